Source: an optimization exercise on an open RTL-to-GDS flow (aim: small area and a short achievable clock period). Production flows keep margins and buffers that such runs may drop. RTL that was checked went through simulation tests only; none was proved equivalent to the original. The runs stand in the order in which they began. Some may have run side by side, so a run need not build on the results above it, and the first need not be the original design. The series may have gaps, and a smaller design here may also do less where the tests do not look. For runs 2 to 7, 9, 20 to 23, 25 to 28, 32, 37 and 38, only the layout was checked, not whether the RTL still works. Power is estimated from default activity; no workload was simulated.

**flow/config.mk**
```make
export PLATFORM = sky130hd
export DESIGN_NAME = pipelined_divider
export DESIGN_NICKNAME = pipelined_divider
export VERILOG_FILES = /design/flow/design.v
export SDC_FILE = /design/flow/constraint.sdc
export NUM_CORES = 4
export LEC_CHECK = 0
export CAP_MARGIN = 20
export CORE_MARGIN = 2
export CORE_UTILIZATION = 40
export SLEW_MARGIN = 20
```
**flow/constraint.sdc**
```tcl
create_clock -name core_clock -period 7.0 [get_ports {clock}]
set_input_delay 1.4000 -clock core_clock [delete_from_list [all_inputs] [get_ports {clock}]]
set_output_delay 1.4000 -clock core_clock [all_outputs]
set_load 0.01 [all_outputs]
```
**flow/design.v**
```verilog
`timescale 1ns/100ps
module pipelined_divider (input                             clock,
                          input                             reset,
                          input                             input_valid,
                          input                       [5:0] input_tag,
                          input       [divisor_width - 1:0] divisor,
                          input      [dividend_width - 1:0] dividend,
                          output reg                        output_valid,
                          output reg                  [5:0] output_tag,
                          output reg [dividend_width - 1:0] quotient,
                          output reg [dividend_width - 1:0] remainder);
    parameter dividend_width = 32, divisor_width = 24, stages = dividend_width + 1;
    reg [dividend_width + divisor_width - 1:0] divisors   [0:stages];
    reg [dividend_width + divisor_width - 1:0] remainders [0:stages];
    reg [dividend_width - 1:0]                 quotients  [0:stages];
    reg neg_flags [0:stages];  
    reg stage_valid [0:stages];
    reg [5:0] stage_tag [0:stages];
    always @(posedge clock) begin
        if (dividend[dividend_width - 1] == 1'b1) begin
            neg_flags[0] <= 1'b1;
            remainders[0] <= {{divisor_width{1'b0}}, -dividend};
        end else begin
            neg_flags[0] <= 1'b0;
            remainders[0] <= {{divisor_width{1'b0}}, dividend};
        end
        divisors[0]   <= {divisor, {dividend_width{1'b0}}};
        quotients[0]  <= {dividend_width{1'b0}};
        stage_valid[0] <= reset ? 1'b0 : input_valid;
        stage_tag[0] <= input_tag;
    end
    genvar i;
    generate
        for (i = 0; i < stages; i = i + 1) begin
            always @(posedge clock) begin
                if (remainders[i] - divisors[i] <= remainders[i]) begin  
                    remainders[i + 1] <= remainders[i] - divisors[i];
                    quotients[i + 1] <= (quotients[i] << 1) | 1;
                end else begin  
                    remainders[i + 1] <= remainders[i];
                    quotients[i + 1] <= quotients[i] << 1;
                end
                divisors[i + 1] <= divisors[i] >> 1;
                neg_flags[i + 1] <= neg_flags[i];
                stage_valid[i + 1] <= reset ? 1'b0 : stage_valid[i];
                stage_tag[i + 1] <= stage_tag[i];
            end
        end
    endgenerate
    always @(posedge clock) begin
        if (neg_flags[stages]) begin
            quotient <= -quotients[stages];
            remainder <= -remainders[stages];  
        end else begin
            quotient <= quotients[stages];
            remainder <= remainders[stages];
        end
        output_valid <= reset ? 1'b0 : stage_valid[stages];
        output_tag <= stage_tag[stages];
    end
endmodule
```
**flow/run.sh**
```bash
#!/bin/bash
# synth_recipe.tcl (not shown) runs the flow's synth.tcl, then flattens the netlist and writes it again
# the make line also repeats each setting of config.mk as NAME=value (left out here)
make -C /OpenROAD-flow-scripts/flow DESIGN_CONFIG=/design/flow/config.mk WORK_HOME=/design/flow/orfs CLKGATE_MAP_FILE= SYNTH_SCRIPT=/design/flow/synth_recipe.tcl finish
```
==> impl.org, run 1 <==
** Power and ir drop
- Power density over cell area :: 551 mW/mm²
- Overall Power :: 103 mW
- Largest voltage drop on the vdd net :: 0.293 mV
- Leakage power figure :: roughly 86 nW

** Layout
- Area growth syn-to-layout :: 13.4%
- For this run, the post-layout net count is 19700.
- End-of-flow core utilization :: 45.5%
- The post-route netlist has 7.85% of its cells at a drive strength greater than 1.

** Placement
- At the end of routability-driven placement, the weighted congestion stood at approximately 0.89.
- Dpl hpwl :: between 300000 and 400000 µm
- At the placement stage, the worst setup path has a slack of around 300 ps.
- Number of buffers inserted by port buffering :: ~140

** Clocking
- Gates resized during post-CTS repair numbered 0.
- Number of buffers added by the clock tree synthesis step :: 373
- The tree built by TritonCTS fans out to 3519 sinks.
- Clock latency on the worst-skew pair :: 950 ps
- Number of setup buffers added after CTS :: 0
- CTS tree :: done
- Clock transition at the registers of the reported paths :: 70 ps
- After clock tree synthesis, the flow added hold-fix buffers numbering 0.
- Max clock buf depth :: 4
- CTS root buf :: clkbuf_16
- H-tree levels :: 5

** Floorplanning
- From bottom edge to top edge, the die measures 645 µm.
- The floorplan step defined a die boundary enclosing 0.416 mm².
- After floorplanning, the core was divided into 235 placement rows.
- The total area inside the core boundary comes to 0.409 mm².
- Measured along the x axis, the die boundary spans around 640 µm.
- The initial utilization of the core area, before any placement, comes to 40.1%.
- Pin placement for this block handled 136 I/O pins.

** Logic synthesis
- Sorting the synthesized cells by how often they occur yields 3519 x dfxtp_1, 2111 x inv_1, 1786 x ha_1.
- Share of synthesized flip-flops with an asynchronous set or reset :: 0%
- Area share of the largest cell type after synthesis :: 42.9%
- Synthesis handed over a netlist of 17400 instances.
- Of all cell types, the one taking the most synthesized area is dfxtp_1.
- Counting distinct cell types in the post-synthesis netlist gives 117.
- Number of enable-type register cells in the synthesized netlist :: 0
- In the post-synthesis netlist, the cell with the most instances is dfxtp_1.
- Mean post-synth cell area :: 9.44 µm²
- Cell area after technology mapping :: 0.164 mm²
- Total of flip-flops plus latches after synthesis :: between 3000 and 4000
- Most frequently used flop master after synthesis :: dfxtp_1
- By area the synthesized netlist is led by dfxtp_1 43%, ha_1 14%, inv_1 4.8%, xnor2_1 4.0%, a21oi_1 3.1%.
- The Yosys step of the flow raised 7 warnings.
- Sequential element share of the synthesized area :: 42.9%

** Setup path
- Critical-path cell with the highest stage delay :: fa_1
- STA classifies the critical path startpoint as a flip-flop.
- Critical path arrival :: 7310 ps
- Along the worst path, the maximum fanout reaches 62.
- CP Data Required Time :: 7800 ps
- Worst setup path class :: flip-flop to flip-flop
- STA classifies the critical path endpoint as a flip-flop.
- Largest stage delay, worst path :: around 400 ps

** Timing
- Count of endpoints failing setup in the final report :: 0
- Peak Freq :: about 0.15 GHz
- Slew of the pin with the lowest slew margin :: around 1000 ps
- Clock period minus final worst setup slack :: 6510 ps
- Setup total negative slack on the finished layout was measured at 0 ps.
- The worst pin sits at a relative slew slack of 31.6%.
- After layout, the worst setup slack is 486 ps.
- Max-slew violations :: 0
- Setup repair after global routing left no endpoint under its margin.
- Post-route clock period utilization :: 93.1%
- The number of hold violations in the final report is 0.
- Worst slack on hold paths :: 285 ps
- Between clock sinks in the finished design, the worst skew comes to 53.6 ps.

** Global route
- Global routing used 18.7% of the available tracks.
- The number of antenna violations at the first check in global routing was 29.
- Vias in the first global route :: 116000
- After global routing the overflow that remains totals 0.
- First-pass GRT wire length :: 630000 µm
- Entering global routing, the biggest net connects 80 pins.

** Drt
- Post-DR wirelength/cell :: about 17 µm
- For this run, design rule violations remaining after detail routing come to 0.
- Iteration-0 DRC Markers :: 6885
- After detailed routing, the number of vias per cell comes to 5.05.
- Summed over all layers, the routed wires come to 399000 µm.
- The detail route stage leaves a number of antenna-violating nets equal to 0.
- The routed layout has roughly 120k vias.
- For this run, the detailed router's first-pass iteration total came to 6.

** Status
- Status :: finished clean

** Job
- Max-cap violations :: 0

** Worst hold path
- In this run the worst hold path is classified as flip-flop to flip-flop.
## worst paths after layout
kind                    startpoint                end  slack [ps]  cells after the start
setup reg to reg   divisors[26][6]  remainders[27][8]         490                     28
setup / recovery   divisors[26][6]  remainders[27][8]         490                     28
hold / removal    quotients[32][2]   quotients[33][3]         290                      0
hold reg to reg   quotients[32][2]   quotients[33][3]         290                      0
## critical path: cells and delay by family, from the launching register on
kind                       cells  cell delay [ps]
DFF                            1              390
adders and majority gates      3              870
xor gates and xnor gates       1              200
muxes                          1              370
and+or+nand+nor                9             1760
buffers and inverters          3              500
AOI/OAI and AO/OA             11             2270
## through the flow
| stage | cell area (µm²) | instances |
|---|---|---|
| CTS | 186000 | 23600 |
| detailed placement | 173000 | 22900 |
| global placement | 173000 | 22900 |
| floorplan | 164000 | 17400 |
| finish | 186000 | 23600 |
| global route | 186000 | 23600 |
## final cells by class
cell class	instances	area (µm²)
inverters	2113	7930
flip-flops and latches	3519	70500
fillers	39200	223000
well taps	5451	6820
clock inverters	189	2750
multi-input cells	11500	85100
diodes	60	150
clock buffers	500	10500
repair buffers	266	2570
## cells in the final DEF, fill, tap and decap left out, types with 160 or more instances in the layout
cell type and count:
a21o_1 508, a21oi_1 1021, clkbuf_16 375, dfxtp_1 3517, ha_1 1786, inv_1 2111, mux2_2 415, mux2i_1 210
nand2_1 994, nand2b_1 203, nand3_1 264, nand4_1 228, nor2_1 1009, nor2b_1 263, nor3_1 382, o21a_1 176
o21ai_0 883, or3_1 160, xnor2_1 759, xor2_1 439
## kinds of logic (layout without fill, tap and decap cells)
| kind of cell | Yosys count | count (layout) | share of synthesized area [%] |
|---|---|---|---|
| mux | 635 | 635 | 4.19 |
| buf+inv | 2386 | 3068 | 5.58 |
| flops | 3519 | 3519 | 42.9 |
| fa+ha+maj | 1818 | 1818 | 14.0 |
| xor+xnor | 1198 | 1198 | 6.39 |
| simple gates | 4232 | 4233 | 12.9 |
| other cells | 1 | 82 | 0.00228 |
| compound gates | 3620 | 3621 | 14.0 |
## sequential cells by signal, indices dropped and copies added, names as in the netlist
register	flops
output_valid	1
neg_flags	34
remainder	32
divisors	792
stage_valid	34
remainders	1856
output_tag	6
quotients	528
quotient	32
stage_tag	204
## power breakdown
group	switching [mW]	internal (mW)	leakage, nW
clock network	8.38	12.4	6.43
logic	27.8	22.8	49.9
registers	5.40	25.9	29.6
## layer usage
layer / GRT usage, % / vias to the layer above / part of all wire [%] / wire length [µm]
met5: 0 / - / 0.0033 / 13
met4: 6.13 / 2 / 3.3 / 13000
met3: 2.12 / 631 / 3.9 / 15700
met2: 32.1 / 2265 / 47 / 186000
met1: 24.3 / 55400 / 46 / 184000
li1: - / 60900 / - / -
==> inputs of run 2 (changes only) <==
==> flow/design.v (replaced) <==
`timescale 1ns/100ps
module pipelined_divider (input             clock,
                          input             reset,
                          input             input_valid,
                          input       [5:0] input_tag,
                          input      [23:0] divisor,
                          input      [31:0] dividend,
                          output reg        output_valid,
                          output reg  [5:0] output_tag,
                          output reg [31:0] quotient,
                          output reg [31:0] remainder);
    reg        v0;
    reg  [5:0] t0;
    reg [31:0] a0;
    reg [23:0] d0;
    reg        z0;
    wire       in_z = (divisor == 24'd0);
    always @(posedge clock) begin
        v0 <= reset ? 1'b0 : input_valid;
        t0 <= input_tag;
        a0 <= dividend;
        d0 <= {divisor[23:1], divisor[0] | in_z};
        z0 <= in_z;
    end
    wire        n0 = a0[31];
    wire [31:0] x0 = n0 ? -a0 : a0;
    wire [0:0] p1 = x0[31];
    wire [1:0] s1 = {1'b0, p1} - {1'b0, d0[0:0]};
    wire g1 = (d0[23:1] == 23'd0) & ~s1[1];
    wire [0:0] r1_c = g1 ? s1[0:0] : p1;
    wire [1:0] p2 = {r1_c, x0[30]};
    wire [2:0] s2 = {1'b0, p2} - {1'b0, d0[1:0]};
    wire g2 = (d0[23:2] == 22'd0) & ~s2[2];
    wire [1:0] r2_c = g2 ? s2[1:0] : p2;
    wire [2:0] p3 = {r2_c, x0[29]};
    wire [3:0] s3 = {1'b0, p3} - {1'b0, d0[2:0]};
    wire g3 = (d0[23:3] == 21'd0) & ~s3[3];
    wire [2:0] r3_c = g3 ? s3[2:0] : p3;
    wire [3:0] p4 = {r3_c, x0[28]};
    wire [4:0] s4 = {1'b0, p4} - {1'b0, d0[3:0]};
    wire g4 = (d0[23:4] == 20'd0) & ~s4[4];
    wire [3:0] r4_c = g4 ? s4[3:0] : p4;
    reg        v1, n1, z1;
    reg  [5:0] t1;
    reg [23:0] d1;
    reg [27:0] a1;
    reg [31:28] q1;
    reg [3:0] r1;
    always @(posedge clock) begin
        v1 <= reset ? 1'b0 : v0;
        t1 <= t0;
        n1 <= n0;
        z1 <= z0;
        d1 <= d0;
        a1 <= x0[27:0];
        q1 <= {g1, g2, g3, g4};
        r1 <= r4_c;
    end
    wire [4:0] p5 = {r1, a1[27]};
    wire [5:0] s5 = {1'b0, p5} - {1'b0, d1[4:0]};
    wire g5 = (d1[23:5] == 19'd0) & ~s5[5];
    wire [4:0] r5_c = g5 ? s5[4:0] : p5;
    wire [5:0] p6 = {r5_c, a1[26]};
    wire [6:0] s6 = {1'b0, p6} - {1'b0, d1[5:0]};
    wire g6 = (d1[23:6] == 18'd0) & ~s6[6];
    wire [5:0] r6_c = g6 ? s6[5:0] : p6;
    wire [6:0] p7 = {r6_c, a1[25]};
    wire [7:0] s7 = {1'b0, p7} - {1'b0, d1[6:0]};
    wire g7 = (d1[23:7] == 17'd0) & ~s7[7];
    wire [6:0] r7_c = g7 ? s7[6:0] : p7;
    reg        v2, n2, z2;
    reg  [5:0] t2;
    reg [23:0] d2;
    reg [24:0] a2;
    reg [31:25] q2;
    reg [6:0] r2;
    always @(posedge clock) begin
        v2 <= reset ? 1'b0 : v1;
        t2 <= t1;
        n2 <= n1;
        z2 <= z1;
        d2 <= d1;
        a2 <= a1[24:0];
        q2 <= {q1, g5, g6, g7};
        r2 <= r7_c;
    end
    wire [7:0] p8 = {r2, a2[24]};
    wire [8:0] s8 = {1'b0, p8} - {1'b0, d2[7:0]};
    wire g8 = (d2[23:8] == 16'd0) & ~s8[8];
    wire [7:0] r8_c = g8 ? s8[7:0] : p8;
    wire [8:0] p9 = {r8_c, a2[23]};
    wire [9:0] s9 = {1'b0, p9} - {1'b0, d2[8:0]};
    wire g9 = (d2[23:9] == 15'd0) & ~s9[9];
    wire [8:0] r9_c = g9 ? s9[8:0] : p9;
    wire [9:0] p10 = {r9_c, a2[22]};
    wire [10:0] s10 = {1'b0, p10} - {1'b0, d2[9:0]};
    wire g10 = (d2[23:10] == 14'd0) & ~s10[10];
    wire [9:0] r10_c = g10 ? s10[9:0] : p10;
    reg        v3, n3, z3;
    reg  [5:0] t3;
    reg [23:0] d3;
    reg [21:0] a3;
    reg [31:22] q3;
    reg [9:0] r3;
    always @(posedge clock) begin
        v3 <= reset ? 1'b0 : v2;
        t3 <= t2;
        n3 <= n2;
        z3 <= z2;
        d3 <= d2;
        a3 <= a2[21:0];
        q3 <= {q2, g8, g9, g10};
        r3 <= r10_c;
    end
    wire [10:0] p11 = {r3, a3[21]};
    wire [11:0] s11 = {1'b0, p11} - {1'b0, d3[10:0]};
    wire g11 = (d3[23:11] == 13'd0) & ~s11[11];
    wire [10:0] r11_c = g11 ? s11[10:0] : p11;
    wire [11:0] p12 = {r11_c, a3[20]};
    wire [12:0] s12 = {1'b0, p12} - {1'b0, d3[11:0]};
    wire g12 = (d3[23:12] == 12'd0) & ~s12[12];
    wire [11:0] r12_c = g12 ? s12[11:0] : p12;
    reg        v4, n4, z4;
    reg  [5:0] t4;
    reg [23:0] d4;
    reg [19:0] a4;
    reg [31:20] q4;
    reg [11:0] r4;
    always @(posedge clock) begin
        v4 <= reset ? 1'b0 : v3;
        t4 <= t3;
        n4 <= n3;
        z4 <= z3;
        d4 <= d3;
        a4 <= a3[19:0];
        q4 <= {q3, g11, g12};
        r4 <= r12_c;
    end
    wire [12:0] p13 = {r4, a4[19]};
    wire [13:0] s13 = {1'b0, p13} - {1'b0, d4[12:0]};
    wire g13 = (d4[23:13] == 11'd0) & ~s13[13];
    wire [12:0] r13_c = g13 ? s13[12:0] : p13;
    wire [13:0] p14 = {r13_c, a4[18]};
    wire [14:0] s14 = {1'b0, p14} - {1'b0, d4[13:0]};
    wire g14 = (d4[23:14] == 10'd0) & ~s14[14];
    wire [13:0] r14_c = g14 ? s14[13:0] : p14;
    reg        v5, n5, z5;
    reg  [5:0] t5;
    reg [23:0] d5;
    reg [17:0] a5;
    reg [31:18] q5;
    reg [13:0] r5;
    always @(posedge clock) begin
        v5 <= reset ? 1'b0 : v4;
        t5 <= t4;
        n5 <= n4;
        z5 <= z4;
        d5 <= d4;
        a5 <= a4[17:0];
        q5 <= {q4, g13, g14};
        r5 <= r14_c;
    end
    wire [14:0] p15 = {r5, a5[17]};
    wire [15:0] s15 = {1'b0, p15} - {1'b0, d5[14:0]};
    wire g15 = (d5[23:15] == 9'd0) & ~s15[15];
    wire [14:0] r15_c = g15 ? s15[14:0] : p15;
    wire [15:0] p16 = {r15_c, a5[16]};
    wire [16:0] s16 = {1'b0, p16} - {1'b0, d5[15:0]};
    wire g16 = (d5[23:16] == 8'd0) & ~s16[16];
    wire [15:0] r16_c = g16 ? s16[15:0] : p16;
    reg        v6, n6, z6;
    reg  [5:0] t6;
    reg [23:0] d6;
    reg [15:0] a6;
    reg [31:16] q6;
    reg [15:0] r6;
    always @(posedge clock) begin
        v6 <= reset ? 1'b0 : v5;
        t6 <= t5;
        n6 <= n5;
        z6 <= z5;
        d6 <= d5;
        a6 <= a5[15:0];
        q6 <= {q5, g15, g16};
        r6 <= r16_c;
    end
    wire [16:0] p17 = {r6, a6[15]};
    wire [17:0] s17 = {1'b0, p17} - {1'b0, d6[16:0]};
    wire g17 = (d6[23:17] == 7'd0) & ~s17[17];
    wire [16:0] r17_c = g17 ? s17[16:0] : p17;
    wire [17:0] p18 = {r17_c, a6[14]};
    wire [18:0] s18 = {1'b0, p18} - {1'b0, d6[17:0]};
    wire g18 = (d6[23:18] == 6'd0) & ~s18[18];
    wire [17:0] r18_c = g18 ? s18[17:0] : p18;
    reg        v7, n7, z7;
    reg  [5:0] t7;
    reg [23:0] d7;
    reg [13:0] a7;
    reg [31:14] q7;
    reg [17:0] r7;
    always @(posedge clock) begin
        v7 <= reset ? 1'b0 : v6;
        t7 <= t6;
        n7 <= n6;
        z7 <= z6;
        d7 <= d6;
        a7 <= a6[13:0];
        q7 <= {q6, g17, g18};
        r7 <= r18_c;
    end
    wire [18:0] p19 = {r7, a7[13]};
    wire [19:0] s19 = {1'b0, p19} - {1'b0, d7[18:0]};
    wire g19 = (d7[23:19] == 5'd0) & ~s19[19];
    wire [18:0] r19_c = g19 ? s19[18:0] : p19;
    wire [19:0] p20 = {r19_c, a7[12]};
    wire [20:0] s20 = {1'b0, p20} - {1'b0, d7[19:0]};
    wire g20 = (d7[23:20] == 4'd0) & ~s20[20];
    wire [19:0] r20_c = g20 ? s20[19:0] : p20;
    reg        v8, n8, z8;
    reg  [5:0] t8;
    reg [23:0] d8;
    reg [11:0] a8;
    reg [31:12] q8;
    reg [19:0] r8;
    always @(posedge clock) begin
        v8 <= reset ? 1'b0 : v7;
        t8 <= t7;
        n8 <= n7;
        z8 <= z7;
        d8 <= d7;
        a8 <= a7[11:0];
        q8 <= {q7, g19, g20};
        r8 <= r20_c;
    end
    wire [20:0] p21 = {r8, a8[11]};
    wire [21:0] s21 = {1'b0, p21} - {1'b0, d8[20:0]};
    wire g21 = (d8[23:21] == 3'd0) & ~s21[21];
    wire [20:0] r21_c = g21 ? s21[20:0] : p21;
    wire [21:0] p22 = {r21_c, a8[10]};
    wire [22:0] s22 = {1'b0, p22} - {1'b0, d8[21:0]};
    wire g22 = (d8[23:22] == 2'd0) & ~s22[22];
    wire [21:0] r22_c = g22 ? s22[21:0] : p22;
    reg        v9, n9, z9;
    reg  [5:0] t9;
    reg [23:0] d9;
    reg [9:0] a9;
    reg [31:10] q9;
    reg [21:0] r9;
    always @(posedge clock) begin
        v9 <= reset ? 1'b0 : v8;
        t9 <= t8;
        n9 <= n8;
        z9 <= z8;
        d9 <= d8;
        a9 <= a8[9:0];
        q9 <= {q8, g21, g22};
        r9 <= r22_c;
    end
    wire [22:0] p23 = {r9, a9[9]};
    wire [23:0] s23 = {1'b0, p23} - {1'b0, d9[22:0]};
    wire g23 = (d9[23:23] == 1'd0) & ~s23[23];
    wire [22:0] r23_c = g23 ? s23[22:0] : p23;
    wire [23:0] p24 = {r23_c, a9[8]};
    wire [24:0] s24 = {1'b0, p24} - {1'b0, d9[23:0]};
    wire g24 = 1'b1 & ~s24[24];
    wire [23:0] r24_c = g24 ? s24[23:0] : p24;
    reg        v10, n10, z10;
    reg  [5:0] t10;
    reg [23:0] d10;
    reg [7:0] a10;
    reg [31:8] q10;
    reg [23:0] r10;
    always @(posedge clock) begin
        v10 <= reset ? 1'b0 : v9;
        t10 <= t9;
        n10 <= n9;
        z10 <= z9;
        d10 <= d9;
        a10 <= a9[7:0];
        q10 <= {q9, g23, g24};
        r10 <= r24_c;
    end
    wire [24:0] p25 = {r10, a10[7]};
    wire [25:0] s25 = {1'b0, p25} - {2'b0, d10};
    wire g25 = ~s25[25];
    wire [23:0] r25_c = g25 ? s25[23:0] : p25[23:0];
    wire [24:0] p26 = {r25_c, a10[6]};
    wire [25:0] s26 = {1'b0, p26} - {2'b0, d10};
    wire g26 = ~s26[25];
    wire [23:0] r26_c = g26 ? s26[23:0] : p26[23:0];
    reg        v11, n11, z11;
    reg  [5:0] t11;
    reg [23:0] d11;
    reg [5:0] a11;
    reg [31:6] q11;
    reg [23:0] r11;
    always @(posedge clock) begin
        v11 <= reset ? 1'b0 : v10;
        t11 <= t10;
        n11 <= n10;
        z11 <= z10;
        d11 <= d10;
        a11 <= a10[5:0];
        q11 <= {q10, g25, g26};
        r11 <= r26_c;
    end
    wire [24:0] p27 = {r11, a11[5]};
    wire [25:0] s27 = {1'b0, p27} - {2'b0, d11};
    wire g27 = ~s27[25];
    wire [23:0] r27_c = g27 ? s27[23:0] : p27[23:0];
    wire [24:0] p28 = {r27_c, a11[4]};
    wire [25:0] s28 = {1'b0, p28} - {2'b0, d11};
    wire g28 = ~s28[25];
    wire [23:0] r28_c = g28 ? s28[23:0] : p28[23:0];
    reg        v12, n12, z12;
    reg  [5:0] t12;
    reg [23:0] d12;
    reg [3:0] a12;
    reg [31:4] q12;
    reg [23:0] r12;
    always @(posedge clock) begin
        v12 <= reset ? 1'b0 : v11;
        t12 <= t11;
        n12 <= n11;
        z12 <= z11;
        d12 <= d11;
        a12 <= a11[3:0];
        q12 <= {q11, g27, g28};
        r12 <= r28_c;
    end
    wire [24:0] p29 = {r12, a12[3]};
    wire [25:0] s29 = {1'b0, p29} - {2'b0, d12};
    wire g29 = ~s29[25];
    wire [23:0] r29_c = g29 ? s29[23:0] : p29[23:0];
    wire [24:0] p30 = {r29_c, a12[2]};
    wire [25:0] s30 = {1'b0, p30} - {2'b0, d12};
    wire g30 = ~s30[25];
    wire [23:0] r30_c = g30 ? s30[23:0] : p30[23:0];
    reg        v13, n13, z13;
    reg  [5:0] t13;
    reg [23:0] d13;
    reg [1:0] a13;
    reg [31:2] q13;
    reg [23:0] r13;
    always @(posedge clock) begin
        v13 <= reset ? 1'b0 : v12;
        t13 <= t12;
        n13 <= n12;
        z13 <= z12;
        d13 <= d12;
        a13 <= a12[1:0];
        q13 <= {q12, g29, g30};
        r13 <= r30_c;
    end
    wire [24:0] p31 = {r13, a13[1]};
    wire [25:0] s31 = {1'b0, p31} - {2'b0, d13};
    wire g31 = ~s31[25];
    wire [23:0] r31_c = g31 ? s31[23:0] : p31[23:0];
    wire [24:0] p32 = {r31_c, a13[0]};
    wire [25:0] s32 = {1'b0, p32} - {2'b0, d13};
    wire g32 = ~s32[25];
    wire [23:0] r32_c = g32 ? s32[23:0] : p32[23:0];
    wire [31:0] qf = {q13, g31, g32};
    wire [23:0] rf = r32_c;
    reg        v14, n14, z14;
    reg  [5:0] t14;
    reg [31:0] q14;
    reg [23:0] r14;
    always @(posedge clock) begin
        v14 <= reset ? 1'b0 : v13;
        t14 <= t13;
        n14 <= n13;
        z14 <= z13;
        q14 <= qf;
        r14 <= rf;
    end
    wire [31:0] qs = n14 ? -q14 : q14;
    wire [31:0] rs = n14 ? -{8'd0, r14} : {8'd0, r14};
    always @(posedge clock) begin
        output_valid <= reset ? 1'b0 : v14;
        output_tag <= t14;
        quotient <= z14 ? {{31{~n14}}, 1'b1} : qs;
        remainder <= z14 ? qs : rs;
    end
endmodule
--- a/flow/config.mk
+++ b/flow/config.mk
@@ -6,6 +6,8 @@
 export NUM_CORES = 4
 export LEC_CHECK = 0
+export ABC_CLOCK_PERIOD_IN_PS = 3500
 export CAP_MARGIN = 20
 export CORE_MARGIN = 2
 export CORE_UTILIZATION = 40
+export SETUP_SLACK_MARGIN = 3.5
 export SLEW_MARGIN = 20
==> impl.org, run 2 <==
** Status
- The run finished with no timing, DRC or antenna violations.

** Global route
- Vias in the first global route :: 40900
- Initial antenna violation count :: 5
- Entering global routing, the biggest net connects 77 pins.
- Global routing used 18.9% of the available tracks.
- Leftover overflow at the end of global routing :: 0
- The first global-routing pass estimated 215000 µm of wire.

** Drt
- Summing over every cut layer, the via total after detailed routing is 41300.
- After detailed routing, the average wire length per cell comes to 17.0 µm.
- Iteration-0 DRC Markers :: 1897
- After detailed routing, the total wire length is 138000 µm.
- DRC violation count after routing :: 0
- Number of routed nets with antenna violations :: 0
- Via-per-instance ratio :: 5.08
- First-pass detailed-route iteration total :: 6

** Layout
- Area growth syn-to-layout :: 35.0%
- Leading cell types in the layout, fill and taps excluded :: 1184 x dfxtp_1, 365 x buf_4, 358 x inv_1
- Most common library cell in the layout ignoring fill and taps :: dfxtp_1
- Fraction of final layout cells with drive strength greater than 1 :: between 20 and 30%
- After the flow finishes, the layout carries non-filler instances totaling slightly above 8000.
- The number of antenna diodes in the final layout is 0.
- Net count reported at finish :: 6815
- End-of-flow core utilization :: 54.2%

** Logic synthesis
- Total of flip-flops plus latches after synthesis :: about 1300
- dfxtp_1 is the most common cell in the netlist.
- Counting flops with a built-in enable in the synthesized netlist gives 0.
- Cell area after technology mapping :: 0.0550 mm²
- Share of synthesized flip-flops with an asynchronous set or reset :: 0%
- Cell accounting for the most synthesized area :: dfxtp_1
- Counting distinct cell types in the post-synthesis netlist gives between 80 and 90.
- Area share of the largest cell type after synthesis :: ~46%
- Yosys warns :: 1
- Sequential element share of the synthesized area :: 46.0%
- After synthesis, the mean cell area works out to 10.0 µm².
- The most used flip-flop cell after synthesis is dfxtp_1.
- Most numerous cell types in the synthesized netlist :: 1264 x dfxtp_1, 494 x ha_1, 409 x inv_1
- The cell count after synthesis came out at between 5000 and 6000.
- Area contributors post-synth :: dfxtp_1 46%, ha_1 11%, mux2_2 5.7%, xnor2_1 4.6%, a21oi_1 3.5%

** Clocking
- Buffers inserted to repair hold after CTS numbered 0.
- For the worst-skew pair, the clock arrives at the later sink with an insertion delay of 780 ps.
- After clock tree synthesis, the clock-pin slew on the worst setup and hold paths is 60 ps.
- CTS tree :: done
- H-tree levels :: 4
- CTS root buf :: clkbuf_16
- The longest clock path from root to sink contains 3 buffers.
- The tree built by TritonCTS fans out to ~1300 sinks.
- Number of buffers added by the clock tree synthesis step :: 135

** Placement
- Once detailed placement completed, the half-perimeter wirelength came to 92700 µm.
- Worst slack after detailed placement :: between 200 and 250 ps
- Placed instance count :: 7359
- Routability-driven placement congestion ratio :: 0.842
- Number of buffers inserted by port buffering :: 135

** Worst hold path
- The min-delay analysis places its worst path in the category flip-flop to flip-flop.
- Number of cells traversed by the worst hold path :: 0
- The worst hold path terminates at q14[3].
- The worst hold path begins at q13[3].

** Setup path
- Cell occurring most often along the worst timing path :: buf_4
- Beginning of the worst register-to-register path :: a2[24]
- Highest net fanout along the worst path :: 6
- STA classifies the critical path endpoint as a flip-flop.
- STA puts the critical path data required time at 7660 ps.
- The worst setup path is of the flip-flop to flip-flop kind.
- Measured in cells, the most critical reg-to-reg path has a length of 36.
- Critical Path Source Type :: flip-flop
- The worst register-to-register path has a setup slack of around 880 ps.
- Largest stage delay, worst path :: 370 ps
- The worst register-to-register path ends at r3[1].
- Critical path arrival :: 6780 ps
- Critical-path cell with the highest stage delay :: mux2_2

** Timing
- Count of endpoints failing setup in the final report :: 0
- Clock period minus final worst setup slack :: 6120 ps
- Number of hold-slack violations in the final timing report :: 0
- Post-route clock period utilization :: 87.4%
- Peak Freq :: 0.164 GHz
- Final Worst Setup Slack :: 884 ps
- Setup repair after global routing missed its margin :: yes
- Max-slew violations :: 0
- Adding up every negative setup slack in the final design gives 0 ps.
- Clock skew on the completed layout was measured at about 54 ps.
- The worst pin sits at a relative slew slack of 41.3%.
- At the pin with the least slew margin, the transition time is 877 ps.

** Power and ir drop
- Power comes to 36.2 mW.
- VDD sags by at most 0.346 mV.
- Power density over cell area :: around 490 mW/mm²
- Leakage power figure :: 32.0 nW

** Job
- Max-cap violations :: 0

** Floorplanning
- Area of the core :: approximately 0.14 mm²
- Row generation in the floorplan step produced 136 rows.
- In this run the horizontal extent of the chip is roughly 370 µm.
- The floorplan step defined a die boundary enclosing 0.140 mm².
- Initial standard-cell utilization of the core :: 40.1%
- Die Span Y :: 375 µm
- Number of primary I/O pins :: 136
==> run 2: changes by cell type in the layout (fill, tap and decap cells not counted), sizes merged, moves of 639 or more <==
| cell | previous run | this run |
|---|---|---|
| inv | 2131 | 414 |
| dfxtp | 3519 | 1264 |
| a21oi | 1043 | 383 |
| ha | 1786 | 494 |
| nor2 | 1013 | 374 |
| nand2 | 996 | 317 |
==> run 2: worst max-delay path by stage <==
stage	from	endpoint	slack [ps]	cells after the start
5_1_grt	a2[24]	r3[1]	610	35
4_1_cts	a0[13]	r1[1]	850	23
2_1_floorplan	a2[24]	r3[4]	880	36
6_report	a2[24]	r3[1]	880	36
3_5_place_dp	d2[0]	r3[9]	220	33
3_3_place_gp	a2[24]	r3[1]	280	34
==> run 2: power breakdown <==
group | switching, mW | internal, mW | leakage, nW
Clock | 3.06 | 4.36 | 2.31
Sequential | 0.692 | 8.26 | 10.6
Combinational | 9.18 | 10.7 | 19.1
==> run 2: logic make-up (layout without fill, tap and decap cells) <==
kind of cell | Yosys count | after routing | share of synthesized area (%)
DFF | 1264 | 1264 | 46.0
AOI/OAI and AO/OA | 1261 | 1265 | 14.5
and+or+nand+nor | 1196 | 1204 | 10.4
adders and majority gates | 525 | 525 | 12.4
buffers and inverters | 504 | 1325 | 3.49
xor gates and xnor gates | 436 | 436 | 6.95
muxes | 310 | 310 | 6.30
==> run 2: worst max-delay path: cells and delay by family, from the launching register on <==
| kind | cells | cell delay (ps) |
|---|---|---|
| AOI/OAI and AO/OA | 13 | 1910 |
| buffers and inverters | 11 | 1240 |
| adders and majority gates | 4 | 1020 |
| muxes | 3 | 900 |
| and+or+nand+nor | 4 | 450 |
| DFF | 1 | 330 |
| xor gates and xnor gates | 1 | 140 |
==> run 2: timing repair <==
action                                 in CTS  in global routing
buffers inserted                          352                126
cloned                                     41                  4
gates resized for setup                   665                383
endpoints found under the hold margin       0                  0
pin swaps                                 284                217
setup endpoints to repair                 266                269
==> run 2: routing by layer <==
layer  vias up  share of wire, %  GRT usage (%)  wire length (µm)
met4         0               2.5           5.30              3390
met2       684                50           33.8             68900
met3       233               3.3           2.60              4630
met1     19700                44           23.7             61400
met5         -                 0              0                 0
li1      20700                 -              -                 -
==> run 2: per-stage QoR <==
stage	instance area (µm²)	hold slack, ps
after detailed placement	60000	312
after global routing	74200	314
after global placement	60000	310
final	74200	295
after CTS	71500	298
after floorplan	57000	310
==> run 2: final cells by class <==
cell class | instances | area [µm²]
clock buffers | 176 | 3790
clock inverters | 65 | 1020
fillers | 11600 | 62800
inverters | 410 | 1610
multi-input cells | 3740 | 33200
flip-flops and latches | 1264 | 25500
well taps | 1794 | 2240
repair buffers | 673 | 6900
repair inverters | 1 | 7.51
==> inputs of run 3 (changes only) <==
==> flow/design.v (replaced) <==
`timescale 1ns/100ps
module pipelined_divider (input             clock,
                          input             reset,
                          input             input_valid,
                          input       [5:0] input_tag,
                          input      [23:0] divisor,
                          input      [31:0] dividend,
                          output reg        output_valid,
                          output reg  [5:0] output_tag,
                          output reg [31:0] quotient,
                          output reg [31:0] remainder);
    reg        v0;
    reg  [5:0] t0;
    reg [31:0] a0;
    reg [23:0] d0;
    reg        z0;
    wire       in_z = (divisor == 24'd0);
    always @(posedge clock) begin
        v0 <= reset ? 1'b0 : input_valid;
        t0 <= input_tag;
        a0 <= dividend;
        d0 <= {divisor[23:1], divisor[0] | in_z};
        z0 <= in_z;
    end
    wire        n0 = a0[31];
    wire [31:0] x0 = n0 ? -a0 : a0;
    wire [0:0] p1 = x0[31];
    wire [1:0] s1 = {1'b0, p1} - {1'b0, d0[0:0]};
    wire g1 = (d0[23:1] == 23'd0) & ~s1[1];
    wire [0:0] r1_c = g1 ? s1[0:0] : p1;
    reg        v1, n1, z1;
    reg  [5:0] t1;
    reg [23:0] d1;
    reg [30:0] a1;
    reg [31:31] q1;
    reg [0:0] r1;
    always @(posedge clock) begin
        v1 <= reset ? 1'b0 : v0;
        t1 <= t0;
        n1 <= n0;
        z1 <= z0;
        d1 <= d0;
        a1 <= x0[30:0];
        q1 <= {g1};
        r1 <= r1_c;
    end
    wire [1:0] p2 = {r1, a1[30]};
    wire [2:0] s2 = {1'b0, p2} - {1'b0, d1[1:0]};
    wire g2 = (d1[23:2] == 22'd0) & ~s2[2];
    wire [1:0] r2_c = g2 ? s2[1:0] : p2;
    reg        v2, n2, z2;
    reg  [5:0] t2;
    reg [23:0] d2;
    reg [29:0] a2;
    reg [31:30] q2;
    reg [1:0] r2;
    always @(posedge clock) begin
        v2 <= reset ? 1'b0 : v1;
        t2 <= t1;
        n2 <= n1;
        z2 <= z1;
        d2 <= d1;
        a2 <= a1[29:0];
        q2 <= {q1, g2};
        r2 <= r2_c;
    end
    wire [2:0] p3 = {r2, a2[29]};
    wire [3:0] s3 = {1'b0, p3} - {1'b0, d2[2:0]};
    wire g3 = (d2[23:3] == 21'd0) & ~s3[3];
    wire [2:0] r3_c = g3 ? s3[2:0] : p3;
    reg        v3, n3, z3;
    reg  [5:0] t3;
    reg [23:0] d3;
    reg [28:0] a3;
    reg [31:29] q3;
    reg [2:0] r3;
    always @(posedge clock) begin
        v3 <= reset ? 1'b0 : v2;
        t3 <= t2;
        n3 <= n2;
        z3 <= z2;
        d3 <= d2;
        a3 <= a2[28:0];
        q3 <= {q2, g3};
        r3 <= r3_c;
    end
    wire [3:0] p4 = {r3, a3[28]};
    wire [4:0] s4 = {1'b0, p4} - {1'b0, d3[3:0]};
    wire g4 = (d3[23:4] == 20'd0) & ~s4[4];
    wire [3:0] r4_c = g4 ? s4[3:0] : p4;
    reg        v4, n4, z4;
    reg  [5:0] t4;
    reg [23:0] d4;
    reg [27:0] a4;
    reg [31:28] q4;
    reg [3:0] r4;
    always @(posedge clock) begin
        v4 <= reset ? 1'b0 : v3;
        t4 <= t3;
        n4 <= n3;
        z4 <= z3;
        d4 <= d3;
        a4 <= a3[27:0];
        q4 <= {q3, g4};
        r4 <= r4_c;
    end
    wire [4:0] p5 = {r4, a4[27]};
    wire [5:0] s5 = {1'b0, p5} - {1'b0, d4[4:0]};
    wire g5 = (d4[23:5] == 19'd0) & ~s5[5];
    wire [4:0] r5_c = g5 ? s5[4:0] : p5;
    reg        v5, n5, z5;
    reg  [5:0] t5;
    reg [23:0] d5;
    reg [26:0] a5;
    reg [31:27] q5;
    reg [4:0] r5;
    always @(posedge clock) begin
        v5 <= reset ? 1'b0 : v4;
        t5 <= t4;
        n5 <= n4;
        z5 <= z4;
        d5 <= d4;
        a5 <= a4[26:0];
        q5 <= {q4, g5};
        r5 <= r5_c;
    end
    wire [5:0] p6 = {r5, a5[26]};
    wire [6:0] s6 = {1'b0, p6} - {1'b0, d5[5:0]};
    wire g6 = (d5[23:6] == 18'd0) & ~s6[6];
    wire [5:0] r6_c = g6 ? s6[5:0] : p6;
    reg        v6, n6, z6;
    reg  [5:0] t6;
    reg [23:0] d6;
    reg [25:0] a6;
    reg [31:26] q6;
    reg [5:0] r6;
    always @(posedge clock) begin
        v6 <= reset ? 1'b0 : v5;
        t6 <= t5;
        n6 <= n5;
        z6 <= z5;
        d6 <= d5;
        a6 <= a5[25:0];
        q6 <= {q5, g6};
        r6 <= r6_c;
    end
    wire [6:0] p7 = {r6, a6[25]};
    wire [7:0] s7 = {1'b0, p7} - {1'b0, d6[6:0]};
    wire g7 = (d6[23:7] == 17'd0) & ~s7[7];
    wire [6:0] r7_c = g7 ? s7[6:0] : p7;
    reg        v7, n7, z7;
    reg  [5:0] t7;
    reg [23:0] d7;
    reg [24:0] a7;
    reg [31:25] q7;
    reg [6:0] r7;
    always @(posedge clock) begin
        v7 <= reset ? 1'b0 : v6;
        t7 <= t6;
        n7 <= n6;
        z7 <= z6;
        d7 <= d6;
        a7 <= a6[24:0];
        q7 <= {q6, g7};
        r7 <= r7_c;
    end
    wire [7:0] p8 = {r7, a7[24]};
    wire [8:0] s8 = {1'b0, p8} - {1'b0, d7[7:0]};
    wire g8 = (d7[23:8] == 16'd0) & ~s8[8];
    wire [7:0] r8_c = g8 ? s8[7:0] : p8;
    reg        v8, n8, z8;
    reg  [5:0] t8;
    reg [23:0] d8;
    reg [23:0] a8;
    reg [31:24] q8;
    reg [7:0] r8;
    always @(posedge clock) begin
        v8 <= reset ? 1'b0 : v7;
        t8 <= t7;
        n8 <= n7;
        z8 <= z7;
        d8 <= d7;
        a8 <= a7[23:0];
        q8 <= {q7, g8};
        r8 <= r8_c;
    end
    wire [8:0] p9 = {r8, a8[23]};
    wire [9:0] s9 = {1'b0, p9} - {1'b0, d8[8:0]};
    wire g9 = (d8[23:9] == 15'd0) & ~s9[9];
    wire [8:0] r9_c = g9 ? s9[8:0] : p9;
    reg        v9, n9, z9;
    reg  [5:0] t9;
    reg [23:0] d9;
    reg [22:0] a9;
    reg [31:23] q9;
    reg [8:0] r9;
    always @(posedge clock) begin
        v9 <= reset ? 1'b0 : v8;
        t9 <= t8;
        n9 <= n8;
        z9 <= z8;
        d9 <= d8;
        a9 <= a8[22:0];
        q9 <= {q8, g9};
        r9 <= r9_c;
    end
    wire [9:0] p10 = {r9, a9[22]};
    wire [10:0] s10 = {1'b0, p10} - {1'b0, d9[9:0]};
    wire g10 = (d9[23:10] == 14'd0) & ~s10[10];
    wire [9:0] r10_c = g10 ? s10[9:0] : p10;
    reg        v10, n10, z10;
    reg  [5:0] t10;
    reg [23:0] d10;
    reg [21:0] a10;
    reg [31:22] q10;
    reg [9:0] r10;
    always @(posedge clock) begin
        v10 <= reset ? 1'b0 : v9;
        t10 <= t9;
        n10 <= n9;
        z10 <= z9;
        d10 <= d9;
        a10 <= a9[21:0];
        q10 <= {q9, g10};
        r10 <= r10_c;
    end
    wire [10:0] p11 = {r10, a10[21]};
    wire [11:0] s11 = {1'b0, p11} - {1'b0, d10[10:0]};
    wire g11 = (d10[23:11] == 13'd0) & ~s11[11];
    wire [10:0] r11_c = g11 ? s11[10:0] : p11;
    reg        v11, n11, z11;
    reg  [5:0] t11;
    reg [23:0] d11;
    reg [20:0] a11;
    reg [31:21] q11;
    reg [10:0] r11;
    always @(posedge clock) begin
        v11 <= reset ? 1'b0 : v10;
        t11 <= t10;
        n11 <= n10;
        z11 <= z10;
        d11 <= d10;
        a11 <= a10[20:0];
        q11 <= {q10, g11};
        r11 <= r11_c;
    end
    wire [11:0] p12 = {r11, a11[20]};
    wire [12:0] s12 = {1'b0, p12} - {1'b0, d11[11:0]};
    wire g12 = (d11[23:12] == 12'd0) & ~s12[12];
    wire [11:0] r12_c = g12 ? s12[11:0] : p12;
    reg        v12, n12, z12;
    reg  [5:0] t12;
    reg [23:0] d12;
    reg [19:0] a12;
    reg [31:20] q12;
    reg [11:0] r12;
    always @(posedge clock) begin
        v12 <= reset ? 1'b0 : v11;
        t12 <= t11;
        n12 <= n11;
        z12 <= z11;
        d12 <= d11;
        a12 <= a11[19:0];
        q12 <= {q11, g12};
        r12 <= r12_c;
    end
    wire [12:0] p13 = {r12, a12[19]};
    wire [13:0] s13 = {1'b0, p13} - {1'b0, d12[12:0]};
    wire g13 = (d12[23:13] == 11'd0) & ~s13[13];
    wire [12:0] r13_c = g13 ? s13[12:0] : p13;
    reg        v13, n13, z13;
    reg  [5:0] t13;
    reg [23:0] d13;
    reg [18:0] a13;
    reg [31:19] q13;
    reg [12:0] r13;
    always @(posedge clock) begin
        v13 <= reset ? 1'b0 : v12;
        t13 <= t12;
        n13 <= n12;
        z13 <= z12;
        d13 <= d12;
        a13 <= a12[18:0];
        q13 <= {q12, g13};
        r13 <= r13_c;
    end
    wire [13:0] p14 = {r13, a13[18]};
    wire [14:0] s14 = {1'b0, p14} - {1'b0, d13[13:0]};
    wire g14 = (d13[23:14] == 10'd0) & ~s14[14];
    wire [13:0] r14_c = g14 ? s14[13:0] : p14;
    reg        v14, n14, z14;
    reg  [5:0] t14;
    reg [23:0] d14;
    reg [17:0] a14;
    reg [31:18] q14;
    reg [13:0] r14;
    always @(posedge clock) begin
        v14 <= reset ? 1'b0 : v13;
        t14 <= t13;
        n14 <= n13;
        z14 <= z13;
        d14 <= d13;
        a14 <= a13[17:0];
        q14 <= {q13, g14};
        r14 <= r14_c;
    end
    wire [14:0] p15 = {r14, a14[17]};
    wire [15:0] s15 = {1'b0, p15} - {1'b0, d14[14:0]};
    wire g15 = (d14[23:15] == 9'd0) & ~s15[15];
    wire [14:0] r15_c = g15 ? s15[14:0] : p15;
    reg        v15, n15, z15;
    reg  [5:0] t15;
    reg [23:0] d15;
    reg [16:0] a15;
    reg [31:17] q15;
    reg [14:0] r15;
    always @(posedge clock) begin
        v15 <= reset ? 1'b0 : v14;
        t15 <= t14;
        n15 <= n14;
        z15 <= z14;
        d15 <= d14;
        a15 <= a14[16:0];
        q15 <= {q14, g15};
        r15 <= r15_c;
    end
    wire [15:0] p16 = {r15, a15[16]};
    wire [16:0] s16 = {1'b0, p16} - {1'b0, d15[15:0]};
    wire g16 = (d15[23:16] == 8'd0) & ~s16[16];
    wire [15:0] r16_c = g16 ? s16[15:0] : p16;
    reg        v16, n16, z16;
    reg  [5:0] t16;
    reg [23:0] d16;
    reg [15:0] a16;
    reg [31:16] q16;
    reg [15:0] r16;
    always @(posedge clock) begin
        v16 <= reset ? 1'b0 : v15;
        t16 <= t15;
        n16 <= n15;
        z16 <= z15;
        d16 <= d15;
        a16 <= a15[15:0];
        q16 <= {q15, g16};
        r16 <= r16_c;
    end
    wire [16:0] p17 = {r16, a16[15]};
    wire [17:0] s17 = {1'b0, p17} - {1'b0, d16[16:0]};
    wire g17 = (d16[23:17] == 7'd0) & ~s17[17];
    wire [16:0] r17_c = g17 ? s17[16:0] : p17;
    reg        v17, n17, z17;
    reg  [5:0] t17;
    reg [23:0] d17;
    reg [14:0] a17;
    reg [31:15] q17;
    reg [16:0] r17;
    always @(posedge clock) begin
        v17 <= reset ? 1'b0 : v16;
        t17 <= t16;
        n17 <= n16;
        z17 <= z16;
        d17 <= d16;
        a17 <= a16[14:0];
        q17 <= {q16, g17};
        r17 <= r17_c;
    end
    wire [17:0] p18 = {r17, a17[14]};
    wire [18:0] s18 = {1'b0, p18} - {1'b0, d17[17:0]};
    wire g18 = (d17[23:18] == 6'd0) & ~s18[18];
    wire [17:0] r18_c = g18 ? s18[17:0] : p18;
    reg        v18, n18, z18;
    reg  [5:0] t18;
    reg [23:0] d18;
    reg [13:0] a18;
    reg [31:14] q18;
    reg [17:0] r18;
    always @(posedge clock) begin
        v18 <= reset ? 1'b0 : v17;
        t18 <= t17;
        n18 <= n17;
        z18 <= z17;
        d18 <= d17;
        a18 <= a17[13:0];
        q18 <= {q17, g18};
        r18 <= r18_c;
    end
    wire [18:0] p19 = {r18, a18[13]};
    wire [19:0] s19 = {1'b0, p19} - {1'b0, d18[18:0]};
    wire g19 = (d18[23:19] == 5'd0) & ~s19[19];
    wire [18:0] r19_c = g19 ? s19[18:0] : p19;
    reg        v19, n19, z19;
    reg  [5:0] t19;
    reg [23:0] d19;
    reg [12:0] a19;
    reg [31:13] q19;
    reg [18:0] r19;
    always @(posedge clock) begin
        v19 <= reset ? 1'b0 : v18;
        t19 <= t18;
        n19 <= n18;
        z19 <= z18;
        d19 <= d18;
        a19 <= a18[12:0];
        q19 <= {q18, g19};
        r19 <= r19_c;
    end
    wire [19:0] p20 = {r19, a19[12]};
    wire [20:0] s20 = {1'b0, p20} - {1'b0, d19[19:0]};
    wire g20 = (d19[23:20] == 4'd0) & ~s20[20];
    wire [19:0] r20_c = g20 ? s20[19:0] : p20;
    reg        v20, n20, z20;
    reg  [5:0] t20;
    reg [23:0] d20;
    reg [11:0] a20;
    reg [31:12] q20;
    reg [19:0] r20;
    always @(posedge clock) begin
        v20 <= reset ? 1'b0 : v19;
        t20 <= t19;
        n20 <= n19;
        z20 <= z19;
        d20 <= d19;
        a20 <= a19[11:0];
        q20 <= {q19, g20};
        r20 <= r20_c;
    end
    wire [20:0] p21 = {r20, a20[11]};
    wire [21:0] s21 = {1'b0, p21} - {1'b0, d20[20:0]};
    wire g21 = (d20[23:21] == 3'd0) & ~s21[21];
    wire [20:0] r21_c = g21 ? s21[20:0] : p21;
    reg        v21, n21, z21;
    reg  [5:0] t21;
    reg [23:0] d21;
    reg [10:0] a21;
    reg [31:11] q21;
    reg [20:0] r21;
    always @(posedge clock) begin
        v21 <= reset ? 1'b0 : v20;
        t21 <= t20;
        n21 <= n20;
        z21 <= z20;
        d21 <= d20;
        a21 <= a20[10:0];
        q21 <= {q20, g21};
        r21 <= r21_c;
    end
    wire [21:0] p22 = {r21, a21[10]};
    wire [22:0] s22 = {1'b0, p22} - {1'b0, d21[21:0]};
    wire g22 = (d21[23:22] == 2'd0) & ~s22[22];
    wire [21:0] r22_c = g22 ? s22[21:0] : p22;
    reg        v22, n22, z22;
    reg  [5:0] t22;
    reg [23:0] d22;
    reg [9:0] a22;
    reg [31:10] q22;
    reg [21:0] r22;
    always @(posedge clock) begin
        v22 <= reset ? 1'b0 : v21;
        t22 <= t21;
        n22 <= n21;
        z22 <= z21;
        d22 <= d21;
        a22 <= a21[9:0];
        q22 <= {q21, g22};
        r22 <= r22_c;
    end
    wire [22:0] p23 = {r22, a22[9]};
    wire [23:0] s23 = {1'b0, p23} - {1'b0, d22[22:0]};
    wire g23 = (d22[23:23] == 1'd0) & ~s23[23];
    wire [22:0] r23_c = g23 ? s23[22:0] : p23;
    reg        v23, n23, z23;
    reg  [5:0] t23;
    reg [23:0] d23;
    reg [8:0] a23;
    reg [31:9] q23;
    reg [22:0] r23;
    always @(posedge clock) begin
        v23 <= reset ? 1'b0 : v22;
        t23 <= t22;
        n23 <= n22;
        z23 <= z22;
        d23 <= d22;
        a23 <= a22[8:0];
        q23 <= {q22, g23};
        r23 <= r23_c;
    end
    wire [23:0] p24 = {r23, a23[8]};
    wire [24:0] s24 = {1'b0, p24} - {1'b0, d23[23:0]};
    wire g24 = 1'b1 & ~s24[24];
    wire [23:0] r24_c = g24 ? s24[23:0] : p24;
    reg        v24, n24, z24;
    reg  [5:0] t24;
    reg [23:0] d24;
    reg [7:0] a24;
    reg [31:8] q24;
    reg [23:0] r24;
    always @(posedge clock) begin
        v24 <= reset ? 1'b0 : v23;
        t24 <= t23;
        n24 <= n23;
        z24 <= z23;
        d24 <= d23;
        a24 <= a23[7:0];
        q24 <= {q23, g24};
        r24 <= r24_c;
    end
    wire [24:0] p25 = {r24, a24[7]};
    wire [25:0] s25 = {1'b0, p25} - {2'b0, d24};
    wire g25 = ~s25[25];
    wire [23:0] r25_c = g25 ? s25[23:0] : p25[23:0];
    reg        v25, n25, z25;
    reg  [5:0] t25;
    reg [23:0] d25;
    reg [6:0] a25;
    reg [31:7] q25;
    reg [23:0] r25;
    always @(posedge clock) begin
        v25 <= reset ? 1'b0 : v24;
        t25 <= t24;
        n25 <= n24;
        z25 <= z24;
        d25 <= d24;
        a25 <= a24[6:0];
        q25 <= {q24, g25};
        r25 <= r25_c;
    end
    wire [24:0] p26 = {r25, a25[6]};
    wire [25:0] s26 = {1'b0, p26} - {2'b0, d25};
    wire g26 = ~s26[25];
    wire [23:0] r26_c = g26 ? s26[23:0] : p26[23:0];
    reg        v26, n26, z26;
    reg  [5:0] t26;
    reg [23:0] d26;
    reg [5:0] a26;
    reg [31:6] q26;
    reg [23:0] r26;
    always @(posedge clock) begin
        v26 <= reset ? 1'b0 : v25;
        t26 <= t25;
        n26 <= n25;
        z26 <= z25;
        d26 <= d25;
        a26 <= a25[5:0];
        q26 <= {q25, g26};
        r26 <= r26_c;
    end
    wire [24:0] p27 = {r26, a26[5]};
    wire [25:0] s27 = {1'b0, p27} - {2'b0, d26};
    wire g27 = ~s27[25];
    wire [23:0] r27_c = g27 ? s27[23:0] : p27[23:0];
    reg        v27, n27, z27;
    reg  [5:0] t27;
    reg [23:0] d27;
    reg [4:0] a27;
    reg [31:5] q27;
    reg [23:0] r27;
    always @(posedge clock) begin
        v27 <= reset ? 1'b0 : v26;
        t27 <= t26;
        n27 <= n26;
        z27 <= z26;
        d27 <= d26;
        a27 <= a26[4:0];
        q27 <= {q26, g27};
        r27 <= r27_c;
    end
    wire [24:0] p28 = {r27, a27[4]};
    wire [25:0] s28 = {1'b0, p28} - {2'b0, d27};
    wire g28 = ~s28[25];
    wire [23:0] r28_c = g28 ? s28[23:0] : p28[23:0];
    reg        v28, n28, z28;
    reg  [5:0] t28;
    reg [23:0] d28;
    reg [3:0] a28;
    reg [31:4] q28;
    reg [23:0] r28;
    always @(posedge clock) begin
        v28 <= reset ? 1'b0 : v27;
        t28 <= t27;
        n28 <= n27;
        z28 <= z27;
        d28 <= d27;
        a28 <= a27[3:0];
        q28 <= {q27, g28};
        r28 <= r28_c;
    end
    wire [24:0] p29 = {r28, a28[3]};
    wire [25:0] s29 = {1'b0, p29} - {2'b0, d28};
    wire g29 = ~s29[25];
    wire [23:0] r29_c = g29 ? s29[23:0] : p29[23:0];
    reg        v29, n29, z29;
    reg  [5:0] t29;
    reg [23:0] d29;
    reg [2:0] a29;
    reg [31:3] q29;
    reg [23:0] r29;
    always @(posedge clock) begin
        v29 <= reset ? 1'b0 : v28;
        t29 <= t28;
        n29 <= n28;
        z29 <= z28;
        d29 <= d28;
        a29 <= a28[2:0];
        q29 <= {q28, g29};
        r29 <= r29_c;
    end
    wire [24:0] p30 = {r29, a29[2]};
    wire [25:0] s30 = {1'b0, p30} - {2'b0, d29};
    wire g30 = ~s30[25];
    wire [23:0] r30_c = g30 ? s30[23:0] : p30[23:0];
    reg        v30, n30, z30;
    reg  [5:0] t30;
    reg [23:0] d30;
    reg [1:0] a30;
    reg [31:2] q30;
    reg [23:0] r30;
    always @(posedge clock) begin
        v30 <= reset ? 1'b0 : v29;
        t30 <= t29;
        n30 <= n29;
        z30 <= z29;
        d30 <= d29;
        a30 <= a29[1:0];
        q30 <= {q29, g30};
        r30 <= r30_c;
    end
    wire [24:0] p31 = {r30, a30[1]};
    wire [25:0] s31 = {1'b0, p31} - {2'b0, d30};
    wire g31 = ~s31[25];
    wire [23:0] r31_c = g31 ? s31[23:0] : p31[23:0];
    reg        v31, n31, z31;
    reg  [5:0] t31;
    reg [23:0] d31;
    reg [0:0] a31;
    reg [31:1] q31;
    reg [23:0] r31;
    always @(posedge clock) begin
        v31 <= reset ? 1'b0 : v30;
        t31 <= t30;
        n31 <= n30;
        z31 <= z30;
        d31 <= d30;
        a31 <= a30[0:0];
        q31 <= {q30, g31};
        r31 <= r31_c;
    end
    wire [24:0] p32 = {r31, a31[0]};
    wire [25:0] s32 = {1'b0, p32} - {2'b0, d31};
    wire g32 = ~s32[25];
    wire [23:0] r32_c = g32 ? s32[23:0] : p32[23:0];
    wire [31:0] qf = {q31, g32};
    wire [23:0] rf = r32_c;
    reg        v32, n32, z32;
    reg  [5:0] t32;
    reg [31:0] q32;
    reg [23:0] r32;
    always @(posedge clock) begin
        v32 <= reset ? 1'b0 : v31;
        t32 <= t31;
        n32 <= n31;
        z32 <= z31;
        q32 <= qf;
        r32 <= rf;
    end
    wire [31:0] qs = n32 ? -q32 : q32;
    wire [31:0] rs = n32 ? -{8'd0, r32} : {8'd0, r32};
    always @(posedge clock) begin
        output_valid <= reset ? 1'b0 : v32;
        output_tag <= t32;
        quotient <= z32 ? {{31{~n32}}, 1'b1} : qs;
        remainder <= z32 ? qs : rs;
    end
endmodule
--- a/flow/config.mk
+++ b/flow/config.mk
@@ -6,8 +6,8 @@
 export NUM_CORES = 4
 export LEC_CHECK = 0
-export ABC_CLOCK_PERIOD_IN_PS = 3500
+export ABC_CLOCK_PERIOD_IN_PS = 2500
 export CAP_MARGIN = 20
 export CORE_MARGIN = 2
 export CORE_UTILIZATION = 40
-export SETUP_SLACK_MARGIN = 3.5
+export SETUP_SLACK_MARGIN = 4.5
 export SLEW_MARGIN = 20
==> impl.org, run 3 <==
** Clocking
- Total number of clock tree sinks :: 2683
- In this run, CTS created clock tree buffers numbering 285.
- In this run, post-CTS hold repair placed 0 buffers.
- CTS tree :: done
- For the worst-skew pair, the clock arrives at the later sink with an insertion delay of 940 ps.
- After clock tree synthesis, the clock-pin slew on the worst setup and hold paths is approximately 60 ps.
- The clock passes through at most 4 buffers.
- CTS placed an instance of clkbuf_16 at the clock tree root.
- H-tree levels :: 5

** Placement
- Number of buffers inserted by port buffering :: roughly 140
- Dpl hpwl :: ~110000 µm
- Routability-driven placement congestion ratio :: 0.852

** Logic synthesis
- Most numerous cell types in the synthesized netlist :: 2683 x dfxtp_1, 648 x inv_1, 494 x ha_1
- Synthesized instance count :: 7385
- After synthesis the netlist holds a flip-flop and latch count of approximately 2700.
- Cell accounting for the most synthesized area :: dfxtp_1
- After synthesis, flip-flops and latches occupy 63.2% of the total area.
- Number of enable-type register cells in the synthesized netlist :: 0
- Yosys instantiated no cell more often than dfxtp_1.
- The most used flip-flop cell after synthesis is dfxtp_1.
- For this run, the number of Yosys warnings is 1.
- Each instance of the synthesized netlist takes up on average 11.5 µm².
- The synthesized netlist occupies a cell area of about 0.085 mm².
- Area contributors post-synth :: dfxtp_1 63%, ha_1 7.3%, inv_1 2.9%, mux2_2 2.8%, xnor2_1 2.7%
- Share of synthesized flip-flops with an asynchronous set or reset :: 0%
- The synthesized design devotes to its leading area cell type around 63% of total area.
- The netlist uses 80 different library cells.

** Global route
- Vias in the first global route :: 55300
- Entering global routing, the biggest net connects 95 pins.
- Initial antenna violation count :: 5
- Global routing finished with a remaining overflow of 0.
- Gr busiest metal :: met2
- Met2 routing resource usage after global routing :: 29.4%
- Gr usage total :: 15.6%
- The first global-routing pass estimated roughly 270000 µm of wire.
- Global routing used between 15 and 20% of the available met1 tracks.
- Global routing used 3.04% of the available met3 tracks.

** Floorplanning
- For this configuration, the core starts out at a cell density of 40.2%.
- Die Span Y :: 465 µm
- ~140 I/O pins were placed.
- From left edge to right edge, the die measures 465 µm.
- The region available for standard cell placement spans 0.212 mm².
- The floorplan has approximately 170 rows.
- Die Outline Area :: about 0.22 mm²

** Layout
- The library cell used most frequently in the layout, excluding fill and tap cells, is dfxtp_1.
- Fraction of final layout cells with drive strength greater than 1 :: approximately 29%
- End-of-flow core utilization :: ~53%
- In the final design database the tool counted 8856 nets.
- The filler cells instantiated in the layout total approximately 17000.
- Area growth syn-to-layout :: 32.3%
- Leading cell types in the layout, fill and taps excluded :: 2525 x dfxtp_1, 584 x inv_1, 388 x ha_1

** Timing
- Slew of the pin with the lowest slew margin :: 1090 ps
- Clock period minus final worst setup slack :: between 3000 and 4000 ps
- Number of hold-slack violations in the final timing report :: 0
- Max-slew violations :: 0
- The clock arrives with roughly 97 ps of skew.
- Setup violations remaining at the end of the flow were counted as 0.
- Worst slew margin :: 27.3%
- Dividing the final minimum period by the clock period gives 51.0%.
- Setup repair after global routing missed its margin :: yes
- After routing, the total negative slack on setup checks comes to 0 ps.
- Static timing analysis puts the maximum clock frequency at 0.280 GHz.

** Setup path
- In this design, the stage delay of the slowest critical-path cell is 330 ps.
- The worst setup path is captured at a flip-flop.
- The worst setup path is launched from a flip-flop.
- Worst setup path class :: flip-flop to flip-flop
- Critical-path cell with the highest stage delay :: dfxtp_2
- Data on the critical path is required at its endpoint by 7840 ps.
- Critical path arrival :: roughly 4400 ps
- Of all nets on the critical path, the largest fanout is 2.
- Cell occurring most often along the worst timing path :: buf_6

** Power and ir drop
- For this design the static power due to leakage is 48.9 nW.
- Dividing total power by cell area gives a power density of 428 mW/mm².
- IR analysis of the VDD net gives a maximum drop of 0.305 mV.

** Drt
- Number of routed nets with antenna violations :: 0
- First-pass detailed-route iteration total :: 5
- Summed over all layers, the routed wires come to 175000 µm.
- The routed layout has 53400 vias.
- After detailed routing, the average wire length per cell comes to between 15 and 20 µm.
- In the routed design, unresolved DRC markers number 0.
- After detailed routing, the number of vias per cell comes to ~4.7.
- Iteration-0 DRC Markers :: 2333

** Worst hold path
- Type of the worst min-delay path :: flip-flop to flip-flop

** Status
- Status :: finished clean

** Job
- Max-cap violations :: 0
-- run 3: changes by cell type in the layout (fill, tap and decap cells not counted), sizes merged, moves of 40 or more --
cell           delta
dfxtp          +1419
inv             +241
clkbuf          +219
buf              +91
nand2            +82
o21ai            +74
clkdlybuf4s50    -72
mux2             -66
nor4             +40
-- run 3: worst max-delay path, delay by kind of cell, from the launching register on --
kind	cells	cell delay [ps]
buffers and inverters	30	3020
DFF	1	330
muxes	1	110
-- run 3: repair_timing --
item,CTS,global route
buffers inserted,340,119
endpoints found under the hold margin,0,0
endpoints found under the setup margin,603,602
pin swaps,435,352
cloned,83,2
resized for setup,1440,568
-- run 3: worst paths after layout --
check | startpoint | endpoint | slack (ps) | depth (start not counted)
max | a21[10] | r22[0] | 3430 | 31
min | a2[0] | a3[0] | 280 | 0
max reg2reg | a21[10] | r22[0] | 3430 | 31
min reg2reg | a2[0] | a3[0] | 280 | 0
-- run 3: through the flow --
step                      cells  area (µm²)  setup slack [ps]  hold WS, ps  total power, mW
after floorplan            7385       86800              3720          310             25.8
after global placement    10300       91100              3390          310             27.6
after detailed placement  10300       91100              3400          312             27.8
after CTS                 11200      109000              3570          280             47.0
after global routing      11300      113000              3380          289             50.6
final                     11300      113000              3430          283             48.2
-- run 3: logic make-up after synthesis --
family,Yosys count,share of synthesized area [%]
AOI/OAI and AO/OA,1338,9.85
adders and majority gates,525,8.00
and+or+nand+nor,1403,7.94
DFF,2683,63.2
xor gates and xnor gates,435,4.48
muxes,246,3.22
buffers and inverters,755,3.34
-- run 3: power breakdown --
part	switching (mW)	internal, mW	total, mW
clock	5.78	9.13	14.9
sequential	1.20	17.1	18.3
combinational	7.15	7.76	14.9
total	14.1	34.0	48.2
-- run 3: per-layer routing --
| metal | up-vias | part of all wire, % |
|---|---|---|
| met1 | 25300 | 40 |
| met2 | 930 | 53 |
| li1 | 26800 | - |
| met5 | - | 0 |
| met4 | 0 | 3.4 |
| met3 | 413 | 4.1 |
-- run 3: final cells by class --
type	count	area, µm²	area share, %
repair buffers	688	7910	7.03
multi-input cells	3960	35200	31.3
diodes	3	7.51	0.00667
clock inverters	89	1140	1.01
well taps	2821	3530	3.14
inverters	648	2460	2.19
clock buffers	397	8280	7.36
flip-flops and latches	2683	53900	47.9
==> inputs of run 4 (changes only) <==
==> flow/design.v (replaced) <==
`timescale 1ns/100ps
module pipelined_divider (input             clock,
                          input             reset,
                          input             input_valid,
                          input       [5:0] input_tag,
                          input      [23:0] divisor,
                          input      [31:0] dividend,
                          output reg        output_valid,
                          output reg  [5:0] output_tag,
                          output reg [31:0] quotient,
                          output reg [31:0] remainder);
    reg        v0;
    reg  [5:0] t0;
    reg [31:0] a0;
    reg [23:0] d0;
    reg        z0;
    reg        n0;
    wire       in_z = (divisor == 24'd0);
    always @(posedge clock) begin
        v0 <= reset ? 1'b0 : input_valid;
        t0 <= input_tag;
        a0 <= dividend ^ {32{dividend[31]}};   
        d0 <= {divisor[23:1], divisor[0] | in_z};
        z0 <= in_z;
        n0 <= dividend[31];
    end
    wire [31:0] x0 = a0;
    wire [25:0] d3_0 = {2'd0, d0} + {1'd0, d0, 1'b0};
    wire [0:0] p1 = x0[31];
    wire [1:0] s1 = {1'b0, p1} - {1'b0, d0[0:0]};
    wire g1 = (d0[23:1] == 23'd0) & ~s1[1];
    wire [0:0] r1_c = g1 ? s1[0:0] : p1;
    wire [1:0] p2 = {r1_c, x0[30]};
    wire [2:0] s2 = {1'b0, p2} - {1'b0, d0[1:0]};
    wire g2 = (d0[23:2] == 22'd0) & ~s2[2];
    wire [1:0] r2_c = g2 ? s2[1:0] : p2;
    reg        v1, n1, z1;
    reg  [5:0] t1;
    reg [23:0] d1;
    reg [25:0] d3_1;
    reg [29:0] a1;
    reg [31:30] q1;
    reg [1:0] r1;
    always @(posedge clock) begin
        v1 <= reset ? 1'b0 : v0;
        t1 <= t0;
        n1 <= n0;
        z1 <= z0;
        d1 <= d0;
        d3_1 <= d3_0;
        a1 <= x0[29:0];
        q1 <= {g1, g2};
        r1 <= r2_c;
    end
    wire [3:0] x4 = {r1, a1[29], a1[28]};
    wire [26:0] s4_1 = {23'd0, x4} - {3'd0, d1};
    wire [26:0] s4_2 = {23'd0, x4} - {2'd0, d1, 1'b0};
    wire [26:0] s4_3 = {23'd0, x4} - {1'd0, d3_1};
    wire c4_1 = ~s4_1[26], c4_2 = ~s4_2[26], c4_3 = ~s4_3[26];
    wire [3:0] r4_c = c4_2 ? (c4_3 ? s4_3[3:0] : s4_2[3:0]) : (c4_1 ? s4_1[3:0] : x4[3:0]);
    reg        v2, n2, z2;
    reg  [5:0] t2;
    reg [23:0] d2;
    reg [25:0] d3_2;
    reg [27:0] a2;
    reg [31:28] q2;
    reg [3:0] r2;
    always @(posedge clock) begin
        v2 <= reset ? 1'b0 : v1;
        t2 <= t1;
        n2 <= n1;
        z2 <= z1;
        d2 <= d1;
        d3_2 <= d3_1;
        a2 <= a1[27:0];
        q2 <= {q1, c4_2, (c4_2 ? c4_3 : c4_1)};
        r2 <= r4_c;
    end
    wire [5:0] x6 = {r2, a2[27], a2[26]};
    wire [26:0] s6_1 = {21'd0, x6} - {3'd0, d2};
    wire [26:0] s6_2 = {21'd0, x6} - {2'd0, d2, 1'b0};
    wire [26:0] s6_3 = {21'd0, x6} - {1'd0, d3_2};
    wire c6_1 = ~s6_1[26], c6_2 = ~s6_2[26], c6_3 = ~s6_3[26];
    wire [5:0] r6_c = c6_2 ? (c6_3 ? s6_3[5:0] : s6_2[5:0]) : (c6_1 ? s6_1[5:0] : x6[5:0]);
    reg        v3, n3, z3;
    reg  [5:0] t3;
    reg [23:0] d3;
    reg [25:0] d3_3;
    reg [25:0] a3;
    reg [31:26] q3;
    reg [5:0] r3;
    always @(posedge clock) begin
        v3 <= reset ? 1'b0 : v2;
        t3 <= t2;
        n3 <= n2;
        z3 <= z2;
        d3 <= d2;
        d3_3 <= d3_2;
        a3 <= a2[25:0];
        q3 <= {q2, c6_2, (c6_2 ? c6_3 : c6_1)};
        r3 <= r6_c;
    end
    wire [7:0] x8 = {r3, a3[25], a3[24]};
    wire [26:0] s8_1 = {19'd0, x8} - {3'd0, d3};
    wire [26:0] s8_2 = {19'd0, x8} - {2'd0, d3, 1'b0};
    wire [26:0] s8_3 = {19'd0, x8} - {1'd0, d3_3};
    wire c8_1 = ~s8_1[26], c8_2 = ~s8_2[26], c8_3 = ~s8_3[26];
    wire [7:0] r8_c = c8_2 ? (c8_3 ? s8_3[7:0] : s8_2[7:0]) : (c8_1 ? s8_1[7:0] : x8[7:0]);
    reg        v4, n4, z4;
    reg  [5:0] t4;
    reg [23:0] d4;
    reg [25:0] d3_4;
    reg [23:0] a4;
    reg [31:24] q4;
    reg [7:0] r4;
    always @(posedge clock) begin
        v4 <= reset ? 1'b0 : v3;
        t4 <= t3;
        n4 <= n3;
        z4 <= z3;
        d4 <= d3;
        d3_4 <= d3_3;
        a4 <= a3[23:0];
        q4 <= {q3, c8_2, (c8_2 ? c8_3 : c8_1)};
        r4 <= r8_c;
    end
    wire [9:0] x10 = {r4, a4[23], a4[22]};
    wire [26:0] s10_1 = {17'd0, x10} - {3'd0, d4};
    wire [26:0] s10_2 = {17'd0, x10} - {2'd0, d4, 1'b0};
    wire [26:0] s10_3 = {17'd0, x10} - {1'd0, d3_4};
    wire c10_1 = ~s10_1[26], c10_2 = ~s10_2[26], c10_3 = ~s10_3[26];
    wire [9:0] r10_c = c10_2 ? (c10_3 ? s10_3[9:0] : s10_2[9:0]) : (c10_1 ? s10_1[9:0] : x10[9:0]);
    reg        v5, n5, z5;
    reg  [5:0] t5;
    reg [23:0] d5;
    reg [25:0] d3_5;
    reg [21:0] a5;
    reg [31:22] q5;
    reg [9:0] r5;
    always @(posedge clock) begin
        v5 <= reset ? 1'b0 : v4;
        t5 <= t4;
        n5 <= n4;
        z5 <= z4;
        d5 <= d4;
        d3_5 <= d3_4;
        a5 <= a4[21:0];
        q5 <= {q4, c10_2, (c10_2 ? c10_3 : c10_1)};
        r5 <= r10_c;
    end
    wire [11:0] x12 = {r5, a5[21], a5[20]};
    wire [26:0] s12_1 = {15'd0, x12} - {3'd0, d5};
    wire [26:0] s12_2 = {15'd0, x12} - {2'd0, d5, 1'b0};
    wire [26:0] s12_3 = {15'd0, x12} - {1'd0, d3_5};
    wire c12_1 = ~s12_1[26], c12_2 = ~s12_2[26], c12_3 = ~s12_3[26];
    wire [11:0] r12_c = c12_2 ? (c12_3 ? s12_3[11:0] : s12_2[11:0]) : (c12_1 ? s12_1[11:0] : x12[11:0]);
    reg        v6, n6, z6;
    reg  [5:0] t6;
    reg [23:0] d6;
    reg [25:0] d3_6;
    reg [19:0] a6;
    reg [31:20] q6;
    reg [11:0] r6;
    always @(posedge clock) begin
        v6 <= reset ? 1'b0 : v5;
        t6 <= t5;
        n6 <= n5;
        z6 <= z5;
        d6 <= d5;
        d3_6 <= d3_5;
        a6 <= a5[19:0];
        q6 <= {q5, c12_2, (c12_2 ? c12_3 : c12_1)};
        r6 <= r12_c;
    end
    wire [13:0] x14 = {r6, a6[19], a6[18]};
    wire [26:0] s14_1 = {13'd0, x14} - {3'd0, d6};
    wire [26:0] s14_2 = {13'd0, x14} - {2'd0, d6, 1'b0};
    wire [26:0] s14_3 = {13'd0, x14} - {1'd0, d3_6};
    wire c14_1 = ~s14_1[26], c14_2 = ~s14_2[26], c14_3 = ~s14_3[26];
    wire [13:0] r14_c = c14_2 ? (c14_3 ? s14_3[13:0] : s14_2[13:0]) : (c14_1 ? s14_1[13:0] : x14[13:0]);
    reg        v7, n7, z7;
    reg  [5:0] t7;
    reg [23:0] d7;
    reg [25:0] d3_7;
    reg [17:0] a7;
    reg [31:18] q7;
    reg [13:0] r7;
    always @(posedge clock) begin
        v7 <= reset ? 1'b0 : v6;
        t7 <= t6;
        n7 <= n6;
        z7 <= z6;
        d7 <= d6;
        d3_7 <= d3_6;
        a7 <= a6[17:0];
        q7 <= {q6, c14_2, (c14_2 ? c14_3 : c14_1)};
        r7 <= r14_c;
    end
    wire [15:0] x16 = {r7, a7[17], a7[16]};
    wire [26:0] s16_1 = {11'd0, x16} - {3'd0, d7};
    wire [26:0] s16_2 = {11'd0, x16} - {2'd0, d7, 1'b0};
    wire [26:0] s16_3 = {11'd0, x16} - {1'd0, d3_7};
    wire c16_1 = ~s16_1[26], c16_2 = ~s16_2[26], c16_3 = ~s16_3[26];
    wire [15:0] r16_c = c16_2 ? (c16_3 ? s16_3[15:0] : s16_2[15:0]) : (c16_1 ? s16_1[15:0] : x16[15:0]);
    reg        v8, n8, z8;
    reg  [5:0] t8;
    reg [23:0] d8;
    reg [25:0] d3_8;
    reg [15:0] a8;
    reg [31:16] q8;
    reg [15:0] r8;
    always @(posedge clock) begin
        v8 <= reset ? 1'b0 : v7;
        t8 <= t7;
        n8 <= n7;
        z8 <= z7;
        d8 <= d7;
        d3_8 <= d3_7;
        a8 <= a7[15:0];
        q8 <= {q7, c16_2, (c16_2 ? c16_3 : c16_1)};
        r8 <= r16_c;
    end
    wire [17:0] x18 = {r8, a8[15], a8[14]};
    wire [26:0] s18_1 = {9'd0, x18} - {3'd0, d8};
    wire [26:0] s18_2 = {9'd0, x18} - {2'd0, d8, 1'b0};
    wire [26:0] s18_3 = {9'd0, x18} - {1'd0, d3_8};
    wire c18_1 = ~s18_1[26], c18_2 = ~s18_2[26], c18_3 = ~s18_3[26];
    wire [17:0] r18_c = c18_2 ? (c18_3 ? s18_3[17:0] : s18_2[17:0]) : (c18_1 ? s18_1[17:0] : x18[17:0]);
    reg        v9, n9, z9;
    reg  [5:0] t9;
    reg [23:0] d9;
    reg [25:0] d3_9;
    reg [13:0] a9;
    reg [31:14] q9;
    reg [17:0] r9;
    always @(posedge clock) begin
        v9 <= reset ? 1'b0 : v8;
        t9 <= t8;
        n9 <= n8;
        z9 <= z8;
        d9 <= d8;
        d3_9 <= d3_8;
        a9 <= a8[13:0];
        q9 <= {q8, c18_2, (c18_2 ? c18_3 : c18_1)};
        r9 <= r18_c;
    end
    wire [19:0] x20 = {r9, a9[13], a9[12]};
    wire [26:0] s20_1 = {7'd0, x20} - {3'd0, d9};
    wire [26:0] s20_2 = {7'd0, x20} - {2'd0, d9, 1'b0};
    wire [26:0] s20_3 = {7'd0, x20} - {1'd0, d3_9};
    wire c20_1 = ~s20_1[26], c20_2 = ~s20_2[26], c20_3 = ~s20_3[26];
    wire [19:0] r20_c = c20_2 ? (c20_3 ? s20_3[19:0] : s20_2[19:0]) : (c20_1 ? s20_1[19:0] : x20[19:0]);
    reg        v10, n10, z10;
    reg  [5:0] t10;
    reg [23:0] d10;
    reg [25:0] d3_10;
    reg [11:0] a10;
    reg [31:12] q10;
    reg [19:0] r10;
    always @(posedge clock) begin
        v10 <= reset ? 1'b0 : v9;
        t10 <= t9;
        n10 <= n9;
        z10 <= z9;
        d10 <= d9;
        d3_10 <= d3_9;
        a10 <= a9[11:0];
        q10 <= {q9, c20_2, (c20_2 ? c20_3 : c20_1)};
        r10 <= r20_c;
    end
    wire [21:0] x22 = {r10, a10[11], a10[10]};
    wire [26:0] s22_1 = {5'd0, x22} - {3'd0, d10};
    wire [26:0] s22_2 = {5'd0, x22} - {2'd0, d10, 1'b0};
    wire [26:0] s22_3 = {5'd0, x22} - {1'd0, d3_10};
    wire c22_1 = ~s22_1[26], c22_2 = ~s22_2[26], c22_3 = ~s22_3[26];
    wire [21:0] r22_c = c22_2 ? (c22_3 ? s22_3[21:0] : s22_2[21:0]) : (c22_1 ? s22_1[21:0] : x22[21:0]);
    reg        v11, n11, z11;
    reg  [5:0] t11;
    reg [23:0] d11;
    reg [25:0] d3_11;
    reg [9:0] a11;
    reg [31:10] q11;
    reg [21:0] r11;
    always @(posedge clock) begin
        v11 <= reset ? 1'b0 : v10;
        t11 <= t10;
        n11 <= n10;
        z11 <= z10;
        d11 <= d10;
        d3_11 <= d3_10;
        a11 <= a10[9:0];
        q11 <= {q10, c22_2, (c22_2 ? c22_3 : c22_1)};
        r11 <= r22_c;
    end
    wire [23:0] x24 = {r11, a11[9], a11[8]};
    wire [26:0] s24_1 = {3'd0, x24} - {3'd0, d11};
    wire [26:0] s24_2 = {3'd0, x24} - {2'd0, d11, 1'b0};
    wire [26:0] s24_3 = {3'd0, x24} - {1'd0, d3_11};
    wire c24_1 = ~s24_1[26], c24_2 = ~s24_2[26], c24_3 = ~s24_3[26];
    wire [23:0] r24_c = c24_2 ? (c24_3 ? s24_3[23:0] : s24_2[23:0]) : (c24_1 ? s24_1[23:0] : x24[23:0]);
    reg        v12, n12, z12;
    reg  [5:0] t12;
    reg [23:0] d12;
    reg [25:0] d3_12;
    reg [7:0] a12;
    reg [31:8] q12;
    reg [23:0] r12;
    always @(posedge clock) begin
        v12 <= reset ? 1'b0 : v11;
        t12 <= t11;
        n12 <= n11;
        z12 <= z11;
        d12 <= d11;
        d3_12 <= d3_11;
        a12 <= a11[7:0];
        q12 <= {q11, c24_2, (c24_2 ? c24_3 : c24_1)};
        r12 <= r24_c;
    end
    wire [25:0] x26 = {r12, a12[7], a12[6]};
    wire [26:0] s26_1 = {1'd0, x26} - {3'd0, d12};
    wire [26:0] s26_2 = {1'd0, x26} - {2'd0, d12, 1'b0};
    wire [26:0] s26_3 = {1'd0, x26} - {1'd0, d3_12};
    wire c26_1 = ~s26_1[26], c26_2 = ~s26_2[26], c26_3 = ~s26_3[26];
    wire [23:0] r26_c = c26_2 ? (c26_3 ? s26_3[23:0] : s26_2[23:0]) : (c26_1 ? s26_1[23:0] : x26[23:0]);
    reg        v13, n13, z13;
    reg  [5:0] t13;
    reg [23:0] d13;
    reg [25:0] d3_13;
    reg [5:0] a13;
    reg [31:6] q13;
    reg [23:0] r13;
    always @(posedge clock) begin
        v13 <= reset ? 1'b0 : v12;
        t13 <= t12;
        n13 <= n12;
        z13 <= z12;
        d13 <= d12;
        d3_13 <= d3_12;
        a13 <= a12[5:0];
        q13 <= {q12, c26_2, (c26_2 ? c26_3 : c26_1)};
        r13 <= r26_c;
    end
    wire [25:0] x28 = {r13, a13[5], a13[4]};
    wire [26:0] s28_1 = {1'd0, x28} - {3'd0, d13};
    wire [26:0] s28_2 = {1'd0, x28} - {2'd0, d13, 1'b0};
    wire [26:0] s28_3 = {1'd0, x28} - {1'd0, d3_13};
    wire c28_1 = ~s28_1[26], c28_2 = ~s28_2[26], c28_3 = ~s28_3[26];
    wire [23:0] r28_c = c28_2 ? (c28_3 ? s28_3[23:0] : s28_2[23:0]) : (c28_1 ? s28_1[23:0] : x28[23:0]);
    reg        v14, n14, z14;
    reg  [5:0] t14;
    reg [23:0] d14;
    reg [25:0] d3_14;
    reg [3:0] a14;
    reg [31:4] q14;
    reg [23:0] r14;
    always @(posedge clock) begin
        v14 <= reset ? 1'b0 : v13;
        t14 <= t13;
        n14 <= n13;
        z14 <= z13;
        d14 <= d13;
        d3_14 <= d3_13;
        a14 <= a13[3:0];
        q14 <= {q13, c28_2, (c28_2 ? c28_3 : c28_1)};
        r14 <= r28_c;
    end
    wire [25:0] x30 = {r14, a14[3], a14[2]};
    wire [26:0] s30_1 = {1'd0, x30} - {3'd0, d14};
    wire [26:0] s30_2 = {1'd0, x30} - {2'd0, d14, 1'b0};
    wire [26:0] s30_3 = {1'd0, x30} - {1'd0, d3_14};
    wire c30_1 = ~s30_1[26], c30_2 = ~s30_2[26], c30_3 = ~s30_3[26];
    wire [23:0] r30_c = c30_2 ? (c30_3 ? s30_3[23:0] : s30_2[23:0]) : (c30_1 ? s30_1[23:0] : x30[23:0]);
    reg        v15, n15, z15;
    reg  [5:0] t15;
    reg [23:0] d15;
    reg [25:0] d3_15;
    reg [1:0] a15;
    reg [31:2] q15;
    reg [23:0] r15;
    always @(posedge clock) begin
        v15 <= reset ? 1'b0 : v14;
        t15 <= t14;
        n15 <= n14;
        z15 <= z14;
        d15 <= d14;
        d3_15 <= d3_14;
        a15 <= a14[1:0];
        q15 <= {q14, c30_2, (c30_2 ? c30_3 : c30_1)};
        r15 <= r30_c;
    end
    wire [25:0] x32 = {r15, a15[1], a15[0]};
    wire [26:0] s32_1 = {1'd0, x32} - {3'd0, d15};
    wire [26:0] s32_2 = {1'd0, x32} - {2'd0, d15, 1'b0};
    wire [26:0] s32_3 = {1'd0, x32} - {1'd0, d3_15};
    wire c32_1 = ~s32_1[26], c32_2 = ~s32_2[26], c32_3 = ~s32_3[26];
    wire [23:0] r32_c = c32_2 ? (c32_3 ? s32_3[23:0] : s32_2[23:0]) : (c32_1 ? s32_1[23:0] : x32[23:0]);
    wire [31:0] qf = {q15, c32_2, (c32_2 ? c32_3 : c32_1)};
    wire [23:0] rf = r32_c;
    reg        v16, n16, z16;
    reg  [5:0] t16;
    reg [31:0] q16;
    reg [23:0] r16;
    reg [23:0] d16;
    always @(posedge clock) begin
        d16 <= d15;
        v16 <= reset ? 1'b0 : v15;
        t16 <= t15;
        n16 <= n15;
        z16 <= z15;
        q16 <= qf;
        r16 <= rf;
    end
    wire        ex = ({1'b0, r16} + 25'd1) == {1'b0, d16};
    wire [31:0] qs = n16 ? ~q16 + {31'd0, ~ex} : q16;
    wire [31:0] rs = n16 ? (ex ? 32'd0 : ~{8'd0, r16}) : {8'd0, r16};
    always @(posedge clock) begin
        output_valid <= reset ? 1'b0 : v16;
        output_tag <= t16;
        quotient <= z16 ? {{31{~n16}}, 1'b1} : qs;
        remainder <= z16 ? qs : rs;
    end
endmodule
--- a/flow/config.mk
+++ b/flow/config.mk
@@ -6,8 +6,8 @@
 export NUM_CORES = 4
 export LEC_CHECK = 0
-export ABC_CLOCK_PERIOD_IN_PS = 2500
+export ABC_CLOCK_PERIOD_IN_PS = 3000
 export CAP_MARGIN = 20
 export CORE_MARGIN = 2
 export CORE_UTILIZATION = 40
-export SETUP_SLACK_MARGIN = 4.5
+export SETUP_SLACK_MARGIN = 3.0
 export SLEW_MARGIN = 20
==> impl.org, run 4 <==
** Status
- The flow ran to the end and the layout has no timing, DRC or antenna violations.

** Worst hold path
- The worst hold path begins at a6[13].
- Type of the worst min-delay path :: flip-flop to flip-flop
- The worst hold path passes through 0 cells.
- Hold Path End :: a7[13]

** Setup path
- Counting cells, the worst reg-to-reg path comes to 21.
- Of all nets on the critical path, the largest fanout is 6.
- Cell occurring most often along the worst timing path :: or3_4
- The critical path runs through a total of 21 cells.
- Critical Path Source Type :: flip-flop
- Grouping stages by cell kind, the critical path spends the most delay in simple AND/OR/NAND/NOR gates.
- Critical path arrival :: 4850 ps
- Traced cell by cell, the critical path runs through and4_4 -> nand4_1 -> buf_4 -> buf_4 -> nor2_1 -> xnor2_1 -> nor4_2 -> and3_1 -> nand3_1 -> or4_4 -> ha_4 -> ha_4 -> nand2_4 -> or3_4 -> nor3_4 -> nand2_2 -> or3_4 -> or3_4 -> nand2_2 -> xnor2_1 -> a21o_1.
- R2R Path End :: remainder[28]
- Among all stages on the critical path, the largest delay is contributed by dfxtp_4.
- Worst setup path class :: flip-flop to flip-flop
- At the worst endpoint, the required time is 7710 ps.
- In this run the critical register-to-register path is launched from r16[4].
- Sort of element at the end of the critical path :: flip-flop
- Largest stage delay, worst path :: slightly below 400 ps
- The critical path contains buffers and inverters numbering 2 combined.
- For flop-to-flop paths, the worst setup slack is 2860 ps.

** Logic synthesis
- Synthesis produced a netlist whose cell count is 8607.
- Counting instances in the post-synthesis netlist gives the leading cell types as 1802 x dfxtp_1, 783 x ha_1, 698 x inv_1.
- Distinct cells, synth :: 105
- Counting flops with an async set or reset pin after synthesis yields a share of 0%.
- Cell accounting for the most synthesized area :: dfxtp_1
- Yosys warns :: 1
- Of the post-synthesis cell area, the dominant cell type holds 43.8%.
- Mean post-synth cell area :: about 9.6 µm²
- Sequential element share of the synthesized area :: between 40 and 50%
- Most frequently used flop master after synthesis :: dfxtp_1
- Yosys instantiated no cell more often than dfxtp_1.
- Number of enable-type register cells in the synthesized netlist :: 0
- Ranked by total cell area, the synthesized netlist is headed by dfxtp_1 44%, ha_1 12%, a21oi_1 3.8%, xnor2_1 3.6%, inv_1 3.2%.
- Total of flip-flops plus latches after synthesis :: between 1500 and 2000
- After synthesis the cells add up to between 0.08 and 0.09 mm².

** Clocking
- The tree is rooted in a clkbuf_16.
- Clock latency on the worst-skew pair, taken at its later pin, is 830 ps.
- TritonCTS built the clock tree.
- In this run the deepest clock path goes through 3 buffers.
- Clock tree synthesis inserted a total of 184 buffers.
- The clock tree synthesis step divided the H-tree into 4 levels.
- Clock transition at the registers of the reported paths :: 60 ps
- The clock net in this run drives a total of roughly 1800 sinks.

** Floorplanning
- Initial standard-cell utilization of the core :: 40.3%
- Die Span Y :: roughly 460 µm
- Number of placement rows :: 166
- Pin placement for this block handled 136 I/O pins.
- Die X-Extent :: 458 µm
- Die Outline Area :: roughly 0.21 mm²
- The region available for standard cell placement spans 0.205 mm².

** Timing
- Subtracting the final worst setup slack from the clock period gives 4140 ps.
- Of the available clock period, the critical path in the final layout requires 59.1%.
- Number of hold-slack violations in the final timing report :: 0
- Max-slew violations :: 0
- Setup repair after global routing could not meet its margin everywhere.
- Worst slew margin :: 18.8%
- Worst slack on hold paths :: around 300 ps
- At the pin with the least slew margin, the transition time is about 1200 ps.
- Final-layout setup total negative slack :: 0 ps
- Layout Skew :: about 50 ps
- Setup violations remaining at the end of the flow were counted as 0.
- Final Worst Setup Slack :: 2860 ps
- Peak Freq :: 0.242 GHz

** Power and ir drop
- Largest voltage drop on the vdd net :: 0.351 mV
- Summed over all cells, the static leakage comes to 41.8 nW.
- Power spread over the standard cell area amounts to 417 mW/mm².

** Placement
- Number of buffers inserted by port buffering :: 135
- Dpl hpwl :: 167000 µm
- Timing analysis after detailed placement gives a worst setup slack of 2320 ps.
- The congestion estimate from routability-driven global placement came to 0.903.

** Global route
- Initial antenna violation count :: 1
- Gr usage total :: 19.5%
- Largest net degree at the start of global routing :: 75
- The first global-routing pass estimated 329000 µm of wire.
- Leftover overflow at the end of global routing :: 0
- The number of global-route vias before repair came to 60000.

** Layout
- Area growth syn-to-layout :: 14.4%
- Net count reported at finish :: 9741
- Number of diodes added for antenna fixing :: 0
- Cells fill 46.1% of the core in the end.
- The library cell used most frequently in the layout, excluding fill and tap cells, is dfxtp_1.
- Fraction of final layout cells with drive strength greater than 1 :: 6.92%
- Top Registers :: q16 (32), quotient (32), remainder (32)
- Leading cell types in the layout, fill and taps excluded :: 1789 x dfxtp_1, 780 x ha_1, 697 x inv_1

** Drt
- DR vias :: 61600
- First-pass detailed-route iteration total :: 6
- The detailed router finished its first iteration with 3648 violations.
- DRC violation count after routing :: 0
- In the final routed layout, each cell accounts on average for 18.2 µm.
- Routed wire length :: about 210000 µm
- Number of routed nets with antenna violations :: 0
- Via-per-instance ratio :: approximately 5.3

** Job
- The tool flagged a number of max-cap violations equal to 0.
==> run 4: changes by cell type after synthesis, moves of 62 or more <==
cell / change
a211oi_1: +152
a31oi_1: +62
nor2_1: +221
xnor2_1: +80
nor3_1: +88
a21oi_1: +263
dfxtp_1: -881
ha_1: +289
mux2_2: -174
o21a_1: +84
mux2i_1: +206
o21ai_0: +65
==> run 4: layer usage <==
metal	share of wire, %	global-route usage (%)
met1	43	23.8
met2	49	34.9
met3	4.0	2.62
met4	3.6	7.26
met5	0	0
==> run 4: logic make-up (layout without fill, tap and decap cells) <==
| kind of cell | count (synthesis) | in the layout | share of synthesized area [%] |
|---|---|---|---|
| other | 1 | 1 | 0.00455 |
| AND/OR/NAND/NOR | 2043 | 2043 | 12.2 |
| multiplexers | 278 | 278 | 3.44 |
| flip-flops | 1802 | 1802 | 43.8 |
| XOR/XNOR | 560 | 560 | 5.95 |
| buffers and inverters | 868 | 1257 | 4.06 |
| adder cells (fa/ha/maj) | 830 | 830 | 13.0 |
| AO/OA/AOI/OAI | 2225 | 2227 | 17.5 |
==> run 4: stage by stage <==
stage                     instances  cell area [µm²]  power, mW
after CTS                     11700            93800       39.3
after global routing          11700            94200       41.9
after detailed placement      11300            86900       28.6
final                         11700            94200       39.3
after floorplan                8607            82400       24.6
after global placement        11300            86900       28.4
==> run 4: repair_timing <==
item / 4_1_cts / 5_1_grt
gates cloned: 0 / 3
hold buffers: 0 / 0
endpoints found under the setup margin: 89 / 204
buffers inserted: 24 / 15
pin swaps: 15 / 9
resized for setup: 45 / 48
endpoints found under the hold margin: 0 / 0
==> run 4: worst register-to-register path, cell delays in order (launching register included) <==
cell	delay, ps
dfxtp_4	390
and4_4	270
nand4_1	250
buf_4	230
buf_4	130
nor2_1	110
xnor2_1	170
nor4_2	70
and3_1	150
nand3_1	60
or4_4	160
ha_4	150
ha_4	140
nand2_4	40
or3_4	380
nor3_4	170
nand2_2	110
or3_4	350
or3_4	350
nand2_2	80
xnor2_1	80
a21o_1	180
==> run 4: power by group <==
part / switching, mW / internal (mW)
Sequential: 1.51 / 11.8
Combinational: 8.76 / 6.85
Clock: 4.20 / 6.19
==> run 4: cell type report <==
class | instances | area (µm²)
inverter | 702 | 2650
timing repair buffer | 217 | 2060
tap | 2688 | 3360
clock buffer | 243 | 5220
clock inverter | 95 | 1380
multi-input combinational | 5939 | 43400
sequential | 1802 | 36100
fill | 19300 | 110000
==> run 4: worst max-delay path by stage <==
stage	from	endpoint	slack [ps]
floorplan	r16[2]	remainder[28]	2900
global placement	r16[9]	remainder[28]	2320
detailed placement	r16[9]	remainder[28]	2320
CTS	r16[0]	remainder[28]	2880
global route	r16[0]	remainder[28]	2670
finish	r16[4]	remainder[28]	2860
==> inputs of run 5 (changes only) <==
--- a/flow/config.mk
+++ b/flow/config.mk
@@ -10,4 +10,4 @@
 export CORE_MARGIN = 2
 export CORE_UTILIZATION = 40
-export SETUP_SLACK_MARGIN = 3.0
+export SETUP_SLACK_MARGIN = 3.6
 export SLEW_MARGIN = 20
==> impl.org, run 5 <==
** Status
- Status :: finished clean

** Layout
- The library cells used most frequently in the layout, excluding fill and tap cells, are 1744 x dfxtp_1, 749 x ha_1, 682 x inv_1.
- For this run, the post-layout net count is between 9000 and 10000.
- For this run, the share of the core covered by cells in the final layout is 48.7%.
- Leaving out fill and tap cells, the most frequent cell in the layout is dfxtp_1.
- Fraction of final layout cells with drive strength greater than 1 :: 13.4%
- Top Registers :: q16 (32), quotient (32), remainder (32)
- Layout filler cell count :: roughly 19000
- Area growth syn-to-layout :: 20.9%
- With fillers left out, the area of the finished cells amounts to between 0.09 and 0.1 mm².

** Setup path
- The worst register-to-register path has a setup slack of between 2000 and 3000 ps.
- Beginning of the worst register-to-register path :: r16[0]
- R2R Path End :: remainder[28]
- Sum of buffers and inverters on the critical path :: 1
- The worst setup path is captured at a flip-flop.
- On the critical path, the stage with the largest delay is an instance of dfxtp_4.
- The cell family contributing the most delay on the critical path is simple AND/OR/NAND/NOR gates.
- Cell breakdown of the critical path :: ha_4 -> and2_4 -> buf_6 -> nor2_1 -> o211a_1 -> o31ai_1 -> o31a_1 -> nor4_2 -> and3_1 -> nand3_1 -> or4_4 -> ha_4 -> ha_4 -> nand2_4 -> or3_4 -> nor3_4 -> nand2_2 -> or3_4 -> or3_4 -> nand2_2 -> xnor2_1 -> a21o_1
- Cell count of the worst reg-to-reg path :: 22
- Critical Path Source Type :: flip-flop
- Highest net fanout along the worst path :: 4
- For the worst setup path, the data required time is 7720 ps.
- Critical path arrival :: 4880 ps
- Worst setup path class :: flip-flop to flip-flop
- In this design, the stage delay of the slowest critical-path cell is between 300 and 400 ps.

** Global route
- The number of global-route vias before repair came to 61500.
- The first global-routing pass estimated 346000 µm of wire.
- The number of antenna violations at the first check in global routing is 7.
- Global routing used 20.7% of the available tracks across all layers.
- Largest net degree at the start of global routing :: between 80 and 90
- Summed over all layers, the global routing overflow is 0.

** Logic synthesis
- Most common cell in the netlist :: dfxtp_1
- Synthesis produced 8607 cells.
- Area contributors post-synth :: dfxtp_1 44%, ha_1 12%, a21oi_1 3.8%, xnor2_1 3.6%, inv_1 3.2%
- Dividing the synthesized area by the synthesized cell count gives around 9.6 µm².
- Sequential elements use around 44% of the synthesized area.
- Share of synthesized flip-flops with an asynchronous set or reset :: 0%
- Most numerous cell types in the synthesized netlist :: 1802 x dfxtp_1, 783 x ha_1, 698 x inv_1
- After Yosys synthesis, full adders, half adders and majority gates account for between 10% and 20% of the synthesized area.
- Counting flops and latches in the post-synthesis netlist gives roughly 1800.
- Multiplexer cells account for 3.44% of the synthesized area.
- After synthesis, the largest family of logic cells by area is compound AO/OA/AOI/OAI gates.
- Yosys mapped a number of flops with a built-in enable equal to 0.
- Distinct cells, synth :: between 100 and 150
- Summing the areas of all and, or, nand and nor instances in the mapped netlist gives 12.2% of the synthesized area.
- Cell area after technology mapping :: 0.0824 mm²
- The synthesized design devotes to its leading area cell type 43.8% of total area.
- The synthesized design spends more area on one cell type than any other, namely dfxtp_1.
- Synthesized-area fraction occupied by ao, oa, aoi and oai cells :: 17.5%
- For this run, the number of Yosys warnings is 1.
- For this run, the leading register cell type out of synthesis is dfxtp_1.
- Post-synthesis share of cell area spent on xor and xnor gates :: 5.95%

** Placement
- Number of buffers inserted by port buffering :: roughly 140
- Dpl hpwl :: around 170000 µm
- Standard cell area after detailed placement :: 0.0869 mm²
- Routability-driven placement congestion ratio :: about 0.9

** Power and ir drop
- The clock network burns 25.1% of the power.
- The internal power of the cells totals between 20 and 30 mW.
- The analysis attributes to net switching a power of between 15 and 20 mW.
- IR analysis of the VDD net gives a maximum drop of 0.315 mV.
- Switching Share :: 37.7%
- Proportion of power drawn by flip-flops and latches :: 31.4%
- Power share of the combinational group :: 43.6%
- Leakage power figure :: 43.7 nW
- Dividing total power by cell area gives a power density of 426 mW/mm².

** Timing
- Slew of the pin with the lowest slew margin :: 990 ps
- Layout Skew :: between 50 and 60 ps
- Max-slew violations :: 0
- Final-layout setup total negative slack :: 0 ps
- Count of endpoints failing setup in the final report :: 0
- Setup repair after global routing missed its margin :: yes
- Number of hold-slack violations in the final timing report :: 0
- Timing would allow up to 0.240 GHz.
- Headroom to the max-slew limit came out at 34.0%.
- Post-route clock period utilization :: 59.5%
- Clock period minus final worst setup slack :: 4160 ps

** Drt
- For this block, wires on met1 add up to 99200 µm.
- The routed design uses 9800 µm of met3 wire.
- Iteration-0 DRC Markers :: 4216
- Summing over every cut layer, the via total after detailed routing is 64000.
- DRC violation count after routing :: 0
- Max layer used :: met5
- After detailed routing, the met2 layer carries 115000 µm of wire.
- First-pass detailed-route iteration total :: 6
- Routed wire length :: ~230000 µm
- Post-DR wirelength/cell :: 19.5 µm
- Via-per-instance ratio :: approximately 5.4
- Once detail routing completed, the nets flagged for antenna violations numbered 0.

** Clocking
- TritonCTS built the clock tree.
- CTS root buf :: clkbuf_16
- Clock transition at the registers of the reported paths :: around 60 ps
- The later pin in the worst-skew pair is clocked with a latency of about 840 ps.
- Max clock buf depth :: 3
- Total number of clock tree sinks :: 1802
- Number of buffers added by the clock tree synthesis step :: 188
- H-tree levels :: 4

** Floorplanning
- During I/O placement, the number of pins put on the boundary was 136.
- After floorplanning, the core was sized to cover 0.205 mm².
- The floorplan step defined a die boundary enclosing 0.210 mm².
- Measured along the x axis, the die boundary spans 458 µm.
- Number of placement rows :: 166
- Die Span Y :: 458 µm
- Initial standard-cell utilization of the core :: slightly above 40%

** Worst hold path
- The worst hold path begins at a6[13].
- Hold Path End :: a7[13]
- Number of cells traversed by the worst hold path :: 0
- Type of the worst min-delay path :: flip-flop to flip-flop

** Job
- Max-cap violations :: 0
run 5: final cells by class:
cell class	count	area, µm²	area share (%)
Clock buffer	247	5260	5.28
Clock inverter	97	1540	1.54
Inverter	702	2670	2.68
Multi-Input combinational cell	5947	45800	46.0
Antenna cell	10	25.0	0.0251
Tap cell	2688	3360	3.38
Timing Repair Buffer	458	4700	4.72
Sequential cell	1802	36200	36.4
run 5: metal layers:
layer	GRT usage, %	vias to the layer above
met5	0	-
met4	7.69	4
li1	-	31400
met1	25.3	30600
met2	37.0	1464
met3	2.72	463
run 5: power by group through the flow:
stage,Combinational [mW],Sequential [mW],Clock [mW]
2_1_floorplan,11.9,12.6,0
3_3_place_gp,15.2,13.5,0
3_5_place_dp,15.4,13.5,0
4_1_cts,16.7,13.3,10.9
5_1_grt,20.1,13.4,11.3
6_report,18.5,13.3,10.6
run 5: cells by family after synthesis:
| family | count (synthesis) |
|---|---|
| compound gates | 2225 |
| xor+xnor | 560 |
| fa+ha+maj | 830 |
| buf+inv | 868 |
| flops | 1802 |
| mux | 278 |
| other cells | 1 |
| simple gates | 2043 |
run 5: stage by stage:
step | hold slack (ps) | setup WS (ps) | power [mW] | std cells
floorplan | 310 | 2900 | 24.6 | 8607
global placement | 309 | 2290 | 28.7 | 11300
detailed placement | 312 | 2270 | 28.9 | 11300
CTS | 291 | 2860 | 40.9 | 11800
global route | 296 | 2700 | 44.9 | 11900
finish | 286 | 2840 | 42.4 | 12000
run 5: timing repair:
item                       4_1_cts  5_1_grt
gates cloned                    19       22
setup endpoints to repair      300      300
hold buffers                     0        0
gates resized for setup        358      362
setup buffers                  105      149
pin swaps                      111      150
run 5: how the worst max path moves through the flow:
stage / from / end / slack [ps] / cells past startpoint
after global placement: r16[9] / remainder[28] / 2290 / 19
after CTS: r16[5] / remainder[28] / 2860 / 19
after detailed placement: r16[9] / remainder[28] / 2270 / 19
after floorplan: r16[2] / remainder[28] / 2900 / 21
after global routing: r16[0] / quotient[24] / 2700 / 25
final: r16[0] / remainder[28] / 2840 / 22
==> inputs of run 6 (changes only) <==
--- a/flow/design.v
+++ b/flow/design.v
@@ -26,5 +26,4 @@
     end
     wire [31:0] x0 = a0;
-    wire [25:0] d3_0 = {2'd0, d0} + {1'd0, d0, 1'b0};
     wire [0:0] p1 = x0[31];
     wire [1:0] s1 = {1'b0, p1} - {1'b0, d0[0:0]};
@@ -48,5 +47,5 @@
         z1 <= z0;
         d1 <= d0;
-        d3_1 <= d3_0;
+        d3_1 <= {2'd0, d0} + {1'd0, d0, 1'b0};
         a1 <= x0[29:0];
         q1 <= {g1, g2};
@@ -54,8 +53,11 @@
     end
     wire [3:0] x4 = {r1, a1[29], a1[28]};
-    wire [26:0] s4_1 = {23'd0, x4} - {3'd0, d1};
-    wire [26:0] s4_2 = {23'd0, x4} - {2'd0, d1, 1'b0};
-    wire [26:0] s4_3 = {23'd0, x4} - {1'd0, d3_1};
-    wire c4_1 = ~s4_1[26], c4_2 = ~s4_2[26], c4_3 = ~s4_3[26];
+    wire [3:0] dl4 = d1[3:0];
+    wire hz4 = (d1[23:4] == 20'd0);
+    wire [5:0] dl4_3 = {2'd0, dl4} + {1'd0, dl4, 1'b0};
+    wire [6:0] s4_1 = {3'd0, x4} - {3'd0, dl4};
+    wire [6:0] s4_2 = {3'd0, x4} - {2'd0, dl4, 1'b0};
+    wire [6:0] s4_3 = {3'd0, x4} - {1'd0, dl4_3};
+    wire c4_1 = hz4 & ~s4_1[6], c4_2 = hz4 & ~s4_2[6], c4_3 = hz4 & ~s4_3[6];
     wire [3:0] r4_c = c4_2 ? (c4_3 ? s4_3[3:0] : s4_2[3:0]) : (c4_1 ? s4_1[3:0] : x4[3:0]);
     reg        v2, n2, z2;
@@ -78,8 +80,11 @@
     end
     wire [5:0] x6 = {r2, a2[27], a2[26]};
-    wire [26:0] s6_1 = {21'd0, x6} - {3'd0, d2};
-    wire [26:0] s6_2 = {21'd0, x6} - {2'd0, d2, 1'b0};
-    wire [26:0] s6_3 = {21'd0, x6} - {1'd0, d3_2};
-    wire c6_1 = ~s6_1[26], c6_2 = ~s6_2[26], c6_3 = ~s6_3[26];
+    wire [5:0] dl6 = d2[5:0];
+    wire hz6 = (d2[23:6] == 18'd0);
+    wire [7:0] dl6_3 = {2'd0, dl6} + {1'd0, dl6, 1'b0};
+    wire [8:0] s6_1 = {3'd0, x6} - {3'd0, dl6};
+    wire [8:0] s6_2 = {3'd0, x6} - {2'd0, dl6, 1'b0};
+    wire [8:0] s6_3 = {3'd0, x6} - {1'd0, dl6_3};
+    wire c6_1 = hz6 & ~s6_1[8], c6_2 = hz6 & ~s6_2[8], c6_3 = hz6 & ~s6_3[8];
     wire [5:0] r6_c = c6_2 ? (c6_3 ? s6_3[5:0] : s6_2[5:0]) : (c6_1 ? s6_1[5:0] : x6[5:0]);
     reg        v3, n3, z3;
@@ -102,8 +107,11 @@
     end
     wire [7:0] x8 = {r3, a3[25], a3[24]};
-    wire [26:0] s8_1 = {19'd0, x8} - {3'd0, d3};
-    wire [26:0] s8_2 = {19'd0, x8} - {2'd0, d3, 1'b0};
-    wire [26:0] s8_3 = {19'd0, x8} - {1'd0, d3_3};
-    wire c8_1 = ~s8_1[26], c8_2 = ~s8_2[26], c8_3 = ~s8_3[26];
+    wire [7:0] dl8 = d3[7:0];
+    wire hz8 = (d3[23:8] == 16'd0);
+    wire [9:0] dl8_3 = {2'd0, dl8} + {1'd0, dl8, 1'b0};
+    wire [10:0] s8_1 = {3'd0, x8} - {3'd0, dl8};
+    wire [10:0] s8_2 = {3'd0, x8} - {2'd0, dl8, 1'b0};
+    wire [10:0] s8_3 = {3'd0, x8} - {1'd0, dl8_3};
+    wire c8_1 = hz8 & ~s8_1[10], c8_2 = hz8 & ~s8_2[10], c8_3 = hz8 & ~s8_3[10];
     wire [7:0] r8_c = c8_2 ? (c8_3 ? s8_3[7:0] : s8_2[7:0]) : (c8_1 ? s8_1[7:0] : x8[7:0]);
     reg        v4, n4, z4;
@@ -126,8 +134,11 @@
     end
     wire [9:0] x10 = {r4, a4[23], a4[22]};
-    wire [26:0] s10_1 = {17'd0, x10} - {3'd0, d4};
-    wire [26:0] s10_2 = {17'd0, x10} - {2'd0, d4, 1'b0};
-    wire [26:0] s10_3 = {17'd0, x10} - {1'd0, d3_4};
-    wire c10_1 = ~s10_1[26], c10_2 = ~s10_2[26], c10_3 = ~s10_3[26];
+    wire [9:0] dl10 = d4[9:0];
+    wire hz10 = (d4[23:10] == 14'd0);
+    wire [11:0] dl10_3 = {2'd0, dl10} + {1'd0, dl10, 1'b0};
+    wire [12:0] s10_1 = {3'd0, x10} - {3'd0, dl10};
+    wire [12:0] s10_2 = {3'd0, x10} - {2'd0, dl10, 1'b0};
+    wire [12:0] s10_3 = {3'd0, x10} - {1'd0, dl10_3};
+    wire c10_1 = hz10 & ~s10_1[12], c10_2 = hz10 & ~s10_2[12], c10_3 = hz10 & ~s10_3[12];
     wire [9:0] r10_c = c10_2 ? (c10_3 ? s10_3[9:0] : s10_2[9:0]) : (c10_1 ? s10_1[9:0] : x10[9:0]);
     reg        v5, n5, z5;
@@ -150,8 +161,11 @@
     end
     wire [11:0] x12 = {r5, a5[21], a5[20]};
-    wire [26:0] s12_1 = {15'd0, x12} - {3'd0, d5};
-    wire [26:0] s12_2 = {15'd0, x12} - {2'd0, d5, 1'b0};
-    wire [26:0] s12_3 = {15'd0, x12} - {1'd0, d3_5};
-    wire c12_1 = ~s12_1[26], c12_2 = ~s12_2[26], c12_3 = ~s12_3[26];
+    wire [11:0] dl12 = d5[11:0];
+    wire hz12 = (d5[23:12] == 12'd0);
+    wire [13:0] dl12_3 = {2'd0, dl12} + {1'd0, dl12, 1'b0};
+    wire [14:0] s12_1 = {3'd0, x12} - {3'd0, dl12};
+    wire [14:0] s12_2 = {3'd0, x12} - {2'd0, dl12, 1'b0};
+    wire [14:0] s12_3 = {3'd0, x12} - {1'd0, dl12_3};
+    wire c12_1 = hz12 & ~s12_1[14], c12_2 = hz12 & ~s12_2[14], c12_3 = hz12 & ~s12_3[14];
     wire [11:0] r12_c = c12_2 ? (c12_3 ? s12_3[11:0] : s12_2[11:0]) : (c12_1 ? s12_1[11:0] : x12[11:0]);
     reg        v6, n6, z6;
@@ -412,11 +426,13 @@
     end
     wire        ex = ({1'b0, r16} + 25'd1) == {1'b0, d16};
-    wire [31:0] qs = n16 ? ~q16 + {31'd0, ~ex} : q16;
+    wire [31:0] qn = -q16;
+    wire [31:0] qs = n16 ? (ex ? ~q16 : qn) : q16;
     wire [31:0] rs = n16 ? (ex ? 32'd0 : ~{8'd0, r16}) : {8'd0, r16};
+    wire [31:0] qa = q16 ^ {32{n16}};   
     always @(posedge clock) begin
         output_valid <= reset ? 1'b0 : v16;
         output_tag <= t16;
         quotient <= z16 ? {{31{~n16}}, 1'b1} : qs;
-        remainder <= z16 ? qs : rs;
+        remainder <= z16 ? qa : rs;
     end
 endmodule
==> impl.org, run 6 <==
** Setup path
- For the worst setup path, the data required time is 7730 ps.
- Sort of element at the end of the critical path :: flip-flop
- Along the worst path, the maximum fanout reaches 5.
- Cell count of the worst reg-to-reg path :: 15
- Critical-path cell with the highest stage delay :: or3_4
- Data arrives at the worst endpoint at between 4000 and 5000 ps.
- Critical Path Source Type :: flip-flop
- Cell breakdown of the critical path :: inv_2 -> ha_4 -> inv_2 -> fa_2 -> a211oi_4 -> o21a_1 -> nor4b_2 -> or3_4 -> o21ai_4 -> a21oi_2 -> a22o_4 -> buf_6 -> o31a_4 -> or3_1 -> a31oi_1
- Cell occurring most often along the worst timing path :: inv_2
- Worst setup path class :: flip-flop to flip-flop
- Largest stage delay, worst path :: about 410 ps

** Floorplanning
- Number of primary I/O pins :: 136
- For this configuration, the core starts out at a cell density of about two fifths.
- The die is 458 µm tall.
- Die X-Extent :: roughly 460 µm
- The initialized floorplan defines 166 standard-cell rows.
- Area of the core :: between 0.2 and 0.25 mm²
- Die Outline Area :: roughly 0.21 mm²

** Layout
- Layout filler cell count :: 18700
- Top Registers :: q16 (32), quotient (32), remainder (32)
- The library cells used most frequently in the layout, excluding fill and tap cells, are 1734 x dfxtp_1, 763 x ha_1, 714 x inv_1.
- Final cell count without fillers :: about 12000
- Fraction of final layout cells with drive strength greater than 1 :: 13.4%
- Area growth syn-to-layout :: 20.3%
- The sequential cells in the finished layout cover a total of 0.0362 mm².
- Area of the multi-input gates :: 0.0459 mm²
- For this run, the post-layout net count is 9914.
- Most common library cell in the layout ignoring fill and taps :: dfxtp_1

** Timing
- Max-slew violations :: 8
- The clock period could shrink to roughly 3500 ps.
- Layout Skew :: between 50 and 60 ps
- The number of hold violations in the final report was 0.
- In this run the tightest slew margin relative to its limit is -7.79%.
- Slew of the pin with the lowest slew margin :: 1600 ps
- Count of endpoints failing setup in the final report :: 0
- Post-route clock period utilization :: between 40 and 50%
- Hold is met by 305 ps.
- After layout, the worst setup slack is 3510 ps.
- Final-layout setup total negative slack :: 0 ps
- Peak Freq :: 0.286 GHz
- Setup repair after global routing missed its margin :: yes

** Drt
- First-pass detailed-route iteration total :: 6
- Routed wire length :: 224000 µm
- Via-per-instance ratio :: 5.33
- After detailed routing, the wire length on met1 is 95600 µm.
- Once detail routing completed, the nets flagged for antenna violations numbered 0.
- Wire length on met3 :: 9270 µm
- For this run, design rule violations remaining after detail routing come to 0.
- Iteration-0 DRC Markers :: a little under 4000
- For this block, the via count after detailed routing is 63000.
- Max layer used :: met4
- Dividing the detail-routed wire length by the instance count gives 19.0 µm.
- Wire length on met2 :: 110000 µm

** Logic synthesis
- Mean post-synth cell area :: 9.69 µm²
- By count the netlist is led by 1802 x dfxtp_1, 794 x ha_1, 741 x inv_1.
- Number of enable-type register cells in the synthesized netlist :: 0
- Cell accounting for the most synthesized area :: dfxtp_1
- Area share of the largest cell type after synthesis :: between 40% and 50%
- For this run, the number of Yosys warnings is 1.
- In the post-synthesis netlist, the cell with the most instances is dfxtp_1.
- Sequential element share of the synthesized area :: approximately 44%
- Distinct cells, synth :: 95
- Total of flip-flops plus latches after synthesis :: 1802
- Ranked by total cell area, the synthesized netlist is headed by dfxtp_1 44%, ha_1 12%, xnor2_1 3.9%, a21oi_1 3.8%, mux2i_1 3.5%.
- Most frequently used flop master after synthesis :: dfxtp_1
- Share of synthesized flip-flops with an asynchronous set or reset :: 0%
- Cell area after technology mapping :: 0.0826 mm²
- Synthesized instance count :: between 8000 and 9000

** Placement
- Placed instance count :: 11200
- During placement, the flow inserted port buffers numbering around 140.
- The congestion estimate from routability-driven global placement came to 0.897.
- Dpl hpwl :: 161000 µm
- Before CTS, the worst setup slack after placement is 2620 ps.

** Clocking
- Clock transition at the registers of the reported paths :: 70 ps
- TritonCTS built the clock tree.
- CTS root buf :: clkbuf_16
- Max clock buf depth :: 3
- Total number of clock tree sinks :: 1802
- In this run, post-CTS hold repair placed 0 buffers.
- Number of buffers added by the clock tree synthesis step :: about 180
- Clock latency on the worst-skew pair :: about 840 ps
- The clock tree synthesis step divided the H-tree into 4 levels.

** Worst hold path
- The worst hold path was traced through 0 stages.
- Type of the worst min-delay path :: flip-flop to flip-flop

** Global route
- The number of antenna violations at the first check in global routing was 1.
- The first global-routing pass estimated 341000 µm of wire.
- Gr usage total :: 20.3%
- Leftover overflow at the end of global routing :: 0
- Largest net degree at the start of global routing :: 79
- Vias in the first global route :: roughly 62000

** Status
- The run finished, with violations left.
- SO Viols :: max-capacitance violations, max-slew violations

** Power and ir drop
- IR analysis of the VDD net gives a maximum drop of 0.297 mV.
- Leakage power figure :: 43.4 nW
- Overall Power :: 42.2 mW
- Power density over cell area :: 424 mW/mm²

** Job
- Across the run, the number of max-cap violations was 1.
## run 6: cell count changes after synthesis, moves of 21 or more
cell	change
a31oi_1	-23
xnor2_1	+24
o221a_2	+21
nand2_1	-22
or3_1	-23
o21ai_0	-29
nor2_1	-32
fa_1	+30
o211ai_1	+30
a211oi_1	-21
inv_1	+43
mux2i_1	+49
nor2b_1	-27
nand2b_1	-27
## run 6: power breakdown
group | leakage [nW] | internal, mW | total (mW) | switching (mW)
combinational | 25.1 | 8.35 | 18.5 | 10.1
sequential | 15.1 | 11.8 | 13.3 | 1.52
clock | 3.19 | 6.18 | 10.4 | 4.25
total | 43.4 | 26.3 | 42.2 | 15.9
## run 6: cells by family (layout without fill, tap and decap cells)
logic type,after synthesis,in the layout,synth area share [%]
AO/OA/AOI/OAI,2174,2193,17.1
AND/OR/NAND/NOR,1864,1866,10.9
flip-flops,1802,1802,43.7
buffers and inverters,912,1497,4.20
adder cells (fa/ha/maj),871,871,13.9
XOR/XNOR,576,576,6.11
multiplexers,326,326,4.01
other,1,2,0.00454
## run 6: layout make-up
cell class                 count  area share, %
timing repair buffer         411           4.35
multi-input combinational   5833           46.2
sequential                  1802           36.4
tap                         2688           3.39
antenna                        1        0.00252
clock inverter               102           1.62
inverter                     744           2.85
clock buffer                 236           5.07
timing repair inverter         4         0.0365
## run 6: worst max-delay path, delay by kind of cell (launching register included)
family | cells | cell delay [ps]
AND/OR/NAND/NOR | 3 | 850
buffers and inverters | 3 | 230
AO/OA/AOI/OAI | 7 | 1460
flip-flops | 1 | 310
adder cells (fa/ha/maj) | 2 | 550
## run 6: per-stage QoR
step           util [%]  instance area (µm²)
6_report           48.5                99300
5_1_grt            48.5                99300
4_1_cts            47.3                97000
3_5_place_dp       42.5                87000
3_3_place_gp       42.4                87000
2_1_floorplan         -                82600
## run 6: layer usage
metal / GRT usage [%] / up-vias
met5: 0 / -
met4: 8.34 / 0
met3: 2.79 / 457
met2: 35.8 / 1422
met1: 24.6 / 30100
li1: - / 31100
## run 6: repair_timing
action,in CTS,in global routing
setup buffers,137,77
resized for setup,392,368
endpoints found under the setup margin,323,316
pin swaps,131,164
cloned,30,19
## run 6: final timing paths
path	slack [ps]	start	to
setup / recovery	3510	a11[8]	r12[13]
hold / removal	310	d3_5[14]	d3_6[14]
setup reg to reg	3510	a11[8]	r12[13]
hold reg to reg	310	d3_5[14]	d3_6[14]
==> inputs of run 7 (changes only) <==
--- a/flow/config.mk
+++ b/flow/config.mk
@@ -6,4 +6,5 @@
 export NUM_CORES = 4
 export LEC_CHECK = 0
+export ABC_AREA = 1
 export ABC_CLOCK_PERIOD_IN_PS = 3000
 export CAP_MARGIN = 20
==> impl.org, run 7 <==
** Logic synthesis
- For this run, the leading register cell type out of synthesis is dfxtp_1.
- Area share of the largest cell type after synthesis :: 40.6%
- Total of flip-flops plus latches after synthesis :: between 1500 and 2000
- Share of synthesized flip-flops with an asynchronous set or reset :: 0%
- Yosys attributes the largest share of cell area to dfxtp_1 41%, ha_1 11%, nand2_1 9.3%, inv_1 6.0%, a21oi_1 4.7%.
- Most common cell in the netlist :: nand2_1
- Dividing the synthesized area by the synthesized cell count gives 7.94 µm².
- Yosys mapped a number of flops with a built-in enable equal to 0.
- Cell area after technology mapping :: between 0.08 and 0.09 mm²
- The synthesized design spends more area on one cell type than any other, namely dfxtp_1.
- Synthesis produced roughly 11000 cells.
- The commonest cells after synthesis are 2200 x nand2_1, 1802 x dfxtp_1, 1411 x inv_1.
- Yosys mapped the design onto 68 distinct sky130hd cell types.
- Sequential element share of the synthesized area :: 40.6%
- Yosys warns :: 1

** Floorplanning
- For this configuration, the core starts out at a cell density of 40.4%.
- Die Outline Area :: 0.226 mm²
- The die is 475 µm tall.
- 136 I/O pins were placed.
- The core region is 0.220 mm².
- Number of placement rows :: 172
- The die is 475 µm wide.

** Drt
- For this run, the detailed router's first-pass iteration total came to 6.
- Post-DR wirelength/cell :: 21.7 µm
- DRC violation count after routing :: 0
- Summed over all layers, the routed wires come to 317000 µm.
- After detailed routing, the number of vias per cell comes to 5.27.
- Detailed routing inserted a total of 76900 vias.
- After the first detailed-routing iteration, the DRC count stood at 6447.
- The count of nets left with antenna violations once routing finished came out at 0.

** Layout
- Leading cell types in the layout, fill and taps excluded :: 2191 x nand2_1, 1762 x dfxtp_1, 1393 x inv_1
- Leaving out fill and tap cells, the most frequent cell in the layout is nand2_1.
- Area growth syn-to-layout :: 13.6%
- End-of-flow core utilization :: 45.9%
- Top Registers :: q16 (32), quotient (32), remainder (32)
- Fraction of final layout cells with drive strength greater than 1 :: 5.54%
- The net count of the finished layout is 12400.
- The count of cells in the finished layout, fillers not included, comes to about 15000.
- Layout filler cell count :: 21900

** Global route
- Global routing met3 resource utilization :: 3.79%
- Global routing met1 resource utilization :: 36.8%
- Leftover overflow at the end of global routing :: 0
- The number of antenna violations at the first check in global routing was 26.
- Met2 routing resource usage after global routing :: between 40% and 50%
- The number of global-route vias before repair was 73800.
- Largest net degree at the start of global routing :: 63
- Gr usage total :: 27.4%
- The first global-routing pass estimated 466000 µm of wire.
- In this run the most used layer during global routing was met2.

** Setup path
- Sum of buffers and inverters on the critical path :: 1
- By startpoint and endpoint, the worst setup path is classified as flip-flop to output pin.
- Sort of element at the end of the critical path :: output pin
- Critical-path cell with the highest stage delay :: clkdlybuf4s50_1
- Critical Path Source Type :: flip-flop
- Data on the critical path arrives at its endpoint at 1950 ps.
- In this run the worst path has a maximum fanout of 1.
- In this design, the stage delay of the slowest critical-path cell is 600 ps.
- The critical path goes through clkdlybuf4s50_1.
- Number of cells on the critical path :: 1
- STA puts the critical path data required time at 5600 ps.
- For the worst flop-to-flop path, the logic depth is 13.
- Among cell families on the critical path, the largest total delay comes from buffers and inverters.

** Job
- Max-cap violations :: 0

** Clocking
- Clock transition at the registers of the reported paths :: 60 ps
- Number of buffers added by the clock tree synthesis step :: 193
- Clock tree synthesis selected as its root buffer the cell clkbuf_16.
- Max clock buf depth :: 3
- TritonCTS built the clock tree.
- Total number of clock tree sinks :: 1802
- Number of buffers added to fix hold violations after cts :: 0
- H-tree levels :: 4
- Clock latency on the worst-skew pair :: approximately 890 ps

** Timing
- For the pin with the worst max-slew slack, the measured transition is 997 ps.
- Number of hold-slack violations in the final timing report :: 0
- Layout Skew :: ~68 ps
- Worst slew margin :: 32.9%
- The worst path uses 47.8% of the clock period.
- In the post-route analysis, the smallest setup slack over all paths is ~3700 ps.
- Peak Freq :: 0.299 GHz
- Max-slew violations :: 0
- Setup repair after global routing could not meet its margin everywhere.
- Final-layout setup total negative slack :: 0 ps
- Count of endpoints failing setup in the final report :: 0
- Subtracting the final worst setup slack from the clock period gives 3350 ps.

** Status
- The run finished with no timing, DRC or antenna violations.

** Power and ir drop
- Summed over all cells, the static leakage comes to between 40 and 50 nW.
- Largest voltage drop on the vdd net :: 0.275 mV
- Summing internal, switching and leakage power gives 43.6 mW.
- Power density over cell area :: 432 mW/mm²

** Placement
- Number of buffers inserted by port buffering :: 135
- Once placement completed, the tool counted placed cells totaling 14200.
- Routability-driven placement congestion ratio :: 1.01
- Worst slack after detailed placement :: 2920 ps
- Dpl hpwl :: 260000 µm

** Worst hold path
- Number of cells traversed by the worst hold path :: 0
- The min-delay analysis places its worst path in the category flip-flop to flip-flop.
[run 7: cell count changes in the layout (fill, tap and decap cells not counted), sizes merged, moves of 103 or more]
cell    delta
nand3    +437
nand4    +124
buf      -205
o21ai    +481
a211oi   -124
nor2b    -140
xnor2    -148
xor2     +135
mux2i    -274
a21oi    +217
inv      +679
a21o     -103
nor2     +251
nand2   +1802
[run 7: path summary, 6_finish.rpt]
path	start	endpoint	slack, ps
setup reg to reg	d14[6]	r15[19]	3680
hold / removal	a1[11]	a2[11]	300
setup / recovery	quotient[8]	quotient[8]	3650
hold reg to reg	a1[11]	a2[11]	300
[run 7: metal layers]
metal	vias to the layer above	wire length, µm
met2	2543	140000
met3	581	18900
met4	4	15200
met5	-	28
li1	37700	-
met1	36000	143000
[run 7: repair_timing]
action | CTS | global route
gates cloned | 6 | 7
buffers inserted | 0 | 26
gates resized for setup | 76 | 83
pin swaps | 0 | 1
endpoints found under the setup margin | 166 | 201
[run 7: cell families (layout without fill, tap and decap cells)]
group	count (synthesis)	after routing	synth area share [%]
and+or+nand+nor	4071	4071	19.5
AOI/OAI and AO/OA	2294	2294	14.5
DFF	1802	1802	40.6
buffers and inverters	1576	1992	6.76
adders and majority gates	871	871	12.9
xor gates and xnor gates	563	563	5.55
muxes	14	14	0.158
other	1	16	0.00422
[run 7: through the flow]
step           cell area, µm²  hold WS [ps]
4_1_cts                100000           305
3_3_place_gp            93500           310
6_report               101000           300
3_5_place_dp            93500           312
5_1_grt                101000           296
2_1_floorplan           88800           310
[run 7: power breakdown]
group          total, mW  internal [mW]  leakage [nW]  switching (mW)
logic               19.0           6.54          28.6            12.4
clock network       10.7           6.11          3.27            4.59
registers           14.0           11.8          15.1            2.17
[run 7: layout make-up]
class                      instances  area [µm²]  share of cell area (%)
sequential                      1802       36100                    35.8
timing repair buffer             193        1850                    1.83
multi-input combinational       7814       46900                    46.5
inverter                        1426        5430                    5.38
clock buffer                     238        5270                    5.22
antenna                           15        37.5                  0.0372
tap                             2958        3700                    3.67
clock inverter                   122        1530                    1.52
timing repair inverter            13        95.1                  0.0942
==> inputs of run 8 (changes only) <==
==> flow/design.v (replaced) <==
`timescale 1ns/100ps
module pipelined_divider (input             clock,
                          input             reset,
                          input             input_valid,
                          input       [5:0] input_tag,
                          input      [23:0] divisor,
                          input      [31:0] dividend,
                          output reg        output_valid,
                          output reg  [5:0] output_tag,
                          output reg [31:0] quotient,
                          output reg [31:0] remainder);
    reg        v0;
    reg  [5:0] t0;
    reg [31:0] a0;
    reg [23:0] d0;
    reg        z0;
    reg        n0;
    wire       in_z = (divisor == 24'd0);
    always @(posedge clock) begin
        v0 <= reset ? 1'b0 : input_valid;
        t0 <= input_tag;
        a0 <= dividend ^ {32{dividend[31]}};   
        d0 <= {divisor[23:1], divisor[0] | in_z};
        z0 <= in_z;
        n0 <= dividend[31];
    end
    wire [31:0] x0 = a0;
    wire [1:0] x2 = {x0[31], x0[30]};
    wire [1:0] dl2 = d0[1:0];
    wire hz2 = (d0[23:2] == 22'd0);
    wire [3:0] dl2_3 = {2'd0, dl2} + {1'd0, dl2, 1'b0};
    wire [4:0] s2_1 = {3'd0, x2} - {3'd0, dl2};
    wire [4:0] s2_2 = {3'd0, x2} - {2'd0, dl2, 1'b0};
    wire [4:0] s2_3 = {3'd0, x2} - {1'd0, dl2_3};
    wire c2_1 = hz2 & ~s2_1[4], c2_2 = hz2 & ~s2_2[4], c2_3 = hz2 & ~s2_3[4];
    wire [1:0] r2_c = c2_2 ? (c2_3 ? s2_3[1:0] : s2_2[1:0]) : (c2_1 ? s2_1[1:0] : x2[1:0]);
    wire [3:0] x4 = {r2_c, x0[29], x0[28]};
    wire [3:0] dl4 = d0[3:0];
    wire hz4 = (d0[23:4] == 20'd0);
    wire [5:0] dl4_3 = {2'd0, dl4} + {1'd0, dl4, 1'b0};
    wire [6:0] s4_1 = {3'd0, x4} - {3'd0, dl4};
    wire [6:0] s4_2 = {3'd0, x4} - {2'd0, dl4, 1'b0};
    wire [6:0] s4_3 = {3'd0, x4} - {1'd0, dl4_3};
    wire c4_1 = hz4 & ~s4_1[6], c4_2 = hz4 & ~s4_2[6], c4_3 = hz4 & ~s4_3[6];
    wire [3:0] r4_c = c4_2 ? (c4_3 ? s4_3[3:0] : s4_2[3:0]) : (c4_1 ? s4_1[3:0] : x4[3:0]);
    reg        v1, n1, z1;
    reg  [5:0] t1;
    reg [23:0] d1;
    reg [25:0] d3_1;
    reg [27:0] a1;
    reg [31:28] q1;
    reg [3:0] r1;
    always @(posedge clock) begin
        v1 <= reset ? 1'b0 : v0;
        t1 <= t0;
        n1 <= n0;
        z1 <= z0;
        d1 <= d0;
        d3_1 <= {2'd0, d0} + {1'd0, d0, 1'b0};
        a1 <= x0[27:0];
        q1 <= {c2_2, (c2_2 ? c2_3 : c2_1), c4_2, (c4_2 ? c4_3 : c4_1)};
        r1 <= r4_c;
    end
    wire [5:0] x6 = {r1, a1[27], a1[26]};
    wire [5:0] dl6 = d1[5:0];
    wire hz6 = (d1[23:6] == 18'd0);
    wire [7:0] dl6_3 = {2'd0, dl6} + {1'd0, dl6, 1'b0};
    wire [8:0] s6_1 = {3'd0, x6} - {3'd0, dl6};
    wire [8:0] s6_2 = {3'd0, x6} - {2'd0, dl6, 1'b0};
    wire [8:0] s6_3 = {3'd0, x6} - {1'd0, dl6_3};
    wire c6_1 = hz6 & ~s6_1[8], c6_2 = hz6 & ~s6_2[8], c6_3 = hz6 & ~s6_3[8];
    wire [5:0] r6_c = c6_2 ? (c6_3 ? s6_3[5:0] : s6_2[5:0]) : (c6_1 ? s6_1[5:0] : x6[5:0]);
    reg        v2, n2, z2;
    reg  [5:0] t2;
    reg [23:0] d2;
    reg [25:0] d3_2;
    reg [25:0] a2;
    reg [31:26] q2;
    reg [5:0] r2;
    always @(posedge clock) begin
        v2 <= reset ? 1'b0 : v1;
        t2 <= t1;
        n2 <= n1;
        z2 <= z1;
        d2 <= d1;
        d3_2 <= d3_1;
        a2 <= a1[25:0];
        q2 <= {q1, c6_2, (c6_2 ? c6_3 : c6_1)};
        r2 <= r6_c;
    end
    wire [7:0] x8 = {r2, a2[25], a2[24]};
    wire [7:0] dl8 = d2[7:0];
    wire hz8 = (d2[23:8] == 16'd0);
    wire [9:0] dl8_3 = {2'd0, dl8} + {1'd0, dl8, 1'b0};
    wire [10:0] s8_1 = {3'd0, x8} - {3'd0, dl8};
    wire [10:0] s8_2 = {3'd0, x8} - {2'd0, dl8, 1'b0};
    wire [10:0] s8_3 = {3'd0, x8} - {1'd0, dl8_3};
    wire c8_1 = hz8 & ~s8_1[10], c8_2 = hz8 & ~s8_2[10], c8_3 = hz8 & ~s8_3[10];
    wire [7:0] r8_c = c8_2 ? (c8_3 ? s8_3[7:0] : s8_2[7:0]) : (c8_1 ? s8_1[7:0] : x8[7:0]);
    reg        v3, n3, z3;
    reg  [5:0] t3;
    reg [23:0] d3;
    reg [25:0] d3_3;
    reg [23:0] a3;
    reg [31:24] q3;
    reg [7:0] r3;
    always @(posedge clock) begin
        v3 <= reset ? 1'b0 : v2;
        t3 <= t2;
        n3 <= n2;
        z3 <= z2;
        d3 <= d2;
        d3_3 <= d3_2;
        a3 <= a2[23:0];
        q3 <= {q2, c8_2, (c8_2 ? c8_3 : c8_1)};
        r3 <= r8_c;
    end
    wire [9:0] x10 = {r3, a3[23], a3[22]};
    wire [9:0] dl10 = d3[9:0];
    wire hz10 = (d3[23:10] == 14'd0);
    wire [11:0] dl10_3 = {2'd0, dl10} + {1'd0, dl10, 1'b0};
    wire [12:0] s10_1 = {3'd0, x10} - {3'd0, dl10};
    wire [12:0] s10_2 = {3'd0, x10} - {2'd0, dl10, 1'b0};
    wire [12:0] s10_3 = {3'd0, x10} - {1'd0, dl10_3};
    wire c10_1 = hz10 & ~s10_1[12], c10_2 = hz10 & ~s10_2[12], c10_3 = hz10 & ~s10_3[12];
    wire [9:0] r10_c = c10_2 ? (c10_3 ? s10_3[9:0] : s10_2[9:0]) : (c10_1 ? s10_1[9:0] : x10[9:0]);
    reg        v4, n4, z4;
    reg  [5:0] t4;
    reg [23:0] d4;
    reg [25:0] d3_4;
    reg [21:0] a4;
    reg [31:22] q4;
    reg [9:0] r4;
    always @(posedge clock) begin
        v4 <= reset ? 1'b0 : v3;
        t4 <= t3;
        n4 <= n3;
        z4 <= z3;
        d4 <= d3;
        d3_4 <= d3_3;
        a4 <= a3[21:0];
        q4 <= {q3, c10_2, (c10_2 ? c10_3 : c10_1)};
        r4 <= r10_c;
    end
    wire [11:0] x12 = {r4, a4[21], a4[20]};
    wire [11:0] dl12 = d4[11:0];
    wire hz12 = (d4[23:12] == 12'd0);
    wire [13:0] dl12_3 = {2'd0, dl12} + {1'd0, dl12, 1'b0};
    wire [14:0] s12_1 = {3'd0, x12} - {3'd0, dl12};
    wire [14:0] s12_2 = {3'd0, x12} - {2'd0, dl12, 1'b0};
    wire [14:0] s12_3 = {3'd0, x12} - {1'd0, dl12_3};
    wire c12_1 = hz12 & ~s12_1[14], c12_2 = hz12 & ~s12_2[14], c12_3 = hz12 & ~s12_3[14];
    wire [11:0] r12_c = c12_2 ? (c12_3 ? s12_3[11:0] : s12_2[11:0]) : (c12_1 ? s12_1[11:0] : x12[11:0]);
    reg        v5, n5, z5;
    reg  [5:0] t5;
    reg [23:0] d5;
    reg [25:0] d3_5;
    reg [19:0] a5;
    reg [31:20] q5;
    reg [11:0] r5;
    always @(posedge clock) begin
        v5 <= reset ? 1'b0 : v4;
        t5 <= t4;
        n5 <= n4;
        z5 <= z4;
        d5 <= d4;
        d3_5 <= d3_4;
        a5 <= a4[19:0];
        q5 <= {q4, c12_2, (c12_2 ? c12_3 : c12_1)};
        r5 <= r12_c;
    end
    wire [13:0] x14 = {r5, a5[19], a5[18]};
    wire [13:0] dl14 = d5[13:0];
    wire hz14 = (d5[23:14] == 10'd0);
    wire [15:0] dl14_3 = {2'd0, dl14} + {1'd0, dl14, 1'b0};
    wire [16:0] s14_1 = {3'd0, x14} - {3'd0, dl14};
    wire [16:0] s14_2 = {3'd0, x14} - {2'd0, dl14, 1'b0};
    wire [16:0] s14_3 = {3'd0, x14} - {1'd0, dl14_3};
    wire c14_1 = hz14 & ~s14_1[16], c14_2 = hz14 & ~s14_2[16], c14_3 = hz14 & ~s14_3[16];
    wire [13:0] r14_c = c14_2 ? (c14_3 ? s14_3[13:0] : s14_2[13:0]) : (c14_1 ? s14_1[13:0] : x14[13:0]);
    reg        v6, n6, z6;
    reg  [5:0] t6;
    reg [23:0] d6;
    reg [25:0] d3_6;
    reg [17:0] a6;
    reg [31:18] q6;
    reg [13:0] r6;
    always @(posedge clock) begin
        v6 <= reset ? 1'b0 : v5;
        t6 <= t5;
        n6 <= n5;
        z6 <= z5;
        d6 <= d5;
        d3_6 <= d3_5;
        a6 <= a5[17:0];
        q6 <= {q5, c14_2, (c14_2 ? c14_3 : c14_1)};
        r6 <= r14_c;
    end
    wire [15:0] x16 = {r6, a6[17], a6[16]};
    wire [26:0] s16_1 = {11'd0, x16} - {3'd0, d6};
    wire [26:0] s16_2 = {11'd0, x16} - {2'd0, d6, 1'b0};
    wire [26:0] s16_3 = {11'd0, x16} - {1'd0, d3_6};
    wire c16_1 = ~s16_1[26], c16_2 = ~s16_2[26], c16_3 = ~s16_3[26];
    wire [15:0] r16_c = c16_2 ? (c16_3 ? s16_3[15:0] : s16_2[15:0]) : (c16_1 ? s16_1[15:0] : x16[15:0]);
    reg        v7, n7, z7;
    reg  [5:0] t7;
    reg [23:0] d7;
    reg [25:0] d3_7;
    reg [15:0] a7;
    reg [31:16] q7;
    reg [15:0] r7;
    always @(posedge clock) begin
        v7 <= reset ? 1'b0 : v6;
        t7 <= t6;
        n7 <= n6;
        z7 <= z6;
        d7 <= d6;
        d3_7 <= d3_6;
        a7 <= a6[15:0];
        q7 <= {q6, c16_2, (c16_2 ? c16_3 : c16_1)};
        r7 <= r16_c;
    end
    wire [17:0] x18 = {r7, a7[15], a7[14]};
    wire [26:0] s18_1 = {9'd0, x18} - {3'd0, d7};
    wire [26:0] s18_2 = {9'd0, x18} - {2'd0, d7, 1'b0};
    wire [26:0] s18_3 = {9'd0, x18} - {1'd0, d3_7};
    wire c18_1 = ~s18_1[26], c18_2 = ~s18_2[26], c18_3 = ~s18_3[26];
    wire [17:0] r18_c = c18_2 ? (c18_3 ? s18_3[17:0] : s18_2[17:0]) : (c18_1 ? s18_1[17:0] : x18[17:0]);
    reg        v8, n8, z8;
    reg  [5:0] t8;
    reg [23:0] d8;
    reg [25:0] d3_8;
    reg [13:0] a8;
    reg [31:14] q8;
    reg [17:0] r8;
    always @(posedge clock) begin
        v8 <= reset ? 1'b0 : v7;
        t8 <= t7;
        n8 <= n7;
        z8 <= z7;
        d8 <= d7;
        d3_8 <= d3_7;
        a8 <= a7[13:0];
        q8 <= {q7, c18_2, (c18_2 ? c18_3 : c18_1)};
        r8 <= r18_c;
    end
    wire [19:0] x20 = {r8, a8[13], a8[12]};
    wire [26:0] s20_1 = {7'd0, x20} - {3'd0, d8};
    wire [26:0] s20_2 = {7'd0, x20} - {2'd0, d8, 1'b0};
    wire [26:0] s20_3 = {7'd0, x20} - {1'd0, d3_8};
    wire c20_1 = ~s20_1[26], c20_2 = ~s20_2[26], c20_3 = ~s20_3[26];
    wire [19:0] r20_c = c20_2 ? (c20_3 ? s20_3[19:0] : s20_2[19:0]) : (c20_1 ? s20_1[19:0] : x20[19:0]);
    reg        v9, n9, z9;
    reg  [5:0] t9;
    reg [23:0] d9;
    reg [25:0] d3_9;
    reg [11:0] a9;
    reg [31:12] q9;
    reg [19:0] r9;
    always @(posedge clock) begin
        v9 <= reset ? 1'b0 : v8;
        t9 <= t8;
        n9 <= n8;
        z9 <= z8;
        d9 <= d8;
        d3_9 <= d3_8;
        a9 <= a8[11:0];
        q9 <= {q8, c20_2, (c20_2 ? c20_3 : c20_1)};
        r9 <= r20_c;
    end
    wire [21:0] x22 = {r9, a9[11], a9[10]};
    wire [26:0] s22_1 = {5'd0, x22} - {3'd0, d9};
    wire [26:0] s22_2 = {5'd0, x22} - {2'd0, d9, 1'b0};
    wire [26:0] s22_3 = {5'd0, x22} - {1'd0, d3_9};
    wire c22_1 = ~s22_1[26], c22_2 = ~s22_2[26], c22_3 = ~s22_3[26];
    wire [21:0] r22_c = c22_2 ? (c22_3 ? s22_3[21:0] : s22_2[21:0]) : (c22_1 ? s22_1[21:0] : x22[21:0]);
    reg        v10, n10, z10;
    reg  [5:0] t10;
    reg [23:0] d10;
    reg [25:0] d3_10;
    reg [9:0] a10;
    reg [31:10] q10;
    reg [21:0] r10;
    always @(posedge clock) begin
        v10 <= reset ? 1'b0 : v9;
        t10 <= t9;
        n10 <= n9;
        z10 <= z9;
        d10 <= d9;
        d3_10 <= d3_9;
        a10 <= a9[9:0];
        q10 <= {q9, c22_2, (c22_2 ? c22_3 : c22_1)};
        r10 <= r22_c;
    end
    wire [23:0] x24 = {r10, a10[9], a10[8]};
    wire [26:0] s24_1 = {3'd0, x24} - {3'd0, d10};
    wire [26:0] s24_2 = {3'd0, x24} - {2'd0, d10, 1'b0};
    wire [26:0] s24_3 = {3'd0, x24} - {1'd0, d3_10};
    wire c24_1 = ~s24_1[26], c24_2 = ~s24_2[26], c24_3 = ~s24_3[26];
    wire [23:0] r24_c = c24_2 ? (c24_3 ? s24_3[23:0] : s24_2[23:0]) : (c24_1 ? s24_1[23:0] : x24[23:0]);
    reg        v11, n11, z11;
    reg  [5:0] t11;
    reg [23:0] d11;
    reg [25:0] d3_11;
    reg [7:0] a11;
    reg [31:8] q11;
    reg [23:0] r11;
    always @(posedge clock) begin
        v11 <= reset ? 1'b0 : v10;
        t11 <= t10;
        n11 <= n10;
        z11 <= z10;
        d11 <= d10;
        d3_11 <= d3_10;
        a11 <= a10[7:0];
        q11 <= {q10, c24_2, (c24_2 ? c24_3 : c24_1)};
        r11 <= r24_c;
    end
    wire [25:0] x26 = {r11, a11[7], a11[6]};
    wire [26:0] s26_1 = {1'd0, x26} - {3'd0, d11};
    wire [26:0] s26_2 = {1'd0, x26} - {2'd0, d11, 1'b0};
    wire [26:0] s26_3 = {1'd0, x26} - {1'd0, d3_11};
    wire c26_1 = ~s26_1[26], c26_2 = ~s26_2[26], c26_3 = ~s26_3[26];
    wire [23:0] r26_c = c26_2 ? (c26_3 ? s26_3[23:0] : s26_2[23:0]) : (c26_1 ? s26_1[23:0] : x26[23:0]);
    reg        v12, n12, z12;
    reg  [5:0] t12;
    reg [23:0] d12;
    reg [25:0] d3_12;
    reg [5:0] a12;
    reg [31:6] q12;
    reg [23:0] r12;
    always @(posedge clock) begin
        v12 <= reset ? 1'b0 : v11;
        t12 <= t11;
        n12 <= n11;
        z12 <= z11;
        d12 <= d11;
        d3_12 <= d3_11;
        a12 <= a11[5:0];
        q12 <= {q11, c26_2, (c26_2 ? c26_3 : c26_1)};
        r12 <= r26_c;
    end
    wire [25:0] x28 = {r12, a12[5], a12[4]};
    wire [26:0] s28_1 = {1'd0, x28} - {3'd0, d12};
    wire [26:0] s28_2 = {1'd0, x28} - {2'd0, d12, 1'b0};
    wire [26:0] s28_3 = {1'd0, x28} - {1'd0, d3_12};
    wire c28_1 = ~s28_1[26], c28_2 = ~s28_2[26], c28_3 = ~s28_3[26];
    wire [23:0] r28_c = c28_2 ? (c28_3 ? s28_3[23:0] : s28_2[23:0]) : (c28_1 ? s28_1[23:0] : x28[23:0]);
    reg        v13, n13, z13;
    reg  [5:0] t13;
    reg [23:0] d13;
    reg [25:0] d3_13;
    reg [3:0] a13;
    reg [31:4] q13;
    reg [23:0] r13;
    always @(posedge clock) begin
        v13 <= reset ? 1'b0 : v12;
        t13 <= t12;
        n13 <= n12;
        z13 <= z12;
        d13 <= d12;
        d3_13 <= d3_12;
        a13 <= a12[3:0];
        q13 <= {q12, c28_2, (c28_2 ? c28_3 : c28_1)};
        r13 <= r28_c;
    end
    wire [25:0] x30 = {r13, a13[3], a13[2]};
    wire [26:0] s30_1 = {1'd0, x30} - {3'd0, d13};
    wire [26:0] s30_2 = {1'd0, x30} - {2'd0, d13, 1'b0};
    wire [26:0] s30_3 = {1'd0, x30} - {1'd0, d3_13};
    wire c30_1 = ~s30_1[26], c30_2 = ~s30_2[26], c30_3 = ~s30_3[26];
    wire [23:0] r30_c = c30_2 ? (c30_3 ? s30_3[23:0] : s30_2[23:0]) : (c30_1 ? s30_1[23:0] : x30[23:0]);
    reg        v14, n14, z14;
    reg  [5:0] t14;
    reg [23:0] d14;
    reg [25:0] d3_14;
    reg [1:0] a14;
    reg [31:2] q14;
    reg [23:0] r14;
    always @(posedge clock) begin
        v14 <= reset ? 1'b0 : v13;
        t14 <= t13;
        n14 <= n13;
        z14 <= z13;
        d14 <= d13;
        d3_14 <= d3_13;
        a14 <= a13[1:0];
        q14 <= {q13, c30_2, (c30_2 ? c30_3 : c30_1)};
        r14 <= r30_c;
    end
    wire [25:0] x32 = {r14, a14[1], a14[0]};
    wire [26:0] s32_1 = {1'd0, x32} - {3'd0, d14};
    wire [26:0] s32_2 = {1'd0, x32} - {2'd0, d14, 1'b0};
    wire [26:0] s32_3 = {1'd0, x32} - {1'd0, d3_14};
    wire c32_1 = ~s32_1[26], c32_2 = ~s32_2[26], c32_3 = ~s32_3[26];
    wire [23:0] r32_c = c32_2 ? (c32_3 ? s32_3[23:0] : s32_2[23:0]) : (c32_1 ? s32_1[23:0] : x32[23:0]);
    wire [31:0] qf = {q14, c32_2, (c32_2 ? c32_3 : c32_1)};
    wire [23:0] rf = r32_c;
    reg        v15, n15, z15;
    reg  [5:0] t15;
    reg [31:0] q15;
    reg [23:0] r15;
    reg [23:0] d15;
    always @(posedge clock) begin
        d15 <= d14;
        v15 <= reset ? 1'b0 : v14;
        t15 <= t14;
        n15 <= n14;
        z15 <= z14;
        q15 <= qf;
        r15 <= rf;
    end
    wire        ex = ({1'b0, r15} + 25'd1) == {1'b0, d15};
    wire [31:0] qn = -q15;
    wire [31:0] qs = n15 ? (ex ? ~q15 : qn) : q15;
    wire [31:0] rs = n15 ? (ex ? 32'd0 : ~{8'd0, r15}) : {8'd0, r15};
    wire [31:0] qa = q15 ^ {32{n15}};   
    always @(posedge clock) begin
        output_valid <= reset ? 1'b0 : v15;
        output_tag <= t15;
        quotient <= z15 ? {{31{~n15}}, 1'b1} : qs;
        remainder <= z15 ? qa : rs;
    end
endmodule
--- a/flow/config.mk
+++ b/flow/config.mk
@@ -6,9 +6,8 @@
 export NUM_CORES = 4
 export LEC_CHECK = 0
-export ABC_AREA = 1
 export ABC_CLOCK_PERIOD_IN_PS = 3000
 export CAP_MARGIN = 20
 export CORE_MARGIN = 2
 export CORE_UTILIZATION = 40
-export SETUP_SLACK_MARGIN = 3.6
+export SETUP_SLACK_MARGIN = 3.9
 export SLEW_MARGIN = 20
==> impl.org, run 8 <==
** Status
- The flow ran to the end and the layout has no timing, DRC or antenna violations.

** Logic synthesis
- Cell accounting for the most synthesized area :: dfxtp_1
- Dividing the synthesized area by the synthesized cell count gives about 9.6 µm².
- Counting every instance in the synthesized netlist gives 8421.
- Yosys attributes the largest share of cell area to dfxtp_1 42%, ha_1 12%, xnor2_1 4.0%, a21oi_1 3.8%, mux2i_1 3.4%.
- Counting flops with an async set or reset pin after synthesis yields a share of 0%.
- For this run, the number of Yosys warnings is 1.
- Most frequently used flop master after synthesis :: dfxtp_1
- Of the post-synthesis cell area, the dominant cell type holds 42.4%.
- Sequential element share of the synthesized area :: between 40% and 50%
- Cell area after technology mapping :: 0.0806 mm²
- The synthesized netlist contains between 90 and 100 unique library cells.
- dfxtp_1 is the most common cell in the netlist.
- Number of enable-type register cells in the synthesized netlist :: 0
- After synthesis the netlist holds a flip-flop and latch count of 1710.
- Most numerous cell types in the synthesized netlist :: 1710 x dfxtp_1, 788 x ha_1, 705 x inv_1

** Drt
- Via-per-instance ratio :: around 5.4
- Routed wire length :: 233000 µm
- The first routing iteration left 4276 violations.
- For this run, the detailed router's first-pass iteration total came to 5.
- DR vias :: 64100
- In the routed design, unresolved DRC markers number 0.
- Number of routed nets with antenna violations :: 0
- Post-DR wirelength/cell :: ~20 µm

** Global route
- Global routing finished with a remaining overflow of 0.
- Across every metal layer, demand over resource in global routing totals about a fifth.
- Gr busiest metal :: met2
- The number of global-route vias before repair came to 62500.
- In the global route stage, met2 resource usage came out at 37.1%.
- For this run, global-route usage on met1 was measured as 26.0%.
- First-pass GRT wire length :: around 340000 µm
- Largest net degree at the start of global routing :: 105
- For this run, global-route usage on met3 was measured as 2.73%.
- The number of antenna violations at the first check in global routing is 9.

** Timing
- Number of hold-slack violations in the final timing report :: 0
- Peak Freq :: 0.299 GHz
- Final-layout setup total negative slack :: 0 ps
- Setup repair after global routing missed its margin :: yes
- Count of endpoints failing setup in the final report :: 0
- After layout, the worst path uses 47.8% of the clock period.
- Worst slew margin :: between 30 and 40%
- Slew of the pin with the lowest slew margin :: approximately 1000 ps
- Max-slew violations :: 0
- Clock period minus final worst setup slack :: around 3300 ps
- On the final layout, the worst clock skew is 44.5 ps.

** Layout
- Final cell count without fillers :: 11900
- Cell area after layout :: roughly 0.10 mm²
- In the final layout, the share of cells above drive strength 1 is 21.2%.
- In the final design database the tool counted 10100 nets.
- Most common library cell in the layout ignoring fill and taps :: dfxtp_1
- Cells fill 51.5% of the core in the end.
- The largest registers in the layout are q15 (32), quotient (32), remainder (32).
- Leading cell types in the layout, fill and taps excluded :: 1550 x dfxtp_1, 719 x ha_1, 650 x inv_1
- Compared with the post-synthesis result, the final layout area differs by 27.7%.

** Placement
- Dpl hpwl :: 161000 µm
- Placed instance count :: 11100
- In this run the cell area measured after placement is between 0.08 and 0.09 mm².
- The congestion estimate from routability-driven global placement came to between 0.8 and 0.9.
- Number of buffers inserted by port buffering :: 135

** Clocking
- CTS tree :: done
- After clock tree synthesis, the clock-pin slew on the worst setup and hold paths is 70 ps.
- Number of buffers added to fix hold violations after cts :: 0
- The tree built by TritonCTS fans out to about 1700 sinks.
- CTS root buf :: clkbuf_16
- In this run the number of H-tree levels came out at 4.
- Clock latency on the worst-skew pair :: 830 ps
- TritonCTS created 177 clock buffers.
- Max clock buf depth :: 3

** Setup path
- Critical Path Source :: a14[0]
- Data on the critical path is required at its endpoint by 7700 ps.
- In this run the critical register-to-register path is launched from a14[0].
- Internal reg-to-reg setup slack :: 3650 ps
- Sort of element at the end of the critical path :: flip-flop
- Following the worst setup path forward leads to its endpoint at r15[23].
- Worst setup path class :: flip-flop to flip-flop
- Critical Path Source Type :: flip-flop
- At the worst endpoint, the arrival time is 4040 ps.
- Of all nets on the critical path, the largest fanout is 7.
- R2R Path End :: r15[23]
- Cell count of the worst reg-to-reg path :: 16

** Floorplanning
- Pin placement for this block handled roughly 140 I/O pins.
- Area of the core :: 0.200 mm²
- Die Span Y :: between 400 and 500 µm
- The floorplan has ~160 rows.
- The floorplan step defined a die boundary enclosing 0.205 mm².
- Initial standard-cell utilization of the core :: 40.3%
- The floorplan step set the die width to between 400 and 500 µm.

** Worst hold path
- The startpoint identified for the worst hold timing path is a8[1].
- Type of the worst min-delay path :: flip-flop to flip-flop

** Power and ir drop
- Leakage power figure :: 44.5 nW
- Power density over cell area :: 418 mW/mm²
- VDD sags by at most ~0.29 mV.

** Job
- Max-cap violations in this run came to 0.
## run 8: changes by cell type in the layout (fill, tap and decap cells not counted), sizes merged, moves of 127 or more
cell   previous run  this run
xor2            347       220
xnor2           216       370
buf              59       525
nor2            818       567
mux2i            14       272
o21ai           896       436
a21oi           840       607
nand2          2211       407
nand3           566       123
nor2b             0       173
inv            1434       714
## run 8: cell families (layout without fill, tap and decap cells)
group           Yosys count  after routing  share of synthesized area, %
xor+xnor                591            591                          6.44
fa+ha+maj               876            876                          14.4
flops                  1710           1710                          42.4
other cells               0              5                             0
compound gates         2138           2150                          17.0
mux                     308            308                          3.88
buf+inv                 880           1721                          4.13
simple gates           1918           1919                          11.7
## run 8: per-stage QoR
stage | total power, mW | hold WS [ps] | worst slack [ps]
2_1_floorplan | 23.8 | 310 | 3900
3_3_place_gp | 27.6 | 310 | 2640
3_5_place_dp | 27.8 | 312 | 2690
4_1_cts | 40.3 | 305 | 3670
5_1_grt | 45.4 | 316 | 3530
6_report | 43.0 | 309 | 3650
## run 8: layout make-up
type	count	area [µm²]
fill	17800	97100
multi-input combinational	5844	48700
sequential	1710	34600
timing repair buffer	684	7470
clock buffer	216	4740
tap	2656	3320
inverter	710	2750
clock inverter	109	1440
antenna	5	12.5
timing repair inverter	2	11.3
## run 8: power breakdown
| group | total [mW] | internal, mW | switching (mW) |
|---|---|---|---|
| Sequential | 12.7 | 11.2 | 1.53 |
| Clock | 9.75 | 5.59 | 4.16 |
| Combinational | 20.5 | 9.50 | 11.0 |
## run 8: routing by layer
metal	share of wire [%]	wire, µm
met5	0	0
met4	4.2	9670
met1	43	99600
met3	4.4	10200
met2	49	113000
## run 8: how the worst min path moves through the flow
stage	end	cells past startpoint
after floorplan	a10[0]	0
after global placement	a4[2]	0
after detailed placement	a10[7]	0
after CTS	a7[2]	0
after global routing	a7[2]	0
final	a9[1]	0
## run 8: worst max-delay path: stages (launching register included)
cell and delay (ps):
dfxtp_2 320, inv_2 70, ha_4 160, buf_6 100, buf_6 80, fa_2 210
nor2b_4 60, o31a_1 300, o221ai_4 270, nand3_4 140, a41oi_4 230, o21ai_2 110
a2111oi_4 320, buf_6 260, buf_12 180, o21ai_0 100, a221o_1 300
## run 8: timing repair
action,CTS,global route
setup buffers,250,203
gates resized for setup,904,797
pin swaps,265,420
cloned,44,33
endpoints found under the setup margin,421,331
==> inputs of run 9 (changes only) <==
--- a/flow/design.v
+++ b/flow/design.v
@@ -10,45 +10,27 @@
                           output reg [31:0] quotient,
                           output reg [31:0] remainder);
-    reg        v0;
-    reg  [5:0] t0;
-    reg [31:0] a0;
-    reg [23:0] d0;
-    reg        z0;
-    reg        n0;
     wire       in_z = (divisor == 24'd0);
-    always @(posedge clock) begin
-        v0 <= reset ? 1'b0 : input_valid;
-        t0 <= input_tag;
-        a0 <= dividend ^ {32{dividend[31]}};   
-        d0 <= {divisor[23:1], divisor[0] | in_z};
-        z0 <= in_z;
-        n0 <= dividend[31];
-    end
+    wire       v0 = input_valid;
+    wire [5:0] t0 = input_tag;
+    wire [31:0] a0 = dividend ^ {32{dividend[31]}};   
+    wire [23:0] d0 = {divisor[23:1], divisor[0] | in_z};
+    wire       z0 = in_z;
+    wire       n0 = dividend[31];
     wire [31:0] x0 = a0;
-    wire [1:0] x2 = {x0[31], x0[30]};
-    wire [1:0] dl2 = d0[1:0];
-    wire hz2 = (d0[23:2] == 22'd0);
-    wire [3:0] dl2_3 = {2'd0, dl2} + {1'd0, dl2, 1'b0};
-    wire [4:0] s2_1 = {3'd0, x2} - {3'd0, dl2};
-    wire [4:0] s2_2 = {3'd0, x2} - {2'd0, dl2, 1'b0};
-    wire [4:0] s2_3 = {3'd0, x2} - {1'd0, dl2_3};
-    wire c2_1 = hz2 & ~s2_1[4], c2_2 = hz2 & ~s2_2[4], c2_3 = hz2 & ~s2_3[4];
-    wire [1:0] r2_c = c2_2 ? (c2_3 ? s2_3[1:0] : s2_2[1:0]) : (c2_1 ? s2_1[1:0] : x2[1:0]);
-    wire [3:0] x4 = {r2_c, x0[29], x0[28]};
-    wire [3:0] dl4 = d0[3:0];
-    wire hz4 = (d0[23:4] == 20'd0);
-    wire [5:0] dl4_3 = {2'd0, dl4} + {1'd0, dl4, 1'b0};
-    wire [6:0] s4_1 = {3'd0, x4} - {3'd0, dl4};
-    wire [6:0] s4_2 = {3'd0, x4} - {2'd0, dl4, 1'b0};
-    wire [6:0] s4_3 = {3'd0, x4} - {1'd0, dl4_3};
-    wire c4_1 = hz4 & ~s4_1[6], c4_2 = hz4 & ~s4_2[6], c4_3 = hz4 & ~s4_3[6];
-    wire [3:0] r4_c = c4_2 ? (c4_3 ? s4_3[3:0] : s4_2[3:0]) : (c4_1 ? s4_1[3:0] : x4[3:0]);
+    wire [0:0] p1 = x0[31];
+    wire [1:0] s1 = {1'b0, p1} - {1'b0, d0[0:0]};
+    wire g1 = (d0[23:1] == 23'd0) & ~s1[1];
+    wire [0:0] r1_c = g1 ? s1[0:0] : p1;
+    wire [1:0] p2 = {r1_c, x0[30]};
+    wire [2:0] s2 = {1'b0, p2} - {1'b0, d0[1:0]};
+    wire g2 = (d0[23:2] == 22'd0) & ~s2[2];
+    wire [1:0] r2_c = g2 ? s2[1:0] : p2;
     reg        v1, n1, z1;
     reg  [5:0] t1;
     reg [23:0] d1;
     reg [25:0] d3_1;
-    reg [27:0] a1;
-    reg [31:28] q1;
-    reg [3:0] r1;
+    reg [29:0] a1;
+    reg [31:30] q1;
+    reg [1:0] r1;
     always @(posedge clock) begin
         v1 <= reset ? 1'b0 : v0;
@@ -58,9 +40,18 @@
         d1 <= d0;
         d3_1 <= {2'd0, d0} + {1'd0, d0, 1'b0};
-        a1 <= x0[27:0];
-        q1 <= {c2_2, (c2_2 ? c2_3 : c2_1), c4_2, (c4_2 ? c4_3 : c4_1)};
-        r1 <= r4_c;
+        a1 <= x0[29:0];
+        q1 <= {g1, g2};
+        r1 <= r2_c;
     end
-    wire [5:0] x6 = {r1, a1[27], a1[26]};
+    wire [3:0] x4 = {r1, a1[29], a1[28]};
+    wire [3:0] dl4 = d1[3:0];
+    wire hz4 = (d1[23:4] == 20'd0);
+    wire [5:0] dl4_3 = {2'd0, dl4} + {1'd0, dl4, 1'b0};
+    wire [6:0] s4_1 = {3'd0, x4} - {3'd0, dl4};
+    wire [6:0] s4_2 = {3'd0, x4} - {2'd0, dl4, 1'b0};
+    wire [6:0] s4_3 = {3'd0, x4} - {1'd0, dl4_3};
+    wire c4_1 = hz4 & ~s4_1[6], c4_2 = hz4 & ~s4_2[6], c4_3 = hz4 & ~s4_3[6];
+    wire [3:0] r4_c = c4_2 ? (c4_3 ? s4_3[3:0] : s4_2[3:0]) : (c4_1 ? s4_1[3:0] : x4[3:0]);
+    wire [5:0] x6 = {r4_c, a1[27], a1[26]};
     wire [5:0] dl6 = d1[5:0];
     wire hz6 = (d1[23:6] == 18'd0);
@@ -86,5 +77,5 @@
         d3_2 <= d3_1;
         a2 <= a1[25:0];
-        q2 <= {q1, c6_2, (c6_2 ? c6_3 : c6_1)};
+        q2 <= {q1, c4_2, (c4_2 ? c4_3 : c4_1), c6_2, (c6_2 ? c6_3 : c6_1)};
         r2 <= r6_c;
     end
--- a/flow/config.mk
+++ b/flow/config.mk
@@ -10,4 +10,4 @@
 export CORE_MARGIN = 2
 export CORE_UTILIZATION = 40
-export SETUP_SLACK_MARGIN = 3.9
+export SETUP_SLACK_MARGIN = 3.6
 export SLEW_MARGIN = 20
==> impl.org, run 9 <==
** Power and ir drop
- Largest voltage drop on the vdd net :: 0.283 mV
- Clock share of power :: between 20 and 25%
- In this run the static leakage power is 41.9 nW.
- Overall Power :: about 39 mW
- Int Pwr :: 24.2 mW
- Power spread over the standard cell area amounts to 411 mW/mm².
- Of the total power, registers draw between 30% and 40%.
- Net switching power of the design :: between 15 and 20 mW
- In this run switching power makes up 38.8% of total power.
- Power share of the combinational group :: a little under half

** Global route
- Gr usage total :: between 20% and 30%
- Leftover overflow at the end of global routing :: 0
- The first global-routing pass estimated 336000 µm of wire.
- Entering global routing, the biggest net connects 73 pins.
- The number of global-route vias before repair was approximately 60000.
- Initial antenna violation count :: 6

** Timing
- Count of endpoints failing setup in the final report :: 0
- Setup repair after global routing could not meet its margin everywhere.
- Number of hold-slack violations in the final timing report :: 0
- Once routing completed, OpenROAD measured the worst setup slack at 2470 ps.
- The final count of pins violating max slew was 0.
- For the pin with the worst max-slew slack, the measured transition is around 960 ps.
- Worst slew margin :: 35.7%
- For the final database, setup skew stands at 33.3 ps.
- Adding up every negative setup slack in the final design gives 0 ps.
- Post-route clock period utilization :: 64.7%
- Peak Freq :: approximately 0.22 GHz
- For the finished layout, the period the worst path requires is 4530 ps.

** Logic synthesis
- Multiplexer cells account for 3.40% of the synthesized area.
- Yosys warns :: 1
- The mapped netlist covers 0.0798 mm².
- Post-synthesis share of cell area spent on xor and xnor gates :: 6.23%
- Post-Synth Simple-Gate Area :: 12.1%
- By count the netlist is led by 1644 x dfxtp_1, 798 x ha_1, 688 x inv_1.
- Mean post-synth cell area :: 9.46 µm²
- Cell accounting for the most synthesized area :: dfxtp_1
- By instance count, the leading cell after synthesis is dfxtp_1.
- Summing the areas of all compound-gate instances in the mapped netlist gives 18.2% of the synthesized area.
- In this run, distinct cell masters in the synthesized netlist total 90.
- Area share of the largest cell type after synthesis :: 41.2%
- Sequential element share of the synthesized area :: between 40% and 50%
- The most used flip-flop cell after synthesis is dfxtp_1.
- In the synthesized netlist the async set-or-reset flop fraction comes to 0%.
- After synthesis the netlist holds a flip-flop and latch count of 1644.
- In this run, synthesis inferred 0 flip-flops with an integrated enable.
- After Yosys synthesis, full adders, half adders and majority gates account for 14.7% of the synthesized area.
- Largest family of logic cells by synthesized area :: compound AO/OA/AOI/OAI gates
- The cell count after synthesis came out at 8439.
- Yosys attributes the largest share of cell area to dfxtp_1 41%, ha_1 13%, a21oi_1 3.8%, xnor2_1 3.7%, inv_1 3.2%.

** Layout
- Fraction of final layout cells with drive strength greater than 1 :: 13.7%
- In the layout the commonest cells are 1584 x dfxtp_1, 757 x ha_1, 641 x inv_1.
- The largest registers in the layout are q15 (32), quotient (32), remainder (32).
- The area growth from synthesis to layout is 20.2%.
- Final cell count without fillers :: 11700
- Net count reported at finish :: 9852
- Most common library cell in the layout ignoring fill and taps :: dfxtp_1
- Layout filler cell count :: 18300
- Cells fill around half of the core in the end.

** Placement
- Buffers placed on the I/O ports in this run total 135.
- Dpl hpwl :: approximately 160000 µm
- The number of placed instances, taps included, is 11100.
- Prior to clock tree synthesis, the placed netlist has a worst setup slack of approximately 1600 ps.
- The congestion estimate from routability-driven global placement came to 0.913.

** Setup path
- The critical path is of the flip-flop to flip-flop type.
- Critical-path cell with the highest stage delay :: fa_1
- The worst setup path is captured at a flip-flop.
- In this design, the largest share of critical-path delay is due to adder cells.
- In this run the worst path has a maximum fanout of 6.
- Sum of buffers and inverters on the critical path :: 4
- Walking the worst path, the cells encountered are inv_8 -> fa_1 -> ha_4 -> a21o_1 -> a21oi_2 -> nor3b_2 -> and2_4 -> a21oi_4 -> a221o_1 -> inv_2 -> fa_1 -> inv_2 -> ha_4 -> nor2b_4 -> o21ai_2 -> nand2b_1 -> a21oi_2 -> nor2b_1 -> o211ai_1 -> buf_4 -> mux2_4 -> o21ai_2.
- Critical Path Source Type :: flip-flop
- STA puts the critical path data required time at 7720 ps.
- The largest single stage delay on the critical path is around 490 ps.
- Critical path arrival :: about 5300 ps
- In this run the register-to-register setup slack is 2470 ps.

** Floorplanning
- Number of primary I/O pins :: 136
- Die Outline Area :: 0.203 mm²
- Die X-Extent :: approximately 450 µm
- The floorplan has 163 rows.
- Die Span Y :: 451 µm
- Initial standard-cell utilization of the core :: 40.3%
- The total area inside the core boundary comes to 0.198 mm².

** Drt
- The first detailed-routing pass took 6 iterations.
- DRC violation count after routing :: 0
- DR vias :: 62300
- For this block, the routed nets add up to 222000 µm of wire.
- Number of routed nets with antenna violations :: 0
- Post-DR wirelength/cell :: 19.0 µm
- For this block, the initial DRC count from the detailed router was 4564.
- After detailed routing, the number of vias per cell comes to 5.34.

** Clocking
- Clock transition at the registers of the reported paths :: 60 ps
- CTS tree :: done
- Clock latency on the worst-skew pair :: around 800 ps
- Number of buffers added by the clock tree synthesis step :: 165
- The longest clock path from root to sink contains 3 buffers.
- The clock tree synthesis step divided the H-tree into 4 levels.
- The tree is rooted in a clkbuf_16.
- For this design, the sink count on the clock tree is 1644.

** Worst hold path
- Type of the worst min-delay path :: flip-flop to flip-flop

** Status
- The run finished with no timing, DRC or antenna violations.

** Job
- Max-cap violations :: 0
==> run 9: power groups by stage <==
stage / clock network, mW / logic, mW / registers (mW)
finish: 9.01 / 18.2 / 12.2
global route: 9.63 / 20.0 / 12.3
CTS: 9.24 / 16.8 / 12.2
detailed placement: 0 / 15.1 / 12.4
global placement: 0 / 14.9 / 12.4
floorplan: 0 / 11.9 / 11.6
==> run 9: worst paths after layout <==
path	startpoint	to	cells past startpoint
max	d1[2]	r2[1]	22
max reg2reg	d1[2]	r2[1]	22
min	q11[21]	q12[21]	0
min reg2reg	q11[21]	q12[21]	0
==> run 9: cell type report <==
type                            instances  area [µm²]  area share (%)
Clock buffer                          208        4540            4.74
Multi-Input combinational cell       5948       46500            48.5
Tap cell                             2640        3300            3.44
Clock inverter                         92        1120            1.17
Timing Repair Buffer                  451        4640            4.83
Inverter                              691        2730            2.85
Sequential cell                      1644       33000            34.4
Antenna cell                            5        12.5          0.0130
==> run 9: per-layer routing <==
metal	routed length (µm)	GRT usage, %	vias to the layer above
met4	7920	7.15	0
met2	106000	35.2	1521
met1	98000	26.4	29600
met5	0	0	-
met3	10300	2.85	420
li1	-	-	30800
==> run 9: per-stage QoR <==
| step | cell area (µm²) | hold slack (ps) |
|---|---|---|
| after global routing | 95900 | 318 |
| after floorplan | 80100 | 310 |
| after CTS | 93000 | 314 |
| after detailed placement | 84500 | 312 |
| after global placement | 84500 | 310 |
| final | 95900 | 300 |
==> run 9: logic make-up after synthesis <==
kind of cell             after synthesis
flip-flops                          1644
adder cells (fa/ha/maj)              886
AND/OR/NAND/NOR                     1989
XOR/XNOR                             568
buffers and inverters                857
AO/OA/AOI/OAI                       2227
multiplexers                         267
other                                  1
==> run 9: worst register-to-register path: stages (launching register included) <==
cell,delay [ps]
dfxtp_4,380
inv_8,50
fa_1,490
ha_4,290
a21o_1,130
a21oi_2,70
nor3b_2,230
and2_4,200
a21oi_4,30
a221o_1,370
inv_2,70
fa_1,420
inv_2,80
ha_4,200
nor2b_4,130
o21ai_2,100
nand2b_1,100
a21oi_2,130
nor2b_1,50
o211ai_1,290
buf_4,210
mux2_4,310
o21ai_2,130
==> run 9: what timing repair did <==
item,4_1_cts,5_1_grt
gates resized for setup,460,400
endpoints found under the setup margin,342,295
hold buffers,0,0
pin swaps,114,188
buffers inserted,129,122
gates cloned,18,19
==> inputs of run 10 (changes only) <==
==> flow/design.v: back to that of run 8 <==
==> impl.org, run 10 <==
** Job
- Max-cap violations :: 0

** Status
- Status :: finished clean

** Placement
- Dpl hpwl :: 161000 µm
- Number of buffers inserted by port buffering :: 135
- Worst slack after detailed placement :: between 2000 and 3000 ps
- Routability-driven placement congestion ratio :: ~0.9

** Timing
- In this run the tightest slew margin relative to its limit is about 31%.
- Number of hold-slack violations in the final timing report :: 0
- Slew of the pin with the lowest slew margin :: about 1000 ps
- Layout Skew :: 47.5 ps
- Count of endpoints failing setup in the final report :: 0
- Post-route clock period utilization :: 48.9%
- On the final layout, the worst hold slack is 311 ps.
- Setup repair after global routing missed its margin :: yes
- The final count of pins violating max slew was 0.
- Peak Freq :: 0.292 GHz
- For the finished layout, the period the worst path requires is 3420 ps.
- The worst path meets setup with 3580 ps of slack.
- Adding up every negative setup slack in the final design gives 0 ps.

** Logic synthesis
- Total of flip-flops plus latches after synthesis :: 1710
- The biggest area contributor in the post-synthesis netlist is dfxtp_1.
- In this run the mean area of a mapped cell was 9.58 µm².
- Number of enable-type register cells in the synthesized netlist :: 0
- Distinct cells, synth :: 94
- Sequential cells were found to cover 42.4% of the synthesized design area.
- In the synthesized netlist the dominant register cell turns out to be dfxtp_1.
- Share of synthesized flip-flops with an asynchronous set or reset :: 0%
- Most common cell in the netlist :: dfxtp_1
- Yosys warns :: 1
- By count the netlist is led by 1710 x dfxtp_1, 788 x ha_1, 705 x inv_1.
- After technology mapping, the gate count stands at between 8000 and 9000.
- Area contributors post-synth :: dfxtp_1 42%, ha_1 12%, xnor2_1 4.0%, a21oi_1 3.8%, mux2i_1 3.4%
- Area share of the largest cell type after synthesis :: 42.4%
- Cell area after technology mapping :: 0.0806 mm²

** Power and ir drop
- Power share of the combinational group :: 43.3%
- Int Pwr :: 24.6 mW
- Summed over all nets, the switching power comes to 15.0 mW.
- In this run switching power makes up between 30% and 40% of total power.
- The worst-case IR drop observed on VDD is 0.253 mV.
- Clock share of power :: 24.7%
- Power density over cell area :: 411 mW/mm²
- Overall Power :: around 40 mW
- Leakage power figure :: around 42 nW
- Per report_power, the sequential group accounts for 32.0% of the total.

** Clocking
- Clock latency on the worst-skew pair :: a little over 800 ps
- No sink is reached through more buffers than the 3 on the longest clock path.
- CTS placed an instance of clkbuf_16 at the clock tree root.
- CTS tree :: done
- Clock transition at the registers of the reported paths :: 60 ps
- CTS built an H-tree with a depth of 4.
- Counting the buffers created by CTS gives 174.
- The tree built by TritonCTS fans out to roughly 1700 sinks.

** Layout
- Net count reported at finish :: approximately 9800
- The largest registers in the layout are q15 (32), quotient (32), remainder (32).
- In the final layout, the multi-input gates occupy 0.0456 mm².
- End-of-flow core utilization :: 48.1%
- The library cell used most frequently in the layout, excluding fill and tap cells, is dfxtp_1.
- Relative to the synthesized area, the layout overhead comes to 19.4%.
- Leading cell types in the layout, fill and taps excluded :: 1629 x dfxtp_1, 758 x ha_1, 673 x inv_1
- The filler cells instantiated in the layout total 18500.
- Register Area :: 0.0344 mm²
- Of the cells placed in the final design, the portion with a size suffix greater than 1 is 12.2%.

** Drt
- Iteration-0 DRC Markers :: around 3500
- In the routed layout, each cell is associated on average with a via count of 5.30.
- Number of routed nets with antenna violations :: 0
- In the routed design, unresolved DRC markers number 0.
- DR vias :: 61600
- First-pass detailed-route iteration total :: 6
- The final layout contains routed wiring with a total length of ~220000 µm.
- Post-DR wirelength/cell :: 18.6 µm

** Setup path
- Highest net fanout along the worst path :: 6
- For the worst flop-to-flop path, the logic depth is 10.
- Beginning of the worst register-to-register path :: q15[9]
- Across all register-to-register paths, the minimum setup slack is 3580 ps.
- Critical Path Source :: q15[9]
- Worst setup path class :: flip-flop to flip-flop
- Data on the critical path arrives at its endpoint at 4150 ps.
- STA classifies the critical path endpoint as a flip-flop.
- R2R Path End :: quotient[31]
- CP Data Required Time :: between 7000 and 8000 ps
- Critical Path Source Type :: flip-flop
- In this run the worst setup path terminates at quotient[31].

** Floorplanning
- Measured along the y axis, the die boundary spans 453 µm.
- Die Outline Area :: 0.205 mm²
- Number of primary I/O pins :: 136
- Die X-Extent :: 453 µm
- Number of placement rows :: 164
- Initial standard-cell utilization of the core :: between 40% and 50%
- The floorplan step defined a core boundary enclosing 0.200 mm².

** Global route
- After global routing, the most crowded layer is met2.
- Entering global routing, the biggest net connects 105 pins.
- First-pass GRT wire length :: 329000 µm
- Met2 routing resource usage after global routing :: 34.4%
- Initial antenna violation count :: 6
- Global routing used 20.0% of the available tracks.
- Global routing consumed, on the met1 layer, between 20% and 30% of the routing resources.
- For met3 alone, demand over resource in global routing was 2.74%.
- The number of global-route vias before repair came to 60500.
- Global routing finished with a remaining overflow of 0.

** Worst hold path
- Type of the worst min-delay path :: flip-flop to flip-flop
- Worst Hold Launch :: a11[2]
==> run 10: cell types whose count changed in the layout (fill, tap and decap cells not counted), sizes merged, moves of 23 or more <==
| cell | before | now |
|---|---|---|
| xnor2 | 337 | 370 |
| nor2 | 633 | 567 |
| clkdlybuf4s50 | 110 | 134 |
| a31oi | 114 | 72 |
| clkbuf | 226 | 250 |
| mux2i | 237 | 272 |
| dfxtp | 1644 | 1710 |
| o221a | 25 | 2 |
| buf | 315 | 245 |
| nand2b | 145 | 111 |
| nor3 | 138 | 172 |
| nand2 | 438 | 407 |
==> run 10: repair_timing <==
| item | in CTS | in global routing |
|---|---|---|
| setup endpoints to repair | 337 | 320 |
| pin swaps | 85 | 147 |
| gates cloned | 8 | 21 |
| buffers inserted | 100 | 103 |
| resized for setup | 319 | 386 |
| endpoints found under the hold margin | 0 | 0 |
| hold buffers | 0 | 0 |
==> run 10: cells by family after synthesis <==
logic type      synth area share (%)
compound gates                  17.0
flops                           42.4
buf+inv                         4.13
xor+xnor                        6.44
simple gates                    11.7
mux                             3.88
fa+ha+maj                       14.4
==> run 10: how the worst min path moves through the flow <==
stage	cells past startpoint	slack, ps	to
finish	0	310	a12[2]
detailed placement	0	310	z15
floorplan	0	310	a10[0]
global placement	0	310	a12[2]
CTS	0	310	q15[2]
global route	0	320	d3_14[5]
==> run 10: through the flow <==
stage                     std cells  cell area, µm²
after detailed placement      11100           85100
final                         11600           96300
after global routing          11600           96300
after floorplan                8421           80700
after global placement        11100           85100
after CTS                     11500           93600
==> run 10: area by class of cell <==
type                       instances  share of cell area (%)
multi-input combinational       5840                    47.4
sequential                      1710                    35.7
clock buffer                     239                    5.17
timing repair buffer             394                    4.13
tap                             2656                    3.45
inverter                         710                    2.83
clock inverter                    77                    1.29
antenna                            3                 0.00780
==> run 10: metal layers <==
layer | wire [µm] | vias to the layer above | share of wire [%]
met5 | 0 | - | 0
met3 | 8600 | 428 | 4.0
met4 | 8730 | 0 | 4.0
li1 | - | 30500 | -
met2 | 104000 | 1367 | 48
met1 | 95200 | 29300 | 44
==> run 10: power by group through the flow <==
stage | Combinational (mW) | Clock, mW | Sequential [mW]
after detailed placement | 15.0 | 0 | 12.8
after CTS | 15.9 | 10.0 | 12.6
after floorplan | 11.8 | 0 | 12.0
after global placement | 14.7 | 0 | 12.8
final | 17.2 | 9.79 | 12.7
after global routing | 18.9 | 10.4 | 12.8
==> run 10: worst max-delay path: stages, from the launching register on <==
cell and delay, ps:
dfxtp_4 400, nor3_4 250, nand4b_4 130, or4_4 550, nor3_4 220, or3b_4 410
or3_4 420, or4_4 480, nor2_4 130, o221ai_2 100, a211oi_2 230
==> inputs of run 11 (changes only) <==
--- a/flow/config.mk
+++ b/flow/config.mk
@@ -10,4 +10,4 @@
 export CORE_MARGIN = 2
 export CORE_UTILIZATION = 40
-export SETUP_SLACK_MARGIN = 3.6
+export SETUP_SLACK_MARGIN = 3.3
 export SLEW_MARGIN = 20
==> impl.org, run 11 <==
** Setup path
- The setup check on the worst reg-to-reg path leaves a slack of 3430 ps.
- At the worst endpoint, the required time is between 7000 and 8000 ps.
- Critical-path cell with the highest stage delay :: fa_1
- Beginning of the worst register-to-register path :: d3_11[0]
- Cell breakdown of the critical path :: ha_1 -> fa_1 -> nor2b_2 -> o2111ai_1 -> and3_1 -> or2_2 -> o311ai_4 -> nand3_1 -> a31oi_2 -> nor2_2 -> buf_6 -> mux2i_1 -> mux2_2
- For this run, the slowest stage of the critical path takes 460 ps.
- The worst setup path is of the flip-flop to flip-flop kind.
- The worst register-to-register path ends at r12[1].
- Critical Path Source Type :: flip-flop
- Data arrives at the worst endpoint at between 4000 and 5000 ps.
- Cell count of the worst reg-to-reg path :: 13
- Highest net fanout along the worst path :: 26
- STA classifies the critical path endpoint as a flip-flop.

** Placement
- Port buffering added around 140 buffers.
- Routability-driven placement congestion ratio :: 0.897
- Dpl hpwl :: 160000 µm
- The number of placed instances, taps included, is 11100.

** Layout
- Net count reported at finish :: 9619
- Of the cells placed in the final design, the portion with a size suffix greater than 1 is ~7.9%.
- Leading cell types in the layout, fill and taps excluded :: 1699 x dfxtp_1, 784 x ha_1, 697 x inv_1
- Once layout is complete, the cells apart from fillers number between 10000 and 15000.
- Top Registers :: q15 (32), quotient (32), remainder (32)
- The library cell used most frequently in the layout, excluding fill and tap cells, is dfxtp_1.
- Area growth syn-to-layout :: 15.8%
- After filler insertion, the fill cell instance count of the layout stands at around 19000.
- Once layout is complete, the utilization of the core stands at 46.7%.

** Logic synthesis
- Most common cell in the netlist :: dfxtp_1
- In this run, synthesis inferred 0 flip-flops with an integrated enable.
- Area contributors post-synth :: dfxtp_1 42%, ha_1 12%, xnor2_1 4.0%, a21oi_1 3.8%, mux2i_1 3.4%
- Most frequently used flop master after synthesis :: dfxtp_1
- dfxtp_1 takes more of the synthesized area than any other cell.
- The cell count after synthesis came out at 8421.
- The mapped netlist covers 0.0806 mm².
- Most numerous cell types in the synthesized netlist :: 1710 x dfxtp_1, 788 x ha_1, 705 x inv_1
- For this run, the number of Yosys warnings is 1.
- Distinct cells, synth :: 94
- After synthesis, flip-flops and latches occupy between 40 and 50% of the total area.
- Mean post-synth cell area :: 9.58 µm²
- After synthesis, the largest area contributor takes up 42.4% of total cell area.
- In this run, synthesis produced a sequential element count of 1710.
- Of all flip-flops after synthesis, the portion carrying an async set or reset was 0%.

** Global route
- Leftover overflow at the end of global routing :: 0
- Entering global routing, the biggest net connects 105 pins.
- The number of antenna violations at the first check in global routing was 7.
- Global routing used 19.6% of the available tracks across all layers.
- The number of global-route vias before repair is 59300.
- First-pass GRT wire length :: 322000 µm

** Clocking
- Clock transition at the registers of the reported paths :: 60 ps
- The number of clock buffers added by TritonCTS is 178.
- The tree is rooted in a clkbuf_16.
- CTS built an H-tree with a depth of 4.
- Max clock buf depth :: 3
- Total number of clock tree sinks :: 1710
- The later pin in the worst-skew pair is clocked with a latency of 840 ps.
- CTS tree :: done

** Timing
- The final count of pins violating max slew is 0.
- Across all hold checks on the routed design, the worst slack comes to 286 ps.
- Setup repair after global routing could not meet its margin everywhere.
- Final-layout setup total negative slack :: 0 ps
- Layout Skew :: 54.5 ps
- For the pin with the worst max-slew slack, the measured transition is 1020 ps.
- Post-route clock period utilization :: about half
- Number of hold-slack violations in the final timing report :: 0
- Clock period minus final worst setup slack :: ~3600 ps
- Worst slew margin :: 30.3%
- Setup violations remaining at the end of the flow were counted as 0.
- Derived from the worst setup path, the maximum achievable clock frequency is 0.280 GHz.

** Worst hold path
- Worst Hold Launch :: q2[30]
- Type of the worst min-delay path :: flip-flop to flip-flop
- Hold Path End :: q3[30]
- Number of cells traversed by the worst hold path :: 0

** Floorplanning
- Die Span Y :: 453 µm
- Measured along the x axis, the die boundary spans 453 µm.
- Area of the core :: about 0.2 mm²
- Number of placement rows :: 164
- 136 I/O pins were placed.
- The initial utilization of the core area, before any placement, comes to 40.3%.
- The floorplan step defined a die boundary enclosing 0.205 mm².

** Power and ir drop
- For this design the static power due to leakage is 41.1 nW.
- Dividing total power by cell area gives a power density of 412 mW/mm².
- IR analysis of the VDD net gives a maximum drop of 0.288 mV.

** Status
- Status :: finished clean

** Job
- Across the run, the number of max-cap violations was 0.

** Drt
- For this block, the routed nets add up to 207000 µm of wire.
- Using the TritonRoute via totals, the vias-per-cell ratio works out to 5.24.
- For this block, the via count after detailed routing is between 60000 and 70000.
- In the final routed layout, each cell accounts on average for around 18 µm.
- Iteration-0 DRC Markers :: between 3000 and 4000
- After detailed routing, the number of remaining DRC violations is 0.
- Number of routed nets with antenna violations :: 0
- Before antenna repair, the detailed router went through 5 iterations.
## run 11: cell counts after synthesis
Identical to the previous run, type by type.
## run 11: cell families after synthesis
family	synth area share [%]
adder cells (fa/ha/maj)	14.4
AO/OA/AOI/OAI	17.0
XOR/XNOR	6.44
flip-flops	42.4
AND/OR/NAND/NOR	11.7
multiplexers	3.88
buffers and inverters	4.13
## run 11: power breakdown
part	total, mW	internal (mW)	leakage [nW]	switching [mW]
Clock	10.0	5.93	3.13	4.09
Sequential	12.6	11.2	14.3	1.42
Combinational	15.9	6.95	23.6	8.94
Total	38.5	24.0	41.1	14.4
## run 11: repair_timing
action / CTS / global route
endpoints found under the setup margin: 300 / 289
pin swaps: 17 / 46
gates resized for setup: 113 / 140
hold buffers: 0 / 0
gates cloned: 4 / 4
buffers inserted: 27 / 42
## run 11: area by class of cell
class / count / area [µm²] / share of cell area (%)
Sequential cell: 1710 / 34200 / 36.7
Tap cell: 2656 / 3320 / 3.56
Multi-Input combinational cell: 5837 / 44200 / 47.4
Clock inverter: 91 / 1350 / 1.44
Inverter: 710 / 2700 / 2.90
Antenna cell: 4 / 10.0 / 0.0107
Timing Repair Buffer: 241 / 2380 / 2.55
Clock buffer: 241 / 5130 / 5.49
## run 11: per-stage QoR
step | total power, mW | setup slack (ps) | instance area, µm²
after CTS | 38.3 | 3300 | 92400
after floorplan | 23.8 | 3380 | 80600
after global placement | 27.6 | 2670 | 85100
after detailed placement | 27.8 | 2610 | 85100
final | 38.5 | 3430 | 93400
after global routing | 41.1 | 3280 | 93400
## run 11: how the worst max path moves through the flow
stage	end	start	cells after the start	slack, ps
6_report	r12[1]	d3_11[0]	13	3430
5_1_grt	r15[0]	r14[12]	12	3280
4_1_cts	r9[10]	a8[13]	15	3300
3_5_place_dp	r9[17]	d3_8[0]	12	2610
3_3_place_gp	r9[2]	d3_8[0]	12	2670
2_1_floorplan	r6[13]	d5[1]	14	3380
## run 11: critical path, delay by kind of cell, from the launching register on
family,cells,cell delay (ps)
multiplexers,2,430
adder cells (fa/ha/maj),2,730
AND/OR/NAND/NOR,5,980
AO/OA/AOI/OAI,3,760
buffers and inverters,1,200
flip-flops,1,330
## run 11: layer usage
metal  vias up  GRT usage [%]  wire length [µm]
li1      30200              -                 -
met3       364           2.55              7730
met4         0           7.24              7390
met1     28400           24.7             91700
met5         -              0                 0
met2      1268           33.8             99700
==> inputs of run 12 (changes only) <==
--- a/flow/config.mk
+++ b/flow/config.mk
@@ -10,4 +10,5 @@
 export CORE_MARGIN = 2
 export CORE_UTILIZATION = 40
-export SETUP_SLACK_MARGIN = 3.3
+export CTS_BUF_LIST = sky130_fd_sc_hd__clkbuf_8
+export SETUP_SLACK_MARGIN = 3.6
 export SLEW_MARGIN = 20
==> impl.org, run 12 <==
** Setup path
- In this design, the stage delay of the slowest critical-path cell is 390 ps.
- Critical path arrival :: approximately 4200 ps
- STA classifies the critical path endpoint as a flip-flop.
- Worst setup path class :: flip-flop to flip-flop
- The critical path goes through inv_2 -> ha_4 -> fa_2 -> nor2b_2 -> o31a_1 -> o41ai_4 -> a21oi_2 -> o211ai_1 -> nand3_1 -> a31o_2 -> a31oi_4 -> buf_12 -> buf_8 -> a21boi_2 -> a22oi_2.
- Among all stages on the critical path, the largest delay is contributed by o41ai_4.
- Highest net fanout along the worst path :: 6
- The worst setup path is launched from a flip-flop.
- STA puts the critical path data required time at 7840 ps.

** Drt
- DR vias :: 62500
- Via-per-instance ratio :: around 5.3
- First-pass detailed-route iteration total :: 6
- In the final routed layout, each cell accounts on average for 18.6 µm.
- The detailed router finished its first iteration with between 3000 and 4000 violations.
- Number of routed nets with antenna violations :: 0
- DRC violation count after routing :: 0
- Summed over all layers, the routed wires come to approximately 220000 µm.

** Logic synthesis
- Most frequently used flop master after synthesis :: dfxtp_1
- Synthesis produced approximately 8400 cells.
- Sorting the synthesized cells by area gives the leading types as dfxtp_1 42%, ha_1 12%, xnor2_1 4.0%, a21oi_1 3.8%, mux2i_1 3.4%.
- Mean post-synth cell area :: 9.58 µm²
- Of all cell types, the one taking the most synthesized area is dfxtp_1.
- The most common cell in the synthesized netlist is dfxtp_1.
- For this run, the register share of the synthesized area comes to 42.4%.
- Share of synthesized flip-flops with an asynchronous set or reset :: 0%
- The mapped netlist covers 0.0806 mm².
- Total of flip-flops plus latches after synthesis :: 1710
- The synthesized netlist contains 94 unique library cells.
- By count the netlist is led by 1710 x dfxtp_1, 788 x ha_1, 705 x inv_1.
- Number of enable-type register cells in the synthesized netlist :: 0
- Area share of the largest cell type after synthesis :: 42.4%
- For this run, the number of Yosys warnings is 1.

** Timing
- Final Worst Setup Slack :: approximately 3600 ps
- The final count of pins violating max slew was 0.
- Derived from the worst setup path, the maximum achievable clock frequency is 0.295 GHz.
- Final-layout setup total negative slack :: 0 ps
- Post-route clock period utilization :: 48.4%
- Setup repair after global routing missed its margin :: yes
- Worst slew margin :: 33.1%
- Count of endpoints failing setup in the final report :: 0
- Between clock sinks in the finished design, the worst skew comes to 59.3 ps.
- The number of hold violations in the final report was 0.
- For the pin with the worst max-slew slack, the measured transition is 1000 ps.
- Clock period minus final worst setup slack :: 3390 ps

** Power and ir drop
- Of the total power, the share spent switching nets is 38.4%.
- Net switching power of the design :: between 15 and 20 mW
- Clock share of power :: around 23%
- The worst-case IR drop observed on VDD is 0.193 mV.
- Power share of the combinational group :: 44.5%
- Summed over all cells, the static leakage comes to 42.5 nW.
- Power density over cell area :: 407 mW/mm²
- The internal power of the cells totals 24.2 mW.
- Sequential cells burn 32.3% of the power.

** Floorplanning
- Initial standard-cell utilization of the core :: about 40%
- Die Span Y :: approximately 450 µm
- From left edge to right edge, the die measures 453 µm.
- Die Outline Area :: 0.205 mm²
- The core region is between 0.2 and 0.25 mm².
- The floorplan has 164 rows.
- around 140 I/O pins were placed.

** Global route
- Largest net degree at the start of global routing :: 105
- Gr usage total :: 20.2%
- First-pass GRT wire length :: 333000 µm
- The number of antenna violations at the first check in global routing was 11.
- Leftover overflow at the end of global routing :: 0
- Vias in the first global route :: 61300

** Clocking
- For this design, the CTS-stage hold fixing added 0 buffers.
- TritonCTS built the clock tree.
- Number of buffers added by the clock tree synthesis step :: 295
- CTS placed an instance of clkbuf_8 at the clock tree root.
- For this design, the sink count on the clock tree is 1710.
- Clock transition at the registers of the reported paths :: roughly 60 ps
- No sink is reached through more buffers than the 4 on the longest clock path.
- H-tree levels :: 5
- The clock reaches the later pin of the worst-skew pair after 990 ps.

** Layout
- Most common library cell in the layout ignoring fill and taps :: dfxtp_1
- Net count reported at finish :: 9909
- Leading cell types in the layout, fill and taps excluded :: 1628 x dfxtp_1, 756 x ha_1, 734 x inv_1
- In the final layout, the registers with the most flip-flops are q15 (32), quotient (32), remainder (32).
- Of the cells placed in the final design, the portion with a size suffix greater than 1 is between 10% and 20%.
- The area growth from synthesis to layout is 19.6%.

** Placement
- Routability-driven placement finished with a final weighted congestion of 0.900.
- Dpl hpwl :: between 150000 and 200000 µm
- At the placement stage, the worst setup path has a slack of between 2000 and 3000 ps.
- Number of buffers inserted by port buffering :: 135

** Status
- The run finished with no timing, DRC or antenna violations.

** Job
- The tool flagged a number of max-cap violations equal to 0.

** Worst hold path
- Type of the worst min-delay path :: flip-flop to flip-flop
## run 12: cell count changes in the layout (fill, tap and decap cells not counted), sizes merged, moves of 2 or more
cell,delta
buf,+158
clkbuf,+128
inv,+53
clkinv,-9
clkdlybuf4s50,-5
dlygate4sd2,+5
bufinv,-4
a31o,+3
bufbuf,+2
clkinvlp,+2
diode,+2
o21a,-2
## run 12: power groups by stage
stage / clock network, mW / logic [mW] / registers [mW]
6_report: 9.11 / 17.5 / 12.7
4_1_cts: 9.41 / 15.9 / 12.6
5_1_grt: 9.85 / 19.2 / 12.8
3_5_place_dp: 0 / 15.0 / 12.8
3_3_place_gp: 0 / 14.7 / 12.8
2_1_floorplan: 0 / 11.8 / 12.0
## run 12: per-stage QoR
stage / hold slack [ps] / cell area, µm² / power, mW / util (%) / std cells
3_3_place_gp: 310 / 85100 / 27.5 / 42.5 / 11100
6_report: 275 / 96400 / 39.3 / 48.2 / 11800
2_1_floorplan: 310 / 80700 / 23.8 / - / 8421
3_5_place_dp: 312 / 85100 / 27.8 / 42.5 / 11100
4_1_cts: 275 / 93500 / 37.9 / 46.7 / 11700
5_1_grt: 293 / 96400 / 41.9 / 48.2 / 11800
## run 12: area by class of cell
cell class              instances  area [µm²]
inverters                     710        2720
fillers                     18700      104000
well taps                    2656        3320
repair buffers                412        4280
clock buffers                 358        4930
flip-flops and latches       1710       34400
diodes                          6        15.0
clock inverters               133        1010
multi-input cells            5839       45800
## run 12: cells by family (layout without fill, tap and decap cells)
kind of cell / count (synthesis) / in the layout / share of synthesized area (%)
xor gates and xnor gates: 591 / 591 / 6.44
AOI/OAI and AO/OA: 2138 / 2146 / 17.0
buffers and inverters: 880 / 1613 / 4.13
DFF: 1710 / 1710 / 42.4
muxes: 308 / 308 / 3.88
adders and majority gates: 876 / 876 / 14.4
other: 0 / 6 / 0
and+or+nand+nor: 1918 / 1918 / 11.7
## run 12: path summary, 6_finish.rpt
path,from,to,slack (ps),depth (start not counted)
worst min register to register,q9[12],q10[12],280,0
worst max register to register,a8[13],r9[19],3610,15
worst min-delay path,q9[12],q10[12],280,0
worst max-delay path,a8[13],r9[19],3610,15
## run 12: layer usage
| metal | vias to the layer above | track usage (%) | routed length [µm] |
|---|---|---|---|
| li1 | 30900 | - | - |
| met1 | 29600 | 25.1 | 95500 |
| met2 | 1511 | 34.5 | 105000 |
| met3 | 523 | 3.00 | 9700 |
| met4 | 0 | 9.11 | 9820 |
| met5 | - | 0 | 0 |
## run 12: timing repair
| action | 4_1_cts | 5_1_grt |
|---|---|---|
| setup endpoints to repair | 342 | 307 |
| cloned | 10 | 24 |
| pin swaps | 89 | 175 |
| gates resized for setup | 328 | 451 |
| buffers inserted | 106 | 109 |
| endpoints found under the hold margin | 0 | 0 |
## run 12: critical path: cells and delay by family, from the launching register on
family / cells / cell delay (ps)
buf+inv: 3 / 410
compound gates: 8 / 1990
simple gates: 2 / 190
flops: 1 / 320
fa+ha+maj: 2 / 370
==> inputs of run 13 (changes only) <==
--- a/flow/config.mk
+++ b/flow/config.mk
@@ -9,6 +9,6 @@
 export CAP_MARGIN = 20
 export CORE_MARGIN = 2
-export CORE_UTILIZATION = 40
-export CTS_BUF_LIST = sky130_fd_sc_hd__clkbuf_8
+export CORE_UTILIZATION = 60
+export PLACE_DENSITY = 0.7
 export SETUP_SLACK_MARGIN = 3.6
 export SLEW_MARGIN = 20
==> impl.org, run 13 <==
** Status
- The run finished with no timing, DRC or antenna violations.

** Setup path
- Data on the critical path is required at its endpoint by 7690 ps.
- STA classifies the critical path startpoint as a flip-flop.
- Highest net fanout along the worst path :: 12
- Tracing the worst setup path back leads to its startpoint at a13[2].
- The largest single stage delay on the critical path is about 400 ps.
- Beginning of the worst register-to-register path :: a13[2]
- CP delay by family, top :: compound AO/OA/AOI/OAI gates
- Worst setup path class :: flip-flop to flip-flop
- Sum of buffers and inverters on the critical path :: 3
- Critical path arrival :: 4120 ps
- Sort of element at the end of the critical path :: flip-flop
- On the critical path, the stage with the largest delay is an instance of o31ai_2.
- Cell breakdown of the critical path :: inv_1 -> ha_1 -> fa_2 -> nor2b_4 -> o31a_1 -> o221ai_2 -> a21boi_2 -> a311oi_2 -> o31ai_2 -> a31oi_4 -> buf_12 -> inv_2 -> mux2_2 -> mux2i_1

** Drt
- In the routed design, unresolved DRC markers number 0.
- Number of routed nets with antenna violations :: 0
- For this block, the routed nets add up to between 200000 and 250000 µm of wire.
- The first routing iteration left 4478 violations.
- The pre-antenna-repair detailed-routing pass consisted of 6 iterations.
- In the routed layout, each cell is associated on average with a via count of 5.80.
- Post-DR wirelength/cell :: ~20 µm
- Detailed routing inserted a total of 62200 vias.

** Global route
- Largest net degree at the start of global routing :: roughly 110
- Vias in the first global route :: around 60000
- The number of antenna violations at the first check in global routing came to 8.
- For met1 alone, demand over resource in global routing was a little under two fifths.
- Leftover overflow at the end of global routing :: 0
- Global routing consumed, over all layers together, 29.4% of the routing resources.
- Global routing met3 resource utilization :: 4.02%
- First-pass GRT wire length :: 321000 µm
- Met2 routing resource usage after global routing :: 51.2%
- Gr busiest metal :: met2

** Power and ir drop
- The analysis attributes to cell leakage a power of approximately 42 nW.
- Largest voltage drop on the vdd net :: 0.275 mV
- Power density over cell area :: 414 mW/mm²
- Clock share of power :: a little under a quarter
- Internal power comes to 24.2 mW.
- In this run switching power makes up about two fifths of total power.
- Power share of the combinational group :: 44.1%
- Proportion of power drawn by flip-flops and latches :: 32.0%
- The completed layout was analyzed and its total power is 39.3 mW.
- Net switching power of the design :: 15.0 mW

** Logic synthesis
- Number of enable-type register cells in the synthesized netlist :: 0
- Sequential element share of the synthesized area :: 42.4%
- Synthesis produced 8421 cells.
- Most common cell in the netlist :: dfxtp_1
- Counting flops with an async set or reset pin after synthesis yields a share of 0%.
- Dividing the synthesized area by the synthesized cell count gives around 9.6 µm².
- The mapped netlist covers 0.0806 mm².
- Most frequently used flop master after synthesis :: dfxtp_1
- Cell accounting for the most synthesized area :: dfxtp_1
- For this run, the number of Yosys warnings is 1.
- By count the netlist is led by 1710 x dfxtp_1, 788 x ha_1, 705 x inv_1.
- Counting flops and latches in the post-synthesis netlist gives 1710.
- The netlist uses 94 different library cells.
- Area share of the largest cell type after synthesis :: 42.4%
- Area contributors post-synth :: dfxtp_1 42%, ha_1 12%, xnor2_1 4.0%, a21oi_1 3.8%, mux2i_1 3.4%

** Layout
- Area of the multi-input gates :: 0.0456 mm²
- After routing the design area is 0.0949 mm².
- Most common library cell in the layout ignoring fill and taps :: dfxtp_1
- In the final layout, the share of cells above drive strength 1 is approximately an eighth.
- Register Area :: 0.0344 mm²
- Relative to the synthesized area, the layout overhead comes to 17.6%.
- The largest registers in the layout are q15 (32), quotient (32), remainder (32).
- Layout filler cell count :: around 10000
- Leading cell types in the layout, fill and taps excluded :: 1639 x dfxtp_1, 763 x ha_1, 678 x inv_1
- The final layout contains a little under 10000 nets.

** Timing
- Layout Skew :: 74.2 ps
- The final count of pins violating max slew is 0.
- Setup violations remaining at the end of the flow were counted as 0.
- Clock period minus final worst setup slack :: approximately 3400 ps
- Number of hold-slack violations in the final timing report :: 0
- At the pin with the least slew margin, the transition time is between 1000 and 1500 ps.
- Peak Freq :: 0.292 GHz
- Post-route clock period utilization :: 48.9%
- In this run the tightest slew margin relative to its limit is between 30% and 40%.
- Setup repair after global routing missed its margin :: yes
- After routing, the total negative slack on setup checks comes to 0 ps.

** Floorplanning
- The floorplan has 134 rows.
- Once the floorplan was initialized, standard cells occupied 60.4% of the core.
- Die Span Y :: 371 µm
- Die Outline Area :: 0.137 mm²
- Die X-Extent :: 371 µm
- Number of primary I/O pins :: around 140
- The region available for standard cell placement spans 0.133 mm².

** Clocking
- CTS root buf :: clkbuf_16
- The H-tree was split into 4 levels.
- Number of buffers added by the clock tree synthesis step :: between 150 and 200
- The clock reaches the later pin of the worst-skew pair after between 800 and 900 ps.
- TritonCTS built the clock tree.
- Clock transition at the registers of the reported paths :: 70 ps
- Max clock buf depth :: 3
- Total number of clock tree sinks :: 1710

** Placement
- Once detailed placement completed, the half-perimeter wirelength came to 157000 µm.
- In this run the cell area measured after placement is 0.0840 mm².
- Number of buffers inserted by port buffering :: 135
- Routability-driven placement congestion ratio :: between 0.9 and 1

** Worst hold path
- Type of the worst min-delay path :: flip-flop to flip-flop
- Worst Hold Launch :: a4[14]

** Job
- Max-cap violations :: 0
run 13: timing repair:
action,in CTS,in global routing
resized for setup,288,388
pin swaps,62,173
cloned,9,27
buffers inserted,64,129
hold buffers,0,0
endpoints found under the setup margin,328,310
run 13: routing by layer:
metal  up-vias  part of all wire (%)  routed length [µm]
li1      30500                     -                   -
met1     29500                    43               91800
met2      1704                    48              104000
met3       444                   5.4               11500
met4         2                   3.8                8240
met5         -                0.0060                  13
run 13: power groups by stage:
stage / logic (mW) / registers (mW) / clock network (mW)
final: 17.3 / 12.6 / 9.35
after global routing: 19.0 / 12.7 / 9.94
after global placement: 14.6 / 12.7 / 0
after detailed placement: 14.9 / 12.7 / 0
after CTS: 15.7 / 12.5 / 9.53
after floorplan: 11.8 / 12.0 / 0
run 13: path summary, 6_finish.rpt:
kind | to | slack (ps) | depth (start not counted)
max | r14[0] | 3580 | 14
min | a5[14] | 300 | 0
max reg2reg | r14[0] | 3580 | 14
min reg2reg | a5[14] | 300 | 0
run 13: cell families (layout without fill, tap and decap cells):
kind of cell,Yosys count,after routing,share of synthesized area [%]
compound gates,2138,2147,17.0
mux,308,308,3.88
simple gates,1918,1918,11.7
buf+inv,880,1409,4.13
xor+xnor,591,591,6.44
other cells,0,2,0
flops,1710,1710,42.4
fa+ha+maj,876,876,14.4
run 13: through the flow:
step	hold slack, ps	setup slack, ps	std cells	utilization [%]
finish	299	3580	10700	71.1
global route	305	3470	10700	71.1
CTS	294	3520	10600	68.8
detailed placement	312	2680	10200	62.9
floorplan	310	3620	8421	-
global placement	309	2650	10200	62.9
run 13: layout make-up:
class / instances / share of cell area, %
repair inverters: 2 / 0.0106
clock buffers: 224 / 5.06
clock inverters: 85 / 1.20
diodes: 2 / 0.00528
repair buffers: 388 / 4.27
flip-flops and latches: 1710 / 36.2
well taps: 1768 / 2.33
multi-input cells: 5840 / 48.0
inverters: 710 / 2.85
run 13: worst reg2reg max path, stage by stage (launching register included):
cell and delay, ps:
dfxtp_1 320, inv_1 60, ha_1 240, fa_2 390
nor2b_4 140, o31a_1 220, o221ai_2 180, a21boi_2 270
a311oi_2 160, o31ai_2 400, a31oi_4 190, buf_12 200
inv_2 140, mux2_2 200, mux2i_1 210
==> inputs of run 14 (changes only) <==
--- a/flow/config.mk
+++ b/flow/config.mk
@@ -6,9 +6,9 @@
 export NUM_CORES = 4
 export LEC_CHECK = 0
+export ABC_AREA = 1
 export ABC_CLOCK_PERIOD_IN_PS = 3000
 export CAP_MARGIN = 20
 export CORE_MARGIN = 2
-export CORE_UTILIZATION = 60
-export PLACE_DENSITY = 0.7
-export SETUP_SLACK_MARGIN = 3.6
+export CORE_UTILIZATION = 40
+export SETUP_SLACK_MARGIN = 3.9
 export SLEW_MARGIN = 20
==> impl.org, run 14 <==
** Timing
- Post-route clock period utilization :: 44.0%
- At the pin with the least slew margin, the transition time is 913 ps.
- Worst slew margin :: 38.5%
- Max-slew violations :: 0
- Count of endpoints failing setup in the final report :: 0
- The number of hold violations in the final report was 0.
- Across the routed clock network, the largest skew measured is between 80 and 90 ps.
- Adding up every negative setup slack in the final design gives 0 ps.
- Setup repair after global routing could not meet its margin everywhere.
- Clock period minus final worst setup slack :: 3080 ps
- Peak Freq :: 0.324 GHz

** Drt
- In the routed design, unresolved DRC markers number 0.
- The routed design has 313000 µm of wire.
- Number of routed nets with antenna violations :: 0
- The first detailed-routing pass took 8 iterations.
- After the first detailed-routing iteration, the DRC count stood at 6587.
- DR vias :: 76700
- After detailed routing, the average wire length per cell comes to 21.6 µm.
- Dividing the detail-routed via count by the number of cells gives 5.28.

** Worst hold path
- Number of cells traversed by the worst hold path :: 0
- The worst hold path terminates at a5[16].
- Worst Hold Launch :: a4[16]
- The worst hold path belongs to the class flip-flop to flip-flop.

** Setup path
- R2R Path End :: r13[20]
- For flop-to-flop paths, the worst setup slack is 3920 ps.
- In this run the worst path has a maximum fanout of 4.
- Sort of element at the end of the critical path :: flip-flop
- Cell count of the worst reg-to-reg path :: 10
- STA classifies the critical path startpoint as a flip-flop.
- STA puts the critical path data required time at roughly 8000 ps.
- At the worst endpoint, the arrival time is roughly 3900 ps.
- The setup path with the least slack is of type flip-flop to flip-flop.
- The worst register-to-register path begins at r12[11].

** Logic synthesis
- Most common cell in the netlist :: nand2_1
- Largest family of logic cells by synthesized area :: simple AND/OR/NAND/NOR gates
- The synthesized netlist devotes ~14% of its cell area to compound gates.
- Synthesis produced about 11000 cells.
- Cell accounting for the most synthesized area :: dfxtp_1
- In this run the biggest area consumer among cell types represents 39.3% of the synthesized area.
- In the synthesized netlist the dominant register cell turns out to be dfxtp_1.
- Summing the areas of all fa, ha and maj instances in the mapped netlist gives 13.3% of the synthesized area.
- Mean post-synth cell area :: 7.80 µm²
- Of the post-synthesis cell area, the part taken by muxes is 0.172%.
- Sorting the synthesized cells by area gives the leading types as dfxtp_1 39%, ha_1 11%, nand2_1 10%, inv_1 6.1%, a21oi_1 4.8%.
- The cell area that synthesis handed to floorplanning was between 0.08 and 0.09 mm².
- Post-synthesis share of cell area spent on xor and xnor gates :: 5.72%
- Sequential cells were found to cover 39.3% of the synthesized design area.
- Distinct cells, synth :: 58
- Number of enable-type register cells in the synthesized netlist :: 0
- Total of flip-flops plus latches after synthesis :: 1710
- Post-Synth Simple-Gate Area :: 20.2%
- Most numerous cell types in the synthesized netlist :: 2361 x nand2_1, 1710 x dfxtp_1, 1406 x inv_1
- For this run, the number of Yosys warnings is 1.
- After synthesis, the share of flip-flops with an asynchronous set or reset is 0%.

** Clocking
- At the later pin of the worst-skew pair, clock insertion delay measures 890 ps.
- Buffers inserted during clock tree synthesis total 182.
- In this run the clock root is driven by a clkbuf_16.
- Total number of clock tree sinks :: roughly 1700
- In this run the deepest clock path goes through 3 buffers.
- After clock tree synthesis, the clock-pin slew on the worst setup and hold paths is 60 ps.
- The clock tree synthesis step divided the H-tree into 4 levels.
- Number of buffers added to fix hold violations after cts :: 0
- TritonCTS built the clock tree.

** Global route
- First-pass GRT wire length :: 459000 µm
- Initial antenna violation count :: 25
- Global routing finished with a remaining overflow of 0.
- Vias in the first global route :: roughly 73000
- Gr usage total :: 27.1%
- Largest net degree at the start of global routing :: 73

** Floorplanning
- Initial standard-cell utilization of the core :: 40.2%
- Number of placement rows :: 171
- For this design the top-level I/O count stands at 136.
- In this run the vertical extent of the chip is around 470 µm.
- Area of the core :: between 0.2 and 0.25 mm²
- The die covers 0.222 mm².
- Die X-Extent :: 471 µm

** Placement
- Number of buffers inserted by port buffering :: 135
- Routability-driven placement finished with a final weighted congestion of slightly above 1.
- Dpl hpwl :: about 260000 µm

** Layout
- Leaving out fill and tap cells, the most frequent cells in the layout are 2330 x nand2_1, 1628 x dfxtp_1, 1365 x inv_1.
- In the final layout, the registers with the most flip-flops are q15 (32), quotient (32), remainder (32).
- Net count reported at finish :: 12400
- The library cell used most frequently in the layout, excluding fill and tap cells, is nand2_1.
- Area growth syn-to-layout :: 15.5%
- Cells with a size suffix above 1 make up 7.80% of the layout.

** Power and ir drop
- Largest voltage drop on the vdd net :: 0.304 mV
- Overall Power :: roughly 43 mW
- Summed over all cells, the static leakage comes to approximately 47 nW.
- Power density over cell area :: 430 mW/mm²

** Job
- Across the run, the number of max-cap violations was 0.

** Status
- The flow ran to the end and the layout has no timing, DRC or antenna violations.
==> run 14: cell types whose count changed after synthesis, sizes merged, moves of 111 or more <==
cell    delta
nor2     +247
nand2b   -111
xnor2    -127
inv      +712
nand2   +1961
a211oi   -122
a21oi    +229
o21ai    +453
mux2i    -257
o21a     -115
nand3    +428
nor2b    -173
==> run 14: how the worst max path moves through the flow <==
stage	startpoint	endpoint	slack (ps)
after global routing	d0[6]	r1[0]	3840
final	r12[11]	r13[20]	3920
after detailed placement	a6[17]	r7[12]	2870
after global placement	a6[17]	r7[12]	2960
after CTS	d11[4]	r12[0]	3900
after floorplan	d0[16]	r1[0]	3930
==> run 14: kinds of logic after synthesis <==
family	count (synthesis)
DFF	1710
xor gates and xnor gates	569
and+or+nand+nor	4182
AOI/OAI and AO/OA	2238
buffers and inverters	1585
adders and majority gates	876
muxes	15
==> run 14: power breakdown <==
part           switching (mW)  internal (mW)  total (mW)
clock network            4.28           5.87        10.2
registers                2.06           11.2        13.3
logic                    13.0           6.84        19.8
total                    19.3           23.9        43.2
==> run 14: layer usage <==
layer / global-route usage (%) / wire, µm / part of all wire (%)
met1: 37.0 / 142000 / 45
met2: 44.1 / 142000 / 45
met3: 3.47 / 17700 / 5.7
met4: 9.47 / 11000 / 3.5
met5: 0 / 41 / 0.013
==> run 14: metrics by stage <==
stage               utilization, %  hold WS [ps]  area [µm²]  setup slack, ps  instances
CTS                           45.8           265       99300             3900      14400
finish                        46.4           273      101000             3920      14500
global placement              42.2           310       91700             2960      14000
detailed placement            42.2           312       91700             2870      14000
global route                  46.4           278      101000             3840      14500
floorplan                        -           310       87200             3930      11200
==> run 14: critical path: stages, from the launching register on <==
cell,delay [ps]
dfxtp_1,500
ha_1,360
a21oi_1,290
o21ai_0,340
a211oi_2,520
nand3_1,340
xor2_1,250
nand2_1,70
o21ai_0,100
nand2_1,120
nand2_1,70
==> run 14: cell type report <==
type / count / area (µm²)
Fill cell: 21700 / 116000
Timing Repair inverter: 5 / 37.5
Sequential cell: 1710 / 34400
Inverter: 1428 / 5460
Tap cell: 2854 / 3570
Clock inverter: 97 / 1410
Multi-Input combinational cell: 7893 / 48100
Clock buffer: 242 / 5110
Antenna cell: 38 / 95.1
Timing Repair Buffer: 258 / 2430
==> run 14: what timing repair did <==
item	CTS	global route
gates cloned	9	12
gates resized for setup	336	248
pin swaps	15	35
buffers inserted	47	44
setup endpoints to repair	347	296
==> inputs of run 15 (changes only) <==
==> flow/flow/run.sh (new file) <==
#!/bin/bash
set -euo pipefail
here=$(cd "$(dirname "$0")" && pwd)
source "$here/vars.sh"
bash standard.sh > flow.log 2>&1
==> flow/flow/vars.sh (new file) <==
# ORFS variables for this flow (see run.sh)
# No full-adder cell mapping in synthesis: ABC maps the adders itself.
export ADDER_MAP_FILE=
# Port buffers: a plain buffer rather than the default pick (a delay cell).
export BUFFER_PORTS_ARGS="-buffer_cell sky130_fd_sc_hd__buf_2"
==> flow/standard.sh (new file) <==
#!/bin/bash
# synth_recipe.tcl (not shown) runs the flow's synth.tcl, then flattens the netlist and writes it again
# the make line also repeats each setting of config.mk as NAME=value (left out here)
make -C /OpenROAD-flow-scripts/flow DESIGN_CONFIG=/design/flow/config.mk WORK_HOME=/design/flow/orfs CLKGATE_MAP_FILE= SYNTH_SCRIPT=/design/flow/synth_recipe.tcl "${@:-finish}"
removed: flow/run.sh
==> impl.org, run 15 <==
** Layout
- Cells with a size suffix above 1 make up 5.74% of the layout.
- Area growth syn-to-layout :: 12.8%
- Top Registers :: q15 (32), quotient (32), remainder (32)
- Most common library cell in the layout ignoring fill and taps :: nand2_1
- Layout filler cell count :: 23000
- For this run, the number of standard cells in the final layout without fillers is 16900.
- End-of-flow core utilization :: 45.3%
- After the last flow step, the layout net total stands at 14000.
- In the layout the commonest cells are 3697 x nand2_1, 2159 x nor2_1, 1865 x inv_1.
- Cell area after layout :: 0.0994 mm²

** Drt
- The routed design has 312000 µm of wire.
- First-pass detailed-route iteration total :: 7
- Using the TritonRoute via totals, the vias-per-cell ratio works out to 5.11.
- DRC violation count after routing :: 0
- In the final routed layout, each cell accounts on average for 18.4 µm.
- The first routing iteration left 8410 violations.
- DR vias :: 86500
- In this run the remaining antenna-violating nets after routing total 0.

** Clocking
- The clock tree synthesis step divided the H-tree into 4 levels.
- Clock transition at the registers of the reported paths :: 60 ps
- Clock tree synthesis found a total of about 1700 sinks.
- The tree is rooted in a clkbuf_16.
- Clock latency on the worst-skew pair :: 860 ps
- TritonCTS built the clock tree.
- The number of clock buffers added by TritonCTS is 181.
- The clock passes through at most 3 buffers.

** Global route
- Gr usage total :: 26.8%
- For this run the aggregate overflow at the end of global routing stands at 0.
- Vias in the first global route :: 79000
- Largest net degree at the start of global routing :: 95
- First-pass GRT wire length :: 466000 µm
- Initial antenna violation count :: 15

** Setup path
- At the worst endpoint, the required time is 5600 ps.
- Internal reg-to-reg setup slack :: 4020 ps
- Counting cells, the worst reg-to-reg path comes to 12.
- The worst register-to-register path begins at d3_13[0].
- Sum of buffers and inverters on the critical path :: 1
- The slowest stage of the critical path belongs to the cell dfxtp_1.
- Of all nets on the critical path, the largest fanout is 1.
- CP delay by family, top :: flip-flops
- Sort of element at the end of the critical path :: output pin
- The endpoint identified for the worst register-to-register timing path is r14[7].
- Critical Path Source Type :: flip-flop
- Critical path arrival :: 1590 ps
- Worst setup path class :: flip-flop to output pin
- Largest stage delay, worst path :: about 470 ps
- Cell breakdown of the critical path :: buf_2

** Power and ir drop
- Power density over cell area :: 411 mW/mm²
- VDD sags by at most 0.283 mV.
- Overall Power :: 40.9 mW
- Leakage power figure :: 49.4 nW

** Timing
- Number of hold-slack violations in the final timing report :: 0
- Based on the critical path, the design can be clocked at up to approximately 0.33 GHz.
- Worst slack on hold paths :: roughly 280 ps
- Count of endpoints failing setup in the final report :: 0
- Layout Skew :: 75.1 ps
- Setup repair after global routing could not meet its margin everywhere.
- Post-route clock period utilization :: 42.7%
- Adding up every negative setup slack in the final design gives 0 ps.
- Measured against its own limit, the worst slew margin works out to 25.5%.
- For the pin with the worst max-slew slack, the measured transition is 1110 ps.
- Max-slew violations :: 0
- Clock period minus final worst setup slack :: around 3000 ps
- Across all setup checks in the final design, the least slack found is 4010 ps.

** Floorplanning
- Area of the core :: 0.219 mm²
- Die Span Y :: between 400 and 500 µm
- Initial standard-cell utilization of the core :: 40.2%
- Number of primary I/O pins :: 136
- In this run the horizontal extent of the chip is 473 µm.
- Number of placement rows :: 172
- Die Outline Area :: 0.224 mm²

** Logic synthesis
- Area share of the largest cell type after synthesis :: between 30% and 40%
- Counting every instance in the synthesized netlist gives around 14000.
- Most numerous cell types in the synthesized netlist :: 3716 x nand2_1, 2176 x nor2_1, 1877 x inv_1
- Distinct cells, synth :: 69
- The share of the Yosys chip area taken by registers is just under 40%.
- Most frequently used flop master after synthesis :: dfxtp_1
- Yosys warns :: 1
- Most common cell in the netlist :: nand2_1
- The synthesized design contains 0 enable-type register cells.
- Counting flops and latches in the post-synthesis netlist gives 1710.
- Share of synthesized flip-flops with an asynchronous set or reset :: 0%
- Yosys attributes the largest share of cell area to dfxtp_1 39%, nand2_1 16%, nor2_1 9.3%, inv_1 8.0%, nand3_1 5.3%.
- Mean post-synth cell area :: 6.45 µm²
- The mapped netlist covers ~0.088 mm².
- Cell accounting for the most synthesized area :: dfxtp_1

** Placement
- Routability-driven placement congestion ratio :: 1.00
- Number of buffers inserted by port buffering :: 135
- Standard cell area after detailed placement :: 0.0919 mm²
- After legalization and detailed placement, the total HPWL measured 252000 µm.
- OpenSTA, run right after detailed placement, puts the worst setup slack at 3260 ps.
- Placed instance count :: ~17000

** Worst hold path
- The worst hold path was traced through 0 stages.
- The worst hold path begins at d3_4[1].
- Type of the worst min-delay path :: flip-flop to flip-flop
- The worst hold path terminates at d3_5[1].

** Job
- Max-cap violations :: 0

** Status
- The flow ran to the end and the layout has no timing, DRC or antenna violations.
[run 15: cell types whose count changed after synthesis, sizes merged, moves of 62 or more]
cell,delta
nor2,+1379
ha,-788
fa,-88
a21o,-79
nand2,+1368
xnor2,-69
a21oi,-129
o211ai,+62
nand3,+385
inv,+479
o21ai,-89
[run 15: power breakdown]
group	internal, mW	total (mW)	switching (mW)
sequential	11.1	12.8	1.68
clock	6.03	10.4	4.33
combinational	5.38	17.7	12.4
[run 15: layer usage]
layer / share of wire [%] / track usage [%] / vias up
met5: 0.0042 / 0 / -
met4: 3.9 / 9.80 / 2
met3: 7.4 / 3.83 / 548
met2: 43 / 42.1 / 3056
met1: 46 / 37.3 / 39000
li1: - / - / 43900
[run 15: area by class of cell]
cell class | count | area (µm²) | area share (%)
antenna | 3 | 7.51 | 0.00755
tap | 2871 | 3590 | 3.61
inverter | 1899 | 7190 | 7.23
timing repair buffer | 207 | 1330 | 1.34
clock buffer | 229 | 5010 | 5.04
timing repair inverter | 5 | 35.0 | 0.0352
clock inverter | 107 | 1620 | 1.63
multi-input combinational | 9891 | 46400 | 46.6
sequential | 1710 | 34300 | 34.5
[run 15: worst max-delay path by stage]
stage,depth (start not counted),slack [ps],endpoint,startpoint
floorplan,3,4770,a0[0],dividend[31]
finish,1,4010,remainder[19],remainder[19]
detailed placement,12,3260,r13[11],d3_12[0]
global placement,12,3250,r13[11],d3_12[0]
CTS,12,3870,r13[11],d3_12[0]
global route,12,3880,r13[11],r12[3]
[run 15: cell families (layout without fill, tap and decap cells)]
| family | count (synthesis) | count (layout) | synth area share (%) |
|---|---|---|---|
| other | 1 | 4 | 0.00425 |
| AOI/OAI and AO/OA | 1978 | 1980 | 12.6 |
| buffers and inverters | 2067 | 2447 | 9.00 |
| and+or+nand+nor | 7372 | 7373 | 34.2 |
| xor gates and xnor gates | 534 | 534 | 5.30 |
| adders and majority gates | 3 | 3 | 0.0341 |
| DFF | 1710 | 1710 | 38.8 |
[run 15: what timing repair did]
| item | CTS | global route |
|---|---|---|
| hold buffers | 0 | 0 |
| endpoints found under the setup margin | 156 | 268 |
| gates resized for setup | 45 | 117 |
| gates cloned | 5 | 3 |
| buffers inserted | 16 | 21 |
| pin swaps | 2 | 5 |
==> inputs of run 16 (changes only) <==
==> flow/flow/vars.sh (replaced) <==
# ORFS variables for this flow (see run.sh)
# No full-adder cell mapping in synthesis: ABC maps the adders itself.
export ADDER_MAP_FILE=
==> impl.org, run 16 <==
** Placement
- Number of buffers inserted by port buffering :: 135
- The HPWL after detailed placement is 245000 µm.
- Routability-driven placement congestion ratio :: 1.02
- Prior to clock tree synthesis, the placed netlist has a worst setup slack of 3380 ps.
- Placed instance count :: 16500
- Standard cell area after detailed placement :: 0.0926 mm²

** Floorplanning
- Initial standard-cell utilization of the core :: 40.2%
- Pin placement for this block handled 136 I/O pins.
- The initialized floorplan defines 172 standard-cell rows.
- From left edge to right edge, the die measures 473 µm.
- From bottom edge to top edge, the die measures 473 µm.
- Die Outline Area :: ~0.22 mm²
- The core region is roughly 0.22 mm².

** Drt
- DR vias :: 86800
- Dividing the detail-routed via count by the number of cells gives ~5.1.
- First-pass detailed-route iteration total :: 6
- For this run, design rule violations remaining after detail routing come to 0.
- The count of nets left with antenna violations once routing finished came out at 0.
- After detailed routing, the total wire length is 304000 µm.
- The detailed router finished its first iteration with 8495 violations.
- Post-DR wirelength/cell :: 18.0 µm

** Setup path
- CP delay by family, top :: flip-flops
- Together, buffers and inverters on the worst path number 1.
- The setup path with the least slack is of type flip-flop to output pin.
- Cell breakdown of the critical path :: clkdlybuf4s15_2
- The slowest stage of the critical path belongs to the cell dfxtp_1.
- Largest stage delay, worst path :: 450 ps
- STA classifies the critical path startpoint as a flip-flop.
- Of all nets on the critical path, the largest fanout is 1.
- STA puts the critical path data required time at between 5000 and 6000 ps.
- The worst setup path is captured at an output pin.
- At the worst endpoint, the arrival time is 1630 ps.

** Clocking
- Clock transition at the registers of the reported paths :: 60 ps
- H-tree levels :: 4
- TritonCTS built the clock tree.
- Number of buffers added by the clock tree synthesis step :: 183
- CTS saw between 1500 and 2000 sinks.
- Max clock buf depth :: 3
- Number of buffers added to fix hold violations after cts :: 0
- In this run the clock root is driven by a clkbuf_16.
- Clock latency on the worst-skew pair, taken at its later pin, is approximately 860 ps.

** Power and ir drop
- Dividing total power by cell area gives a power density of 409 mW/mm².
- The analysis attributes to cell leakage a power of 49.5 nW.
- The worst-case IR drop observed on VDD is 0.285 mV.
- Overall Power :: approximately 41 mW

** Logic synthesis
- For this run, the number of Yosys warnings is 1.
- The synthesized design spends more area on one cell type than any other, namely dfxtp_1.
- The most used flip-flop cell after synthesis is dfxtp_1.
- Most common cell in the netlist :: nand2_1
- Cell area after technology mapping :: 0.0882 mm²
- Area share of the largest cell type after synthesis :: 38.8%
- Synthesized instance count :: between 10000 and 15000
- Sequential element share of the synthesized area :: 38.8%
- The netlist uses 69 different library cells.
- Share of synthesized flip-flops with an asynchronous set or reset :: 0%
- After synthesis, the mean cell area works out to 6.45 µm².
- Most numerous cell types in the synthesized netlist :: 3716 x nand2_1, 2176 x nor2_1, 1877 x inv_1
- Area contributors post-synth :: dfxtp_1 39%, nand2_1 16%, nor2_1 9.3%, inv_1 8.0%, nand3_1 5.3%
- Counting flops with a built-in enable in the synthesized netlist gives 0.
- The synthesized design contains 1710 register bits.

** Layout
- For this run, the post-layout net count is about 14000.
- Most common library cell in the layout ignoring fill and taps :: nand2_1
- The finished cells cover 0.100 mm².
- The post-route netlist has 4.75% of its cells at a drive strength greater than 1.
- End-of-flow core utilization :: 45.6%
- Area growth syn-to-layout :: 13.5%
- The largest registers in the layout are q15 (32), quotient (32), remainder (32).
- The finished layout holds approximately 17000 standard cells, fillers aside.
- The filler cells instantiated in the layout total 23100.
- Leading cell types in the layout, fill and taps excluded :: 3696 x nand2_1, 2155 x nor2_1, 1864 x inv_1

** Timing
- Setup violations remaining at the end of the flow were counted as 0.
- The number of hold violations in the final report came to 0.
- Clock period minus final worst setup slack :: 3030 ps
- Worst slack on hold paths :: 284 ps
- The worst pin sits at a relative slew slack of 27.6%.
- Derived from the worst setup path, the maximum achievable clock frequency is between 0.3 and 0.4 GHz.
- The final count of pins violating max slew is 0.
- In the finished design, the share of the clock period the worst path needs comes to roughly 43%.
- Across the routed clock network, the largest skew measured is 73.9 ps.
- Summed over all failing endpoints, the final setup total negative slack is 0 ps.
- At the pin with the least slew margin, the transition time is around 1100 ps.
- The worst path meets setup with 3970 ps of slack.
- Setup repair after global routing missed its margin :: yes

** Job
- Max-cap violations :: 0

** Global route
- Largest net degree at the start of global routing :: 95
- The first global-routing pass estimated 459000 µm of wire.
- Gr usage total :: about a quarter
- Initial antenna violation count :: 9
- The number of global-route vias before repair came to approximately 79000.
- After global routing the overflow that remains totals 0.

** Worst hold path
- In this run the worst hold path is classified as flip-flop to flip-flop.

** Status
- The run finished with no timing, DRC or antenna violations.
[run 16: logic make-up after synthesis]
family | after synthesis | share of synthesized area [%]
flip-flops | 1710 | 38.8
AO/OA/AOI/OAI | 1978 | 12.6
buffers and inverters | 2067 | 9.00
other | 1 | 0.00425
AND/OR/NAND/NOR | 7372 | 34.2
adder cells (fa/ha/maj) | 3 | 0.0341
XOR/XNOR | 534 | 5.30
[run 16: per-layer routing]
layer / global-route usage (%) / vias up / routed length (µm)
li1: - / 43900 / -
met1: 36.6 / 39200 / 139000
met2: 40.9 / 3138 / 131000
met3: 3.82 / 548 / 22000
met4: 9.77 / 0 / 12100
met5: 0 / - / 0
[run 16: timing repair]
| item | CTS | global route |
|---|---|---|
| setup buffers | 12 | 21 |
| endpoints found under the setup margin | 247 | 267 |
| gates cloned | 6 | 4 |
| pin swaps | 3 | 5 |
| gates resized for setup | 133 | 118 |
[run 16: path summary, 6_finish.rpt]
check / end / depth (start not counted) / slack, ps / startpoint
setup / recovery: remainder[19] / 1 / 3970 / remainder[19]
hold / removal: d3_4[13] / 0 / 280 / d3_3[13]
setup reg to reg: r12[19] / 14 / 4010 / d11[11]
hold reg to reg: d3_4[13] / 0 / 280 / d3_3[13]
[run 16: final cells by class]
type	instances	area, µm²	share of cell area, %
multi-input cells	9892	46400	46.4
flip-flops and latches	1710	34300	34.2
inverters	1899	7200	7.19
clock buffers	233	5040	5.03
well taps	2871	3590	3.59
repair buffers	199	1840	1.84
clock inverters	111	1700	1.70
repair inverters	6	45.0	0.0450
diodes	5	12.5	0.0125
[run 16: worst reg2reg max path: cells and delay by family (launching register included)]
kind	cells	cell delay (ps)
buffers and inverters	3	300
AND/OR/NAND/NOR	9	1460
AO/OA/AOI/OAI	2	600
flip-flops	1	590
[run 16: power by group]
part / internal [mW] / switching, mW
Combinational: 5.38 / 12.3
Sequential: 11.1 / 1.63
Clock: 6.14 / 4.34
Total: 22.6 / 18.3
==> inputs of run 17 (changes only) <==
==> flow/flow/vars.sh (replaced) <==
# ORFS variables for this flow (see run.sh)
# No full-adder cell mapping in synthesis: ABC maps the adders itself.
export ADDER_MAP_FILE=
# Port buffers: a plain buffer rather than the default pick (a delay cell).
export BUFFER_PORTS_ARGS="-buffer_cell sky130_fd_sc_hd__buf_2"
--- a/flow/config.mk
+++ b/flow/config.mk
@@ -11,4 +11,6 @@
 export CORE_MARGIN = 2
 export CORE_UTILIZATION = 40
-export SETUP_SLACK_MARGIN = 3.9
+export CTS_CLUSTER_DIAMETER = 80
+export CTS_CLUSTER_SIZE = 30
+export SETUP_SLACK_MARGIN = 4.2
 export SLEW_MARGIN = 20
==> impl.org, run 17 <==
** Clocking
- Number of buffers added by the clock tree synthesis step :: 106
- Clock latency on the worst-skew pair :: approximately 800 ps
- CTS built an H-tree with a depth of 3.
- CTS root buf :: clkbuf_16
- The number of hold buffers added after CTS was 0.
- The clock passes through at most 3 buffers.
- TritonCTS built the clock tree.
- Clock-pin slew was measured on the worst setup and hold paths at approximately 100 ps.
- Total number of clock tree sinks :: 1710

** Placement
- Input and output buffers added on the ports amount to 135.
- In this run, placement finished with an instance count of around 17000.
- The wire-length estimate of the detail-placed layout is between 200000 and 300000 µm.
- Routability-driven placement congestion ratio :: 1.00

** Layout
- The area growth from synthesis to layout is 11.5%.
- Top Registers :: q15 (32), quotient (32), remainder (32)
- For this run, the share of the core covered by cells in the final layout is 44.8%.
- After the last flow step, the layout net total stands at 13900.
- The library cell used most frequently in the layout, excluding fill and tap cells, is nand2_1.
- Final cell count without fillers :: around 17000
- Fraction of final layout cells with drive strength greater than 1 :: 7.15%
- Counting the fill cells in the layout gives ~23000.
- The library cells used most frequently in the layout, excluding fill and tap cells, are 3658 x nand2_1, 2081 x nor2_1, 1851 x inv_1.

** Global route
- Global routing finished with a remaining overflow of 0.
- The number of antenna violations at the first check in global routing came to 9.
- Gr usage total :: about a quarter
- The first global-routing pass estimated ~460000 µm of wire.
- Entering global routing, the biggest net connects 95 pins.
- The number of global-route vias before repair is just under 80000.

** Timing
- Worst slew margin :: between 20 and 30%
- Count of endpoints failing setup in the final report :: 0
- Slew of the pin with the lowest slew margin :: 1080 ps
- Number of hold-slack violations in the final timing report :: 0
- After layout, the minimum clock period comes to around 2800 ps.
- Setup repair after global routing could not meet its margin everywhere.
- Max-slew violations :: 0
- Layout Skew :: 52.0 ps
- Peak Freq :: 0.362 GHz
- Final-layout setup total negative slack :: 0 ps
- Dividing the final minimum period by the clock period gives about two fifths.

** Setup path
- Critical Path Source :: remainder[6]
- Sum of buffers and inverters on the critical path :: 1
- The worst setup path is launched from a flip-flop.
- Among cell families on the critical path, the largest total delay comes from flip-flops.
- Highest net fanout along the worst path :: 1
- Sort of element at the end of the critical path :: output pin
- Critical-path cell with the highest stage delay :: dfxtp_1
- By startpoint and endpoint, the worst setup path is classified as flip-flop to output pin.
- The worst register-to-register path begins at d13[11].
- In this design, the stage delay of the slowest critical-path cell is 380 ps.
- In this run the critical register-to-register path is captured at r14[22].
- Critical path arrival :: roughly 1400 ps
- The worst register-to-register path has a depth of 13.
- Internal reg-to-reg setup slack :: 4250 ps
- Cell breakdown of the critical path :: buf_4
- CP Data Required Time :: 5600 ps

** Drt
- After detailed routing, the average wire length per cell comes to 18.6 µm.
- The count of nets left with antenna violations once routing finished came out at 0.
- In the routed layout, each cell is associated on average with a via count of a little over 5.
- The routed layout has 86200 vias.
- The detailed router finished its first iteration with 8379 violations.
- First-pass detailed-route iteration total :: 7
- The routed design has 312000 µm of wire.
- After detailed routing, the number of remaining DRC violations is 0.

** Floorplanning
- Initial standard-cell utilization of the core :: about 40%
- Die Span Y :: 473 µm
- In this run the core area contains 172 standard-cell rows.
- Die X-Extent :: 473 µm
- In this run the count of I/O pins placed on the die edge is around 140.
- Die Outline Area :: 0.224 mm²
- The floorplan step defined a core boundary enclosing 0.219 mm².

** Worst hold path
- Number of cells traversed by the worst hold path :: 0
- Type of the worst min-delay path :: flip-flop to flip-flop
- The path with the worst hold slack has its endpoint at t5[4].
- The worst hold path begins at t4[4].

** Logic synthesis
- Area contributors post-synth :: dfxtp_1 39%, nand2_1 16%, nor2_1 9.3%, inv_1 8.0%, nand3_1 5.3%
- Number of enable-type register cells in the synthesized netlist :: 0
- Yosys warns :: 1
- Most frequently used flop master after synthesis :: dfxtp_1
- Sequential element share of the synthesized area :: ~39%
- Distinct cells, synth :: a little under 70
- The average instance in the mapped netlist occupies 6.45 µm².
- Most numerous cell types in the synthesized netlist :: 3716 x nand2_1, 2176 x nor2_1, 1877 x inv_1
- The synthesized design contains 1710 register bits.
- Synthesized instance count :: 13700
- By instance count, the leading cell after synthesis is nand2_1.
- Cell area after technology mapping :: 0.0882 mm²
- The top cell type by area accounts for ~39% of the synthesized area.
- The biggest area contributor in the post-synthesis netlist is dfxtp_1.
- Counting flops with an async set or reset pin after synthesis yields a share of 0%.

** Power and ir drop
- The worst-case IR drop observed on VDD is 0.217 mV.
- Leakage power figure :: about 49 nW
- Power density over cell area :: between 300 and 400 mW/mm²

** Status
- The flow ran to the end and the layout has no timing, DRC or antenna violations.

** Job
- The tool flagged a number of max-cap violations equal to 0.
## run 17: cell counts after synthesis
Identical to the previous run, type by type.
## run 17: repair_timing
| item | CTS | global route |
|---|---|---|
| setup buffers | 40 | 36 |
| cloned | 8 | 8 |
| resized for setup | 182 | 422 |
| pin swaps | 8 | 33 |
| setup endpoints to repair | 292 | 309 |
## run 17: worst max-delay path by stage
stage                     depth (start not counted)           end  slack (ps)
final                                             1  remainder[6]        4240
after global routing                             15       r10[13]        4120
after CTS                                        12       r13[11]        4120
after detailed placement                         12       r13[11]        3260
after global placement                           12       r13[11]        3250
after floorplan                                   3         a0[0]        4770
## run 17: through the flow
step                total power [mW]  hold WS, ps  setup slack [ps]  instance area [µm²]
detailed placement              29.8          312              3260                91900
floorplan                       24.3          310              4770                88200
global placement                29.9          310              3250                91900
finish                          38.3          314              4240                98300
global route                    40.8          317              4120                98300
CTS                             37.4          315              4120                96800
## run 17: cells by family after synthesis
family | after synthesis | synth area share (%)
AND/OR/NAND/NOR | 7372 | 34.2
buffers and inverters | 2067 | 9.00
AO/OA/AOI/OAI | 1978 | 12.6
flip-flops | 1710 | 38.8
XOR/XNOR | 534 | 5.30
adder cells (fa/ha/maj) | 3 | 0.0341
other | 1 | 0.00425
## run 17: layer usage
layer	vias to the layer above	track usage (%)	routed length [µm]
met4	2	9.42	12300
met5	-	0	13
met3	498	3.52	22000
met2	2833	41.9	134000
li1	43800	-	-
met1	39100	37.4	144000
## run 17: power by group
group          leakage [nW]  internal [mW]  switching [mW]
logic                  32.4           5.65            12.6
registers              14.3           11.1            1.69
clock network          1.86           3.15            4.01
total                  48.6           19.9            18.3
## run 17: area by class of cell
type / instances / area (µm²) / share of cell area [%]
clock buffers: 111 / 2720 / 2.77
repair buffers: 250 / 1890 / 1.92
multi-input cells: 9895 / 47200 / 48.0
flip-flops and latches: 1710 / 34500 / 35.0
inverters: 1899 / 7230 / 7.35
clock inverters: 71 / 1170 / 1.19
repair inverters: 5 / 37.5 / 0.0382
diodes: 4 / 10.0 / 0.0102
well taps: 2871 / 3590 / 3.65
==> inputs of run 18 (changes only) <==
--- a/flow/config.mk
+++ b/flow/config.mk
@@ -13,4 +13,4 @@
 export CTS_CLUSTER_DIAMETER = 80
 export CTS_CLUSTER_SIZE = 30
-export SETUP_SLACK_MARGIN = 4.2
+export SETUP_SLACK_MARGIN = 4.4
 export SLEW_MARGIN = 20
==> impl.org, run 18 <==
** Setup path
- Worst setup path class :: flip-flop to output pin
- STA classifies the critical path startpoint as a flip-flop.
- In this design, the stage delay of the slowest critical-path cell is approximately 440 ps.
- CP delay by family, top :: flip-flops
- STA classifies the critical path endpoint as an output pin.
- Of all nets on the critical path, the largest fanout is 1.
- Data on the critical path arrives at its endpoint at 1350 ps.
- For the worst setup path, the data required time is 5600 ps.
- Critical Path Source :: remainder[14]
- Traced cell by cell, the critical path runs through buf_6.
- The startpoint identified for the worst register-to-register timing path is r15[7].
- Sum of buffers and inverters on the critical path :: 1
- Critical-path cell with the highest stage delay :: dfxtp_4

** Global route
- Leftover overflow at the end of global routing :: 0
- Global routing used 26.9% of the available tracks across all layers.
- The number of global-route vias before repair came to just under 80000.
- Entering global routing, the biggest net connects 95 pins.
- Initial antenna violation count :: 8
- The first global-routing pass estimated 468000 µm of wire.

** Floorplanning
- Number of primary I/O pins :: 136
- Once the floorplan was initialized, standard cells occupied 40.2% of the core.
- Area of the core :: roughly 0.22 mm²
- Die Outline Area :: ~0.22 mm²
- Number of placement rows :: 172
- Die Span Y :: 473 µm
- Die X-Extent :: 473 µm

** Drt
- In the routed layout, each cell is associated on average with a via count of 5.18.
- After detailed routing, the total wire length is 321000 µm.
- For this run, the detailed router's first-pass iteration total came to 6.
- Post-DR wirelength/cell :: 18.9 µm
- For this run, design rule violations remaining after detail routing come to 0.
- DR vias :: 87900
- After the first detailed-routing iteration, the DRC count stood at a little under 9000.
- Number of routed nets with antenna violations :: 0

** Timing
- After routing, the total negative slack on setup checks comes to 0 ps.
- Setup violations remaining at the end of the flow were counted as 0.
- Max-slew violations :: 0
- Layout Skew :: 55.0 ps
- Worst slew margin :: around 27%
- Worst slack on hold paths :: about 310 ps
- Final Worst Setup Slack :: 4250 ps
- Post-route clock period utilization :: 39.3%
- Clock period minus final worst setup slack :: 2750 ps
- Number of hold-slack violations in the final timing report :: 0
- Peak Freq :: 0.363 GHz
- At the pin with the least slew margin, the transition time is roughly 1100 ps.
- Setup repair after global routing could not meet its margin everywhere.

** Layout
- Most common library cell in the layout ignoring fill and taps :: nand2_1
- End-of-flow core utilization :: 47.0%
- At the end of the flow, the number of nets in the layout was around 14000.
- After filler insertion, the fill cell instance count of the layout stands at 22900.
- In the final layout, the registers with the most flip-flops are q15 (32), quotient (32), remainder (32).
- Leading cell types in the layout, fill and taps excluded :: 3550 x nand2_1, 1911 x nor2_1, 1823 x inv_1
- Area growth syn-to-layout :: 16.8%
- Cell area after layout :: 0.103 mm²
- Fraction of final layout cells with drive strength greater than 1 :: 13.2%
- Final cell count without fillers :: 17000

** Worst hold path
- In this run the most critical hold path is launched from t4[4].
- The path class of the tightest hold or removal check is flip-flop to flip-flop.

** Logic synthesis
- Most common cell in the netlist :: nand2_1
- Yosys warns :: 1
- Total of flip-flops plus latches after synthesis :: roughly 1700
- The cell area that synthesis handed to floorplanning was 0.0882 mm².
- By area the synthesized netlist is led by dfxtp_1 39%, nand2_1 16%, nor2_1 9.3%, inv_1 8.0%, nand3_1 5.3%.
- After synthesis, the share of flip-flops with an asynchronous set or reset is 0%.
- Counting flops with a built-in enable in the synthesized netlist gives 0.
- Synthesized instance count :: between 10000 and 15000
- Of the synthesized area, sequential elements account for 38.8%.
- Dividing the synthesized area by the synthesized cell count gives 6.45 µm².
- Distinct cells, synth :: 69
- In the synthesized netlist the dominant register cell turns out to be dfxtp_1.
- The synthesized design devotes to its leading area cell type approximately two fifths of total area.
- The largest total area in the synthesized netlist belongs to dfxtp_1.
- Most numerous cell types in the synthesized netlist :: 3716 x nand2_1, 2176 x nor2_1, 1877 x inv_1

** Clocking
- In this run the clock root is driven by a clkbuf_16.
- The longest clock path from root to sink contains 3 buffers.
- Clock latency on the worst-skew pair :: 790 ps
- Number of buffers added by the clock tree synthesis step :: 106
- The number of hold buffers added after CTS was 0.
- H-tree levels :: 3
- TritonCTS built the clock tree.
- Clock transition at the registers of the reported paths :: 100 ps
- The tree built by TritonCTS fans out to 1710 sinks.

** Power and ir drop
- In this run the power density over the cells is 388 mW/mm².
- VDD sags by at most 0.217 mV.
- Total power for the finished layout comes to 40.0 mW.
- In this run the static leakage power is 50.1 nW.

** Placement
- Once placement finished, the instance area stood at 0.0919 mm².
- Placed instance count :: approximately 17000
- Dpl hpwl :: between 200000 and 300000 µm
- Port buffering added 135 buffers.
- Before CTS, the worst setup slack after placement is 3260 ps.
- Routability-driven placement finished with a final weighted congestion of 1.00.

** Job
- Max-cap violations in this run came to 0.

** Status
- The run finished with no timing, DRC or antenna violations.
## run 18: kinds of logic after synthesis
logic type / after synthesis / share of synthesized area, %
other: 1 / 0.00425
XOR/XNOR: 534 / 5.30
flip-flops: 1710 / 38.8
AO/OA/AOI/OAI: 1978 / 12.6
buffers and inverters: 2067 / 9.00
AND/OR/NAND/NOR: 7372 / 34.2
adder cells (fa/ha/maj): 3 / 0.0341
## run 18: path summary, 6_finish.rpt
check / endpoint / slack, ps / depth (start not counted)
min: t5[4] / 310 / 0
max reg2reg: remainder[19] / 4330 / 18
max: remainder[14] / 4250 / 1
min reg2reg: t5[4] / 310 / 0
## run 18: power breakdown
part           switching, mW  internal, mW  total, mW
sequential              1.74          11.2       13.0
combinational           13.4          6.47       19.8
clock                   4.02          3.15       7.18
## run 18: what timing repair did
item / 4_1_cts / 5_1_grt
gates cloned: 14 / 23
hold endpoints to repair: 0 / 0
buffers inserted: 74 / 144
setup endpoints to repair: 394 / 403
gates resized for setup: 577 / 1050
pin swaps: 31 / 137
## run 18: final cells by class
| type | instances | area (µm²) | share of cell area, % |
|---|---|---|---|
| Clock inverter | 71 | 1170 | 1.14 |
| Inverter | 1899 | 7270 | 7.06 |
| Multi-Input combinational cell | 9902 | 49500 | 48.1 |
| Clock buffer | 111 | 2720 | 2.64 |
| Antenna cell | 2 | 5.00 | 0.00486 |
| Tap cell | 2871 | 3590 | 3.49 |
| Sequential cell | 1710 | 34800 | 33.8 |
| Timing Repair Buffer | 404 | 3840 | 3.73 |
| Timing Repair inverter | 7 | 50.0 | 0.0486 |
## run 18: layer usage
layer  track usage, %  part of all wire, %  up-vias
li1                 -                    -    44100
met1             37.7                   45    40100
met5                0                    0        -
met3             3.60                  7.4      549
met4             9.99                  4.2        0
met2             42.1                   43     3173
==> inputs of run 19 (changes only) <==
--- a/flow/config.mk
+++ b/flow/config.mk
@@ -11,6 +11,4 @@
 export CORE_MARGIN = 2
 export CORE_UTILIZATION = 40
-export CTS_CLUSTER_DIAMETER = 80
-export CTS_CLUSTER_SIZE = 30
-export SETUP_SLACK_MARGIN = 4.4
+export SETUP_SLACK_MARGIN = 4.2
 export SLEW_MARGIN = 20
==> impl.org, run 19 <==
** Clocking
- Clock transition at the registers of the reported paths :: 60 ps
- In this run, CTS created clock tree buffers numbering 181.
- Hold repair after CTS inserted 0 buffers.
- Max clock buf depth :: 3
- For this design, the sink count on the clock tree is 1710.
- H-tree levels :: 4
- CTS root buf :: clkbuf_16
- Clock latency on the worst-skew pair :: between 800 and 900 ps
- TritonCTS built the clock tree.

** Layout
- Net count reported at finish :: around 14000
- The library cells used most frequently in the layout, excluding fill and tap cells, are 3666 x nand2_1, 2078 x nor2_1, 1853 x inv_1.
- End-of-flow core utilization :: 46.1%
- The library cell used most frequently in the layout, excluding fill and tap cells, is nand2_1.
- Register Area :: 0.0344 mm²
- Area growth syn-to-layout :: 14.7%
- Top Registers :: q15 (32), quotient (32), remainder (32)
- Counting the fill cells in the layout gives 22900.
- Cells with a size suffix above 1 make up 7.99% of the layout.
- Area of the multi-input gates :: 0.0473 mm²
- After routing the design area is 0.101 mm².

** Drt
- Max layer used :: met4
- The first routing iteration left 8570 violations.
- DR vias :: 87000
- Routed metal-1 wirelength :: 144000 µm
- Number of routed nets with antenna violations :: 0
- Wire length on met2 :: 135000 µm
- Post-DR wirelength/cell :: 18.5 µm
- Using the TritonRoute via totals, the vias-per-cell ratio works out to approximately 5.1.
- Routed wire length :: 314000 µm
- DRC violation count after routing :: 0
- Detailed routing placed a total of 22800 µm of wire on met3.
- First-pass detailed-route iteration total :: 6

** Logic synthesis
- Cell area after technology mapping :: 0.0882 mm²
- By instance count, the leading cell after synthesis is nand2_1.
- Averaged over all synthesized cells, the footprint is 6.45 µm².
- Cell accounting for the most synthesized area :: dfxtp_1
- Sequential element share of the synthesized area :: between 30% and 40%
- Summed over its instances, the top area cell type makes up 38.8% of the synthesized netlist area.
- Area contributors post-synth :: dfxtp_1 39%, nand2_1 16%, nor2_1 9.3%, inv_1 8.0%, nand3_1 5.3%
- Total of flip-flops plus latches after synthesis :: approximately 1700
- Distinct cells, synth :: slightly below 70
- Number of enable-type register cells in the synthesized netlist :: 0
- Yosys warns :: 1
- Share of synthesized flip-flops with an asynchronous set or reset :: 0%
- The most used flip-flop cell after synthesis is dfxtp_1.
- The commonest cells after synthesis are 3716 x nand2_1, 2176 x nor2_1, 1877 x inv_1.
- Synthesized instance count :: 13700

** Timing
- Subtracting the final worst setup slack from the clock period gives approximately 2800 ps.
- The worst pin sits at a relative slew slack of 25.3%.
- Final-layout setup total negative slack :: 0 ps
- Setup repair after global routing missed its margin :: yes
- Count of endpoints failing setup in the final report :: 0
- Post-route clock period utilization :: about 40%
- The final count of pins violating max slew was 0.
- Slew of the pin with the lowest slew margin :: between 1000 and 1500 ps
- Peak Freq :: 0.359 GHz
- Layout Skew :: approximately 75 ps
- The number of hold violations in the final report came to 0.

** Global route
- Global routing finished with a remaining overflow of 0.
- Entering global routing, the biggest net connects 95 pins.
- Vias in the first global route :: 79300
- Gr usage total :: 27.0%
- The first global-routing pass estimated 468000 µm of wire.
- The number of antenna violations at the first check in global routing came to 10.

** Power and ir drop
- Net switching power of the design :: roughly 19 mW
- Power density over cell area :: 410 mW/mm²
- Leakage power figure :: 49.9 nW
- Largest voltage drop on the vdd net :: 0.283 mV
- Clock share of power :: 25.0%
- The design draws approximately 41 mW.
- Net switching is roughly 45% of the power.
- The share of total power dissipated in combinational logic is ~44%.
- The internal power of the cells totals about 23 mW.
- Proportion of power drawn by flip-flops and latches :: 31.0%

** Setup path
- Critical Path Source :: remainder[14]
- Largest stage delay, worst path :: 420 ps
- At the worst endpoint, the arrival time is 1390 ps.
- In this run the worst setup path terminates at remainder[14].
- Together, buffers and inverters on the worst path number 1.
- In this run the number of cells on the critical path is 1.
- The critical path is of the flip-flop to output pin type.
- The worst setup path is launched from a flip-flop.
- The number of cells on the worst reg-to-reg path is 13.
- Among cell families on the critical path, the largest total delay comes from flip-flops.
- Internal reg-to-reg setup slack :: ~4300 ps
- The critical path goes through buf_6.
- CP Data Required Time :: 5600 ps
- Along the worst path, the maximum fanout reaches 1.
- The slowest stage of the critical path belongs to the cell dfxtp_4.
- The worst register-to-register path ends at r12[16].
- The worst setup path is captured at an output pin.
- In this run the critical register-to-register path is launched from r11[4].

** Floorplanning
- The floorplan step defined a die boundary enclosing 0.224 mm².
- The core region is approximately 0.22 mm².
- The initial utilization of the core area, before any placement, comes to 40.2%.
- Pin placement for this block handled 136 I/O pins.
- Die X-Extent :: 473 µm
- Die Span Y :: 473 µm
- Number of placement rows :: 172

** Status
- Status :: finished clean

** Job
- Across the run, the number of max-cap violations was 0.

** Placement
- The count of buffers added on input and output ports is 135.
- The placed instances occupy a cell area of 0.0919 mm².
- Routability-driven placement congestion ratio :: 1.00
- Once detailed placement completed, the half-perimeter wirelength came to 252000 µm.

** Worst hold path
- The min-delay analysis places its worst path in the category flip-flop to flip-flop.
run 19: cell families (layout without fill, tap and decap cells):
| group | after synthesis | in the layout | synth area share, % |
|---|---|---|---|
| buffers and inverters | 2067 | 2492 | 9.00 |
| adders and majority gates | 3 | 3 | 0.0341 |
| xor gates and xnor gates | 534 | 534 | 5.30 |
| DFF | 1710 | 1710 | 38.8 |
| other | 1 | 6 | 0.00425 |
| and+or+nand+nor | 7372 | 7376 | 34.2 |
| AOI/OAI and AO/OA | 1978 | 1980 | 12.6 |
run 19: power groups by stage:
stage / clock network [mW] / logic (mW) / registers, mW
2_1_floorplan: 0 / 12.2 / 12.1
3_3_place_gp: 0 / 16.9 / 13.0
3_5_place_dp: 0 / 16.8 / 13.0
4_1_cts: 10.6 / 17.3 / 12.8
5_1_grt: 11.0 / 20.1 / 12.9
6_report: 10.4 / 18.3 / 12.9
run 19: final cells by class:
| class | count | area share (%) |
|---|---|---|
| clock inverter | 107 | 1.60 |
| tap | 2871 | 3.55 |
| clock buffer | 229 | 4.96 |
| multi-input combinational | 9894 | 46.8 |
| inverter | 1899 | 7.15 |
| timing repair inverter | 6 | 0.0421 |
| antenna | 5 | 0.0124 |
| timing repair buffer | 251 | 1.87 |
| sequential | 1710 | 34.1 |
run 19: worst min-delay path by stage:
stage / start / to / slack [ps] / depth (start not counted)
floorplan: a9[0] / a10[0] / 310 / 0
CTS: d3_1[13] / d3_2[13] / 270 / 0
global placement: q10[24] / q11[24] / 310 / 0
detailed placement: a0[12] / a1[12] / 310 / 0
finish: d3_4[1] / d3_5[1] / 280 / 0
global route: d3_3[13] / d3_4[13] / 290 / 0
run 19: per-layer routing:
| metal | global-route usage [%] | vias up |
|---|---|---|
| met4 | 9.87 | 0 |
| met3 | 3.79 | 564 |
| met1 | 37.5 | 39400 |
| met2 | 42.3 | 3068 |
| li1 | - | 44000 |
| met5 | 0 | - |
run 19: repair_timing:
action,in CTS,in global routing
buffers inserted,45,34
cloned,8,6
pin swaps,8,27
gates resized for setup,186,424
endpoints found under the setup margin,296,324
run 19: stage by stage:
step	worst slack [ps]	instances	hold slack [ps]
global route	4140	17000	289
CTS	4040	16900	272
global placement	3250	16500	310
detailed placement	3260	16500	312
finish	4210	17000	282
floorplan	4770	13700	310
==> inputs of run 20 (changes only) <==
--- a/flow/design.v
+++ b/flow/design.v
@@ -47,5 +47,4 @@
     reg  [5:0] t1;
     reg [23:0] d1;
-    reg [25:0] d3_1;
     reg [27:0] a1;
     reg [31:28] q1;
@@ -57,5 +56,4 @@
         z1 <= z0;
         d1 <= d0;
-        d3_1 <= {2'd0, d0} + {1'd0, d0, 1'b0};
         a1 <= x0[27:0];
         q1 <= {c2_2, (c2_2 ? c2_3 : c2_1), c4_2, (c4_2 ? c4_3 : c4_1)};
@@ -74,5 +72,4 @@
     reg  [5:0] t2;
     reg [23:0] d2;
-    reg [25:0] d3_2;
     reg [25:0] a2;
     reg [31:26] q2;
@@ -84,5 +81,4 @@
         z2 <= z1;
         d2 <= d1;
-        d3_2 <= d3_1;
         a2 <= a1[25:0];
         q2 <= {q1, c6_2, (c6_2 ? c6_3 : c6_1)};
@@ -101,5 +97,4 @@
     reg  [5:0] t3;
     reg [23:0] d3;
-    reg [25:0] d3_3;
     reg [23:0] a3;
     reg [31:24] q3;
@@ -111,5 +106,4 @@
         z3 <= z2;
         d3 <= d2;
-        d3_3 <= d3_2;
         a3 <= a2[23:0];
         q3 <= {q2, c8_2, (c8_2 ? c8_3 : c8_1)};
@@ -128,5 +122,4 @@
     reg  [5:0] t4;
     reg [23:0] d4;
-    reg [25:0] d3_4;
     reg [21:0] a4;
     reg [31:22] q4;
@@ -138,5 +131,4 @@
         z4 <= z3;
         d4 <= d3;
-        d3_4 <= d3_3;
         a4 <= a3[21:0];
         q4 <= {q3, c10_2, (c10_2 ? c10_3 : c10_1)};
@@ -155,5 +147,4 @@
     reg  [5:0] t5;
     reg [23:0] d5;
-    reg [25:0] d3_5;
     reg [19:0] a5;
     reg [31:20] q5;
@@ -165,5 +156,4 @@
         z5 <= z4;
         d5 <= d4;
-        d3_5 <= d3_4;
         a5 <= a4[19:0];
         q5 <= {q4, c12_2, (c12_2 ? c12_3 : c12_1)};
@@ -192,5 +182,5 @@
         z6 <= z5;
         d6 <= d5;
-        d3_6 <= d3_5;
+        d3_6 <= {2'd0, d5} + {1'd0, d5, 1'b0};
         a6 <= a5[17:0];
         q6 <= {q5, c14_2, (c14_2 ? c14_3 : c14_1)};
==> impl.org, run 20 <==
** Logic synthesis
- The synthesized netlist devotes between 30% and 40% of its cell area to simple gates.
- Sequential element share of the synthesized area :: 36.9%
- Summing the areas of all xor and xnor instances in the mapped netlist gives roughly 5% of the synthesized area.
- In the post-synthesis netlist, the biggest area contributors are dfxtp_1 37%, nand2_1 16%, nor2_1 9.7%, inv_1 8.1%, nand3_1 5.6%.
- Share of synthesized flip-flops with an asynchronous set or reset :: 0%
- Synthesized-area fraction occupied by ao, oa, aoi and oai cells :: 12.8%
- Most common cell in the netlist :: nand2_1
- Total of flip-flops plus latches after synthesis :: 1585
- Counting distinct cell types in the post-synthesis netlist gives 61.
- Yosys warns :: 1
- Synthesized instance count :: 13600
- Most numerous cell types in the synthesized netlist :: 3757 x nand2_1, 2231 x nor2_1, 1848 x inv_1
- By area, the combinational part of the netlist is dominated by simple AND/OR/NAND/NOR gates.
- Cell area after technology mapping :: 0.0861 mm²
- Counting flops with a built-in enable in the synthesized netlist gives 0.
- Mean post-synth cell area :: 6.31 µm²
- The most used flip-flop cell after synthesis is dfxtp_1.
- Area share of the largest cell type after synthesis :: 36.9%
- Measured against the total synthesized area, the mux share comes to 0%.
- Adder-cell area share of the yosys netlist :: 0%
- The biggest area contributor in the post-synthesis netlist is dfxtp_1.

** Setup path
- Along the worst path, the maximum fanout reaches 5.
- Walking the worst path, the cells encountered are inv_1 -> or2_2 -> nand2_2 -> o21ai_0 -> nand3_2 -> o211ai_1 -> a21oi_1 -> nand4_1 -> nand3_1 -> nand2_1 -> nand2_1 -> nand2_1.
- In this run the critical register-to-register path is launched from r12[18].
- For the worst setup path, the data required time is 7740 ps.
- Largest stage delay, worst path :: 390 ps
- STA classifies the critical path startpoint as a flip-flop.
- Cell occurring most often along the worst timing path :: nand2_1
- Tracing the worst setup path back leads to its startpoint at r12[18].
- For the worst flop-to-flop path, the logic depth is 12.
- The worst setup path is captured at a flip-flop.
- The critical path is of the flip-flop to flip-flop type.
- On the critical path, the stage with the largest delay is an instance of dfxtp_2.
- Critical path arrival :: 3560 ps

** Clocking
- CTS tree :: done
- CTS placed an instance of clkbuf_16 at the clock tree root.
- Clock transition at the registers of the reported paths :: 60 ps
- H-tree levels :: 4
- The clock net in this run drives a total of 1585 sinks.
- Max clock buf depth :: 3
- Number of buffers added to fix hold violations after cts :: 0
- Number of buffers added by the clock tree synthesis step :: 174
- Clock latency on the worst-skew pair :: 890 ps

** Floorplanning
- Number of placement rows :: 170
- In this run the standard cell core region covers 0.214 mm².
- The die is 468 µm tall.
- Initial standard-cell utilization of the core :: approximately 40%
- The die covers 0.219 mm².
- Number of primary I/O pins :: ~140
- Die X-Extent :: between 400 and 500 µm

** Timing
- The clock arrives with between 70 and 80 ps of skew.
- The number of hold violations in the final report came to 0.
- Count of endpoints failing setup in the final report :: 0
- Final-layout setup total negative slack :: 0 ps
- Setup repair after global routing missed its margin :: yes
- Worst slew margin :: 32.9%
- At the pin with the least slew margin, the transition time is 1010 ps.
- Dividing the final minimum period by the clock period gives around two fifths.
- Once routing completed, OpenROAD measured the worst setup slack at ~4200 ps.
- Peak Freq :: 0.354 GHz
- Worst slack on hold paths :: between 200 and 300 ps
- Clock period minus final worst setup slack :: 2830 ps
- Max-slew violations :: 0

** Job
- Max-cap violations :: 0

** Worst hold path
- Worst Hold Launch :: a4[11]
- Type of the worst min-delay path :: flip-flop to flip-flop
- Counting instances, the worst hold path has a depth of 0.

** Layout
- The library cell used most frequently in the layout, excluding fill and tap cells, is nand2_1.
- Top Registers :: q15 (32), quotient (32), remainder (32)
- Cell area after layout :: slightly below 0.1 mm²
- Area growth syn-to-layout :: 14.8%
- Final cell count without fillers :: 16900
- Counting the fill cells in the layout gives 22500.
- The top cell types in the final layout, fill and taps aside, are 3717 x nand2_1, 2117 x nor2_1, 1833 x inv_1.
- Net count reported at finish :: 14000
- Fraction of final layout cells with drive strength greater than 1 :: 8.31%

** Drt
- The pre-antenna-repair detailed-routing pass consisted of 8 iterations.
- DR vias :: 88000
- DRC violation count after routing :: 0
- In the final routed layout, each cell accounts on average for 19.0 µm.
- Number of routed nets with antenna violations :: 0
- For this block, the initial DRC count from the detailed router was just over 9000.
- Dividing the detail-routed via count by the number of cells gives 5.21.
- Routed wire length :: 321000 µm

** Placement
- In this run the tool buffered the top-level ports with about 140 buffer cells.
- Routability-driven placement congestion ratio :: ~1.1
- After detailed placement, the total cell area comes to roughly 0.090 mm².
- Before CTS, the worst setup slack after placement is between 3000 and 4000 ps.
- Placed instance count :: 16500
- Once detailed placement completed, the half-perimeter wirelength came to 259000 µm.

** Global route
- Initial antenna violation count :: 19
- Entering global routing, the biggest net connects 96 pins.
- Leftover overflow at the end of global routing :: 0
- The number of global-route vias before repair came to 79600.
- Global routing used 28.2% of the available tracks.
- The first global-routing pass estimated 475000 µm of wire.

** Power and ir drop
- Largest voltage drop on the vdd net :: 0.313 mV
- Power density over cell area :: 410 mW/mm²
- Leakage power figure :: 48.9 nW

** Status
- The flow ran to the end and the layout has no timing, DRC or antenna violations.
run 20: cell types whose count changed in the layout (fill, tap and decap cells not counted), moves of 22 or more:
cell      previous run  this run
o211ai_1           183       210
dfxtp_2            106       128
dfxtp_1           1584      1434
nor2_1            2078      2117
nand2_1           3666      3717
nand3_1            920       947
o21bai_1            63        87
nand4_1            140       168
o21ai_0            678       613
run 20: final cells by class:
class	instances	area, µm²	area share, %
timing repair buffer	244	1980	2.00
inverter	1899	7250	7.34
timing repair inverter	3	22.5	0.0228
multi-input combinational	10000	47700	48.3
clock inverter	112	1600	1.62
antenna	8	20.0	0.0203
tap	2838	3550	3.59
clock buffer	211	4710	4.77
sequential	1585	32000	32.4
run 20: cell families (layout without fill, tap and decap cells):
logic type             count (synthesis)  in the layout
flip-flops                          1585           1585
XOR/XNOR                             494            494
AND/OR/NAND/NOR                     7543           7556
other                                  1              9
buffers and inverters               2069           2469
AO/OA/AOI/OAI                       1949           1949
run 20: per-layer routing:
layer	vias up	wire length, µm	global-route usage, %
met5	-	40	0
met4	6	14400	11.7
met3	618	27000	5.09
met2	3421	137000	43.0
met1	40000	143000	38.8
li1	43900	-	-
run 20: path summary, 6_finish.rpt:
check / to / slack, ps
setup / recovery: r13[23] / 4170
hold / removal: a5[11] / 290
setup reg to reg: r13[23] / 4170
hold reg to reg: a5[11] / 290
run 20: critical path, delay by kind of cell (launching register included):
| kind | cells | cell delay (ps) |
|---|---|---|
| simple gates | 8 | 1440 |
| buf+inv | 1 | 120 |
| compound gates | 3 | 740 |
| flops | 1 | 390 |
run 20: through the flow:
| stage | utilization [%] | power [mW] |
|---|---|---|
| 2_1_floorplan | - | 23.4 |
| 3_3_place_gp | 41.9 | 29.0 |
| 3_5_place_dp | 41.9 | 28.8 |
| 4_1_cts | 45.3 | 39.4 |
| 5_1_grt | 46.1 | 43.0 |
| 6_report | 46.1 | 40.5 |
run 20: power by group:
group	switching [mW]	total, mW	internal (mW)
Sequential	1.68	12.0	10.3
Clock	4.14	9.97	5.83
Combinational	12.7	18.5	5.75
run 20: timing repair:
| item | CTS | global route |
|---|---|---|
| buffers inserted | 31 | 50 |
| setup endpoints to repair | 329 | 330 |
| pin swaps | 18 | 30 |
| gates resized for setup | 231 | 407 |
| gates cloned | 10 | 7 |
==> inputs of run 21 (changes only) <==
--- a/flow/design.v
+++ b/flow/design.v
@@ -10,19 +10,11 @@
                           output reg [31:0] quotient,
                           output reg [31:0] remainder);
-    reg        v0;
-    reg  [5:0] t0;
-    reg [31:0] a0;
-    reg [23:0] d0;
-    reg        z0;
-    reg        n0;
     wire       in_z = (divisor == 24'd0);
-    always @(posedge clock) begin
-        v0 <= reset ? 1'b0 : input_valid;
-        t0 <= input_tag;
-        a0 <= dividend ^ {32{dividend[31]}};   
-        d0 <= {divisor[23:1], divisor[0] | in_z};
-        z0 <= in_z;
-        n0 <= dividend[31];
-    end
+    wire       v0 = input_valid;
+    wire [5:0] t0 = input_tag;
+    wire [31:0] a0 = dividend ^ {32{dividend[31]}};   
+    wire [23:0] d0 = {divisor[23:1], divisor[0] | in_z};
+    wire       z0 = in_z;
+    wire       n0 = dividend[31];
     wire [31:0] x0 = a0;
     wire [1:0] x2 = {x0[31], x0[30]};
@@ -35,19 +27,10 @@
     wire c2_1 = hz2 & ~s2_1[4], c2_2 = hz2 & ~s2_2[4], c2_3 = hz2 & ~s2_3[4];
     wire [1:0] r2_c = c2_2 ? (c2_3 ? s2_3[1:0] : s2_2[1:0]) : (c2_1 ? s2_1[1:0] : x2[1:0]);
-    wire [3:0] x4 = {r2_c, x0[29], x0[28]};
-    wire [3:0] dl4 = d0[3:0];
-    wire hz4 = (d0[23:4] == 20'd0);
-    wire [5:0] dl4_3 = {2'd0, dl4} + {1'd0, dl4, 1'b0};
-    wire [6:0] s4_1 = {3'd0, x4} - {3'd0, dl4};
-    wire [6:0] s4_2 = {3'd0, x4} - {2'd0, dl4, 1'b0};
-    wire [6:0] s4_3 = {3'd0, x4} - {1'd0, dl4_3};
-    wire c4_1 = hz4 & ~s4_1[6], c4_2 = hz4 & ~s4_2[6], c4_3 = hz4 & ~s4_3[6];
-    wire [3:0] r4_c = c4_2 ? (c4_3 ? s4_3[3:0] : s4_2[3:0]) : (c4_1 ? s4_1[3:0] : x4[3:0]);
     reg        v1, n1, z1;
     reg  [5:0] t1;
     reg [23:0] d1;
-    reg [27:0] a1;
-    reg [31:28] q1;
-    reg [3:0] r1;
+    reg [29:0] a1;
+    reg [31:30] q1;
+    reg [1:0] r1;
     always @(posedge clock) begin
         v1 <= reset ? 1'b0 : v0;
@@ -56,9 +39,18 @@
         z1 <= z0;
         d1 <= d0;
-        a1 <= x0[27:0];
-        q1 <= {c2_2, (c2_2 ? c2_3 : c2_1), c4_2, (c4_2 ? c4_3 : c4_1)};
-        r1 <= r4_c;
+        a1 <= x0[29:0];
+        q1 <= {c2_2, (c2_2 ? c2_3 : c2_1)};
+        r1 <= r2_c;
     end
-    wire [5:0] x6 = {r1, a1[27], a1[26]};
+    wire [3:0] x4 = {r1, a1[29], a1[28]};
+    wire [3:0] dl4 = d1[3:0];
+    wire hz4 = (d1[23:4] == 20'd0);
+    wire [5:0] dl4_3 = {2'd0, dl4} + {1'd0, dl4, 1'b0};
+    wire [6:0] s4_1 = {3'd0, x4} - {3'd0, dl4};
+    wire [6:0] s4_2 = {3'd0, x4} - {2'd0, dl4, 1'b0};
+    wire [6:0] s4_3 = {3'd0, x4} - {1'd0, dl4_3};
+    wire c4_1 = hz4 & ~s4_1[6], c4_2 = hz4 & ~s4_2[6], c4_3 = hz4 & ~s4_3[6];
+    wire [3:0] r4_c = c4_2 ? (c4_3 ? s4_3[3:0] : s4_2[3:0]) : (c4_1 ? s4_1[3:0] : x4[3:0]);
+    wire [5:0] x6 = {r4_c, a1[27], a1[26]};
     wire [5:0] dl6 = d1[5:0];
     wire hz6 = (d1[23:6] == 18'd0);
@@ -82,5 +74,5 @@
         d2 <= d1;
         a2 <= a1[25:0];
-        q2 <= {q1, c6_2, (c6_2 ? c6_3 : c6_1)};
+        q2 <= {q1, c4_2, (c4_2 ? c4_3 : c4_1), c6_2, (c6_2 ? c6_3 : c6_1)};
         r2 <= r6_c;
     end
==> impl.org, run 21 <==
** Timing
- The final count of pins violating max slew is 0.
- Setup violations remaining at the end of the flow were counted as 0.
- After layout, the minimum clock period comes to 2890 ps.
- For this run, the top clock speed supported by timing is 0.346 GHz.
- The number of hold violations in the final report was 0.
- Post-route clock period utilization :: 41.3%
- The worst pin sits at a relative slew slack of between 30% and 40%.
- Final-layout setup total negative slack :: 0 ps
- Slew of the pin with the lowest slew margin :: 1020 ps
- Layout Skew :: 54.9 ps
- Setup repair after global routing missed its margin :: yes

** Drt
- The first detailed-routing pass took 5 iterations.
- Number of routed nets with antenna violations :: 0
- In the routed layout, each cell is associated on average with a via count of 5.18.
- Wires add up to roughly 270000 µm.
- After detailed routing, the number of remaining DRC violations is 0.
- Iteration-0 DRC Markers :: between 5000 and 6000
- Post-DR wirelength/cell :: ~18 µm
- For this block, the via count after detailed routing is between 70000 and 80000.

** Clocking
- H-tree levels :: 4
- Number of buffers added by the clock tree synthesis step :: 166
- Max clock buf depth :: 3
- CTS root buf :: clkbuf_16
- Clock transition at the registers of the reported paths :: 60 ps
- For this design, the sink count on the clock tree is 1519.
- CTS tree :: done
- Clock latency on the worst-skew pair :: just over 800 ps

** Setup path
- Highest net fanout along the worst path :: 5
- For the worst flop-to-flop path, the logic depth is 19.
- The endpoint identified for the worst register-to-register timing path is quotient[9].
- STA classifies the critical path startpoint as a flip-flop.
- The worst setup path is captured at a flip-flop.
- The setup check on the worst reg-to-reg path leaves a slack of 4110 ps.
- The startpoint identified for the worst register-to-register timing path is r15[2].
- The most critical setup path has its startpoint at r15[2].
- Data arrives at the worst endpoint at 3560 ps.
- Worst setup path class :: flip-flop to flip-flop
- Data on the critical path is required at its endpoint by 7670 ps.

** Global route
- Initial antenna violation count :: 7
- First-pass GRT wire length :: around 400000 µm
- The number of global-route vias before repair came to 71600.
- The total overflow left after global routing is 0.
- Gr usage total :: 25.9%
- Entering global routing, the biggest net connects 104 pins.

** Layout
- Of the cells placed in the final design, the portion with a size suffix greater than 1 is 18.9%.
- The final layout contains 12200 nets.
- Top Registers :: q15 (32), quotient (32), remainder (32)
- Layout filler cell count :: roughly 19000
- From synthesis to final layout, the design area changed by 23.9%.
- Leaving out fill and tap cells, the most frequent cell in the layout is nor2_1.
- The top cell types in the final layout, fill and taps aside, are 2019 x nor2_1, 1950 x nand2_1, 1612 x inv_1.
- End-of-flow core utilization :: around 50%
- After routing the design area is 0.0960 mm².

** Logic synthesis
- Share of synthesized flip-flops with an asynchronous set or reset :: 0%
- Area share of the largest cell type after synthesis :: 39.3%
- The cell area that synthesis handed to floorplanning was 0.0775 mm².
- Counting distinct cell types in the post-synthesis netlist gives slightly below 80.
- In the post-synthesis netlist, the cell with the most instances is nor2_1.
- In the synthesized netlist the dominant register cell turns out to be dfxtp_1.
- Yosys warns :: 1
- The synthesized design contains between 1500 and 2000 register bits.
- Number of enable-type register cells in the synthesized netlist :: 0
- After technology mapping, the gate count stands at 11600.
- The largest total area in the synthesized netlist belongs to dfxtp_1.
- Sorting the synthesized cells by area gives the leading types as dfxtp_1 39%, nor2_1 11%, nand2_1 11%, inv_1 8.5%, xor2_1 5.3%.
- Mean post-synth cell area :: 6.66 µm²
- Most numerous cell types in the synthesized netlist :: 2292 x nor2_1, 2170 x nand2_1, 1748 x inv_1
- Sequential element share of the synthesized area :: 39.3%

** Floorplanning
- Number of primary I/O pins :: 136
- After floorplanning, the core was sized to cover around 0.19 mm².
- Initial standard-cell utilization of the core :: 40.3%
- Number of placement rows :: 161
- Die Span Y :: about 440 µm
- The die is 444 µm wide.
- The die covers 0.197 mm².

** Placement
- The congestion estimate from routability-driven global placement came to 1.00.
- Standard cell area after detailed placement :: approximately 0.081 mm²
- During placement, the flow inserted port buffers numbering 135.
- Once detailed placement completed, the half-perimeter wirelength came to 206000 µm.

** Worst hold path
- Along the worst hold path, the cell count comes to 0.
- The startpoint identified for the worst hold timing path is a4[1].
- The tightest min-delay check is of the flip-flop to flip-flop type.
- For hold timing, the worst endpoint is a5[1].

** Power and ir drop
- Largest voltage drop on the vdd net :: 0.254 mV
- The analysis attributes to cell leakage a power of 45.3 nW.
- In this run the power density over the cells is 404 mW/mm².

** Job
- Across the run, the number of max-cap violations was 0.

** Status
- Status :: finished clean
run 21: worst max path at each step:
stage,endpoint,cells after the start
floorplan,r6[12],16
global placement,r14[2],15
detailed placement,r14[2],15
CTS,remainder[7],15
global route,r2[2],19
finish,quotient[9],19
run 21: kinds of logic after synthesis:
family | synth area share [%]
and+or+nand+nor | 29.0
AOI/OAI and AO/OA | 15.3
buffers and inverters | 9.76
DFF | 39.3
xor gates and xnor gates | 6.62
muxes | 0.0388
other | 0.00484
run 21: layout make-up:
type                    count  area (µm²)  area share [%]
repair inverters            7        56.3          0.0587
multi-input cells        8165       44400            46.3
inverters                1779        6950            7.24
clock inverters            89        1250            1.30
repair buffers            521        4560            4.75
flip-flops and latches   1519       30900            32.2
clock buffers             217        4630            4.82
well taps                2526        3160            3.29
diodes                      8        20.0          0.0209
run 21: stage by stage:
stage	hold slack [ps]	instances	worst slack (ps)	total power, mW
2_1_floorplan	310	11600	4590	21.4
3_3_place_gp	310	14200	2390	26.1
3_5_place_dp	312	14200	2380	26.1
4_1_cts	309	14600	4080	36.8
5_1_grt	315	14800	3920	41.2
6_report	309	14800	4110	38.8
run 21: layer usage:
| metal | track usage, % | routed length, µm | up-vias |
|---|---|---|---|
| met4 | 12.7 | 15200 | 0 |
| li1 | - | - | 38200 |
| met3 | 3.12 | 14400 | 584 |
| met5 | 0 | 0 | - |
| met2 | 44.0 | 127000 | 2323 |
| met1 | 32.5 | 115000 | 35700 |
run 21: power breakdown:
group          switching, mW  internal, mW  leakage [nW]
Combinational           11.6          6.36          29.7
Sequential              1.62          9.98          12.8
Clock                   3.80          5.40          2.85
run 21: repair_timing:
action                                  in CTS  in global routing
cloned                                      22                 18
gates resized for setup                    660               1289
setup buffers                              137                187
endpoints found under the setup margin     336                327
pin swaps                                   93                261
hold buffers                                 0                  0
run 21: worst max-delay path, cell delays in order (launching register included):
cell,delay [ps]
dfxtp_4,380
nand4_4,150
nor2_4,180
nand3_2,110
nor2_4,150
nand3_2,90
or3_1,340
xor2_1,170
nor2_2,100
nand2_2,70
nor2_4,130
buf_12,140
nand3_4,150
buf_6,200
nand2_1,50
o21ai_1,60
nand2_1,60
o21ai_1,80
nand2_1,100
nand2_1,60
==> inputs of run 22 (changes only) <==
==> flow/design.v: back to that of run 20 <==
--- a/flow/config.mk
+++ b/flow/config.mk
@@ -11,4 +11,6 @@
 export CORE_MARGIN = 2
 export CORE_UTILIZATION = 40
-export SETUP_SLACK_MARGIN = 4.2
+export CTS_CLUSTER_DIAMETER = 80
+export CTS_CLUSTER_SIZE = 30
+export SETUP_SLACK_MARGIN = 4.25
 export SLEW_MARGIN = 20
==> impl.org, run 22 <==
** Layout
- Area growth syn-to-layout :: 13.3%
- Once layout is done, the placed cells without fillers occupy 0.0976 mm².
- Net count reported at finish :: 13900
- The library cell used most frequently in the layout, excluding fill and tap cells, is nand2_1.
- Of the cells placed in the final design, the portion with a size suffix greater than 1 is 8.56%.
- Top Registers :: q15 (32), quotient (32), remainder (32)
- In the layout the commonest cells are 3703 x nand2_1, 2085 x nor2_1, 1830 x inv_1.

** Drt
- Dividing the detail-routed wire length by the instance count gives approximately 19 µm.
- First-pass detailed-route iteration total :: 6
- After detailed routing, the number of vias per cell comes to about 5.2.
- DRC violation count after routing :: 0
- The routed layout has approximately 87000 vias.
- The first routing iteration left approximately 9000 violations.
- Number of routed nets with antenna violations :: 0
- Routed wire length :: 319000 µm

** Global route
- Entering global routing, the biggest net connects 96 pins.
- For this run, the total global-route usage over all layers was measured as 28.0%.
- The number of global-route vias before repair was roughly 80000.
- Leftover overflow at the end of global routing :: 0
- Initial antenna violation count :: 16
- First-pass GRT wire length :: 473000 µm

** Status
- Status :: finished clean

** Worst hold path
- Number of cells traversed by the worst hold path :: 0
- Type of the worst min-delay path :: flip-flop to flip-flop
- The startpoint identified for the worst hold timing path is a1[15].
- For hold timing, the worst endpoint is a2[15].

** Floorplanning
- Number of primary I/O pins :: 136
- Once the floorplan was initialized, standard cells occupied 40.2% of the core.
- Die Outline Area :: about 0.22 mm²
- Number of placement rows :: 170
- Die Span Y :: around 470 µm
- Area of the core :: ~0.21 mm²
- Die X-Extent :: 468 µm

** Timing
- Setup violations remaining at the end of the flow were counted as 0.
- The worst pin sits at a relative slew slack of between 30% and 40%.
- Layout Skew :: 77.2 ps
- Final Worst Setup Slack :: 4170 ps
- Post-route clock period utilization :: 40.4%
- Setup repair after global routing missed its margin :: yes
- For the final routed database, the setup TNS stands at 0 ps.
- After layout, the minimum clock period comes to 2830 ps.
- Peak Freq :: 0.354 GHz
- Max-slew violations :: 0
- Across all hold checks on the routed design, the worst slack comes to about 280 ps.
- For the pin with the worst max-slew slack, the measured transition is 1010 ps.
- Number of hold-slack violations in the final timing report :: 0

** Setup path
- STA classifies the critical path startpoint as a flip-flop.
- STA classifies the critical path endpoint as a flip-flop.
- The critical path is of the flip-flop to flip-flop type.
- Cell count of the worst reg-to-reg path :: 11
- Of all nets on the critical path, the largest fanout is 6.
- For this run, the slowest stage of the critical path takes 670 ps.
- The setup check on the worst reg-to-reg path leaves a slack of around 4200 ps.
- Cell occurring most often along the worst timing path :: nand3_1
- The signal on the critical path passes through inv_1 -> nand2_1 -> nand2_1 -> nor2_1 -> nand2_1 -> nor4_1 -> nand3_1 -> nand3_1 -> nand3_1 -> nand3_1 -> xor2_1.
- Critical path arrival :: 3570 ps
- R2R Path End :: d3_6[23]
- STA puts the critical path data required time at 7740 ps.
- Beginning of the worst register-to-register path :: d5[10]
- On the critical path, the stage with the largest delay is an instance of nor4_1.

** Placement
- During placement, the flow inserted port buffers numbering 135.
- Dpl hpwl :: 259000 µm
- Routability-driven placement congestion ratio :: 1.05
- Standard cell area after detailed placement :: about 0.090 mm²
- OpenSTA, run right after detailed placement, puts the worst setup slack at between 3000 and 4000 ps.

** Logic synthesis
- After synthesis the cells add up to 0.0861 mm².
- The netlist uses approximately 60 different library cells.
- Sequential element share of the synthesized area :: 36.9%
- Most frequently used flop master after synthesis :: dfxtp_1
- The top cell type by area accounts for 36.9% of the synthesized area.
- Synthesized instance count :: between 10000 and 15000
- In the synthesized netlist the async set-or-reset flop fraction comes to 0%.
- In this run the mean area of a mapped cell was 6.31 µm².
- The largest total area in the synthesized netlist belongs to dfxtp_1.
- By count the netlist is led by 3757 x nand2_1, 2231 x nor2_1, 1848 x inv_1.
- By area the synthesized netlist is led by dfxtp_1 37%, nand2_1 16%, nor2_1 9.7%, inv_1 8.1%, nand3_1 5.6%.
- Most common cell in the netlist :: nand2_1
- Counting flops and latches in the post-synthesis netlist gives between 1500 and 2000.
- Yosys warns :: 1
- In this run, synthesis inferred 0 flip-flops with an integrated enable.

** Clocking
- The tree is rooted in a clkbuf_16.
- The clock tree synthesis step divided the H-tree into 3 levels.
- Clock latency on the worst-skew pair, taken at its later pin, is 840 ps.
- Total number of clock tree sinks :: 1585
- CTS tree :: done
- Max clock buf depth :: 3
- Clock transition at the registers of the reported paths :: 100 ps
- Number of buffers added by the clock tree synthesis step :: ~110

** Power and ir drop
- VDD sags by at most between 0.2 and 0.3 mV.
- The analysis attributes to cell leakage a power of 48.1 nW.
- For this design the ratio of total power to cell area is 393 mW/mm².
- After layout, the design draws a total of between 30 and 40 mW.

** Job
- Max-cap violations in this run came to 0.
-- run 22: cell types whose count changed after synthesis, moves of 48 or more --
| cell | change |
|---|---|
| clkbuf_1 | -48 |
| nand2_1 | +1587 |
| nor2_1 | -61 |
| inv_1 | +100 |
| a21oi_1 | -81 |
| nand3_1 | +419 |
| xor2_1 | -120 |
| o211ai_1 | +79 |
| buf_2 | +50 |
| nand4_1 | +85 |
| dfxtp_1 | +66 |
-- run 22: cell families (layout without fill, tap and decap cells) --
kind of cell,after synthesis,count (layout),share of synthesized area [%]
AOI/OAI and AO/OA,1949,1949,12.8
xor gates and xnor gates,494,494,5.03
buffers and inverters,2069,2357,9.26
DFF,1585,1585,36.9
other,1,10,0.00436
and+or+nand+nor,7543,7558,36.0
-- run 22: layout make-up --
type	count	area, µm²
Timing Repair inverter	3	22.5
Inverter	1899	7260
Tap cell	2838	3550
Clock inverter	81	1640
Sequential cell	1585	32100
Antenna cell	9	22.5
Clock buffer	114	2790
Multi-Input combinational cell	10000	48000
Timing Repair Buffer	260	2250
Fill cell	22700	117000
-- run 22: critical path, delay by kind of cell (launching register included) --
family	cells	cell delay (ps)
xor+xnor	1	160
flops	1	430
simple gates	9	2060
buf+inv	1	100
-- run 22: power by group --
part	switching [mW]	leakage, nW	internal (mW)
logic	12.8	32.8	5.87
clock network	4.17	2.08	3.47
registers	1.69	13.3	10.3
total	18.6	48.1	19.7
-- run 22: worst max-delay path by stage --
| stage | start | endpoint | slack (ps) | depth (start not counted) |
|---|---|---|---|---|
| floorplan | dividend[31] | a0[0] | 4770 | 3 |
| global placement | d3_10[0] | r11[2] | 3380 | 13 |
| detailed placement | d3_10[0] | r11[2] | 3380 | 14 |
| CTS | r10[17] | r11[2] | 4150 | 13 |
| global route | d5[10] | d3_6[23] | 4150 | 11 |
| finish | d5[10] | d3_6[23] | 4170 | 11 |
-- run 22: metrics by stage --
| step | std cells | utilization, % |
|---|---|---|
| final | 16800 | 45.5 |
| after global routing | 16800 | 45.5 |
| after CTS | 16700 | 44.6 |
| after floorplan | 13600 | - |
| after detailed placement | 16500 | 41.9 |
| after global placement | 16500 | 41.9 |
-- run 22: repair_timing --
item	in CTS	in global routing
pin swaps	21	47
hold buffers	0	0
buffers inserted	42	55
setup endpoints to repair	344	348
gates cloned	14	5
resized for setup	311	503
-- run 22: per-layer routing --
metal  wire length, µm  vias up  track usage [%]
met5                13        -                0
met4             13600        2             11.0
met1            143000    39700             38.7
li1                  -    43800                -
met3             26400      552             4.89
met2            136000     3271             43.0
==> inputs of run 23 (changes only) <==
==> flow/design.v: back to that of run 21 <==
==> impl.org, run 23 <==
** Clocking
- Number of buffers added by the clock tree synthesis step :: 99
- Number of buffers added to fix hold violations after cts :: 0
- In this run the number of H-tree levels came out at 3.
- Clock-pin slew was measured on the worst setup and hold paths at 100 ps.
- The cell sitting at the root of the clock tree is a clkbuf_16.
- CTS tree :: done
- Total number of clock tree sinks :: approximately 1500
- Clock latency on the worst-skew pair :: roughly 800 ps
- Counting along the longest clock path gives a buffer depth of 3.

** Logic synthesis
- Yosys warns :: 1
- Cell accounting for the most synthesized area :: dfxtp_1
- Area share of the largest cell type after synthesis :: between 30 and 40%
- Most frequently used flop master after synthesis :: dfxtp_1
- Most common cell in the netlist :: nor2_1
- Sequential element share of the synthesized area :: 39.3%
- After synthesis, the share of flip-flops with an asynchronous set or reset is 0%.
- The mapped netlist covers approximately 0.077 mm².
- Counting every instance in the synthesized netlist gives about 12000.
- In this run, synthesis produced a sequential element count of roughly 1500.
- Most numerous cell types in the synthesized netlist :: 2292 x nor2_1, 2170 x nand2_1, 1748 x inv_1
- The synthesized design contains 0 enable-type register cells.
- The average instance in the mapped netlist occupies 6.66 µm².
- The synthesized netlist contains a little under 80 unique library cells.
- Area contributors post-synth :: dfxtp_1 39%, nor2_1 11%, nand2_1 11%, inv_1 8.5%, xor2_1 5.3%

** Layout
- After the flow finishes, the layout carries non-filler instances totaling about 15000.
- The area growth from synthesis to layout is 24.7%.
- The library cell used most frequently in the layout, excluding fill and tap cells, is nor2_1.
- Leading cell types in the layout, fill and taps excluded :: 1940 x nor2_1, 1890 x nand2_1, 1558 x inv_1
- Register Area :: 0.0311 mm²
- In the final layout, the multi-input gates occupy 0.0455 mm².
- Cells with a size suffix above 1 make up 22.2% of the layout.
- The largest registers in the layout are q15 (32), quotient (32), remainder (32).
- Net count reported at finish :: 12300
- Layout filler cell count :: 19000

** Timing
- Clock period minus final worst setup slack :: between 2000 and 3000 ps
- Setup violations remaining at the end of the flow were counted as 0.
- Setup slack on the critical path of the routed design comes to 4030 ps.
- Number of hold-slack violations in the final timing report :: 0
- Setup repair after global routing could not meet its margin everywhere.
- Worst slew margin :: 33.4%
- Between clock sinks in the finished design, the worst skew comes to approximately 30 ps.
- Slew of the pin with the lowest slew margin :: 998 ps
- Post-route clock period utilization :: 42.4%
- The final count of pins violating max slew was 0.
- Timing would allow up to 0.337 GHz.
- Final-layout setup total negative slack :: 0 ps

** Floorplanning
- Initial standard-cell utilization of the core :: 40.3%
- The floorplan step set the die height to 444 µm.
- The die is 444 µm wide.
- Die Outline Area :: about 0.20 mm²
- Number of primary I/O pins :: 136
- The initialized floorplan defines ~160 standard-cell rows.
- Area of the core :: 0.192 mm²

** Setup path
- The worst setup path is launched from a flip-flop.
- Critical path arrival :: ~3600 ps
- Of all nets on the critical path, the largest fanout is 6.
- CP Data Required Time :: 7640 ps
- The critical path is of the flip-flop to flip-flop type.
- STA classifies the critical path endpoint as a flip-flop.

** Placement
- Worst slack after detailed placement :: approximately 2400 ps
- Placed instance count :: roughly 14000
- Number of buffers inserted by port buffering :: 135
- Dpl hpwl :: 206000 µm
- At the end of routability-driven placement, the weighted congestion stood at around 1.0.

** Power and ir drop
- Across the VDD grid, the largest voltage drop is 0.219 mV.
- Dividing total power by cell area gives a power density of about 380 mW/mm².
- Leakage power figure :: between 40 and 50 nW
- Overall Power :: ~37 mW

** Drt
- DRC violation count after routing :: 0
- The final layout contains routed wiring with a total length of 274000 µm.
- Via-per-instance ratio :: 5.20
- DR vias :: 77400
- Number of routed nets with antenna violations :: 0
- Post-DR wirelength/cell :: approximately 18 µm
- The first routing iteration left 6302 violations.
- First-pass detailed-route iteration total :: 8

** Global route
- Summed over all layers, the global routing overflow is 0.
- The number of global-route vias before repair is 71400.
- Gr usage total :: 25.9%
- Largest net degree at the start of global routing :: 104
- The first global-routing pass estimated 404000 µm of wire.
- Initial antenna violation count :: 11

** Status
- Status :: finished clean

** Worst hold path
- Type of the worst min-delay path :: flip-flop to flip-flop

** Job
- Max-cap violations :: 0
run 23: cell types whose count changed in the layout (fill, tap and decap cells not counted), moves of 131 or more:
cell	previous run	this run
buf_4	93	456
inv_1	1830	1558
nand2_2	59	240
inv_2	36	167
nand3_1	945	460
dfxtp_1	1381	1217
nor2_1	2085	1940
nand2_1	3703	1890
run 23: final cells by class:
type                            count  share of cell area, %
Tap cell                         2526                   3.27
Timing Repair inverter             12                  0.104
Clock inverter                     66                   1.08
Timing Repair Buffer              706                   6.35
Inverter                         1779                   7.23
Sequential cell                  1519                   32.2
Clock buffer                      106                   2.64
Antenna cell                        5                 0.0130
Multi-Input combinational cell   8165                   47.1
run 23: worst paths after layout:
kind	from	to	slack (ps)	cells past startpoint
hold / removal	a7[3]	a8[3]	330	0
hold reg to reg	a7[3]	a8[3]	330	0
setup / recovery	r15[14]	quotient[12]	4030	17
setup reg to reg	r15[14]	quotient[12]	4030	17
run 23: power by group:
group,switching [mW],internal (mW)
logic,12.1,6.88
clock network,3.57,2.96
registers,1.62,9.99
run 23: per-stage QoR:
stage          hold WS (ps)  instance area, µm²  utilization, %
2_1_floorplan           310               77500               -
4_1_cts                 326               89100            46.3
5_1_grt                 324               96600            50.2
3_5_place_dp            312               80700            42.0
6_report                326               96600            50.2
3_3_place_gp            310               80700            42.0
run 23: repair_timing:
item                       4_1_cts  5_1_grt
cloned                          28       21
gates resized for setup        876     1581
buffers inserted               193      313
pin swaps                      142      417
setup endpoints to repair      343      331
run 23: cells by family (layout without fill, tap and decap cells):
| kind of cell | after synthesis | after routing | synth area share (%) |
|---|---|---|---|
| compound gates | 2081 | 2081 | 15.3 |
| xor+xnor | 585 | 585 | 6.62 |
| buf+inv | 1957 | 2669 | 9.76 |
| flops | 1519 | 1519 | 39.3 |
| mux | 3 | 3 | 0.0388 |
| other cells | 1 | 7 | 0.00484 |
| simple gates | 5483 | 5494 | 29.0 |
run 23: critical path: stages, from the launching register on:
cell and delay [ps]:
dfxtp_1 580, nand2_1 230, nor2_1 180, nand3_2 100
or3_4 380, xor2_4 170, nor2_2 100, nand2_2 70
nor2_4 130, buf_12 150, nand3_4 140, buf_6 190
nand2_1 60, o21ai_2 50, nand2_1 60, nand2_1 100
nand2_1 80, nand2_1 70
run 23: per-layer routing:
| metal | up-vias | part of all wire, % | global-route usage [%] |
|---|---|---|---|
| li1 | 38400 | - | - |
| met1 | 35900 | 42 | 32.6 |
| met2 | 2460 | 47 | 44.2 |
| met3 | 581 | 5.1 | 2.85 |
| met4 | 4 | 5.7 | 12.3 |
| met5 | - | 0.0099 | 0 |
==> inputs of run 24 (changes only) <==
--- a/flow/design.v
+++ b/flow/design.v
@@ -383,7 +383,7 @@
     reg [31:0] q15;
     reg [23:0] r15;
-    reg [23:0] d15;
+    reg [23:0] dm15;   
     always @(posedge clock) begin
-        d15 <= d14;
+        dm15 <= d14 - 24'd1;
         v15 <= reset ? 1'b0 : v14;
         t15 <= t14;
@@ -393,5 +393,5 @@
         r15 <= rf;
     end
-    wire        ex = ({1'b0, r15} + 25'd1) == {1'b0, d15};
+    wire        ex = (r15 == dm15);
     wire [31:0] qn = -q15;
     wire [31:0] qs = n15 ? (ex ? ~q15 : qn) : q15;
==> impl.org, run 24 <==
** Status
- The flow ran to the end and the layout has no timing, DRC or antenna violations.

** Timing
- Final-layout setup total negative slack :: 0 ps
- Setup repair after global routing missed its margin :: yes
- For the pin with the worst max-slew slack, the measured transition is 1240 ps.
- In the finished design, the share of the clock period the worst path needs comes to 41.0%.
- Setup violations remaining at the end of the flow were counted as 0.
- The number of hold violations in the final report is 0.
- Across the routed clock network, the largest skew measured is ~46 ps.
- The final count of pins violating max slew was 0.
- Setup slack on the critical path of the routed design comes to 4130 ps.
- Worst slack on hold paths :: 305 ps
- Based on the critical path, the design can be clocked at up to 0.349 GHz.
- Worst slew margin :: 17.1%
- After layout, the minimum clock period comes to 2870 ps.

** Logic synthesis
- Most common cell in the netlist :: nor2_1
- By area the synthesized netlist is led by dfxtp_1 39%, nor2_1 11%, nand2_1 10%, inv_1 8.4%, xor2_1 5.7%.
- For this run, the number of Yosys warnings is 1.
- Area share of the largest cell type after synthesis :: about two fifths
- Number of enable-type register cells in the synthesized netlist :: 0
- Share of synthesized flip-flops with an asynchronous set or reset :: 0%
- In this run, distinct cell masters in the synthesized netlist total 81.
- Cell accounting for the most synthesized area :: dfxtp_1
- In the synthesized netlist, the number of instances is between 10000 and 15000.
- Sequential element share of the synthesized area :: between 30% and 40%
- Averaged over all synthesized cells, the footprint is just under 7 µm².
- Most frequently used flop master after synthesis :: dfxtp_1
- After synthesis the netlist holds a flip-flop and latch count of 1519.
- The commonest cells after synthesis are 2234 x nor2_1, 2109 x nand2_1, 1717 x inv_1.
- Cell area after technology mapping :: 0.0771 mm²

** Floorplanning
- Die Span Y :: 443 µm
- The floorplan step set the die width to 443 µm.
- The initialized floorplan defines 161 standard-cell rows.
- Initial standard-cell utilization of the core :: 40.2%
- Number of primary I/O pins :: around 140
- Die Outline Area :: 0.196 mm²
- Area of the core :: 0.192 mm²

** Drt
- For this block, the via count after detailed routing is 75700.
- For this run, design rule violations remaining after detail routing come to 0.
- First-pass detailed-route iteration total :: 8
- Routed wire length :: approximately 270000 µm
- After detailed routing, the number of vias per cell comes to 5.19.
- Iteration-0 DRC Markers :: 6585
- Dividing the detail-routed wire length by the instance count gives about 18 µm.
- Number of routed nets with antenna violations :: 0

** Setup path
- STA classifies the critical path startpoint as a flip-flop.
- Across all register-to-register paths, the minimum setup slack is 4130 ps.
- Cell count of the worst reg-to-reg path :: 24
- In this run the critical register-to-register path is captured at r2[3].
- Sort of element at the end of the critical path :: flip-flop
- Beginning of the worst register-to-register path :: d1[10]
- CP Data Required Time :: 7650 ps
- Critical path arrival :: 3520 ps
- Along the worst path, the maximum fanout reaches 7.
- The worst setup path is of the flip-flop to flip-flop kind.

** Power and ir drop
- Switching Share :: 46.0%
- For this design the static power due to leakage is ~44 nW.
- Overall Power :: 35.7 mW
- For this design the total switching power over the nets is about 16 mW.
- Largest voltage drop on the vdd net :: 0.229 mV
- For this design the ratio of total power to cell area is 379 mW/mm².
- Power share of the combinational group :: 49.1%
- In this run, the clock network consumes 18.8% of the power.
- Proportion of power drawn by flip-flops and latches :: 32.1%
- Internal power comes to 19.3 mW.

** Layout
- Fraction of final layout cells with drive strength greater than 1 :: roughly a fifth
- The area growth from synthesis to layout is 22.2%.
- The largest registers in the layout are q15 (32), quotient (32), remainder (32).
- Leaving out fill and tap cells, the most frequent cells in the layout are 1970 x nor2_1, 1902 x nand2_1, 1576 x inv_1.
- At the end of the flow, the number of nets in the layout was roughly 12000.
- Cell area after layout :: 0.0942 mm²
- The library cell used most frequently in the layout, excluding fill and tap cells, is nor2_1.
- Measured on the finished design, the core utilization comes to 49.1%.
- Excluding fillers, the count of instances in the completed layout stands at 14600.

** Worst hold path
- Type of the worst min-delay path :: flip-flop to flip-flop
- Number of cells traversed by the worst hold path :: 0
- The worst hold path terminates at q5[23].
- Worst Hold Launch :: q4[23]

** Clocking
- CTS root buf :: clkbuf_16
- The clock reaches the later pin of the worst-skew pair after around 790 ps.
- The longest clock path from root to sink contains 3 buffers.
- In this run, CTS created clock tree buffers numbering 95.
- Clock-pin slew was measured on the worst setup and hold paths at 100 ps.
- Total number of clock tree sinks :: 1519
- CTS tree :: done
- In this run the number of H-tree levels came out at 3.

** Placement
- Standard cell area after detailed placement :: ~0.080 mm²
- Number of buffers inserted by port buffering :: 135
- The HPWL after detailed placement is 198000 µm.
- Routability-driven placement congestion ratio :: 0.961
- OpenSTA, run right after detailed placement, puts the worst setup slack at between 2000 and 3000 ps.
- Once placement completed, the tool counted placed cells totaling 14000.

** Global route
- Initial antenna violation count :: 12
- Vias in the first global route :: around 68000
- Gr usage total :: 24.9%
- Entering global routing, the biggest net connects 87 pins.
- The first global-routing pass estimated 388000 µm of wire.
- Leftover overflow at the end of global routing :: 0

** Job
- Max-cap violations in this run came to 0.
## run 24: cell count changes after synthesis, moves of 20 or more
cell      before   now
inv_2         22    46
o21bai_1      52    32
nor2_1      2292  2234
o21ai_0      664   692
clkbuf_1      92    69
o211ai_1     131   157
o21ai_1      100    73
nand2_2       16    39
nand2_1     2170  2109
or2_2        105    81
a31oi_1       81    55
nand3_1      538   442
inv_1       1748  1717
xor2_1       465   502
## run 24: layer usage
layer  vias up  global-route usage [%]  share of wire (%)
li1      37500                       -                  -
met1     35200                    32.8                 44
met2      2444                    42.3                 47
met3       466                    2.87                6.3
met4         0                    7.93                3.3
met5         -                       0                  0
## run 24: cell families after synthesis
kind of cell    synth area share, %
other cells                 0.00486
compound gates                 15.3
buf+inv                        9.70
flops                          39.4
xor+xnor                       7.19
simple gates                   28.3
mux                          0.0260
## run 24: repair_timing
action | in CTS | in global routing
setup buffers | 126 | 275
resized for setup | 706 | 1312
gates cloned | 25 | 26
pin swaps | 96 | 293
hold buffers | 0 | 0
setup endpoints to repair | 308 | 298
## run 24: worst max-delay path: stages (launching register included)
cell	delay, ps
dfxtp_4	390
nor2_2	110
nand2_1	80
nor2_4	130
nand3_4	170
nor2_4	160
nand2_2	70
nor2_4	200
nand2_4	100
nand2_4	80
nand3_4	140
nand2_4	120
nand2_4	70
nand2_4	80
nand2_2	60
nand2_2	70
inv_2	40
nand3_2	90
nand2_2	80
nand2_4	100
nand2_8	70
nand2_8	120
nand2_4	50
nand3_2	60
nand2_2	80
## run 24: power by group through the flow
stage                     sequential (mW)  combinational (mW)  clock [mW]
after global placement               11.5                13.7           0
after CTS                            11.3                15.1        6.88
after floorplan                      10.7                10.4           0
after detailed placement             11.5                13.8           0
final                                11.4                17.5        6.69
after global routing                 11.5                19.2        7.21
## run 24: how the worst max path moves through the flow
stage | startpoint | to | slack [ps] | depth (start not counted)
finish | d1[10] | r2[3] | 4130 | 24
global route | d1[22] | r2[3] | 3970 | 23
CTS | d1[10] | r2[3] | 4140 | 21
detailed placement | d3_10[0] | r11[0] | 2800 | 17
global placement | d3_10[0] | r11[0] | 2770 | 17
floorplan | d5[0] | r6[5] | 4680 | 20
## run 24: final cells by class
class / count / area, µm²
diodes: 6 / 15.0
clock buffers: 101 / 2430
clock inverters: 66 / 1320
flip-flops and latches: 1519 / 31100
repair inverters: 16 / 139
repair buffers: 581 / 5100
inverters: 1768 / 6950
multi-input cells: 8010 / 44000
well taps: 2526 / 3160
fillers: 19100 / 97800
==> inputs of run 25 (changes only) <==
--- a/flow/design.v
+++ b/flow/design.v
@@ -356,5 +356,4 @@
     reg  [5:0] t14;
     reg [23:0] d14;
-    reg [25:0] d3_14;
     reg [1:0] a14;
     reg [31:2] q14;
@@ -366,36 +365,40 @@
         z14 <= z13;
         d14 <= d13;
-        d3_14 <= d3_13;
         a14 <= a13[1:0];
         q14 <= {q13, c30_2, (c30_2 ? c30_3 : c30_1)};
         r14 <= r30_c;
     end
-    wire [25:0] x32 = {r14, a14[1], a14[0]};
-    wire [26:0] s32_1 = {1'd0, x32} - {3'd0, d14};
-    wire [26:0] s32_2 = {1'd0, x32} - {2'd0, d14, 1'b0};
-    wire [26:0] s32_3 = {1'd0, x32} - {1'd0, d3_14};
-    wire c32_1 = ~s32_1[26], c32_2 = ~s32_2[26], c32_3 = ~s32_3[26];
-    wire [23:0] r32_c = c32_2 ? (c32_3 ? s32_3[23:0] : s32_2[23:0]) : (c32_1 ? s32_1[23:0] : x32[23:0]);
-    wire [31:0] qf = {q14, c32_2, (c32_2 ? c32_3 : c32_1)};
-    wire [23:0] rf = r32_c;
+    wire [24:0] p31 = {r14, a14[1]};
+    wire [25:0] s31 = {1'b0, p31} - {2'b0, d14};
+    wire g31 = ~s31[25];
+    wire [23:0] r31_c = g31 ? s31[23:0] : p31[23:0];
     reg        v15, n15, z15;
     reg  [5:0] t15;
-    reg [31:0] q15;
+    reg [23:0] d15;
+    reg [0:0] a15;
+    reg [31:1] q15;
     reg [23:0] r15;
-    reg [23:0] dm15;   
     always @(posedge clock) begin
-        dm15 <= d14 - 24'd1;
         v15 <= reset ? 1'b0 : v14;
         t15 <= t14;
         n15 <= n14;
         z15 <= z14;
-        q15 <= qf;
-        r15 <= rf;
+        d15 <= d14;
+        a15 <= a14[0:0];
+        q15 <= {q14, g31};
+        r15 <= r31_c;
     end
-    wire        ex = (r15 == dm15);
-    wire [31:0] qn = -q15;
-    wire [31:0] qs = n15 ? (ex ? ~q15 : qn) : q15;
-    wire [31:0] rs = n15 ? (ex ? 32'd0 : ~{8'd0, r15}) : {8'd0, r15};
-    wire [31:0] qa = q15 ^ {32{n15}};   
+    wire [24:0] xf = {r15, a15[0]};
+    wire [25:0] sf = {1'b0, xf} - {2'd0, d15};
+    wire        gf = ~sf[25];
+    wire [23:0] rf = gf ? sf[23:0] : xf[23:0];
+    wire [31:0] qf = {q15, gf};
+    wire [25:0] xi = {1'b0, xf} + 26'd1;
+    wire        ex = gf ? (xi == {1'b0, d15, 1'b0}) : (xi == {2'd0, d15});
+    wire [30:0] qhn = -q15;
+    wire [31:0] qn = gf ? {~q15, 1'b1} : {qhn, 1'b0};   
+    wire [31:0] qs = n15 ? (ex ? ~qf : qn) : qf;
+    wire [31:0] rs = n15 ? (ex ? 32'd0 : ~{8'd0, rf}) : {8'd0, rf};
+    wire [31:0] qa = qf ^ {32{n15}};   
     always @(posedge clock) begin
         output_valid <= reset ? 1'b0 : v15;
==> impl.org, run 25 <==
** Power and ir drop
- Dividing total power by cell area gives a power density of slightly below 400 mW/mm².
- Leakage power figure :: 45.9 nW
- Across the VDD grid, the largest voltage drop is approximately 0.26 mV.

** Floorplanning
- 136 I/O pins were placed.
- The die covers 0.194 mm².
- Die Span Y :: between 400 and 500 µm
- Number of placement rows :: 160
- The total area inside the core boundary comes to 0.190 mm².
- Die X-Extent :: 440 µm
- The initial utilization of the core area, before any placement, comes to 40.1%.

** Worst hold path
- The tightest min-delay check is of the flip-flop to flip-flop type.
- Number of cells traversed by the worst hold path :: 0

** Setup path
- Critical Path Source Type :: flip-flop
- Of all nets on the critical path, the largest fanout is 8.
- Worst setup path class :: flip-flop to flip-flop
- Cell count of the worst reg-to-reg path :: 25
- CP Data Required Time :: 7660 ps
- Critical path arrival :: 3840 ps
- Sort of element at the end of the critical path :: flip-flop

** Logic synthesis
- Summing the sequential cell areas from Yosys gives approximately two fifths of the chip area.
- After synthesis the netlist holds a flip-flop and latch count of 1494.
- Share of synthesized flip-flops with an asynchronous set or reset :: 0%
- Area share of the largest cell type after synthesis :: 39.3%
- Yosys warns :: 1
- In the post-synthesis netlist, the cell with the most instances is nand2_1.
- Most numerous cell types in the synthesized netlist :: 2294 x nand2_1, 2286 x nor2_1, 1786 x inv_1
- Synthesis handed over a netlist of 11600 instances.
- Cell accounting for the most synthesized area :: dfxtp_1
- Distinct cells, synth :: 70
- Most frequently used flop master after synthesis :: dfxtp_1
- Cell area after technology mapping :: 0.0761 mm²
- Area contributors post-synth :: dfxtp_1 39%, nand2_1 11%, nor2_1 11%, inv_1 8.8%, xor2_1 4.9%
- Counting flops with a built-in enable in the synthesized netlist gives 0.
- Mean post-synth cell area :: 6.57 µm²

** Timing
- Post-route clock period utilization :: 45.4%
- Summed over all failing endpoints, the final setup total negative slack is 0 ps.
- Static timing analysis puts the maximum clock frequency at 0.315 GHz.
- The number of hold violations in the final report came to 0.
- Clock skew on the completed layout was measured at between 40 and 50 ps.
- Setup repair after global routing could not meet its margin everywhere.
- Max-slew violations :: 0
- Slew of the pin with the lowest slew margin :: 976 ps
- Counting I/O delays and the setup requirement, the final critical path takes 3180 ps.
- Worst slew margin :: about a third
- Count of endpoints failing setup in the final report :: 0
- Across all hold checks on the routed design, the worst slack comes to 312 ps.

** Drt
- Routed wire length :: 277000 µm
- DRC violation count after routing :: 0
- Number of routed nets with antenna violations :: 0
- The routed design uses 132000 µm of met2 wire.
- First-pass detailed-route iteration total :: 6
- After detailed routing, no signal wire sits above met5.
- Dividing the detail-routed via count by the number of cells gives between 5 and 6.
- Iteration-0 DRC Markers :: 5783
- After detailed routing, the average wire length per cell comes to 18.6 µm.
- The final route contains between 70000 and 80000 vias.
- Detailed routing placed a total of 13200 µm of wire on met3.
- Routed metal-1 wirelength :: 120000 µm

** Placement
- Number of buffers inserted by port buffering :: 135
- Dpl hpwl :: between 200000 and 250000 µm
- Routability-driven placement congestion ratio :: just under 1

** Layout
- The filler cells instantiated in the layout total 18600.
- The library cell used most frequently in the layout, excluding fill and tap cells, is nand2_1.
- In the final layout, flip-flops and latches occupy 0.0307 mm².
- Area growth syn-to-layout :: 28.3%
- Number of diodes added for antenna fixing :: 0
- In the layout the commonest cells are 1925 x nand2_1, 1910 x nor2_1, 1595 x inv_1.
- The largest registers in the layout are quotient (32), remainder (32), q15 (31).
- Area of the multi-input gates :: 0.0457 mm²
- Fraction of final layout cells with drive strength greater than 1 :: 24.3%
- The final layout contains 12400 nets.

** Clocking
- Buffers inserted during clock tree synthesis total 97.
- For this design, the sink count on the clock tree is 1494.
- In this run the clock root is driven by a clkbuf_16.
- At the later pin of the worst-skew pair, clock insertion delay measures slightly below 800 ps.
- CTS built an H-tree with a depth of 3.
- Counting along the longest clock path gives a buffer depth of 3.
- The number of hold buffers added after CTS was 0.
- TritonCTS built the clock tree.
- Clock-pin slew was measured on the worst setup and hold paths at 100 ps.

** Status
- The flow ran to the end and the layout has no timing, DRC or antenna violations.

** Global route
- Largest net degree at the start of global routing :: 118
- Global routing used about a quarter of the available tracks across all layers.
- Vias in the first global route :: between 70000 and 80000
- The number of antenna violations at the first check in global routing came to 6.
- The first global-routing pass estimated between 400000 and 500000 µm of wire.
- After global routing the overflow that remains totals 0.

** Job
- Across the run, the number of max-cap violations was 0.
run 25: cell count changes after synthesis, moves of 48 or more:
cell	previous run	this run
nand3_1	442	611
nand2_1	2109	2294
xor2_1	502	422
inv_1	1717	1786
nor2_1	2234	2286
clkbuf_1	69	117
run 25: routing by layer:
layer / vias up / GRT usage, %
met1: 35800 / 34.1
met5: - / 0
li1: 38300 / -
met2: 2133 / 45.8
met3: 533 / 2.73
met4: 2 / 10.5
run 25: layout make-up:
cell class                 count  area share, %
tap                         2511           3.22
multi-input combinational   8117           46.8
clock buffer                 105           2.55
inverter                    1828           7.31
clock inverter                66           1.18
sequential                  1494           31.4
timing repair buffer         785           7.34
timing repair inverter        14          0.127
run 25: worst max-delay path, stage by stage (launching register included):
cell	delay [ps]
dfxtp_2	380
inv_2	70
buf_4	130
buf_4	120
buf_4	120
buf_4	120
buf_4	120
buf_4	120
buf_4	120
buf_4	120
buf_4	120
buf_4	120
nand3_1	110
nand3_1	90
nand2_1	110
nand2_1	80
nor2_2	140
nand2_2	110
nor2_4	130
buf_12	120
nand2_8	90
buf_6	180
nand3_2	70
nand3b_1	80
nand2_1	70
inv_1	30
run 25: cells by family after synthesis:
| group | synth area share, % |
|---|---|
| xor+xnor | 6.14 |
| mux | 0.0395 |
| flops | 39.3 |
| compound gates | 14.4 |
| simple gates | 30.2 |
| buf+inv | 9.89 |
| other cells | 0.00493 |
run 25: repair_timing:
item | CTS | global route
endpoints found under the setup margin | 358 | 333
hold endpoints to repair | 0 | 0
gates resized for setup | 1273 | 1615
buffers inserted | 270 | 304
pin swaps | 232 | 485
cloned | 27 | 26
run 25: path summary, 6_finish.rpt:
path           start  slack [ps]           end
max reg2reg  d15[16]        3820  quotient[22]
min            a1[1]         310         a2[1]
max          d15[16]        3820  quotient[22]
min reg2reg    a1[1]         310         a2[1]
run 25: through the flow:
stage / cells / total power, mW / cell area (µm²) / setup WS [ps] / utilization (%)
finish: 14900 / 38.1 / 97600 / 3820 / 51.5
floorplan: 11600 / 20.9 / 76100 / 4360 / -
global route: 14900 / 40.4 / 97600 / 3650 / 51.5
CTS: 14600 / 35.0 / 89800 / 3860 / 47.4
detailed placement: 14100 / 25.8 / 79600 / 2830 / 42.0
global placement: 14100 / 25.8 / 79600 / 2410 / 42.0
run 25: power breakdown:
part	total (mW)	internal [mW]	switching (mW)
clock	6.52	2.93	3.60
sequential	11.2	9.82	1.34
combinational	20.4	7.49	12.9
total	38.1	20.2	17.8
==> inputs of run 26 (changes only) <==
--- a/flow/design.v
+++ b/flow/design.v
@@ -10,11 +10,19 @@
                           output reg [31:0] quotient,
                           output reg [31:0] remainder);
+    reg        v0;
+    reg  [5:0] t0;
+    reg [31:0] a0;
+    reg [23:0] d0;
+    reg        z0;
+    reg        n0;
     wire       in_z = (divisor == 24'd0);
-    wire       v0 = input_valid;
-    wire [5:0] t0 = input_tag;
-    wire [31:0] a0 = dividend ^ {32{dividend[31]}};   
-    wire [23:0] d0 = {divisor[23:1], divisor[0] | in_z};
-    wire       z0 = in_z;
-    wire       n0 = dividend[31];
+    always @(posedge clock) begin
+        v0 <= reset ? 1'b0 : input_valid;
+        t0 <= input_tag;
+        a0 <= dividend ^ {32{dividend[31]}};   
+        d0 <= {divisor[23:1], divisor[0] | in_z};
+        z0 <= in_z;
+        n0 <= dividend[31];
+    end
     wire [31:0] x0 = a0;
     wire [1:0] x2 = {x0[31], x0[30]};
@@ -27,10 +35,19 @@
     wire c2_1 = hz2 & ~s2_1[4], c2_2 = hz2 & ~s2_2[4], c2_3 = hz2 & ~s2_3[4];
     wire [1:0] r2_c = c2_2 ? (c2_3 ? s2_3[1:0] : s2_2[1:0]) : (c2_1 ? s2_1[1:0] : x2[1:0]);
+    wire [3:0] x4 = {r2_c, x0[29], x0[28]};
+    wire [3:0] dl4 = d0[3:0];
+    wire hz4 = (d0[23:4] == 20'd0);
+    wire [5:0] dl4_3 = {2'd0, dl4} + {1'd0, dl4, 1'b0};
+    wire [6:0] s4_1 = {3'd0, x4} - {3'd0, dl4};
+    wire [6:0] s4_2 = {3'd0, x4} - {2'd0, dl4, 1'b0};
+    wire [6:0] s4_3 = {3'd0, x4} - {1'd0, dl4_3};
+    wire c4_1 = hz4 & ~s4_1[6], c4_2 = hz4 & ~s4_2[6], c4_3 = hz4 & ~s4_3[6];
+    wire [3:0] r4_c = c4_2 ? (c4_3 ? s4_3[3:0] : s4_2[3:0]) : (c4_1 ? s4_1[3:0] : x4[3:0]);
     reg        v1, n1, z1;
     reg  [5:0] t1;
     reg [23:0] d1;
-    reg [29:0] a1;
-    reg [31:30] q1;
-    reg [1:0] r1;
+    reg [27:0] a1;
+    reg [31:28] q1;
+    reg [3:0] r1;
     always @(posedge clock) begin
         v1 <= reset ? 1'b0 : v0;
@@ -39,18 +56,9 @@
         z1 <= z0;
         d1 <= d0;
-        a1 <= x0[29:0];
-        q1 <= {c2_2, (c2_2 ? c2_3 : c2_1)};
-        r1 <= r2_c;
+        a1 <= x0[27:0];
+        q1 <= {c2_2, (c2_2 ? c2_3 : c2_1), c4_2, (c4_2 ? c4_3 : c4_1)};
+        r1 <= r4_c;
     end
-    wire [3:0] x4 = {r1, a1[29], a1[28]};
-    wire [3:0] dl4 = d1[3:0];
-    wire hz4 = (d1[23:4] == 20'd0);
-    wire [5:0] dl4_3 = {2'd0, dl4} + {1'd0, dl4, 1'b0};
-    wire [6:0] s4_1 = {3'd0, x4} - {3'd0, dl4};
-    wire [6:0] s4_2 = {3'd0, x4} - {2'd0, dl4, 1'b0};
-    wire [6:0] s4_3 = {3'd0, x4} - {1'd0, dl4_3};
-    wire c4_1 = hz4 & ~s4_1[6], c4_2 = hz4 & ~s4_2[6], c4_3 = hz4 & ~s4_3[6];
-    wire [3:0] r4_c = c4_2 ? (c4_3 ? s4_3[3:0] : s4_2[3:0]) : (c4_1 ? s4_1[3:0] : x4[3:0]);
-    wire [5:0] x6 = {r4_c, a1[27], a1[26]};
+    wire [5:0] x6 = {r1, a1[27], a1[26]};
     wire [5:0] dl6 = d1[5:0];
     wire hz6 = (d1[23:6] == 18'd0);
@@ -74,5 +82,5 @@
         d2 <= d1;
         a2 <= a1[25:0];
-        q2 <= {q1, c4_2, (c4_2 ? c4_3 : c4_1), c6_2, (c6_2 ? c6_3 : c6_1)};
+        q2 <= {q1, c6_2, (c6_2 ? c6_3 : c6_1)};
         r2 <= r6_c;
     end
==> impl.org, run 26 <==
** Status
- Status :: finished clean

** Drt
- Across all layers, the routed design uses around 75000 vias.
- Routed wire length :: 259000 µm
- First-pass detailed-route iteration total :: 7
- Via-per-instance ratio :: ~5.1
- Dividing the detail-routed wire length by the instance count gives 17.5 µm.
- DRC violation count after routing :: 0
- Number of routed nets with antenna violations :: 0
- The detailed router finished its first iteration with 5457 violations.

** Clocking
- TritonCTS built the clock tree.
- The tree is rooted in a clkbuf_16.
- After clock tree synthesis, the clock-pin slew on the worst setup and hold paths is roughly 110 ps.
- At the later pin of the worst-skew pair, clock insertion delay measures between 700 and 800 ps.
- Max clock buf depth :: 3
- The clock net in this run drives a total of 1560 sinks.
- The H-tree was split into 3 levels.
- In this run, CTS created clock tree buffers numbering 96.

** Logic synthesis
- Sequential element share of the synthesized area :: ~40%
- Most numerous cell types in the synthesized netlist :: 2294 x nor2_1, 2255 x nand2_1, 1800 x inv_1
- Total of flip-flops plus latches after synthesis :: 1560
- In this run, distinct cell masters in the synthesized netlist total 62.
- Most frequently used flop master after synthesis :: dfxtp_1
- For this run, asynchronously set or reset flops after synthesis account for 0%.
- The synthesized design spends more area on one cell type than any other, namely dfxtp_1.
- Number of enable-type register cells in the synthesized netlist :: 0
- The share of synthesized area in the top cell type comes to 40.3%.
- Area contributors post-synth :: dfxtp_1 40%, nor2_1 11%, nand2_1 11%, inv_1 8.7%, a21oi_1 5.1%
- Mean post-synth cell area :: 6.64 µm²
- The most common cell in the synthesized netlist is nor2_1.
- Synthesis handed over a netlist of 11700 instances.
- Yosys warns :: 1
- In this run the cell area of the synthesized design comes to 0.0776 mm².

** Global route
- The first global-routing pass estimated around 390000 µm of wire.
- Leftover overflow at the end of global routing :: 0
- The number of global-route vias before repair was between 60000 and 70000.
- Across every metal layer, demand over resource in global routing totals 24.6%.
- Entering global routing, the biggest net connects 70 pins.
- The number of antenna violations at the first check in global routing is 5.

** Layout
- At the end of the flow the core is filled with cells to 48.7%.
- The number of antenna diodes in the final layout is 0.
- Fraction of final layout cells with drive strength greater than 1 :: 17.3%
- Leading cell types in the layout, fill and taps excluded :: 2056 x nor2_1, 2022 x nand2_1, 1708 x inv_1
- Most common library cell in the layout ignoring fill and taps :: nor2_1
- From synthesis to final layout, the design area changed by 21.0%.
- Net count reported at finish :: 12200
- With fillers left out, the area of the finished cells amounts to 0.0938 mm².
- The finished layout holds 14800 standard cells, fillers aside.
- In the final layout, the registers with the most flip-flops are quotient (32), remainder (32).

** Setup path
- Number of cells on the critical path :: 22
- For the worst setup path, the data arrival time is 3820 ps.
- Internal reg-to-reg setup slack :: ~3900 ps
- Worst Setup EP :: quotient[24]
- Critical Path Source Type :: flip-flop
- On the critical path the largest part of the delay comes from simple AND/OR/NAND/NOR gates.
- Worst setup path class :: flip-flop to flip-flop
- Critical-path cell with the highest stage delay :: dfxtp_1
- Cell count of the worst reg-to-reg path :: 22
- In this run the worst setup path begins at d15[5].
- R2R Path End :: quotient[24]
- In this run the critical register-to-register path is launched from d15[5].
- Sum of buffers and inverters on the critical path :: 3
- CP Data Required Time :: 7670 ps
- On the worst path, the slowest cell contributes a delay of between 400 and 500 ps.
- Walking the worst path, the cells encountered are nor2_2 -> nor2_2 -> nand2_1 -> nor2_1 -> nand2_1 -> nand2_4 -> nand2_8 -> nand2_8 -> buf_12 -> nand2_4 -> nand4_1 -> nand2_1 -> nor2_1 -> nand2_1 -> nor2_2 -> nand3_4 -> buf_12 -> clkbuf_16 -> nand3b_1 -> nand2_1 -> nand2_1 -> nand2_1.
- The most numerous cell type found on the critical path is nand2_1.
- Highest net fanout along the worst path :: 8
- STA classifies the critical path endpoint as a flip-flop.

** Power and ir drop
- Int Pwr :: 19.7 mW
- For this design the ratio of total power to cell area is 387 mW/mm².
- Total power for the finished layout comes to 36.3 mW.
- Sequential cells account for 31.5% of the total power.
- Clock share of power :: 17.9%
- The analysis attributes to cell leakage a power of 44.8 nW.
- Largest voltage drop on the vdd net :: 0.246 mV
- Summed over all nets, the switching power comes to between 15 and 20 mW.
- Net switching is between 40% and 50% of the power.
- Power share of the combinational group :: 50.6%

** Placement
- Timing analysis after detailed placement gives a worst setup slack of 1580 ps.
- Counting tap cells, the placed design contains a total of 14200 instances.
- Dpl hpwl :: 196000 µm
- Standard cell area after detailed placement :: 0.0810 mm²
- Number of buffers inserted by port buffering :: roughly 140
- At the end of routability-driven placement, the weighted congestion stood at between 0.9 and 1.

** Timing
- Final Worst Setup Slack :: 3850 ps
- Slew of the pin with the lowest slew margin :: 1140 ps
- Clock period minus final worst setup slack :: 3150 ps
- Layout Skew :: between 40 and 50 ps
- The final count of pins violating max slew came to 0.
- Setup violations remaining at the end of the flow were counted as 0.
- The number of hold violations in the final report was 0.
- The worst pin sits at a relative slew slack of a little under a quarter.
- Peak Freq :: between 0.3 and 0.4 GHz
- Worst slack on hold paths :: about 320 ps
- Post-route clock period utilization :: between 40 and 50%
- Setup repair after global routing missed its margin :: yes
- After routing, the total negative slack on setup checks comes to 0 ps.

** Worst hold path
- The startpoint identified for the worst hold timing path is t2[1].
- Type of the worst min-delay path :: flip-flop to flip-flop

** Floorplanning
- In this run the count of I/O pins placed on the die edge is between 100 and 150.
- Initial standard-cell utilization of the core :: 40.3%
- The die covers ~0.20 mm².
- Area of the core :: 0.193 mm²
- Number of placement rows :: 161
- In this run the vertical extent of the chip is 444 µm.
- Die X-Extent :: about 440 µm

** Job
- The tool flagged a number of max-cap violations equal to 0.
-- run 26: cell types whose count changed after synthesis, sizes merged, moves of 16 or more --
| cell | previous run | this run |
|---|---|---|
| dfxtp | 1494 | 1560 |
| a21oi | 732 | 797 |
| o21ai | 727 | 779 |
| nand3 | 617 | 571 |
| nand2 | 2301 | 2260 |
| xnor2 | 111 | 136 |
| or2 | 100 | 123 |
| a31oi | 66 | 87 |
| o211ai | 114 | 95 |
| o22ai | 28 | 12 |
-- run 26: worst min path at each step --
stage	to	slack, ps	cells past startpoint
floorplan	a10[0]	310	0
global route	q7[22]	320	0
detailed placement	a10[3]	310	0
CTS	a10[8]	310	0
global placement	q5[22]	310	0
finish	t3[1]	320	0
-- run 26: power by group through the flow --
stage / Combinational, mW / Sequential, mW / Clock (mW)
after floorplan: 10.5 / 10.9 / 0
after global placement: 14.4 / 11.5 / 0
after detailed placement: 14.4 / 11.5 / 0
after CTS: 16.4 / 11.4 / 6.74
after global routing: 20.2 / 11.6 / 7.04
final: 18.4 / 11.4 / 6.51
-- run 26: per-layer routing --
layer / routed length [µm] / track usage (%) / vias up
li1: - / - / 37900
met1: 115000 / 32.3 / 35200
met2: 123000 / 42.6 / 2018
met3: 12700 / 2.68 / 387
met4: 7510 / 6.73 / 0
met5: 0 / 0 / -
-- run 26: final cells by class --
type	count	area, µm²
Clock buffer	100	2450
Clock inverter	62	1110
Fill cell	19300	98700
Inverter	1827	7030
Multi-Input combinational cell	8141	43200
Sequential cell	1560	31700
Tap cell	2526	3160
Timing Repair Buffer	540	5150
Timing Repair inverter	5	36.3
-- run 26: timing repair --
item / CTS / global route
hold buffers: 0 / 0
gates cloned: 32 / 17
pin swaps: 104 / 258
endpoints found under the setup margin: 356 / 330
gates resized for setup: 782 / 1061
setup buffers: 166 / 165
-- run 26: logic make-up (layout without fill, tap and decap cells) --
kind of cell,after synthesis,after routing,share of synthesized area [%]
AND/OR/NAND/NOR,5557,5566,29.2
other,1,1,0.00483
flip-flops,1560,1560,40.3
multiplexers,2,2,0.0258
adder cells (fa/ha/maj),1,1,0.0129
buffers and inverters,1997,2534,9.78
AO/OA/AOI/OAI,1999,1999,14.3
XOR/XNOR,572,572,6.46
==> inputs of run 27 (changes only) <==
==> flow/design.v: back to that of run 25 <==
--- a/flow/config.mk
+++ b/flow/config.mk
@@ -6,6 +6,6 @@
 export NUM_CORES = 4
 export LEC_CHECK = 0
-export ABC_AREA = 1
-export ABC_CLOCK_PERIOD_IN_PS = 3000
+export ABC_AREA = 0
+export ABC_CLOCK_PERIOD_IN_PS = 2500
 export CAP_MARGIN = 20
 export CORE_MARGIN = 2
==> impl.org, run 27 <==
** Status
- Status :: finished clean

** Logic synthesis
- In this run the biggest area consumer among cell types represents 45.2% of the synthesized area.
- Yosys warns :: 1
- After synthesis, the most frequently instantiated cells are 1494 x dfxtp_1, 818 x xnor2_1, 539 x nand2_1.
- Synthesis produced 7301 cells.
- Distinct cells, synth :: 105
- Number of enable-type register cells in the synthesized netlist :: 0
- Cell accounting for the most synthesized area :: dfxtp_1
- In the post-synthesis netlist, the biggest area contributors are dfxtp_1 45%, xnor2_1 11%, maj3_1 4.5%, xor2_1 3.2%, o21ai_0 3.1%.
- For this run, the leading register cell type out of synthesis is dfxtp_1.
- Synthesis inferred 1494 register bits.
- Most common cell in the netlist :: dfxtp_1
- Cell area after technology mapping :: 0.0662 mm²
- After synthesis, the share of flip-flops with an asynchronous set or reset is 0%.
- Mean post-synth cell area :: about 9 µm²
- Of the synthesized area, sequential elements account for 45.2%.

** Drt
- After detailed routing, the total wire length is 186000 µm.
- Via-per-instance ratio :: ~5.2
- For this run, design rule violations remaining after detail routing come to 0.
- The first routing iteration left between 3000 and 4000 violations.
- Post-DR wirelength/cell :: 18.0 µm
- Number of routed nets with antenna violations :: 0
- For this run, the detailed router's first-pass iteration total came to 6.
- DR vias :: 54200

** Worst hold path
- The path class of the tightest hold or removal check is flip-flop to flip-flop.
- Worst Hold Launch :: a7[13]
- The worst hold path was traced through 0 stages.
- For hold timing, the worst endpoint is a8[13].

** Setup path
- Internal reg-to-reg setup slack :: a little over 2000 ps
- Critical path arrival :: 5550 ps
- Beginning of the worst register-to-register path :: d15[0]
- Cell count of the worst reg-to-reg path :: 24
- Sort of element at the end of the critical path :: flip-flop
- The endpoint identified for the worst register-to-register timing path is quotient[4].
- In this run the worst setup path begins at d15[0].
- Cell breakdown of the critical path :: nor2b_4 -> a221oi_4 -> o31ai_4 -> a31oi_2 -> o21ai_2 -> maj3_2 -> a211o_1 -> o211a_4 -> nor2_4 -> buf_4 -> buf_6 -> mux2i_4 -> xnor2_2 -> nor4_1 -> and4_4 -> buf_6 -> buf_6 -> buf_6 -> buf_12 -> nand2b_4 -> or3_4 -> nor2_4 -> mux2i_1 -> o22ai_1
- Cell occurring most often along the worst timing path :: buf_6
- CP Data Required Time :: 7600 ps
- Critical Path Source Type :: flip-flop
- Among all stages on the critical path, the largest delay is contributed by or3_4.
- On the worst path, the slowest cell contributes a delay of 420 ps.
- The critical path in this run is classified as flip-flop to flip-flop.
- Along the worst path, the maximum fanout reaches 4.

** Timing
- For the pin with the worst max-slew slack, the measured transition is 1020 ps.
- Post-route clock period utilization :: 70.7%
- Layout Skew :: 57.1 ps
- Number of hold-slack violations in the final timing report :: 0
- Headroom to the max-slew limit came out at 31.4%.
- Final Worst Setup Slack :: between 2000 and 2500 ps
- Peak Freq :: approximately 0.20 GHz
- Setup repair after global routing could not meet its margin everywhere.
- Setup violations remaining at the end of the flow were counted as 0.
- The final count of pins violating max slew is 0.
- The smallest clock period supported by the final layout is computed as 4950 ps.
- Summed over all failing endpoints, the final setup total negative slack is 0 ps.

** Floorplanning
- The die covers 0.169 mm².
- Initial standard-cell utilization of the core :: 40.2%
- In this run the horizontal extent of the chip is 411 µm.
- The total area inside the core boundary comes to roughly 0.16 mm².
- From bottom edge to top edge, the die measures 411 µm.
- For this design the top-level I/O count stands at 136.
- Number of placement rows :: 149

** Power and ir drop
- Leakage power figure :: 34.7 nW
- In this run the power density over the cells is about 380 mW/mm².
- Largest voltage drop on the vdd net :: 0.281 mV

** Global route
- The number of antenna violations at the first check in global routing came to 1.
- Vias in the first global route :: roughly 52000
- Across every metal layer, demand over resource in global routing totals 20.5%.
- Entering global routing, the biggest net connects between 90 and 100 pins.
- Leftover overflow at the end of global routing :: 0
- The first global-routing pass estimated 282000 µm of wire.

** Job
- Max-cap violations :: 0

** Layout
- Area growth syn-to-layout :: 33.7%
- Layout filler cell count :: 14000
- Fraction of final layout cells with drive strength greater than 1 :: 31.7%
- The library cell used most frequently in the layout, excluding fill and tap cells, is dfxtp_1.
- Measured on the finished design, the core utilization comes to 53.8%.
- Net count reported at finish :: 8147
- Leading cell types in the layout, fill and taps excluded :: 1350 x dfxtp_1, 765 x xnor2_1, 589 x buf_4
- Top Registers :: quotient (32), remainder (32), q15 (31)

** Clocking
- Buffers inserted to repair hold after CTS numbered 0.
- CTS tree :: done
- Clock transition at the registers of the reported paths :: 100 ps
- The clock tree synthesis step divided the H-tree into 3 levels.
- CTS root buf :: clkbuf_16
- Clock tree synthesis inserted a total of 87 buffers.
- Clock tree synthesis found a total of 1494 sinks.
- Clock latency on the worst-skew pair :: 760 ps
- Max clock buf depth :: 3

** Placement
- Worst slack after detailed placement :: 1220 ps
- At the end of routability-driven placement, the weighted congestion stood at approximately 0.86.
- Detailed placement ended at an HPWL of about 120000 µm.
- Input and output buffers added on the ports amount to 135.
==> run 27: timing repair <==
action	in CTS	in global routing
buffers inserted	562	228
resized for setup	865	601
gates cloned	40	9
setup endpoints to repair	352	348
pin swaps	563	575
==> run 27: per-stage QoR <==
stage	instance area, µm²	std cells	hold WS [ps]	power, mW
3_5_place_dp	71600	9341	312	22.7
6_report	88500	10300	313	33.8
2_1_floorplan	69900	7302	309	20.4
5_1_grt	88500	10300	309	35.7
3_3_place_gp	71600	9341	310	22.5
4_1_cts	83800	10100	314	32.2
==> run 27: power by group <==
group / internal [mW] / switching [mW] / leakage (nW)
Sequential: 9.75 / 1.65 / 12.5
Clock: 2.68 / 3.31 / 1.53
Combinational: 8.19 / 8.23 / 20.6
==> run 27: how the worst max path moves through the flow <==
stage                   end  slack (ps)
4_1_cts               r8[3]        2010
3_5_place_dp   quotient[31]        1220
2_1_floorplan        r8[16]        2380
5_1_grt         quotient[4]        1870
6_report        quotient[4]        2050
3_3_place_gp   quotient[31]        1170
==> run 27: layout make-up <==
class                           count  area (µm²)  share of cell area [%]
Antenna cell                        2        5.00                 0.00565
Clock buffer                       92        2230                    2.52
Clock inverter                     58         991                    1.12
Inverter                          418        1640                    1.85
Multi-Input combinational cell   5087       41500                    46.8
Sequential cell                  1494       30300                    34.2
Tap cell                         2189        2740                    3.09
Timing Repair Buffer              994        9180                    10.4
==> run 27: routing by layer <==
metal | vias to the layer above | share of wire (%) | track usage [%]
li1 | 26600 | - | -
met3 | 397 | 3.4 | 2.30
met5 | - | 0 | 0
met2 | 1154 | 51 | 37.5
met4 | 0 | 4.1 | 7.89
met1 | 26000 | 41 | 24.3
==> run 27: logic make-up (layout without fill, tap and decap cells) <==
family / Yosys count / after routing / synth area share, %
simple gates: 1975 / 1984 / 14.4
compound gates: 1610 / 1614 / 15.7
flops: 1494 / 1494 / 45.2
xor+xnor: 1063 / 1063 / 14.1
buf+inv: 742 / 1562 / 4.32
fa+ha+maj: 322 / 330 / 4.91
mux: 94 / 94 / 1.45
other cells: 1 / 4 / 0.00566
==> run 27: worst max-delay path, delay by kind of cell (launching register included) <==
kind            cells  cell delay, ps
mux                 2             430
fa+ha+maj           1             330
buf+inv             6             710
simple gates        7            1280
flops               1             360
compound gates      7            1540
xor+xnor            1             150
==> inputs of run 28 (changes only) <==
--- a/flow/design.v
+++ b/flow/design.v
@@ -392,12 +392,16 @@
     wire [25:0] sf = {1'b0, xf} - {2'd0, d15};
     wire        gf = ~sf[25];
-    wire [23:0] rf = gf ? sf[23:0] : xf[23:0];
     wire [31:0] qf = {q15, gf};
     wire [25:0] xi = {1'b0, xf} + 26'd1;
-    wire        ex = gf ? (xi == {1'b0, d15, 1'b0}) : (xi == {2'd0, d15});
+    wire        e0 = (xi == {2'd0, d15});         
+    wire        e1 = (xi == {1'b0, d15, 1'b0});   
     wire [30:0] qhn = -q15;
-    wire [31:0] qn = gf ? {~q15, 1'b1} : {qhn, 1'b0};   
-    wire [31:0] qs = n15 ? (ex ? ~qf : qn) : qf;
-    wire [31:0] rs = n15 ? (ex ? 32'd0 : ~{8'd0, rf}) : {8'd0, rf};
+    wire [30:0] qsh = n15 ? ((gf | e0) ? ~q15 : qhn) : q15;
+    wire        qs0 = gf ^ (n15 & (gf ? e1 : e0));
+    wire [31:0] qs = {qsh, qs0};
+    wire [23:0] rg1 = n15 ? (e1 ? 24'd0 : ~sf[23:0]) : sf[23:0];
+    wire [23:0] rg0 = n15 ? (e0 ? 24'd0 : ~xf[23:0]) : xf[23:0];
+    wire [7:0]  rs8 = {8{n15 & ~(gf ? e1 : e0)}};
+    wire [31:0] rs = {rs8, gf ? rg1 : rg0};
     wire [31:0] qa = qf ^ {32{n15}};   
     always @(posedge clock) begin
--- a/flow/config.mk
+++ b/flow/config.mk
@@ -6,6 +6,6 @@
 export NUM_CORES = 4
 export LEC_CHECK = 0
-export ABC_AREA = 0
-export ABC_CLOCK_PERIOD_IN_PS = 2500
+export ABC_AREA = 1
+export ABC_CLOCK_PERIOD_IN_PS = 3000
 export CAP_MARGIN = 20
 export CORE_MARGIN = 2
==> impl.org, run 28 <==
** Floorplanning
- Row generation in the floorplan step produced 159 rows.
- Die Outline Area :: 0.193 mm²
- Initial standard-cell utilization of the core :: between 40% and 50%
- The die is ~440 µm wide.
- The total area inside the core boundary comes to between 0.15 and 0.2 mm².
- Number of primary I/O pins :: roughly 140
- Die Span Y :: around 440 µm

** Setup path
- Highest net fanout along the worst path :: 6
- Critical Path Source :: r15[2]
- The worst setup path is captured at a flip-flop.
- Critical path arrival :: approximately 3700 ps
- Worst setup path class :: flip-flop to flip-flop
- The critical path ends at quotient[5].
- Critical-path cell with the highest stage delay :: dfxtp_4
- Counting stages on the worst path, the most repeated cell is buf_6.
- For the worst setup path, the data required time is roughly 7700 ps.
- Cell count of the worst reg-to-reg path :: 20
- The endpoint identified for the worst register-to-register timing path is quotient[5].
- Largest stage delay, worst path :: roughly 380 ps
- Critical Path Source Type :: flip-flop
- For flop-to-flop paths, the worst setup slack is approximately 3900 ps.
- Beginning of the worst register-to-register path :: r15[2]
- Walking the worst path, the cells encountered are clkinvlp_4 -> nor3_4 -> nand2_4 -> inv_4 -> nand3_4 -> nor2_4 -> xor2_1 -> nand4_1 -> a21oi_2 -> nand4_1 -> nor3_4 -> buf_6 -> buf_6 -> buf_12 -> a21oi_4 -> buf_6 -> nand2_2 -> nand3_2 -> nand3_2 -> nand2_1.

** Drt
- Number of routed nets with antenna violations :: 0
- DR vias :: 75400
- DRC violation count after routing :: 0
- Wires add up to 262000 µm.
- After detailed routing, the average wire length per cell comes to between 15 and 20 µm.
- After detailed routing, the number of vias per cell comes to 5.18.
- The first detailed-routing pass took 6 iterations.
- The detailed router finished its first iteration with 5811 violations.

** Timing
- Post-route clock period utilization :: 44.0%
- Setup repair after global routing missed its margin :: yes
- Slew of the pin with the lowest slew margin :: 1130 ps
- Max-slew violations :: 0
- Final-layout setup total negative slack :: 0 ps
- Number of hold-slack violations in the final timing report :: 0
- Worst slew margin :: about a quarter
- Static timing analysis puts the maximum clock frequency at 0.325 GHz.
- Subtracting the final worst setup slack from the clock period gives about 3100 ps.
- Setup violations remaining at the end of the flow were counted as 0.
- Layout Skew :: 70.1 ps

** Logic synthesis
- Ranked by instance count, the synthesized netlist is headed by 2279 x nor2_1, 2031 x nand2_1, 1791 x inv_1.
- The most common cell in the synthesized netlist is nor2_1.
- Area contributors post-synth :: dfxtp_1 40%, nor2_1 11%, nand2_1 10%, inv_1 8.9%, xor2_1 5.4%
- Sequential cells were found to cover 39.5% of the synthesized design area.
- Number of enable-type register cells in the synthesized netlist :: 0
- Synthesized instance count :: 11400
- A synthesized cell averages approximately 6.7 µm².
- The mapped netlist covers 0.0757 mm².
- In the synthesized netlist the dominant register cell turns out to be dfxtp_1.
- Synthesis inferred 1494 register bits.
- For this run, the number of Yosys warnings is 1.
- Share of synthesized flip-flops with an asynchronous set or reset :: 0%
- In this run the biggest area consumer among cell types represents 39.5% of the synthesized area.
- Cell accounting for the most synthesized area :: dfxtp_1
- Distinct cells, synth :: 75

** Power and ir drop
- Leakage power figure :: 44.8 nW
- Proportion of power drawn by flip-flops and latches :: 31.2%
- Switching Share :: approximately 46%
- Net switching power of the design :: 16.5 mW
- Power share of the combinational group :: 51.3%
- Overall Power :: 35.8 mW
- Largest voltage drop on the vdd net :: 0.233 mV
- In this run the power density over the cells is 375 mW/mm².
- Of the total power, the clock network draws 17.5%.
- The internal power of the cells totals between 15 and 20 mW.

** Global route
- First-pass GRT wire length :: 384000 µm
- Leftover overflow at the end of global routing :: 0
- Gr usage total :: 25.1%
- Vias in the first global route :: 68600
- The number of antenna violations at the first check in global routing is 8.
- Entering global routing, the biggest net connects 94 pins.

** Placement
- At the end of routability-driven placement, the weighted congestion stood at 0.963.
- The wire-length estimate of the detail-placed layout is 192000 µm.
- Number of buffers inserted by port buffering :: approximately 140

** Layout
- In the final layout, the multi-input gates occupy 0.0452 mm².
- Layout filler cell count :: 18500
- Leaving out fill and tap cells, the most frequent cell in the layout is nor2_1.
- Register Area :: 0.0305 mm²
- Cells with a size suffix above 1 make up 22.6% of the layout.
- The library cells used most frequently in the layout, excluding fill and tap cells, are 1971 x nor2_1, 1693 x nand2_1, 1625 x inv_1.
- Area growth syn-to-layout :: 26.2%
- The largest registers in the layout are quotient (32), remainder (32), q15 (31).
- Net count reported at finish :: approximately 12000

** Clocking
- In this run the deepest clock path goes through 3 buffers.
- The tree is rooted in a clkbuf_16.
- Counting every sink on the clock net gives 1494.
- Number of buffers added to fix hold violations after cts :: 0
- CTS tree :: done
- After clock tree synthesis, the clock-pin slew on the worst setup and hold paths is ~110 ps.
- H-tree levels :: 3
- Clock latency on the worst-skew pair :: 780 ps
- Number of buffers added by the clock tree synthesis step :: 90

** Job
- Max-cap violations in this run came to 0.

** Worst hold path
- In this run the worst hold path is classified as flip-flop to flip-flop.

** Status
- Status :: finished clean
## run 28: cell count changes in the layout (fill, tap and decap cells not counted), sizes merged, moves of 391 or more
cell | previous run | this run
nor2 | 540 | 2292
nand2 | 544 | 2061
inv | 436 | 1825
xnor2 | 818 | 118
nand3 | 110 | 539
a21oi | 384 | 775
## run 28: power by group through the flow
stage               combinational [mW]  clock [mW]  sequential, mW
floorplan                         10.1           0            10.6
global placement                  13.6           0            11.2
detailed placement                13.6           0            11.2
CTS                               16.0        6.45            11.0
global route                      20.0        6.75            11.3
finish                            18.4        6.26            11.2
## run 28: through the flow
stage | hold WS [ps] | utilization [%] | cells | area (µm²) | setup slack, ps
after detailed placement | 312 | 42.0 | 13800 | 78900 | 2730
after global placement | 310 | 42.0 | 13800 | 78900 | 2720
after global routing | 310 | 50.8 | 14600 | 95500 | 3760
after floorplan | 310 | - | 11400 | 75700 | 4490
after CTS | 311 | 47.3 | 14300 | 88800 | 3950
final | 315 | 50.8 | 14600 | 95500 | 3920
## run 28: worst min path at each step
| stage | startpoint | end | slack, ps | cells after the start |
|---|---|---|---|---|
| detailed placement | n14 | n15 | 310 | 0 |
| CTS | q12[11] | q13[11] | 310 | 0 |
| finish | a1[25] | a2[25] | 310 | 0 |
| floorplan | a9[0] | a10[0] | 310 | 0 |
| global route | a1[25] | a2[25] | 310 | 0 |
| global placement | q6[25] | q7[25] | 310 | 0 |
## run 28: kinds of logic (layout without fill, tap and decap cells)
group	Yosys count	after routing	synth area share, %
compound gates	1978	1979	14.9
xor+xnor	582	582	6.74
buf+inv	1980	2657	9.98
flops	1494	1494	39.5
other cells	1	3	0.00496
simple gates	5319	5342	28.9
## run 28: what timing repair did
item,in CTS,in global routing
setup endpoints to repair,349,341
pin swaps,245,423
gates cloned,48,11
setup buffers,267,224
resized for setup,1121,1475
## run 28: critical path, delay by kind of cell (launching register included)
family,cells,cell delay (ps)
and+or+nand+nor,11,1440
xor gates and xnor gates,1,170
AOI/OAI and AO/OA,2,200
buffers and inverters,6,770
DFF,1,380
## run 28: per-layer routing
metal | part of all wire (%) | track usage [%] | up-vias
met3 | 5.4 | 2.95 | 498
met1 | 44 | 33.1 | 35300
met5 | 0.0050 | 0 | -
met4 | 3.9 | 8.41 | 2
met2 | 47 | 42.5 | 2163
li1 | - | - | 37400
## run 28: layout make-up
type | instances | area share [%]
clock buffer | 96 | 2.42
antenna | 1 | 0.00262
timing repair inverter | 15 | 0.144
multi-input combinational | 7905 | 47.4
clock inverter | 57 | 1.14
inverter | 1816 | 7.37
timing repair buffer | 673 | 6.29
tap | 2495 | 3.27
sequential | 1494 | 32.0
==> inputs of run 29 (changes only) <==
--- a/flow/design.v
+++ b/flow/design.v
@@ -10,11 +10,19 @@
                           output reg [31:0] quotient,
                           output reg [31:0] remainder);
+    reg        v0;
+    reg  [5:0] t0;
+    reg [31:0] a0;
+    reg [23:0] d0;
+    reg        z0;
+    reg        n0;
     wire       in_z = (divisor == 24'd0);
-    wire       v0 = input_valid;
-    wire [5:0] t0 = input_tag;
-    wire [31:0] a0 = dividend ^ {32{dividend[31]}};   
-    wire [23:0] d0 = {divisor[23:1], divisor[0] | in_z};
-    wire       z0 = in_z;
-    wire       n0 = dividend[31];
+    always @(posedge clock) begin
+        v0 <= reset ? 1'b0 : input_valid;
+        t0 <= input_tag;
+        a0 <= dividend ^ {32{dividend[31]}};   
+        d0 <= {divisor[23:1], divisor[0] | in_z};
+        z0 <= in_z;
+        n0 <= dividend[31];
+    end
     wire [31:0] x0 = a0;
     wire [1:0] x2 = {x0[31], x0[30]};
@@ -27,10 +35,19 @@
     wire c2_1 = hz2 & ~s2_1[4], c2_2 = hz2 & ~s2_2[4], c2_3 = hz2 & ~s2_3[4];
     wire [1:0] r2_c = c2_2 ? (c2_3 ? s2_3[1:0] : s2_2[1:0]) : (c2_1 ? s2_1[1:0] : x2[1:0]);
+    wire [3:0] x4 = {r2_c, x0[29], x0[28]};
+    wire [3:0] dl4 = d0[3:0];
+    wire hz4 = (d0[23:4] == 20'd0);
+    wire [5:0] dl4_3 = {2'd0, dl4} + {1'd0, dl4, 1'b0};
+    wire [6:0] s4_1 = {3'd0, x4} - {3'd0, dl4};
+    wire [6:0] s4_2 = {3'd0, x4} - {2'd0, dl4, 1'b0};
+    wire [6:0] s4_3 = {3'd0, x4} - {1'd0, dl4_3};
+    wire c4_1 = hz4 & ~s4_1[6], c4_2 = hz4 & ~s4_2[6], c4_3 = hz4 & ~s4_3[6];
+    wire [3:0] r4_c = c4_2 ? (c4_3 ? s4_3[3:0] : s4_2[3:0]) : (c4_1 ? s4_1[3:0] : x4[3:0]);
     reg        v1, n1, z1;
     reg  [5:0] t1;
     reg [23:0] d1;
-    reg [29:0] a1;
-    reg [31:30] q1;
-    reg [1:0] r1;
+    reg [27:0] a1;
+    reg [31:28] q1;
+    reg [3:0] r1;
     always @(posedge clock) begin
         v1 <= reset ? 1'b0 : v0;
@@ -39,18 +56,9 @@
         z1 <= z0;
         d1 <= d0;
-        a1 <= x0[29:0];
-        q1 <= {c2_2, (c2_2 ? c2_3 : c2_1)};
-        r1 <= r2_c;
+        a1 <= x0[27:0];
+        q1 <= {c2_2, (c2_2 ? c2_3 : c2_1), c4_2, (c4_2 ? c4_3 : c4_1)};
+        r1 <= r4_c;
     end
-    wire [3:0] x4 = {r1, a1[29], a1[28]};
-    wire [3:0] dl4 = d1[3:0];
-    wire hz4 = (d1[23:4] == 20'd0);
-    wire [5:0] dl4_3 = {2'd0, dl4} + {1'd0, dl4, 1'b0};
-    wire [6:0] s4_1 = {3'd0, x4} - {3'd0, dl4};
-    wire [6:0] s4_2 = {3'd0, x4} - {2'd0, dl4, 1'b0};
-    wire [6:0] s4_3 = {3'd0, x4} - {1'd0, dl4_3};
-    wire c4_1 = hz4 & ~s4_1[6], c4_2 = hz4 & ~s4_2[6], c4_3 = hz4 & ~s4_3[6];
-    wire [3:0] r4_c = c4_2 ? (c4_3 ? s4_3[3:0] : s4_2[3:0]) : (c4_1 ? s4_1[3:0] : x4[3:0]);
-    wire [5:0] x6 = {r4_c, a1[27], a1[26]};
+    wire [5:0] x6 = {r1, a1[27], a1[26]};
     wire [5:0] dl6 = d1[5:0];
     wire hz6 = (d1[23:6] == 18'd0);
@@ -74,5 +82,5 @@
         d2 <= d1;
         a2 <= a1[25:0];
-        q2 <= {q1, c4_2, (c4_2 ? c4_3 : c4_1), c6_2, (c6_2 ? c6_3 : c6_1)};
+        q2 <= {q1, c6_2, (c6_2 ? c6_3 : c6_1)};
         r2 <= r6_c;
     end
==> impl.org, run 29 <==
** Status
- Status :: finished clean

** Drt
- After detailed routing, the total wire length is approximately 320000 µm.
- Before antenna repair, the detailed router went through 6 iterations.
- After detailed routing, the number of vias per cell comes to 5.26.
- DRC violation count after routing :: 0
- The count of nets left with antenna violations once routing finished came out at 0.
- Iteration-0 DRC Markers :: 7626
- Post-DR wirelength/cell :: 20.2 µm
- DR vias :: 82400

** Setup path
- CP delay by family, top :: simple AND/OR/NAND/NOR gates
- Critical path arrival :: 3330 ps
- Traced cell by cell, the critical path runs through nor2_1 -> nor2_1 -> nand2_1 -> nor3_2 -> nand2_1 -> nand2_2 -> inv_1 -> nor3_2 -> nor2_2 -> bufinv_8 -> a21oi_1 -> o21ai_0 -> nand2_1.
- Sum of buffers and inverters on the critical path :: 2
- Critical-path cell with the highest stage delay :: dfxtp_1
- Critical Path Source Type :: flip-flop
- Highest net fanout along the worst path :: 13
- In this design, the critical path's most frequently occurring cell is nand2_1.
- CP Data Required Time :: 7570 ps
- Largest stage delay, worst path :: 500 ps
- STA classifies the critical path endpoint as a flip-flop.
- Worst setup path class :: flip-flop to flip-flop

** Floorplanning
- Row generation in the floorplan step produced between 150 and 200 rows.
- Number of primary I/O pins :: 136
- The initial utilization of the core area, before any placement, comes to 40.3%.
- Die Outline Area :: 0.208 mm²
- Die Span Y :: between 400 and 500 µm
- Die X-Extent :: between 400 and 500 µm
- The core region is 0.203 mm².

** Placement
- Routability-driven placement congestion ratio :: between 0.9 and 1
- Detailed placement finished with a half-perimeter wire length of 252000 µm.
- Summing all placed instances gives a cell area of 0.0853 mm².
- At the placement stage, the worst setup path has a slack of 3100 ps.
- The count of buffers added on input and output ports is ~140.

** Clocking
- Number of buffers added to fix hold violations after cts :: 0
- The cell sitting at the root of the clock tree is a clkbuf_16.
- The H-tree was split into 3 levels.
- Number of buffers added by the clock tree synthesis step :: 98
- Clock transition at the registers of the reported paths :: around 100 ps
- Clock latency on the worst-skew pair :: slightly above 800 ps
- The longest clock path from root to sink contains 3 buffers.
- CTS tree :: done
- Total number of clock tree sinks :: 1560

** Layout
- Fraction of final layout cells with drive strength greater than 1 :: 12.4%
- Top Registers :: quotient (32), remainder (32)
- Area growth syn-to-layout :: 15.9%
- Leading cell types in the layout, fill and taps excluded :: 2934 x nand2_1, 1983 x nor2_1, 1659 x inv_1
- With fillers left out, the area of the finished cells amounts to 0.0948 mm².
- Net count reported at finish :: 13000
- Most common library cell in the layout ignoring fill and taps :: nand2_1

** Power and ir drop
- Largest voltage drop on the vdd net :: 0.244 mV
- In this run the static leakage power is around 45 nW.
- Power spread over the standard cell area amounts to 392 mW/mm².

** Logic synthesis
- Distinct cells, synth :: 71
- Mean post-synth cell area :: about 6.5 µm²
- The most common cell in the synthesized netlist is nand2_1.
- In this run, synthesis inferred 0 flip-flops with an integrated enable.
- The most used flip-flop cell after synthesis is dfxtp_1.
- Sequential element share of the synthesized area :: a little under two fifths
- Most numerous cell types in the synthesized netlist :: 3042 x nand2_1, 2217 x nor2_1, 1710 x inv_1
- Synthesis produced 12600 cells.
- Summed over its instances, the top area cell type makes up 38.2% of the synthesized netlist area.
- Share of synthesized flip-flops with an asynchronous set or reset :: 0%
- The synthesized design contains around 1600 register bits.
- For this run, the number of Yosys warnings is 1.
- By area the synthesized netlist is led by dfxtp_1 38%, nand2_1 14%, nor2_1 10%, inv_1 7.8%, a21oi_1 4.9%.
- Summing every instance area after synthesis gives 0.0818 mm².
- Of all cell types, the one taking the most synthesized area is dfxtp_1.

** Timing
- Dividing the final minimum period by the clock period gives 39.4%.
- Max-slew violations :: 0
- Layout Skew :: approximately 65 ps
- Peak Freq :: 0.363 GHz
- Clock period minus final worst setup slack :: 2760 ps
- Setup repair after global routing missed its margin :: yes
- Worst slew margin :: 35.4%
- Final Worst Setup Slack :: 4240 ps
- Number of hold-slack violations in the final timing report :: 0
- Adding up every negative setup slack in the final design gives 0 ps.
- Slew of the pin with the lowest slew margin :: 969 ps
- Setup violations remaining at the end of the flow were counted as 0.

** Global route
- Gr usage total :: roughly 29%
- Leftover overflow at the end of global routing :: 0
- The number of antenna violations at the first check in global routing is 13.
- First-pass GRT wire length :: 463000 µm
- Entering global routing, the biggest net connects 60 pins.
- The number of global-route vias before repair was about 75000.

** Job
- The tool flagged a number of max-cap violations equal to 0.

** Worst hold path
- The tightest min-delay check is of the flip-flop to flip-flop type.
run 29: cell types whose count changed in the layout (fill, tap and decap cells not counted), moves of 67 or more:
cell / previous run / this run
a21oi_1: 641 / 745
nand3_2: 95 / 22
inv_2: 135 / 49
o21ai_2: 102 / 35
dfxtp_1: 1187 / 1259
nand2_2: 249 / 91
nand2_4: 97 / 25
nand3_1: 395 / 672
o21ai_0: 443 / 653
nand2_1: 1693 / 2934
buf_4: 401 / 148
run 29: repair_timing:
action,in CTS,in global routing
setup buffers,43,107
gates resized for setup,524,801
endpoints found under the setup margin,341,338
gates cloned,15,16
pin swaps,20,108
run 29: layer usage:
metal / wire (µm) / part of all wire, % / global-route usage, %
met1: 142000 / 45 / 38.9
met2: 141000 / 45 / 46.4
met4: 14800 / 4.7 / 11.6
met5: 13 / 0.0041 / 0
met3: 18000 / 5.7 / 3.13
run 29: per-stage QoR:
| step | util (%) | instances | power [mW] | hold slack [ps] |
|---|---|---|---|---|
| after global routing | 46.7 | 15600 | 39.5 | 318 |
| after floorplan | - | 12600 | 22.4 | 310 |
| after global placement | 42.1 | 15300 | 28.1 | 310 |
| final | 46.7 | 15600 | 37.2 | 305 |
| after detailed placement | 42.1 | 15300 | 28.0 | 312 |
| after CTS | 45.0 | 15500 | 35.9 | 311 |
run 29: path summary, 6_finish.rpt:
path / startpoint / to / slack [ps] / depth (start not counted)
worst min-delay path: n14 / n15 / 310 / 0
worst max register to register: d12[5] / r13[5] / 4240 / 13
worst max-delay path: d12[5] / r13[5] / 4240 / 13
worst min register to register: n14 / n15 / 310 / 0
run 29: cells by family after synthesis:
| kind of cell | synth area share, % |
|---|---|
| compound gates | 13.6 |
| xor+xnor | 6.26 |
| fa+ha+maj | 0.0122 |
| buf+inv | 8.99 |
| flops | 38.2 |
| mux | 0.0138 |
| other cells | 0.00459 |
| simple gates | 32.9 |
run 29: where the power goes:
| part | leakage (nW) | switching (mW) | internal, mW | total [mW] |
|---|---|---|---|---|
| Sequential | 13.1 | 1.71 | 10.3 | 12.0 |
| Combinational | 30.5 | 12.3 | 5.83 | 18.1 |
| Clock | 1.87 | 3.94 | 3.13 | 7.07 |
| Total | 45.4 | 18.0 | 19.2 | 37.2 |
run 29: layout make-up:
type	count	area [µm²]
Sequential cell	1560	31800
Clock buffer	104	2520
Inverter	1740	6710
Tap cell	2672	3340
Clock inverter	72	1500
Antenna cell	5	12.5
Fill cell	21000	108000
Multi-Input combinational cell	9150	45700
Timing Repair inverter	7	50.0
Timing Repair Buffer	338	3040
==> inputs of run 30 (changes only) <==
--- a/flow/design.v
+++ b/flow/design.v
@@ -364,4 +364,5 @@
     reg  [5:0] t14;
     reg [23:0] d14;
+    reg [25:0] d3_14;
     reg [1:0] a14;
     reg [31:2] q14;
@@ -373,44 +374,36 @@
         z14 <= z13;
         d14 <= d13;
+        d3_14 <= d3_13;
         a14 <= a13[1:0];
         q14 <= {q13, c30_2, (c30_2 ? c30_3 : c30_1)};
         r14 <= r30_c;
     end
-    wire [24:0] p31 = {r14, a14[1]};
-    wire [25:0] s31 = {1'b0, p31} - {2'b0, d14};
-    wire g31 = ~s31[25];
-    wire [23:0] r31_c = g31 ? s31[23:0] : p31[23:0];
+    wire [25:0] x32 = {r14, a14[1], a14[0]};
+    wire [26:0] s32_1 = {1'd0, x32} - {3'd0, d14};
+    wire [26:0] s32_2 = {1'd0, x32} - {2'd0, d14, 1'b0};
+    wire [26:0] s32_3 = {1'd0, x32} - {1'd0, d3_14};
+    wire c32_1 = ~s32_1[26], c32_2 = ~s32_2[26], c32_3 = ~s32_3[26];
+    wire [23:0] r32_c = c32_2 ? (c32_3 ? s32_3[23:0] : s32_2[23:0]) : (c32_1 ? s32_1[23:0] : x32[23:0]);
+    wire [31:0] qf = {q14, c32_2, (c32_2 ? c32_3 : c32_1)};
+    wire [23:0] rf = r32_c;
     reg        v15, n15, z15;
     reg  [5:0] t15;
-    reg [23:0] d15;
-    reg [0:0] a15;
-    reg [31:1] q15;
+    reg [31:0] q15;
     reg [23:0] r15;
+    reg [23:0] dm15;   
     always @(posedge clock) begin
+        dm15 <= d14 - 24'd1;
         v15 <= reset ? 1'b0 : v14;
         t15 <= t14;
         n15 <= n14;
         z15 <= z14;
-        d15 <= d14;
-        a15 <= a14[0:0];
-        q15 <= {q14, g31};
-        r15 <= r31_c;
+        q15 <= qf;
+        r15 <= rf;
     end
-    wire [24:0] xf = {r15, a15[0]};
-    wire [25:0] sf = {1'b0, xf} - {2'd0, d15};
-    wire        gf = ~sf[25];
-    wire [31:0] qf = {q15, gf};
-    wire [25:0] xi = {1'b0, xf} + 26'd1;
-    wire        e0 = (xi == {2'd0, d15});         
-    wire        e1 = (xi == {1'b0, d15, 1'b0});   
-    wire [30:0] qhn = -q15;
-    wire [30:0] qsh = n15 ? ((gf | e0) ? ~q15 : qhn) : q15;
-    wire        qs0 = gf ^ (n15 & (gf ? e1 : e0));
-    wire [31:0] qs = {qsh, qs0};
-    wire [23:0] rg1 = n15 ? (e1 ? 24'd0 : ~sf[23:0]) : sf[23:0];
-    wire [23:0] rg0 = n15 ? (e0 ? 24'd0 : ~xf[23:0]) : xf[23:0];
-    wire [7:0]  rs8 = {8{n15 & ~(gf ? e1 : e0)}};
-    wire [31:0] rs = {rs8, gf ? rg1 : rg0};
-    wire [31:0] qa = qf ^ {32{n15}};   
+    wire        ex = (r15 == dm15);
+    wire [31:0] qn = -q15;
+    wire [31:0] qs = n15 ? (ex ? ~q15 : qn) : q15;
+    wire [31:0] rs = n15 ? (ex ? 32'd0 : ~{8'd0, r15}) : {8'd0, r15};
+    wire [31:0] qa = q15 ^ {32{n15}};   
     always @(posedge clock) begin
         output_valid <= reset ? 1'b0 : v15;
==> impl.org, run 30 <==
** Power and ir drop
- IR analysis of the VDD net gives a maximum drop of 0.241 mV.
- In this run the power density over the cells is ~390 mW/mm².
- In this run the static leakage power is 48.2 nW.
- Overall Power :: approximately 38 mW

** Setup path
- For this design, the slowest cell found on the critical path is dfxtp_4.
- Critical path arrival :: 1440 ps
- The worst setup path is launched from a flip-flop.
- For this run, the slowest stage of the critical path takes roughly 470 ps.
- At the worst endpoint, the required time is 5600 ps.
- Worst setup path class :: flip-flop to output pin
- Counting both buffers and inverters, the worst setup path holds a total of 1.
- STA classifies the critical path endpoint as an output pin.
- Cell count of the worst reg-to-reg path :: 12
- In this run the critical register-to-register path is launched from d13[15].
- Walking the worst path, the cells encountered are buf_6.
- Of all nets on the critical path, the largest fanout is 1.
- In this run the critical register-to-register path is captured at r14[14].
- CP delay by family, top :: flip-flops
- Internal reg-to-reg setup slack :: 4300 ps

** Clocking
- Clock transition at the registers of the reported paths :: 100 ps
- The clock passes through at most 3 buffers.
- Total number of clock tree sinks :: ~1600
- Number of buffers added by the clock tree synthesis step :: 105
- The clock reaches the later pin of the worst-skew pair after 850 ps.
- Number of buffers added to fix hold violations after cts :: 0
- CTS root buf :: clkbuf_16
- CTS tree :: done
- H-tree levels :: 3

** Floorplanning
- Area of the core :: 0.214 mm²
- Die Outline Area :: ~0.22 mm²
- Die Span Y :: 468 µm
- Initial standard-cell utilization of the core :: a little over 40%
- The floorplan has 170 rows.
- Number of primary I/O pins :: 136
- Die X-Extent :: roughly 470 µm

** Logic synthesis
- Sequential elements use between 30% and 40% of the synthesized area.
- Area contributors post-synth :: dfxtp_1 37%, nand2_1 18%, nor2_1 8.6%, inv_1 7.6%, nand3_1 5.5%
- Each instance of the synthesized netlist takes up on average about 6.3 µm².
- Number of enable-type register cells in the synthesized netlist :: 0
- dfxtp_1 takes more of the synthesized area than any other cell.
- Most frequently used flop master after synthesis :: dfxtp_1
- Post-synthesis share of cell area spent on xor and xnor gates :: 5.52%
- The synthesized netlist devotes 12.8% of its cell area to compound gates.
- Synthesized instance count :: 13600
- Total of flip-flops plus latches after synthesis :: between 1500 and 2000
- For this run, asynchronously set or reset flops after synthesis account for 0%.
- Distinct cells, synth :: 68
- For this run, the number of Yosys warnings is 1.
- Summing the areas of all and, or, nand and nor instances in the mapped netlist gives 35.9% of the synthesized area.
- Portion of netlist area occupied by mux cells :: 0%
- Area share of the largest cell type after synthesis :: between 30 and 40%
- By count the netlist is led by 4029 x nand2_1, 1970 x nor2_1, 1755 x inv_1.
- By area, the combinational part of the netlist is dominated by simple AND/OR/NAND/NOR gates.
- In the post-synthesis netlist, the cell with the most instances is nand2_1.
- The mapped netlist covers 0.0863 mm².
- Adder-cell area share of the yosys netlist :: 0%

** Timing
- Layout Skew :: ~66 ps
- Measured against its own limit, the worst slew margin works out to 29.1%.
- Final-layout setup total negative slack :: 0 ps
- Derived from the worst setup path, the maximum achievable clock frequency is 0.352 GHz.
- Counting I/O delays and the setup requirement, the final critical path takes 2840 ps.
- Setup violations remaining at the end of the flow were counted as 0.
- Setup repair after global routing missed its margin :: yes
- At the pin with the least slew margin, the transition time is 1050 ps.
- Of the available clock period, the critical path in the final layout requires about two fifths.
- The number of hold violations in the final report was 0.
- The final count of pins violating max slew came to 0.

** Drt
- The final route contains between 80000 and 90000 vias.
- In the final routed layout, each cell accounts on average for 19.0 µm.
- The detailed router finished its first iteration with between 8000 and 9000 violations.
- First-pass detailed-route iteration total :: 7
- In the routed design, unresolved DRC markers number 0.
- Using the TritonRoute via totals, the vias-per-cell ratio works out to 5.19.
- For this block, the routed nets add up to 317000 µm of wire.
- Number of routed nets with antenna violations :: 0

** Global route
- Global routing finished with a remaining overflow of 0.
- Largest net degree at the start of global routing :: 92
- The number of global-route vias before repair came to a little under 80000.
- Global routing used 27.6% of the available tracks across all layers.
- The first global-routing pass estimated 468000 µm of wire.
- The number of antenna violations at the first check in global routing is 22.

** Layout
- Fraction of final layout cells with drive strength greater than 1 :: 7.82%
- End-of-flow core utilization :: 45.2%
- The library cell used most frequently in the layout, excluding fill and tap cells, is nand2_1.
- The finished layout holds 16700 standard cells, fillers aside.
- Area growth syn-to-layout :: 12.2%
- Cell area after layout :: 0.0968 mm²
- Top Registers :: q15 (32), quotient (32), remainder (32)
- The top cell types in the final layout, fill and taps aside, are 3978 x nand2_1, 1900 x nor2_1, 1739 x inv_1.
- Net count reported at finish :: between 10000 and 15000

** Placement
- Input and output buffers added on the ports amount to roughly 140.
- Dpl hpwl :: roughly 260000 µm
- Standard cell area after detailed placement :: ~0.09 mm²
- Once placement completed, the tool counted placed cells totaling 16400.
- At the end of routability-driven placement, the weighted congestion stood at ~1.0.

** Status
- The flow ran to the end and the layout has no timing, DRC or antenna violations.

** Worst hold path
- The tightest min-delay check is of the flip-flop to flip-flop type.
- The worst hold path terminates at q6[20].
- The worst hold path was traced through 0 stages.
- The startpoint identified for the worst hold timing path is q5[20].

** Job
- Across the run, the number of max-cap violations was 0.
[run 30: changes by cell type in the layout (fill, tap and decap cells not counted), sizes merged, moves of 32 or more]
| cell | before | now |
|---|---|---|
| xor2 | 394 | 362 |
| o21ai | 790 | 749 |
| nor2 | 2237 | 1992 |
| or2 | 125 | 64 |
| inv | 1752 | 1841 |
| buf | 327 | 233 |
| a21boi | 36 | 73 |
| nand4 | 145 | 212 |
| nand2 | 3062 | 4071 |
| nand3 | 704 | 969 |
| a21oi | 797 | 689 |
[run 30: where the power goes]
| group | switching (mW) | internal, mW | leakage, nW | total [mW] |
|---|---|---|---|---|
| sequential | 1.63 | 10.3 | 13.3 | 12.0 |
| combinational | 12.8 | 5.84 | 32.9 | 18.6 |
| clock | 4.10 | 3.18 | 1.96 | 7.29 |
[run 30: layer usage]
layer / vias up / global-route usage (%) / share of wire, %
met5: - / 0 / 0.0098
met4: 4 / 10.3 / 4.0
met3: 467 / 4.11 / 7.7
met2: 3252 / 42.9 / 43
met1: 39300 / 38.6 / 45
li1: 43700 / - / -
[run 30: cell type report]
class / count / area [µm²]
Antenna cell: 10 / 25.0
Clock buffer: 107 / 2640
Clock inverter: 77 / 1550
Fill cell: 22900 / 118000
Inverter: 1811 / 6900
Multi-Input combinational cell: 10000 / 48000
Sequential cell: 1585 / 32100
Tap cell: 2838 / 3550
Timing Repair Buffer: 237 / 2070
Timing Repair inverter: 6 / 42.5
[run 30: worst reg2reg max path, stage by stage, from the launching register on]
cell,delay (ps)
dfxtp_1,520
inv_1,110
nand2_1,110
nand2_1,140
inv_1,110
nand2_1,70
o21ai_1,250
a21oi_1,120
o211ai_1,360
nand2b_4,280
buf_6,240
nand2_1,80
o21ai_0,250
[run 30: how the worst max path moves through the flow]
stage | endpoint | cells after the start | start | slack, ps
2_1_floorplan | a0[0] | 3 | dividend[31] | 4770
3_3_place_gp | r11[1] | 17 | d10[3] | 3680
3_5_place_dp | r11[8] | 13 | r10[3] | 3650
4_1_cts | remainder[14] | 1 | remainder[14] | 4080
5_1_grt | remainder[11] | 1 | remainder[11] | 4140
6_report | remainder[11] | 1 | remainder[11] | 4160
[run 30: kinds of logic after synthesis]
logic type             Yosys count
AND/OR/NAND/NOR               7553
buffers and inverters         1978
other                            1
XOR/XNOR                       544
flip-flops                    1585
AO/OA/AOI/OAI                 1932
[run 30: through the flow]
step                      hold slack (ps)  worst slack (ps)
final                                 288              4160
after global routing                  288              4140
after CTS                             285              4080
after detailed placement              312              3650
after global placement                310              3680
after floorplan                       310              4770
[run 30: what timing repair did]
action,4_1_cts,5_1_grt
resized for setup,272,409
endpoints found under the setup margin,329,331
pin swaps,7,34
setup buffers,21,49
cloned,7,15
==> inputs of run 31 (changes only) <==
==> flow/design.v: back to that of run 29 <==
--- a/flow/config.mk
+++ b/flow/config.mk
@@ -15,2 +15,3 @@
 export SETUP_SLACK_MARGIN = 4.25
 export SLEW_MARGIN = 20
+export TNS_END_PERCENT = 20
==> impl.org, run 31 <==
** Status
- Status :: finished clean

** Power and ir drop
- For this design the ratio of total power to cell area is 394 mW/mm².
- Sequential cells burn approximately 32% of the power.
- Clock share of power :: 19.2%
- The completed layout was analyzed and its total power is 36.8 mW.
- For this design the total switching power over the nets is 17.8 mW.
- Int Pwr :: 19.0 mW
- Switching Share :: 48.4%
- Leakage power figure :: 45.1 nW
- Largest voltage drop on the vdd net :: 0.251 mV
- Power share of the combinational group :: 48.5%

** Setup path
- CP Data Required Time :: 5600 ps
- The worst setup path is launched from a flip-flop.
- In this run the number of cells on the critical path is 1.
- Sum of buffers and inverters on the critical path :: 1
- The worst register-to-register path has a setup slack of 4190 ps.
- The slowest stage of the critical path belongs to the cell dfxtp_1.
- In this run the critical register-to-register path is launched from r7[8].
- STA classifies the critical path endpoint as an output pin.
- Critical path arrival :: about 1400 ps
- The endpoint identified for the worst register-to-register timing path is r8[6].
- Cell count of the worst reg-to-reg path :: 13
- By startpoint and endpoint, the worst setup path is classified as flip-flop to output pin.
- Along the worst path, the maximum fanout reaches 1.
- Cell breakdown of the critical path :: buf_2
- The kind of cell with the highest combined delay along the critical path is flip-flops.
- Largest stage delay, worst path :: ~460 ps

** Global route
- The number of antenna violations at the first check in global routing is 12.
- The first global-routing pass estimated between 400000 and 500000 µm of wire.
- Largest net degree at the start of global routing :: 60
- The number of global-route vias before repair is 75300.
- Global routing finished with a remaining overflow of 0.
- For this run, the total global-route usage over all layers was measured as 28.5%.

** Clocking
- Clock tree synthesis found a total of 1560 sinks.
- At the later pin of the worst-skew pair, clock insertion delay measures 830 ps.
- Number of buffers added by the clock tree synthesis step :: 98
- The number of hold buffers added after CTS was 0.
- Max clock buf depth :: 3
- Clock tree synthesis selected as its root buffer the cell clkbuf_16.
- Clock transition at the registers of the reported paths :: 100 ps
- The H-tree was split into 3 levels.
- TritonCTS built the clock tree.

** Layout
- Most common library cell in the layout ignoring fill and taps :: nand2_1
- End-of-flow core utilization :: 46.1%
- Top Registers :: quotient (32), remainder (32)
- Area growth syn-to-layout :: 14.4%
- In the final layout, the share of cells above drive strength 1 is 10.8%.
- The library cells used most frequently in the layout, excluding fill and tap cells, are 2946 x nand2_1, 2023 x nor2_1, 1664 x inv_1.
- Net count reported at finish :: 12900

** Timing
- Based on the critical path, the design can be clocked at up to approximately 0.35 GHz.
- Slew of the pin with the lowest slew margin :: 950 ps
- Worst slack on hold paths :: 308 ps
- Final-layout setup total negative slack :: 0 ps
- Setup repair after global routing missed its margin :: yes
- Worst slew margin :: 36.7%
- Number of hold-slack violations in the final timing report :: 0
- The final count of pins violating max slew is 0.
- The smallest clock period supported by the final layout is computed as 2840 ps.
- Count of endpoints failing setup in the final report :: 0
- The final critical path takes up about two fifths of the cycle.
- Layout Skew :: 60.6 ps
- Final Worst Setup Slack :: ~4200 ps

** Drt
- The detailed router put a total of 141000 µm of wire on met1.
- The detailed router placed 82200 vias in this run.
- Wire length on met2 :: 142000 µm
- DRC violation count after routing :: 0
- In this run the top signal layer used is met5.
- Routed wire length :: 315000 µm
- Iteration-0 DRC Markers :: 7563
- Post-DR wirelength/cell :: 20.1 µm
- Wire length on met3 :: 18600 µm
- First-pass detailed-route iteration total :: 7
- Number of routed nets with antenna violations :: 0
- Via-per-instance ratio :: 5.26

** Logic synthesis
- dfxtp_1 takes more of the synthesized area than any other cell.
- Averaged over all synthesized cells, the footprint is 6.48 µm².
- Yosys mapped a number of flops with a built-in enable equal to 0.
- After synthesis, the share of flip-flops with an asynchronous set or reset is 0%.
- Sorting the synthesized cells by area gives the leading types as dfxtp_1 38%, nand2_1 14%, nor2_1 10%, inv_1 7.8%, a21oi_1 4.9%.
- The most used flip-flop cell after synthesis is dfxtp_1.
- In the synthesized netlist, the cells that appear most often are 3042 x nand2_1, 2217 x nor2_1, 1710 x inv_1.
- Synthesis produced a netlist whose cell count is 12600.
- Distinct cells, synth :: 71
- The share of the Yosys chip area taken by registers is between 30% and 40%.
- Most common cell in the netlist :: nand2_1
- Yosys warns :: 1
- Total of flip-flops plus latches after synthesis :: roughly 1600
- After synthesis the cells add up to between 0.08 and 0.09 mm².
- After synthesis, the largest area contributor takes up between 30% and 40% of total cell area.

** Placement
- Routability-driven placement congestion ratio :: about 1
- Before CTS, the worst setup slack after placement is about 3100 ps.
- Detailed placement finished with a half-perimeter wire length of 252000 µm.
- The count of buffers added on input and output ports is between 100 and 150.

** Floorplanning
- From bottom edge to top edge, the die measures 456 µm.
- In this run the horizontal extent of the chip is between 400 and 500 µm.
- The floorplan step defined a die boundary enclosing 0.208 mm².
- Pin placement for this block handled 136 I/O pins.
- The total area inside the core boundary comes to 0.203 mm².
- Initial standard-cell utilization of the core :: 40.3%
- Number of placement rows :: 165

** Worst hold path
- Hold Path End :: n15
- The tightest min-delay check is of the flip-flop to flip-flop type.
- The worst hold path passes through 0 cells.
- The worst hold path begins at n14.

** Job
- Max-cap violations :: 0
run 31: cell count changes in the layout (fill, tap and decap cells not counted), sizes merged, moves of 56 or more:
cell   delta
nand4    -67
a21oi   +108
nand3   -265
or2      +61
buf      +56
inv      -89
nand2  -1010
nor2    +245
run 31: repair_timing:
item / 4_1_cts / 5_1_grt
gates cloned: 10 / 16
pin swaps: 11 / 71
endpoints found under the setup margin: 341 / 362
setup buffers: 28 / 88
gates resized for setup: 280 / 771
run 31: metal layers:
layer | vias up | GRT usage [%]
li1 | 40500 | -
met1 | 38300 | 38.8
met2 | 2801 | 46.5
met3 | 555 | 2.95
met4 | 2 | 11.0
met5 | - | 0
run 31: per-stage QoR:
stage	cell area [µm²]	instances
after floorplan	81800	12600
after global placement	85300	15300
after detailed placement	85300	15300
after CTS	90400	15500
after global routing	93500	15600
final	93600	15600
run 31: area by class of cell:
class,count,area [µm²]
inverters,1740,6720
diodes,11,27.5
flip-flops and latches,1560,31700
fillers,21200,109000
repair buffers,301,2490
clock buffers,104,2520
multi-input cells,9149,45200
clock inverters,72,1500
well taps,2672,3340
repair inverters,6,46.3
run 31: logic make-up after synthesis:
group | count (synthesis) | synth area share (%)
AOI/OAI and AO/OA | 2010 | 13.6
xor gates and xnor gates | 582 | 6.26
adders and majority gates | 1 | 0.0122
buffers and inverters | 1915 | 8.99
DFF | 1560 | 38.2
muxes | 1 | 0.0138
other | 1 | 0.00459
and+or+nand+nor | 6547 | 32.9
run 31: how the worst max path moves through the flow:
stage	slack [ps]	to	from
floorplan	4770	a0[0]	dividend[31]
global route	4090	r8[6]	r7[13]
finish	4160	remainder[13]	remainder[13]
detailed placement	3100	quotient[8]	r15[16]
global placement	3110	quotient[8]	r15[16]
CTS	4040	r6[5]	d5[7]
run 31: worst register-to-register path, stage by stage (launching register included):
cell and delay (ps):
dfxtp_1 390, inv_2 130, nor2_1 60, or2_2 350, nor2_2 140, a21oi_1 110
o211ai_1 180, buf_4 160, nand2_1 60, nand3_2 140, buf_12 190, clkinvlp_4 220
o21ai_0 310, o22ai_1 200
run 31: power by group through the flow:
| stage | logic [mW] | clock network, mW | registers (mW) |
|---|---|---|---|
| floorplan | 11.4 | 0 | 11.0 |
| global placement | 16.1 | 0 | 11.9 |
| detailed placement | 16.0 | 0 | 11.9 |
| CTS | 16.5 | 7.26 | 11.8 |
| global route | 19.6 | 7.58 | 12.0 |
| finish | 17.9 | 7.08 | 11.9 |
==> inputs of run 32 (changes only) <==
--- a/flow/design.v
+++ b/flow/design.v
@@ -172,5 +172,4 @@
     reg  [5:0] t6;
     reg [23:0] d6;
-    reg [25:0] d3_6;
     reg [17:0] a6;
     reg [31:18] q6;
@@ -182,5 +181,4 @@
         z6 <= z5;
         d6 <= d5;
-        d3_6 <= {2'd0, d5} + {1'd0, d5, 1'b0};
         a6 <= a5[17:0];
         q6 <= {q5, c14_2, (c14_2 ? c14_3 : c14_1)};
@@ -188,13 +186,15 @@
     end
     wire [15:0] x16 = {r6, a6[17], a6[16]};
-    wire [26:0] s16_1 = {11'd0, x16} - {3'd0, d6};
-    wire [26:0] s16_2 = {11'd0, x16} - {2'd0, d6, 1'b0};
-    wire [26:0] s16_3 = {11'd0, x16} - {1'd0, d3_6};
-    wire c16_1 = ~s16_1[26], c16_2 = ~s16_2[26], c16_3 = ~s16_3[26];
+    wire [15:0] dl16 = d6[15:0];
+    wire hz16 = (d6[23:16] == 8'd0);
+    wire [17:0] dl16_3 = {2'd0, dl16} + {1'd0, dl16, 1'b0};
+    wire [18:0] s16_1 = {3'd0, x16} - {3'd0, dl16};
+    wire [18:0] s16_2 = {3'd0, x16} - {2'd0, dl16, 1'b0};
+    wire [18:0] s16_3 = {3'd0, x16} - {1'd0, dl16_3};
+    wire c16_1 = hz16 & ~s16_1[18], c16_2 = hz16 & ~s16_2[18], c16_3 = hz16 & ~s16_3[18];
     wire [15:0] r16_c = c16_2 ? (c16_3 ? s16_3[15:0] : s16_2[15:0]) : (c16_1 ? s16_1[15:0] : x16[15:0]);
     reg        v7, n7, z7;
     reg  [5:0] t7;
     reg [23:0] d7;
-    reg [25:0] d3_7;
     reg [15:0] a7;
     reg [31:16] q7;
@@ -206,5 +206,4 @@
         z7 <= z6;
         d7 <= d6;
-        d3_7 <= d3_6;
         a7 <= a6[15:0];
         q7 <= {q6, c16_2, (c16_2 ? c16_3 : c16_1)};
@@ -212,8 +211,11 @@
     end
     wire [17:0] x18 = {r7, a7[15], a7[14]};
-    wire [26:0] s18_1 = {9'd0, x18} - {3'd0, d7};
-    wire [26:0] s18_2 = {9'd0, x18} - {2'd0, d7, 1'b0};
-    wire [26:0] s18_3 = {9'd0, x18} - {1'd0, d3_7};
-    wire c18_1 = ~s18_1[26], c18_2 = ~s18_2[26], c18_3 = ~s18_3[26];
+    wire [17:0] dl18 = d7[17:0];
+    wire hz18 = (d7[23:18] == 6'd0);
+    wire [19:0] dl18_3 = {2'd0, dl18} + {1'd0, dl18, 1'b0};
+    wire [20:0] s18_1 = {3'd0, x18} - {3'd0, dl18};
+    wire [20:0] s18_2 = {3'd0, x18} - {2'd0, dl18, 1'b0};
+    wire [20:0] s18_3 = {3'd0, x18} - {1'd0, dl18_3};
+    wire c18_1 = hz18 & ~s18_1[20], c18_2 = hz18 & ~s18_2[20], c18_3 = hz18 & ~s18_3[20];
     wire [17:0] r18_c = c18_2 ? (c18_3 ? s18_3[17:0] : s18_2[17:0]) : (c18_1 ? s18_1[17:0] : x18[17:0]);
     reg        v8, n8, z8;
@@ -230,5 +232,5 @@
         z8 <= z7;
         d8 <= d7;
-        d3_8 <= d3_7;
+        d3_8 <= {2'd0, d7} + {1'd0, d7, 1'b0};
         a8 <= a7[13:0];
         q8 <= {q7, c18_2, (c18_2 ? c18_3 : c18_1)};
--- a/flow/config.mk
+++ b/flow/config.mk
@@ -10,8 +10,7 @@
 export CAP_MARGIN = 20
 export CORE_MARGIN = 2
-export CORE_UTILIZATION = 40
+export CORE_UTILIZATION = 50
 export CTS_CLUSTER_DIAMETER = 80
 export CTS_CLUSTER_SIZE = 30
 export SETUP_SLACK_MARGIN = 4.25
 export SLEW_MARGIN = 20
-export TNS_END_PERCENT = 20
==> impl.org, run 32 <==
** Setup path
- The startpoint identified for the worst register-to-register timing path is r12[15].
- In this run the worst setup path begins at r12[15].
- In this run the worst path has a maximum fanout of 15.
- CP Data Required Time :: 7690 ps
- Across all register-to-register paths, the minimum setup slack is 4190 ps.
- Worst Setup EP :: r13[6]
- Data on the critical path arrives at its endpoint at ~3500 ps.
- Worst setup path class :: flip-flop to flip-flop
- STA classifies the critical path startpoint as a flip-flop.
- STA classifies the critical path endpoint as a flip-flop.
- The number of cells on the worst reg-to-reg path is 14.
- In this run the critical register-to-register path is captured at r13[6].

** Global route
- Initial antenna violation count :: 15
- Entering global routing, the biggest net connects 82 pins.
- Global routing used 35.4% of the available tracks across all layers.
- The first global-routing pass estimated 463000 µm of wire.
- Summed over all layers, the global routing overflow is 0.
- The number of global-route vias before repair was 79300.

** Placement
- Standard cell area after detailed placement :: around 0.086 mm²
- Placed instance count :: 15200
- Detailed placement finished with a half-perimeter wire length of 251000 µm.
- Routability-driven placement congestion ratio :: approximately 1.1
- The count of buffers added on input and output ports is 135.

** Floorplanning
- Number of primary I/O pins :: between 100 and 150
- Die X-Extent :: around 400 µm
- Measured along the y axis, the die boundary spans 411 µm.
- Die Outline Area :: between 0.15 and 0.2 mm²
- For this configuration, the core starts out at a cell density of 50.3%.
- Number of placement rows :: 149
- After floorplanning, the core was sized to cover 0.165 mm².

** Drt
- After detailed routing, the number of vias per cell comes to 5.61.
- Number of routed nets with antenna violations :: 0
- The first routing iteration left 10100 violations.
- In the final routed layout, each cell accounts on average for 20.5 µm.
- First-pass detailed-route iteration total :: 9
- The routed design has 320000 µm of wire.
- Detailed routing inserted a total of 87700 vias.
- For this run, design rule violations remaining after detail routing come to 0.

** Layout
- The multi-input combinational cells in the finished layout cover a total of 0.0481 mm².
- The largest registers in the layout are quotient (32), remainder (32).
- Final cell count without fillers :: 15600
- Layout filler cell count :: roughly 16000
- Net count reported at finish :: 13400
- The sequential cells in the finished layout cover a total of slightly above 0.03 mm².
- End-of-flow core utilization :: 57.6%
- Leading cell types in the layout, fill and taps excluded :: 3326 x nand2_1, 1903 x nor2_1, 1690 x inv_1
- Fraction of final layout cells with drive strength greater than 1 :: between 10% and 20%
- From synthesis to final layout, the design area changed by 14.4%.
- Most common library cell in the layout ignoring fill and taps :: nand2_1
- Cell area after layout :: approximately 0.095 mm²

** Timing
- Max-slew violations :: 0
- The number of hold violations in the final report came to 0.
- Post-route clock period utilization :: 40.1%
- Setup repair after global routing could not meet its margin everywhere.
- The smallest clock period supported by the final layout is computed as 2810 ps.
- Count of endpoints failing setup in the final report :: 0
- In the final timing run, aggregate negative setup slack is 0 ps.
- For this run, the top clock speed supported by timing is between 0.3 and 0.4 GHz.
- The clock arrives with between 60 and 70 ps of skew.
- Worst slew margin :: between 10% and 20%
- For the pin with the worst max-slew slack, the measured transition is 1240 ps.
- Worst slack on hold paths :: approximately 290 ps

** Logic synthesis
- Yosys warns :: 1
- After technology mapping, the gate count stands at around 13000.
- Yosys mapped a number of flops with a built-in enable equal to 0.
- Cell area after technology mapping :: 0.0830 mm²
- Sequential element share of the synthesized area :: 36.4%
- The netlist uses 76 different library cells.
- Counting flops with an async set or reset pin after synthesis yields a share of 0%.
- Post-Synth Simple-Gate Area :: 34.7%
- Of the total synthesized cell area, the portion taken by full adders, half adders and majority gates is 0%.
- The biggest area contributor in the post-synthesis netlist is dfxtp_1.
- Post-synthesis share of cell area spent on xor and xnor gates :: just under 6%
- Most frequently used flop master after synthesis :: dfxtp_1
- Measured against the total synthesized area, the mux share comes to less than 1%.
- Largest family of logic cells by synthesized area :: simple AND/OR/NAND/NOR gates
- Counting flops and latches in the post-synthesis netlist gives ~1500.
- Most common cell in the netlist :: nand2_1
- Of the post-synthesis cell area, the dominant cell type holds between 30% and 40%.
- After synthesis, the mean cell area works out to 6.35 µm².
- Synthesized-area fraction occupied by ao, oa, aoi and oai cells :: 13.7%
- Sorting the synthesized cells by area gives the leading types as dfxtp_1 36%, nand2_1 16%, nor2_1 10%, inv_1 7.9%, a21oi_1 4.6%.
- Most numerous cell types in the synthesized netlist :: 3435 x nand2_1, 2209 x nor2_1, 1747 x inv_1

** Power and ir drop
- Power density over cell area :: 389 mW/mm²
- The worst-case IR drop observed on VDD is 0.325 mV.
- In this run the static leakage power is between 40 and 50 nW.

** Clocking
- Clock latency on the worst-skew pair :: between 800 and 900 ps
- Counting the buffers created by CTS gives 90.
- Clock-pin slew was measured on the worst setup and hold paths at 110 ps.
- CTS root buf :: clkbuf_16
- CTS tree :: done
- For this design, the sink count on the clock tree is 1510.
- The clock passes through at most 3 buffers.
- In this run the number of H-tree levels came out at 3.

** Job
- Max-cap violations :: 0

** Worst hold path
- Type of the worst min-delay path :: flip-flop to flip-flop

** Status
- Status :: finished clean
-- run 32: layout make-up --
type | count | share of cell area, %
Multi-Input combinational cell | 9613 | 50.7
Sequential cell | 1510 | 32.4
Inverter | 1781 | 7.21
Timing Repair Buffer | 369 | 3.22
Tap cell | 2189 | 2.89
Clock buffer | 94 | 2.42
Clock inverter | 62 | 1.18
Timing Repair inverter | 4 | 0.0290
Antenna cell | 11 | 0.0290
-- run 32: how the worst min path moves through the flow --
stage             from  slack (ps)       to  depth (start not counted)
2_1_floorplan    a9[0]         310   a10[0]                          0
3_3_place_gp    t12[1]         310   t13[1]                          0
3_5_place_dp     a9[2]         310   a10[2]                          0
4_1_cts        q14[15]         280  q15[15]                          0
5_1_grt        q14[15]         310  q15[15]                          0
6_report       q14[15]         290  q15[15]                          0
-- run 32: power by group --
| group | switching (mW) | internal, mW | leakage (nW) | total [mW] |
|---|---|---|---|---|
| registers | 1.75 | 9.90 | 12.7 | 11.7 |
| logic | 13.0 | 5.98 | 32.3 | 19.0 |
| clock network | 3.60 | 2.72 | 1.63 | 6.33 |
| total | 18.4 | 18.6 | 46.6 | 37.0 |
-- run 32: repair_timing --
| item | in CTS | in global routing |
|---|---|---|
| endpoints found under the setup margin | 318 | 318 |
| setup buffers | 39 | 151 |
| resized for setup | 510 | 851 |
| hold buffers | 0 | 0 |
| cloned | 12 | 22 |
| pin swaps | 22 | 96 |
-- run 32: routing by layer --
layer | GRT usage (%) | vias to the layer above | routed length, µm
li1 | - | 42100 | -
met1 | 47.4 | 40400 | 132000
met2 | 54.2 | 4386 | 136000
met3 | 6.01 | 821 | 30800
met4 | 19.5 | 8 | 20100
met5 | 0 | - | 46
-- run 32: kinds of logic after synthesis --
family	Yosys count
xor+xnor	558
flops	1510
buf+inv	1966
mux	7
other cells	1
simple gates	7004
compound gates	2026
-- run 32: worst max-delay path, stage by stage (launching register included) --
cell        delay (ps)
dfxtp_2            460
inv_1              160
nor2_2             170
nor2_1             120
a21oi_1            240
o21ai_1            190
a21oi_2            180
o211ai_1           140
nor2_4             150
buf_6              130
clkinvlp_4         120
buf_12             180
a21oi_2            190
o21ai_0            180
nand2_1            130
-- run 32: metrics by stage --
stage          worst slack [ps]  power (mW)
6_report                   4190        37.0
2_1_floorplan              4770        22.2
3_5_place_dp               3050        27.7
4_1_cts                    4210        34.8
5_1_grt                    4110        39.0
3_3_place_gp               3090        27.7
==> inputs of run 33 (changes only) <==
==> flow/design.v: back to that of run 30 <==
--- a/flow/config.mk
+++ b/flow/config.mk
@@ -10,7 +10,8 @@
 export CAP_MARGIN = 20
 export CORE_MARGIN = 2
-export CORE_UTILIZATION = 50
+export CORE_UTILIZATION = 40
 export CTS_CLUSTER_DIAMETER = 80
 export CTS_CLUSTER_SIZE = 30
-export SETUP_SLACK_MARGIN = 4.25
+export SETUP_SLACK_MARGIN = 4.35
 export SLEW_MARGIN = 20
+export TNS_END_PERCENT = 20
==> impl.org, run 33 <==
** Status
- The run finished with no timing, DRC or antenna violations.

** Floorplanning
- The initial utilization of the core area, before any placement, comes to between 40% and 50%.
- Die Outline Area :: roughly 0.22 mm²
- Die Span Y :: 468 µm
- The die is 468 µm wide.
- Number of primary I/O pins :: ~140
- The core region is 0.214 mm².
- After floorplanning, the core was divided into 170 placement rows.

** Timing
- Clock period minus final worst setup slack :: 2830 ps
- Final Worst Setup Slack :: 4170 ps
- Setup violations remaining at the end of the flow were counted as 0.
- Peak Freq :: 0.353 GHz
- On the final layout, the worst clock skew is 71.6 ps.
- Worst slack on hold paths :: 294 ps
- Slew of the pin with the lowest slew margin :: 1070 ps
- The final count of pins violating max slew is 0.
- Setup repair after global routing could not meet its margin everywhere.
- Number of hold-slack violations in the final timing report :: 0
- The worst path uses 40.5% of the clock period.
- In this run the tightest slew margin relative to its limit is 27.8%.
- Final-layout setup total negative slack :: 0 ps

** Clocking
- Clock latency on the worst-skew pair :: 850 ps
- The longest clock path from root to sink contains 3 buffers.
- Buffers inserted to repair hold after CTS numbered 0.
- CTS root buf :: clkbuf_16
- CTS tree :: done
- Total number of clock tree sinks :: between 1500 and 2000
- Clock-pin slew was measured on the worst setup and hold paths at ~100 ps.
- H-tree levels :: 3
- Clock tree synthesis inserted a total of approximately 110 buffers.

** Global route
- The first global-routing pass estimated 468000 µm of wire.
- Gr usage total :: 27.7%
- Largest net degree at the start of global routing :: 92
- Vias in the first global route :: approximately 79000
- Leftover overflow at the end of global routing :: 0
- The number of antenna violations at the first check in global routing was 25.

** Drt
- DRC violation count after routing :: 0
- Post-DR wirelength/cell :: 19.0 µm
- The count of nets left with antenna violations once routing finished came out at 0.
- First-pass detailed-route iteration total :: 7
- Routed wire length :: 317000 µm
- Via-per-instance ratio :: 5.20
- The detailed router finished its first iteration with around 8600 violations.
- Detailed routing inserted a total of 86800 vias.

** Power and ir drop
- Overall Power :: between 30 and 40 mW
- For this design the static power due to leakage is 48.0 nW.
- Power density over cell area :: a little under 400 mW/mm²
- The worst-case IR drop observed on VDD is 0.241 mV.

** Logic synthesis
- After synthesis the netlist holds a flip-flop and latch count of 1585.
- Number of enable-type register cells in the synthesized netlist :: 0
- For this run, the register share of the synthesized area comes to between 30% and 40%.
- Synthesized instance count :: between 10000 and 15000
- Distinct cells, synth :: 68
- dfxtp_1 takes more of the synthesized area than any other cell.
- Yosys attributes the largest share of cell area to dfxtp_1 37%, nand2_1 18%, nor2_1 8.6%, inv_1 7.6%, nand3_1 5.5%.
- Area share of the largest cell type after synthesis :: 36.8%
- Most frequently used flop master after synthesis :: dfxtp_1
- Yosys instantiated no cell more often than nand2_1.
- Summing every instance area after synthesis gives 0.0863 mm².
- A synthesized cell averages 6.35 µm².
- For this run, the number of Yosys warnings is 1.
- Share of synthesized flip-flops with an asynchronous set or reset :: 0%
- Most numerous cell types in the synthesized netlist :: 4029 x nand2_1, 1970 x nor2_1, 1755 x inv_1

** Setup path
- Sort of element at the end of the critical path :: output pin
- The kind of cell with the highest combined delay along the critical path is flip-flops.
- Highest net fanout along the worst path :: 1
- Counting both buffers and inverters, the worst setup path holds a total of 1.
- On the worst path, the slowest cell contributes a delay of 460 ps.
- At the worst endpoint, the required time is 5600 ps.
- Among all stages on the critical path, the largest delay is contributed by dfxtp_4.
- The setup path with the least slack is of type flip-flop to output pin.
- Critical path arrival :: 1430 ps
- STA classifies the critical path startpoint as a flip-flop.
- The critical path goes through buf_6.

** Layout
- Leading cell types in the layout, fill and taps excluded :: 3981 x nand2_1, 1916 x nor2_1, 1738 x inv_1
- Area of the multi-input gates :: 0.0480 mm²
- Once layout is complete, the cells apart from fillers number 16700.
- The finished cells cover 0.0964 mm².
- Area growth syn-to-layout :: 11.7%
- Fill cells in the final layout number 22900.
- Register Area :: 0.0320 mm²
- The largest registers in the layout are q15 (32), quotient (32), remainder (32).
- Fraction of final layout cells with drive strength greater than 1 :: 7.38%
- The library cell used most frequently in the layout, excluding fill and tap cells, is nand2_1.
- End-of-flow core utilization :: 45.0%
- The net count of the finished layout is 13800.

** Placement
- After detailed placement, the design holds a cell count of 16400.
- Routability-driven placement finished with a final weighted congestion of 1.03.
- Timing analysis after detailed placement gives a worst setup slack of 3650 ps.
- Dpl hpwl :: roughly 260000 µm
- Number of buffers inserted by port buffering :: 135
- Standard cell area after detailed placement :: 0.0898 mm²

** Worst hold path
- Type of the worst min-delay path :: flip-flop to flip-flop

** Job
- Max-cap violations :: 0
-- run 33: cell types whose count changed in the layout (fill, tap and decap cells not counted), sizes merged, moves of 54 or more --
cell	delta
o21ai	-54
buf	-142
dfxtp	+75
nor2	-239
a21oi	-76
nand3	+204
nand2	+604
nand4	+54
-- run 33: what timing repair did --
item,in CTS,in global routing
pin swaps,8,26
setup endpoints to repair,351,389
gates cloned,10,11
gates resized for setup,190,399
setup buffers,18,36
-- run 33: kinds of logic (layout without fill, tap and decap cells) --
logic type	count (synthesis)	after routing	synth area share [%]
flops	1585	1585	36.8
compound gates	1932	1933	12.8
buf+inv	1978	2220	8.96
other cells	1	16	0.00435
xor+xnor	544	544	5.52
simple gates	7553	7565	35.9
-- run 33: layer usage --
metal | part of all wire (%) | global-route usage, % | wire length (µm) | vias to the layer above
li1 | - | - | - | 43700
met3 | 7.9 | 4.01 | 25100 | 463
met2 | 43 | 42.9 | 135000 | 3211
met4 | 4.0 | 10.5 | 12700 | 4
met5 | 0.0079 | 0 | 25 | -
met1 | 45 | 38.7 | 143000 | 39400
-- run 33: area by class of cell --
| class | count | area share, % |
|---|---|---|
| multi-input combinational | 10000 | 49.8 |
| sequential | 1585 | 33.2 |
| inverter | 1811 | 7.16 |
| tap | 2838 | 3.68 |
| clock buffer | 107 | 2.73 |
| timing repair buffer | 219 | 1.71 |
| clock inverter | 77 | 1.60 |
| timing repair inverter | 6 | 0.0441 |
| antenna | 15 | 0.0389 |
-- run 33: worst paths after layout --
kind	startpoint	end	slack, ps	cells past startpoint
worst max register to register	r15[2]	remainder[7]	4190	9
worst min register to register	q5[20]	q6[20]	290	0
worst max-delay path	remainder[14]	remainder[14]	4170	1
worst min-delay path	q5[20]	q6[20]	290	0
-- run 33: power by group --
part           switching [mW]  internal [mW]
combinational            12.7           5.73
clock                    4.10           3.18
sequential               1.62           10.3
total                    18.5           19.2
==> inputs of run 34 (changes only) <==
==> flow/design.v: back to that of run 29 <==
==> impl.org, run 34 <==
** Status
- Status :: finished clean

** Drt
- In the routed layout, each cell is associated on average with a via count of 5.27.
- The final layout contains routed wiring with a total length of roughly 320000 µm.
- The pre-antenna-repair detailed-routing pass consisted of 7 iterations.
- Number of routed nets with antenna violations :: 0
- DR vias :: 82700
- In the final routed layout, each cell accounts on average for 20.3 µm.
- After detailed routing, the number of remaining DRC violations is 0.
- Iteration-0 DRC Markers :: 7986

** Power and ir drop
- Proportion of power drawn by flip-flops and latches :: 31.8%
- In this run the power spent charging and discharging nets is 18.2 mW.
- Power share of the combinational group :: 49.4%
- For this design the static power due to leakage is ~46 nW.
- The clock network burns 18.8% of the power.
- Largest voltage drop on the vdd net :: 0.253 mV
- Switching Share :: 48.4%
- Power density over cell area :: 393 mW/mm²
- Overall Power :: 37.6 mW
- Int Pwr :: 19.4 mW

** Layout
- Relative to the synthesized area, the layout overhead comes to 17.2%.
- Layout filler cell count :: ~21000
- Cell area after layout :: roughly 0.096 mm²
- Of the cells placed in the final design, the portion with a size suffix greater than 1 is 14.6%.
- Net count reported at finish :: roughly 13000
- In the final layout, the registers with the most flip-flops are quotient (32), remainder (32).
- The finished layout holds 15700 standard cells, fillers aside.
- End-of-flow core utilization :: between 40 and 50%
- The top cell types in the final layout, fill and taps aside, are 2879 x nand2_1, 1907 x nor2_1, 1615 x inv_1.
- Leaving out fill and tap cells, the most frequent cell in the layout is nand2_1.

** Global route
- The total overflow left after global routing is 0.
- Largest net degree at the start of global routing :: 61
- The first global-routing pass estimated 464000 µm of wire.
- Global routing used 28.7% of the available tracks.
- Initial antenna violation count :: 13
- The number of global-route vias before repair is 75500.

** Timing
- Across all setup checks in the final design, the least slack found is 4260 ps.
- Final-layout setup total negative slack :: 0 ps
- Max-slew violations :: 0
- The number of hold violations in the final report came to 0.
- Layout Skew :: ~62 ps
- Worst slack on hold paths :: 307 ps
- Setup violations remaining at the end of the flow were counted as 0.
- Clock period minus final worst setup slack :: 2740 ps
- Worst slew margin :: a little over a third
- Peak Freq :: 0.365 GHz
- Setup repair after global routing could not meet its margin everywhere.
- For the pin with the worst max-slew slack, the measured transition is between 900 and 1000 ps.
- Post-route clock period utilization :: 39.2%

** Logic synthesis
- Most numerous cell types in the synthesized netlist :: 3042 x nand2_1, 2217 x nor2_1, 1710 x inv_1
- After synthesis the cells add up to 0.0818 mm².
- In the post-synthesis netlist, the biggest area contributors are dfxtp_1 38%, nand2_1 14%, nor2_1 10%, inv_1 7.8%, a21oi_1 4.9%.
- dfxtp_1 takes more of the synthesized area than any other cell.
- Area share of the largest cell type after synthesis :: 38.2%
- Yosys warns :: 1
- The most common cell in the synthesized netlist is nand2_1.
- Total of flip-flops plus latches after synthesis :: 1560
- Synthesized instance count :: 12600
- Counting distinct cell types in the post-synthesis netlist gives 71.
- The share of the Yosys chip area taken by registers is 38.2%.
- Number of enable-type register cells in the synthesized netlist :: 0
- Mean post-synth cell area :: 6.48 µm²
- Most frequently used flop master after synthesis :: dfxtp_1
- Share of synthesized flip-flops with an asynchronous set or reset :: 0%

** Setup path
- Cell breakdown of the critical path :: buf_2
- For the worst setup path, the data required time is 5600 ps.
- The number of cells on the worst reg-to-reg path is 12.
- For this design, the slowest cell found on the critical path is dfxtp_4.
- Critical path arrival :: between 1000 and 1500 ps
- Sum of buffers and inverters on the critical path :: 1
- Beginning of the worst register-to-register path :: r13[7]
- Setup slack on the worst reg-to-reg path comes out at between 4000 and 5000 ps.
- The worst register-to-register path ends at r14[17].
- The critical path in this run is classified as flip-flop to output pin.
- In this run the worst path has a maximum fanout of 1.
- Largest stage delay, worst path :: 400 ps
- In this design, the largest share of critical-path delay is due to flip-flops.
- The worst setup path is captured at an output pin.
- Critical Path Source Type :: flip-flop

** Placement
- Worst slack after detailed placement :: 3100 ps
- In this run, placement finished with an instance count of 15300.
- Detailed placement ended at an HPWL of 252000 µm.
- In this run the tool buffered the top-level ports with 135 buffer cells.
- After detailed placement, the total cell area comes to 0.0853 mm².
- Routability-driven placement congestion ratio :: 0.995

** Floorplanning
- Area of the core :: 0.203 mm²
- Die Outline Area :: 0.208 mm²
- Number of primary I/O pins :: 136
- The initial utilization of the core area, before any placement, comes to between 40% and 50%.
- The floorplan step set the die width to roughly 460 µm.
- Die Span Y :: 456 µm
- After floorplanning, the core was divided into 165 placement rows.

** Worst hold path
- The path class of the tightest hold or removal check is flip-flop to flip-flop.
- The worst hold path was traced through 0 stages.
- The startpoint identified for the worst hold timing path is n14.
- Hold Path End :: n15

** Job
- Max-cap violations :: 0

** Clocking
- CTS root buf :: clkbuf_16
- Clock latency on the worst-skew pair, taken at its later pin, is 830 ps.
- The clock passes through at most 3 buffers.
- Number of buffers added by the clock tree synthesis step :: 98
- In this run the number of H-tree levels came out at 3.
- CTS tree :: done
- Clock transition at the registers of the reported paths :: 100 ps
- Total number of clock tree sinks :: 1560
==> run 34: worst max path at each step <==
stage          depth (start not counted)  slack (ps)            end     startpoint
2_1_floorplan                          3        4770          a0[0]   dividend[31]
3_5_place_dp                          18        3100    quotient[8]        r15[16]
5_1_grt                                1        4200  remainder[16]  remainder[16]
3_3_place_gp                          18        3110    quotient[8]        r15[16]
6_report                               1        4260  remainder[15]  remainder[15]
4_1_cts                                1        4200  remainder[10]  remainder[10]
==> run 34: power by group through the flow <==
stage | registers, mW | clock network [mW] | logic, mW
global route | 12.0 | 7.58 | 20.3
CTS | 11.8 | 7.26 | 16.8
detailed placement | 11.9 | 0 | 16.0
floorplan | 11.0 | 0 | 11.4
global placement | 11.9 | 0 | 16.1
finish | 12.0 | 7.08 | 18.6
==> run 34: cell families after synthesis <==
logic type	Yosys count	share of synthesized area [%]
simple gates	6547	32.9
compound gates	2010	13.6
buf+inv	1915	8.99
flops	1560	38.2
xor+xnor	582	6.26
fa+ha+maj	1	0.0122
other cells	1	0.00459
mux	1	0.0138
==> run 34: layer usage <==
layer  vias to the layer above  GRT usage [%]  wire length, µm
li1                      40700              -                -
met1                     38600           39.0           142000
met2                      2848           46.7           143000
met3                       553           3.06            18800
met4                         2           11.4            14400
met5                         -              0               13
==> run 34: what timing repair did <==
action | in CTS | in global routing
gates resized for setup | 494 | 1144
setup buffers | 44 | 143
setup endpoints to repair | 389 | 394
gates cloned | 17 | 19
pin swaps | 27 | 128
hold endpoints to repair | 0 | 0
hold buffers | 0 | 0
==> run 34: layout make-up <==
class / instances / area (µm²) / share of cell area (%)
timing repair buffer: 379 / 3290 / 3.43
sequential: 1560 / 31900 / 33.3
multi-input combinational: 9150 / 46500 / 48.5
clock buffer: 104 / 2520 / 2.63
tap: 2672 / 3340 / 3.49
inverter: 1740 / 6710 / 7.00
timing repair inverter: 8 / 55.1 / 0.0574
clock inverter: 72 / 1500 / 1.57
antenna: 8 / 20.0 / 0.0209
==> inputs of run 35 (changes only) <==
--- a/flow/config.mk
+++ b/flow/config.mk
@@ -13,5 +13,5 @@
 export CTS_CLUSTER_DIAMETER = 80
 export CTS_CLUSTER_SIZE = 30
-export SETUP_SLACK_MARGIN = 4.35
+export SETUP_SLACK_MARGIN = 4.4
 export SLEW_MARGIN = 20
-export TNS_END_PERCENT = 20
+export TNS_END_PERCENT = 5
==> impl.org, run 35 <==
** Clocking
- Total number of clock tree sinks :: ~1600
- The H-tree generated during clock tree synthesis spans 3 levels.
- Number of buffers added by the clock tree synthesis step :: 98
- Max clock buf depth :: 3
- Clock latency on the worst-skew pair :: just over 800 ps
- The tree is rooted in a clkbuf_16.
- TritonCTS built the clock tree.
- After clock tree synthesis, the clock-pin slew on the worst setup and hold paths is 110 ps.

** Worst hold path
- The path class of the tightest hold or removal check is flip-flop to flip-flop.

** Global route
- Entering global routing, the biggest net connects slightly above 60 pins.
- Leftover overflow at the end of global routing :: 0
- First-pass GRT wire length :: 463000 µm
- Initial antenna violation count :: 13
- Gr usage total :: 28.7%
- Vias in the first global route :: between 70000 and 80000

** Setup path
- Sort of element at the end of the critical path :: flip-flop
- The critical path ends at r11[17].
- Critical Path Source :: r10[10]
- Along the worst path, the maximum fanout reaches 12.
- Critical path arrival :: 3410 ps
- The worst register-to-register path ends at r11[17].
- Data on the critical path is required at its endpoint by roughly 7700 ps.
- Worst setup path class :: flip-flop to flip-flop
- Measured in cells, the most critical reg-to-reg path has a length of 15.
- Beginning of the worst register-to-register path :: r10[10]
- In this run the register-to-register setup slack is 4250 ps.
- The worst setup path is launched from a flip-flop.

** Logic synthesis
- The synthesized design contains 0 enable-type register cells.
- The mapped netlist covers 0.0818 mm².
- Synthesis produced 12600 cells.
- Most frequently used flop master after synthesis :: dfxtp_1
- Mean post-synth cell area :: roughly 6.5 µm²
- Cell accounting for the most synthesized area :: dfxtp_1
- Total of flip-flops plus latches after synthesis :: 1560
- The commonest cells after synthesis are 3042 x nand2_1, 2217 x nor2_1, 1710 x inv_1.
- Share of synthesized flip-flops with an asynchronous set or reset :: 0%
- The number of different library cells used by synthesis comes to 71.
- Area share of the largest cell type after synthesis :: 38.2%
- In the post-synthesis netlist, the biggest area contributors are dfxtp_1 38%, nand2_1 14%, nor2_1 10%, inv_1 7.8%, a21oi_1 4.9%.
- In the post-synthesis netlist, the cell with the most instances is nand2_1.
- Sequential element share of the synthesized area :: a little under two fifths
- Yosys warns :: 1

** Floorplanning
- The floorplan step defined a die boundary enclosing roughly 0.21 mm².
- The die is 456 µm wide.
- Initial standard-cell utilization of the core :: 40.3%
- Die Span Y :: 456 µm
- roughly 140 I/O pins were placed.
- After floorplanning, the core was sized to cover 0.203 mm².
- The floorplan has between 150 and 200 rows.

** Drt
- Iteration-0 DRC Markers :: 7901
- Post-DR wirelength/cell :: 20.2 µm
- DRC violation count after routing :: 0
- The final layout contains routed wiring with a total length of 317000 µm.
- Across all layers, the routed design uses ~83000 vias.
- After detailed routing, the number of vias per cell comes to 5.28.
- The detail route stage leaves a number of antenna-violating nets equal to 0.
- First-pass detailed-route iteration total :: 8

** Layout
- Net count reported at finish :: 13000
- Relative to the synthesized area, the layout overhead comes to 16.4%.
- Area of the multi-input gates :: 0.0462 mm²
- Top Registers :: quotient (32), remainder (32)
- After routing the design area is around 0.095 mm².
- Layout filler cell count :: 21000
- Leaving out fill and tap cells, the most frequent cell in the layout is nand2_1.
- At the end of the flow the core is filled with cells to 46.9%.
- Leading cell types in the layout, fill and taps excluded :: 2897 x nand2_1, 1948 x nor2_1, 1617 x inv_1
- Fraction of final layout cells with drive strength greater than 1 :: 13.6%
- The finished layout holds 15700 standard cells, fillers aside.
- Register Area :: between 0.03 and 0.04 mm²

** Timing
- Clock period minus final worst setup slack :: approximately 2800 ps
- In this run the tightest slew margin relative to its limit is 37.5%.
- Max-slew violations :: 0
- Worst slack on hold paths :: 303 ps
- Slew of the pin with the lowest slew margin :: 937 ps
- Of the available clock period, the critical path in the final layout requires 39.3%.
- Setup repair after global routing could not meet its margin everywhere.
- Static timing analysis puts the maximum clock frequency at 0.363 GHz.
- Number of hold-slack violations in the final timing report :: 0
- On the final layout, the worst clock skew is approximately 67 ps.
- Setup violations remaining at the end of the flow were counted as 0.
- For the final routed database, the setup TNS stands at 0 ps.

** Placement
- Routability-driven placement finished with a final weighted congestion of 0.995.
- Dpl hpwl :: 252000 µm
- Summing all placed instances gives a cell area of ~0.085 mm².
- Placed instance count :: between 15000 and 20000
- Port buffering added 135 buffers.

** Power and ir drop
- VDD sags by at most about 0.24 mV.
- Leakage power figure :: 45.6 nW
- Power spread over the standard cell area amounts to 393 mW/mm².

** Job
- Max-cap violations :: 0

** Status
- Status :: finished clean
[run 35: cell counts after synthesis]
No cell type changed its count.
[run 35: logic make-up after synthesis]
family	after synthesis	share of synthesized area (%)
DFF	1560	38.2
other	1	0.00459
AOI/OAI and AO/OA	2010	13.6
and+or+nand+nor	6547	32.9
adders and majority gates	1	0.0122
buffers and inverters	1915	8.99
muxes	1	0.0138
xor gates and xnor gates	582	6.26
[run 35: report_power, final]
part / leakage (nW) / total (mW) / internal [mW] / switching (mW)
combinational: 30.6 / 18.4 / 5.94 / 12.4
clock: 1.87 / 7.08 / 3.13 / 3.95
sequential: 13.1 / 12.0 / 10.3 / 1.71
[run 35: repair_timing]
item                       CTS  global route
buffers inserted            42           124
pin swaps                   23           120
cloned                      16            14
resized for setup          509           993
setup endpoints to repair  395           402
hold buffers                 0             0
[run 35: worst min path at each step]
stage | start | end | slack, ps | depth (start not counted)
floorplan | a9[0] | a10[0] | 310 | 0
global placement | q2[31] | q3[31] | 310 | 0
detailed placement | z14 | z15 | 310 | 0
CTS | n14 | n15 | 310 | 0
global route | q3[24] | q4[24] | 320 | 0
finish | n14 | n15 | 300 | 0
[run 35: per-stage QoR]
stage | total power [mW] | worst slack, ps
4_1_cts | 35.9 | 4210
3_5_place_dp | 28.0 | 3100
3_3_place_gp | 28.1 | 3110
2_1_floorplan | 22.4 | 4770
6_report | 37.4 | 4250
5_1_grt | 39.7 | 4170
[run 35: layout make-up]
| type | count | area share (%) |
|---|---|---|
| clock inverter | 72 | 1.58 |
| timing repair inverter | 7 | 0.0526 |
| clock buffer | 104 | 2.65 |
| antenna | 3 | 0.00789 |
| multi-input combinational | 9150 | 48.5 |
| tap | 2672 | 3.51 |
| timing repair buffer | 353 | 3.17 |
| inverter | 1740 | 7.05 |
| sequential | 1560 | 33.5 |
[run 35: routing by layer]
layer,up-vias,wire [µm],global-route usage [%]
li1,40600,-,-
met2,2837,142000,46.7
met3,551,18300,3.07
met1,38600,142000,38.9
met4,2,14200,11.3
met5,-,13,0
[run 35: critical path, cell delays in order, from the launching register on]
cell	delay, ps
dfxtp_2	380
inv_1	120
nor2_1	80
nor2_1	350
nand2_1	120
o21ai_0	180
nor2_1	80
nand2_2	140
a21o_1	160
nand2_1	90
nand2_4	100
buf_12	160
clkinvlp_4	120
buf_12	150
o211ai_1	180
nand2_1	170
==> inputs of run 36 (changes only) <==
--- a/flow/config.mk
+++ b/flow/config.mk
@@ -10,8 +10,8 @@
 export CAP_MARGIN = 20
 export CORE_MARGIN = 2
-export CORE_UTILIZATION = 40
+export CORE_UTILIZATION = 45
 export CTS_CLUSTER_DIAMETER = 80
 export CTS_CLUSTER_SIZE = 30
-export SETUP_SLACK_MARGIN = 4.4
+export SETUP_SLACK_MARGIN = 4.35
 export SLEW_MARGIN = 20
-export TNS_END_PERCENT = 5
+export TNS_END_PERCENT = 20
==> impl.org, run 36 <==
** Clocking
- Number of buffers added by the clock tree synthesis step :: 100
- The later pin in the worst-skew pair is clocked with a latency of 810 ps.
- H-tree levels :: 3
- Clock transition at the registers of the reported paths :: roughly 100 ps
- The clock passes through at most 3 buffers.
- CTS root buf :: clkbuf_16
- Clock tree synthesis found a total of roughly 1600 sinks.
- CTS tree :: done
- Number of buffers added to fix hold violations after cts :: 0

** Logic synthesis
- Most common cell in the netlist :: nand2_1
- Sequential element share of the synthesized area :: 38.2%
- In the synthesized netlist, the cells that appear most often are 3042 x nand2_1, 2217 x nor2_1, 1710 x inv_1.
- Yosys warns :: 1
- Cell accounting for the most synthesized area :: dfxtp_1
- Distinct cells, synth :: 71
- Total of flip-flops plus latches after synthesis :: 1560
- Mean post-synth cell area :: between 6 and 7 µm²
- Area contributors post-synth :: dfxtp_1 38%, nand2_1 14%, nor2_1 10%, inv_1 7.8%, a21oi_1 4.9%
- Share of synthesized flip-flops with an asynchronous set or reset :: 0%
- Area share of the largest cell type after synthesis :: between 30% and 40%
- The synthesized design contains 0 enable-type register cells.
- Synthesized instance count :: 12600
- Most frequently used flop master after synthesis :: dfxtp_1
- Cell area after technology mapping :: 0.0818 mm²

** Floorplanning
- Die Span Y :: 430 µm
- Number of primary I/O pins :: 136
- Initial standard-cell utilization of the core :: 45.2%
- The core region is roughly 0.18 mm².
- Number of placement rows :: 156
- The die covers roughly 0.19 mm².
- In this run the horizontal extent of the chip is 430 µm.

** Setup path
- Cell breakdown of the critical path :: inv_1 -> nor2_2 -> nor2_2 -> inv_1 -> nor2_1 -> nand2_1 -> o21ai_2 -> nand3_1 -> nand3_2 -> buf_12 -> inv_8 -> or2_2 -> o211ai_1 -> nand2_1
- Highest net fanout along the worst path :: 17
- Among all stages on the critical path, the largest delay is contributed by dfxtp_1.
- CP Data Required Time :: 7660 ps
- Worst setup path class :: flip-flop to flip-flop
- The critical path contains buffers and inverters numbering 4 combined.
- STA classifies the critical path startpoint as a flip-flop.
- CP delay by family, top :: simple AND/OR/NAND/NOR gates
- Largest stage delay, worst path :: 370 ps
- Setup slack on the worst reg-to-reg path comes out at around 4200 ps.
- At the worst endpoint, the arrival time is 3430 ps.
- The worst setup path is captured at a flip-flop.

** Drt
- Iteration-0 DRC Markers :: approximately 8000
- Routed wire length :: approximately 310000 µm
- After detailed routing, the average wire length per cell comes to 20.2 µm.
- The first detailed-routing pass took 7 iterations.
- Via-per-instance ratio :: about 5.4
- In this run the remaining antenna-violating nets after routing total 0.
- For this run, design rule violations remaining after detail routing come to 0.
- DR vias :: 82300

** Timing
- Final-layout setup total negative slack :: 0 ps
- For the pin with the worst max-slew slack, the measured transition is 994 ps.
- Number of hold-slack violations in the final timing report :: 0
- Setup violations remaining at the end of the flow were counted as 0.
- The worst pin sits at a relative slew slack of about 34%.
- Max-slew violations :: 0
- Setup repair after global routing could not meet its margin everywhere.
- Peak Freq :: 0.361 GHz
- On the final layout, the worst clock skew is approximately 47 ps.
- Clock period minus final worst setup slack :: approximately 2800 ps
- The final critical path takes up about two fifths of the cycle.

** Global route
- Across every metal layer, demand over resource in global routing totals 31.9%.
- Leftover overflow at the end of global routing :: 0
- The number of global-route vias before repair came to 76500.
- The first global-routing pass estimated 456000 µm of wire.
- Largest net degree at the start of global routing :: 103
- Initial antenna violation count :: 16

** Power and ir drop
- IR analysis of the VDD net gives a maximum drop of between 0.2 and 0.3 mV.
- Overall Power :: 37.6 mW
- Power density over cell area :: 399 mW/mm²
- For this design the static power due to leakage is around 45 nW.

** Job
- The tool flagged a number of max-cap violations equal to 0.

** Worst hold path
- In this run the worst hold path is classified as flip-flop to flip-flop.

** Layout
- In the final layout, the share of cells above drive strength 1 is about an eighth.
- The library cell used most frequently in the layout, excluding fill and tap cells, is nand2_1.
- At the end of the flow, the number of nets in the layout was between 10000 and 15000.
- Leading cell types in the layout, fill and taps excluded :: 2936 x nand2_1, 1950 x nor2_1, 1641 x inv_1
- In the final layout, the registers with the most flip-flops are quotient (32), remainder (32).
- Area growth syn-to-layout :: 15.2%

** Placement
- In this run the tool buffered the top-level ports with 135 buffer cells.
- Dpl hpwl :: 246000 µm
- Routability-driven placement congestion ratio :: 0.999

** Status
- Status :: finished clean
## run 36: report_power, final
part	internal, mW	switching [mW]	total [mW]
sequential	10.2	1.67	11.9
combinational	5.99	12.6	18.6
clock	3.18	3.87	7.05
## run 36: layer usage
metal | global-route usage, % | part of all wire [%] | wire length, µm | vias up
met4 | 17.4 | 6.2 | 19300 | 6
met5 | 0 | 0.015 | 47 | -
met3 | 3.33 | 5.9 | 18400 | 711
met1 | 40.9 | 42 | 131000 | 37900
met2 | 52.6 | 45 | 141000 | 2989
li1 | - | - | - | 40700
## run 36: cell type report
cell class	count	area, µm²
Antenna cell	3	7.51
Tap cell	2370	2970
Timing Repair inverter	8	63.8
Sequential cell	1560	31800
Timing Repair Buffer	348	2860
Fill cell	18200	86500
Clock inverter	73	1420
Clock buffer	105	2560
Multi-Input combinational cell	9151	45800
Inverter	1740	6710
## run 36: cell families (layout without fill, tap and decap cells)
logic type      after synthesis  count (layout)  synth area share [%]
compound gates             2010            2010                  13.6
xor+xnor                    582             582                  6.26
fa+ha+maj                     1               1                0.0122
buf+inv                    1915            2274                  8.99
flops                      1560            1560                  38.2
mux                           1               1                0.0138
other cells                   1               4               0.00459
simple gates               6547            6556                  32.9
## run 36: timing repair
| action | 4_1_cts | 5_1_grt |
|---|---|---|
| buffers inserted | 58 | 111 |
| gates cloned | 15 | 14 |
| pin swaps | 36 | 98 |
| gates resized for setup | 527 | 826 |
| endpoints found under the setup margin | 384 | 390 |
## run 36: metrics by stage
stage          hold WS [ps]  util (%)  instances  instance area [µm²]  setup WS (ps)
2_1_floorplan           310         -      12600                81800           4770
3_3_place_gp            310      46.9      15000                84800           3020
3_5_place_dp            312      46.9      15000                84800           2930
4_1_cts                 308      50.3      15200                90900           4230
5_1_grt                 313      52.1      15400                94200           4160
6_report                309      52.1      15400                94200           4230
## run 36: worst paths after layout
kind	startpoint	endpoint	depth (start not counted)
hold reg to reg	q13[7]	q14[7]	0
hold / removal	q13[7]	q14[7]	0
setup reg to reg	r11[6]	r12[14]	14
setup / recovery	r11[6]	r12[14]	14
==> inputs of run 37 (changes only) <==
--- a/flow/design.v
+++ b/flow/design.v
@@ -10,19 +10,11 @@
                           output reg [31:0] quotient,
                           output reg [31:0] remainder);
-    reg        v0;
-    reg  [5:0] t0;
-    reg [31:0] a0;
-    reg [23:0] d0;
-    reg        z0;
-    reg        n0;
     wire       in_z = (divisor == 24'd0);
-    always @(posedge clock) begin
-        v0 <= reset ? 1'b0 : input_valid;
-        t0 <= input_tag;
-        a0 <= dividend ^ {32{dividend[31]}};   
-        d0 <= {divisor[23:1], divisor[0] | in_z};
-        z0 <= in_z;
-        n0 <= dividend[31];
-    end
+    wire       v0 = input_valid;
+    wire [5:0] t0 = input_tag;
+    wire [31:0] a0 = dividend ^ {32{dividend[31]}};   
+    wire [23:0] d0 = {divisor[23:1], divisor[0] | in_z};
+    wire       z0 = in_z;
+    wire       n0 = dividend[31];
     wire [31:0] x0 = a0;
     wire [1:0] x2 = {x0[31], x0[30]};
@@ -35,19 +27,11 @@
     wire c2_1 = hz2 & ~s2_1[4], c2_2 = hz2 & ~s2_2[4], c2_3 = hz2 & ~s2_3[4];
     wire [1:0] r2_c = c2_2 ? (c2_3 ? s2_3[1:0] : s2_2[1:0]) : (c2_1 ? s2_1[1:0] : x2[1:0]);
-    wire [3:0] x4 = {r2_c, x0[29], x0[28]};
-    wire [3:0] dl4 = d0[3:0];
-    wire hz4 = (d0[23:4] == 20'd0);
-    wire [5:0] dl4_3 = {2'd0, dl4} + {1'd0, dl4, 1'b0};
-    wire [6:0] s4_1 = {3'd0, x4} - {3'd0, dl4};
-    wire [6:0] s4_2 = {3'd0, x4} - {2'd0, dl4, 1'b0};
-    wire [6:0] s4_3 = {3'd0, x4} - {1'd0, dl4_3};
-    wire c4_1 = hz4 & ~s4_1[6], c4_2 = hz4 & ~s4_2[6], c4_3 = hz4 & ~s4_3[6];
-    wire [3:0] r4_c = c4_2 ? (c4_3 ? s4_3[3:0] : s4_2[3:0]) : (c4_1 ? s4_1[3:0] : x4[3:0]);
     reg        v1, n1, z1;
     reg  [5:0] t1;
     reg [23:0] d1;
-    reg [27:0] a1;
-    reg [31:28] q1;
-    reg [3:0] r1;
+    reg [7:0] t3_1;
+    reg [29:0] a1;
+    reg [31:30] q1;
+    reg [1:0] r1;
     always @(posedge clock) begin
         v1 <= reset ? 1'b0 : v0;
@@ -56,12 +40,22 @@
         z1 <= z0;
         d1 <= d0;
-        a1 <= x0[27:0];
-        q1 <= {c2_2, (c2_2 ? c2_3 : c2_1), c4_2, (c4_2 ? c4_3 : c4_1)};
-        r1 <= r4_c;
+        t3_1 <= {2'd0, d0[5:0]} + {1'd0, d0[5:0], 1'b0};
+        a1 <= x0[29:0];
+        q1 <= {c2_2, (c2_2 ? c2_3 : c2_1)};
+        r1 <= r2_c;
     end
-    wire [5:0] x6 = {r1, a1[27], a1[26]};
+    wire [3:0] x4 = {r1, a1[29], a1[28]};
+    wire [3:0] dl4 = d1[3:0];
+    wire hz4 = (d1[23:4] == 20'd0);
+    wire [5:0] dl4_3 = t3_1[5:0];
+    wire [6:0] s4_1 = {3'd0, x4} - {3'd0, dl4};
+    wire [6:0] s4_2 = {3'd0, x4} - {2'd0, dl4, 1'b0};
+    wire [6:0] s4_3 = {3'd0, x4} - {1'd0, dl4_3};
+    wire c4_1 = hz4 & ~s4_1[6], c4_2 = hz4 & ~s4_2[6], c4_3 = hz4 & ~s4_3[6];
+    wire [3:0] r4_c = c4_2 ? (c4_3 ? s4_3[3:0] : s4_2[3:0]) : (c4_1 ? s4_1[3:0] : x4[3:0]);
+    wire [5:0] x6 = {r4_c, a1[27], a1[26]};
     wire [5:0] dl6 = d1[5:0];
     wire hz6 = (d1[23:6] == 18'd0);
-    wire [7:0] dl6_3 = {2'd0, dl6} + {1'd0, dl6, 1'b0};
+    wire [7:0] dl6_3 = t3_1[7:0];
     wire [8:0] s6_1 = {3'd0, x6} - {3'd0, dl6};
     wire [8:0] s6_2 = {3'd0, x6} - {2'd0, dl6, 1'b0};
@@ -82,5 +76,5 @@
         d2 <= d1;
         a2 <= a1[25:0];
-        q2 <= {q1, c6_2, (c6_2 ? c6_3 : c6_1)};
+        q2 <= {q1, c4_2, (c4_2 ? c4_3 : c4_1), c6_2, (c6_2 ? c6_3 : c6_1)};
         r2 <= r6_c;
     end
--- a/flow/config.mk
+++ b/flow/config.mk
@@ -10,5 +10,5 @@
 export CAP_MARGIN = 20
 export CORE_MARGIN = 2
-export CORE_UTILIZATION = 45
+export CORE_UTILIZATION = 40
 export CTS_CLUSTER_DIAMETER = 80
 export CTS_CLUSTER_SIZE = 30
==> impl.org, run 37 <==
** Status
- The flow ran to the end and the layout has no timing, DRC or antenna violations.

** Logic synthesis
- Synthesized instance count :: ~13000
- Yosys warns :: 1
- Most frequently used flop master after synthesis :: dfxtp_1
- Most common cell in the netlist :: nand2_1
- Sequential element share of the synthesized area :: 37.1%
- Counting distinct cell types in the post-synthesis netlist gives 81.
- Most numerous cell types in the synthesized netlist :: 2809 x nand2_1, 2342 x nor2_1, 1847 x inv_1
- Synthesis inferred 1501 register bits.
- In the post-synthesis netlist, the biggest area contributors are dfxtp_1 37%, nand2_1 13%, nor2_1 11%, inv_1 8.6%, a21oi_1 5.0%.
- Share of synthesized flip-flops with an asynchronous set or reset :: 0%
- Cell area after technology mapping :: 0.0810 mm²
- In this run, synthesis inferred 0 flip-flops with an integrated enable.
- Cell accounting for the most synthesized area :: dfxtp_1
- Mean post-synth cell area :: 6.44 µm²
- Area share of the largest cell type after synthesis :: 37.1%

** Clocking
- Total number of clock tree sinks :: 1501
- The clock passes through at most 3 buffers.
- Clock transition at the registers of the reported paths :: 100 ps
- H-tree levels :: 3
- Number of buffers added by the clock tree synthesis step :: 99
- CTS root buf :: clkbuf_16
- Clock latency on the worst-skew pair :: 800 ps
- TritonCTS built the clock tree.

** Timing
- Setup violations remaining at the end of the flow were counted as 0.
- Worst slew margin :: between 30% and 40%
- Post-route clock period utilization :: 39.1%
- Max-slew violations :: 0
- Final-layout setup total negative slack :: 0 ps
- Setup repair after global routing missed its margin :: yes
- Slew of the pin with the lowest slew margin :: between 900 and 1000 ps
- The number of hold violations in the final report is 0.
- The worst path meets setup with 4260 ps of slack.
- Peak Freq :: 0.365 GHz
- On the final layout, the worst clock skew is 72.6 ps.
- Clock period minus final worst setup slack :: 2740 ps

** Floorplanning
- Die Outline Area :: ~0.21 mm²
- After floorplanning, the core was sized to cover 0.202 mm².
- The floorplan step set the die width to 454 µm.
- Number of placement rows :: 165
- Initial standard-cell utilization of the core :: approximately two fifths
- Number of primary I/O pins :: 136
- In this run the vertical extent of the chip is around 450 µm.

** Power and ir drop
- The design draws 36.2 mW.
- In this run the power density over the cells is 379 mW/mm².
- Largest voltage drop on the vdd net :: 0.243 mV
- Leakage power figure :: 45.9 nW

** Drt
- Dividing the detail-routed wire length by the instance count gives 17.9 µm.
- Routed wire length :: ~280000 µm
- For this run, design rule violations remaining after detail routing come to 0.
- Number of routed nets with antenna violations :: 0
- First-pass detailed-route iteration total :: 8
- Via-per-instance ratio :: roughly 5
- Iteration-0 DRC Markers :: ~7100
- DR vias :: 80200

** Placement
- Port buffering added around 140 buffers.
- At the end of routability-driven placement, the weighted congestion stood at 0.983.
- Summed over all nets, the half-perimeter wirelength after detailed placement is 217000 µm.
- Prior to clock tree synthesis, the placed netlist has a worst setup slack of 2620 ps.

** Worst hold path
- The worst hold path terminates at a6[13].
- Type of the worst min-delay path :: flip-flop to flip-flop
- Worst Hold Launch :: a5[13]
- The worst hold path was traced through 0 stages.

** Layout
- Most common library cell in the layout ignoring fill and taps :: nand2_1
- Net count reported at finish :: between 10000 and 15000
- Relative to the synthesized area, the layout overhead comes to 17.9%.
- Top Registers :: quotient (32), remainder (32), q15 (31)
- The post-route netlist has 14.8% of its cells at a drive strength greater than 1.
- Leading cell types in the layout, fill and taps excluded :: 2659 x nand2_1, 2094 x nor2_1, 1754 x inv_1

** Global route
- The number of global-route vias before repair is slightly above 70000.
- In the global route stage, overall resource usage came out at roughly a quarter.
- Entering global routing, the biggest net connects 70 pins.
- The first global-routing pass estimated 416000 µm of wire.
- For this run the aggregate overflow at the end of global routing stands at 0.
- The number of antenna violations at the first check in global routing came to 7.

** Setup path
- Data on the critical path arrives at its endpoint at 3430 ps.
- Cell count of the worst reg-to-reg path :: 14
- Of all nets on the critical path, the largest fanout is 4.
- STA puts the critical path data required time at 7690 ps.
- R2R Path End :: r11[22]
- The worst setup path is launched from a flip-flop.
- In this run the register-to-register setup slack is roughly 4300 ps.
- Beginning of the worst register-to-register path :: d10[17]
- By startpoint and endpoint, the worst setup path is classified as flip-flop to flip-flop.
- The worst setup path is captured at a flip-flop.

** Job
- Max-cap violations :: 0
[run 37: repair_timing]
item / CTS / global route
endpoints found under the setup margin: 402 / 406
pin swaps: 63 / 193
setup buffers: 107 / 166
gates resized for setup: 499 / 1047
endpoints found under the hold margin: 0 / 0
cloned: 24 / 22
hold buffers: 0 / 0
[run 37: layer usage]
layer / routed length, µm / vias up / GRT usage, %
li1: - / 40700 / -
met1: 127000 / 36500 / 35.2
met2: 126000 / 2494 / 41.8
met3: 16500 / 489 / 2.39
met4: 11600 / 2 / 9.57
met5: 7 / - / 0
[run 37: layout make-up]
cell class	count	area (µm²)
Timing Repair Buffer	452	3910
Inverter	1872	7220
Clock inverter	75	1330
Timing Repair inverter	15	118
Tap cell	2672	3340
Multi-Input combinational cell	9046	46500
Antenna cell	4	10.0
Sequential cell	1501	30600
Clock buffer	103	2520
Fill cell	20900	106000
[run 37: cells by family (layout without fill, tap and decap cells)]
| family | count (synthesis) | count (layout) | synth area share (%) |
|---|---|---|---|
| muxes | 1 | 1 | 0.0124 |
| DFF | 1501 | 1501 | 37.1 |
| buffers and inverters | 2064 | 2517 | 9.94 |
| other | 1 | 6 | 0.00463 |
| AOI/OAI and AO/OA | 2030 | 2030 | 13.9 |
| adders and majority gates | 1 | 1 | 0.0124 |
| and+or+nand+nor | 6415 | 6432 | 32.8 |
| xor gates and xnor gates | 580 | 580 | 6.29 |
[run 37: critical path, stage by stage (launching register included)]
cell     delay, ps
dfxtp_1        510
nor2_1         130
nor2_1         240
nand2_1        200
nor2_1         200
and3_1         260
nand4_1        100
buf_4          170
nand3_1        110
nand3_1        120
nand2_1         70
o21ai_0         70
nand3_1         70
o21ai_0        110
o21ai_0        260
[run 37: power breakdown]
group / switching [mW] / internal (mW) / leakage (nW)
combinational: 11.9 / 6.06 / 31.5
sequential: 1.54 / 9.88 / 12.6
clock: 3.76 / 3.05 / 1.82
total: 17.2 / 19.0 / 45.9
[run 37: metrics by stage]
| stage | hold slack, ps | util (%) | area, µm² | instances |
|---|---|---|---|---|
| 2_1_floorplan | 310 | - | 81100 | 12600 |
| 3_3_place_gp | 310 | 41.8 | 84300 | 15200 |
| 3_5_place_dp | 312 | 41.8 | 84300 | 15200 |
| 4_1_cts | 315 | 45.0 | 90800 | 15500 |
| 5_1_grt | 309 | 47.4 | 95500 | 15700 |
| 6_report | 311 | 47.4 | 95500 | 15700 |
[run 37: worst max-delay path by stage]
stage | endpoint | startpoint | cells after the start | slack, ps
3_5_place_dp | r11[1] | d3_10[0] | 18 | 2620
5_1_grt | r11[23] | r10[12] | 15 | 4030
3_3_place_gp | r11[1] | d3_10[0] | 18 | 2560
4_1_cts | quotient[12] | quotient[12] | 1 | 4220
6_report | r11[22] | d10[17] | 14 | 4260
2_1_floorplan | t3_1[5] | divisor[12] | 11 | 4190
==> inputs of run 38 (changes only) <==
--- a/flow/config.mk
+++ b/flow/config.mk
@@ -10,5 +10,5 @@
 export CAP_MARGIN = 20
 export CORE_MARGIN = 2
-export CORE_UTILIZATION = 40
+export CORE_UTILIZATION = 45
 export CTS_CLUSTER_DIAMETER = 80
 export CTS_CLUSTER_SIZE = 30
==> impl.org, run 38 <==
** Clocking
- Max clock buf depth :: 3
- The tree is rooted in a clkbuf_16.
- Clock tree synthesis inserted a total of 96 buffers.
- For the worst-skew pair, the clock arrives at the later sink with an insertion delay of 800 ps.
- Hold repair after CTS inserted 0 buffers.
- For this design, the sink count on the clock tree is 1501.
- Clock-pin slew was measured on the worst setup and hold paths at 100 ps.
- H-tree levels :: 3
- CTS tree :: done

** Setup path
- Critical path arrival :: between 3000 and 4000 ps
- CP Data Required Time :: about 7700 ps
- Critical-path cell with the highest stage delay :: nor4_1
- Together, buffers and inverters on the worst path number 3.
- Sort of element at the end of the critical path :: flip-flop
- Critical Path Source Type :: flip-flop
- Grouping stages by cell kind, the critical path spends the most delay in simple AND/OR/NAND/NOR gates.
- Cell breakdown of the critical path :: inv_1 -> nor2_1 -> nor2_1 -> inv_1 -> nor2_1 -> inv_1 -> nor4_1 -> o2111ai_1 -> a31o_2 -> nand3_1 -> nand3_1 -> nand2_1
- Worst setup path class :: flip-flop to flip-flop
- Largest stage delay, worst path :: 510 ps
- Highest net fanout along the worst path :: 5

** Drt
- First-pass detailed-route iteration total :: 8
- Via-per-instance ratio :: 5.31
- Routed wire length :: 299000 µm
- Detailed routing inserted a total of 81800 vias.
- Once detail routing completed, the nets flagged for antenna violations numbered 0.
- Iteration-0 DRC Markers :: a little under 8000
- DRC violation count after routing :: 0
- Post-DR wirelength/cell :: 19.4 µm

** Timing
- Setup repair after global routing missed its margin :: yes
- The final count of pins violating max slew is 0.
- Peak Freq :: 0.338 GHz
- Worst slack on hold paths :: 291 ps
- Layout Skew :: 48.8 ps
- At the pin with the least slew margin, the transition time is 872 ps.
- Number of hold-slack violations in the final timing report :: 0
- Count of endpoints failing setup in the final report :: 0
- For the finished layout, the period the worst path requires is between 2000 and 3000 ps.
- In the finished design, the share of the clock period the worst path needs comes to between 40% and 50%.
- Worst slew margin :: 41.9%
- Final-layout setup total negative slack :: 0 ps

** Power and ir drop
- IR analysis of the VDD net gives a maximum drop of around 0.33 mV.
- Proportion of power drawn by flip-flops and latches :: 31.3%
- Combinational cells account for 50.2% of the total power.
- The internal power of the cells totals 18.8 mW.
- Net switching is between 40% and 50% of the power.
- The clock network burns 18.5% of the power.
- Leakage power figure :: 45.9 nW
- For this design the total switching power over the nets is between 15 and 20 mW.
- Dividing total power by cell area gives a power density of 383 mW/mm².

** Floorplanning
- Number of placement rows :: ~160
- Area of the core :: 0.179 mm²
- Initial standard-cell utilization of the core :: 45.4%
- The floorplan step defined a die boundary enclosing 0.183 mm².
- The die is 428 µm wide.
- Die Span Y :: 428 µm
- Number of primary I/O pins :: ~140

** Global route
- The number of global-route vias before repair was 73600.
- Largest net degree at the start of global routing :: 90
- Gr usage total :: a little under a third
- Initial antenna violation count :: 14
- The total overflow left after global routing is 0.
- The first global-routing pass estimated roughly 440000 µm of wire.

** Logic synthesis
- Synthesized instance count :: 12600
- Cell accounting for the most synthesized area :: dfxtp_1
- The mapped netlist covers 0.0810 mm².
- For this run, the leading register cell type out of synthesis is dfxtp_1.
- Area contributors post-synth :: dfxtp_1 37%, nand2_1 13%, nor2_1 11%, inv_1 8.6%, a21oi_1 5.0%
- Most numerous cell types in the synthesized netlist :: 2809 x nand2_1, 2342 x nor2_1, 1847 x inv_1
- For this run, the number of Yosys warnings is 1.
- Yosys mapped the design onto 81 distinct sky130hd cell types.
- Most common cell in the netlist :: nand2_1
- The synthesized design contains 1501 register bits.
- Sequential element share of the synthesized area :: 37.1%
- Yosys mapped a number of flops with a built-in enable equal to 0.
- In this run the biggest area consumer among cell types represents between 30% and 40% of the synthesized area.
- Mean post-synth cell area :: 6.44 µm²
- Counting flops with an async set or reset pin after synthesis yields a share of 0%.

** Layout
- Leading cell types in the layout, fill and taps excluded :: 2620 x nand2_1, 2089 x nor2_1, 1751 x inv_1
- Area growth syn-to-layout :: 17.6%
- In the final layout, the share of cells above drive strength 1 is 14.9%.
- Most common library cell in the layout ignoring fill and taps :: nand2_1
- The largest registers in the layout are quotient (32), remainder (32), q15 (31).
- Net count reported at finish :: 13100

** Placement
- Routability-driven placement congestion ratio :: 1.04
- Buffers placed on the I/O ports in this run total 135.
- Dpl hpwl :: 234000 µm

** Status
- Status :: finished clean

** Worst hold path
- Type of the worst min-delay path :: flip-flop to flip-flop

** Job
- Max-cap violations :: 0
[run 38: cell counts after synthesis]
No cell type changed its count.
[run 38: routing by layer]
metal  up-vias  wire (µm)  track usage (%)
li1      40700          -                -
met2      2812     132000             48.2
met5         -         41                0
met1     37900     136000             42.6
met4         6      11100             11.0
met3       484      20600             3.57
[run 38: worst paths after layout]
check | from | cells past startpoint | slack, ps | to
min | q10[25] | 0 | 290 | q11[25]
min reg2reg | q10[25] | 0 | 290 | q11[25]
max | r10[11] | 12 | 4040 | r11[18]
max reg2reg | r10[11] | 12 | 4040 | r11[18]
[run 38: final cells by class]
type / count / area, µm²
fillers: 18000 / 83300
multi-input cells: 9051 / 46700
diodes: 3 / 7.51
repair inverters: 18 / 134
well taps: 2355 / 2950
repair buffers: 448 / 3860
inverters: 1872 / 7220
clock inverters: 68 / 1390
flip-flops and latches: 1501 / 30600
clock buffers: 100 / 2460
[run 38: power by group through the flow]
| stage | combinational, mW | clock [mW] | sequential, mW |
|---|---|---|---|
| 2_1_floorplan | 11.3 | 0 | 10.6 |
| 3_3_place_gp | 15.6 | 0 | 11.5 |
| 3_5_place_dp | 15.5 | 0 | 11.5 |
| 4_1_cts | 16.6 | 6.91 | 11.4 |
| 5_1_grt | 20.0 | 7.22 | 11.5 |
| 6_report | 18.3 | 6.75 | 11.4 |
[run 38: metrics by stage]
stage	total power, mW	cell area [µm²]	util (%)	setup WS, ps	instances
after detailed placement	27.0	83900	47.0	2690	14900
final	36.5	95300	53.4	4040	15400
after floorplan	22.0	81100	-	4190	12600
after global routing	38.8	95300	53.3	4000	15400
after global placement	27.0	83900	47.0	2710	14900
after CTS	34.9	90600	50.7	4160	15200
[run 38: kinds of logic after synthesis]
logic type / Yosys count / synth area share (%)
and+or+nand+nor: 6415 / 32.8
muxes: 1 / 0.0124
xor gates and xnor gates: 580 / 6.29
buffers and inverters: 2064 / 9.94
DFF: 1501 / 37.1
adders and majority gates: 1 / 0.0124
AOI/OAI and AO/OA: 2030 / 13.9
other: 1 / 0.00463
[run 38: repair_timing]
item | 4_1_cts | 5_1_grt
setup endpoints to repair | 413 | 397
pin swaps | 76 | 174
buffers inserted | 91 | 178
gates cloned | 30 | 26
gates resized for setup | 594 | 989

==> what the ideal ports hide <==
In the flow no input, the clock included, has a driving cell. The finished layouts below were timed again as built, in two steps. Step 1 assumes that a clkbuf_16 drives the clock port and a buf_2 every other input. Step 2, shift: input delay + t, output delay - t, t = (earliest + latest rising clock arrival at the registers) / 2. This alone moves slack from input paths to output paths. Three values: no drivers, after step 1, after step 2; two values: the first two.
run | t (ns) | slack for setup (ns) | latest minus earliest clock arrival (ns)
run 1 | 1.038 | 0.486 / 0.486 / 0.486 | 0.065 / 0.065
run 2 | 0.830 | 0.884 / 0.884 / 0.884 | 0.059 / 0.059
run 3 | 0.973 | 3.429 / 3.429 / 3.429 | 0.103 / 0.104
run 4 | 0.893 | 2.862 / 2.862 / 2.862 | 0.051 / 0.051
run 5 | 0.898 | 2.838 / 2.838 / 2.838 | 0.069 / 0.070
run 6 | 0.891 | 3.509 / 3.509 / 3.509 | 0.057 / 0.057
run 7 | 0.948 | 3.651 / 3.560 / 3.684 | 0.072 / 0.071
run 8 | 0.893 | 3.655 / 3.655 / 3.655 | 0.058 / 0.057
run 9 | 0.867 | 2.472 / 2.472 / 2.454 | 0.038 / 0.038
run 10 | 0.886 | 3.580 / 3.580 / 3.580 | 0.059 / 0.058
run 11 | 0.901 | 3.429 / 3.429 / 3.429 | 0.057 / 0.057
run 12 | 1.047 | 3.614 / 3.614 / 3.614 | 0.071 / 0.070
run 13 | 0.861 | 3.576 / 3.576 / 3.576 | 0.083 / 0.083
run 14 | 0.942 | 3.917 / 3.876 / 3.917 | 0.099 / 0.098
run 15 | 0.916 | 4.012 / 3.919 / 4.024 | 0.076 / 0.076
run 16 | 0.916 | 3.970 / 3.879 / 3.941 | 0.075 / 0.076
run 17 | 0.849 | 4.240 / 4.156 / 4.246 | 0.053 / 0.053
run 18 | 0.847 | 4.246 / 4.162 / 4.304 | 0.056 / 0.057
run 19 | 0.916 | 4.211 / 4.119 / 4.264 | 0.077 / 0.077
run 20 | 0.940 | 4.172 / 4.096 / 3.854 | 0.087 / 0.087
run 21 | 0.884 | 4.112 / 4.112 / 4.098 | 0.062 / 0.062
run 22 | 0.891 | 4.172 / 4.125 / 3.881 | 0.079 / 0.079
run 23 | 0.849 | 4.029 / 4.029 / 4.029 | 0.046 / 0.046
run 24 | 0.854 | 4.133 / 4.133 / 3.633 | 0.056 / 0.056
run 25 | 0.857 | 3.823 / 3.823 / 3.823 | 0.053 / 0.053
run 26 | 0.844 | 3.851 / 3.851 / 3.851 | 0.056 / 0.056
run 27 | 0.809 | 2.053 / 2.053 / 2.053 | 0.059 / 0.060
run 28 | 0.838 | 3.922 / 3.922 / 3.922 | 0.080 / 0.080
run 29 | 0.873 | 4.243 / 4.182 / 3.894 | 0.083 / 0.083
run 30 | 0.891 | 4.162 / 4.072 / 4.300 | 0.095 / 0.096
run 31 | 0.870 | 4.159 / 4.077 / 3.889 | 0.085 / 0.084
run 32 | 0.859 | 4.191 / 4.191 / 4.136 | 0.069 / 0.068
run 33 | 0.895 | 4.167 / 4.077 / 4.193 | 0.095 / 0.094
run 34 | 0.872 | 4.259 / 4.176 / 3.905 | 0.084 / 0.084
run 35 | 0.869 | 4.248 / 4.181 / 3.927 | 0.084 / 0.083
run 36 | 0.866 | 4.227 / 4.212 / 4.211 | 0.058 / 0.058
run 37 | 0.861 | 4.262 / 4.190 / 3.675 | 0.083 / 0.082
run 38 | 0.865 | 4.039 / 4.039 / 3.786 | 0.057 / 0.057
The setup slack of run 37, which loses most, moves by -0.072 ns with the drivers and by -0.587 ns with both steps.
